Background: an optimization exercise with open tools, aiming at small area and a short achievable clock period. Do not read the settings as production practice.
RTL that was checked went through simulation tests only; none was proved equivalent to the original.
Order is by start time. A run may have started before the one above it ended, and the first run may already hold edits.
The series may have gaps, and a smaller design here may also do less where the tests do not look.
Function not checked in runs 2, 4, 6, 7, 12 to 14, 16 and 18: the RTL went through the layout flow alone.

`flow/run.sh`:
```
#!/bin/bash
# synth_recipe.tcl (not shown) runs the flow's synth.tcl, then flattens the netlist and writes it again
# the make line also repeats each setting of config.mk as NAME=value (left out here)
make -C /OpenROAD-flow-scripts/flow DESIGN_CONFIG=/design/flow/config.mk WORK_HOME=/design/flow/orfs CLKGATE_MAP_FILE= SYNTH_SCRIPT=/design/flow/synth_recipe.tcl finish
```
`flow/config.mk`:
```
export PLATFORM = sky130hd
export DESIGN_NAME = float_recip
export DESIGN_NICKNAME = float_recip
export VERILOG_FILES = /design/flow/design.v
export SDC_FILE = /design/flow/constraint.sdc
export NUM_CORES = 4
export LEC_CHECK = 0
export CAP_MARGIN = 20
export CORE_MARGIN = 2
export CORE_UTILIZATION = 40
export PLACE_DENSITY = 0.6
export SLEW_MARGIN = 20
```
`flow/constraint.sdc`:
```
create_clock -name core_clock -period 10.0 [get_ports {clk}]
set_input_delay 2.0000 -clock core_clock [delete_from_list [all_inputs] [get_ports {clk}]]
set_output_delay 2.0000 -clock core_clock [all_outputs]
set_load 0.01 [all_outputs]
```
`flow/design.v`:
```
module recip_lut(n, mantissa);
input  wire [6:0] n;
output reg [3:0] mantissa;
always@*
begin
case(n[6:0])
7'b0000000: mantissa = 4'b0000;
7'b0000001: mantissa = 4'b1111;
7'b0000010: mantissa = 4'b1111;
7'b0000011: mantissa = 4'b1111;
7'b0000100: mantissa = 4'b1111;
7'b0000101: mantissa = 4'b1110;
7'b0000110: mantissa = 4'b1110;
7'b0000111: mantissa = 4'b1110;
7'b0001000: mantissa = 4'b1110;
7'b0001001: mantissa = 4'b1101;
7'b0001010: mantissa = 4'b1101;
7'b0001011: mantissa = 4'b1101;
7'b0001100: mantissa = 4'b1101;
7'b0001101: mantissa = 4'b1101;
7'b0001110: mantissa = 4'b1100;
7'b0001111: mantissa = 4'b1100;
7'b0010000: mantissa = 4'b1100;
7'b0010001: mantissa = 4'b1100;
7'b0010010: mantissa = 4'b1100;
7'b0010011: mantissa = 4'b1011;
7'b0010100: mantissa = 4'b1011;
7'b0010101: mantissa = 4'b1011;
7'b0010110: mantissa = 4'b1011;
7'b0010111: mantissa = 4'b1011;
7'b0011000: mantissa = 4'b1010;
7'b0011001: mantissa = 4'b1010;
7'b0011010: mantissa = 4'b1010;
7'b0011011: mantissa = 4'b1010;
7'b0011100: mantissa = 4'b1010;
7'b0011101: mantissa = 4'b1010;
7'b0011110: mantissa = 4'b1001;
7'b0011111: mantissa = 4'b1001;
7'b0100000: mantissa = 4'b1001;
7'b0100001: mantissa = 4'b1001;
7'b0100010: mantissa = 4'b1001;
7'b0100011: mantissa = 4'b1001;
7'b0100100: mantissa = 4'b1000;
7'b0100101: mantissa = 4'b1000;
7'b0100110: mantissa = 4'b1000;
7'b0100111: mantissa = 4'b1000;
7'b0101000: mantissa = 4'b1000;
7'b0101001: mantissa = 4'b1000;
7'b0101010: mantissa = 4'b1000;
7'b0101011: mantissa = 4'b0111;
7'b0101100: mantissa = 4'b0111;
7'b0101101: mantissa = 4'b0111;
7'b0101110: mantissa = 4'b0111;
7'b0101111: mantissa = 4'b0111;
7'b0110000: mantissa = 4'b0111;
7'b0110001: mantissa = 4'b0111;
7'b0110010: mantissa = 4'b0111;
7'b0110011: mantissa = 4'b0110;
7'b0110100: mantissa = 4'b0110;
7'b0110101: mantissa = 4'b0110;
7'b0110110: mantissa = 4'b0110;
7'b0110111: mantissa = 4'b0110;
7'b0111000: mantissa = 4'b0110;
7'b0111001: mantissa = 4'b0110;
7'b0111010: mantissa = 4'b0110;
7'b0111011: mantissa = 4'b0101;
7'b0111100: mantissa = 4'b0101;
7'b0111101: mantissa = 4'b0101;
7'b0111110: mantissa = 4'b0101;
7'b0111111: mantissa = 4'b0101;
7'b1000000: mantissa = 4'b0101;
7'b1000001: mantissa = 4'b0101;
7'b1000010: mantissa = 4'b0101;
7'b1000011: mantissa = 4'b0101;
7'b1000100: mantissa = 4'b0100;
7'b1000101: mantissa = 4'b0100;
7'b1000110: mantissa = 4'b0100;
7'b1000111: mantissa = 4'b0100;
7'b1001000: mantissa = 4'b0100;
7'b1001001: mantissa = 4'b0100;
7'b1001010: mantissa = 4'b0100;
7'b1001011: mantissa = 4'b0100;
7'b1001100: mantissa = 4'b0100;
7'b1001101: mantissa = 4'b0011;
7'b1001110: mantissa = 4'b0011;
7'b1001111: mantissa = 4'b0011;
7'b1010000: mantissa = 4'b0011;
7'b1010001: mantissa = 4'b0011;
7'b1010010: mantissa = 4'b0011;
7'b1010011: mantissa = 4'b0011;
7'b1010100: mantissa = 4'b0011;
7'b1010101: mantissa = 4'b0011;
7'b1010110: mantissa = 4'b0011;
7'b1010111: mantissa = 4'b0011;
7'b1011000: mantissa = 4'b0010;
7'b1011001: mantissa = 4'b0010;
7'b1011010: mantissa = 4'b0010;
7'b1011011: mantissa = 4'b0010;
7'b1011100: mantissa = 4'b0010;
7'b1011101: mantissa = 4'b0010;
7'b1011110: mantissa = 4'b0010;
7'b1011111: mantissa = 4'b0010;
7'b1100000: mantissa = 4'b0010;
7'b1100001: mantissa = 4'b0010;
7'b1100010: mantissa = 4'b0010;
7'b1100011: mantissa = 4'b0010;
7'b1100100: mantissa = 4'b0001;
7'b1100101: mantissa = 4'b0001;
7'b1100110: mantissa = 4'b0001;
7'b1100111: mantissa = 4'b0001;
7'b1101000: mantissa = 4'b0001;
7'b1101001: mantissa = 4'b0001;
7'b1101010: mantissa = 4'b0001;
7'b1101011: mantissa = 4'b0001;
7'b1101100: mantissa = 4'b0001;
7'b1101101: mantissa = 4'b0001;
7'b1101110: mantissa = 4'b0001;
7'b1101111: mantissa = 4'b0001;
7'b1110000: mantissa = 4'b0001;
7'b1110001: mantissa = 4'b0000;
7'b1110010: mantissa = 4'b0000;
7'b1110011: mantissa = 4'b0000;
7'b1110100: mantissa = 4'b0000;
7'b1110101: mantissa = 4'b0000;
7'b1110110: mantissa = 4'b0000;
7'b1110111: mantissa = 4'b0000;
7'b1111000: mantissa = 4'b0000;
7'b1111001: mantissa = 4'b0000;
7'b1111010: mantissa = 4'b0000;
7'b1111011: mantissa = 4'b0000;
7'b1111100: mantissa = 4'b0000;
7'b1111101: mantissa = 4'b0000;
7'b1111110: mantissa = 4'b0000;
7'b1111111: mantissa = 4'b0000;
endcase
end
endmodule
module float_recip(clk,rst,i_cip,i_sj,i_vstart,i_vector_length,i_v0,i_v1,i_v2,i_v3,i_v4,i_v5,i_v6,i_v7,o_result, o_busy);
input  wire clk;         
input  wire rst;
input  wire [15:0] i_cip;     
input  wire i_vstart;
input  wire [6:0] i_vector_length;
input wire [63:0] i_v0;
input wire [63:0] i_v1;
input wire [63:0] i_v2;
input wire [63:0] i_v3;
input wire [63:0] i_v4;
input wire [63:0] i_v5;
input wire [63:0] i_v6;
input wire [63:0] i_v7;
input  wire [63:0] i_sj;
output reg [63:0] o_result;
output wire       o_busy;
reg  [2:0]  cur_j;
reg  [7:0]  reservation_time;
reg  [15:0]  sj [8:0];  
wire [63:0]  selected_src;
reg  [63:0]  tmp_src;
reg  [63:0]  v_src;
wire [3:0]  x_init;
reg  [4:0]  x0, x0_2, x0_3, x0_4;
reg  [9:0]  x1_a;
reg  [10:0] x1_b1;
reg  [10:0] x1_b2;
wire [15:0] x1_c;
reg  [7:0]  x1, x1_2, x1_3, x1_4;
reg  [15:0] x2_a;
reg  [16:0] x2_b1;
reg  [16:0] x2_b2;
wire [24:0] x2_c;
reg  [15:0] x2, x2_2, x2_3, x2_4;
reg  [31:0] x3_a;
reg  [32:0] x3_b1;
reg  [32:0] x3_b2;
wire [48:0] x3_c;
reg  [47:0] x3;
reg  [47:0] x3_2;
reg [14:0] exponent_1;
reg [14:0] exponent_2;
reg [14:0] exponent_3;
reg [14:0] exponent_4;
reg [14:0] exponent_5;
reg [14:0] exponent_6;
reg [14:0] exponent_7;
reg [14:0] exponent_8;
reg [14:0] exponent_9;
reg [14:0] exponent_10;
reg [14:0] exponent_11;
reg [14:0] exponent_12;
reg [12:0] sign;
reg [12:0] is_half;
always@*
   begin
	   case(cur_j)
		   3'o0:v_src = i_v0;
			3'o1:v_src = i_v1;
			3'o2:v_src = i_v2;
			3'o3:v_src = i_v3;
			3'o4:v_src = i_v4;
			3'o5:v_src = i_v5;
			3'o6:v_src = i_v6;
			3'o7:v_src = i_v7;
		endcase
	end
assign selected_src = (reservation_time==7'b0) ? i_sj : v_src;
always@(posedge clk)
   if(rst)
	    reservation_time <= 7'b0;
	else if(i_vstart)
	    reservation_time <= i_vector_length + 7'b0000100;    
	else if(reservation_time!=7'b0)
	    reservation_time <= reservation_time - 7'b1;
always@(posedge clk)
   if(i_vstart)
      cur_j <= i_cip[5:3];
assign o_busy = (reservation_time != 7'b0);
always@(posedge clk)
   o_result <= is_half[12] ? {sign[12],exponent_12,1'b1,47'b0} : {sign[12],exponent_12,x3};
always@(posedge clk)
begin
   sj[0] <= selected_src[47:32];
	sj[1] <= sj[0];
	sj[2] <= sj[1];
	sj[3] <= sj[2];
	sj[4] <= sj[3];
	sj[5] <= sj[4];
	sj[6] <= sj[5];
	sj[7] <= sj[6];
	sj[8] <= sj[7];
end
always@(posedge clk)
begin
   is_half[0] <= (selected_src[47:40]==8'b10000000);
   is_half[12:1] <= is_half[11:0];
end
recip_lut lut(.n(selected_src[46:40]), .mantissa(x_init));
always@(posedge clk)
begin
   x0   <= {1'b1,x_init};
   x0_2 <= x0;                
	x0_3 <= x0_2;
	x0_4 <= x0_3;
end
always@(posedge clk)
   x1_a <= x0 * sj[0][15:11];
always@(posedge clk)
   x1_b1 <= (11'b10000000000 - {1'b0,x1_a});
always@(posedge clk)
   x1_b2 <= x1_b1[10] ? x1_b1 : x1_b1[9] ? x1_b1 << 1 :  x1_b1 << 2;
assign x1_c = x0_4 * x1_b2;
always@(posedge clk)
begin
   x1 <= x1_c[15] ? x1_c[15:8] : x1_c[14] ? x1_c[14:7] : x1_c[13:6];
	x1_2 <= x1;
	x1_3 <= x1_2;
	x1_4 <= x1_3;
end
always@(posedge clk)
   x2_a <= x1 * sj[4][15:8];
always@(posedge clk)
   x2_b1 <= (17'b10000000000000000 - {1'b0,x2_a});
always@(posedge clk)
   x2_b2 <= x2_b1[16] ? x2_b1 : x2_b1[15] ? x2_b1 << 1 : x2_b1 << 2;
assign x2_c = x1_4 * x2_b2;
always@(posedge clk)
begin
   x2 <= x2_c[24] ? x2_c[24:9] : x2_c[23] ? x2_c[23:8] : x2_c[22:7];
	x2_2 <= x2;
	x2_3 <= x2_2;
	x2_4 <= x2_3;
end
always@(posedge clk)
   x3_a <= x2 * sj[8];
always@(posedge clk)
   x3_b1 <= (33'b100000000000000000000000000000000 - {1'b0,x3_a});
always@(posedge clk)
   x3_b2 <= x3_b1[32] ? x3_b1 : x3_b1[31] ? x3_b1 << 1 : x3_b1 << 2;
assign x3_c = x2_4 * x3_b2;
always@(posedge clk)
begin
   x3[47:0] <= x3_c[48] ? x3_c[48:1] : x3_c[47] ? x3_c[47:0] : {x3_c[46:0],1'b0};
end
always@(posedge clk)
   tmp_src <= selected_src[63:0];
always@(posedge clk)
   begin
	   exponent_1 <= (tmp_src[47:40]==8'b10000000) ? (tmp_src[62] ? (~(tmp_src[62:48]-15'b10) + 15'b1) : (~(tmp_src[62:48]+15'b10) + 15'b1)) : (tmp_src[62] ? (~(tmp_src[62:48]-15'b1) + 15'b1) : (~(tmp_src[62:48]+15'b1) + 15'b1)) ;
		exponent_2 <= exponent_1;
		exponent_3 <= exponent_2;
		exponent_4 <= exponent_3;
		exponent_5 <= exponent_4;
		exponent_6 <= exponent_5;
		exponent_7 <= exponent_6;
		exponent_8 <= exponent_7;
		exponent_9 <= exponent_8;
		exponent_10 <= exponent_9;
		exponent_11 <= exponent_10;
		exponent_12 <= exponent_11;
	end
always@(posedge clk)
   begin
      sign[0]    <= selected_src[63];
		sign[12:1] <= sign[11:0];
   end
endmodule
```
==> out/results.ini, run 1 <==
[critical_path]
worstPathArrival_ns=8.92
path_delay_family=adder cells
path_cells=buf_4, nand2_1, fa_1, inv_1, fa_1, inv_1, fa_1, inv_1, fa_1, fa_1, inv_1, fa_1, inv_1, ha_1, and3_1, and4_1, and3_1, a221oi_1, a21oi_1, o41ai_1, xnor2_2, buf_12, mux2_2
crit_fanout=92
worstPathRequired_ns=10.60
crit_path_start_kind=flip-flop
cpMostUsedCell=fa_1
crit_buf_inv=7
cpMaxStageDelayCell=dfxtp_1
worst-path-stages=23
cpPeakStageDelay_ns=1.06
cp-end-kind=flip-flop
critPathKind=flip-flop to flip-flop
r2r.worst_path.cells=23

[synthesis]
async_flop_share_pct=0
yosysTopAreaCell=fa_1
synth_top_area_share_pct=28.0
synth_simple_gate_area_share_pct=14.7
synthFlopType=dfxtp_1
synth_fa_ha_area_share_pct=36.0
synth_common_cells=inv_1 (895), nand2_1 (804), fa_1 (786), dfxtp_1 (777), and2_1 (484)
synthMuxAreaShare_pct=4.24
avgSynthCellArea_um2=9.74
ys_warn_count=3
synth_seq_area_share_pct=27.8
synth-xor-area-share_pct=3.16
synth_compound_area_share_pct=6.39
synth_area_leaders=fa_1 (28%), dfxtp_1 (28%), ha_1 (8.0%), inv_1 (6.0%), and2_1 (5.4%)
synth_edf_count=3
synth_cell_type_count=83
syn-cell-area_mm2=0.0562
ys_ff_latch=780
syn_inst=5765
yosysMostFrequentCell=inv_1
synth_top_family_by_area=adder cells

[route]
drcViolationCount=0
routed_wl_mm=136
viasPerCell=4.89
num_vias=39000
drt-initial-drc-count=1845
wl_per_cell_um=17.0
final_antenna_net_count=0
firstDrtPassIters=5

[global_routing]
track_usage_pct=19.3
grtUsageMet3_pct=2.75
grt_pass1_vias=40700
use_met2_pct=34.1
grt_pass1_wl_mm=219
grt_busiest_layer=met2
grt_use_met1_pct=23.3
grt.overflow.total=0
antenna_found_initial=17
grt_max_degree=93

[worst_hold_path]
hold_depth=0
hold_class=flip-flop to flip-flop

[clock_network]
cts-resized-gates=0
clk_pin_slew_ns=0.08
clock_path_buffers=3
insertion_delay_ns=0.73
cts_hold_repair.buffers=0
cts_buffers=84
cts_sinks=780
htreeDepth=3
cts_tree=yes
cts_setup_buffers=0
ctsRootBufferMaster=clkbuf_16

[floorplan]
start_util_pct=40.3
die_area_mm2=0.143
die_h_um=379
rows=137
io_pins=667
die-width_um=379
core_mm2=0.140

[layout]
fin_nets=7767
syn_to_final_growth_pct=14.8
drive_gt1_share_pct=4.42

[timing]
tightest_slew_ns=1.13
skew_ns=0.0794
fin_setup_tns_ns=0
hold_viol_final=0
setup_viol=0
rsz0062_at_grt=no
fmax_mhz=120
min_period_ns=8.32
period_share_pct=83.2
maxSlewViolCount=0
maxSlewHeadroom_pct=24.8

[placed_design]
detailed_place_hpwl_mm=106
gp_congestion=0.927
port_buffers=365

[job]
maxCapViolCount=0

[outcome]
status=finished clean

flip-flops by register name (all words and copies together), names as in the netlist, 16 cells and up:
| signal | count |
|---|---|
| o_result | 64 |
| x2_4 | 16 |
| x3_a | 32 |
| tmp_src | 16 |
| x2_b1 | 17 |
| x3_b2 | 33 |
| x2_2 | 16 |
| x2 | 16 |
| x3_b1 | 33 |
| x3 | 48 |
| x2_b2 | 17 |
| x2_3 | 16 |
| x2_a | 16 |
| sj | 143 |
path summary, 6_finish.rpt:
| check | startpoint | end | slack (ns) |
|---|---|---|---|
| max | x2_4[4] | x3[25] | 1.68 |
| min | x2_3[15] | x2_4[15] | 0.26 |
| max reg2reg | x2_4[4] | x3[25] | 1.68 |
| min reg2reg | x2_3[15] | x2_4[15] | 0.26 |
logic make-up after synthesis:
logic type	Yosys count
and+or+nand+nor	1716
muxes	203
buffers and inverters	1128
xor gates and xnor gates	202
adders and majority gates	1144
AOI/OAI and AO/OA	592
DFF	780
placed cells by master, fill, tap and decap left out, types with 19 or more instances in the layout:
master           count
nand2_1            804
nand3_1             41
nor2_1             166
nor3_1              44
xor2_1              66
inv_1              895
nand4_1             19
dfxtp_1            767
clkbuf_16           84
ha_1               358
nor2b_1             59
a21o_1              53
o21ai_1             45
and2_1             484
fa_1               786
mux2i_1            133
nand2b_1            20
buf_4               32
o21ai_0            178
a21oi_1            144
xnor2_1            133
clkdlybuf4s50_1    365
mux2_2              40
mux4_2              22
a211oi_1            21
area by class of cell:
cell class	instances	area (um^2)
diodes	10	25.0
clock buffers	110	2300
clock inverters	45	596
fillers	13300	75100
inverters	900	3380
multi-input cells	3857	36300
flip-flops and latches	780	15700
well taps	1876	2350
repair buffers	398	3910
stage by stage:
stage / worst slack (ns) / util [%] / cell area, um^2 / hold WS (ns) / cells
2_1_floorplan: 3.36 / - / 56200 / 0.310 / 5765
3_3_place_gp: 1.64 / 44.1 / 61600 / 0.310 / 7811
3_5_place_dp: 1.62 / 44.1 / 61600 / 0.312 / 7811
4_1_cts: 1.68 / 46.2 / 64400 / 0.245 / 7966
5_1_grt: 1.29 / 46.2 / 64500 / 0.283 / 7975
6_report: 1.68 / 46.2 / 64500 / 0.255 / 7976
metal layers:
layer / vias to the layer above / wire length, um / share of wire (%)
met3: 241 / 6280 / 4.6
li1: 18500 / - / -
met4: 0 / 5440 / 4.0
met2: 942 / 68600 / 51
met1: 19400 / 55400 / 41
met5: - / 0 / 0
Power of run 1 is not shown: default switching activity piles up to over one toggle a cycle in this logic, so the estimate is an artifact.
==> run 2: too many edits to list; what changed since run 1 <==
flow/design.v: 306 -> 2031 lines; modules unchanged: 0
  recip_x2_lut: new, 265 lines
  float_recip: edited, 169 -> 123 lines
  mul_a: new, 559 lines, not shown
  mul_c: new, 1067 lines, shown in part
  rfa: new, 6 lines
  rha: new, 6 lines
  rbp: new, 5 lines
  removed: recip_lut
==> module recip_x2_lut as of run 2 <==
module recip_x2_lut(n, y);
input  wire [7:0] n;
output reg [14:0] y;
always @*
begin
case (n)
8'd0: y = 15'h0000;
8'd1: y = 15'h770f;
8'd2: y = 15'h761f;
8'd3: y = 15'h752f;
8'd4: y = 15'h743f;
8'd5: y = 15'h6b9b;
8'd6: y = 15'h6aba;
8'd7: y = 15'h69d9;
8'd8: y = 15'h616e;
8'd9: y = 15'h5a0c;
8'd10: y = 15'h5946;
8'd11: y = 15'h5880;
8'd12: y = 15'h57ba;
8'd13: y = 15'h56f5;
8'd14: y = 15'h4ef0;
8'd15: y = 15'h4e38;
8'd16: y = 15'h4821;
8'd17: y = 15'h4773;
8'd18: y = 15'h46c5;
8'd19: y = 15'h3fef;
8'd20: y = 15'h3f4c;
8'd21: y = 15'h3eaa;
8'd22: y = 15'h3e07;
8'd23: y = 15'h3d65;
8'd24: y = 15'h3280;
8'd25: y = 15'h31f0;
8'd26: y = 15'h3160;
8'd27: y = 15'h30d0;
8'd28: y = 15'h3040;
8'd29: y = 15'h2fb0;
8'd30: y = 15'h2955;
8'd31: y = 15'h28cf;
8'd32: y = 15'h242e;
8'd33: y = 15'h23af;
8'd34: y = 15'h2330;
8'd35: y = 15'h22b2;
8'd36: y = 15'h1d5e;
8'd37: y = 15'h1ce8;
8'd38: y = 15'h1c71;
8'd39: y = 15'h1bfb;
8'd40: y = 15'h1791;
8'd41: y = 15'h1721;
8'd42: y = 15'h16b2;
8'd43: y = 15'h1191;
8'd44: y = 15'h1129;
8'd45: y = 15'h10c1;
8'd46: y = 15'h1059;
8'd47: y = 15'h0ff2;
8'd48: y = 15'h0c7b;
8'd49: y = 15'h0c19;
8'd50: y = 15'h0bb6;
8'd51: y = 15'h06c8;
8'd52: y = 15'h066d;
8'd53: y = 15'h0611;
8'd54: y = 15'h05b6;
8'd55: y = 15'h055a;
8'd56: y = 15'h0207;
8'd57: y = 15'h01b0;
8'd58: y = 15'h015a;
8'd59: y = 15'h792e;
8'd60: y = 15'h788e;
8'd61: y = 15'h77ee;
8'd62: y = 15'h774f;
8'd63: y = 15'h76af;
8'd64: y = 15'h71b8;
8'd65: y = 15'h711e;
8'd66: y = 15'h7085;
8'd67: y = 15'h6fec;
8'd68: y = 15'h682d;
8'd69: y = 15'h679f;
8'd70: y = 15'h6711;
8'd71: y = 15'h6682;
8'd72: y = 15'h604a;
8'd73: y = 15'h5fc4;
8'd74: y = 15'h5f3e;
8'd75: y = 15'h5eb8;
8'd76: y = 15'h5e32;
8'd77: y = 15'h31cb;
8'd78: y = 15'h30d1;
8'd79: y = 15'h2fd7;
8'd80: y = 15'h2c86;
8'd81: y = 15'h2b98;
8'd82: y = 15'h2aaa;
8'd83: y = 15'h29bb;
8'd84: y = 15'h28cd;
8'd85: y = 15'h27df;
8'd86: y = 15'h26f0;
8'd87: y = 15'h2602;
8'd88: y = 15'h1fba;
8'd89: y = 15'h1ee7;
8'd90: y = 15'h1e15;
8'd91: y = 15'h1d43;
8'd92: y = 15'h1c71;
8'd93: y = 15'h1b9e;
8'd94: y = 15'h1acc;
8'd95: y = 15'h19fa;
8'd96: y = 15'h1784;
8'd97: y = 15'h16bb;
8'd98: y = 15'h15f2;
8'd99: y = 15'h1528;
8'd100: y = 15'h1125;
8'd101: y = 15'h106d;
8'd102: y = 15'h0fb5;
8'd103: y = 15'h0efe;
8'd104: y = 15'h0d00;
8'd105: y = 15'h0c4f;
8'd106: y = 15'h0b9e;
8'd107: y = 15'h0aed;
8'd108: y = 15'h0a3b;
8'd109: y = 15'h098a;
8'd110: y = 15'h08d9;
8'd111: y = 15'h0828;
8'd112: y = 15'h0610;
8'd113: y = 15'h0307;
8'd114: y = 15'h026b;
8'd115: y = 15'h01cf;
8'd116: y = 15'h0133;
8'd117: y = 15'h0096;
8'd118: y = 15'h7ff5;
8'd119: y = 15'h7ebc;
8'd120: y = 15'h7b51;
8'd121: y = 15'h7a24;
8'd122: y = 15'h78f8;
8'd123: y = 15'h77cc;
8'd124: y = 15'h76a0;
8'd125: y = 15'h7574;
8'd126: y = 15'h7448;
8'd127: y = 15'h731c;
8'd128: y = 15'h7000;
8'd129: y = 15'h7e02;
8'd130: y = 15'h7c06;
8'd131: y = 15'h7a0a;
8'd132: y = 15'h780e;
8'd133: y = 15'h7612;
8'd134: y = 15'h7416;
8'd135: y = 15'h721a;
8'd136: y = 15'h70f0;
8'd137: y = 15'h6f2e;
8'd138: y = 15'h6d6c;
8'd139: y = 15'h6baa;
8'd140: y = 15'h69e8;
8'd141: y = 15'h6826;
8'd142: y = 15'h6677;
8'd143: y = 15'h64b9;
8'd144: y = 15'h638d;
8'd145: y = 15'h61fb;
8'd146: y = 15'h6068;
8'd147: y = 15'h5ede;
8'd148: y = 15'h5d4f;
8'd149: y = 15'h5bc0;
8'd150: y = 15'h5a31;
8'd151: y = 15'h58a2;
8'd152: y = 15'h5793;
8'd153: y = 15'h562a;
8'd154: y = 15'h54c1;
8'd155: y = 15'h5358;
8'd156: y = 15'h51ef;
8'd157: y = 15'h5086;
8'd158: y = 15'h4f2e;
8'd159: y = 15'h4dc8;
8'd160: y = 15'h4ccc;
8'd161: y = 15'h4b86;
8'd162: y = 15'h4a41;
8'd163: y = 15'h48fc;
8'd164: y = 15'h47b7;
8'd165: y = 15'h4672;
8'd166: y = 15'h452d;
8'd167: y = 15'h43e8;
8'd168: y = 15'h430c;
8'd169: y = 15'h41e3;
8'd170: y = 15'h40ba;
8'd171: y = 15'h3f98;
8'd172: y = 15'h3e72;
8'd173: y = 15'h3d4c;
8'd174: y = 15'h3c26;
8'd175: y = 15'h3b00;
8'd176: y = 15'h3a2e;
8'd177: y = 15'h3920;
8'd178: y = 15'h3811;
8'd179: y = 15'h370a;
8'd180: y = 15'h35ff;
8'd181: y = 15'h34f3;
8'd182: y = 15'h33e8;
8'd183: y = 15'h32dc;
8'd184: y = 15'h3216;
8'd185: y = 15'h311e;
8'd186: y = 15'h3027;
8'd187: y = 15'h2f36;
8'd188: y = 15'h2e41;
8'd189: y = 15'h2d4c;
8'd190: y = 15'h2c58;
8'd191: y = 15'h2b63;
8'd192: y = 15'h2aaa;
8'd193: y = 15'h29c8;
8'd194: y = 15'h28e6;
8'd195: y = 15'h2804;
8'd196: y = 15'h2722;
8'd197: y = 15'h2641;
8'd198: y = 15'h255f;
8'd199: y = 15'h247d;
8'd200: y = 15'h23d5;
8'd201: y = 15'h2306;
8'd202: y = 15'h2236;
8'd203: y = 15'h2167;
8'd204: y = 15'h2097;
8'd205: y = 15'h1fd0;
8'd206: y = 15'h1f03;
8'd207: y = 15'h1e36;
8'd208: y = 15'h1d89;
8'd209: y = 15'h1cc8;
8'd210: y = 15'h1c08;
8'd211: y = 15'h1b47;
8'd212: y = 15'h1a87;
8'd213: y = 15'h19c6;
8'd214: y = 15'h1905;
8'd215: y = 15'h1845;
8'd216: y = 15'h17b3;
8'd217: y = 15'h1701;
8'd218: y = 15'h164f;
8'd219: y = 15'h159c;
8'd220: y = 15'h14ea;
8'd221: y = 15'h1438;
8'd222: y = 15'h1386;
8'd223: y = 15'h12d4;
8'd224: y = 15'h1249;
8'd225: y = 15'h11a2;
8'd226: y = 15'h10fb;
8'd227: y = 15'h1055;
8'd228: y = 15'h0fb5;
8'd229: y = 15'h0f10;
8'd230: y = 15'h0e6c;
8'd231: y = 15'h0dc8;
8'd232: y = 15'h0d3d;
8'd233: y = 15'h0ca2;
8'd234: y = 15'h0c07;
8'd235: y = 15'h0b6b;
8'd236: y = 15'h0ad0;
8'd237: y = 15'h0a35;
8'd238: y = 15'h0999;
8'd239: y = 15'h08fe;
8'd240: y = 15'h0888;
8'd241: y = 15'h07f7;
8'd242: y = 15'h0767;
8'd243: y = 15'h06d6;
8'd244: y = 15'h0646;
8'd245: y = 15'h05b5;
8'd246: y = 15'h0525;
8'd247: y = 15'h0494;
8'd248: y = 15'h0421;
8'd249: y = 15'h0398;
8'd250: y = 15'h0310;
8'd251: y = 15'h0288;
8'd252: y = 15'h0200;
8'd253: y = 15'h0178;
8'd254: y = 15'h00f0;
8'd255: y = 15'h0068;
endcase
end
endmodule
==> module float_recip as of run 2 <==
module float_recip(clk,rst,i_cip,i_sj,i_vstart,i_vector_length,i_v0,i_v1,i_v2,i_v3,i_v4,i_v5,i_v6,i_v7,o_result, o_busy);
input  wire clk;         
input  wire rst;
input  wire [15:0] i_cip;     
input  wire i_vstart;
input  wire [6:0] i_vector_length;
input wire [63:0] i_v0;
input wire [63:0] i_v1;
input wire [63:0] i_v2;
input wire [63:0] i_v3;
input wire [63:0] i_v4;
input wire [63:0] i_v5;
input wire [63:0] i_v6;
input wire [63:0] i_v7;
input  wire [63:0] i_sj;
output reg [63:0] o_result;
output wire       o_busy;
reg  [7:0] reservation_time;
reg        busy;         
reg  [7:0] vsel;         
always @(posedge clk)
   if (rst)
      reservation_time <= 8'd0;
   else if (i_vstart)
      reservation_time <= {1'b0, i_vector_length} + 8'd4;    
   else if (reservation_time != 8'd0)
      reservation_time <= reservation_time - 8'd1;
wire busy_next = ~rst & (i_vstart | (reservation_time[7:1] != 7'd0));
always @(posedge clk)
begin
   busy <= busy_next;
   if (i_vstart)
      vsel <= busy_next ? (8'd1 << i_cip[5:3]) : 8'd0;
   else
      vsel <= busy_next ? vsel : 8'd0;
end
assign o_busy = busy;
wire [31:0] src = ({32{~busy}}   & i_sj[63:32]) |
                  ({32{vsel[0]}} & i_v0[63:32]) |
                  ({32{vsel[1]}} & i_v1[63:32]) |
                  ({32{vsel[2]}} & i_v2[63:32]) |
                  ({32{vsel[3]}} & i_v3[63:32]) |
                  ({32{vsel[4]}} & i_v4[63:32]) |
                  ({32{vsel[5]}} & i_v5[63:32]) |
                  ({32{vsel[6]}} & i_v6[63:32]) |
                  ({32{vsel[7]}} & i_v7[63:32]);
reg        s0;
reg [14:0] e0;
reg [15:0] d0;
always @(posedge clk)
begin
   s0 <= src[31];
   e0 <= src[30:16];
   d0 <= src[15:0];
end
wire        half0 = (d0[15:8] == 8'h80);
wire [14:0] exp0  = half0 ? (e0[14] ? (~(e0 - 15'd2) + 15'd1) : (~(e0 + 15'd2) + 15'd1))
                          : (e0[14] ? (~(e0 - 15'd1) + 15'd1) : (~(e0 + 15'd1) + 15'd1));
reg [15:0] se1, se2, se3, se4, se5, se6, se7, se8, se9, se10, se11, se12;    
reg [15:0] d1, d2, d3, d4, d5, d6, d7, d8, d9;
always @(posedge clk)
begin
   se1  <= {s0, exp0};
   se2  <= se1;
   se3  <= se2;
   se4  <= se3;
   se5  <= se4;
   se6  <= se5;
   se7  <= se6;
   se8  <= se7;
   se9  <= se8;
   se10 <= se9;
   se11 <= se10;
   se12 <= se11;
   d1 <= d0;
   d2 <= d1;
   d3 <= d2;
   d4 <= d3;
   d5 <= d4;
   d6 <= d5;
   d7 <= d6;
   d8 <= d7;
   d9 <= d8;
end
wire [14:0] x2_tab;
recip_x2_lut lut(.n(d8[15:8]), .y(x2_tab));
reg [14:0] x2_9, x2_10, x2_11;
reg        half9, half10, half11, half12;
always @(posedge clk)
begin
   x2_9   <= x2_tab;
   x2_10  <= x2_9;
   x2_11  <= x2_10;
   half9  <= (d8[15:8] == 8'h80);
   half10 <= half9;
   half11 <= half10;
   half12 <= half11;
end
wire [32:0] b3_a, b3_b;
mul_a ma(.yl(x2_9), .m(d9), .ra(b3_a), .rb(b3_b));
reg  [32:0] b3a_10, b3b_10;
always @(posedge clk)
begin
   b3a_10 <= b3_a;
   b3b_10 <= b3_b;
end
wire [32:0] b3 = b3a_10 + b3b_10;
reg  [32:0] n3_11;
always @(posedge clk)
   n3_11 <= b3[32] ? b3 : b3[31] ? {b3[31:0], 1'b0} : {b3[30:0], 2'b0};
wire [48:0] c3_a, c3_b;
mul_c mc(.yl(x2_11), .m(n3_11), .ra(c3_a), .rb(c3_b));
reg  [48:0] c3a_12, c3b_12;
always @(posedge clk)
begin
   c3a_12 <= c3_a;
   c3b_12 <= c3_b;
end
wire [48:0] c3 = c3a_12 + c3b_12;
wire [47:0] x3 = c3[48] ? c3[48:1] : c3[47] ? c3[47:0] : {c3[46:0], 1'b0};
always @(posedge clk)
   o_result <= half12 ? {se12, 1'b1, 47'b0} : {se12, x3};
endmodule
==> module mul_c as of run 2, first 43 of 1067 lines <==
module mul_c(yl, m, ra, rb);
input  wire [14:0] yl;
input  wire [32:0] m;
output wire [48:0] ra;
output wire [48:0] rb;
wire [15:0] yy = {1'b1, yl};
wire one0 = yy[0] ^ 1'b0;
wire two0 = (yy[1] & ~yy[0] & ~1'b0) | (~yy[1] & yy[0] & 1'b0);
wire sg0 = yy[1];
wire p0_0 = (one0 & m[0]) ^ sg0;
wire p0_1;
rbp b0_1 (.one(one0), .two(two0), .neg(sg0), .a(m[1]), .b(m[0]), .p(p0_1));
wire p0_2;
rbp b0_2 (.one(one0), .two(two0), .neg(sg0), .a(m[2]), .b(m[1]), .p(p0_2));
wire p0_3;
rbp b0_3 (.one(one0), .two(two0), .neg(sg0), .a(m[3]), .b(m[2]), .p(p0_3));
wire p0_4;
rbp b0_4 (.one(one0), .two(two0), .neg(sg0), .a(m[4]), .b(m[3]), .p(p0_4));
wire p0_5;
rbp b0_5 (.one(one0), .two(two0), .neg(sg0), .a(m[5]), .b(m[4]), .p(p0_5));
wire p0_6;
rbp b0_6 (.one(one0), .two(two0), .neg(sg0), .a(m[6]), .b(m[5]), .p(p0_6));
wire p0_7;
rbp b0_7 (.one(one0), .two(two0), .neg(sg0), .a(m[7]), .b(m[6]), .p(p0_7));
wire p0_8;
rbp b0_8 (.one(one0), .two(two0), .neg(sg0), .a(m[8]), .b(m[7]), .p(p0_8));
wire p0_9;
rbp b0_9 (.one(one0), .two(two0), .neg(sg0), .a(m[9]), .b(m[8]), .p(p0_9));
wire p0_10;
rbp b0_10 (.one(one0), .two(two0), .neg(sg0), .a(m[10]), .b(m[9]), .p(p0_10));
wire p0_11;
rbp b0_11 (.one(one0), .two(two0), .neg(sg0), .a(m[11]), .b(m[10]), .p(p0_11));
wire p0_12;
rbp b0_12 (.one(one0), .two(two0), .neg(sg0), .a(m[12]), .b(m[11]), .p(p0_12));
wire p0_13;
rbp b0_13 (.one(one0), .two(two0), .neg(sg0), .a(m[13]), .b(m[12]), .p(p0_13));
wire p0_14;
rbp b0_14 (.one(one0), .two(two0), .neg(sg0), .a(m[14]), .b(m[13]), .p(p0_14));
wire p0_15;
rbp b0_15 (.one(one0), .two(two0), .neg(sg0), .a(m[15]), .b(m[14]), .p(p0_15));
wire p0_16;
rbp b0_16 (.one(one0), .two(two0), .neg(sg0), .a(m[16]), .b(m[15]), .p(p0_16));
wire p0_17;
==> module rfa as of run 2 <==
module rfa(a, b, c, s, co);
input wire a, b, c;
output wire s, co;
assign s = a ^ b ^ c;
assign co = (a & b) | (a & c) | (b & c);
endmodule
==> module rha as of run 2 <==
module rha(a, b, s, co);
input wire a, b;
output wire s, co;
assign s = a ^ b;
assign co = a & b;
endmodule
==> module rbp as of run 2 <==
module rbp(one, two, neg, a, b, p);
input wire one, two, neg, a, b;
output wire p;
assign p = ((one & a) | (two & b)) ^ neg;
endmodule
--- a/flow/config.mk
+++ b/flow/config.mk
@@ -11,2 +11,4 @@
 export PLACE_DENSITY = 0.6
 export SLEW_MARGIN = 20
+export SYNTH_HIERARCHICAL = 1
+export SYNTH_MINIMUM_KEEP_SIZE = 0
==> run 2 against run 1 <==
First-iteration DRC count up 73%. Critical path depth down 13. Synthesized cell count down 25%. Final area down 18%. Utilization up 0.62 points. Clock skew down 0.031 ns. Critical path type unchanged. Cell count down 23%. Critical endpoint is now c3b_12[20]. Sequential cell count down 85. Sequential share of layout area up 2.3 points.
==> out/results.ini, run 2 <==
[outcome]
status=finished clean

[route]
firstDrtPassIters=8
routed_wl_mm=137
drcViolationCount=0
wl_per_cell_um=22.4
final_antenna_net_count=0
num_vias=34800
viasPerCell=5.68
drt-initial-drc-count=3185

[critical_path]
critPathCapture=c3b_12[20]
r2r.worst_path.cells=10
rr_endpoint=c3b_12[20]
crit_fanout=40
crit_path_start_kind=flip-flop
cp-end-kind=flip-flop
critPathLaunch=x2_11[9]
worstPathRequired_ns=10.55
path_cells=buf_4, nand2b_1, o21ai_4, buf_4, a22oi_2, xnor2_1, fa_1, fa_1, fa_1, fa_1
ff2ff_setup_slack_ns=5.32
rr_startpoint=x2_11[9]
cpMostUsedCell=fa_1
critPathKind=flip-flop to flip-flop
worstPathArrival_ns=5.23
cpMaxStageDelayCell=buf_4
cpPeakStageDelay_ns=0.68

[global_routing]
track_usage_pct=23.0
grt_pass1_vias=35000
antenna_found_initial=3
grt.overflow.total=0
grt_max_degree=72
grt_pass1_wl_mm=210

[timing]
hold_viol_final=0
fin_setup_tns_ns=0
maxSlewHeadroom_pct=18.6
period_share_pct=46.8
maxSlewViolCount=0
min_period_ns=4.68
fmax_mhz=214
tightest_slew_ns=1.22
skew_ns=0.0482
rsz0062_at_grt=no
setup_viol=0

[synthesis]
yosysTopAreaCell=dfxtp_1
synthFlopType=dfxtp_1
synth_common_cells=dfxtp_1 (687), xnor2_1 (461), a22oi_2 (376), fa_1 (339), nand2_1 (220)
async_flop_share_pct=0
synth_top_area_share_pct=30.3
ys_warn_count=8
synth_area_leaders=dfxtp_1 (30%), fa_1 (15%), a22oi_2 (10%), xnor2_1 (8.9%), ha_1 (3.9%)
synth_seq_area_share_pct=30.8
synth_cell_type_count=107
syn_inst=4330
ys_ff_latch=695
syn-cell-area_mm2=0.0454
synth_edf_count=8
yosysMostFrequentCell=dfxtp_1
avgSynthCellArea_um2=10.5

[layout]
nFillCells=10500
syn_to_final_growth_pct=16.1
largest_register=o_result
drive_gt1_share_pct=15.7
fin_nets=5645
reg.largest.list=o_result (64), c3a_12 (49), c3b_12 (49)
final_cell_mix=dfxtp_1 (673), xnor2_1 (461), a22oi_2 (376), clkdlybuf4s50_1 (365), fa_1 (339)
final_common_cell=dfxtp_1
largest_reg_flops=64

[clock_network]
cts_setup_buffers=0
insertion_delay_ns=0.67
cts_tree=yes
cts_sinks=695
cts_buffers=75
clk_pin_slew_ns=0.07
cts-resized-gates=0
cts_hold_repair.buffers=0
ctsRootBufferMaster=clkbuf_16
clock_path_buffers=3
htreeDepth=3

[placed_design]
gp_congestion=0.970
detailed_place_hpwl_mm=95.1
port_buffers=365

[floorplan]
io_pins=667
start_util_pct=40.4
die_area_mm2=0.116
die-width_um=341
core_mm2=0.112
rows=123
die_h_um=341

[worst_hold_path]
hold_depth=0
hold_start=x2_10[5]
hold_class=flip-flop to flip-flop

[job]
maxCapViolCount=0

run 2: cell count changes in the layout (fill, tap and decap cells not counted), sizes merged, moves of 101 or more:
cell	change
inv	-798
nand2	-581
fa	-447
xnor2	+329
ha	-215
mux2i	-101
a22oi	+408
and2	-461
run 2: per-module statistics from Yosys (local to each module, per instance):
module,cells inside,cell area (um^2),copies in the design,flip-flops and latches
mul_c,196,1300,1,0
rha,1,12.5,34,0
recip_x2_lut,728,4450,1,0
rfa,1,20.0,337,0
float_recip,2120,23400,1,695
rbp,2,21.3,376,0
mul_a,163,1040,1,0
run 2: cell families (layout without fill, tap and decap cells):
family | count (synthesis) | in the layout | share of synthesized area [%]
AOI/OAI and AO/OA | 1279 | 1279 | 24.3
xor gates and xnor gates | 514 | 514 | 10.0
adders and majority gates | 482 | 482 | 18.9
buffers and inverters | 469 | 713 | 5.84
DFF | 695 | 695 | 30.8
muxes | 42 | 42 | 1.05
other | 4 | 55 | 0.0331
and+or+nand+nor | 845 | 845 | 9.08
run 2: metrics by stage:
stage	area, um^2	std cells	util, %	hold slack, ns	setup WS (ns)
after floorplan	45600	4380	-	0.310	2.77
after global placement	49900	5984	44.4	0.310	5.41
after detailed placement	49900	5984	44.4	0.312	5.37
after CTS	52700	6124	46.8	0.316	5.37
after global routing	52700	6124	46.8	0.325	5.14
final	52700	6125	46.8	0.310	5.32
run 2: layer usage:
layer / global-route usage, % / wire length, um / vias up
met4: 8.67 / 5220 / 4
met2: 37.3 / 63100 / 1492
met5: 0 / 14 / -
met3: 4.26 / 10600 / 323
li1: - / - / 15900
met1: 30.4 / 58300 / 17000
run 2: area by class of cell:
class	count	area [um^2]	area share, %
Antenna cell	1	2.50	0.00475
Clock buffer	97	2130	4.05
Clock inverter	43	618	1.17
Inverter	97	364	0.691
Multi-Input combinational cell	3216	29200	55.4
Sequential cell	695	14000	26.6
Tap cell	1500	1880	3.56
Timing Repair Buffer	476	4490	8.52
run 2: worst min path at each step:
| stage | end | slack (ns) |
|---|---|---|
| 3_5_place_dp | d8[10] | 0.31 |
| 2_1_floorplan | d1[0] | 0.31 |
| 6_report | x2_11[5] | 0.31 |
| 5_1_grt | d7[13] | 0.33 |
| 4_1_cts | d6[0] | 0.32 |
| 3_3_place_gp | se3[9] | 0.31 |
run 2: critical path: cells and delay by family (launching register included):
family / cells / cell delay [ns]
AO/OA/AOI/OAI: 2 / 0.64
buffers and inverters: 2 / 1.22
AND/OR/NAND/NOR: 1 / 0.19
flip-flops: 1 / 0.32
adder cells (fa/ha/maj): 4 / 1.91
XOR/XNOR: 1 / 0.23
Power of run 2 is left out for the same reason.
## Run 3: large edit since run 2, in outline
flow/design.v: 2031 -> 2023 lines; modules unchanged: 4
  float_recip: edited, 123 -> 132 lines
  mul_a: edited, 559 -> 544 lines
  mul_c: edited, 1067 -> 1052 lines, shown in part
  booth_enc: new, 13 lines
==> module float_recip, changes in run 3 <==
@@ -55,6 +55,5 @@
 end
 wire        half0 = (d0[15:8] == 8'h80);
-wire [14:0] exp0  = half0 ? (e0[14] ? (~(e0 - 15'd2) + 15'd1) : (~(e0 + 15'd2) + 15'd1))
-                          : (e0[14] ? (~(e0 - 15'd1) + 15'd1) : (~(e0 + 15'd1) + 15'd1));
+wire [14:0] exp0  = ~e0 + (half0 ? (e0[14] ? 15'd3 : 15'h7fff) : (e0[14] ? 15'd2 : 15'd0));
 reg [15:0] se1, se2, se3, se4, se5, se6, se7, se8, se9, se10, se11, se12;    
 reg [15:0] d1, d2, d3, d4, d5, d6, d7, d8, d9;
@@ -85,11 +84,21 @@
 wire [14:0] x2_tab;
 recip_x2_lut lut(.n(d8[15:8]), .y(x2_tab));
-reg [14:0] x2_9, x2_10, x2_11;
+wire [7:0]  x2_neg, x2_one, x2_two;
+booth_enc enc(.yl(x2_tab), .neg(x2_neg), .one(x2_one), .two(x2_two));
+reg [6:0]  neg9, neg10, neg11;
+reg [7:0]  one9, one10, one11;
+reg [7:0]  two9, two10, two11;
 reg        half9, half10, half11, half12;
 always @(posedge clk)
 begin
-   x2_9   <= x2_tab;
-   x2_10  <= x2_9;
-   x2_11  <= x2_10;
+   neg9   <= x2_neg[6:0];
+   one9   <= x2_one;
+   two9   <= x2_two;
+   neg10  <= neg9;
+   one10  <= one9;
+   two10  <= two9;
+   neg11  <= neg10;
+   one11  <= one10;
+   two11  <= two10;
    half9  <= (d8[15:8] == 8'h80);
    half10 <= half9;
@@ -98,5 +107,5 @@
 end
 wire [32:0] b3_a, b3_b;
-mul_a ma(.yl(x2_9), .m(d9), .ra(b3_a), .rb(b3_b));
+mul_a ma(.neg({1'b1, neg9}), .one(one9), .two(two9), .m(d9), .ra(b3_a), .rb(b3_b));
 reg  [32:0] b3a_10, b3b_10;
 always @(posedge clk)
@@ -110,5 +119,5 @@
    n3_11 <= b3[32] ? b3 : b3[31] ? {b3[31:0], 1'b0} : {b3[30:0], 2'b0};
 wire [48:0] c3_a, c3_b;
-mul_c mc(.yl(x2_11), .m(n3_11), .ra(c3_a), .rb(c3_b));
+mul_c mc(.neg({1'b1, neg11}), .one(one11), .two(two11), .m(n3_11), .ra(c3_a), .rb(c3_b));
 reg  [48:0] c3a_12, c3b_12;
 always @(posedge clk)
==> module mul_a as of run 3 <==
module mul_a(neg, one, two, m, ra, rb);
input  wire [7:0] neg;
input  wire [7:0] one;
input  wire [7:0] two;
input  wire [15:0] m;
output wire [32:0] ra;
output wire [32:0] rb;
wire sg0 = ~neg[0];
wire p0_0 = (one[0] & m[0]) ^ sg0;
wire p0_1;
rbp b0_1 (.one(one[0]), .two(two[0]), .neg(sg0), .a(m[1]), .b(m[0]), .p(p0_1));
wire p0_2;
rbp b0_2 (.one(one[0]), .two(two[0]), .neg(sg0), .a(m[2]), .b(m[1]), .p(p0_2));
wire p0_3;
rbp b0_3 (.one(one[0]), .two(two[0]), .neg(sg0), .a(m[3]), .b(m[2]), .p(p0_3));
wire p0_4;
rbp b0_4 (.one(one[0]), .two(two[0]), .neg(sg0), .a(m[4]), .b(m[3]), .p(p0_4));
wire p0_5;
rbp b0_5 (.one(one[0]), .two(two[0]), .neg(sg0), .a(m[5]), .b(m[4]), .p(p0_5));
wire p0_6;
rbp b0_6 (.one(one[0]), .two(two[0]), .neg(sg0), .a(m[6]), .b(m[5]), .p(p0_6));
wire p0_7;
rbp b0_7 (.one(one[0]), .two(two[0]), .neg(sg0), .a(m[7]), .b(m[6]), .p(p0_7));
wire p0_8;
rbp b0_8 (.one(one[0]), .two(two[0]), .neg(sg0), .a(m[8]), .b(m[7]), .p(p0_8));
wire p0_9;
rbp b0_9 (.one(one[0]), .two(two[0]), .neg(sg0), .a(m[9]), .b(m[8]), .p(p0_9));
wire p0_10;
rbp b0_10 (.one(one[0]), .two(two[0]), .neg(sg0), .a(m[10]), .b(m[9]), .p(p0_10));
wire p0_11;
rbp b0_11 (.one(one[0]), .two(two[0]), .neg(sg0), .a(m[11]), .b(m[10]), .p(p0_11));
wire p0_12;
rbp b0_12 (.one(one[0]), .two(two[0]), .neg(sg0), .a(m[12]), .b(m[11]), .p(p0_12));
wire p0_13;
rbp b0_13 (.one(one[0]), .two(two[0]), .neg(sg0), .a(m[13]), .b(m[12]), .p(p0_13));
wire p0_14;
rbp b0_14 (.one(one[0]), .two(two[0]), .neg(sg0), .a(m[14]), .b(m[13]), .p(p0_14));
wire p0_15;
rbp b0_15 (.one(one[0]), .two(two[0]), .neg(sg0), .a(m[15]), .b(m[14]), .p(p0_15));
wire p0_16 = (two[0] & m[15]) ^ sg0;
wire sg1 = ~neg[1];
wire p1_0 = (one[1] & m[0]) ^ sg1;
wire p1_1;
rbp b1_1 (.one(one[1]), .two(two[1]), .neg(sg1), .a(m[1]), .b(m[0]), .p(p1_1));
wire p1_2;
rbp b1_2 (.one(one[1]), .two(two[1]), .neg(sg1), .a(m[2]), .b(m[1]), .p(p1_2));
wire p1_3;
rbp b1_3 (.one(one[1]), .two(two[1]), .neg(sg1), .a(m[3]), .b(m[2]), .p(p1_3));
wire p1_4;
rbp b1_4 (.one(one[1]), .two(two[1]), .neg(sg1), .a(m[4]), .b(m[3]), .p(p1_4));
wire p1_5;
rbp b1_5 (.one(one[1]), .two(two[1]), .neg(sg1), .a(m[5]), .b(m[4]), .p(p1_5));
wire p1_6;
rbp b1_6 (.one(one[1]), .two(two[1]), .neg(sg1), .a(m[6]), .b(m[5]), .p(p1_6));
wire p1_7;
rbp b1_7 (.one(one[1]), .two(two[1]), .neg(sg1), .a(m[7]), .b(m[6]), .p(p1_7));
wire p1_8;
rbp b1_8 (.one(one[1]), .two(two[1]), .neg(sg1), .a(m[8]), .b(m[7]), .p(p1_8));
wire p1_9;
rbp b1_9 (.one(one[1]), .two(two[1]), .neg(sg1), .a(m[9]), .b(m[8]), .p(p1_9));
wire p1_10;
rbp b1_10 (.one(one[1]), .two(two[1]), .neg(sg1), .a(m[10]), .b(m[9]), .p(p1_10));
wire p1_11;
rbp b1_11 (.one(one[1]), .two(two[1]), .neg(sg1), .a(m[11]), .b(m[10]), .p(p1_11));
wire p1_12;
rbp b1_12 (.one(one[1]), .two(two[1]), .neg(sg1), .a(m[12]), .b(m[11]), .p(p1_12));
wire p1_13;
rbp b1_13 (.one(one[1]), .two(two[1]), .neg(sg1), .a(m[13]), .b(m[12]), .p(p1_13));
wire p1_14;
rbp b1_14 (.one(one[1]), .two(two[1]), .neg(sg1), .a(m[14]), .b(m[13]), .p(p1_14));
wire p1_15;
rbp b1_15 (.one(one[1]), .two(two[1]), .neg(sg1), .a(m[15]), .b(m[14]), .p(p1_15));
wire p1_16 = (two[1] & m[15]) ^ sg1;
wire sg2 = ~neg[2];
wire p2_0 = (one[2] & m[0]) ^ sg2;
wire p2_1;
rbp b2_1 (.one(one[2]), .two(two[2]), .neg(sg2), .a(m[1]), .b(m[0]), .p(p2_1));
wire p2_2;
rbp b2_2 (.one(one[2]), .two(two[2]), .neg(sg2), .a(m[2]), .b(m[1]), .p(p2_2));
wire p2_3;
rbp b2_3 (.one(one[2]), .two(two[2]), .neg(sg2), .a(m[3]), .b(m[2]), .p(p2_3));
wire p2_4;
rbp b2_4 (.one(one[2]), .two(two[2]), .neg(sg2), .a(m[4]), .b(m[3]), .p(p2_4));
wire p2_5;
rbp b2_5 (.one(one[2]), .two(two[2]), .neg(sg2), .a(m[5]), .b(m[4]), .p(p2_5));
wire p2_6;
rbp b2_6 (.one(one[2]), .two(two[2]), .neg(sg2), .a(m[6]), .b(m[5]), .p(p2_6));
wire p2_7;
rbp b2_7 (.one(one[2]), .two(two[2]), .neg(sg2), .a(m[7]), .b(m[6]), .p(p2_7));
wire p2_8;
rbp b2_8 (.one(one[2]), .two(two[2]), .neg(sg2), .a(m[8]), .b(m[7]), .p(p2_8));
wire p2_9;
rbp b2_9 (.one(one[2]), .two(two[2]), .neg(sg2), .a(m[9]), .b(m[8]), .p(p2_9));
wire p2_10;
rbp b2_10 (.one(one[2]), .two(two[2]), .neg(sg2), .a(m[10]), .b(m[9]), .p(p2_10));
wire p2_11;
rbp b2_11 (.one(one[2]), .two(two[2]), .neg(sg2), .a(m[11]), .b(m[10]), .p(p2_11));
wire p2_12;
rbp b2_12 (.one(one[2]), .two(two[2]), .neg(sg2), .a(m[12]), .b(m[11]), .p(p2_12));
wire p2_13;
rbp b2_13 (.one(one[2]), .two(two[2]), .neg(sg2), .a(m[13]), .b(m[12]), .p(p2_13));
wire p2_14;
rbp b2_14 (.one(one[2]), .two(two[2]), .neg(sg2), .a(m[14]), .b(m[13]), .p(p2_14));
wire p2_15;
rbp b2_15 (.one(one[2]), .two(two[2]), .neg(sg2), .a(m[15]), .b(m[14]), .p(p2_15));
wire p2_16 = (two[2] & m[15]) ^ sg2;
wire sg3 = ~neg[3];
wire p3_0 = (one[3] & m[0]) ^ sg3;
wire p3_1;
rbp b3_1 (.one(one[3]), .two(two[3]), .neg(sg3), .a(m[1]), .b(m[0]), .p(p3_1));
wire p3_2;
rbp b3_2 (.one(one[3]), .two(two[3]), .neg(sg3), .a(m[2]), .b(m[1]), .p(p3_2));
wire p3_3;
rbp b3_3 (.one(one[3]), .two(two[3]), .neg(sg3), .a(m[3]), .b(m[2]), .p(p3_3));
wire p3_4;
rbp b3_4 (.one(one[3]), .two(two[3]), .neg(sg3), .a(m[4]), .b(m[3]), .p(p3_4));
wire p3_5;
rbp b3_5 (.one(one[3]), .two(two[3]), .neg(sg3), .a(m[5]), .b(m[4]), .p(p3_5));
wire p3_6;
rbp b3_6 (.one(one[3]), .two(two[3]), .neg(sg3), .a(m[6]), .b(m[5]), .p(p3_6));
wire p3_7;
rbp b3_7 (.one(one[3]), .two(two[3]), .neg(sg3), .a(m[7]), .b(m[6]), .p(p3_7));
wire p3_8;
rbp b3_8 (.one(one[3]), .two(two[3]), .neg(sg3), .a(m[8]), .b(m[7]), .p(p3_8));
wire p3_9;
rbp b3_9 (.one(one[3]), .two(two[3]), .neg(sg3), .a(m[9]), .b(m[8]), .p(p3_9));
wire p3_10;
rbp b3_10 (.one(one[3]), .two(two[3]), .neg(sg3), .a(m[10]), .b(m[9]), .p(p3_10));
wire p3_11;
rbp b3_11 (.one(one[3]), .two(two[3]), .neg(sg3), .a(m[11]), .b(m[10]), .p(p3_11));
wire p3_12;
rbp b3_12 (.one(one[3]), .two(two[3]), .neg(sg3), .a(m[12]), .b(m[11]), .p(p3_12));
wire p3_13;
rbp b3_13 (.one(one[3]), .two(two[3]), .neg(sg3), .a(m[13]), .b(m[12]), .p(p3_13));
wire p3_14;
rbp b3_14 (.one(one[3]), .two(two[3]), .neg(sg3), .a(m[14]), .b(m[13]), .p(p3_14));
wire p3_15;
rbp b3_15 (.one(one[3]), .two(two[3]), .neg(sg3), .a(m[15]), .b(m[14]), .p(p3_15));
wire p3_16 = (two[3] & m[15]) ^ sg3;
wire sg4 = ~neg[4];
wire p4_0 = (one[4] & m[0]) ^ sg4;
wire p4_1;
rbp b4_1 (.one(one[4]), .two(two[4]), .neg(sg4), .a(m[1]), .b(m[0]), .p(p4_1));
wire p4_2;
rbp b4_2 (.one(one[4]), .two(two[4]), .neg(sg4), .a(m[2]), .b(m[1]), .p(p4_2));
wire p4_3;
rbp b4_3 (.one(one[4]), .two(two[4]), .neg(sg4), .a(m[3]), .b(m[2]), .p(p4_3));
wire p4_4;
rbp b4_4 (.one(one[4]), .two(two[4]), .neg(sg4), .a(m[4]), .b(m[3]), .p(p4_4));
wire p4_5;
rbp b4_5 (.one(one[4]), .two(two[4]), .neg(sg4), .a(m[5]), .b(m[4]), .p(p4_5));
wire p4_6;
rbp b4_6 (.one(one[4]), .two(two[4]), .neg(sg4), .a(m[6]), .b(m[5]), .p(p4_6));
wire p4_7;
rbp b4_7 (.one(one[4]), .two(two[4]), .neg(sg4), .a(m[7]), .b(m[6]), .p(p4_7));
wire p4_8;
rbp b4_8 (.one(one[4]), .two(two[4]), .neg(sg4), .a(m[8]), .b(m[7]), .p(p4_8));
wire p4_9;
rbp b4_9 (.one(one[4]), .two(two[4]), .neg(sg4), .a(m[9]), .b(m[8]), .p(p4_9));
wire p4_10;
rbp b4_10 (.one(one[4]), .two(two[4]), .neg(sg4), .a(m[10]), .b(m[9]), .p(p4_10));
wire p4_11;
rbp b4_11 (.one(one[4]), .two(two[4]), .neg(sg4), .a(m[11]), .b(m[10]), .p(p4_11));
wire p4_12;
rbp b4_12 (.one(one[4]), .two(two[4]), .neg(sg4), .a(m[12]), .b(m[11]), .p(p4_12));
wire p4_13;
rbp b4_13 (.one(one[4]), .two(two[4]), .neg(sg4), .a(m[13]), .b(m[12]), .p(p4_13));
wire p4_14;
rbp b4_14 (.one(one[4]), .two(two[4]), .neg(sg4), .a(m[14]), .b(m[13]), .p(p4_14));
wire p4_15;
rbp b4_15 (.one(one[4]), .two(two[4]), .neg(sg4), .a(m[15]), .b(m[14]), .p(p4_15));
wire p4_16 = (two[4] & m[15]) ^ sg4;
wire sg5 = ~neg[5];
wire p5_0 = (one[5] & m[0]) ^ sg5;
wire p5_1;
rbp b5_1 (.one(one[5]), .two(two[5]), .neg(sg5), .a(m[1]), .b(m[0]), .p(p5_1));
wire p5_2;
rbp b5_2 (.one(one[5]), .two(two[5]), .neg(sg5), .a(m[2]), .b(m[1]), .p(p5_2));
wire p5_3;
rbp b5_3 (.one(one[5]), .two(two[5]), .neg(sg5), .a(m[3]), .b(m[2]), .p(p5_3));
wire p5_4;
rbp b5_4 (.one(one[5]), .two(two[5]), .neg(sg5), .a(m[4]), .b(m[3]), .p(p5_4));
wire p5_5;
rbp b5_5 (.one(one[5]), .two(two[5]), .neg(sg5), .a(m[5]), .b(m[4]), .p(p5_5));
wire p5_6;
rbp b5_6 (.one(one[5]), .two(two[5]), .neg(sg5), .a(m[6]), .b(m[5]), .p(p5_6));
wire p5_7;
rbp b5_7 (.one(one[5]), .two(two[5]), .neg(sg5), .a(m[7]), .b(m[6]), .p(p5_7));
wire p5_8;
rbp b5_8 (.one(one[5]), .two(two[5]), .neg(sg5), .a(m[8]), .b(m[7]), .p(p5_8));
wire p5_9;
rbp b5_9 (.one(one[5]), .two(two[5]), .neg(sg5), .a(m[9]), .b(m[8]), .p(p5_9));
wire p5_10;
rbp b5_10 (.one(one[5]), .two(two[5]), .neg(sg5), .a(m[10]), .b(m[9]), .p(p5_10));
wire p5_11;
rbp b5_11 (.one(one[5]), .two(two[5]), .neg(sg5), .a(m[11]), .b(m[10]), .p(p5_11));
wire p5_12;
rbp b5_12 (.one(one[5]), .two(two[5]), .neg(sg5), .a(m[12]), .b(m[11]), .p(p5_12));
wire p5_13;
rbp b5_13 (.one(one[5]), .two(two[5]), .neg(sg5), .a(m[13]), .b(m[12]), .p(p5_13));
wire p5_14;
rbp b5_14 (.one(one[5]), .two(two[5]), .neg(sg5), .a(m[14]), .b(m[13]), .p(p5_14));
wire p5_15;
rbp b5_15 (.one(one[5]), .two(two[5]), .neg(sg5), .a(m[15]), .b(m[14]), .p(p5_15));
wire p5_16 = (two[5] & m[15]) ^ sg5;
wire sg6 = ~neg[6];
wire p6_0 = (one[6] & m[0]) ^ sg6;
wire p6_1;
rbp b6_1 (.one(one[6]), .two(two[6]), .neg(sg6), .a(m[1]), .b(m[0]), .p(p6_1));
wire p6_2;
rbp b6_2 (.one(one[6]), .two(two[6]), .neg(sg6), .a(m[2]), .b(m[1]), .p(p6_2));
wire p6_3;
rbp b6_3 (.one(one[6]), .two(two[6]), .neg(sg6), .a(m[3]), .b(m[2]), .p(p6_3));
wire p6_4;
rbp b6_4 (.one(one[6]), .two(two[6]), .neg(sg6), .a(m[4]), .b(m[3]), .p(p6_4));
wire p6_5;
rbp b6_5 (.one(one[6]), .two(two[6]), .neg(sg6), .a(m[5]), .b(m[4]), .p(p6_5));
wire p6_6;
rbp b6_6 (.one(one[6]), .two(two[6]), .neg(sg6), .a(m[6]), .b(m[5]), .p(p6_6));
wire p6_7;
rbp b6_7 (.one(one[6]), .two(two[6]), .neg(sg6), .a(m[7]), .b(m[6]), .p(p6_7));
wire p6_8;
rbp b6_8 (.one(one[6]), .two(two[6]), .neg(sg6), .a(m[8]), .b(m[7]), .p(p6_8));
wire p6_9;
rbp b6_9 (.one(one[6]), .two(two[6]), .neg(sg6), .a(m[9]), .b(m[8]), .p(p6_9));
wire p6_10;
rbp b6_10 (.one(one[6]), .two(two[6]), .neg(sg6), .a(m[10]), .b(m[9]), .p(p6_10));
wire p6_11;
rbp b6_11 (.one(one[6]), .two(two[6]), .neg(sg6), .a(m[11]), .b(m[10]), .p(p6_11));
wire p6_12;
rbp b6_12 (.one(one[6]), .two(two[6]), .neg(sg6), .a(m[12]), .b(m[11]), .p(p6_12));
wire p6_13;
rbp b6_13 (.one(one[6]), .two(two[6]), .neg(sg6), .a(m[13]), .b(m[12]), .p(p6_13));
wire p6_14;
rbp b6_14 (.one(one[6]), .two(two[6]), .neg(sg6), .a(m[14]), .b(m[13]), .p(p6_14));
wire p6_15;
rbp b6_15 (.one(one[6]), .two(two[6]), .neg(sg6), .a(m[15]), .b(m[14]), .p(p6_15));
wire p6_16 = (two[6] & m[15]) ^ sg6;
wire sg7 = ~neg[7];
wire p7_0 = (one[7] & m[0]) ^ sg7;
wire p7_1;
rbp b7_1 (.one(one[7]), .two(two[7]), .neg(sg7), .a(m[1]), .b(m[0]), .p(p7_1));
wire p7_2;
rbp b7_2 (.one(one[7]), .two(two[7]), .neg(sg7), .a(m[2]), .b(m[1]), .p(p7_2));
wire p7_3;
rbp b7_3 (.one(one[7]), .two(two[7]), .neg(sg7), .a(m[3]), .b(m[2]), .p(p7_3));
wire p7_4;
rbp b7_4 (.one(one[7]), .two(two[7]), .neg(sg7), .a(m[4]), .b(m[3]), .p(p7_4));
wire p7_5;
rbp b7_5 (.one(one[7]), .two(two[7]), .neg(sg7), .a(m[5]), .b(m[4]), .p(p7_5));
wire p7_6;
rbp b7_6 (.one(one[7]), .two(two[7]), .neg(sg7), .a(m[6]), .b(m[5]), .p(p7_6));
wire p7_7;
rbp b7_7 (.one(one[7]), .two(two[7]), .neg(sg7), .a(m[7]), .b(m[6]), .p(p7_7));
wire p7_8;
rbp b7_8 (.one(one[7]), .two(two[7]), .neg(sg7), .a(m[8]), .b(m[7]), .p(p7_8));
wire p7_9;
rbp b7_9 (.one(one[7]), .two(two[7]), .neg(sg7), .a(m[9]), .b(m[8]), .p(p7_9));
wire p7_10;
rbp b7_10 (.one(one[7]), .two(two[7]), .neg(sg7), .a(m[10]), .b(m[9]), .p(p7_10));
wire p7_11;
rbp b7_11 (.one(one[7]), .two(two[7]), .neg(sg7), .a(m[11]), .b(m[10]), .p(p7_11));
wire p7_12;
rbp b7_12 (.one(one[7]), .two(two[7]), .neg(sg7), .a(m[12]), .b(m[11]), .p(p7_12));
wire p7_13;
rbp b7_13 (.one(one[7]), .two(two[7]), .neg(sg7), .a(m[13]), .b(m[12]), .p(p7_13));
wire p7_14;
rbp b7_14 (.one(one[7]), .two(two[7]), .neg(sg7), .a(m[14]), .b(m[13]), .p(p7_14));
wire p7_15;
rbp b7_15 (.one(one[7]), .two(two[7]), .neg(sg7), .a(m[15]), .b(m[14]), .p(p7_15));
wire p7_16 = (two[7] & m[15]) ^ sg7;
wire ts0 = ~(~m[0]);
wire tc0 = ~m[0];
wire ts1 = ~((~sg0) ^ (~m[1]));
wire tc1 = (~sg0) | (~m[1]);
wire ts2 = ~(~m[2]);
wire tc2 = ~m[2];
wire ts3, tc3;
rha uts3 (.a(sg5), .b(p0_10), .s(ts3), .co(tc3));
wire ts4, tc4;
rha uts4 (.a(p0_11), .b(p1_9), .s(ts4), .co(tc4));
wire ts5, tc5;
rfa uts5 (.a(sg6), .b(p0_12), .c(p1_10), .s(ts5), .co(tc5));
wire ts6, tc6;
rha uts6 (.a(p2_8), .b(p3_6), .s(ts6), .co(tc6));
wire ts7, tc7;
rfa uts7 (.a(p0_13), .b(p1_11), .c(p2_9), .s(ts7), .co(tc7));
wire ts8, tc8;
rha uts8 (.a(p3_7), .b(p4_5), .s(ts8), .co(tc8));
wire ts9, tc9;
rfa uts9 (.a(sg7), .b(p0_14), .c(p1_12), .s(ts9), .co(tc9));
wire ts10, tc10;
rfa uts10 (.a(p2_10), .b(p3_8), .c(p4_6), .s(ts10), .co(tc10));
wire ts11, tc11;
rha uts11 (.a(p5_4), .b(p6_2), .s(ts11), .co(tc11));
wire ts12, tc12;
rfa uts12 (.a(p0_15), .b(p1_13), .c(p2_11), .s(ts12), .co(tc12));
wire ts13, tc13;
rfa uts13 (.a(p3_9), .b(p4_7), .c(p5_5), .s(ts13), .co(tc13));
wire ts14, tc14;
rha uts14 (.a(p6_3), .b(p7_1), .s(ts14), .co(tc14));
wire ts15, tc15;
rfa uts15 (.a(ts0), .b(p0_16), .c(p1_14), .s(ts15), .co(tc15));
wire ts16, tc16;
rfa uts16 (.a(p2_12), .b(p3_10), .c(p4_8), .s(ts16), .co(tc16));
wire ts17, tc17;
rfa uts17 (.a(p5_6), .b(p6_4), .c(p7_2), .s(ts17), .co(tc17));
wire ts18, tc18;
rfa uts18 (.a(tc0), .b(ts1), .c(p1_15), .s(ts18), .co(tc18));
wire ts19, tc19;
rfa uts19 (.a(p2_13), .b(p3_11), .c(p4_9), .s(ts19), .co(tc19));
wire ts20, tc20;
rfa uts20 (.a(p5_7), .b(p6_5), .c(p7_3), .s(ts20), .co(tc20));
wire ts21, tc21;
rfa uts21 (.a(ts2), .b(tc1), .c(p1_16), .s(ts21), .co(tc21));
wire ts22, tc22;
rfa uts22 (.a(p2_14), .b(p3_12), .c(p4_10), .s(ts22), .co(tc22));
wire ts23, tc23;
rfa uts23 (.a(p5_8), .b(p6_6), .c(p7_4), .s(ts23), .co(tc23));
wire ts24, tc24;
rfa uts24 (.a(~sg1), .b(tc2), .c(~m[3]), .s(ts24), .co(tc24));
wire ts25, tc25;
rfa uts25 (.a(p2_15), .b(p3_13), .c(p4_11), .s(ts25), .co(tc25));
wire ts26, tc26;
rfa uts26 (.a(p5_9), .b(p6_7), .c(p7_5), .s(ts26), .co(tc26));
wire ts27 = ~((~m[4]) ^ (p2_16));
wire tc27 = (~m[4]) | (p2_16);
wire ts28, tc28;
rfa uts28 (.a(p3_14), .b(p4_12), .c(p5_10), .s(ts28), .co(tc28));
wire ts29, tc29;
rha uts29 (.a(p6_8), .b(p7_6), .s(ts29), .co(tc29));
wire ts30, tc30;
rfa uts30 (.a(~sg2), .b(~m[5]), .c(p3_15), .s(ts30), .co(tc30));
wire ts31, tc31;
rfa uts31 (.a(p4_13), .b(p5_11), .c(p6_9), .s(ts31), .co(tc31));
wire ts32 = ~((~m[6]) ^ (p3_16));
wire tc32 = (~m[6]) | (p3_16);
wire ts33, tc33;
rha uts33 (.a(p4_14), .b(p5_12), .s(ts33), .co(tc33));
wire ts34, tc34;
rfa uts34 (.a(~sg3), .b(~m[7]), .c(p4_15), .s(ts34), .co(tc34));
wire ts35 = ~(~m[8]);
wire tc35 = ~m[8];
wire ts36, tc36;
rha uts36 (.a(sg3), .b(p0_6), .s(ts36), .co(tc36));
wire ts37, tc37;
rha uts37 (.a(p0_7), .b(p1_5), .s(ts37), .co(tc37));
wire ts38, tc38;
rfa uts38 (.a(sg4), .b(p0_8), .c(p1_6), .s(ts38), .co(tc38));
wire ts39, tc39;
rha uts39 (.a(p2_4), .b(p3_2), .s(ts39), .co(tc39));
wire ts40, tc40;
rfa uts40 (.a(p0_9), .b(p1_7), .c(p2_5), .s(ts40), .co(tc40));
wire ts41, tc41;
rha uts41 (.a(p3_3), .b(p4_1), .s(ts41), .co(tc41));
wire ts42, tc42;
rfa uts42 (.a(p1_8), .b(p2_6), .c(p3_4), .s(ts42), .co(tc42));
wire ts43, tc43;
rfa uts43 (.a(p4_2), .b(p5_0), .c(ts3), .s(ts43), .co(tc43));
wire ts44, tc44;
rfa uts44 (.a(p2_7), .b(p3_5), .c(p4_3), .s(ts44), .co(tc44));
wire ts45, tc45;
rfa uts45 (.a(p5_1), .b(tc3), .c(ts4), .s(ts45), .co(tc45));
wire ts46, tc46;
rfa uts46 (.a(p4_4), .b(p5_2), .c(p6_0), .s(ts46), .co(tc46));
wire ts47, tc47;
rfa uts47 (.a(tc4), .b(ts6), .c(ts5), .s(ts47), .co(tc47));
wire ts48, tc48;
rfa uts48 (.a(p5_3), .b(p6_1), .c(tc6), .s(ts48), .co(tc48));
wire ts49, tc49;
rfa uts49 (.a(ts8), .b(tc5), .c(ts7), .s(ts49), .co(tc49));
wire ts50, tc50;
rfa uts50 (.a(p7_0), .b(tc8), .c(ts11), .s(ts50), .co(tc50));
wire ts51, tc51;
rfa uts51 (.a(tc7), .b(ts9), .c(ts10), .s(ts51), .co(tc51));
wire ts52, tc52;
rfa uts52 (.a(tc11), .b(ts14), .c(tc9), .s(ts52), .co(tc52));
wire ts53, tc53;
rfa uts53 (.a(tc10), .b(ts12), .c(ts13), .s(ts53), .co(tc53));
wire ts54, tc54;
rfa uts54 (.a(tc14), .b(tc12), .c(tc13), .s(ts54), .co(tc54));
wire ts55, tc55;
rfa uts55 (.a(ts15), .b(ts16), .c(ts17), .s(ts55), .co(tc55));
wire ts56, tc56;
rfa uts56 (.a(tc15), .b(tc16), .c(tc17), .s(ts56), .co(tc56));
wire ts57, tc57;
rfa uts57 (.a(ts18), .b(ts19), .c(ts20), .s(ts57), .co(tc57));
wire ts58, tc58;
rfa uts58 (.a(tc18), .b(tc19), .c(tc20), .s(ts58), .co(tc58));
wire ts59, tc59;
rfa uts59 (.a(ts21), .b(ts22), .c(ts23), .s(ts59), .co(tc59));
wire ts60, tc60;
rfa uts60 (.a(ts24), .b(tc21), .c(tc22), .s(ts60), .co(tc60));
wire ts61, tc61;
rfa uts61 (.a(tc23), .b(ts25), .c(ts26), .s(ts61), .co(tc61));
wire ts62, tc62;
rfa uts62 (.a(tc24), .b(ts27), .c(ts29), .s(ts62), .co(tc62));
wire ts63, tc63;
rfa uts63 (.a(tc25), .b(tc26), .c(ts28), .s(ts63), .co(tc63));
wire ts64, tc64;
rfa uts64 (.a(p7_7), .b(tc29), .c(tc27), .s(ts64), .co(tc64));
wire ts65, tc65;
rfa uts65 (.a(tc28), .b(ts30), .c(ts31), .s(ts65), .co(tc65));
wire ts66, tc66;
rfa uts66 (.a(p6_10), .b(p7_8), .c(ts32), .s(ts66), .co(tc66));
wire ts67, tc67;
rfa uts67 (.a(ts33), .b(tc30), .c(tc31), .s(ts67), .co(tc67));
wire ts68, tc68;
rfa uts68 (.a(p5_13), .b(p6_11), .c(p7_9), .s(ts68), .co(tc68));
wire ts69, tc69;
rfa uts69 (.a(tc33), .b(tc32), .c(ts34), .s(ts69), .co(tc69));
wire ts70, tc70;
rfa uts70 (.a(ts35), .b(p4_16), .c(p5_14), .s(ts70), .co(tc70));
wire ts71, tc71;
rfa uts71 (.a(p6_12), .b(p7_10), .c(tc34), .s(ts71), .co(tc71));
wire ts72, tc72;
rfa uts72 (.a(~sg4), .b(tc35), .c(~m[9]), .s(ts72), .co(tc72));
wire ts73, tc73;
rfa uts73 (.a(p5_15), .b(p6_13), .c(p7_11), .s(ts73), .co(tc73));
wire ts74 = ~((~m[10]) ^ (p5_16));
wire tc74 = (~m[10]) | (p5_16);
wire ts75, tc75;
rha uts75 (.a(p6_14), .b(p7_12), .s(ts75), .co(tc75));
wire ts76, tc76;
rfa uts76 (.a(~sg5), .b(~m[11]), .c(p6_15), .s(ts76), .co(tc76));
wire ts77 = ~(~m[12]);
wire tc77 = ~m[12];
wire ts78, tc78;
rha uts78 (.a(sg2), .b(p0_4), .s(ts78), .co(tc78));
wire ts79, tc79;
rha uts79 (.a(p0_5), .b(p1_3), .s(ts79), .co(tc79));
wire ts80, tc80;
rfa uts80 (.a(p1_4), .b(p2_2), .c(p3_0), .s(ts80), .co(tc80));
wire ts81, tc81;
rfa uts81 (.a(p2_3), .b(p3_1), .c(tc36), .s(ts81), .co(tc81));
wire ts82, tc82;
rfa uts82 (.a(p4_0), .b(tc37), .c(ts39), .s(ts82), .co(tc82));
wire ts83, tc83;
rfa uts83 (.a(tc39), .b(ts41), .c(tc38), .s(ts83), .co(tc83));
wire ts84, tc84;
rfa uts84 (.a(tc41), .b(tc40), .c(ts42), .s(ts84), .co(tc84));
wire ts85, tc85;
rfa uts85 (.a(tc42), .b(ts44), .c(tc43), .s(ts85), .co(tc85));
wire ts86, tc86;
rfa uts86 (.a(tc44), .b(ts46), .c(tc45), .s(ts86), .co(tc86));
wire ts87, tc87;
rfa uts87 (.a(tc46), .b(ts48), .c(tc47), .s(ts87), .co(tc87));
wire ts88, tc88;
rfa uts88 (.a(tc48), .b(ts50), .c(tc49), .s(ts88), .co(tc88));
wire ts89, tc89;
rfa uts89 (.a(tc50), .b(tc51), .c(ts52), .s(ts89), .co(tc89));
wire ts90, tc90;
rfa uts90 (.a(tc52), .b(tc53), .c(ts54), .s(ts90), .co(tc90));
wire ts91, tc91;
rfa uts91 (.a(tc54), .b(tc55), .c(ts56), .s(ts91), .co(tc91));
wire ts92, tc92;
rfa uts92 (.a(tc56), .b(tc57), .c(ts58), .s(ts92), .co(tc92));
wire ts93, tc93;
rfa uts93 (.a(tc58), .b(tc59), .c(ts60), .s(ts93), .co(tc93));
wire ts94, tc94;
rfa uts94 (.a(ts62), .b(tc60), .c(tc61), .s(ts94), .co(tc94));
wire ts95, tc95;
rfa uts95 (.a(tc62), .b(ts64), .c(tc63), .s(ts95), .co(tc95));
wire ts96, tc96;
rfa uts96 (.a(tc64), .b(ts66), .c(tc65), .s(ts96), .co(tc96));
wire ts97, tc97;
rfa uts97 (.a(ts68), .b(tc66), .c(tc67), .s(ts97), .co(tc97));
wire ts98, tc98;
rfa uts98 (.a(tc68), .b(ts70), .c(tc69), .s(ts98), .co(tc98));
wire ts99, tc99;
rfa uts99 (.a(ts72), .b(tc70), .c(ts73), .s(ts99), .co(tc99));
wire ts100, tc100;
rfa uts100 (.a(tc72), .b(ts74), .c(ts75), .s(ts100), .co(tc100));
wire ts101, tc101;
rfa uts101 (.a(p7_13), .b(tc75), .c(tc74), .s(ts101), .co(tc101));
wire ts102, tc102;
rfa uts102 (.a(ts77), .b(p6_16), .c(p7_14), .s(ts102), .co(tc102));
wire ts103, tc103;
rfa uts103 (.a(~sg6), .b(tc77), .c(~m[13]), .s(ts103), .co(tc103));
wire ts104 = ~(~m[14]);
wire tc104 = ~m[14];
wire ts105, tc105;
rha uts105 (.a(sg1), .b(p0_2), .s(ts105), .co(tc105));
wire ts106, tc106;
rha uts106 (.a(p0_3), .b(p1_1), .s(ts106), .co(tc106));
wire ts107, tc107;
rfa uts107 (.a(p1_2), .b(p2_0), .c(ts78), .s(ts107), .co(tc107));
wire ts108, tc108;
rfa uts108 (.a(p2_1), .b(tc78), .c(ts79), .s(ts108), .co(tc108));
wire ts109, tc109;
rfa uts109 (.a(tc79), .b(ts36), .c(ts80), .s(ts109), .co(tc109));
wire ts110, tc110;
rfa uts110 (.a(ts37), .b(tc80), .c(ts81), .s(ts110), .co(tc110));
wire ts111, tc111;
rfa uts111 (.a(ts38), .b(tc81), .c(ts82), .s(ts111), .co(tc111));
wire ts112, tc112;
rfa uts112 (.a(ts40), .b(tc82), .c(ts83), .s(ts112), .co(tc112));
wire ts113, tc113;
rfa uts113 (.a(ts43), .b(tc83), .c(ts84), .s(ts113), .co(tc113));
wire ts114, tc114;
rfa uts114 (.a(ts45), .b(tc84), .c(ts85), .s(ts114), .co(tc114));
wire ts115, tc115;
rfa uts115 (.a(ts47), .b(tc85), .c(ts86), .s(ts115), .co(tc115));
wire ts116, tc116;
rfa uts116 (.a(ts49), .b(tc86), .c(ts87), .s(ts116), .co(tc116));
wire ts117, tc117;
rfa uts117 (.a(ts51), .b(tc87), .c(ts88), .s(ts117), .co(tc117));
wire ts118, tc118;
rfa uts118 (.a(ts53), .b(tc88), .c(ts89), .s(ts118), .co(tc118));
wire ts119, tc119;
rfa uts119 (.a(ts55), .b(tc89), .c(ts90), .s(ts119), .co(tc119));
wire ts120, tc120;
rfa uts120 (.a(ts57), .b(tc90), .c(ts91), .s(ts120), .co(tc120));
wire ts121, tc121;
rfa uts121 (.a(ts59), .b(tc91), .c(ts92), .s(ts121), .co(tc121));
wire ts122, tc122;
rfa uts122 (.a(ts61), .b(tc92), .c(ts93), .s(ts122), .co(tc122));
wire ts123, tc123;
rfa uts123 (.a(ts63), .b(tc93), .c(ts94), .s(ts123), .co(tc123));
wire ts124, tc124;
rfa uts124 (.a(ts65), .b(tc94), .c(ts95), .s(ts124), .co(tc124));
wire ts125, tc125;
rfa uts125 (.a(ts67), .b(tc95), .c(ts96), .s(ts125), .co(tc125));
wire ts126, tc126;
rfa uts126 (.a(ts69), .b(tc96), .c(ts97), .s(ts126), .co(tc126));
wire ts127, tc127;
rfa uts127 (.a(ts71), .b(tc97), .c(ts98), .s(ts127), .co(tc127));
wire ts128, tc128;
rfa uts128 (.a(tc71), .b(ts99), .c(tc98), .s(ts128), .co(tc128));
wire ts129, tc129;
rfa uts129 (.a(tc73), .b(ts100), .c(tc99), .s(ts129), .co(tc129));
wire ts130, tc130;
rfa uts130 (.a(ts76), .b(tc100), .c(ts101), .s(ts130), .co(tc130));
wire ts131, tc131;
rfa uts131 (.a(tc76), .b(ts102), .c(tc101), .s(ts131), .co(tc131));
wire ts132, tc132;
rfa uts132 (.a(ts103), .b(p7_15), .c(tc102), .s(ts132), .co(tc132));
wire ts133, tc133;
rfa uts133 (.a(ts104), .b(tc103), .c(p7_16), .s(ts133), .co(tc133));
wire ts134, tc134;
rfa uts134 (.a(~sg7), .b(tc104), .c(~m[15]), .s(ts134), .co(tc134));
assign ra = {tc134, tc133, tc132, tc131, tc130, tc129, tc128, tc127, tc126, tc125, tc124, tc123, tc122, tc121, tc120, tc119, tc118, tc117, tc116, tc115, tc114, tc113, tc112, tc111, tc110, tc109, tc108, tc107, tc106, tc105, ts105, p0_1, sg0};
assign rb = {1'b1, ts134, ts133, ts132, ts131, ts130, ts129, ts128, ts127, ts126, ts125, ts124, ts123, ts122, ts121, ts120, ts119, ts118, ts117, ts116, ts115, ts114, ts113, ts112, ts111, ts110, ts109, ts108, ts107, ts106, p1_0, 1'b0, p0_0};
endmodule
==> module mul_c, changes in run 3, first 40 of 845 lines <==
@@ -1,560 +1,545 @@
-module mul_c(yl, m, ra, rb);
-input  wire [14:0] yl;
+module mul_c(neg, one, two, m, ra, rb);
+input  wire [7:0] neg;
+input  wire [7:0] one;
+input  wire [7:0] two;
 input  wire [32:0] m;
 output wire [48:0] ra;
 output wire [48:0] rb;
-wire [15:0] yy = {1'b1, yl};
-wire one0 = yy[0] ^ 1'b0;
-wire two0 = (yy[1] & ~yy[0] & ~1'b0) | (~yy[1] & yy[0] & 1'b0);
-wire sg0 = yy[1];
-wire p0_0 = (one0 & m[0]) ^ sg0;
+wire sg0 = neg[0];
+wire p0_0 = (one[0] & m[0]) ^ sg0;
 wire p0_1;
-rbp b0_1 (.one(one0), .two(two0), .neg(sg0), .a(m[1]), .b(m[0]), .p(p0_1));
+rbp b0_1 (.one(one[0]), .two(two[0]), .neg(sg0), .a(m[1]), .b(m[0]), .p(p0_1));
 wire p0_2;
-rbp b0_2 (.one(one0), .two(two0), .neg(sg0), .a(m[2]), .b(m[1]), .p(p0_2));
+rbp b0_2 (.one(one[0]), .two(two[0]), .neg(sg0), .a(m[2]), .b(m[1]), .p(p0_2));
 wire p0_3;
-rbp b0_3 (.one(one0), .two(two0), .neg(sg0), .a(m[3]), .b(m[2]), .p(p0_3));
+rbp b0_3 (.one(one[0]), .two(two[0]), .neg(sg0), .a(m[3]), .b(m[2]), .p(p0_3));
 wire p0_4;
-rbp b0_4 (.one(one0), .two(two0), .neg(sg0), .a(m[4]), .b(m[3]), .p(p0_4));
+rbp b0_4 (.one(one[0]), .two(two[0]), .neg(sg0), .a(m[4]), .b(m[3]), .p(p0_4));
 wire p0_5;
-rbp b0_5 (.one(one0), .two(two0), .neg(sg0), .a(m[5]), .b(m[4]), .p(p0_5));
+rbp b0_5 (.one(one[0]), .two(two[0]), .neg(sg0), .a(m[5]), .b(m[4]), .p(p0_5));
 wire p0_6;
-rbp b0_6 (.one(one0), .two(two0), .neg(sg0), .a(m[6]), .b(m[5]), .p(p0_6));
+rbp b0_6 (.one(one[0]), .two(two[0]), .neg(sg0), .a(m[6]), .b(m[5]), .p(p0_6));
 wire p0_7;
-rbp b0_7 (.one(one0), .two(two0), .neg(sg0), .a(m[7]), .b(m[6]), .p(p0_7));
+rbp b0_7 (.one(one[0]), .two(two[0]), .neg(sg0), .a(m[7]), .b(m[6]), .p(p0_7));
 wire p0_8;
-rbp b0_8 (.one(one0), .two(two0), .neg(sg0), .a(m[8]), .b(m[7]), .p(p0_8));
==> module booth_enc as of run 3 <==
module booth_enc(yl, neg, one, two);
input  wire [14:0] yl;
output wire [7:0] neg;
output wire [7:0] one;
output wire [7:0] two;
wire [16:0] yy = {1'b1, yl, 1'b0};
genvar i;
generate for (i = 0; i < 8; i = i + 1) begin : dig
   assign neg[i] = yy[2*i+2];
   assign one[i] = yy[2*i+1] ^ yy[2*i];
   assign two[i] = (yy[2*i+2] & ~yy[2*i+1] & ~yy[2*i]) | (~yy[2*i+2] & yy[2*i+1] & yy[2*i]);
end endgenerate
endmodule
--- a/flow/config.mk
+++ b/flow/config.mk
@@ -10,4 +10,5 @@
 export CORE_UTILIZATION = 40
 export PLACE_DENSITY = 0.6
+export SETUP_SLACK_MARGIN = 5
 export SLEW_MARGIN = 20
 export SYNTH_HIERARCHICAL = 1
==> run 3 against run 2 <==
Final area shrank 1.2%. Count of clock-buffer cells in the layout grew 7. Synthesized cell count is 3.4% lower. Clock skew decreased by 0.014 ns. Area after synthesis is 0.39% lower. First-iteration DRC count decreased by 20%. Sequential cell count up 24. Highest routed layer unchanged. Largest cell class unchanged. Critical endpoint is now se1[14].
==> out/results.ini, run 3 <==
[clock_network]
insertion_delay_ns=0.66
htreeDepth=3
clock_path_buffers=3
cts_hold_repair.buffers=0
ctsRootBufferMaster=clkbuf_16
cts_sinks=719
cts_buffers=77
cts-resized-gates=0
clk_pin_slew_ns=0.06
cts_tree=yes
cts_setup_buffers=0

[layout]
reg.largest.list=o_result (64), c3a_12 (49), c3b_12 (49)
drive_gt1_share_pct=16.0
final_cells=5985
stdcell_area_mm2=0.0521
fin_nets=5502
final_common_cell=dfxtp_1
largest_reg_flops=64
largest_register=o_result
syn_to_final_growth_pct=15.1
final_cell_mix=dfxtp_1 (671), xnor2_1 (446), a22oi_2 (376), clkdlybuf4s50_1 (365), fa_1 (340)

[floorplan]
start_util_pct=40.2
die_area_mm2=0.116
die_h_um=340
core_mm2=0.112
die-width_um=340
io_pins=667
rows=123

[synthesis]
syn_inst=4184
ys_warn_count=8
avgSynthCellArea_um2=10.8
syn-cell-area_mm2=0.0452

[critical_path]
worstPathRequired_ns=10.58
critPathKind=flip-flop to flip-flop
crit_path_start_kind=flip-flop
critPathLaunch=d0[9]
rr_startpoint=d0[9]
crit_fanout=12
worstPathArrival_ns=4.87
cp-end-kind=flip-flop

[route]
wl_per_cell_um=22.8
drt-initial-drc-count=2537
firstDrtPassIters=9
num_vias=33700
drcViolationCount=0
viasPerCell=5.63
routed_wl_mm=136
final_antenna_net_count=0

[timing]
setup_slack_ns=5.71
tightest_slew_ns=1.18
fmax_mhz=233
maxSlewViolCount=0
maxSlewHeadroom_pct=19.3
skew_ns=0.0344
period_share_pct=42.9
setup_viol=0
min_period_ns=4.29
hold_viol_final=0
fin_setup_tns_ns=0
rsz0062_at_grt=no

[global_routing]
grt.overflow.total=0
grt_pass1_wl_mm=209
track_usage_pct=23.2
antenna_found_initial=12
grt_max_degree=60
grt_pass1_vias=34400

[job]
maxCapViolCount=0

[placed_design]
port_buffers=365
placed_area_mm2=0.0494
dp.cells=5829
post-place-ws_ns=5.60
detailed_place_hpwl_mm=96.2
gp_congestion=0.956

[outcome]
status=finished clean

[worst_hold_path]
hold_start=se10[1]
hold_class=flip-flop to flip-flop

[run 3: final timing paths]
| check | end | slack, ns | cells after the start |
|---|---|---|---|
| max reg2reg | se1[14] | 5.71 | 14 |
| min | se11[1] | 0.32 | 0 |
| max | se1[14] | 5.71 | 14 |
| min reg2reg | se11[1] | 0.32 | 0 |
[run 3: cell type report]
cell class              count  area [um^2]
clock buffers             104         2100
multi-input cells        3044        28300
well taps                1500         1880
diodes                     12         30.0
repair buffers            457         4360
clock inverters            39          490
flip-flops and latches    719        14500
fillers                 10500        60300
inverters                 110          413
[run 3: critical path, cell delays in order, from the launching register on]
cell,delay (ns)
dfxtp_1,0.32
nor4_1,0.62
nand2_1,0.32
nor2_1,0.73
ha_1,0.41
a21o_1,0.19
a21oi_1,0.23
o21bai_1,0.09
a21oi_1,0.22
o21bai_1,0.10
a21oi_1,0.26
o211ai_1,0.16
a31o_2,0.25
a21oi_1,0.16
xor2_1,0.15
[run 3: metrics by stage]
stage	hold slack (ns)	utilization [%]
2_1_floorplan	0.310	-
3_3_place_gp	0.310	44.0
3_5_place_dp	0.312	44.0
4_1_cts	0.322	46.3
5_1_grt	0.325	46.3
6_report	0.321	46.3
[run 3: per-layer routing]
layer	part of all wire (%)	vias up	track usage (%)
li1	-	15400	-
met1	40	16400	28.3
met2	48	1562	39.4
met3	7.0	342	4.10
met4	4.9	2	11.3
met5	0.0088	-	0
Power of run 3 is left out for the same reason.
==> run 4, diff against run 3 <==
--- a/flow/design.v
+++ b/flow/design.v
@@ -319,12 +319,19 @@
    d0 <= src[15:0];
 end
-wire        half0 = (d0[15:8] == 8'h80);
-wire [14:0] exp0  = ~e0 + (half0 ? (e0[14] ? 15'd3 : 15'h7fff) : (e0[14] ? 15'd2 : 15'd0));
-reg [15:0] se1, se2, se3, se4, se5, se6, se7, se8, se9, se10, se11, se12;    
-reg [15:0] d1, d2, d3, d4, d5, d6, d7, d8, d9;
+reg        s1;
+reg [14:0] e1;
+reg        h1;
 always @(posedge clk)
 begin
-   se1  <= {s0, exp0};
-   se2  <= se1;
+   s1 <= s0;
+   e1 <= e0;
+   h1 <= (d0[15:8] == 8'h80);
+end
+wire [14:0] exp1 = ~e1 + (h1 ? (e1[14] ? 15'd3 : 15'h7fff) : (e1[14] ? 15'd2 : 15'd0));
+reg [15:0] se2, se3, se4, se5, se6, se7, se8, se9, se10, se11, se12;    
+reg [15:0] d1, d2, d3, d4, d5, d6, d7, d8;
+always @(posedge clk)
+begin
+   se2  <= {s1, exp1};
    se3  <= se2;
    se4  <= se3;
@@ -345,51 +352,62 @@
    d7 <= d6;
    d8 <= d7;
-   d9 <= d8;
 end
 wire [14:0] x2_tab;
-recip_x2_lut lut(.n(d8[15:8]), .y(x2_tab));
-wire [7:0]  x2_neg, x2_one, x2_two;
-booth_enc enc(.yl(x2_tab), .neg(x2_neg), .one(x2_one), .two(x2_two));
-reg [6:0]  neg9, neg10, neg11;
-reg [7:0]  one9, one10, one11;
-reg [7:0]  two9, two10, two11;
-reg        half9, half10, half11, half12;
-always @(posedge clk)
-begin
-   neg9   <= x2_neg[6:0];
-   one9   <= x2_one;
-   two9   <= x2_two;
-   neg10  <= neg9;
-   one10  <= one9;
-   two10  <= two9;
-   neg11  <= neg10;
-   one11  <= one10;
-   two11  <= two10;
-   half9  <= (d8[15:8] == 8'h80);
+recip_x2_lut lut(.n(d6[15:8]), .y(x2_tab));
+reg  [14:0] x2_7;
+reg         half7, half8, half9, half10, half11, half12;
+always @(posedge clk)
+begin
+   x2_7   <= x2_tab;
+   half7  <= (d6[15:8] == 8'h80);
+   half8  <= half7;
+   half9  <= half8;
    half10 <= half9;
    half11 <= half10;
    half12 <= half11;
 end
+wire [7:0]  x2_neg, x2_one, x2_two;
+booth_enc enc(.yl(x2_7), .neg(x2_neg), .one(x2_one), .two(x2_two));
+reg [6:0]  neg8, neg9, neg10;
+reg [7:0]  one8, one9, one10;
+reg [7:0]  two8, two9, two10;
+always @(posedge clk)
+begin
+   neg8  <= x2_neg[6:0];
+   one8  <= x2_one;
+   two8  <= x2_two;
+   neg9  <= neg8;
+   one9  <= one8;
+   two9  <= two8;
+   neg10 <= neg9;
+   one10 <= one9;
+   two10 <= two9;
+end
 wire [32:0] b3_a, b3_b;
-mul_a ma(.neg({1'b1, neg9}), .one(one9), .two(two9), .m(d9), .ra(b3_a), .rb(b3_b));
-reg  [32:0] b3a_10, b3b_10;
+mul_a ma(.neg({1'b1, neg8}), .one(one8), .two(two8), .m(d8), .ra(b3_a), .rb(b3_b));
+reg  [32:0] b3a_9, b3b_9;
 always @(posedge clk)
 begin
-   b3a_10 <= b3_a;
-   b3b_10 <= b3_b;
+   b3a_9 <= b3_a;
+   b3b_9 <= b3_b;
 end
-wire [32:0] b3 = b3a_10 + b3b_10;
-reg  [32:0] n3_11;
+reg  [32:0] b3_10;
 always @(posedge clk)
-   n3_11 <= b3[32] ? b3 : b3[31] ? {b3[31:0], 1'b0} : {b3[30:0], 2'b0};
-wire [48:0] c3_a, c3_b;
-mul_c mc(.neg({1'b1, neg11}), .one(one11), .two(two11), .m(n3_11), .ra(c3_a), .rb(c3_b));
-reg  [48:0] c3a_12, c3b_12;
+   b3_10 <= b3a_9 + b3b_9;
+wire [48:0] p_a, p_b;
+mul_c mc(.neg({1'b1, neg10}), .one(one10), .two(two10), .m(b3_10), .ra(p_a), .rb(p_b));
+reg  [48:0] pa_11, pb_11;
+reg  [1:0]  s11, s12;
 always @(posedge clk)
 begin
-   c3a_12 <= c3_a;
-   c3b_12 <= c3_b;
+   pa_11 <= p_a;
+   pb_11 <= p_b;
+   s11   <= b3_10[32] ? 2'd0 : b3_10[31] ? 2'd1 : 2'd2;
+   s12   <= s11;
 end
-wire [48:0] c3 = c3a_12 + c3b_12;
+reg  [48:0] p_12;
+always @(posedge clk)
+   p_12 <= pa_11 + pb_11;
+wire [48:0] c3 = p_12 << s12;
 wire [47:0] x3 = c3[48] ? c3[48:1] : c3[47] ? c3[47:0] : {c3[46:0], 1'b0};
 always @(posedge clk)
--- a/flow/config.mk
+++ b/flow/config.mk
@@ -10,5 +10,4 @@
 export CORE_UTILIZATION = 40
 export PLACE_DENSITY = 0.6
-export SETUP_SLACK_MARGIN = 5
 export SLEW_MARGIN = 20
 export SYNTH_HIERARCHICAL = 1
==> run 4 against run 3 <==
Highest routed layer unchanged. Hold slack worse by 0.035 ns. Still clean on timing, DRC and antenna. Largest cell class unchanged. Cell count shrank 0.25%. Via count up 0.28%.
==> out/results.ini, run 4 <==
[timing]
setup_viol=0
fmax_mhz=243
hold_viol_final=0
min_period_ns=4.12
maxSlewViolCount=0
rsz0062_at_grt=no
tightest_slew_ns=1.16
period_share_pct=41.2
maxSlewHeadroom_pct=22.6
skew_ns=0.0563
fin_setup_tns_ns=0
setup_slack_ns=5.88

[floorplan]
die-width_um=344
rows=124
die_h_um=344
io_pins=667
die_area_mm2=0.118
core_mm2=0.115
start_util_pct=40.4

[clock_network]
cts_sinks=774
ctsRootBufferMaster=clkbuf_16
insertion_delay_ns=0.68
cts_setup_buffers=0
clk_pin_slew_ns=0.06
cts_buffers=81
clock_path_buffers=3
cts_tree=yes
cts-resized-gates=0
htreeDepth=3
cts_hold_repair.buffers=0

[critical_path]
crit_fanout=25
crit_path_start_kind=flip-flop
path_cells=buf_4, inv_1, ha_1, buf_4, nor2_2, a21oi_1, a211oi_1, or3_1, a21oi_1, nor4_1
critPathKind=flip-flop to flip-flop
path_delay_family=simple AND/OR/NAND/NOR gates
cpMaxStageDelayCell=nor4_1
worstPathRequired_ns=10.43
cpPeakStageDelay_ns=0.83
worstPathArrival_ns=4.56
cp-end-kind=flip-flop
crit_buf_inv=3

[global_routing]
grt_pass1_wl_mm=209
track_usage_pct=23.1
grt.overflow.total=0
antenna_found_initial=18
grt_pass1_vias=34500
grt_max_degree=89

[route]
wl_per_cell_um=23.3
viasPerCell=5.66
routed_wl_mm=139
num_vias=33800
drcViolationCount=0
drt-initial-drc-count=2516
firstDrtPassIters=8
final_antenna_net_count=0

[layout]
fin_nets=5473
final_common_cell=dfxtp_1
drive_gt1_share_pct=16.9
final_cell_mix=dfxtp_1 (728), xnor2_1 (458), a22oi_2 (376), clkdlybuf4s50_1 (365), fa_1 (340)
final_cells=5970
syn_to_final_growth_pct=16.0
largest_register=o_result
utilization_pct=46.9
largest_reg_flops=64

[synthesis]
avgSynthCellArea_um2=11.2
syn_inst=4144
ys_warn_count=8
syn-cell-area_mm2=0.0463

[placed_design]
port_buffers=365
post-place-ws_ns=6.05
gp_congestion=0.967
detailed_place_hpwl_mm=98.2
dp.cells=5808

[job]
maxCapViolCount=0

[worst_hold_path]
hold_class=flip-flop to flip-flop

[outcome]
status=finished clean

-- run 4: path summary, 6_finish.rpt --
path / start / end / slack, ns / cells past startpoint
worst max-delay path: d6[8] / x2_7[5] / 5.88 / 10
worst min register to register: d5[15] / d6[15] / 0.29 / 0
worst max register to register: d6[8] / x2_7[5] / 5.88 / 10
worst min-delay path: d5[15] / d6[15] / 0.29 / 0
-- run 4: cell type report --
class	instances	area (um^2)
inverter	101	379
sequential	774	15600
multi-input combinational	2951	28300
clock buffer	112	2350
tap	1512	1890
antenna	12	30.0
timing repair buffer	471	4460
fill	10600	60800
clock inverter	37	631
-- run 4: per-layer routing --
layer  share of wire [%]  vias up  GRT usage (%)
li1                    -    15300              -
met1                  39    16600           27.2
met2                  48     1486           38.8
met3                 7.2      366           4.41
met4                 6.4        2           14.4
met5              0.0094        -              0
-- run 4: stage by stage --
stage	hold WS [ns]	instance area [um^2]
after CTS	0.285	53600
after global routing	0.284	53700
final	0.286	53700
after global placement	0.310	50600
after floorplan	0.310	46400
after detailed placement	0.312	50600
Power of run 4 is left out for the same reason.
==> run 5, diff against run 4 <==
==> flow/design.v: back to that of run 3 <==
==> run 5 against run 4 <==
Still clean. Synthesized cell count grew 0.97%. Highest routed layer unchanged. Sequential cell count shrank 55. Hold slack better by 0.035 ns. Area after synthesis fell by 2.3%. Critical path type unchanged.
==> out/results.ini, run 5 <==
[clock_network]
cts_sinks=719
ctsRootBufferMaster=clkbuf_16
cts_hold_repair.buffers=0
clock_path_buffers=3
cts_buffers=77
clk_pin_slew_ns=0.06
cts_tree=yes
cts_setup_buffers=0
cts-resized-gates=0
insertion_delay_ns=0.66
htreeDepth=3

[global_routing]
grtUsageMet3_pct=4.10
grt_pass1_vias=34400
grt_use_met1_pct=28.3
antenna_found_initial=12
track_usage_pct=23.2
grt_pass1_wl_mm=209
use_met2_pct=39.4
grt.overflow.total=0
grt_busiest_layer=met2
grt_max_degree=60

[timing]
period_share_pct=42.9
tightest_slew_ns=1.18
maxSlewViolCount=0
fmax_mhz=233
min_period_ns=4.29
maxSlewHeadroom_pct=19.3
fin_setup_tns_ns=0
rsz0062_at_grt=no
skew_ns=0.0344
setup_viol=0
hold_viol_final=0

[critical_path]
critPathKind=flip-flop to flip-flop
crit_path_start_kind=flip-flop
worstPathRequired_ns=10.58
worstPathArrival_ns=4.87
cp-end-kind=flip-flop
crit_fanout=12
path_cells=nor4_1, nand2_1, nor2_1, ha_1, a21o_1, a21oi_1, o21bai_1, a21oi_1, o21bai_1, a21oi_1, o211ai_1, a31o_2, a21oi_1, xor2_1
cpPeakStageDelay_ns=0.73
r2r.worst_path.cells=14
cpMaxStageDelayCell=nor2_1
cpMostUsedCell=a21oi_1

[route]
viasPerCell=5.63
drcViolationCount=0
firstDrtPassIters=9
drt-initial-drc-count=2537
final_antenna_net_count=0
wl_per_cell_um=22.8
num_vias=33700
routed_wl_mm=136

[floorplan]
die_area_mm2=0.116
rows=123
core_mm2=0.112
io_pins=667
die_h_um=340
die-width_um=340
start_util_pct=40.2

[placed_design]
port_buffers=365
detailed_place_hpwl_mm=96.2
gp_congestion=0.956

[outcome]
status=finished clean

[synthesis]
avgSynthCellArea_um2=10.8
syn_inst=4184
ys_warn_count=8
syn-cell-area_mm2=0.0452

[job]
maxCapViolCount=0

[worst_hold_path]
hold_class=flip-flop to flip-flop
hold_depth=0

[layout]
reg.largest.list=o_result (64), c3a_12 (49), c3b_12 (49)
syn_to_final_growth_pct=15.1
largest_reg_flops=64
largest_register=o_result
final_common_cell=dfxtp_1
fin_nets=5502
utilization_pct=46.3
drive_gt1_share_pct=16.0
final_cell_mix=dfxtp_1 (671), xnor2_1 (446), a22oi_2 (376), clkdlybuf4s50_1 (365), fa_1 (340)

==> run 5: through the flow <==
step / worst slack (ns) / cell area, um^2 / instances / hold WS (ns)
2_1_floorplan: 6.20 / 45400 / 4221 / 0.310
5_1_grt: 5.42 / 52100 / 5983 / 0.325
3_3_place_gp: 5.59 / 49400 / 5829 / 0.310
4_1_cts: 5.58 / 52000 / 5972 / 0.322
6_report: 5.71 / 52100 / 5985 / 0.321
3_5_place_dp: 5.60 / 49400 / 5829 / 0.312
==> run 5: layer usage <==
metal	wire length (um)	part of all wire [%]
met1	54600	40
met2	65600	48
met3	9490	7.0
met4	6710	4.9
met5	12	0.0088
==> run 5: critical path, delay by kind of cell, from the launching register on <==
| family | cells | cell delay, ns |
|---|---|---|
| adder cells (fa/ha/maj) | 1 | 0.41 |
| XOR/XNOR | 1 | 0.15 |
| AO/OA/AOI/OAI | 9 | 1.66 |
| AND/OR/NAND/NOR | 3 | 1.67 |
| flip-flops | 1 | 0.32 |
==> run 5: layout make-up <==
| cell class | count | area [um^2] |
|---|---|---|
| Multi-Input combinational cell | 3044 | 28300 |
| Sequential cell | 719 | 14500 |
| Inverter | 110 | 413 |
| Fill cell | 10500 | 60300 |
| Tap cell | 1500 | 1880 |
| Clock buffer | 104 | 2100 |
| Clock inverter | 39 | 490 |
| Antenna cell | 12 | 30.0 |
| Timing Repair Buffer | 457 | 4360 |
==> run 5: worst paths after layout <==
kind / from / endpoint / slack [ns]
worst max-delay path: d0[9] / se1[14] / 5.71
worst max register to register: d0[9] / se1[14] / 5.71
worst min register to register: se10[1] / se11[1] / 0.32
worst min-delay path: se10[1] / se11[1] / 0.32
Power of run 5 is left out for the same reason.
==> run 6, diff against run 5 <==
--- a/flow/design.v
+++ b/flow/design.v
@@ -1,266 +1,21 @@
-module recip_x2_lut(n, y);
-input  wire [7:0] n;
-output reg [14:0] y;
-always @*
-begin
-case (n)
-8'd0: y = 15'h0000;
-8'd1: y = 15'h770f;
-8'd2: y = 15'h761f;
-8'd3: y = 15'h752f;
-8'd4: y = 15'h743f;
-8'd5: y = 15'h6b9b;
-8'd6: y = 15'h6aba;
-8'd7: y = 15'h69d9;
-8'd8: y = 15'h616e;
-8'd9: y = 15'h5a0c;
-8'd10: y = 15'h5946;
-8'd11: y = 15'h5880;
-8'd12: y = 15'h57ba;
-8'd13: y = 15'h56f5;
-8'd14: y = 15'h4ef0;
-8'd15: y = 15'h4e38;
-8'd16: y = 15'h4821;
-8'd17: y = 15'h4773;
-8'd18: y = 15'h46c5;
-8'd19: y = 15'h3fef;
-8'd20: y = 15'h3f4c;
-8'd21: y = 15'h3eaa;
-8'd22: y = 15'h3e07;
-8'd23: y = 15'h3d65;
-8'd24: y = 15'h3280;
-8'd25: y = 15'h31f0;
-8'd26: y = 15'h3160;
-8'd27: y = 15'h30d0;
-8'd28: y = 15'h3040;
-8'd29: y = 15'h2fb0;
-8'd30: y = 15'h2955;
-8'd31: y = 15'h28cf;
-8'd32: y = 15'h242e;
-8'd33: y = 15'h23af;
-8'd34: y = 15'h2330;
-8'd35: y = 15'h22b2;
-8'd36: y = 15'h1d5e;
-8'd37: y = 15'h1ce8;
-8'd38: y = 15'h1c71;
-8'd39: y = 15'h1bfb;
-8'd40: y = 15'h1791;
-8'd41: y = 15'h1721;
-8'd42: y = 15'h16b2;
-8'd43: y = 15'h1191;
-8'd44: y = 15'h1129;
-8'd45: y = 15'h10c1;
-8'd46: y = 15'h1059;
-8'd47: y = 15'h0ff2;
-8'd48: y = 15'h0c7b;
-8'd49: y = 15'h0c19;
-8'd50: y = 15'h0bb6;
-8'd51: y = 15'h06c8;
-8'd52: y = 15'h066d;
-8'd53: y = 15'h0611;
-8'd54: y = 15'h05b6;
-8'd55: y = 15'h055a;
-8'd56: y = 15'h0207;
-8'd57: y = 15'h01b0;
-8'd58: y = 15'h015a;
-8'd59: y = 15'h792e;
-8'd60: y = 15'h788e;
-8'd61: y = 15'h77ee;
-8'd62: y = 15'h774f;
-8'd63: y = 15'h76af;
-8'd64: y = 15'h71b8;
-8'd65: y = 15'h711e;
-8'd66: y = 15'h7085;
-8'd67: y = 15'h6fec;
-8'd68: y = 15'h682d;
-8'd69: y = 15'h679f;
-8'd70: y = 15'h6711;
-8'd71: y = 15'h6682;
-8'd72: y = 15'h604a;
-8'd73: y = 15'h5fc4;
-8'd74: y = 15'h5f3e;
-8'd75: y = 15'h5eb8;
-8'd76: y = 15'h5e32;
-8'd77: y = 15'h31cb;
-8'd78: y = 15'h30d1;
-8'd79: y = 15'h2fd7;
-8'd80: y = 15'h2c86;
-8'd81: y = 15'h2b98;
-8'd82: y = 15'h2aaa;
-8'd83: y = 15'h29bb;
-8'd84: y = 15'h28cd;
-8'd85: y = 15'h27df;
-8'd86: y = 15'h26f0;
-8'd87: y = 15'h2602;
-8'd88: y = 15'h1fba;
-8'd89: y = 15'h1ee7;
-8'd90: y = 15'h1e15;
-8'd91: y = 15'h1d43;
-8'd92: y = 15'h1c71;
-8'd93: y = 15'h1b9e;
-8'd94: y = 15'h1acc;
-8'd95: y = 15'h19fa;
-8'd96: y = 15'h1784;
-8'd97: y = 15'h16bb;
-8'd98: y = 15'h15f2;
-8'd99: y = 15'h1528;
-8'd100: y = 15'h1125;
-8'd101: y = 15'h106d;
-8'd102: y = 15'h0fb5;
-8'd103: y = 15'h0efe;
-8'd104: y = 15'h0d00;
-8'd105: y = 15'h0c4f;
-8'd106: y = 15'h0b9e;
-8'd107: y = 15'h0aed;
-8'd108: y = 15'h0a3b;
-8'd109: y = 15'h098a;
-8'd110: y = 15'h08d9;
-8'd111: y = 15'h0828;
-8'd112: y = 15'h0610;
-8'd113: y = 15'h0307;
-8'd114: y = 15'h026b;
-8'd115: y = 15'h01cf;
-8'd116: y = 15'h0133;
-8'd117: y = 15'h0096;
-8'd118: y = 15'h7ff5;
-8'd119: y = 15'h7ebc;
-8'd120: y = 15'h7b51;
-8'd121: y = 15'h7a24;
-8'd122: y = 15'h78f8;
-8'd123: y = 15'h77cc;
-8'd124: y = 15'h76a0;
-8'd125: y = 15'h7574;
-8'd126: y = 15'h7448;
-8'd127: y = 15'h731c;
-8'd128: y = 15'h7000;
-8'd129: y = 15'h7e02;
-8'd130: y = 15'h7c06;
-8'd131: y = 15'h7a0a;
-8'd132: y = 15'h780e;
-8'd133: y = 15'h7612;
-8'd134: y = 15'h7416;
-8'd135: y = 15'h721a;
-8'd136: y = 15'h70f0;
-8'd137: y = 15'h6f2e;
-8'd138: y = 15'h6d6c;
-8'd139: y = 15'h6baa;
-8'd140: y = 15'h69e8;
-8'd141: y = 15'h6826;
-8'd142: y = 15'h6677;
-8'd143: y = 15'h64b9;
-8'd144: y = 15'h638d;
-8'd145: y = 15'h61fb;
-8'd146: y = 15'h6068;
-8'd147: y = 15'h5ede;
-8'd148: y = 15'h5d4f;
-8'd149: y = 15'h5bc0;
-8'd150: y = 15'h5a31;
-8'd151: y = 15'h58a2;
-8'd152: y = 15'h5793;
-8'd153: y = 15'h562a;
-8'd154: y = 15'h54c1;
-8'd155: y = 15'h5358;
-8'd156: y = 15'h51ef;
-8'd157: y = 15'h5086;
-8'd158: y = 15'h4f2e;
-8'd159: y = 15'h4dc8;
-8'd160: y = 15'h4ccc;
-8'd161: y = 15'h4b86;
-8'd162: y = 15'h4a41;
-8'd163: y = 15'h48fc;
-8'd164: y = 15'h47b7;
-8'd165: y = 15'h4672;
-8'd166: y = 15'h452d;
-8'd167: y = 15'h43e8;
-8'd168: y = 15'h430c;
-8'd169: y = 15'h41e3;
-8'd170: y = 15'h40ba;
-8'd171: y = 15'h3f98;
-8'd172: y = 15'h3e72;
-8'd173: y = 15'h3d4c;
-8'd174: y = 15'h3c26;
-8'd175: y = 15'h3b00;
-8'd176: y = 15'h3a2e;
-8'd177: y = 15'h3920;
-8'd178: y = 15'h3811;
-8'd179: y = 15'h370a;
-8'd180: y = 15'h35ff;
-8'd181: y = 15'h34f3;
-8'd182: y = 15'h33e8;
-8'd183: y = 15'h32dc;
-8'd184: y = 15'h3216;
-8'd185: y = 15'h311e;
-8'd186: y = 15'h3027;
-8'd187: y = 15'h2f36;
-8'd188: y = 15'h2e41;
-8'd189: y = 15'h2d4c;
-8'd190: y = 15'h2c58;
-8'd191: y = 15'h2b63;
-8'd192: y = 15'h2aaa;
-8'd193: y = 15'h29c8;
-8'd194: y = 15'h28e6;
-8'd195: y = 15'h2804;
-8'd196: y = 15'h2722;
-8'd197: y = 15'h2641;
-8'd198: y = 15'h255f;
-8'd199: y = 15'h247d;
-8'd200: y = 15'h23d5;
-8'd201: y = 15'h2306;
-8'd202: y = 15'h2236;
-8'd203: y = 15'h2167;
-8'd204: y = 15'h2097;
-8'd205: y = 15'h1fd0;
-8'd206: y = 15'h1f03;
-8'd207: y = 15'h1e36;
-8'd208: y = 15'h1d89;
-8'd209: y = 15'h1cc8;
-8'd210: y = 15'h1c08;
-8'd211: y = 15'h1b47;
-8'd212: y = 15'h1a87;
-8'd213: y = 15'h19c6;
-8'd214: y = 15'h1905;
-8'd215: y = 15'h1845;
-8'd216: y = 15'h17b3;
-8'd217: y = 15'h1701;
-8'd218: y = 15'h164f;
-8'd219: y = 15'h159c;
-8'd220: y = 15'h14ea;
-8'd221: y = 15'h1438;
-8'd222: y = 15'h1386;
-8'd223: y = 15'h12d4;
-8'd224: y = 15'h1249;
-8'd225: y = 15'h11a2;
-8'd226: y = 15'h10fb;
-8'd227: y = 15'h1055;
-8'd228: y = 15'h0fb5;
-8'd229: y = 15'h0f10;
-8'd230: y = 15'h0e6c;
-8'd231: y = 15'h0dc8;
-8'd232: y = 15'h0d3d;
-8'd233: y = 15'h0ca2;
-8'd234: y = 15'h0c07;
-8'd235: y = 15'h0b6b;
-8'd236: y = 15'h0ad0;
-8'd237: y = 15'h0a35;
-8'd238: y = 15'h0999;
-8'd239: y = 15'h08fe;
-8'd240: y = 15'h0888;
-8'd241: y = 15'h07f7;
-8'd242: y = 15'h0767;
-8'd243: y = 15'h06d6;
-8'd244: y = 15'h0646;
-8'd245: y = 15'h05b5;
-8'd246: y = 15'h0525;
-8'd247: y = 15'h0494;
-8'd248: y = 15'h0421;
-8'd249: y = 15'h0398;
-8'd250: y = 15'h0310;
-8'd251: y = 15'h0288;
-8'd252: y = 15'h0200;
-8'd253: y = 15'h0178;
-8'd254: y = 15'h00f0;
-8'd255: y = 15'h0068;
-endcase
-end
+module recip_x2_lut(h, l, y);
+input  wire [15:0] h;
+input  wire [15:0] l;
+output wire [14:0] y;
+assign y[0] = (h[0] & (l[1] | l[2] | l[3] | l[4] | l[5] | l[7] | l[13])) | (h[1] & (l[0] | l[1] | l[2] | l[3] | l[6] | l[7] | l[14] | l[15])) | (h[2] & (l[1] | l[6] | l[7] | l[8] | l[9] | l[11] | l[12] | l[13] | l[14])) | (h[3] & (l[0] | l[1] | l[4] | l[5] | l[8] | l[14] | l[15])) | (h[4] & (l[2] | l[4] | l[5] | l[6] | l[13] | l[14] | l[15])) | (h[5] & (l[3] | l[4] | l[5] | l[9] | l[10] | l[11] | l[12])) | (h[6] & (l[1] | l[4] | l[5] | l[6] | l[9] | l[11] | l[12] | l[14])) | (h[7] & (l[1] | l[2] | l[3] | l[4] | l[6] | l[8])) | (h[8] & (l[14] | l[15])) | (h[9] & (l[0] | l[1] | l[4] | l[6] | l[8] | l[10] | l[12])) | (h[10] & (l[2] | l[4] | l[6] | l[9])) | (h[11] & (l[2] | l[4] | l[5] | l[10] | l[12] | l[15])) | (h[12] & (l[5] | l[6] | l[7] | l[8] | l[11] | l[12] | l[14])) | (h[13] & (l[0] | l[3] | l[4] | l[6] | l[7] | l[8] | l[9] | l[10])) | (h[14] & (l[0] | l[2] | l[3] | l[4] | l[8] | l[10] | l[11] | l[13] | l[14])) | (h[15] & (l[1] | l[2] | l[5] | l[6] | l[8]));
+assign y[1] = (h[0] & (l[1] | l[2] | l[3] | l[4] | l[5] | l[6] | l[8] | l[10] | l[12])) | (h[1] & (l[1] | l[3] | l[5] | l[6] | l[15])) | (h[2] & (l[0] | l[1] | l[3] | l[4] | l[7] | l[10] | l[15])) | (h[3] & (l[0] | l[2] | l[6] | l[7] | l[8] | l[10] | l[11] | l[12] | l[13] | l[14] | l[15])) | (h[4] & (l[1] | l[5] | l[7] | l[8] | l[10] | l[12] | l[13] | l[15])) | (h[5] & (l[0] | l[2] | l[3] | l[5] | l[7] | l[8] | l[9] | l[11] | l[13] | l[15])) | (h[6] & (l[1] | l[2] | l[7] | l[9] | l[10] | l[12] | l[13])) | (h[7] & (l[1] | l[2] | l[3] | l[4] | l[5])) | (h[8] & (l[1] | l[2] | l[3] | l[4] | l[5] | l[6] | l[7] | l[9] | l[11] | l[13] | l[14])) | (h[9] & (l[1] | l[3] | l[4] | l[7] | l[8] | l[9] | l[12] | l[13] | l[14])) | (h[10] & (l[1] | l[4] | l[5] | l[9] | l[10] | l[12] | l[14])) | (h[11] & (l[0] | l[3] | l[4] | l[5] | l[8] | l[9] | l[10] | l[11] | l[15])) | (h[12] & (l[0] | l[2] | l[4] | l[6] | l[9] | l[10] | l[11] | l[12] | l[14] | l[15])) | (h[13] & (l[3] | l[4] | l[5] | l[8] | l[10] | l[12] | l[14])) | (h[14] & (l[1] | l[2] | l[9] | l[10] | l[11] | l[15])) | (h[15] & (l[1] | l[2] | l[3] | l[4]));
+assign y[2] = (h[0] & (l[1] | l[2] | l[3] | l[4] | l[8] | l[9] | l[10] | l[13])) | (h[1] & (l[2] | l[3] | l[4] | l[6] | l[7] | l[14] | l[15])) | (h[2] & (l[0] | l[1] | l[4])) | (h[3] & (l[2] | l[4] | l[6] | l[8] | l[11] | l[12] | l[13] | l[14] | l[15])) | (h[4] & (l[1] | l[2] | l[3] | l[4] | l[5] | l[9] | l[10] | l[15])) | (h[5] & (l[0] | l[4] | l[5] | l[9] | l[10] | l[13] | l[14])) | (h[6] & (l[0] | l[4] | l[5] | l[6] | l[7] | l[9] | l[10] | l[11])) | (h[7] & (l[1] | l[3] | l[5] | l[6] | l[7] | l[9] | l[11] | l[13] | l[15])) | (h[8] & (l[2] | l[4] | l[6] | l[9] | l[10] | l[13] | l[14])) | (h[9] & (l[0] | l[3] | l[4] | l[12] | l[13] | l[14])) | (h[10] & (l[0] | l[1] | l[3] | l[4] | l[6] | l[8] | l[13] | l[14])) | (h[11] & (l[0] | l[4] | l[7] | l[8] | l[9] | l[10] | l[11] | l[13])) | (h[12] & (l[2] | l[3] | l[6] | l[7] | l[8] | l[9] | l[10] | l[11] | l[12] | l[15])) | (h[13] & (l[3] | l[4] | l[5] | l[6] | l[7] | l[10] | l[11] | l[14] | l[15])) | (h[14] & (l[3] | l[4] | l[6] | l[8] | l[10] | l[13] | l[15])) | (h[15] & (l[1] | l[2] | l[3] | l[4] | l[5] | l[6] | l[7]));
+assign y[3] = (h[0] & (l[1] | l[2] | l[3] | l[4] | l[5] | l[6] | l[7] | l[8] | l[9] | l[12] | l[15])) | (h[1] & (l[3] | l[4] | l[5] | l[15])) | (h[2] & (l[0] | l[1] | l[4] | l[5] | l[7] | l[12] | l[14])) | (h[3] & (l[0] | l[1] | l[3] | l[4] | l[7] | l[10] | l[11] | l[12] | l[13] | l[14] | l[15])) | (h[4] & (l[0] | l[1] | l[3] | l[4] | l[5] | l[8] | l[10] | l[11] | l[13])) | (h[5] & (l[1] | l[2] | l[3] | l[4] | l[5] | l[8] | l[13] | l[14] | l[15])) | (h[6] & (l[1] | l[3] | l[5] | l[7] | l[9] | l[10] | l[11] | l[12] | l[13] | l[14] | l[15])) | (h[7] & (l[2] | l[3] | l[7] | l[10] | l[11] | l[14] | l[15])) | (h[8] & (l[3] | l[4] | l[7] | l[9] | l[10] | l[11] | l[12] | l[15])) | (h[9] & (l[0] | l[1] | l[2] | l[3] | l[4] | l[9] | l[11] | l[12] | l[14] | l[15])) | (h[10] & (l[0] | l[3] | l[6] | l[7] | l[8] | l[10] | l[11] | l[13])) | (h[11] & (l[0] | l[3] | l[4] | l[6] | l[7] | l[9] | l[13] | l[14])) | (h[12] & (l[0] | l[1] | l[6] | l[7])) | (h[13] & (l[0] | l[1] | l[2] | l[10] | l[11] | l[12] | l[13])) | (h[14] & (l[0] | l[2] | l[6] | l[7] | l[8] | l[11] | l[14] | l[15])) | (h[15] & (l[0] | l[9] | l[11] | l[13] | l[15]));
+assign y[4] = (h[0] & (l[2] | l[4] | l[5] | l[6] | l[7] | l[12] | l[13] | l[14] | l[15])) | (h[1] & (l[1] | l[9] | l[11] | l[13] | l[14])) | (h[2] & (l[2] | l[3] | l[4] | l[6] | l[7] | l[8] | l[10] | l[11] | l[14] | l[15])) | (h[3] & (l[0] | l[1] | l[2] | l[5] | l[6] | l[7] | l[9] | l[10])) | (h[4] & (l[0] | l[1] | l[5] | l[6] | l[10] | l[11] | l[12] | l[14] | l[15])) | (h[5] & (l[1] | l[3] | l[5] | l[6] | l[8] | l[10] | l[12] | l[13] | l[15])) | (h[6] & (l[1] | l[2] | l[6] | l[7] | l[10] | l[12] | l[14])) | (h[7] & (l[0] | l[4] | l[5] | l[6] | l[7] | l[8] | l[10] | l[13] | l[15])) | (h[8] & (l[5] | l[6] | l[7] | l[8] | l[14] | l[15])) | (h[9] & (l[1] | l[3] | l[6] | l[8] | l[11])) | (h[10] & (l[3] | l[4] | l[5] | l[10] | l[11] | l[12])) | (h[11] & (l[2] | l[4] | l[5] | l[7] | l[8] | l[9] | l[11] | l[14])) | (h[12] & (l[6] | l[7] | l[8] | l[10] | l[12] | l[13] | l[15])) | (h[13] & (l[8] | l[11] | l[13] | l[15])) | (h[14] & (l[2] | l[3] | l[4] | l[5] | l[8] | l[12] | l[13] | l[14] | l[15])) | (h[15] & (l[1] | l[3] | l[5] | l[7] | l[9] | l[10] | l[13] | l[14]));
+assign y[5] = (h[0] & (l[3] | l[4] | l[6] | l[8] | l[12] | l[13] | l[14] | l[15])) | (h[1] & (l[0] | l[1] | l[3] | l[5] | l[7] | l[9] | l[10] | l[13])) | (h[2] & (l[0] | l[1] | l[2] | l[3] | l[5] | l[6] | l[7] | l[9] | l[10] | l[12] | l[15])) | (h[3] & (l[0] | l[2] | l[4] | l[6] | l[9] | l[11] | l[13] | l[15])) | (h[4] & (l[0] | l[3] | l[4] | l[10] | l[11] | l[12])) | (h[5] & (l[2] | l[3] | l[6] | l[8] | l[9] | l[12] | l[15])) | (h[6] & (l[1] | l[2] | l[3] | l[4] | l[5] | l[6] | l[7] | l[11] | l[12] | l[15])) | (h[7] & (l[2] | l[4] | l[6] | l[7] | l[9] | l[10] | l[12] | l[13])) | (h[8] & (l[8] | l[9] | l[10] | l[11] | l[12] | l[13] | l[14] | l[15])) | (h[9] & (l[1] | l[2] | l[6] | l[7] | l[9] | l[12] | l[14])) | (h[10] & (l[3] | l[4] | l[5] | l[6] | l[7] | l[9] | l[10] | l[12] | l[14])) | (h[11] & (l[0] | l[1] | l[4] | l[5] | l[6] | l[10] | l[11] | l[15])) | (h[12] & (l[0] | l[2] | l[4] | l[7] | l[10] | l[11] | l[15])) | (h[13] & (l[8] | l[12] | l[13])) | (h[14] & (l[1] | l[2] | l[4] | l[6] | l[8] | l[9] | l[11] | l[13] | l[15])) | (h[15] & (l[1] | l[2] | l[5] | l[6] | l[8] | l[13] | l[14] | l[15]));
+assign y[6] = (h[0] & (l[7] | l[8] | l[10] | l[13] | l[14])) | (h[1] & (l[1] | l[2] | l[3] | l[4] | l[7] | l[9] | l[10] | l[11] | l[12] | l[14] | l[15])) | (h[2] & (l[4] | l[5] | l[6] | l[7] | l[13] | l[14] | l[15])) | (h[3] & (l[0] | l[3] | l[4] | l[7] | l[10] | l[13] | l[14])) | (h[4] & (l[3] | l[8] | l[9] | l[13] | l[14] | l[15])) | (h[5] & (l[4] | l[5] | l[6] | l[9] | l[11] | l[12] | l[14] | l[15])) | (h[6] & (l[2] | l[5] | l[7] | l[9] | l[11] | l[14])) | (h[7] & (l[2] | l[3] | l[6] | l[8] | l[10] | l[11] | l[13] | l[14])) | (h[8] & (l[8] | l[10] | l[12] | l[14])) | (h[9] & (l[1] | l[2] | l[3] | l[4] | l[5] | l[10] | l[11] | l[12] | l[15])) | (h[10] & (l[0] | l[2] | l[3] | l[5] | l[7] | l[9] | l[12] | l[13])) | (h[11] & (l[4] | l[5] | l[6] | l[7] | l[12] | l[13] | l[14] | l[15])) | (h[12] & (l[1] | l[2] | l[5] | l[6] | l[7] | l[8] | l[11] | l[13])) | (h[13] & (l[1] | l[3] | l[5] | l[7] | l[10] | l[12] | l[15])) | (h[14] & (l[0] | l[2] | l[3] | l[6] | l[7] | l[11] | l[12] | l[15])) | (h[15] & (l[1] | l[2] | l[3] | l[4] | l[13] | l[14] | l[15]));
+assign y[7] = (h[0] & (l[5] | l[6] | l[7] | l[11] | l[12] | l[13] | l[14])) | (h[1] & (l[2] | l[3] | l[5] | l[8] | l[9] | l[11] | l[13] | l[15])) | (h[2] & (l[1] | l[3] | l[5] | l[7] | l[8] | l[10] | l[11] | l[13] | l[15])) | (h[3] & (l[2] | l[3] | l[6] | l[9] | l[12] | l[13] | l[15])) | (h[4] & (l[0] | l[2] | l[3] | l[5] | l[7] | l[9] | l[11] | l[13] | l[14] | l[15])) | (h[5] & (l[0] | l[1] | l[2] | l[3] | l[4] | l[5] | l[6] | l[8] | l[9] | l[13] | l[14] | l[15])) | (h[6] & (l[0] | l[1] | l[2] | l[6] | l[7] | l[10] | l[11] | l[13] | l[14])) | (h[7] & (l[3] | l[5] | l[6] | l[7] | l[10] | l[11] | l[12])) | (h[8] & (l[8] | l[11] | l[12] | l[15])) | (h[9] & (l[0] | l[1] | l[3] | l[5] | l[7] | l[8] | l[10] | l[12] | l[13] | l[15])) | (h[10] & (l[0] | l[1] | l[3] | l[4] | l[7] | l[9] | l[10] | l[11])) | (h[11] & (l[4] | l[5] | l[6] | l[7])) | (h[12] & (l[0] | l[1] | l[2] | l[8] | l[12] | l[13])) | (h[13] & (l[0] | l[1] | l[4] | l[5] | l[8] | l[11] | l[12] | l[14] | l[15])) | (h[14] & (l[1] | l[2] | l[4] | l[7] | l[9] | l[12] | l[14] | l[15])) | (h[15] & (l[0] | l[1] | l[3] | l[5] | l[7] | l[9] | l[11] | l[14]));
+assign y[8] = (h[0] & (l[1] | l[3] | l[5] | l[7] | l[8] | l[10] | l[12])) | (h[1] & (l[1] | l[3] | l[4] | l[7] | l[9] | l[10] | l[13] | l[14])) | (h[2] & (l[1] | l[2] | l[4] | l[7] | l[8] | l[9] | l[11] | l[12] | l[15])) | (h[3] & (l[2] | l[6] | l[7] | l[9] | l[10] | l[11] | l[13] | l[14])) | (h[4] & (l[0] | l[1] | l[3] | l[5] | l[6] | l[9] | l[10] | l[13] | l[15])) | (h[5] & (l[1] | l[3] | l[5] | l[8] | l[11] | l[13] | l[15])) | (h[6] & (l[0] | l[2] | l[3] | l[4] | l[6] | l[8] | l[10] | l[13])) | (h[7] & (l[1] | l[3] | l[4] | l[6] | l[8] | l[11] | l[13] | l[15])) | (h[8] & (l[9] | l[10] | l[11] | l[12])) | (h[9] & (l[0] | l[1] | l[4] | l[5] | l[8] | l[11] | l[12] | l[14] | l[15])) | (h[10] & (l[1] | l[4] | l[6] | l[7] | l[8] | l[9] | l[11] | l[13] | l[15])) | (h[11] & (l[1] | l[3] | l[4] | l[6] | l[9] | l[11] | l[13] | l[15])) | (h[12] & (l[1] | l[4] | l[6] | l[8] | l[9] | l[11] | l[13] | l[14])) | (h[13] & (l[0] | l[3] | l[5] | l[6] | l[8] | l[9] | l[11] | l[14])) | (h[14] & (l[1] | l[4] | l[5] | l[7] | l[8] | l[11] | l[14])) | (h[15] & (l[1] | l[2] | l[5] | l[6] | l[9] | l[10] | l[13]));
+assign y[9] = (h[0] & (l[1] | l[2] | l[5] | l[6] | l[9] | l[12] | l[13] | l[14] | l[15])) | (h[1] & (l[1] | l[2] | l[3] | l[4] | l[5] | l[6] | l[8] | l[13])) | (h[2] & (l[1] | l[2] | l[3] | l[7] | l[8] | l[9] | l[10] | l[15])) | (h[3] & (l[2] | l[3] | l[4] | l[5] | l[8] | l[13] | l[14] | l[15])) | (h[4] & (l[3] | l[5] | l[6] | l[7] | l[9] | l[10] | l[11] | l[12] | l[15])) | (h[5] & (l[1] | l[2] | l[5] | l[6] | l[7] | l[8] | l[9] | l[10] | l[13] | l[14])) | (h[6] & (l[0] | l[1] | l[6] | l[7] | l[10] | l[11] | l[12])) | (h[7] & (l[0] | l[1] | l[2] | l[6] | l[7] | l[8] | l[9] | l[11] | l[12] | l[15])) | (h[8] & (l[1] | l[3] | l[5] | l[7] | l[9] | l[11] | l[14])) | (h[9] & (l[0] | l[3] | l[5] | l[6] | l[8] | l[9] | l[11] | l[14])) | (h[10] & (l[1] | l[2] | l[4] | l[5] | l[7] | l[8] | l[11] | l[12] | l[15])) | (h[11] & (l[0] | l[3] | l[6] | l[7] | l[8] | l[11] | l[12] | l[15])) | (h[12] & (l[0] | l[4] | l[5] | l[8] | l[9] | l[10] | l[13] | l[14] | l[15])) | (h[13] & (l[3] | l[4] | l[8] | l[9] | l[10] | l[14] | l[15])) | (h[14] & (l[0] | l[4] | l[5] | l[6] | l[11] | l[12] | l[13])) | (h[15] & (l[1] | l[2] | l[3] | l[4] | l[9] | l[10] | l[11] | l[12]));
+assign y[10] = (h[0] & (l[1] | l[2] | l[3] | l[4] | l[12] | l[13] | l[14] | l[15])) | (h[1] & (l[1] | l[2] | l[3] | l[4] | l[5] | l[6] | l[7] | l[13])) | (h[2] & (l[0] | l[4] | l[5] | l[6] | l[8] | l[9] | l[10] | l[15])) | (h[3] & (l[0] | l[1] | l[3] | l[4] | l[5] | l[6] | l[7] | l[13] | l[14] | l[15])) | (h[4] & (l[3] | l[5] | l[6] | l[7] | l[9] | l[10] | l[11] | l[12] | l[15])) | (h[5] & (l[0] | l[5] | l[6] | l[7] | l[8] | l[9] | l[10] | l[11] | l[12])) | (h[6] & (l[0] | l[1] | l[2] | l[3] | l[6] | l[7] | l[8] | l[9])) | (h[7] & (l[0] | l[6] | l[7] | l[11] | l[12] | l[13] | l[14])) | (h[8] & (l[1] | l[2] | l[5] | l[6] | l[9] | l[10] | l[14] | l[15])) | (h[9] & (l[3] | l[4] | l[8] | l[9] | l[10] | l[14] | l[15])) | (h[10] & (l[0] | l[4] | l[5] | l[6] | l[11] | l[12] | l[13] | l[14])) | (h[11] & (l[3] | l[4] | l[5] | l[11] | l[12] | l[13] | l[14])) | (h[12] & (l[4] | l[5] | l[6] | l[7] | l[13] | l[14] | l[15])) | (h[13] & (l[0] | l[1] | l[2] | l[8] | l[9] | l[10] | l[11] | l[12] | l[13])) | (h[14] & (l[4] | l[5] | l[6] | l[7] | l[8] | l[9] | l[10])) | (h[15] & (l[1] | l[2] | l[3] | l[4] | l[5] | l[6] | l[7] | l[8]));
+assign y[11] = (h[0] & (l[5] | l[6] | l[7] | l[9] | l[10] | l[11] | l[14] | l[15])) | (h[1] & (l[0] | l[3] | l[4] | l[5] | l[6] | l[7] | l[13] | l[14] | l[15])) | (h[2] & (l[4] | l[5] | l[6] | l[7] | l[15])) | (h[3] & (l[0] | l[1] | l[2] | l[11] | l[12])) | (h[4] & (l[3] | l[4] | l[9] | l[10] | l[11] | l[12] | l[15])) | (h[5] & (l[0] | l[1] | l[2] | l[3] | l[4] | l[8] | l[9] | l[10] | l[11] | l[12] | l[13] | l[14] | l[15])) | (h[6] & (l[6] | l[7] | l[8] | l[9] | l[10] | l[11] | l[12] | l[13] | l[14] | l[15])) | (h[7] & (l[6] | l[7] | l[8] | l[9] | l[10])) | (h[8] & (l[1] | l[2] | l[3] | l[4] | l[9] | l[10] | l[11] | l[12] | l[13])) | (h[9] & (l[3] | l[4] | l[5] | l[6] | l[7] | l[14] | l[15])) | (h[10] & (l[0] | l[1] | l[2] | l[3] | l[11] | l[12] | l[13] | l[14] | l[15])) | (h[11] & (l[0] | l[1] | l[2] | l[11] | l[12] | l[13] | l[14] | l[15])) | (h[12] & (l[0] | l[1] | l[2] | l[3] | l[13] | l[14] | l[15])) | (h[13] & (l[0] | l[1] | l[2] | l[3] | l[4] | l[5] | l[6] | l[7])) | (h[14] & (l[4] | l[5] | l[6] | l[7] | l[8] | l[9] | l[10] | l[11] | l[12] | l[13] | l[14] | l[15])) | (h[15] & (l[0]));
+assign y[12] = (h[0] & (l[1] | l[2] | l[3] | l[4] | l[9] | l[10] | l[11] | l[12] | l[13])) | (h[1] & (l[3] | l[4] | l[5] | l[6] | l[7] | l[8] | l[9] | l[10] | l[11] | l[12])) | (h[2] & (l[4] | l[5] | l[6] | l[7] | l[8] | l[9] | l[10] | l[11] | l[12] | l[13] | l[14])) | (h[3] & (l[11] | l[12] | l[13] | l[14] | l[15])) | (h[4] & (l[0] | l[1] | l[2] | l[9] | l[10] | l[11] | l[12] | l[13] | l[14])) | (h[5] & (l[8] | l[9] | l[10] | l[11] | l[12] | l[13] | l[14] | l[15])) | (h[6] & (l[0] | l[1] | l[2] | l[3] | l[4] | l[5])) | (h[7] & (l[6] | l[7] | l[8] | l[9] | l[10] | l[11] | l[12] | l[13] | l[14] | l[15])) | (h[8] & (l[0] | l[1] | l[2] | l[3] | l[4] | l[5] | l[6] | l[7] | l[8])) | (h[9] & (l[3] | l[4] | l[5] | l[6] | l[7] | l[8] | l[9] | l[10] | l[11] | l[12] | l[13])) | (h[10] & (l[11] | l[12] | l[13] | l[14] | l[15])) | (h[11] & (l[0] | l[1] | l[2] | l[3] | l[4] | l[5] | l[6] | l[7] | l[8] | l[9] | l[10])) | (h[12] & (l[13] | l[14] | l[15])) | h[13] | (h[14] & (l[0] | l[1] | l[2] | l[3]));
+assign y[13] = (h[0] & (l[1] | l[2] | l[3] | l[4] | l[5] | l[6] | l[7] | l[8])) | (h[1] & (l[3] | l[4] | l[5] | l[6] | l[7] | l[8] | l[9] | l[10] | l[11] | l[12] | l[13] | l[14] | l[15])) | (h[2] & (l[0] | l[1] | l[2] | l[3])) | (h[3] & (l[11] | l[12] | l[13] | l[14] | l[15])) | (h[4] & (l[0] | l[1] | l[2] | l[3] | l[4] | l[5] | l[6] | l[7] | l[8] | l[13] | l[14] | l[15])) | (h[5] & (l[0] | l[1] | l[2] | l[3] | l[4] | l[5] | l[6] | l[7])) | (h[7] & (l[6] | l[7] | l[8] | l[9] | l[10] | l[11] | l[12] | l[13] | l[14] | l[15])) | h[8] | (h[9] & (l[0] | l[1] | l[2])) | (h[10] & (l[11] | l[12] | l[13] | l[14] | l[15])) | h[11] | (h[12] & (l[0] | l[1] | l[2] | l[3] | l[4] | l[5] | l[6] | l[7] | l[8] | l[9] | l[10] | l[11] | l[12]));
+assign y[14] = (h[0] & (l[1] | l[2] | l[3] | l[4] | l[5] | l[6] | l[7] | l[8] | l[9] | l[10] | l[11] | l[12] | l[13] | l[14] | l[15])) | (h[1] & (l[0] | l[1] | l[2])) | (h[3] & (l[11] | l[12] | l[13] | l[14] | l[15])) | (h[4] & (l[0] | l[1] | l[2] | l[3] | l[4] | l[5] | l[6] | l[7] | l[8] | l[9] | l[10] | l[11] | l[12])) | (h[7] & (l[6] | l[7] | l[8] | l[9] | l[10] | l[11] | l[12] | l[13] | l[14] | l[15])) | h[8] | h[9] | (h[10] & (l[0] | l[1] | l[2] | l[3] | l[4] | l[5] | l[6] | l[7] | l[8] | l[9] | l[10]));
 endmodule
 module float_recip(clk,rst,i_cip,i_sj,i_vstart,i_vector_length,i_v0,i_v1,i_v2,i_v3,i_v4,i_v5,i_v6,i_v7,o_result, o_busy);
@@ -319,13 +74,36 @@
    d0 <= src[15:0];
 end
-wire        half0 = (d0[15:8] == 8'h80);
-wire [14:0] exp0  = ~e0 + (half0 ? (e0[14] ? 15'd3 : 15'h7fff) : (e0[14] ? 15'd2 : 15'd0));
-reg [15:0] se1, se2, se3, se4, se5, se6, se7, se8, se9, se10, se11, se12;    
-reg [15:0] d1, d2, d3, d4, d5, d6, d7, d8, d9;
+reg        s1;
+reg [14:0] e1;
+reg        h1;
+always @(posedge clk)
+begin
+   s1 <= s0;
+   e1 <= e0;
+   h1 <= (d0[15:8] == 8'h80);
+end
+wire [14:0] ek1 = h1 ? (e1[14] ? 15'd3 : 15'h7fff) : (e1[14] ? 15'd2 : 15'd0);
+wire [8:0]  elo1 = {1'b0, ~e1[7:0]} + {1'b0, ek1[7:0]};
+reg        s2;
+reg [7:0]  elo2;
+reg        ec2;          
+reg [6:0]  ehi2;         
+reg        em2;          
+always @(posedge clk)
+begin
+   s2   <= s1;
+   elo2 <= elo1[7:0];
+   ec2  <= elo1[8];
+   ehi2 <= ~e1[14:8];
+   em2  <= ek1[14];
+end
+wire [6:0] ehi = ehi2 + {7{em2}} + {6'd0, ec2};
+reg [15:0] se3, se4, se5, se6, se7, se8, se9, se10, se11, se12;    
+reg [15:0] d1, d2, d3, d4, d5, d6;
+reg [7:0]  d7lo;
+reg [15:0] d8;
 always @(posedge clk)
 begin
-   se1  <= {s0, exp0};
-   se2  <= se1;
-   se3  <= se2;
+   se3  <= {s2, ehi, elo2};
    se4  <= se3;
    se5  <= se4;
@@ -343,28 +121,39 @@
    d5 <= d4;
    d6 <= d5;
-   d7 <= d6;
-   d8 <= d7;
-   d9 <= d8;
+   d7lo <= d6[7:0];
+end
+reg [15:0] dh7;          
+reg [15:0] dl7;          
+always @(posedge clk)
+begin
+   dh7 <= 16'd1 << d6[15:12];
+   dl7 <= 16'd1 << d6[11:8];
 end
+wire [3:0] dh7_bin = {|dh7[15:8], |{dh7[15:12], dh7[7:4]}, |{dh7[15:14], dh7[11:10], dh7[7:6], dh7[3:2]},
+                      |{dh7[15], dh7[13], dh7[11], dh7[9], dh7[7], dh7[5], dh7[3], dh7[1]}};
+wire [3:0] dl7_bin = {|dl7[15:8], |{dl7[15:12], dl7[7:4]}, |{dl7[15:14], dl7[11:10], dl7[7:6], dl7[3:2]},
+                      |{dl7[15], dl7[13], dl7[11], dl7[9], dl7[7], dl7[5], dl7[3], dl7[1]}};
 wire [14:0] x2_tab;
-recip_x2_lut lut(.n(d8[15:8]), .y(x2_tab));
+recip_x2_lut lut(.h(dh7), .l(dl7), .y(x2_tab));
 wire [7:0]  x2_neg, x2_one, x2_two;
 booth_enc enc(.yl(x2_tab), .neg(x2_neg), .one(x2_one), .two(x2_two));
-reg [6:0]  neg9, neg10, neg11;
-reg [7:0]  one9, one10, one11;
-reg [7:0]  two9, two10, two11;
-reg        half9, half10, half11, half12;
-always @(posedge clk)
-begin
-   neg9   <= x2_neg[6:0];
-   one9   <= x2_one;
-   two9   <= x2_two;
-   neg10  <= neg9;
-   one10  <= one9;
-   two10  <= two9;
-   neg11  <= neg10;
-   one11  <= one10;
-   two11  <= two10;
-   half9  <= (d8[15:8] == 8'h80);
+reg [6:0]  neg8, neg9, neg10;
+reg [7:0]  one8, one9, one10;
+reg [7:0]  two8, two9, two10;
+reg        half8, half9, half10, half11, half12;
+always @(posedge clk)
+begin
+   d8    <= {dh7_bin, dl7_bin, d7lo};
+   neg8  <= x2_neg[6:0];
+   one8  <= x2_one;
+   two8  <= x2_two;
+   neg9  <= neg8;
+   one9  <= one8;
+   two9  <= two8;
+   neg10 <= neg9;
+   one10 <= one9;
+   two10 <= two9;
+   half8  <= dh7[8] & dl7[0];
+   half9  <= half8;
    half10 <= half9;
    half11 <= half10;
@@ -372,24 +161,29 @@
 end
 wire [32:0] b3_a, b3_b;
-mul_a ma(.neg({1'b1, neg9}), .one(one9), .two(two9), .m(d9), .ra(b3_a), .rb(b3_b));
-reg  [32:0] b3a_10, b3b_10;
+mul_a ma(.neg({1'b1, neg8}), .one(one8), .two(two8), .m(d8), .ra(b3_a), .rb(b3_b));
+reg  [32:0] b3a_9, b3b_9;
 always @(posedge clk)
 begin
-   b3a_10 <= b3_a;
-   b3b_10 <= b3_b;
+   b3a_9 <= b3_a;
+   b3b_9 <= b3_b;
 end
-wire [32:0] b3 = b3a_10 + b3b_10;
-reg  [32:0] n3_11;
+reg  [32:0] b3_10;
 always @(posedge clk)
-   n3_11 <= b3[32] ? b3 : b3[31] ? {b3[31:0], 1'b0} : {b3[30:0], 2'b0};
-wire [48:0] c3_a, c3_b;
-mul_c mc(.neg({1'b1, neg11}), .one(one11), .two(two11), .m(n3_11), .ra(c3_a), .rb(c3_b));
-reg  [48:0] c3a_12, c3b_12;
+   b3_10 <= b3a_9 + b3b_9;
+wire [48:0] p_a, p_b;
+mul_c mc(.neg({1'b1, neg10}), .one(one10), .two(two10), .m(b3_10), .ra(p_a), .rb(p_b));
+reg  [48:0] pa_11, pb_11;
+reg  [1:0]  s11, s12;
 always @(posedge clk)
 begin
-   c3a_12 <= c3_a;
-   c3b_12 <= c3_b;
+   pa_11 <= p_a;
+   pb_11 <= p_b;
+   s11   <= b3_10[32] ? 2'd0 : b3_10[31] ? 2'd1 : 2'd2;
+   s12   <= s11;
 end
-wire [48:0] c3 = c3a_12 + c3b_12;
+reg  [48:0] p_12;
+always @(posedge clk)
+   p_12 <= pa_11 + pb_11;
+wire [48:0] c3 = p_12 << s12;
 wire [47:0] x3 = c3[48] ? c3[48:1] : c3[47] ? c3[47:0] : {c3[46:0], 1'b0};
 always @(posedge clk)
==> run 6 against run 5 <==
Global-route usage shrank 0.58 points. Hold slack lost 0.030 ns. Fmax rose by 19%. Critical endpoint is now o_result[48]. Via count down 1.6%. Count of clock-buffer cells in the layout grew 1. Register-to-register slack better by 0.71 ns. Final area up 2.3%. Sequential cell count rose by 65. Utilization rose by 0.42 points. Synthesized cell count is 3.7% lower. Sequential share of layout area grew 1.8 points. Cell count down 2.1%.
==> out/results.ini, run 6 <==
[timing]
hold_viol_final=0
tightest_slew_ns=1.16
fin_setup_tns_ns=0
setup_viol=0
skew_ns=0.0500
maxSlewViolCount=0
maxSlewHeadroom_pct=22.3
rsz0062_at_grt=no
min_period_ns=3.60
period_share_pct=36.0
fmax_mhz=278

[route]
firstDrtPassIters=9
wl_per_cell_um=22.8
viasPerCell=5.65
drcViolationCount=0
final_antenna_net_count=0
routed_wl_mm=134
drt-initial-drc-count=2480
num_vias=33100

[clock_network]
cts_setup_buffers=0
cts_tree=yes
clock_path_buffers=3
clk_pin_slew_ns=0.06
cts_sinks=784
cts-resized-gates=0
cts_hold_repair.buffers=0
ctsRootBufferMaster=clkbuf_16
insertion_delay_ns=0.68
htreeDepth=3
cts_buffers=83

[synthesis]
avgSynthCellArea_um2=11.4
ys_warn_count=7
syn_inst=4029
syn-cell-area_mm2=0.0458

[critical_path]
cp-end-kind=output port
path_cells=clkdlybuf4s50_1
critPathKind=flip-flop to output port
worstPathArrival_ns=1.60
crit_buf_inv=1
cpMaxStageDelayCell=clkdlybuf4s50_1
cpPeakStageDelay_ns=0.55
crit_fanout=1
worstPathRequired_ns=8.00
crit_path_start_kind=flip-flop
path_delay_family=buffers and inverters

[layout]
fin_nets=5359
largest_register=o_result
nFillCells=10500
final_common_cell=dfxtp_1
largest_reg_flops=64
syn_to_final_growth_pct=16.3
final_cell_mix=dfxtp_1 (740), xnor2_1 (460), a22oi_2 (376), clkdlybuf4s50_1 (365), fa_1 (342)
drive_gt1_share_pct=17.4

[floorplan]
die_area_mm2=0.117
rows=124
die_h_um=342
core_mm2=0.114
io_pins=667
start_util_pct=40.2
die-width_um=342

[placed_design]
gp_congestion=0.953
detailed_place_hpwl_mm=92.8
port_buffers=365

[job]
maxCapViolCount=0

[global_routing]
grt_pass1_wl_mm=205
track_usage_pct=22.6
grt_max_degree=89
antenna_found_initial=14
grt.overflow.total=0
grt_pass1_vias=34000

[outcome]
status=finished clean

[worst_hold_path]
hold_class=flip-flop to flip-flop

-- run 6: layout make-up --
type / instances / area, um^2 / share of cell area (%)
inverters: 110 / 413 / 0.775
repair buffers: 466 / 4430 / 8.31
clock buffers: 105 / 2280 / 4.28
multi-input cells: 2833 / 27700 / 52.1
flip-flops and latches: 784 / 15800 / 29.7
diodes: 11 / 27.5 / 0.0517
well taps: 1512 / 1890 / 3.55
clock inverters: 40 / 646 / 1.21
-- run 6: layer usage --
layer  GRT usage, %  part of all wire [%]  up-vias
met1           25.9                    38    16200
li1               -                     -    15000
met5              0                     0        -
met3           4.37                   6.9      418
met4           12.8                   5.5        0
met2           39.4                    49     1494
-- run 6: final timing paths --
kind | from | endpoint | cells past startpoint | slack [ns]
max | o_result[48] | o_result[48] | 1 | 6.40
min | d5[13] | d6[13] | 0 | 0.29
max reg2reg | d8[14] | b3b_9[17] | 6 | 6.42
min reg2reg | d5[13] | d6[13] | 0 | 0.29
-- run 6: stage by stage --
| step | util, % | instance area [um^2] | hold slack (ns) | worst slack (ns) | std cells |
|---|---|---|---|---|---|
| floorplan | - | 45900 | 0.310 | 6.20 | 4066 |
| global placement | 44.1 | 50300 | 0.310 | 6.23 | 5703 |
| detailed placement | 44.1 | 50300 | 0.312 | 6.22 | 5703 |
| CTS | 46.7 | 53200 | 0.277 | 6.31 | 5848 |
| global route | 46.8 | 53200 | 0.299 | 6.27 | 5861 |
| finish | 46.8 | 53200 | 0.291 | 6.40 | 5861 |
Power of run 6 is left out for the same reason.
==> run 7, diff against run 6 <==
==> flow/flow/run.sh (new file) <==
#!/bin/bash
set -euo pipefail
bash standard.sh SETUP_SLACK_MARGIN=6.3 "BUFFER_PORTS_ARGS=-buffer_cell sky130_fd_sc_hd__buf_2" finish > standard_flow.log 2>&1
==> flow/standard.sh (new file) <==
#!/bin/bash
# synth_recipe.tcl (not shown) runs the flow's synth.tcl, then flattens the netlist and writes it again
# the make line also repeats each setting of config.mk as NAME=value (left out here)
make -C /OpenROAD-flow-scripts/flow DESIGN_CONFIG=/design/flow/config.mk WORK_HOME=/design/flow/orfs CLKGATE_MAP_FILE= SYNTH_SCRIPT=/design/flow/synth_recipe.tcl "${@:-finish}"
removed: flow/run.sh
==> run 7 against run 6 <==
Largest cell class unchanged. First-iteration DRC count up 7.7%. Hold slack worse by 0.0084 ns. Highest routed layer is now met5. Cell count up 0.12%. Sequential share of layout area up 1.1 points. Count of clock-buffer cells in the layout up 3. Non-clock buffer count down 8.
==> out/results.ini, run 7 <==
[outcome]
status=finished clean

[clock_network]
htreeDepth=3
cts_sinks=784
clk_pin_slew_ns=0.06
cts_tree=yes
cts_setup_buffers=0
cts_hold_repair.buffers=0
clock_path_buffers=3
ctsRootBufferMaster=clkbuf_16
cts_buffers=85
insertion_delay_ns=0.70

[global_routing]
track_usage_pct=22.4
antenna_found_initial=23
use_met2_pct=37.2
grt_max_degree=89
grt_use_met1_pct=27.4
grtUsageMet3_pct=4.70
grt.overflow.total=0
grt_busiest_layer=met2
grt_pass1_vias=33900
grt_pass1_wl_mm=204

[route]
final_antenna_net_count=0
drt-initial-drc-count=2672
firstDrtPassIters=9
viasPerCell=5.68
num_vias=33300
wl_per_cell_um=22.6
drcViolationCount=0
routed_wl_mm=133

[floorplan]
die_h_um=342
rows=124
io_pins=667
die_area_mm2=0.117
die-width_um=342
start_util_pct=40.2
core_mm2=0.114

[layout]
nFillCells=10800
final_cell_mix=dfxtp_1 (737), xnor2_1 (460), a22oi_2 (376), buf_2 (365), fa_1 (342)
fin_nets=5353
largest_reg_flops=64
syn_to_final_growth_pct=12.4
final_common_cell=dfxtp_1
drive_gt1_share_pct=26.0
largest_register=o_result
stdcell_area_mm2=0.0514

[critical_path]
path_cells=inv_1, xnor2_1, fa_1, fa_1, fa_1, fa_1
crit_buf_inv=1
worstPathArrival_ns=4.18
critPathLaunch=neg8[6]
critPathKind=flip-flop to flip-flop
crit_path_start_kind=flip-flop
cpPeakStageDelay_ns=0.83
cpMostUsedCell=fa_1
path_delay_family=adder cells
worstPathRequired_ns=10.53
cp-end-kind=flip-flop
rr_startpoint=neg8[6]
cpMaxStageDelayCell=inv_1
crit_fanout=18

[job]
maxCapViolCount=0

[timing]
skew_ns=0.0628
hold_viol_final=0
period_share_pct=36.6
maxSlewHeadroom_pct=24.4
tightest_slew_ns=1.13
fin_setup_tns_ns=0
setup_viol=0
fmax_mhz=274
rsz0062_at_grt=yes
maxSlewViolCount=0
min_period_ns=3.66

[placed_design]
port_buffers=365
gp_congestion=0.991
detailed_place_hpwl_mm=91.0
placed_area_mm2=0.0484

[synthesis]
avgSynthCellArea_um2=11.4
ys_warn_count=7
syn-cell-area_mm2=0.0458
syn_inst=4029

[worst_hold_path]
hold_start=d0[6]
hold_class=flip-flop to flip-flop

[run 7: worst register-to-register path, delay by kind of cell (launching register included)]
family | cells | cell delay [ns]
XOR/XNOR | 1 | 0.23
flip-flops | 1 | 0.40
buffers and inverters | 1 | 0.84
adder cells (fa/ha/maj) | 4 | 2.03
[run 7: final timing paths]
check	depth (start not counted)	slack, ns	to
min reg2reg	0	0.28	d1[6]
min	0	0.28	d1[6]
max	6	6.34	b3b_9[17]
max reg2reg	6	6.34	b3b_9[17]
[run 7: timing repair]
action	4_1_cts	5_1_grt
resized for setup	0	5
endpoints found under the setup margin	0	10
hold endpoints to repair	0	0
[run 7: final cells by class]
cell class                      instances  area (um^2)  area share (%)
Multi-Input combinational cell       2833        27700            53.9
Clock buffer                          108         2360            4.59
Antenna cell                           18         45.0          0.0876
Timing Repair Buffer                  458         2530            4.92
Inverter                              110          413           0.803
Sequential cell                       784        15800            30.8
Clock inverter                         45          624            1.21
Tap cell                             1512         1890            3.68
[run 7: per-layer routing]
layer | wire length (um) | share of wire [%]
met5 | 13 | 0.0098
met4 | 6730 | 5.1
met3 | 10100 | 7.6
met2 | 63200 | 48
met1 | 52700 | 40
[run 7: metrics by stage]
step	worst slack, ns	instances	hold slack [ns]	util (%)
after floorplan	6.30	4066	0.310	-
after global placement	6.36	5696	0.310	42.5
after detailed placement	6.35	5696	0.312	42.5
after CTS	6.33	5849	0.275	45.1
after global routing	6.26	5865	0.293	45.2
final	6.34	5868	0.283	45.2
Power of run 7 is left out for the same reason.
==> run 8, diff against run 7 <==
--- a/flow/design.v
+++ b/flow/design.v
@@ -172,5 +172,5 @@
    b3_10 <= b3a_9 + b3b_9;
 wire [48:0] p_a, p_b;
-mul_c mc(.neg({1'b1, neg10}), .one(one10), .two(two10), .m(b3_10), .ra(p_a), .rb(p_b));
+mul_c mc(.neg({1'b1, neg10}), .one(one10), .two(two10), .m(b3_10[31:0]), .ra(p_a), .rb(p_b));
 reg  [48:0] pa_11, pb_11;
 reg  [1:0]  s11, s12;
@@ -186,5 +186,6 @@
    p_12 <= pa_11 + pb_11;
 wire [48:0] c3 = p_12 << s12;
-wire [47:0] x3 = c3[48] ? c3[48:1] : c3[47] ? c3[47:0] : {c3[46:0], 1'b0};
+wire [47:0] x3 = (s12 == 2'd0) ? {1'b1, 47'b0} :
+                 c3[48] ? c3[48:1] : c3[47] ? c3[47:0] : {c3[46:0], 1'b0};
 always @(posedge clk)
    o_result <= half12 ? {se12, 1'b1, 47'b0} : {se12, x3};
@@ -738,5 +739,5 @@
 input  wire [7:0] one;
 input  wire [7:0] two;
-input  wire [32:0] m;
+input  wire [31:0] m;
 output wire [48:0] ra;
 output wire [48:0] rb;
@@ -805,7 +806,5 @@
 wire p0_31;
 rbp b0_31 (.one(one[0]), .two(two[0]), .neg(sg0), .a(m[31]), .b(m[30]), .p(p0_31));
-wire p0_32;
-rbp b0_32 (.one(one[0]), .two(two[0]), .neg(sg0), .a(m[32]), .b(m[31]), .p(p0_32));
-wire p0_33 = (two[0] & m[32]) ^ sg0;
+wire p0_32 = (two[0] & m[31]) ^ sg0;
 wire sg1 = neg[1];
 wire p1_0 = (one[1] & m[0]) ^ sg1;
@@ -872,7 +871,5 @@
 wire p1_31;
 rbp b1_31 (.one(one[1]), .two(two[1]), .neg(sg1), .a(m[31]), .b(m[30]), .p(p1_31));
-wire p1_32;
-rbp b1_32 (.one(one[1]), .two(two[1]), .neg(sg1), .a(m[32]), .b(m[31]), .p(p1_32));
-wire p1_33 = (two[1] & m[32]) ^ sg1;
+wire p1_32 = (two[1] & m[31]) ^ sg1;
 wire sg2 = neg[2];
 wire p2_0 = (one[2] & m[0]) ^ sg2;
@@ -939,7 +936,5 @@
 wire p2_31;
 rbp b2_31 (.one(one[2]), .two(two[2]), .neg(sg2), .a(m[31]), .b(m[30]), .p(p2_31));
-wire p2_32;
-rbp b2_32 (.one(one[2]), .two(two[2]), .neg(sg2), .a(m[32]), .b(m[31]), .p(p2_32));
-wire p2_33 = (two[2] & m[32]) ^ sg2;
+wire p2_32 = (two[2] & m[31]) ^ sg2;
 wire sg3 = neg[3];
 wire p3_0 = (one[3] & m[0]) ^ sg3;
@@ -1006,7 +1001,5 @@
 wire p3_31;
 rbp b3_31 (.one(one[3]), .two(two[3]), .neg(sg3), .a(m[31]), .b(m[30]), .p(p3_31));
-wire p3_32;
-rbp b3_32 (.one(one[3]), .two(two[3]), .neg(sg3), .a(m[32]), .b(m[31]), .p(p3_32));
-wire p3_33 = (two[3] & m[32]) ^ sg3;
+wire p3_32 = (two[3] & m[31]) ^ sg3;
 wire sg4 = neg[4];
 wire p4_0 = (one[4] & m[0]) ^ sg4;
@@ -1073,7 +1066,5 @@
 wire p4_31;
 rbp b4_31 (.one(one[4]), .two(two[4]), .neg(sg4), .a(m[31]), .b(m[30]), .p(p4_31));
-wire p4_32;
-rbp b4_32 (.one(one[4]), .two(two[4]), .neg(sg4), .a(m[32]), .b(m[31]), .p(p4_32));
-wire p4_33 = (two[4] & m[32]) ^ sg4;
+wire p4_32 = (two[4] & m[31]) ^ sg4;
 wire sg5 = neg[5];
 wire p5_0 = (one[5] & m[0]) ^ sg5;
@@ -1140,7 +1131,5 @@
 wire p5_31;
 rbp b5_31 (.one(one[5]), .two(two[5]), .neg(sg5), .a(m[31]), .b(m[30]), .p(p5_31));
-wire p5_32;
-rbp b5_32 (.one(one[5]), .two(two[5]), .neg(sg5), .a(m[32]), .b(m[31]), .p(p5_32));
-wire p5_33 = (two[5] & m[32]) ^ sg5;
+wire p5_32 = (two[5] & m[31]) ^ sg5;
 wire sg6 = neg[6];
 wire p6_0 = (one[6] & m[0]) ^ sg6;
@@ -1207,7 +1196,5 @@
 wire p6_31;
 rbp b6_31 (.one(one[6]), .two(two[6]), .neg(sg6), .a(m[31]), .b(m[30]), .p(p6_31));
-wire p6_32;
-rbp b6_32 (.one(one[6]), .two(two[6]), .neg(sg6), .a(m[32]), .b(m[31]), .p(p6_32));
-wire p6_33 = (two[6] & m[32]) ^ sg6;
+wire p6_32 = (two[6] & m[31]) ^ sg6;
 wire sg7 = neg[7];
 wire p7_0 = (one[7] & m[0]) ^ sg7;
@@ -1274,11 +1261,9 @@
 wire p7_31;
 rbp b7_31 (.one(one[7]), .two(two[7]), .neg(sg7), .a(m[31]), .b(m[30]), .p(p7_31));
-wire p7_32;
-rbp b7_32 (.one(one[7]), .two(two[7]), .neg(sg7), .a(m[32]), .b(m[31]), .p(p7_32));
-wire p7_33 = (two[7] & m[32]) ^ sg7;
+wire p7_32 = (two[7] & m[31]) ^ sg7;
 wire ts0 = ~(~sg0);
 wire tc0 = ~sg0;
-wire ts1 = ~(m[19]);
-wire tc1 = m[19];
+wire ts1 = ~(m[18]);
+wire tc1 = m[18];
 wire ts2, tc2;
 rha uts2 (.a(sg5), .b(p0_10), .s(ts2), .co(tc2));
@@ -1408,5 +1393,5 @@
 rfa uts64 (.a(p5_22), .b(p6_20), .c(p7_18), .s(ts64), .co(tc64));
 wire ts65, tc65;
-rfa uts65 (.a(m[17]), .b(p0_33), .c(p1_31), .s(ts65), .co(tc65));
+rfa uts65 (.a(m[17]), .b(ts0), .c(p1_31), .s(ts65), .co(tc65));
 wire ts66, tc66;
 rfa uts66 (.a(p2_29), .b(p3_27), .c(p4_25), .s(ts66), .co(tc66));
@@ -1414,5 +1399,5 @@
 rfa uts67 (.a(p5_23), .b(p6_21), .c(p7_19), .s(ts67), .co(tc67));
 wire ts68, tc68;
-rfa uts68 (.a(m[18]), .b(ts0), .c(p1_32), .s(ts68), .co(tc68));
+rfa uts68 (.a(tc0), .b(ts1), .c(p1_32), .s(ts68), .co(tc68));
 wire ts69, tc69;
 rfa uts69 (.a(p2_30), .b(p3_28), .c(p4_26), .s(ts69), .co(tc69));
@@ -1420,369 +1405,355 @@
 rfa uts70 (.a(p5_24), .b(p6_22), .c(p7_20), .s(ts70), .co(tc70));
 wire ts71, tc71;
-rfa uts71 (.a(tc0), .b(ts1), .c(p1_33), .s(ts71), .co(tc71));
+rfa uts71 (.a(~sg1), .b(tc1), .c(m[19]), .s(ts71), .co(tc71));
 wire ts72, tc72;
 rfa uts72 (.a(p2_31), .b(p3_29), .c(p4_27), .s(ts72), .co(tc72));
 wire ts73, tc73;
 rfa uts73 (.a(p5_25), .b(p6_23), .c(p7_21), .s(ts73), .co(tc73));
-wire ts74, tc74;
-rfa uts74 (.a(~sg1), .b(tc1), .c(m[20]), .s(ts74), .co(tc74));
+wire ts74 = ~((m[20]) ^ (p2_32));
+wire tc74 = (m[20]) | (p2_32);
 wire ts75, tc75;
-rfa uts75 (.a(p2_32), .b(p3_30), .c(p4_28), .s(ts75), .co(tc75));
+rfa uts75 (.a(p3_30), .b(p4_28), .c(p5_26), .s(ts75), .co(tc75));
 wire ts76, tc76;
-rfa uts76 (.a(p5_26), .b(p6_24), .c(p7_22), .s(ts76), .co(tc76));
-wire ts77 = ~((m[21]) ^ (p2_33));
-wire tc77 = (m[21]) | (p2_33);
+rha uts76 (.a(p6_24), .b(p7_22), .s(ts76), .co(tc76));
+wire ts77, tc77;
+rfa uts77 (.a(~sg2), .b(m[21]), .c(p3_31), .s(ts77), .co(tc77));
 wire ts78, tc78;
-rfa uts78 (.a(p3_31), .b(p4_29), .c(p5_27), .s(ts78), .co(tc78));
-wire ts79, tc79;
-rha uts79 (.a(p6_25), .b(p7_23), .s(ts79), .co(tc79));
+rfa uts78 (.a(p4_29), .b(p5_27), .c(p6_25), .s(ts78), .co(tc78));
+wire ts79 = ~((m[22]) ^ (p3_32));
+wire tc79 = (m[22]) | (p3_32);
 wire ts80, tc80;
-rfa uts80 (.a(~sg2), .b(m[22]), .c(p3_32), .s(ts80), .co(tc80));
+rha uts80 (.a(p4_30), .b(p5_28), .s(ts80), .co(tc80));
 wire ts81, tc81;
-rfa uts81 (.a(p4_30), .b(p5_28), .c(p6_26), .s(ts81), .co(tc81));
-wire ts82 = ~((m[23]) ^ (p3_33));
-wire tc82 = (m[23]) | (p3_33);
+rfa uts81 (.a(~sg3), .b(m[23]), .c(p4_31), .s(ts81), .co(tc81));
+wire ts82 = ~(m[24]);
+wire tc82 = m[24];
 wire ts83, tc83;
-rha uts83 (.a(p4_31), .b(p5_29), .s(ts83), .co(tc83));
+rha uts83 (.a(sg3), .b(p0_6), .s(ts83), .co(tc83));
 wire ts84, tc84;
-rfa uts84 (.a(~sg3), .b(m[24]), .c(p4_32), .s(ts84), .co(tc84));
-wire ts85 = ~(m[25]);
-wire tc85 = m[25];
+rha uts84 (.a(p0_7), .b(p1_5), .s(ts84), .co(tc84));
+wire ts85, tc85;
+rfa uts85 (.a(sg4), .b(p0_8), .c(p1_6), .s(ts85), .co(tc85));
 wire ts86, tc86;
-rha uts86 (.a(sg3), .b(p0_6), .s(ts86), .co(tc86));
+rha uts86 (.a(p2_4), .b(p3_2), .s(ts86), .co(tc86));
 wire ts87, tc87;
-rha uts87 (.a(p0_7), .b(p1_5), .s(ts87), .co(tc87));
+rfa uts87 (.a(p0_9), .b(p1_7), .c(p2_5), .s(ts87), .co(tc87));
 wire ts88, tc88;
-rfa uts88 (.a(sg4), .b(p0_8), .c(p1_6), .s(ts88), .co(tc88));
+rha uts88 (.a(p3_3), .b(p4_1), .s(ts88), .co(tc88));
 wire ts89, tc89;
-rha uts89 (.a(p2_4), .b(p3_2), .s(ts89), .co(tc89));
+rfa uts89 (.a(p1_8), .b(p2_6), .c(p3_4), .s(ts89), .co(tc89));
 wire ts90, tc90;
-rfa uts90 (.a(p0_9), .b(p1_7), .c(p2_5), .s(ts90), .co(tc90));
+rfa uts90 (.a(p4_2), .b(p5_0), .c(ts2), .s(ts90), .co(tc90));
 wire ts91, tc91;
-rha uts91 (.a(p3_3), .b(p4_1), .s(ts91), .co(tc91));
+rfa uts91 (.a(p2_7), .b(p3_5), .c(p4_3), .s(ts91), .co(tc91));
 wire ts92, tc92;
-rfa uts92 (.a(p1_8), .b(p2_6), .c(p3_4), .s(ts92), .co(tc92));
+rfa uts92 (.a(p5_1), .b(tc2), .c(ts3), .s(ts92), .co(tc92));
 wire ts93, tc93;
-rfa uts93 (.a(p4_2), .b(p5_0), .c(ts2), .s(ts93), .co(tc93));
+rfa uts93 (.a(p4_4), .b(p5_2), .c(p6_0), .s(ts93), .co(tc93));
 wire ts94, tc94;
-rfa uts94 (.a(p2_7), .b(p3_5), .c(p4_3), .s(ts94), .co(tc94));
+rfa uts94 (.a(tc3), .b(ts5), .c(ts4), .s(ts94), .co(tc94));
 wire ts95, tc95;
-rfa uts95 (.a(p5_1), .b(tc2), .c(ts3), .s(ts95), .co(tc95));
+rfa uts95 (.a(p5_3), .b(p6_1), .c(tc5), .s(ts95), .co(tc95));
 wire ts96, tc96;
-rfa uts96 (.a(p4_4), .b(p5_2), .c(p6_0), .s(ts96), .co(tc96));
+rfa uts96 (.a(ts7), .b(tc4), .c(ts6), .s(ts96), .co(tc96));
 wire ts97, tc97;
-rfa uts97 (.a(tc3), .b(ts5), .c(ts4), .s(ts97), .co(tc97));
+rfa uts97 (.a(p7_0), .b(tc7), .c(ts10), .s(ts97), .co(tc97));
 wire ts98, tc98;
-rfa uts98 (.a(p5_3), .b(p6_1), .c(tc5), .s(ts98), .co(tc98));
+rfa uts98 (.a(tc6), .b(ts8), .c(ts9), .s(ts98), .co(tc98));
 wire ts99, tc99;
-rfa uts99 (.a(ts7), .b(tc4), .c(ts6), .s(ts99), .co(tc99));
+rfa uts99 (.a(tc10), .b(ts13), .c(tc8), .s(ts99), .co(tc99));
 wire ts100, tc100;
-rfa uts100 (.a(p7_0), .b(tc7), .c(ts10), .s(ts100), .co(tc100));
+rfa uts100 (.a(tc9), .b(ts11), .c(ts12), .s(ts100), .co(tc100));
 wire ts101, tc101;
-rfa uts101 (.a(tc6), .b(ts8), .c(ts9), .s(ts101), .co(tc101));
+rfa uts101 (.a(tc13), .b(tc11), .c(tc12), .s(ts101), .co(tc101));
 wire ts102, tc102;
-rfa uts102 (.a(tc10), .b(ts13), .c(tc8), .s(ts102), .co(tc102));
+rfa uts102 (.a(ts14), .b(ts15), .c(ts16), .s(ts102), .co(tc102));
 wire ts103, tc103;
-rfa uts103 (.a(tc9), .b(ts11), .c(ts12), .s(ts103), .co(tc103));
+rfa uts103 (.a(tc14), .b(tc15), .c(tc16), .s(ts103), .co(tc103));
 wire ts104, tc104;
-rfa uts104 (.a(tc13), .b(tc11), .c(tc12), .s(ts104), .co(tc104));
+rfa uts104 (.a(ts17), .b(ts18), .c(ts19), .s(ts104), .co(tc104));
 wire ts105, tc105;
-rfa uts105 (.a(ts14), .b(ts15), .c(ts16), .s(ts105), .co(tc105));
+rfa uts105 (.a(tc17), .b(tc18), .c(tc19), .s(ts105), .co(tc105));
 wire ts106, tc106;
-rfa uts106 (.a(tc14), .b(tc15), .c(tc16), .s(ts106), .co(tc106));
+rfa uts106 (.a(ts20), .b(ts21), .c(ts22), .s(ts106), .co(tc106));
 wire ts107, tc107;
-rfa uts107 (.a(ts17), .b(ts18), .c(ts19), .s(ts107), .co(tc107));
+rfa uts107 (.a(tc20), .b(tc21), .c(tc22), .s(ts107), .co(tc107));
 wire ts108, tc108;
-rfa uts108 (.a(tc17), .b(tc18), .c(tc19), .s(ts108), .co(tc108));
+rfa uts108 (.a(ts23), .b(ts24), .c(ts25), .s(ts108), .co(tc108));
 wire ts109, tc109;
-rfa uts109 (.a(ts20), .b(ts21), .c(ts22), .s(ts109), .co(tc109));
+rfa uts109 (.a(tc23), .b(tc24), .c(tc25), .s(ts109), .co(tc109));
 wire ts110, tc110;
-rfa uts110 (.a(tc20), .b(tc21), .c(tc22), .s(ts110), .co(tc110));
+rfa uts110 (.a(ts26), .b(ts27), .c(ts28), .s(ts110), .co(tc110));
 wire ts111, tc111;
-rfa uts111 (.a(ts23), .b(ts24), .c(ts25), .s(ts111), .co(tc111));
+rfa uts111 (.a(tc26), .b(tc27), .c(tc28), .s(ts111), .co(tc111));
 wire ts112, tc112;
-rfa uts112 (.a(tc23), .b(tc24), .c(tc25), .s(ts112), .co(tc112));
+rfa uts112 (.a(ts29), .b(ts30), .c(ts31), .s(ts112), .co(tc112));
 wire ts113, tc113;
-rfa uts113 (.a(ts26), .b(ts27), .c(ts28), .s(ts113), .co(tc113));
+rfa uts113 (.a(tc29), .b(tc30), .c(tc31), .s(ts113), .co(tc113));
 wire ts114, tc114;
-rfa uts114 (.a(tc26), .b(tc27), .c(tc28), .s(ts114), .co(tc114));
+rfa uts114 (.a(ts32), .b(ts33), .c(ts34), .s(ts114), .co(tc114));
 wire ts115, tc115;
-rfa uts115 (.a(ts29), .b(ts30), .c(ts31), .s(ts115), .co(tc115));
+rfa uts115 (.a(tc32), .b(tc33), .c(tc34), .s(ts115), .co(tc115));
 wire ts116, tc116;
-rfa uts116 (.a(tc29), .b(tc30), .c(tc31), .s(ts116), .co(tc116));
+rfa uts116 (.a(ts35), .b(ts36), .c(ts37), .s(ts116), .co(tc116));
 wire ts117, tc117;
-rfa uts117 (.a(ts32), .b(ts33), .c(ts34), .s(ts117), .co(tc117));
+rfa uts117 (.a(tc35), .b(tc36), .c(tc37), .s(ts117), .co(tc117));
 wire ts118, tc118;
-rfa uts118 (.a(tc32), .b(tc33), .c(tc34), .s(ts118), .co(tc118));
+rfa uts118 (.a(ts38), .b(ts39), .c(ts40), .s(ts118), .co(tc118));
 wire ts119, tc119;
-rfa uts119 (.a(ts35), .b(ts36), .c(ts37), .s(ts119), .co(tc119));
+rfa uts119 (.a(tc38), .b(tc39), .c(tc40), .s(ts119), .co(tc119));
 wire ts120, tc120;
-rfa uts120 (.a(tc35), .b(tc36), .c(tc37), .s(ts120), .co(tc120));
+rfa uts120 (.a(ts41), .b(ts42), .c(ts43), .s(ts120), .co(tc120));
 wire ts121, tc121;
-rfa uts121 (.a(ts38), .b(ts39), .c(ts40), .s(ts121), .co(tc121));
+rfa uts121 (.a(tc41), .b(tc42), .c(tc43), .s(ts121), .co(tc121));
 wire ts122, tc122;
-rfa uts122 (.a(tc38), .b(tc39), .c(tc40), .s(ts122), .co(tc122));
+rfa uts122 (.a(ts44), .b(ts45), .c(ts46), .s(ts122), .co(tc122));
 wire ts123, tc123;
-rfa uts123 (.a(ts41), .b(ts42), .c(ts43), .s(ts123), .co(tc123));
+rfa uts123 (.a(tc44), .b(tc45), .c(tc46), .s(ts123), .co(tc123));
 wire ts124, tc124;
-rfa uts124 (.a(tc41), .b(tc42), .c(tc43), .s(ts124), .co(tc124));
+rfa uts124 (.a(ts47), .b(ts48), .c(ts49), .s(ts124), .co(tc124));
 wire ts125, tc125;
-rfa uts125 (.a(ts44), .b(ts45), .c(ts46), .s(ts125), .co(tc125));
+rfa uts125 (.a(tc47), .b(tc48), .c(tc49), .s(ts125), .co(tc125));
 wire ts126, tc126;
-rfa uts126 (.a(tc44), .b(tc45), .c(tc46), .s(ts126), .co(tc126));
+rfa uts126 (.a(ts50), .b(ts51), .c(ts52), .s(ts126), .co(tc126));
 wire ts127, tc127;
-rfa uts127 (.a(ts47), .b(ts48), .c(ts49), .s(ts127), .co(tc127));
+rfa uts127 (.a(tc50), .b(tc51), .c(tc52), .s(ts127), .co(tc127));
 wire ts128, tc128;
-rfa uts128 (.a(tc47), .b(tc48), .c(tc49), .s(ts128), .co(tc128));
+rfa uts128 (.a(ts53), .b(ts54), .c(ts55), .s(ts128), .co(tc128));
 wire ts129, tc129;
-rfa uts129 (.a(ts50), .b(ts51), .c(ts52), .s(ts129), .co(tc129));
+rfa uts129 (.a(tc53), .b(tc54), .c(tc55), .s(ts129), .co(tc129));
 wire ts130, tc130;
-rfa uts130 (.a(tc50), .b(tc51), .c(tc52), .s(ts130), .co(tc130));
+rfa uts130 (.a(ts56), .b(ts57), .c(ts58), .s(ts130), .co(tc130));
 wire ts131, tc131;
-rfa uts131 (.a(ts53), .b(ts54), .c(ts55), .s(ts131), .co(tc131));
+rfa uts131 (.a(tc56), .b(tc57), .c(tc58), .s(ts131), .co(tc131));
 wire ts132, tc132;
-rfa uts132 (.a(tc53), .b(tc54), .c(tc55), .s(ts132), .co(tc132));
+rfa uts132 (.a(ts59), .b(ts60), .c(ts61), .s(ts132), .co(tc132));
 wire ts133, tc133;
-rfa uts133 (.a(ts56), .b(ts57), .c(ts58), .s(ts133), .co(tc133));
+rfa uts133 (.a(tc59), .b(tc60), .c(tc61), .s(ts133), .co(tc133));
 wire ts134, tc134;
-rfa uts134 (.a(tc56), .b(tc57), .c(tc58), .s(ts134), .co(tc134));
+rfa uts134 (.a(ts62), .b(ts63), .c(ts64), .s(ts134), .co(tc134));
 wire ts135, tc135;
-rfa uts135 (.a(ts59), .b(ts60), .c(ts61), .s(ts135), .co(tc135));
+rfa uts135 (.a(tc62), .b(tc63), .c(tc64), .s(ts135), .co(tc135));
 wire ts136, tc136;
-rfa uts136 (.a(tc59), .b(tc60), .c(tc61), .s(ts136), .co(tc136));
+rfa uts136 (.a(ts65), .b(ts66), .c(ts67), .s(ts136), .co(tc136));
 wire ts137, tc137;
-rfa uts137 (.a(ts62), .b(ts63), .c(ts64), .s(ts137), .co(tc137));
+rfa uts137 (.a(tc65), .b(tc66), .c(tc67), .s(ts137), .co(tc137));
 wire ts138, tc138;
-rfa uts138 (.a(tc62), .b(tc63), .c(tc64), .s(ts138), .co(tc138));
+rfa uts138 (.a(ts68), .b(ts69), .c(ts70), .s(ts138), .co(tc138));
 wire ts139, tc139;
-rfa uts139 (.a(ts65), .b(ts66), .c(ts67), .s(ts139), .co(tc139));
+rfa uts139 (.a(ts71), .b(tc68), .c(tc69), .s(ts139), .co(tc139));
 wire ts140, tc140;
-rfa uts140 (.a(tc65), .b(tc66), .c(tc67), .s(ts140), .co(tc140));
+rfa uts140 (.a(tc70), .b(ts72), .c(ts73), .s(ts140), .co(tc140));
 wire ts141, tc141;
-rfa uts141 (.a(ts68), .b(ts69), .c(ts70), .s(ts141), .co(tc141));
+rfa uts141 (.a(tc71), .b(ts74), .c(ts76), .s(ts141), .co(tc141));
 wire ts142, tc142;
-rfa uts142 (.a(tc68), .b(tc69), .c(tc70), .s(ts142), .co(tc142));
+rfa uts142 (.a(tc72), .b(tc73), .c(ts75), .s(ts142), .co(tc142));
 wire ts143, tc143;
-rfa uts143 (.a(ts71), .b(ts72), .c(ts73), .s(ts143), .co(tc143));
+rfa uts143 (.a(p7_23), .b(tc76), .c(tc74), .s(ts143), .co(tc143));
 wire ts144, tc144;
-rfa uts144 (.a(ts74), .b(tc71), .c(tc72), .s(ts144), .co(tc144));
+rfa uts144 (.a(tc75), .b(ts77), .c(ts78), .s(ts144), .co(tc144));
 wire ts145, tc145;
-rfa uts145 (.a(tc73), .b(ts75), .c(ts76), .s(ts145), .co(tc145));
+rfa uts145 (.a(p6_26), .b(p7_24), .c(ts79), .s(ts145), .co(tc145));
 wire ts146, tc146;
-rfa uts146 (.a(tc74), .b(ts77), .c(ts79), .s(ts146), .co(tc146));
+rfa uts146 (.a(ts80), .b(tc77), .c(tc78), .s(ts146), .co(tc146));
 wire ts147, tc147;
-rfa uts147 (.a(tc75), .b(tc76), .c(ts78), .s(ts147), .co(tc147));
+rfa uts147 (.a(p5_29), .b(p6_27), .c(p7_25), .s(ts147), .co(tc147));
 wire ts148, tc148;
-rfa uts148 (.a(p7_24), .b(tc79), .c(tc77), .s(ts148), .co(tc148));
+rfa uts148 (.a(tc80), .b(tc79), .c(ts81), .s(ts148), .co(tc148));
 wire ts149, tc149;
-rfa uts149 (.a(tc78), .b(ts80), .c(ts81), .s(ts149), .co(tc149));
+rfa uts149 (.a(ts82), .b(p4_32), .c(p5_30), .s(ts149), .co(tc149));
 wire ts150, tc150;
-rfa uts150 (.a(p6_27), .b(p7_25), .c(ts82), .s(ts150), .co(tc150));
+rfa uts150 (.a(p6_28), .b(p7_26), .c(tc81), .s(ts150), .co(tc150));
 wire ts151, tc151;
-rfa uts151 (.a(ts83), .b(tc80), .c(tc81), .s(ts151), .co(tc151));
+rfa uts151 (.a(~sg4), .b(tc82), .c(m[25]), .s(ts151), .co(tc151));
 wire ts152, tc152;
-rfa uts152 (.a(p5_30), .b(p6_28), .c(p7_26), .s(ts152), .co(tc152));
-wire ts153, tc153;
-rfa uts153 (.a(tc83), .b(tc82), .c(ts84), .s(ts153), .co(tc153));
+rfa uts152 (.a(p5_31), .b(p6_29), .c(p7_27), .s(ts152), .co(tc152));
+wire ts153 = ~((m[26]) ^ (p5_32));
+wire tc153 = (m[26]) | (p5_32);
 wire ts154, tc154;
-rfa uts154 (.a(ts85), .b(p4_33), .c(p5_31), .s(ts154), .co(tc154));
+rha uts154 (.a(p6_30), .b(p7_28), .s(ts154), .co(tc154));
 wire ts155, tc155;
-rfa uts155 (.a(p6_29), .b(p7_27), .c(tc84), .s(ts155), .co(tc155));
-wire ts156, tc156;
-rfa uts156 (.a(~sg4), .b(tc85), .c(m[26]), .s(ts156), .co(tc156));
+rfa uts155 (.a(~sg5), .b(m[27]), .c(p6_31), .s(ts155), .co(tc155));
+wire ts156 = ~(m[28]);
+wire tc156 = m[28];
 wire ts157, tc157;
-rfa uts157 (.a(p5_32), .b(p6_30), .c(p7_28), .s(ts157), .co(tc157));
-wire ts158 = ~((m[27]) ^ (p5_33));
-wire tc158 = (m[27]) | (p5_33);
+rha uts157 (.a(sg2), .b(p0_4), .s(ts157), .co(tc157));
+wire ts158, tc158;
+rha uts158 (.a(p0_5), .b(p1_3), .s(ts158), .co(tc158));
 wire ts159, tc159;
-rha uts159 (.a(p6_31), .b(p7_29), .s(ts159), .co(tc159));
+rfa uts159 (.a(p1_4), .b(p2_2), .c(p3_0), .s(ts159), .co(tc159));
 wire ts160, tc160;
-rfa uts160 (.a(~sg5), .b(m[28]), .c(p6_32), .s(ts160), .co(tc160));
-wire ts161 = ~(m[29]);
-wire tc161 = m[29];
+rfa uts160 (.a(p2_3), .b(p3_1), .c(tc83), .s(ts160), .co(tc160));
+wire ts161, tc161;
+rfa uts161 (.a(p4_0), .b(tc84), .c(ts86), .s(ts161), .co(tc161));
 wire ts162, tc162;
-rha uts162 (.a(sg2), .b(p0_4), .s(ts162), .co(tc162));
+rfa uts162 (.a(tc86), .b(ts88), .c(tc85), .s(ts162), .co(tc162));
 wire ts163, tc163;
-rha uts163 (.a(p0_5), .b(p1_3), .s(ts163), .co(tc163));
+rfa uts163 (.a(tc88), .b(tc87), .c(ts89), .s(ts163), .co(tc163));
 wire ts164, tc164;
-rfa uts164 (.a(p1_4), .b(p2_2), .c(p3_0), .s(ts164), .co(tc164));
+rfa uts164 (.a(tc89), .b(ts91), .c(tc90), .s(ts164), .co(tc164));
 wire ts165, tc165;
-rfa uts165 (.a(p2_3), .b(p3_1), .c(tc86), .s(ts165), .co(tc165));
+rfa uts165 (.a(tc91), .b(ts93), .c(tc92), .s(ts165), .co(tc165));
 wire ts166, tc166;
-rfa uts166 (.a(p4_0), .b(tc87), .c(ts89), .s(ts166), .co(tc166));
+rfa uts166 (.a(tc93), .b(ts95), .c(tc94), .s(ts166), .co(tc166));
 wire ts167, tc167;
-rfa uts167 (.a(tc89), .b(ts91), .c(tc88), .s(ts167), .co(tc167));
+rfa uts167 (.a(tc95), .b(ts97), .c(tc96), .s(ts167), .co(tc167));
 wire ts168, tc168;
-rfa uts168 (.a(tc91), .b(tc90), .c(ts92), .s(ts168), .co(tc168));
+rfa uts168 (.a(tc97), .b(tc98), .c(ts99), .s(ts168), .co(tc168));
 wire ts169, tc169;
-rfa uts169 (.a(tc92), .b(ts94), .c(tc93), .s(ts169), .co(tc169));
+rfa uts169 (.a(tc99), .b(tc100), .c(ts101), .s(ts169), .co(tc169));
 wire ts170, tc170;
-rfa uts170 (.a(tc94), .b(ts96), .c(tc95), .s(ts170), .co(tc170));
+rfa uts170 (.a(tc101), .b(tc102), .c(ts103), .s(ts170), .co(tc170));
 wire ts171, tc171;
-rfa uts171 (.a(tc96), .b(ts98), .c(tc97), .s(ts171), .co(tc171));
+rfa uts171 (.a(tc103), .b(tc104), .c(ts105), .s(ts171), .co(tc171));
 wire ts172, tc172;
-rfa uts172 (.a(tc98), .b(ts100), .c(tc99), .s(ts172), .co(tc172));
+rfa uts172 (.a(tc105), .b(tc106), .c(ts107), .s(ts172), .co(tc172));
 wire ts173, tc173;
-rfa uts173 (.a(tc100), .b(tc101), .c(ts102), .s(ts173), .co(tc173));
+rfa uts173 (.a(tc107), .b(tc108), .c(ts109), .s(ts173), .co(tc173));
 wire ts174, tc174;
-rfa uts174 (.a(tc102), .b(tc103), .c(ts104), .s(ts174), .co(tc174));
+rfa uts174 (.a(tc109), .b(tc110), .c(ts111), .s(ts174), .co(tc174));
 wire ts175, tc175;
-rfa uts175 (.a(tc104), .b(tc105), .c(ts106), .s(ts175), .co(tc175));
+rfa uts175 (.a(tc111), .b(tc112), .c(ts113), .s(ts175), .co(tc175));
 wire ts176, tc176;
-rfa uts176 (.a(tc106), .b(tc107), .c(ts108), .s(ts176), .co(tc176));
+rfa uts176 (.a(tc113), .b(tc114), .c(ts115), .s(ts176), .co(tc176));
 wire ts177, tc177;
-rfa uts177 (.a(tc108), .b(tc109), .c(ts110), .s(ts177), .co(tc177));
+rfa uts177 (.a(tc115), .b(tc116), .c(ts117), .s(ts177), .co(tc177));
 wire ts178, tc178;
-rfa uts178 (.a(tc110), .b(tc111), .c(ts112), .s(ts178), .co(tc178));
+rfa uts178 (.a(tc117), .b(tc118), .c(ts119), .s(ts178), .co(tc178));
 wire ts179, tc179;
-rfa uts179 (.a(tc112), .b(tc113), .c(ts114), .s(ts179), .co(tc179));
+rfa uts179 (.a(tc119), .b(tc120), .c(ts121), .s(ts179), .co(tc179));
 wire ts180, tc180;
-rfa uts180 (.a(tc114), .b(tc115), .c(ts116), .s(ts180), .co(tc180));
+rfa uts180 (.a(tc121), .b(tc122), .c(ts123), .s(ts180), .co(tc180));
 wire ts181, tc181;
-rfa uts181 (.a(tc116), .b(tc117), .c(ts118), .s(ts181), .co(tc181));
+rfa uts181 (.a(tc123), .b(tc124), .c(ts125), .s(ts181), .co(tc181));
 wire ts182, tc182;
-rfa uts182 (.a(tc118), .b(tc119), .c(ts120), .s(ts182), .co(tc182));
+rfa uts182 (.a(tc125), .b(tc126), .c(ts127), .s(ts182), .co(tc182));
 wire ts183, tc183;
-rfa uts183 (.a(tc120), .b(tc121), .c(ts122), .s(ts183), .co(tc183));
+rfa uts183 (.a(tc127), .b(tc128), .c(ts129), .s(ts183), .co(tc183));
 wire ts184, tc184;
-rfa uts184 (.a(tc122), .b(tc123), .c(ts124), .s(ts184), .co(tc184));
+rfa uts184 (.a(tc129), .b(tc130), .c(ts131), .s(ts184), .co(tc184));
 wire ts185, tc185;
-rfa uts185 (.a(tc124), .b(tc125), .c(ts126), .s(ts185), .co(tc185));
+rfa uts185 (.a(tc131), .b(tc132), .c(ts133), .s(ts185), .co(tc185));
 wire ts186, tc186;
-rfa uts186 (.a(tc126), .b(tc127), .c(ts128), .s(ts186), .co(tc186));
+rfa uts186 (.a(tc133), .b(tc134), .c(ts135), .s(ts186), .co(tc186));
 wire ts187, tc187;
-rfa uts187 (.a(tc128), .b(tc129), .c(ts130), .s(ts187), .co(tc187));
+rfa uts187 (.a(tc135), .b(tc136), .c(ts137), .s(ts187), .co(tc187));
 wire ts188, tc188;
-rfa uts188 (.a(tc130), .b(tc131), .c(ts132), .s(ts188), .co(tc188));
+rfa uts188 (.a(tc137), .b(tc138), .c(ts139), .s(ts188), .co(tc188));
 wire ts189, tc189;
-rfa uts189 (.a(tc132), .b(tc133), .c(ts134), .s(ts189), .co(tc189));
+rfa uts189 (.a(ts141), .b(tc139), .c(tc140), .s(ts189), .co(tc189));
 wire ts190, tc190;
-rfa uts190 (.a(tc134), .b(tc135), .c(ts136), .s(ts190), .co(tc190));
+rfa uts190 (.a(tc141), .b(ts143), .c(tc142), .s(ts190), .co(tc190));
 wire ts191, tc191;
-rfa uts191 (.a(tc136), .b(tc137), .c(ts138), .s(ts191), .co(tc191));
+rfa uts191 (.a(tc143), .b(ts145), .c(tc144), .s(ts191), .co(tc191));
 wire ts192, tc192;
-rfa uts192 (.a(tc138), .b(tc139), .c(ts140), .s(ts192), .co(tc192));
+rfa uts192 (.a(ts147), .b(tc145), .c(tc146), .s(ts192), .co(tc192));
 wire ts193, tc193;
-rfa uts193 (.a(tc140), .b(tc141), .c(ts142), .s(ts193), .co(tc193));
+rfa uts193 (.a(tc147), .b(ts149), .c(tc148), .s(ts193), .co(tc193));
 wire ts194, tc194;
-rfa uts194 (.a(tc142), .b(tc143), .c(ts144), .s(ts194), .co(tc194));
+rfa uts194 (.a(ts151), .b(tc149), .c(ts152), .s(ts194), .co(tc194));
 wire ts195, tc195;
-rfa uts195 (.a(ts146), .b(tc144), .c(tc145), .s(ts195), .co(tc195));
+rfa uts195 (.a(tc151), .b(ts153), .c(ts154), .s(ts195), .co(tc195));
 wire ts196, tc196;
-rfa uts196 (.a(tc146), .b(ts148), .c(tc147), .s(ts196), .co(tc196));
+rfa uts196 (.a(p7_29), .b(tc154), .c(tc153), .s(ts196), .co(tc196));
 wire ts197, tc197;
-rfa uts197 (.a(tc148), .b(ts150), .c(tc149), .s(ts197), .co(tc197));
+rfa uts197 (.a(ts156), .b(p6_32), .c(p7_30), .s(ts197), .co(tc197));
 wire ts198, tc198;
-rfa uts198 (.a(ts152), .b(tc150), .c(tc151), .s(ts198), .co(tc198));
-wire ts199, tc199;
-rfa uts199 (.a(tc152), .b(ts154), .c(tc153), .s(ts199), .co(tc199));
+rfa uts198 (.a(~sg6), .b(tc156), .c(m[29]), .s(ts198), .co(tc198));
+wire ts199 = ~(m[30]);
+wire tc199 = m[30];
 wire ts200, tc200;
-rfa uts200 (.a(ts156), .b(tc154), .c(ts157), .s(ts200), .co(tc200));
+rha uts200 (.a(sg1), .b(p0_2), .s(ts200), .co(tc200));
 wire ts201, tc201;
-rfa uts201 (.a(tc156), .b(ts158), .c(ts159), .s(ts201), .co(tc201));
+rha uts201 (.a(p0_3), .b(p1_1), .s(ts201), .co(tc201));
 wire ts202, tc202;
-rfa uts202 (.a(p7_30), .b(tc159), .c(tc158), .s(ts202), .co(tc202));
+rfa uts202 (.a(p1_2), .b(p2_0), .c(ts157), .s(ts202), .co(tc202));
 wire ts203, tc203;
-rfa uts203 (.a(ts161), .b(p6_33), .c(p7_31), .s(ts203), .co(tc203));
+rfa uts203 (.a(p2_1), .b(tc157), .c(ts158), .s(ts203), .co(tc203));
 wire ts204, tc204;
-rfa uts204 (.a(~sg6), .b(tc161), .c(m[30]), .s(ts204), .co(tc204));
-wire ts205 = ~(m[31]);
-wire tc205 = m[31];
+rfa uts204 (.a(tc158), .b(ts83), .c(ts159), .s(ts204), .co(tc204));
+wire ts205, tc205;
+rfa uts205 (.a(ts84), .b(tc159), .c(ts160), .s(ts205), .co(tc205));
 wire ts206, tc206;
-rha uts206 (.a(sg1), .b(p0_2), .s(ts206), .co(tc206));
+rfa uts206 (.a(ts85), .b(tc160), .c(ts161), .s(ts206), .co(tc206));
 wire ts207, tc207;
-rha uts207 (.a(p0_3), .b(p1_1), .s(ts207), .co(tc207));
+rfa uts207 (.a(ts87), .b(tc161), .c(ts162), .s(ts207), .co(tc207));
 wire ts208, tc208;
-rfa uts208 (.a(p1_2), .b(p2_0), .c(ts162), .s(ts208), .co(tc208));
+rfa uts208 (.a(ts90), .b(tc162), .c(ts163), .s(ts208), .co(tc208));
 wire ts209, tc209;
-rfa uts209 (.a(p2_1), .b(tc162), .c(ts163), .s(ts209), .co(tc209));
+rfa uts209 (.a(ts92), .b(tc163), .c(ts164), .s(ts209), .co(tc209));
 wire ts210, tc210;
-rfa uts210 (.a(tc163), .b(ts86), .c(ts164), .s(ts210), .co(tc210));
+rfa uts210 (.a(ts94), .b(tc164), .c(ts165), .s(ts210), .co(tc210));
 wire ts211, tc211;
-rfa uts211 (.a(ts87), .b(tc164), .c(ts165), .s(ts211), .co(tc211));
+rfa uts211 (.a(ts96), .b(tc165), .c(ts166), .s(ts211), .co(tc211));
 wire ts212, tc212;
-rfa uts212 (.a(ts88), .b(tc165), .c(ts166), .s(ts212), .co(tc212));
+rfa uts212 (.a(ts98), .b(tc166), .c(ts167), .s(ts212), .co(tc212));
 wire ts213, tc213;
-rfa uts213 (.a(ts90), .b(tc166), .c(ts167), .s(ts213), .co(tc213));
+rfa uts213 (.a(ts100), .b(tc167), .c(ts168), .s(ts213), .co(tc213));
 wire ts214, tc214;
-rfa uts214 (.a(ts93), .b(tc167), .c(ts168), .s(ts214), .co(tc214));
+rfa uts214 (.a(ts102), .b(tc168), .c(ts169), .s(ts214), .co(tc214));
 wire ts215, tc215;
-rfa uts215 (.a(ts95), .b(tc168), .c(ts169), .s(ts215), .co(tc215));
+rfa uts215 (.a(ts104), .b(tc169), .c(ts170), .s(ts215), .co(tc215));
 wire ts216, tc216;
-rfa uts216 (.a(ts97), .b(tc169), .c(ts170), .s(ts216), .co(tc216));
+rfa uts216 (.a(ts106), .b(tc170), .c(ts171), .s(ts216), .co(tc216));
 wire ts217, tc217;
-rfa uts217 (.a(ts99), .b(tc170), .c(ts171), .s(ts217), .co(tc217));
+rfa uts217 (.a(ts108), .b(tc171), .c(ts172), .s(ts217), .co(tc217));
 wire ts218, tc218;
-rfa uts218 (.a(ts101), .b(tc171), .c(ts172), .s(ts218), .co(tc218));
+rfa uts218 (.a(ts110), .b(tc172), .c(ts173), .s(ts218), .co(tc218));
 wire ts219, tc219;
-rfa uts219 (.a(ts103), .b(tc172), .c(ts173), .s(ts219), .co(tc219));
+rfa uts219 (.a(ts112), .b(tc173), .c(ts174), .s(ts219), .co(tc219));
 wire ts220, tc220;
-rfa uts220 (.a(ts105), .b(tc173), .c(ts174), .s(ts220), .co(tc220));
+rfa uts220 (.a(ts114), .b(tc174), .c(ts175), .s(ts220), .co(tc220));
 wire ts221, tc221;
-rfa uts221 (.a(ts107), .b(tc174), .c(ts175), .s(ts221), .co(tc221));
+rfa uts221 (.a(ts116), .b(tc175), .c(ts176), .s(ts221), .co(tc221));
 wire ts222, tc222;
-rfa uts222 (.a(ts109), .b(tc175), .c(ts176), .s(ts222), .co(tc222));
+rfa uts222 (.a(ts118), .b(tc176), .c(ts177), .s(ts222), .co(tc222));
 wire ts223, tc223;
-rfa uts223 (.a(ts111), .b(tc176), .c(ts177), .s(ts223), .co(tc223));
+rfa uts223 (.a(ts120), .b(tc177), .c(ts178), .s(ts223), .co(tc223));
 wire ts224, tc224;
-rfa uts224 (.a(ts113), .b(tc177), .c(ts178), .s(ts224), .co(tc224));
+rfa uts224 (.a(ts122), .b(tc178), .c(ts179), .s(ts224), .co(tc224));
 wire ts225, tc225;
-rfa uts225 (.a(ts115), .b(tc178), .c(ts179), .s(ts225), .co(tc225));
+rfa uts225 (.a(ts124), .b(tc179), .c(ts180), .s(ts225), .co(tc225));
 wire ts226, tc226;
-rfa uts226 (.a(ts117), .b(tc179), .c(ts180), .s(ts226), .co(tc226));
+rfa uts226 (.a(ts126), .b(tc180), .c(ts181), .s(ts226), .co(tc226));
 wire ts227, tc227;
-rfa uts227 (.a(ts119), .b(tc180), .c(ts181), .s(ts227), .co(tc227));
+rfa uts227 (.a(ts128), .b(tc181), .c(ts182), .s(ts227), .co(tc227));
 wire ts228, tc228;
-rfa uts228 (.a(ts121), .b(tc181), .c(ts182), .s(ts228), .co(tc228));
+rfa uts228 (.a(ts130), .b(tc182), .c(ts183), .s(ts228), .co(tc228));
 wire ts229, tc229;
-rfa uts229 (.a(ts123), .b(tc182), .c(ts183), .s(ts229), .co(tc229));
+rfa uts229 (.a(ts132), .b(tc183), .c(ts184), .s(ts229), .co(tc229));
 wire ts230, tc230;
-rfa uts230 (.a(ts125), .b(tc183), .c(ts184), .s(ts230), .co(tc230));
+rfa uts230 (.a(ts134), .b(tc184), .c(ts185), .s(ts230), .co(tc230));
 wire ts231, tc231;
-rfa uts231 (.a(ts127), .b(tc184), .c(ts185), .s(ts231), .co(tc231));
+rfa uts231 (.a(ts136), .b(tc185), .c(ts186), .s(ts231), .co(tc231));
 wire ts232, tc232;
-rfa uts232 (.a(ts129), .b(tc185), .c(ts186), .s(ts232), .co(tc232));
+rfa uts232 (.a(ts138), .b(tc186), .c(ts187), .s(ts232), .co(tc232));
 wire ts233, tc233;
-rfa uts233 (.a(ts131), .b(tc186), .c(ts187), .s(ts233), .co(tc233));
+rfa uts233 (.a(ts140), .b(tc187), .c(ts188), .s(ts233), .co(tc233));
 wire ts234, tc234;
-rfa uts234 (.a(ts133), .b(tc187), .c(ts188), .s(ts234), .co(tc234));
+rfa uts234 (.a(ts142), .b(tc188), .c(ts189), .s(ts234), .co(tc234));
 wire ts235, tc235;
-rfa uts235 (.a(ts135), .b(tc188), .c(ts189), .s(ts235), .co(tc235));
+rfa uts235 (.a(ts144), .b(tc189), .c(ts190), .s(ts235), .co(tc235));
 wire ts236, tc236;
-rfa uts236 (.a(ts137), .b(tc189), .c(ts190), .s(ts236), .co(tc236));
+rfa uts236 (.a(ts146), .b(tc190), .c(ts191), .s(ts236), .co(tc236));
 wire ts237, tc237;
-rfa uts237 (.a(ts139), .b(tc190), .c(ts191), .s(ts237), .co(tc237));
+rfa uts237 (.a(ts148), .b(tc191), .c(ts192), .s(ts237), .co(tc237));
 wire ts238, tc238;
-rfa uts238 (.a(ts141), .b(tc191), .c(ts192), .s(ts238), .co(tc238));
+rfa uts238 (.a(ts150), .b(tc192), .c(ts193), .s(ts238), .co(tc238));
 wire ts239, tc239;
-rfa uts239 (.a(ts143), .b(tc192), .c(ts193), .s(ts239), .co(tc239));
+rfa uts239 (.a(tc150), .b(ts194), .c(tc193), .s(ts239), .co(tc239));
 wire ts240, tc240;
-rfa uts240 (.a(ts145), .b(tc193), .c(ts194), .s(ts240), .co(tc240));
+rfa uts240 (.a(tc152), .b(ts195), .c(tc194), .s(ts240), .co(tc240));
 wire ts241, tc241;
-rfa uts241 (.a(ts147), .b(tc194), .c(ts195), .s(ts241), .co(tc241));
+rfa uts241 (.a(ts155), .b(tc195), .c(ts196), .s(ts241), .co(tc241));
 wire ts242, tc242;
-rfa uts242 (.a(ts149), .b(tc195), .c(ts196), .s(ts242), .co(tc242));
+rfa uts242 (.a(tc155), .b(ts197), .c(tc196), .s(ts242), .co(tc242));
 wire ts243, tc243;
-rfa uts243 (.a(ts151), .b(tc196), .c(ts197), .s(ts243), .co(tc243));
+rfa uts243 (.a(ts198), .b(p7_31), .c(tc197), .s(ts243), .co(tc243));
 wire ts244, tc244;
-rfa uts244 (.a(ts153), .b(tc197), .c(ts198), .s(ts244), .co(tc244));
+rfa uts244 (.a(ts199), .b(tc198), .c(p7_32), .s(ts244), .co(tc244));
 wire ts245, tc245;
-rfa uts245 (.a(ts155), .b(tc198), .c(ts199), .s(ts245), .co(tc245));
-wire ts246, tc246;
-rfa uts246 (.a(tc155), .b(ts200), .c(tc199), .s(ts246), .co(tc246));
-wire ts247, tc247;
-rfa uts247 (.a(tc157), .b(ts201), .c(tc200), .s(ts247), .co(tc247));
-wire ts248, tc248;
-rfa uts248 (.a(ts160), .b(tc201), .c(ts202), .s(ts248), .co(tc248));
-wire ts249, tc249;
-rfa uts249 (.a(tc160), .b(ts203), .c(tc202), .s(ts249), .co(tc249));
-wire ts250, tc250;
-rfa uts250 (.a(ts204), .b(p7_32), .c(tc203), .s(ts250), .co(tc250));
-wire ts251, tc251;
-rfa uts251 (.a(ts205), .b(tc204), .c(p7_33), .s(ts251), .co(tc251));
-wire ts252, tc252;
-rfa uts252 (.a(~sg7), .b(tc205), .c(m[32]), .s(ts252), .co(tc252));
-assign ra = {tc251, tc250, tc249, tc248, tc247, tc246, tc245, tc244, tc243, tc242, tc241, tc240, tc239, tc238, tc237, tc236, tc235, tc234, tc233, tc232, tc231, tc230, tc229, tc228, tc227, tc226, tc225, tc224, tc223, tc222, tc221, tc220, tc219, tc218, tc217, tc216, tc215, tc214, tc213, tc212, tc211, tc210, tc209, tc208, tc207, tc206, ts206, p0_1, sg0};
-assign rb = {ts252, ts251, ts250, ts249, ts248, ts247, ts246, ts245, ts244, ts243, ts242, ts241, ts240, ts239, ts238, ts237, ts236, ts235, ts234, ts233, ts232, ts231, ts230, ts229, ts228, ts227, ts226, ts225, ts224, ts223, ts222, ts221, ts220, ts219, ts218, ts217, ts216, ts215, ts214, ts213, ts212, ts211, ts210, ts209, ts208, ts207, p1_0, 1'b0, p0_0};
+rfa uts245 (.a(~sg7), .b(tc199), .c(m[31]), .s(ts245), .co(tc245));
+assign ra = {tc245, tc244, tc243, tc242, tc241, tc240, tc239, tc238, tc237, tc236, tc235, tc234, tc233, tc232, tc231, tc230, tc229, tc228, tc227, tc226, tc225, tc224, tc223, tc222, tc221, tc220, tc219, tc218, tc217, tc216, tc215, tc214, tc213, tc212, tc211, tc210, tc209, tc208, tc207, tc206, tc205, tc204, tc203, tc202, tc201, tc200, ts200, p0_1, sg0};
+assign rb = {1'b1, ts245, ts244, ts243, ts242, ts241, ts240, ts239, ts238, ts237, ts236, ts235, ts234, ts233, ts232, ts231, ts230, ts229, ts228, ts227, ts226, ts225, ts224, ts223, ts222, ts221, ts220, ts219, ts218, ts217, ts216, ts215, ts214, ts213, ts212, ts211, ts210, ts209, ts208, ts207, ts206, ts205, ts204, ts203, ts202, ts201, p1_0, 1'b0, p0_0};
 endmodule
 module booth_enc(yl, neg, one, two);
==> flow/run.sh (new file) <==
#!/bin/bash
# synth_recipe.tcl (not shown) runs the flow's synth.tcl, then flattens the netlist and writes it again
# the make line also repeats each setting of config.mk as NAME=value (left out here)
make -C /OpenROAD-flow-scripts/flow DESIGN_CONFIG=/design/flow/config.mk WORK_HOME=/design/flow/orfs CLKGATE_MAP_FILE= SYNTH_SCRIPT=/design/flow/synth_recipe.tcl finish
--- a/flow/config.mk
+++ b/flow/config.mk
@@ -9,4 +9,5 @@
 export CORE_MARGIN = 2
 export CORE_UTILIZATION = 40
+export CTS_BUF_LIST = sky130_fd_sc_hd__clkbuf_4 sky130_fd_sc_hd__clkbuf_8
 export PLACE_DENSITY = 0.6
 export SLEW_MARGIN = 20
removed: flow/flow/run.sh
removed: flow/standard.sh
==> run 8 against run 7 <==
Still clean on timing, DRC and antenna. Critical path depth down 5. Synthesized cell count down 0.97%. Worst setup slack worse by 0.078 ns. Via count down 0.46%. Die area down 1.1%. Sequential cell count unchanged. Hold slack better by 0.024 ns. Fmax down 2.1%. Non-clock buffer count up 6. Utilization up 1.8 points. Final area up 2.7%. Critical endpoint is now o_result[48].
==> out/results.ini, run 8 <==
[outcome]
status=finished clean

[timing]
tightest_slew_ns=1.15
maxSlewHeadroom_pct=23.0
skew_ns=0.0461
period_share_pct=37.3
maxSlewViolCount=0
fmax_mhz=268
hold_viol_final=0
fin_setup_tns_ns=0
min_period_ns=3.73
setup_viol=0
rsz0062_at_grt=no

[clock_network]
cts_tree=yes
cts_setup_buffers=0
insertion_delay_ns=0.84
cts_buffers=132
ctsRootBufferMaster=clkbuf_8
cts_hold_repair.buffers=0
cts_sinks=784
clk_pin_slew_ns=0.07
htreeDepth=4
cts-resized-gates=0
clock_path_buffers=3

[placed_design]
port_buffers=365
gp_congestion=0.948
detailed_place_hpwl_mm=92.1
dp.cells=5653

[critical_path]
rr_startpoint=b3_10[29]
worstPathRequired_ns=8.00
cpMaxStageDelayCell=clkdlybuf4s50_1
crit_buf_inv=1
cp-end-kind=output port
crit_path_start_kind=flip-flop
path_delay_family=buffers and inverters
r2r.worst_path.cells=6
cpPeakStageDelay_ns=0.56
rr_endpoint=pb_11[30]
crit_fanout=1
critPathKind=flip-flop to output port
path_cells=clkdlybuf4s50_1
ff2ff_setup_slack_ns=6.33
worstPathArrival_ns=1.73

[floorplan]
die-width_um=340
start_util_pct=40.3
core_mm2=0.112
die_area_mm2=0.116
io_pins=667
rows=123
die_h_um=340

[layout]
largest_register=o_result
final_cells=5910
syn_to_final_growth_pct=16.8
drive_gt1_share_pct=19.1
final_common_cell=dfxtp_1
multi_input_area_mm2=0.0273
final_cell_mix=dfxtp_1 (746), xnor2_1 (455), a22oi_2 (368), clkdlybuf4s50_1 (365), fa_1 (335)
seq_area_mm2=0.0158
fin_nets=5362
nFillCells=10400
largest_reg_flops=64

[synthesis]
syn-cell-area_mm2=0.0452
ys_warn_count=7
avgSynthCellArea_um2=11.3
syn_inst=3990

[global_routing]
track_usage_pct=22.7
antenna_found_initial=15
grt_pass1_wl_mm=204
grt.overflow.total=0
grt_pass1_vias=34700
grt_max_degree=92

[worst_hold_path]
hold_class=flip-flop to flip-flop
hold_depth=0
hold_start=d7lo[7]
whs_endpoint=d8[7]

[route]
routed_wl_mm=133
drcViolationCount=0
firstDrtPassIters=6
wl_per_cell_um=22.5
drt-initial-drc-count=2538
viasPerCell=5.61
num_vias=33200
final_antenna_net_count=0

[job]
maxCapViolCount=0

==> run 8: metal layers <==
metal	routed length, um	vias up	global-route usage [%]
li1	-	15000	-
met1	50200	16100	25.5
met2	65800	1601	39.7
met3	10100	417	4.98
met4	6780	0	12.7
met5	0	-	0
==> run 8: metrics by stage <==
stage | worst slack (ns) | util (%) | cell area (um^2) | hold WS (ns)
after floorplan | 6.24 | - | 45400 | 0.310
after global placement | 6.20 | 44.3 | 49700 | 0.310
after detailed placement | 6.19 | 44.3 | 49800 | 0.312
after CTS | 6.14 | 47.0 | 52800 | 0.308
after global routing | 6.15 | 47.0 | 52800 | 0.314
final | 6.27 | 47.0 | 52800 | 0.307
==> run 8: cell type report <==
type | instances | share of cell area [%]
Antenna cell | 17 | 0.0805
Clock buffer | 202 | 4.88
Clock inverter | 37 | 0.817
Inverter | 105 | 0.746
Multi-Input combinational cell | 2801 | 51.6
Sequential cell | 784 | 29.9
Tap cell | 1500 | 3.55
Timing Repair Buffer | 464 | 8.34
==> run 8: worst max-delay path by stage <==
stage	slack (ns)	to	from	cells after the start
after floorplan	6.24	pb_11[36]	neg10[2]	8
after global placement	6.20	vsel[1]	i_vstart	2
after detailed placement	6.19	vsel[5]	i_vstart	2
after CTS	6.14	o_result[48]	o_result[48]	1
after global routing	6.15	o_result[48]	o_result[48]	1
final	6.27	o_result[48]	o_result[48]	1
Power of run 8 is left out for the same reason.
==> run 9, diff against run 8 <==
==> flow/flow/run.sh (new file) <==
#!/bin/bash
set -euo pipefail
bash standard.sh SETUP_SLACK_MARGIN=7.0 "BUFFER_PORTS_ARGS=-buffer_cell sky130_fd_sc_hd__buf_2" finish > standard_flow.log 2>&1
==> flow/standard.sh (new file) <==
#!/bin/bash
# synth_recipe.tcl (not shown) runs the flow's synth.tcl, then flattens the netlist and writes it again
# the make line also repeats each setting of config.mk as NAME=value (left out here)
make -C /OpenROAD-flow-scripts/flow DESIGN_CONFIG=/design/flow/config.mk WORK_HOME=/design/flow/orfs CLKGATE_MAP_FILE= SYNTH_SCRIPT=/design/flow/synth_recipe.tcl "${@:-finish}"
--- a/flow/config.mk
+++ b/flow/config.mk
@@ -9,5 +9,4 @@
 export CORE_MARGIN = 2
 export CORE_UTILIZATION = 40
-export CTS_BUF_LIST = sky130_fd_sc_hd__clkbuf_4 sky130_fd_sc_hd__clkbuf_8
 export PLACE_DENSITY = 0.6
 export SLEW_MARGIN = 20
removed: flow/run.sh
==> run 9 against run 8 <==
Non-clock buffer count grew 239. Die area is the same. Worst setup slack gained 0.61 ns. Final area grew 4.7%. Utilization grew 2.2 points. Critical path type unchanged.
==> out/results.ini, run 9 <==
[layout]
largest_reg_flops=64
seq_area_mm2=0.0161
largest_register=o_result
multi_input_area_mm2=0.0281
fin_nets=5553
syn_to_final_growth_pct=22.2
final_cell_mix=dfxtp_1 (660), xnor2_1 (403), a22oi_2 (368), buf_2 (346), fa_1 (269)
nFillCells=10100
final_common_cell=dfxtp_1
drive_gt1_share_pct=34.9

[worst_hold_path]
hold_class=flip-flop to flip-flop

[global_routing]
grt_busiest_layer=met2
antenna_found_initial=17
use_met2_pct=40.3
grt_pass1_vias=35100
grtUsageMet3_pct=4.45
grt_use_met1_pct=26.9
grt.overflow.total=0
track_usage_pct=23.4
grt_max_degree=92
grt_pass1_wl_mm=210

[route]
drcViolationCount=0
num_vias=34600
viasPerCell=5.70
firstDrtPassIters=6
drt-initial-drc-count=2887
wl_per_cell_um=23.1
routed_wl_mm=140
final_antenna_net_count=0

[timing]
setup_viol=0
period_share_pct=31.3
hold_viol_final=0
tightest_slew_ns=1.04
maxSlewViolCount=0
rsz0062_at_grt=yes
fin_setup_tns_ns=0
skew_ns=0.0524
maxSlewHeadroom_pct=30.4
min_period_ns=3.13
fmax_mhz=320

[floorplan]
core_mm2=0.112
die_h_um=340
die_area_mm2=0.116
die-width_um=340
start_util_pct=40.3
rows=123
io_pins=667

[synthesis]
avgSynthCellArea_um2=11.3
ys_warn_count=7
syn-cell-area_mm2=0.0452
syn_inst=3990

[critical_path]
worstPathArrival_ns=1.13
worstPathRequired_ns=8.00
critPathKind=flip-flop to output port
ff2ff_setup_slack_ns=6.93
path_cells=buf_6
cpPeakStageDelay_ns=0.34
cp-end-kind=output port
crit_path_start_kind=flip-flop
crit_buf_inv=1
path_delay_family=flip-flops
cpMaxStageDelayCell=dfxtp_2
crit_fanout=2

[clock_network]
cts_tree=yes
clock_path_buffers=3
clk_pin_slew_ns=0.06
cts_sinks=784
insertion_delay_ns=0.70
ctsRootBufferMaster=clkbuf_16
cts_hold_repair.buffers=0
htreeDepth=3
cts_buffers=84

[placed_design]
port_buffers=365
detailed_place_hpwl_mm=90.2
gp_congestion=0.954

[job]
maxCapViolCount=0

[outcome]
status=finished clean

-- run 9: metrics by stage --
stage	hold WS [ns]	instances	setup WS (ns)	instance area, um^2	util [%]
after floorplan	0.309	4026	6.91	45700	-
after global placement	0.310	5590	6.54	47800	42.5
after detailed placement	0.312	5590	6.53	47800	42.5
after CTS	0.302	5896	6.80	53300	47.5
after global routing	0.312	6056	6.81	55300	49.2
final	0.303	6058	6.87	55300	49.2
-- run 9: final timing paths --
path | cells after the start | endpoint | from
min | 0 | neg10[3] | neg9[3]
max | 1 | o_busy | busy
min reg2reg | 0 | neg10[3] | neg9[3]
max reg2reg | 7 | pb_11[29] | one10[2]
-- run 9: timing repair --
item | CTS | global route
gates resized for setup | 117 | 123
cloned | 1 | 3
setup endpoints to repair | 173 | 140
pin swaps | 23 | 70
setup buffers | 150 | 149
-- run 9: layer usage --
metal	wire length (um)	vias to the layer above
li1	-	15400
met1	52300	16800
met2	67800	1834
met3	10300	579
met4	9580	0
met5	0	-
-- run 9: area by class of cell --
cell class | instances | area share, %
diodes | 10 | 0.0452
flip-flops and latches | 784 | 29.2
repair buffers | 703 | 10.3
well taps | 1500 | 3.39
inverters | 105 | 0.760
clock buffers | 113 | 4.27
multi-input cells | 2801 | 50.8
clock inverters | 42 | 1.21
-- run 9: worst reg2reg max path: cells and delay by family, from the launching register on --
family | cells | cell delay [ns]
xor gates and xnor gates | 1 | 0.23
AOI/OAI and AO/OA | 1 | 0.09
DFF | 1 | 0.48
buffers and inverters | 1 | 0.19
adders and majority gates | 4 | 1.91
Power of run 9 is left out for the same reason.
==> run 10, diff against run 9 <==
==> flow/flow/run.sh (replaced) <==
#!/bin/bash
set -euo pipefail
bash standard.sh SETUP_SLACK_MARGIN=7.0 TNS_END_PERCENT=0 "BUFFER_PORTS_ARGS=-buffer_cell sky130_fd_sc_hd__buf_2" finish > standard_flow.log 2>&1
==> run 10 against run 9 <==
Register-to-register slack lost 0.05 ns. Final area shrank 5.6%. Via count shrank 3.0%. Utilization shrank 2.8 points. Critical endpoint unchanged.
==> out/results.ini, run 10 <==
[layout]
fin_nets=5351
final_common_cell=dfxtp_1
final_cell_mix=dfxtp_1 (674), xnor2_1 (450), a22oi_2 (368), buf_2 (360), fa_1 (331)
drive_gt1_share_pct=28.4
largest_reg_flops=64
largest_register=o_result
syn_to_final_growth_pct=15.4

[clock_network]
cts_tree=yes
ctsRootBufferMaster=clkbuf_16
cts_sinks=784
insertion_delay_ns=0.68
clk_pin_slew_ns=0.06
htreeDepth=3
cts_buffers=82
clock_path_buffers=3

[global_routing]
grt_pass1_wl_mm=207
grt.overflow.total=0
grt_max_degree=92
track_usage_pct=23.0
antenna_found_initial=23
grt_pass1_vias=34700

[synthesis]
syn_inst=3990
syn-cell-area_mm2=0.0452
avgSynthCellArea_um2=11.3
ys_warn_count=7

[floorplan]
core_mm2=0.112
start_util_pct=40.3
die-width_um=340
rows=123
die_area_mm2=0.116
io_pins=667
die_h_um=340

[timing]
rsz0062_at_grt=yes
maxSlewHeadroom_pct=32.8
skew_ns=0.0393
fmax_mhz=318
setup_slack_ns=6.85
period_share_pct=31.5
min_period_ns=3.15
tightest_slew_ns=1.01
fin_setup_tns_ns=0
hold_viol_final=0
whs_ns=0.313
setup_viol=0
maxSlewViolCount=0

[route]
num_vias=33500
drt-initial-drc-count=2940
wl_per_cell_um=23.2
drcViolationCount=0
firstDrtPassIters=7
viasPerCell=5.72
final_antenna_net_count=0
routed_wl_mm=136

[critical_path]
crit_fanout=2
path_cells=buf_2
cpPeakStageDelay_ns=0.35
cpMaxStageDelayCell=dfxtp_2
worstPathRequired_ns=8.00
crit_path_start_kind=flip-flop
cp-end-kind=output port
worstPathArrival_ns=1.15
crit_buf_inv=1
path_delay_family=flip-flops
critPathKind=flip-flop to output port

[job]
maxCapViolCount=0

[placed_design]
gp_congestion=0.956
post-place-ws_ns=6.51
detailed_place_hpwl_mm=90.8
port_buffers=365

[worst_hold_path]
hold_class=flip-flop to flip-flop

[outcome]
status=finished clean

## run 10: worst register-to-register path, cell delays in order, from the launching register on
cell and delay (ns):
dfxtp_4 0.62, buf_12 0.29, xnor2_1 0.17, fa_1 0.46
fa_1 0.45, fa_1 0.55, fa_1 0.44
## run 10: cell type report
cell class              count  area (um^2)
fillers                 10400        60100
multi-input cells        2801        27400
flip-flops and latches    784        16100
repair buffers            503         3460
clock buffers             113         2340
well taps                1500         1880
clock inverters            36          561
inverters                 105          420
diodes                     15         37.5
## run 10: per-stage QoR
stage                     instances  utilization [%]  area [um^2]
final                          5857             46.5        52200
after global routing           5856             46.5        52200
after CTS                      5778             45.6        51300
after detailed placement       5590             42.4        47600
after global placement         5590             42.4        47600
after floorplan                4026                -        45600
## run 10: what timing repair did
action | in CTS | in global routing
setup buffers | 39 | 64
setup endpoints to repair | 179 | 190
hold buffers | 0 | 0
resized for setup | 53 | 44
pin swaps | 1 | 5
## run 10: final timing paths
path                  from        end  slack, ns  cells past startpoint
setup reg to reg  neg10[2]  pb_11[16]       6.88                      6
setup / recovery      busy     o_busy       6.85                      1
hold / removal     one9[0]   one10[0]       0.31                      0
hold reg to reg    one9[0]   one10[0]       0.31                      0
## run 10: per-layer routing
| layer | wire length, um | vias to the layer above | GRT usage [%] |
|---|---|---|---|
| met5 | 0 | - | 0 |
| met4 | 8340 | 0 | 13.6 |
| met3 | 10000 | 491 | 4.32 |
| met2 | 66500 | 1689 | 39.6 |
| met1 | 51300 | 16400 | 26.6 |
| li1 | - | 14900 | - |
Power of run 10 is left out for the same reason.
==> run 11, diff against run 10 <==
==> flow/flow/run.sh (replaced) <==
#!/bin/bash
set -euo pipefail
bash standard.sh SETUP_SLACK_MARGIN=6.85 "BUFFER_PORTS_ARGS=-buffer_cell sky130_fd_sc_hd__buf_2" finish > standard_flow.log 2>&1
==> run 11 against run 10 <==
Final area grew 0.25%. Non-clock buffer count up 10. Still clean on timing, DRC and antenna. Register-to-register slack barely moved. Global-route usage decreased by 0.13 points. Wire length shrank 0.25%. Critical path type unchanged. Critical path depth did not move. Via count decreased by 0.52%.
==> out/results.ini, run 11 <==
[outcome]
status=finished clean

[global_routing]
grt_pass1_vias=34100
grt_max_degree=92
antenna_found_initial=23
grt_pass1_wl_mm=205
grt.overflow.total=0
track_usage_pct=22.9

[synthesis]
avgSynthCellArea_um2=11.3
ys_warn_count=7
syn-cell-area_mm2=0.0452
syn_inst=3990

[placed_design]
gp_congestion=1.00
port_buffers=365
detailed_place_hpwl_mm=90.2

[critical_path]
r2r.worst_path.cells=6
ff2ff_setup_slack_ns=6.89
critPathKind=flip-flop to output port
crit_path_start_kind=flip-flop
crit_fanout=1
worst-path-stages=1
cp-end-kind=output port
cpPeakStageDelay_ns=0.35
cpMaxStageDelayCell=dfxtp_2
path_cells=buf_6
worstPathRequired_ns=8.00
path_delay_family=flip-flops
crit_buf_inv=1
worstPathArrival_ns=1.12

[timing]
maxSlewHeadroom_pct=32.7
period_share_pct=31.2
skew_ns=0.0416
rsz0062_at_grt=yes
setup_viol=0
maxSlewViolCount=0
fmax_mhz=320
tightest_slew_ns=1.01
hold_viol_final=0
min_period_ns=3.12
fin_setup_tns_ns=0

[floorplan]
core_mm2=0.112
die_h_um=340
die_area_mm2=0.116
rows=123
start_util_pct=40.3
io_pins=667
die-width_um=340

[layout]
syn_to_final_growth_pct=15.7
fin_nets=5362
largest_reg_flops=64
largest_register=o_result
final_common_cell=dfxtp_1
utilization_pct=46.6
nFillCells=10400
drive_gt1_share_pct=28.7
final_cell_mix=dfxtp_1 (670), xnor2_1 (454), a22oi_2 (368), buf_2 (345), fa_1 (331)

[route]
wl_met3_mm=9.59
wl_met2_mm=66.5
num_vias=33300
wl_per_cell_um=23.2
drt-initial-drc-count=2611
viasPerCell=5.68
final_antenna_net_count=0
firstDrtPassIters=9
routed_wl_mm=136
drt-met1-wl_mm=51.3
highest_layer=met5
drcViolationCount=0

[job]
maxCapViolCount=0

[clock_network]
insertion_delay_ns=0.68
cts_sinks=784
cts_buffers=83
clock_path_buffers=3
cts_hold_repair.buffers=0
clk_pin_slew_ns=0.06
cts_tree=yes
htreeDepth=3
ctsRootBufferMaster=clkbuf_16

[worst_hold_path]
hold_depth=0
hold_class=flip-flop to flip-flop

-- run 11: cell types whose count changed in the layout (fill, tap and decap cells not counted), sizes merged --
cell / before / now
bufinv: 8 / 6
buf: 503 / 513
clkinv: 20 / 22
clkbuf: 113 / 107
diode: 15 / 14
clkinvlp: 10 / 15
-- run 11: repair_timing --
action,in CTS,in global routing
setup endpoints to repair,121,105
pin swaps,2,10
setup buffers,50,48
cloned,0,0
gates resized for setup,89,55
-- run 11: layer usage --
| metal | vias up | global-route usage, % |
|---|---|---|
| li1 | 15000 | - |
| met1 | 16300 | 26.3 |
| met2 | 1617 | 39.6 |
| met3 | 485 | 4.12 |
| met4 | 2 | 13.9 |
| met5 | - | 0 |
-- run 11: layout make-up --
class	instances	area (um^2)	share of cell area (%)
repair buffers	513	3650	6.98
multi-input cells	2801	27400	52.4
diodes	14	35.0	0.0669
clock buffers	107	2310	4.41
clock inverters	41	538	1.03
well taps	1500	1880	3.59
flip-flops and latches	784	16100	30.7
inverters	105	417	0.796
-- run 11: path summary, 6_finish.rpt --
path,startpoint,endpoint
worst min register to register,d7lo[4],d8[4]
worst max register to register,neg10[3],pb_11[21]
worst max-delay path,o_result[48],o_result[48]
worst min-delay path,d7lo[4],d8[4]
-- run 11: metrics by stage --
step | area, um^2 | hold slack (ns) | instances | setup slack, ns
global placement | 47700 | 0.309 | 5605 | 6.29
floorplan | 45500 | 0.309 | 4026 | 6.85
CTS | 51500 | 0.309 | 5803 | 6.80
global route | 52300 | 0.317 | 5863 | 6.82
detailed placement | 47700 | 0.312 | 5605 | 6.42
finish | 52300 | 0.309 | 5865 | 6.88
Power of run 11 is left out for the same reason.
==> run 12, diff against run 11 <==
--- a/flow/design.v
+++ b/flow/design.v
@@ -138,5 +138,5 @@
 wire [7:0]  x2_neg, x2_one, x2_two;
 booth_enc enc(.yl(x2_tab), .neg(x2_neg), .one(x2_one), .two(x2_two));
-reg [6:0]  neg8, neg9, neg10;
+reg [6:0]  sg8, neg9, neg10;
 reg [7:0]  one8, one9, one10;
 reg [7:0]  two8, two9, two10;
@@ -145,8 +145,8 @@
 begin
    d8    <= {dh7_bin, dl7_bin, d7lo};
-   neg8  <= x2_neg[6:0];
+   sg8   <= ~x2_neg[6:0];
    one8  <= x2_one;
    two8  <= x2_two;
-   neg9  <= neg8;
+   neg9  <= ~sg8;
    one9  <= one8;
    two9  <= two8;
@@ -161,5 +161,5 @@
 end
 wire [32:0] b3_a, b3_b;
-mul_a ma(.neg({1'b1, neg8}), .one(one8), .two(two8), .m(d8), .ra(b3_a), .rb(b3_b));
+mul_a ma(.sg({1'b0, sg8}), .one(one8), .two(two8), .m(d8), .ra(b3_a), .rb(b3_b));
 reg  [32:0] b3a_9, b3b_9;
 always @(posedge clk)
@@ -191,6 +191,6 @@
    o_result <= half12 ? {se12, 1'b1, 47'b0} : {se12, x3};
 endmodule
-module mul_a(neg, one, two, m, ra, rb);
-input  wire [7:0] neg;
+module mul_a(sg, one, two, m, ra, rb);
+input  wire [7:0] sg;
 input  wire [7:0] one;
 input  wire [7:0] two;
@@ -198,5 +198,5 @@
 output wire [32:0] ra;
 output wire [32:0] rb;
-wire sg0 = ~neg[0];
+wire sg0 = sg[0];
 wire p0_0 = (one[0] & m[0]) ^ sg0;
 wire p0_1;
@@ -231,5 +231,5 @@
 rbp b0_15 (.one(one[0]), .two(two[0]), .neg(sg0), .a(m[15]), .b(m[14]), .p(p0_15));
 wire p0_16 = (two[0] & m[15]) ^ sg0;
-wire sg1 = ~neg[1];
+wire sg1 = sg[1];
 wire p1_0 = (one[1] & m[0]) ^ sg1;
 wire p1_1;
@@ -264,5 +264,5 @@
 rbp b1_15 (.one(one[1]), .two(two[1]), .neg(sg1), .a(m[15]), .b(m[14]), .p(p1_15));
 wire p1_16 = (two[1] & m[15]) ^ sg1;
-wire sg2 = ~neg[2];
+wire sg2 = sg[2];
 wire p2_0 = (one[2] & m[0]) ^ sg2;
 wire p2_1;
@@ -297,5 +297,5 @@
 rbp b2_15 (.one(one[2]), .two(two[2]), .neg(sg2), .a(m[15]), .b(m[14]), .p(p2_15));
 wire p2_16 = (two[2] & m[15]) ^ sg2;
-wire sg3 = ~neg[3];
+wire sg3 = sg[3];
 wire p3_0 = (one[3] & m[0]) ^ sg3;
 wire p3_1;
@@ -330,5 +330,5 @@
 rbp b3_15 (.one(one[3]), .two(two[3]), .neg(sg3), .a(m[15]), .b(m[14]), .p(p3_15));
 wire p3_16 = (two[3] & m[15]) ^ sg3;
-wire sg4 = ~neg[4];
+wire sg4 = sg[4];
 wire p4_0 = (one[4] & m[0]) ^ sg4;
 wire p4_1;
@@ -363,5 +363,5 @@
 rbp b4_15 (.one(one[4]), .two(two[4]), .neg(sg4), .a(m[15]), .b(m[14]), .p(p4_15));
 wire p4_16 = (two[4] & m[15]) ^ sg4;
-wire sg5 = ~neg[5];
+wire sg5 = sg[5];
 wire p5_0 = (one[5] & m[0]) ^ sg5;
 wire p5_1;
@@ -396,5 +396,5 @@
 rbp b5_15 (.one(one[5]), .two(two[5]), .neg(sg5), .a(m[15]), .b(m[14]), .p(p5_15));
 wire p5_16 = (two[5] & m[15]) ^ sg5;
-wire sg6 = ~neg[6];
+wire sg6 = sg[6];
 wire p6_0 = (one[6] & m[0]) ^ sg6;
 wire p6_1;
@@ -429,5 +429,5 @@
 rbp b6_15 (.one(one[6]), .two(two[6]), .neg(sg6), .a(m[15]), .b(m[14]), .p(p6_15));
 wire p6_16 = (two[6] & m[15]) ^ sg6;
-wire sg7 = ~neg[7];
+wire sg7 = sg[7];
 wire p7_0 = (one[7] & m[0]) ^ sg7;
 wire p7_1;
--- a/flow/config.mk
+++ b/flow/config.mk
@@ -9,4 +9,6 @@
 export CORE_MARGIN = 2
 export CORE_UTILIZATION = 40
+export CTS_CLUSTER_DIAMETER = 150
+export CTS_CLUSTER_SIZE = 30
 export PLACE_DENSITY = 0.6
 export SLEW_MARGIN = 20
==> run 12 against run 11 <==
Area after synthesis is 0.17% higher. Via count is 2.2% lower. Wire length is 3.2% lower. Clock skew is 0.011 ns higher. Non-clock buffer count is 39 lower. Cell count is 1.8% lower. Critical path type unchanged.
==> out/results.ini, run 12 <==
[critical_path]
ff2ff_setup_slack_ns=6.92
cpPeakStageDelay_ns=0.33
cpMaxStageDelayCell=dfxtp_2
worstPathArrival_ns=1.10
worstPathRequired_ns=8.00
crit_fanout=1
critPathKind=flip-flop to output port
cp-end-kind=output port
path_delay_family=flip-flops
crit_path_start_kind=flip-flop
crit_buf_inv=1
path_cells=buf_2

[placed_design]
detailed_place_hpwl_mm=88.5
port_buffers=365
post-place-ws_ns=6.50
placed_area_mm2=0.0478
gp_congestion=0.941

[clock_network]
insertion_delay_ns=0.65
clk_pin_slew_ns=0.10
clock_path_buffers=3
cts_sinks=784
ctsRootBufferMaster=clkbuf_16
cts_buffers=34
htreeDepth=2
cts_tree=yes
cts_hold_repair.buffers=0

[route]
drt-initial-drc-count=2640
drt-met1-wl_mm=52.6
final_antenna_net_count=0
num_vias=32600
wl_met2_mm=63.2
viasPerCell=5.66
firstDrtPassIters=8
highest_layer=met4
wl_met3_mm=9.21
drcViolationCount=0
routed_wl_mm=132
wl_per_cell_um=22.8

[timing]
min_period_ns=3.10
skew_ns=0.0527
fmax_mhz=323
rsz0062_at_grt=yes
period_share_pct=31.0
hold_viol_final=0
setup_viol=0
maxSlewHeadroom_pct=28.9
setup_slack_ns=6.90
fin_setup_tns_ns=0
tightest_slew_ns=1.07
maxSlewViolCount=0

[synthesis]
syn_inst=4010
ys_warn_count=7
avgSynthCellArea_um2=11.3
syn-cell-area_mm2=0.0453

[outcome]
status=finished clean

[layout]
fin_nets=5312
final_cell_mix=dfxtp_1 (676), xnor2_1 (458), a22oi_2 (368), buf_2 (357), fa_1 (334)
stdcell_area_mm2=0.0501
largest_reg_flops=64
syn_to_final_growth_pct=10.6
final_common_cell=dfxtp_1
largest_register=o_result
drive_gt1_share_pct=25.9

[global_routing]
grt.overflow.total=0
grt_max_degree=92
grt_pass1_vias=33100
grt_pass1_wl_mm=202
antenna_found_initial=20
track_usage_pct=22.3

[worst_hold_path]
hold_class=flip-flop to flip-flop

[floorplan]
core_mm2=0.112
start_util_pct=40.3
die-width_um=341
io_pins=667
die_area_mm2=0.116
die_h_um=341
rows=123

[job]
maxCapViolCount=0

## run 12: final cells by class
class,count,area (um^2)
repair buffers,474,3200
flip-flops and latches,784,16100
clock buffers,40,873
inverters,119,447
clock inverters,9,141
fillers,10600,62400
multi-input cells,2825,27500
well taps,1500,1880
diodes,9,22.5
## run 12: stage by stage
step,hold WS (ns),utilization [%],instances
2_1_floorplan,0.309,-,4062
3_3_place_gp,0.309,42.5,5643
3_5_place_dp,0.312,42.5,5643
4_1_cts,0.314,44.1,5725
5_1_grt,0.308,44.6,5759
6_report,0.308,44.6,5760
## run 12: routing by layer
layer | vias up | GRT usage [%]
met5 | - | 0
met4 | 0 | 10.1
met3 | 355 | 3.49
met2 | 1445 | 38.2
met1 | 16000 | 27.5
li1 | 14800 | -
## run 12: final timing paths
| path | from | end | cells after the start |
|---|---|---|---|
| worst min-delay path | se10[5] | se11[5] | 0 |
| worst max-delay path | o_result[53] | o_result[53] | 1 |
| worst min register to register | se10[5] | se11[5] | 0 |
| worst max register to register | b3b_9[0] | b3_10[32] | 11 |
## run 12: timing repair
action | 4_1_cts | 5_1_grt
buffers inserted | 33 | 26
hold endpoints to repair | 0 | 0
pin swaps | 2 | 11
resized for setup | 74 | 52
setup endpoints to repair | 100 | 76
## run 12: worst reg2reg max path, cell delays in order (launching register included)
cell      delay, ns
dfxtp_2        0.35
ha_4           0.17
fa_2           0.37
a211oi_2       0.26
o21ai_2        0.10
a311o_1        0.41
and2_4         0.17
a221o_2        0.45
a211o_4        0.38
a21oi_4        0.16
o21ai_2        0.08
xnor2_1        0.12
Power of run 12 is left out for the same reason.
==> run 13, diff against run 12 <==
--- a/flow/design.v
+++ b/flow/design.v
@@ -1785,4 +1785,16 @@
 input wire one, two, neg, a, b;
 output wire p;
-assign p = ((one & a) | (two & b)) ^ neg;
+wire t;
+rbp_sel sel (.one(one), .two(two), .a(a), .b(b), .t(t));
+rbp_inv inv (.t(t), .neg(neg), .p(p));
+endmodule
+module rbp_sel(one, two, a, b, t);
+input wire one, two, a, b;
+output wire t;
+assign t = (one & a) | (two & b);
+endmodule
+module rbp_inv(t, neg, p);
+input wire t, neg;
+output wire p;
+assign p = t ^ neg;
 endmodule
==> run 13 against run 12 <==
Critical endpoint is now b3_10[32]. Non-clock buffer count shrank 6. Register-to-register slack lost 0.10 ns. Final area shrank 3.1%. Still clean on timing, DRC and antenna. Highest routed layer is now met5. Critical path depth grew 10.
==> out/results.ini, run 13 <==
[outcome]
status=finished clean

[clock_network]
cts_buffers=30
htreeDepth=1
cts_tree=yes
insertion_delay_ns=0.69
clock_path_buffers=3
cts_sinks=784
ctsRootBufferMaster=clkbuf_16
clk_pin_slew_ns=0.12

[timing]
period_share_pct=31.8
rsz0062_at_grt=yes
min_period_ns=3.18
maxSlewHeadroom_pct=33.5
maxSlewViolCount=0
fin_setup_tns_ns=0
setup_viol=0
fmax_mhz=314
skew_ns=0.0575
tightest_slew_ns=0.996
hold_viol_final=0

[floorplan]
rows=121
die-width_um=335
io_pins=667
die_area_mm2=0.113
start_util_pct=40.4
core_mm2=0.109
die_h_um=335

[layout]
largest_register=o_result
final_cell_mix=dfxtp_1 (673), a22o_1 (401), xor2_1 (400), buf_2 (350), fa_1 (334)
drive_gt1_share_pct=17.1
multi_input_area_mm2=0.0261
final_common_cell=dfxtp_1
syn_to_final_growth_pct=10.5
final_cells=5660
utilization_pct=44.6
largest_reg_flops=64
seq_area_mm2=0.0161
fin_nets=5302
nFillCells=10200

[route]
routed_wl_mm=130
drt-met1-wl_mm=50.5
num_vias=32500
wl_met2_mm=62.1
viasPerCell=5.74
drcViolationCount=0
firstDrtPassIters=8
highest_layer=met5
drt-initial-drc-count=3148
wl_met3_mm=10.2
final_antenna_net_count=0
wl_per_cell_um=22.9

[synthesis]
avgSynthCellArea_um2=11.0
syn-cell-area_mm2=0.0439
ys_warn_count=7
syn_inst=4010

[global_routing]
grt_max_degree=92
track_usage_pct=22.4
grt_pass1_wl_mm=197
grt_pass1_vias=32800
antenna_found_initial=25
grt.overflow.total=0

[placed_design]
dp.cells=5556
gp_congestion=0.981
detailed_place_hpwl_mm=85.8
port_buffers=365

[critical_path]
worstPathRequired_ns=10.54
cp-end-kind=flip-flop
crit_path_start_kind=flip-flop
worstPathArrival_ns=3.72
crit_fanout=5
critPathKind=flip-flop to flip-flop

[worst_hold_path]
hold_class=flip-flop to flip-flop

[job]
maxCapViolCount=0

==> run 13: what timing repair did <==
action                     4_1_cts  5_1_grt
hold endpoints to repair         0        0
setup endpoints to repair      120      107
gates resized for setup        104       96
hold buffers                     0        0
pin swaps                        4       14
setup buffers                   23       31
==> run 13: critical path, stage by stage (launching register included) <==
cell      delay [ns]
dfxtp_2         0.35
ha_4            0.16
fa_2            0.38
a211oi_2        0.30
o21ai_2         0.10
a311o_1         0.40
and2_4          0.17
a221o_2         0.45
a211o_4         0.37
a21oi_4         0.15
o21ai_2         0.08
xnor2_1         0.12
==> run 13: path summary, 6_finish.rpt <==
path | slack [ns] | cells after the start | to | start
max reg2reg | 6.82 | 11 | b3_10[32] | b3b_9[0]
max | 6.82 | 11 | b3_10[32] | b3b_9[0]
min reg2reg | 0.31 | 0 | d6[10] | d5[10]
min | 0.31 | 0 | d6[10] | d5[10]
==> run 13: stage by stage <==
step / hold WS, ns / setup slack (ns) / cell area [um^2]
2_1_floorplan: 0.309 / 6.81 / 44200
3_3_place_gp: 0.309 / 6.25 / 46200
3_5_place_dp: 0.312 / 6.37 / 46200
4_1_cts: 0.306 / 6.76 / 47700
5_1_grt: 0.313 / 6.74 / 48500
6_report: 0.309 / 6.82 / 48500
==> run 13: routing by layer <==
| layer | track usage (%) | vias to the layer above |
|---|---|---|
| met5 | 0 | - |
| met4 | 10.1 | 6 |
| met3 | 3.79 | 414 |
| met2 | 38.7 | 1584 |
| met1 | 27.3 | 15700 |
| li1 | - | 14800 |
==> run 13: layout make-up <==
cell class                      instances  share of cell area [%]
Timing Repair Buffer                  468                    6.68
Antenna cell                           12                  0.0619
Clock inverter                          4                   0.175
Tap cell                             1414                    3.64
Inverter                              119                   0.920
Sequential cell                       784                    33.1
Clock buffer                           34                    1.58
Multi-Input combinational cell       2825                    53.8
Power of run 13 is left out for the same reason.
==> run 14, diff against run 13 <==
--- a/flow/config.mk
+++ b/flow/config.mk
@@ -9,6 +9,6 @@
 export CORE_MARGIN = 2
 export CORE_UTILIZATION = 40
-export CTS_CLUSTER_DIAMETER = 150
-export CTS_CLUSTER_SIZE = 30
+export CTS_CLUSTER_DIAMETER = 120
+export CTS_CLUSTER_SIZE = 24
 export PLACE_DENSITY = 0.6
 export SLEW_MARGIN = 20
==> run 14 against run 13 <==
Hold slack improved by 0.016 ns. Sequential cell count unchanged. Sequential share of layout area decreased by 0.48 points. First-iteration DRC count decreased by 0.92%. Area after synthesis unchanged. Synthesized cell count unchanged. Still clean on timing, DRC and antenna. Critical endpoint is now pb_11[36]. Critical path type unchanged.
==> out/results.ini, run 14 <==
[clock_network]
ctsRootBufferMaster=clkbuf_16
cts_sinks=784
cts_tree=yes
cts_buffers=40
clk_pin_slew_ns=0.09
htreeDepth=2
insertion_delay_ns=0.66
clock_path_buffers=3
cts_hold_repair.buffers=0

[floorplan]
core_mm2=0.109
rows=121
die-width_um=335
start_util_pct=40.4
io_pins=667
die_area_mm2=0.113
die_h_um=335

[critical_path]
ff2ff_setup_slack_ns=6.83
worstPathArrival_ns=3.65
critPathKind=flip-flop to flip-flop
worstPathRequired_ns=10.49
rr_startpoint=one10[4]
crit_path_start_kind=flip-flop
crit_fanout=7
cp-end-kind=flip-flop
r2r.worst_path.cells=8
rr_endpoint=pb_11[36]

[global_routing]
track_usage_pct=22.7
grtUsageMet3_pct=3.90
use_met2_pct=38.9
grt_pass1_vias=33000
grt.overflow.total=0
grt_busiest_layer=met2
grt_max_degree=92
antenna_found_initial=26
grt_use_met1_pct=27.6
grt_pass1_wl_mm=199

[layout]
largest_register=o_result
largest_reg_flops=64
final_common_cell=dfxtp_1
stdcell_area_mm2=0.0492
final_cells=5692
fin_nets=5327
nFillCells=10100
syn_to_final_growth_pct=12.1
final_cell_mix=dfxtp_1 (679), a22o_1 (400), xor2_1 (380), buf_2 (359), fa_1 (301)
drive_gt1_share_pct=18.8

[route]
drcViolationCount=0
firstDrtPassIters=6
num_vias=32700
routed_wl_mm=131
drt-initial-drc-count=3119
viasPerCell=5.75
wl_per_cell_um=23.0
final_antenna_net_count=0

[timing]
min_period_ns=3.17
hold_viol_final=0
skew_ns=0.0683
setup_slack_ns=6.83
period_share_pct=31.7
fin_setup_tns_ns=0
fmax_mhz=316
maxSlewHeadroom_pct=32.9
setup_viol=0
rsz0062_at_grt=yes
tightest_slew_ns=1.00
maxSlewViolCount=0

[placed_design]
placed_area_mm2=0.0462
port_buffers=365
detailed_place_hpwl_mm=85.8
dp.cells=5556
gp_congestion=0.981
post-place-ws_ns=6.37

[synthesis]
syn_inst=4010
ys_warn_count=7
syn-cell-area_mm2=0.0439
avgSynthCellArea_um2=11.0

[worst_hold_path]
whs_endpoint=se9[1]
hold_start=se8[1]
hold_depth=0
hold_class=flip-flop to flip-flop

[job]
maxCapViolCount=0

[outcome]
status=finished clean

[run 14: worst max-delay path by stage]
| stage | start | endpoint | slack [ns] |
|---|---|---|---|
| 2_1_floorplan | neg10[2] | pb_11[36] | 6.81 |
| 3_3_place_gp | dl7[15] | two8[1] | 6.25 |
| 3_5_place_dp | dl7[15] | two8[1] | 6.37 |
| 4_1_cts | o_result[63] | o_result[63] | 6.81 |
| 5_1_grt | b3b_9[0] | b3_10[32] | 6.79 |
| 6_report | one10[4] | pb_11[36] | 6.83 |
[run 14: per-layer routing]
| layer | routed length, um | vias to the layer above |
|---|---|---|
| met2 | 62500 | 1638 |
| met5 | 28 | - |
| met3 | 10300 | 425 |
| li1 | - | 14800 |
| met1 | 50900 | 15800 |
| met4 | 7150 | 6 |
[run 14: metrics by stage]
step / hold slack, ns / util [%]
final: 0.324 / 45.2
after global routing: 0.328 / 45.2
after CTS: 0.327 / 44.4
after detailed placement: 0.312 / 42.5
after global placement: 0.309 / 42.5
after floorplan: 0.309 / -
[run 14: timing repair]
item	4_1_cts	5_1_grt
hold endpoints to repair	0	0
resized for setup	123	128
pin swaps	2	43
cloned	0	0
setup endpoints to repair	106	71
setup buffers	42	27
[run 14: layout make-up]
cell class	count	area [um^2]	share of cell area, %
clock buffers	45	1020	2.07
multi-input cells	2825	26400	53.6
inverters	119	447	0.907
clock inverters	9	148	0.300
repair buffers	483	3360	6.83
well taps	1414	1770	3.59
flip-flops and latches	784	16100	32.7
diodes	13	32.5	0.0661
[run 14: critical path, cell delays in order (launching register included)]
cell and delay, ns:
dfxtp_4 0.42, buf_8 0.16, buf_4 0.14, a22o_1 0.24
xor2_1 0.19, fa_2 0.49, fa_1 0.42, fa_1 0.51
fa_1 0.44
Power of run 14 is left out for the same reason.
==> run 15, diff against run 14 <==
--- a/flow/design.v
+++ b/flow/design.v
@@ -429,37 +429,36 @@
 rbp b6_15 (.one(one[6]), .two(two[6]), .neg(sg6), .a(m[15]), .b(m[14]), .p(p6_15));
 wire p6_16 = (two[6] & m[15]) ^ sg6;
-wire sg7 = sg[7];
-wire p7_0 = (one[7] & m[0]) ^ sg7;
+wire p7_0 = (one[7] & m[0]);
 wire p7_1;
-rbp b7_1 (.one(one[7]), .two(two[7]), .neg(sg7), .a(m[1]), .b(m[0]), .p(p7_1));
+rbp_sel b7_1 (.one(one[7]), .two(two[7]), .a(m[1]), .b(m[0]), .t(p7_1));
 wire p7_2;
-rbp b7_2 (.one(one[7]), .two(two[7]), .neg(sg7), .a(m[2]), .b(m[1]), .p(p7_2));
+rbp_sel b7_2 (.one(one[7]), .two(two[7]), .a(m[2]), .b(m[1]), .t(p7_2));
 wire p7_3;
-rbp b7_3 (.one(one[7]), .two(two[7]), .neg(sg7), .a(m[3]), .b(m[2]), .p(p7_3));
+rbp_sel b7_3 (.one(one[7]), .two(two[7]), .a(m[3]), .b(m[2]), .t(p7_3));
 wire p7_4;
-rbp b7_4 (.one(one[7]), .two(two[7]), .neg(sg7), .a(m[4]), .b(m[3]), .p(p7_4));
+rbp_sel b7_4 (.one(one[7]), .two(two[7]), .a(m[4]), .b(m[3]), .t(p7_4));
 wire p7_5;
-rbp b7_5 (.one(one[7]), .two(two[7]), .neg(sg7), .a(m[5]), .b(m[4]), .p(p7_5));
+rbp_sel b7_5 (.one(one[7]), .two(two[7]), .a(m[5]), .b(m[4]), .t(p7_5));
 wire p7_6;
-rbp b7_6 (.one(one[7]), .two(two[7]), .neg(sg7), .a(m[6]), .b(m[5]), .p(p7_6));
+rbp_sel b7_6 (.one(one[7]), .two(two[7]), .a(m[6]), .b(m[5]), .t(p7_6));
 wire p7_7;
-rbp b7_7 (.one(one[7]), .two(two[7]), .neg(sg7), .a(m[7]), .b(m[6]), .p(p7_7));
+rbp_sel b7_7 (.one(one[7]), .two(two[7]), .a(m[7]), .b(m[6]), .t(p7_7));
 wire p7_8;
-rbp b7_8 (.one(one[7]), .two(two[7]), .neg(sg7), .a(m[8]), .b(m[7]), .p(p7_8));
+rbp_sel b7_8 (.one(one[7]), .two(two[7]), .a(m[8]), .b(m[7]), .t(p7_8));
 wire p7_9;
-rbp b7_9 (.one(one[7]), .two(two[7]), .neg(sg7), .a(m[9]), .b(m[8]), .p(p7_9));
+rbp_sel b7_9 (.one(one[7]), .two(two[7]), .a(m[9]), .b(m[8]), .t(p7_9));
 wire p7_10;
-rbp b7_10 (.one(one[7]), .two(two[7]), .neg(sg7), .a(m[10]), .b(m[9]), .p(p7_10));
+rbp_sel b7_10 (.one(one[7]), .two(two[7]), .a(m[10]), .b(m[9]), .t(p7_10));
 wire p7_11;
-rbp b7_11 (.one(one[7]), .two(two[7]), .neg(sg7), .a(m[11]), .b(m[10]), .p(p7_11));
+rbp_sel b7_11 (.one(one[7]), .two(two[7]), .a(m[11]), .b(m[10]), .t(p7_11));
 wire p7_12;
-rbp b7_12 (.one(one[7]), .two(two[7]), .neg(sg7), .a(m[12]), .b(m[11]), .p(p7_12));
+rbp_sel b7_12 (.one(one[7]), .two(two[7]), .a(m[12]), .b(m[11]), .t(p7_12));
 wire p7_13;
-rbp b7_13 (.one(one[7]), .two(two[7]), .neg(sg7), .a(m[13]), .b(m[12]), .p(p7_13));
+rbp_sel b7_13 (.one(one[7]), .two(two[7]), .a(m[13]), .b(m[12]), .t(p7_13));
 wire p7_14;
-rbp b7_14 (.one(one[7]), .two(two[7]), .neg(sg7), .a(m[14]), .b(m[13]), .p(p7_14));
+rbp_sel b7_14 (.one(one[7]), .two(two[7]), .a(m[14]), .b(m[13]), .t(p7_14));
 wire p7_15;
-rbp b7_15 (.one(one[7]), .two(two[7]), .neg(sg7), .a(m[15]), .b(m[14]), .p(p7_15));
-wire p7_16 = (two[7] & m[15]) ^ sg7;
+rbp_sel b7_15 (.one(one[7]), .two(two[7]), .a(m[15]), .b(m[14]), .t(p7_15));
+wire p7_16 = (two[7] & m[15]);
 wire ts0 = ~(~m[0]);
 wire tc0 = ~m[0];
@@ -481,257 +480,253 @@
 rha uts8 (.a(p3_7), .b(p4_5), .s(ts8), .co(tc8));
 wire ts9, tc9;
-rfa uts9 (.a(sg7), .b(p0_14), .c(p1_12), .s(ts9), .co(tc9));
+rfa uts9 (.a(p0_14), .b(p1_12), .c(p2_10), .s(ts9), .co(tc9));
 wire ts10, tc10;
-rfa uts10 (.a(p2_10), .b(p3_8), .c(p4_6), .s(ts10), .co(tc10));
+rfa uts10 (.a(p3_8), .b(p4_6), .c(p5_4), .s(ts10), .co(tc10));
 wire ts11, tc11;
-rha uts11 (.a(p5_4), .b(p6_2), .s(ts11), .co(tc11));
+rfa uts11 (.a(p0_15), .b(p1_13), .c(p2_11), .s(ts11), .co(tc11));
 wire ts12, tc12;
-rfa uts12 (.a(p0_15), .b(p1_13), .c(p2_11), .s(ts12), .co(tc12));
+rfa uts12 (.a(p3_9), .b(p4_7), .c(p5_5), .s(ts12), .co(tc12));
 wire ts13, tc13;
-rfa uts13 (.a(p3_9), .b(p4_7), .c(p5_5), .s(ts13), .co(tc13));
+rfa uts13 (.a(ts0), .b(p0_16), .c(p1_14), .s(ts13), .co(tc13));
 wire ts14, tc14;
-rha uts14 (.a(p6_3), .b(p7_1), .s(ts14), .co(tc14));
+rfa uts14 (.a(p2_12), .b(p3_10), .c(p4_8), .s(ts14), .co(tc14));
 wire ts15, tc15;
-rfa uts15 (.a(ts0), .b(p0_16), .c(p1_14), .s(ts15), .co(tc15));
+rha uts15 (.a(p5_6), .b(p6_4), .s(ts15), .co(tc15));
 wire ts16, tc16;
-rfa uts16 (.a(p2_12), .b(p3_10), .c(p4_8), .s(ts16), .co(tc16));
+rfa uts16 (.a(tc0), .b(ts1), .c(p1_15), .s(ts16), .co(tc16));
 wire ts17, tc17;
-rfa uts17 (.a(p5_6), .b(p6_4), .c(p7_2), .s(ts17), .co(tc17));
+rfa uts17 (.a(p2_13), .b(p3_11), .c(p4_9), .s(ts17), .co(tc17));
 wire ts18, tc18;
-rfa uts18 (.a(tc0), .b(ts1), .c(p1_15), .s(ts18), .co(tc18));
+rfa uts18 (.a(p5_7), .b(p6_5), .c(p7_3), .s(ts18), .co(tc18));
 wire ts19, tc19;
-rfa uts19 (.a(p2_13), .b(p3_11), .c(p4_9), .s(ts19), .co(tc19));
+rfa uts19 (.a(ts2), .b(tc1), .c(p1_16), .s(ts19), .co(tc19));
 wire ts20, tc20;
-rfa uts20 (.a(p5_7), .b(p6_5), .c(p7_3), .s(ts20), .co(tc20));
+rfa uts20 (.a(p2_14), .b(p3_12), .c(p4_10), .s(ts20), .co(tc20));
 wire ts21, tc21;
-rfa uts21 (.a(ts2), .b(tc1), .c(p1_16), .s(ts21), .co(tc21));
+rfa uts21 (.a(p5_8), .b(p6_6), .c(p7_4), .s(ts21), .co(tc21));
 wire ts22, tc22;
-rfa uts22 (.a(p2_14), .b(p3_12), .c(p4_10), .s(ts22), .co(tc22));
+rfa uts22 (.a(~sg1), .b(tc2), .c(~m[3]), .s(ts22), .co(tc22));
 wire ts23, tc23;
-rfa uts23 (.a(p5_8), .b(p6_6), .c(p7_4), .s(ts23), .co(tc23));
+rfa uts23 (.a(p2_15), .b(p3_13), .c(p4_11), .s(ts23), .co(tc23));
 wire ts24, tc24;
-rfa uts24 (.a(~sg1), .b(tc2), .c(~m[3]), .s(ts24), .co(tc24));
-wire ts25, tc25;
-rfa uts25 (.a(p2_15), .b(p3_13), .c(p4_11), .s(ts25), .co(tc25));
+rfa uts24 (.a(p5_9), .b(p6_7), .c(p7_5), .s(ts24), .co(tc24));
+wire ts25 = ~((~m[4]) ^ (p2_16));
+wire tc25 = (~m[4]) | (p2_16);
 wire ts26, tc26;
-rfa uts26 (.a(p5_9), .b(p6_7), .c(p7_5), .s(ts26), .co(tc26));
-wire ts27 = ~((~m[4]) ^ (p2_16));
-wire tc27 = (~m[4]) | (p2_16);
+rfa uts26 (.a(p3_14), .b(p4_12), .c(p5_10), .s(ts26), .co(tc26));
+wire ts27, tc27;
+rha uts27 (.a(p6_8), .b(p7_6), .s(ts27), .co(tc27));
 wire ts28, tc28;
-rfa uts28 (.a(p3_14), .b(p4_12), .c(p5_10), .s(ts28), .co(tc28));
+rfa uts28 (.a(~sg2), .b(~m[5]), .c(p3_15), .s(ts28), .co(tc28));
 wire ts29, tc29;
-rha uts29 (.a(p6_8), .b(p7_6), .s(ts29), .co(tc29));
-wire ts30, tc30;
-rfa uts30 (.a(~sg2), .b(~m[5]), .c(p3_15), .s(ts30), .co(tc30));
+rfa uts29 (.a(p4_13), .b(p5_11), .c(p6_9), .s(ts29), .co(tc29));
+wire ts30 = ~((~m[6]) ^ (p3_16));
+wire tc30 = (~m[6]) | (p3_16);
 wire ts31, tc31;
-rfa uts31 (.a(p4_13), .b(p5_11), .c(p6_9), .s(ts31), .co(tc31));
-wire ts32 = ~((~m[6]) ^ (p3_16));
-wire tc32 = (~m[6]) | (p3_16);
-wire ts33, tc33;
-rha uts33 (.a(p4_14), .b(p5_12), .s(ts33), .co(tc33));
+rha uts31 (.a(p4_14), .b(p5_12), .s(ts31), .co(tc31));
+wire ts32, tc32;
+rfa uts32 (.a(~sg3), .b(~m[7]), .c(p4_15), .s(ts32), .co(tc32));
+wire ts33 = ~(~m[8]);
+wire tc33 = ~m[8];
 wire ts34, tc34;
-rfa uts34 (.a(~sg3), .b(~m[7]), .c(p4_15), .s(ts34), .co(tc34));
-wire ts35 = ~(~m[8]);
-wire tc35 = ~m[8];
+rha uts34 (.a(sg3), .b(p0_6), .s(ts34), .co(tc34));
+wire ts35, tc35;
+rha uts35 (.a(p0_7), .b(p1_5), .s(ts35), .co(tc35));
 wire ts36, tc36;
-rha uts36 (.a(sg3), .b(p0_6), .s(ts36), .co(tc36));
+rfa uts36 (.a(sg4), .b(p0_8), .c(p1_6), .s(ts36), .co(tc36));
 wire ts37, tc37;
-rha uts37 (.a(p0_7), .b(p1_5), .s(ts37), .co(tc37));
+rha uts37 (.a(p2_4), .b(p3_2), .s(ts37), .co(tc37));
 wire ts38, tc38;
-rfa uts38 (.a(sg4), .b(p0_8), .c(p1_6), .s(ts38), .co(tc38));
+rfa uts38 (.a(p0_9), .b(p1_7), .c(p2_5), .s(ts38), .co(tc38));
 wire ts39, tc39;
-rha uts39 (.a(p2_4), .b(p3_2), .s(ts39), .co(tc39));
+rha uts39 (.a(p3_3), .b(p4_1), .s(ts39), .co(tc39));
 wire ts40, tc40;
-rfa uts40 (.a(p0_9), .b(p1_7), .c(p2_5), .s(ts40), .co(tc40));
+rfa uts40 (.a(p1_8), .b(p2_6), .c(p3_4), .s(ts40), .co(tc40));
 wire ts41, tc41;
-rha uts41 (.a(p3_3), .b(p4_1), .s(ts41), .co(tc41));
+rfa uts41 (.a(p4_2), .b(p5_0), .c(ts3), .s(ts41), .co(tc41));
 wire ts42, tc42;
-rfa uts42 (.a(p1_8), .b(p2_6), .c(p3_4), .s(ts42), .co(tc42));
+rfa uts42 (.a(p2_7), .b(p3_5), .c(p4_3), .s(ts42), .co(tc42));
 wire ts43, tc43;
-rfa uts43 (.a(p4_2), .b(p5_0), .c(ts3), .s(ts43), .co(tc43));
+rfa uts43 (.a(p5_1), .b(tc3), .c(ts4), .s(ts43), .co(tc43));
 wire ts44, tc44;
-rfa uts44 (.a(p2_7), .b(p3_5), .c(p4_3), .s(ts44), .co(tc44));
+rfa uts44 (.a(p4_4), .b(p5_2), .c(p6_0), .s(ts44), .co(tc44));
 wire ts45, tc45;
-rfa uts45 (.a(p5_1), .b(tc3), .c(ts4), .s(ts45), .co(tc45));
+rfa uts45 (.a(tc4), .b(ts6), .c(ts5), .s(ts45), .co(tc45));
 wire ts46, tc46;
-rfa uts46 (.a(p4_4), .b(p5_2), .c(p6_0), .s(ts46), .co(tc46));
+rfa uts46 (.a(p5_3), .b(p6_1), .c(tc6), .s(ts46), .co(tc46));
 wire ts47, tc47;
-rfa uts47 (.a(tc4), .b(ts6), .c(ts5), .s(ts47), .co(tc47));
+rfa uts47 (.a(ts8), .b(tc5), .c(ts7), .s(ts47), .co(tc47));
 wire ts48, tc48;
-rfa uts48 (.a(p5_3), .b(p6_1), .c(tc6), .s(ts48), .co(tc48));
+rfa uts48 (.a(p6_2), .b(p7_0), .c(tc8), .s(ts48), .co(tc48));
 wire ts49, tc49;
-rfa uts49 (.a(ts8), .b(tc5), .c(ts7), .s(ts49), .co(tc49));
+rfa uts49 (.a(tc7), .b(ts9), .c(ts10), .s(ts49), .co(tc49));
 wire ts50, tc50;
-rfa uts50 (.a(p7_0), .b(tc8), .c(ts11), .s(ts50), .co(tc50));
+rfa uts50 (.a(p6_3), .b(p7_1), .c(tc9), .s(ts50), .co(tc50));
 wire ts51, tc51;
-rfa uts51 (.a(tc7), .b(ts9), .c(ts10), .s(ts51), .co(tc51));
+rfa uts51 (.a(tc10), .b(ts11), .c(ts12), .s(ts51), .co(tc51));
 wire ts52, tc52;
-rfa uts52 (.a(tc11), .b(ts14), .c(tc9), .s(ts52), .co(tc52));
+rfa uts52 (.a(p7_2), .b(ts15), .c(tc11), .s(ts52), .co(tc52));
 wire ts53, tc53;
-rfa uts53 (.a(tc10), .b(ts12), .c(ts13), .s(ts53), .co(tc53));
+rfa uts53 (.a(tc12), .b(ts13), .c(ts14), .s(ts53), .co(tc53));
 wire ts54, tc54;
-rfa uts54 (.a(tc14), .b(tc12), .c(tc13), .s(ts54), .co(tc54));
+rfa uts54 (.a(tc15), .b(tc13), .c(tc14), .s(ts54), .co(tc54));
 wire ts55, tc55;
-rfa uts55 (.a(ts15), .b(ts16), .c(ts17), .s(ts55), .co(tc55));
+rfa uts55 (.a(ts16), .b(ts17), .c(ts18), .s(ts55), .co(tc55));
 wire ts56, tc56;
-rfa uts56 (.a(tc15), .b(tc16), .c(tc17), .s(ts56), .co(tc56));
+rfa uts56 (.a(tc16), .b(tc17), .c(tc18), .s(ts56), .co(tc56));
 wire ts57, tc57;
-rfa uts57 (.a(ts18), .b(ts19), .c(ts20), .s(ts57), .co(tc57));
+rfa uts57 (.a(ts19), .b(ts20), .c(ts21), .s(ts57), .co(tc57));
 wire ts58, tc58;
-rfa uts58 (.a(tc18), .b(tc19), .c(tc20), .s(ts58), .co(tc58));
+rfa uts58 (.a(ts22), .b(tc19), .c(tc20), .s(ts58), .co(tc58));
 wire ts59, tc59;
-rfa uts59 (.a(ts21), .b(ts22), .c(ts23), .s(ts59), .co(tc59));
+rfa uts59 (.a(tc21), .b(ts23), .c(ts24), .s(ts59), .co(tc59));
 wire ts60, tc60;
-rfa uts60 (.a(ts24), .b(tc21), .c(tc22), .s(ts60), .co(tc60));
+rfa uts60 (.a(tc22), .b(ts25), .c(ts27), .s(ts60), .co(tc60));
 wire ts61, tc61;
-rfa uts61 (.a(tc23), .b(ts25), .c(ts26), .s(ts61), .co(tc61));
+rfa uts61 (.a(tc23), .b(tc24), .c(ts26), .s(ts61), .co(tc61));
 wire ts62, tc62;
-rfa uts62 (.a(tc24), .b(ts27), .c(ts29), .s(ts62), .co(tc62));
+rfa uts62 (.a(p7_7), .b(tc27), .c(tc25), .s(ts62), .co(tc62));
 wire ts63, tc63;
-rfa uts63 (.a(tc25), .b(tc26), .c(ts28), .s(ts63), .co(tc63));
+rfa uts63 (.a(tc26), .b(ts28), .c(ts29), .s(ts63), .co(tc63));
 wire ts64, tc64;
-rfa uts64 (.a(p7_7), .b(tc29), .c(tc27), .s(ts64), .co(tc64));
+rfa uts64 (.a(p6_10), .b(p7_8), .c(ts30), .s(ts64), .co(tc64));
 wire ts65, tc65;
-rfa uts65 (.a(tc28), .b(ts30), .c(ts31), .s(ts65), .co(tc65));
+rfa uts65 (.a(ts31), .b(tc28), .c(tc29), .s(ts65), .co(tc65));
 wire ts66, tc66;
-rfa uts66 (.a(p6_10), .b(p7_8), .c(ts32), .s(ts66), .co(tc66));
+rfa uts66 (.a(p5_13), .b(p6_11), .c(p7_9), .s(ts66), .co(tc66));
 wire ts67, tc67;
-rfa uts67 (.a(ts33), .b(tc30), .c(tc31), .s(ts67), .co(tc67));
+rfa uts67 (.a(tc31), .b(tc30), .c(ts32), .s(ts67), .co(tc67));
 wire ts68, tc68;
-rfa uts68 (.a(p5_13), .b(p6_11), .c(p7_9), .s(ts68), .co(tc68));
+rfa uts68 (.a(ts33), .b(p4_16), .c(p5_14), .s(ts68), .co(tc68));
 wire ts69, tc69;
-rfa uts69 (.a(tc33), .b(tc32), .c(ts34), .s(ts69), .co(tc69));
+rfa uts69 (.a(p6_12), .b(p7_10), .c(tc32), .s(ts69), .co(tc69));
 wire ts70, tc70;
-rfa uts70 (.a(ts35), .b(p4_16), .c(p5_14), .s(ts70), .co(tc70));
+rfa uts70 (.a(~sg4), .b(tc33), .c(~m[9]), .s(ts70), .co(tc70));
 wire ts71, tc71;
-rfa uts71 (.a(p6_12), .b(p7_10), .c(tc34), .s(ts71), .co(tc71));
-wire ts72, tc72;
-rfa uts72 (.a(~sg4), .b(tc35), .c(~m[9]), .s(ts72), .co(tc72));
+rfa uts71 (.a(p5_15), .b(p6_13), .c(p7_11), .s(ts71), .co(tc71));
+wire ts72 = ~((~m[10]) ^ (p5_16));
+wire tc72 = (~m[10]) | (p5_16);
 wire ts73, tc73;
-rfa uts73 (.a(p5_15), .b(p6_13), .c(p7_11), .s(ts73), .co(tc73));
-wire ts74 = ~((~m[10]) ^ (p5_16));
-wire tc74 = (~m[10]) | (p5_16);
-wire ts75, tc75;
-rha uts75 (.a(p6_14), .b(p7_12), .s(ts75), .co(tc75));
+rha uts73 (.a(p6_14), .b(p7_12), .s(ts73), .co(tc73));
+wire ts74, tc74;
+rfa uts74 (.a(~sg5), .b(~m[11]), .c(p6_15), .s(ts74), .co(tc74));
+wire ts75 = ~(~m[12]);
+wire tc75 = ~m[12];
 wire ts76, tc76;
-rfa uts76 (.a(~sg5), .b(~m[11]), .c(p6_15), .s(ts76), .co(tc76));
-wire ts77 = ~(~m[12]);
-wire tc77 = ~m[12];
+rha uts76 (.a(sg2), .b(p0_4), .s(ts76), .co(tc76));
+wire ts77, tc77;
+rha uts77 (.a(p0_5), .b(p1_3), .s(ts77), .co(tc77));
 wire ts78, tc78;
-rha uts78 (.a(sg2), .b(p0_4), .s(ts78), .co(tc78));
+rfa uts78 (.a(p1_4), .b(p2_2), .c(p3_0), .s(ts78), .co(tc78));
 wire ts79, tc79;
-rha uts79 (.a(p0_5), .b(p1_3), .s(ts79), .co(tc79));
+rfa uts79 (.a(p2_3), .b(p3_1), .c(tc34), .s(ts79), .co(tc79));
 wire ts80, tc80;
-rfa uts80 (.a(p1_4), .b(p2_2), .c(p3_0), .s(ts80), .co(tc80));
+rfa uts80 (.a(p4_0), .b(tc35), .c(ts37), .s(ts80), .co(tc80));
 wire ts81, tc81;
-rfa uts81 (.a(p2_3), .b(p3_1), .c(tc36), .s(ts81), .co(tc81));
+rfa uts81 (.a(tc37), .b(ts39), .c(tc36), .s(ts81), .co(tc81));
 wire ts82, tc82;
-rfa uts82 (.a(p4_0), .b(tc37), .c(ts39), .s(ts82), .co(tc82));
+rfa uts82 (.a(tc39), .b(tc38), .c(ts40), .s(ts82), .co(tc82));
 wire ts83, tc83;
-rfa uts83 (.a(tc39), .b(ts41), .c(tc38), .s(ts83), .co(tc83));
+rfa uts83 (.a(tc40), .b(ts42), .c(tc41), .s(ts83), .co(tc83));
 wire ts84, tc84;
-rfa uts84 (.a(tc41), .b(tc40), .c(ts42), .s(ts84), .co(tc84));
+rfa uts84 (.a(tc42), .b(ts44), .c(tc43), .s(ts84), .co(tc84));
 wire ts85, tc85;
-rfa uts85 (.a(tc42), .b(ts44), .c(tc43), .s(ts85), .co(tc85));
+rfa uts85 (.a(tc44), .b(ts46), .c(tc45), .s(ts85), .co(tc85));
 wire ts86, tc86;
-rfa uts86 (.a(tc44), .b(ts46), .c(tc45), .s(ts86), .co(tc86));
+rfa uts86 (.a(tc46), .b(ts48), .c(tc47), .s(ts86), .co(tc86));
 wire ts87, tc87;
-rfa uts87 (.a(tc46), .b(ts48), .c(tc47), .s(ts87), .co(tc87));
+rfa uts87 (.a(tc48), .b(tc49), .c(ts50), .s(ts87), .co(tc87));
 wire ts88, tc88;
-rfa uts88 (.a(tc48), .b(ts50), .c(tc49), .s(ts88), .co(tc88));
+rfa uts88 (.a(tc50), .b(tc51), .c(ts52), .s(ts88), .co(tc88));
 wire ts89, tc89;
-rfa uts89 (.a(tc50), .b(tc51), .c(ts52), .s(ts89), .co(tc89));
+rfa uts89 (.a(tc52), .b(tc53), .c(ts54), .s(ts89), .co(tc89));
 wire ts90, tc90;
-rfa uts90 (.a(tc52), .b(tc53), .c(ts54), .s(ts90), .co(tc90));
+rfa uts90 (.a(tc54), .b(tc55), .c(ts56), .s(ts90), .co(tc90));
 wire ts91, tc91;
-rfa uts91 (.a(tc54), .b(tc55), .c(ts56), .s(ts91), .co(tc91));
+rfa uts91 (.a(tc56), .b(tc57), .c(ts58), .s(ts91), .co(tc91));
 wire ts92, tc92;
-rfa uts92 (.a(tc56), .b(tc57), .c(ts58), .s(ts92), .co(tc92));
+rfa uts92 (.a(ts60), .b(tc58), .c(tc59), .s(ts92), .co(tc92));
 wire ts93, tc93;
-rfa uts93 (.a(tc58), .b(tc59), .c(ts60), .s(ts93), .co(tc93));
+rfa uts93 (.a(tc60), .b(ts62), .c(tc61), .s(ts93), .co(tc93));
 wire ts94, tc94;
-rfa uts94 (.a(ts62), .b(tc60), .c(tc61), .s(ts94), .co(tc94));
+rfa uts94 (.a(tc62), .b(ts64), .c(tc63), .s(ts94), .co(tc94));
 wire ts95, tc95;
-rfa uts95 (.a(tc62), .b(ts64), .c(tc63), .s(ts95), .co(tc95));
+rfa uts95 (.a(ts66), .b(tc64), .c(tc65), .s(ts95), .co(tc95));
 wire ts96, tc96;
-rfa uts96 (.a(tc64), .b(ts66), .c(tc65), .s(ts96), .co(tc96));
+rfa uts96 (.a(tc66), .b(ts68), .c(tc67), .s(ts96), .co(tc96));
 wire ts97, tc97;
-rfa uts97 (.a(ts68), .b(tc66), .c(tc67), .s(ts97), .co(tc97));
+rfa uts97 (.a(ts70), .b(tc68), .c(ts71), .s(ts97), .co(tc97));
 wire ts98, tc98;
-rfa uts98 (.a(tc68), .b(ts70), .c(tc69), .s(ts98), .co(tc98));
+rfa uts98 (.a(tc70), .b(ts72), .c(ts73), .s(ts98), .co(tc98));
 wire ts99, tc99;
-rfa uts99 (.a(ts72), .b(tc70), .c(ts73), .s(ts99), .co(tc99));
+rfa uts99 (.a(p7_13), .b(tc73), .c(tc72), .s(ts99), .co(tc99));
 wire ts100, tc100;
-rfa uts100 (.a(tc72), .b(ts74), .c(ts75), .s(ts100), .co(tc100));
+rfa uts100 (.a(ts75), .b(p6_16), .c(p7_14), .s(ts100), .co(tc100));
 wire ts101, tc101;
-rfa uts101 (.a(p7_13), .b(tc75), .c(tc74), .s(ts101), .co(tc101));
-wire ts102, tc102;
-rfa uts102 (.a(ts77), .b(p6_16), .c(p7_14), .s(ts102), .co(tc102));
+rfa uts101 (.a(~sg6), .b(tc75), .c(~m[13]), .s(ts101), .co(tc101));
+wire ts102 = ~(~m[14]);
+wire tc102 = ~m[14];
 wire ts103, tc103;
-rfa uts103 (.a(~sg6), .b(tc77), .c(~m[13]), .s(ts103), .co(tc103));
-wire ts104 = ~(~m[14]);
-wire tc104 = ~m[14];
+rha uts103 (.a(sg1), .b(p0_2), .s(ts103), .co(tc103));
+wire ts104, tc104;
+rha uts104 (.a(p0_3), .b(p1_1), .s(ts104), .co(tc104));
 wire ts105, tc105;
-rha uts105 (.a(sg1), .b(p0_2), .s(ts105), .co(tc105));
+rfa uts105 (.a(p1_2), .b(p2_0), .c(ts76), .s(ts105), .co(tc105));
 wire ts106, tc106;
-rha uts106 (.a(p0_3), .b(p1_1), .s(ts106), .co(tc106));
+rfa uts106 (.a(p2_1), .b(tc76), .c(ts77), .s(ts106), .co(tc106));
 wire ts107, tc107;
-rfa uts107 (.a(p1_2), .b(p2_0), .c(ts78), .s(ts107), .co(tc107));
+rfa uts107 (.a(tc77), .b(ts34), .c(ts78), .s(ts107), .co(tc107));
 wire ts108, tc108;
-rfa uts108 (.a(p2_1), .b(tc78), .c(ts79), .s(ts108), .co(tc108));
+rfa uts108 (.a(ts35), .b(tc78), .c(ts79), .s(ts108), .co(tc108));
 wire ts109, tc109;
-rfa uts109 (.a(tc79), .b(ts36), .c(ts80), .s(ts109), .co(tc109));
+rfa uts109 (.a(ts36), .b(tc79), .c(ts80), .s(ts109), .co(tc109));
 wire ts110, tc110;
-rfa uts110 (.a(ts37), .b(tc80), .c(ts81), .s(ts110), .co(tc110));
+rfa uts110 (.a(ts38), .b(tc80), .c(ts81), .s(ts110), .co(tc110));
 wire ts111, tc111;
-rfa uts111 (.a(ts38), .b(tc81), .c(ts82), .s(ts111), .co(tc111));
+rfa uts111 (.a(ts41), .b(tc81), .c(ts82), .s(ts111), .co(tc111));
 wire ts112, tc112;
-rfa uts112 (.a(ts40), .b(tc82), .c(ts83), .s(ts112), .co(tc112));
+rfa uts112 (.a(ts43), .b(tc82), .c(ts83), .s(ts112), .co(tc112));
 wire ts113, tc113;
-rfa uts113 (.a(ts43), .b(tc83), .c(ts84), .s(ts113), .co(tc113));
+rfa uts113 (.a(ts45), .b(tc83), .c(ts84), .s(ts113), .co(tc113));
 wire ts114, tc114;
-rfa uts114 (.a(ts45), .b(tc84), .c(ts85), .s(ts114), .co(tc114));
+rfa uts114 (.a(ts47), .b(tc84), .c(ts85), .s(ts114), .co(tc114));
 wire ts115, tc115;
-rfa uts115 (.a(ts47), .b(tc85), .c(ts86), .s(ts115), .co(tc115));
+rfa uts115 (.a(ts49), .b(tc85), .c(ts86), .s(ts115), .co(tc115));
 wire ts116, tc116;
-rfa uts116 (.a(ts49), .b(tc86), .c(ts87), .s(ts116), .co(tc116));
+rfa uts116 (.a(ts51), .b(tc86), .c(ts87), .s(ts116), .co(tc116));
 wire ts117, tc117;
-rfa uts117 (.a(ts51), .b(tc87), .c(ts88), .s(ts117), .co(tc117));
+rfa uts117 (.a(ts53), .b(tc87), .c(ts88), .s(ts117), .co(tc117));
 wire ts118, tc118;
-rfa uts118 (.a(ts53), .b(tc88), .c(ts89), .s(ts118), .co(tc118));
+rfa uts118 (.a(ts55), .b(tc88), .c(ts89), .s(ts118), .co(tc118));
 wire ts119, tc119;
-rfa uts119 (.a(ts55), .b(tc89), .c(ts90), .s(ts119), .co(tc119));
+rfa uts119 (.a(ts57), .b(tc89), .c(ts90), .s(ts119), .co(tc119));
 wire ts120, tc120;
-rfa uts120 (.a(ts57), .b(tc90), .c(ts91), .s(ts120), .co(tc120));
+rfa uts120 (.a(ts59), .b(tc90), .c(ts91), .s(ts120), .co(tc120));
 wire ts121, tc121;
-rfa uts121 (.a(ts59), .b(tc91), .c(ts92), .s(ts121), .co(tc121));
+rfa uts121 (.a(ts61), .b(tc91), .c(ts92), .s(ts121), .co(tc121));
 wire ts122, tc122;
-rfa uts122 (.a(ts61), .b(tc92), .c(ts93), .s(ts122), .co(tc122));
+rfa uts122 (.a(ts63), .b(tc92), .c(ts93), .s(ts122), .co(tc122));
 wire ts123, tc123;
-rfa uts123 (.a(ts63), .b(tc93), .c(ts94), .s(ts123), .co(tc123));
+rfa uts123 (.a(ts65), .b(tc93), .c(ts94), .s(ts123), .co(tc123));
 wire ts124, tc124;
-rfa uts124 (.a(ts65), .b(tc94), .c(ts95), .s(ts124), .co(tc124));
+rfa uts124 (.a(ts67), .b(tc94), .c(ts95), .s(ts124), .co(tc124));
 wire ts125, tc125;
-rfa uts125 (.a(ts67), .b(tc95), .c(ts96), .s(ts125), .co(tc125));
+rfa uts125 (.a(ts69), .b(tc95), .c(ts96), .s(ts125), .co(tc125));
 wire ts126, tc126;
-rfa uts126 (.a(ts69), .b(tc96), .c(ts97), .s(ts126), .co(tc126));
+rfa uts126 (.a(tc69), .b(ts97), .c(tc96), .s(ts126), .co(tc126));
 wire ts127, tc127;
-rfa uts127 (.a(ts71), .b(tc97), .c(ts98), .s(ts127), .co(tc127));
+rfa uts127 (.a(tc71), .b(ts98), .c(tc97), .s(ts127), .co(tc127));
 wire ts128, tc128;
-rfa uts128 (.a(tc71), .b(ts99), .c(tc98), .s(ts128), .co(tc128));
+rfa uts128 (.a(ts74), .b(tc98), .c(ts99), .s(ts128), .co(tc128));
 wire ts129, tc129;
-rfa uts129 (.a(tc73), .b(ts100), .c(tc99), .s(ts129), .co(tc129));
+rfa uts129 (.a(tc74), .b(ts100), .c(tc99), .s(ts129), .co(tc129));
 wire ts130, tc130;
-rfa uts130 (.a(ts76), .b(tc100), .c(ts101), .s(ts130), .co(tc130));
+rfa uts130 (.a(ts101), .b(p7_15), .c(tc100), .s(ts130), .co(tc130));
 wire ts131, tc131;
-rfa uts131 (.a(tc76), .b(ts102), .c(tc101), .s(ts131), .co(tc131));
-wire ts132, tc132;
-rfa uts132 (.a(ts103), .b(p7_15), .c(tc102), .s(ts132), .co(tc132));
-wire ts133, tc133;
-rfa uts133 (.a(ts104), .b(tc103), .c(p7_16), .s(ts133), .co(tc133));
-wire ts134, tc134;
-rfa uts134 (.a(~sg7), .b(tc104), .c(~m[15]), .s(ts134), .co(tc134));
-assign ra = {tc134, tc133, tc132, tc131, tc130, tc129, tc128, tc127, tc126, tc125, tc124, tc123, tc122, tc121, tc120, tc119, tc118, tc117, tc116, tc115, tc114, tc113, tc112, tc111, tc110, tc109, tc108, tc107, tc106, tc105, ts105, p0_1, sg0};
-assign rb = {1'b1, ts134, ts133, ts132, ts131, ts130, ts129, ts128, ts127, ts126, ts125, ts124, ts123, ts122, ts121, ts120, ts119, ts118, ts117, ts116, ts115, ts114, ts113, ts112, ts111, ts110, ts109, ts108, ts107, ts106, p1_0, 1'b0, p0_0};
+rfa uts131 (.a(ts102), .b(tc101), .c(p7_16), .s(ts131), .co(tc131));
+wire ts132 = ~((tc102) ^ (~m[15]));
+wire tc132 = (tc102) | (~m[15]);
+assign ra = {tc132, tc131, tc130, tc129, tc128, tc127, tc126, tc125, tc124, tc123, tc122, tc121, tc120, tc119, tc118, tc117, tc116, tc115, tc114, tc113, tc112, tc111, tc110, tc109, tc108, tc107, tc106, tc105, tc104, tc103, ts103, p0_1, sg0};
+assign rb = {1'b1, ts132, ts131, ts130, ts129, ts128, ts127, ts126, ts125, ts124, ts123, ts122, ts121, ts120, ts119, ts118, ts117, ts116, ts115, ts114, ts113, ts112, ts111, ts110, ts109, ts108, ts107, ts106, ts105, ts104, p1_0, 1'b0, p0_0};
 endmodule
 module mul_c(neg, one, two, m, ra, rb);
@@ -1197,69 +1192,68 @@
 rbp b6_31 (.one(one[6]), .two(two[6]), .neg(sg6), .a(m[31]), .b(m[30]), .p(p6_31));
 wire p6_32 = (two[6] & m[31]) ^ sg6;
-wire sg7 = neg[7];
-wire p7_0 = (one[7] & m[0]) ^ sg7;
+wire p7_0 = ~(one[7] & m[0]);
 wire p7_1;
-rbp b7_1 (.one(one[7]), .two(two[7]), .neg(sg7), .a(m[1]), .b(m[0]), .p(p7_1));
+rbp_seln b7_1 (.one(one[7]), .two(two[7]), .a(m[1]), .b(m[0]), .tn(p7_1));
 wire p7_2;
-rbp b7_2 (.one(one[7]), .two(two[7]), .neg(sg7), .a(m[2]), .b(m[1]), .p(p7_2));
+rbp_seln b7_2 (.one(one[7]), .two(two[7]), .a(m[2]), .b(m[1]), .tn(p7_2));
 wire p7_3;
-rbp b7_3 (.one(one[7]), .two(two[7]), .neg(sg7), .a(m[3]), .b(m[2]), .p(p7_3));
+rbp_seln b7_3 (.one(one[7]), .two(two[7]), .a(m[3]), .b(m[2]), .tn(p7_3));
 wire p7_4;
-rbp b7_4 (.one(one[7]), .two(two[7]), .neg(sg7), .a(m[4]), .b(m[3]), .p(p7_4));
+rbp_seln b7_4 (.one(one[7]), .two(two[7]), .a(m[4]), .b(m[3]), .tn(p7_4));
 wire p7_5;
-rbp b7_5 (.one(one[7]), .two(two[7]), .neg(sg7), .a(m[5]), .b(m[4]), .p(p7_5));
+rbp_seln b7_5 (.one(one[7]), .two(two[7]), .a(m[5]), .b(m[4]), .tn(p7_5));
 wire p7_6;
-rbp b7_6 (.one(one[7]), .two(two[7]), .neg(sg7), .a(m[6]), .b(m[5]), .p(p7_6));
+rbp_seln b7_6 (.one(one[7]), .two(two[7]), .a(m[6]), .b(m[5]), .tn(p7_6));
 wire p7_7;
-rbp b7_7 (.one(one[7]), .two(two[7]), .neg(sg7), .a(m[7]), .b(m[6]), .p(p7_7));
+rbp_seln b7_7 (.one(one[7]), .two(two[7]), .a(m[7]), .b(m[6]), .tn(p7_7));
 wire p7_8;
-rbp b7_8 (.one(one[7]), .two(two[7]), .neg(sg7), .a(m[8]), .b(m[7]), .p(p7_8));
+rbp_seln b7_8 (.one(one[7]), .two(two[7]), .a(m[8]), .b(m[7]), .tn(p7_8));
 wire p7_9;
-rbp b7_9 (.one(one[7]), .two(two[7]), .neg(sg7), .a(m[9]), .b(m[8]), .p(p7_9));
+rbp_seln b7_9 (.one(one[7]), .two(two[7]), .a(m[9]), .b(m[8]), .tn(p7_9));
 wire p7_10;
-rbp b7_10 (.one(one[7]), .two(two[7]), .neg(sg7), .a(m[10]), .b(m[9]), .p(p7_10));
+rbp_seln b7_10 (.one(one[7]), .two(two[7]), .a(m[10]), .b(m[9]), .tn(p7_10));
 wire p7_11;
-rbp b7_11 (.one(one[7]), .two(two[7]), .neg(sg7), .a(m[11]), .b(m[10]), .p(p7_11));
+rbp_seln b7_11 (.one(one[7]), .two(two[7]), .a(m[11]), .b(m[10]), .tn(p7_11));
 wire p7_12;
-rbp b7_12 (.one(one[7]), .two(two[7]), .neg(sg7), .a(m[12]), .b(m[11]), .p(p7_12));
+rbp_seln b7_12 (.one(one[7]), .two(two[7]), .a(m[12]), .b(m[11]), .tn(p7_12));
 wire p7_13;
-rbp b7_13 (.one(one[7]), .two(two[7]), .neg(sg7), .a(m[13]), .b(m[12]), .p(p7_13));
+rbp_seln b7_13 (.one(one[7]), .two(two[7]), .a(m[13]), .b(m[12]), .tn(p7_13));
 wire p7_14;
-rbp b7_14 (.one(one[7]), .two(two[7]), .neg(sg7), .a(m[14]), .b(m[13]), .p(p7_14));
+rbp_seln b7_14 (.one(one[7]), .two(two[7]), .a(m[14]), .b(m[13]), .tn(p7_14));
 wire p7_15;
-rbp b7_15 (.one(one[7]), .two(two[7]), .neg(sg7), .a(m[15]), .b(m[14]), .p(p7_15));
+rbp_seln b7_15 (.one(one[7]), .two(two[7]), .a(m[15]), .b(m[14]), .tn(p7_15));
 wire p7_16;
-rbp b7_16 (.one(one[7]), .two(two[7]), .neg(sg7), .a(m[16]), .b(m[15]), .p(p7_16));
+rbp_seln b7_16 (.one(one[7]), .two(two[7]), .a(m[16]), .b(m[15]), .tn(p7_16));
 wire p7_17;
-rbp b7_17 (.one(one[7]), .two(two[7]), .neg(sg7), .a(m[17]), .b(m[16]), .p(p7_17));
+rbp_seln b7_17 (.one(one[7]), .two(two[7]), .a(m[17]), .b(m[16]), .tn(p7_17));
 wire p7_18;
-rbp b7_18 (.one(one[7]), .two(two[7]), .neg(sg7), .a(m[18]), .b(m[17]), .p(p7_18));
+rbp_seln b7_18 (.one(one[7]), .two(two[7]), .a(m[18]), .b(m[17]), .tn(p7_18));
 wire p7_19;
-rbp b7_19 (.one(one[7]), .two(two[7]), .neg(sg7), .a(m[19]), .b(m[18]), .p(p7_19));
+rbp_seln b7_19 (.one(one[7]), .two(two[7]), .a(m[19]), .b(m[18]), .tn(p7_19));
 wire p7_20;
-rbp b7_20 (.one(one[7]), .two(two[7]), .neg(sg7), .a(m[20]), .b(m[19]), .p(p7_20));
+rbp_seln b7_20 (.one(one[7]), .two(two[7]), .a(m[20]), .b(m[19]), .tn(p7_20));
 wire p7_21;
-rbp b7_21 (.one(one[7]), .two(two[7]), .neg(sg7), .a(m[21]), .b(m[20]), .p(p7_21));
+rbp_seln b7_21 (.one(one[7]), .two(two[7]), .a(m[21]), .b(m[20]), .tn(p7_21));
 wire p7_22;
-rbp b7_22 (.one(one[7]), .two(two[7]), .neg(sg7), .a(m[22]), .b(m[21]), .p(p7_22));
+rbp_seln b7_22 (.one(one[7]), .two(two[7]), .a(m[22]), .b(m[21]), .tn(p7_22));
 wire p7_23;
-rbp b7_23 (.one(one[7]), .two(two[7]), .neg(sg7), .a(m[23]), .b(m[22]), .p(p7_23));
+rbp_seln b7_23 (.one(one[7]), .two(two[7]), .a(m[23]), .b(m[22]), .tn(p7_23));
 wire p7_24;
-rbp b7_24 (.one(one[7]), .two(two[7]), .neg(sg7), .a(m[24]), .b(m[23]), .p(p7_24));
+rbp_seln b7_24 (.one(one[7]), .two(two[7]), .a(m[24]), .b(m[23]), .tn(p7_24));
 wire p7_25;
-rbp b7_25 (.one(one[7]), .two(two[7]), .neg(sg7), .a(m[25]), .b(m[24]), .p(p7_25));
+rbp_seln b7_25 (.one(one[7]), .two(two[7]), .a(m[25]), .b(m[24]), .tn(p7_25));
 wire p7_26;
-rbp b7_26 (.one(one[7]), .two(two[7]), .neg(sg7), .a(m[26]), .b(m[25]), .p(p7_26));
+rbp_seln b7_26 (.one(one[7]), .two(two[7]), .a(m[26]), .b(m[25]), .tn(p7_26));
 wire p7_27;
-rbp b7_27 (.one(one[7]), .two(two[7]), .neg(sg7), .a(m[27]), .b(m[26]), .p(p7_27));
+rbp_seln b7_27 (.one(one[7]), .two(two[7]), .a(m[27]), .b(m[26]), .tn(p7_27));
 wire p7_28;
-rbp b7_28 (.one(one[7]), .two(two[7]), .neg(sg7), .a(m[28]), .b(m[27]), .p(p7_28));
+rbp_seln b7_28 (.one(one[7]), .two(two[7]), .a(m[28]), .b(m[27]), .tn(p7_28));
 wire p7_29;
-rbp b7_29 (.one(one[7]), .two(two[7]), .neg(sg7), .a(m[29]), .b(m[28]), .p(p7_29));
+rbp_seln b7_29 (.one(one[7]), .two(two[7]), .a(m[29]), .b(m[28]), .tn(p7_29));
 wire p7_30;
-rbp b7_30 (.one(one[7]), .two(two[7]), .neg(sg7), .a(m[30]), .b(m[29]), .p(p7_30));
+rbp_seln b7_30 (.one(one[7]), .two(two[7]), .a(m[30]), .b(m[29]), .tn(p7_30));
 wire p7_31;
-rbp b7_31 (.one(one[7]), .two(two[7]), .neg(sg7), .a(m[31]), .b(m[30]), .p(p7_31));
-wire p7_32 = (two[7] & m[31]) ^ sg7;
+rbp_seln b7_31 (.one(one[7]), .two(two[7]), .a(m[31]), .b(m[30]), .tn(p7_31));
+wire p7_32 = ~(two[7] & m[31]);
 wire ts0 = ~(~sg0);
 wire tc0 = ~sg0;
@@ -1278,6 +1272,6 @@
 wire ts7, tc7;
 rha uts7 (.a(p3_7), .b(p4_5), .s(ts7), .co(tc7));
-wire ts8, tc8;
-rfa uts8 (.a(sg7), .b(p0_14), .c(p1_12), .s(ts8), .co(tc8));
+wire ts8 = ~((p0_14) ^ (p1_12));
+wire tc8 = (p0_14) | (p1_12);
 wire ts9, tc9;
 rfa uts9 (.a(p2_10), .b(p3_8), .c(p4_6), .s(ts9), .co(tc9));
@@ -1457,9 +1451,9 @@
 rfa uts96 (.a(ts7), .b(tc4), .c(ts6), .s(ts96), .co(tc96));
 wire ts97, tc97;
-rfa uts97 (.a(p7_0), .b(tc7), .c(ts10), .s(ts97), .co(tc97));
+rfa uts97 (.a(p7_0), .b(tc7), .c(ts8), .s(ts97), .co(tc97));
 wire ts98, tc98;
-rfa uts98 (.a(tc6), .b(ts8), .c(ts9), .s(ts98), .co(tc98));
+rfa uts98 (.a(ts10), .b(tc6), .c(ts9), .s(ts98), .co(tc98));
 wire ts99, tc99;
-rfa uts99 (.a(tc10), .b(ts13), .c(tc8), .s(ts99), .co(tc99));
+rfa uts99 (.a(tc10), .b(tc8), .c(ts13), .s(ts99), .co(tc99));
 wire ts100, tc100;
 rfa uts100 (.a(tc9), .b(ts11), .c(ts12), .s(ts100), .co(tc100));
@@ -1599,5 +1593,5 @@
 rfa uts167 (.a(tc95), .b(ts97), .c(tc96), .s(ts167), .co(tc167));
 wire ts168, tc168;
-rfa uts168 (.a(tc97), .b(tc98), .c(ts99), .s(ts168), .co(tc168));
+rfa uts168 (.a(tc97), .b(ts99), .c(tc98), .s(ts168), .co(tc168));
 wire ts169, tc169;
 rfa uts169 (.a(tc99), .b(tc100), .c(ts101), .s(ts169), .co(tc169));
@@ -1753,5 +1747,5 @@
 rfa uts244 (.a(ts199), .b(tc198), .c(p7_32), .s(ts244), .co(tc244));
 wire ts245, tc245;
-rfa uts245 (.a(~sg7), .b(tc199), .c(m[31]), .s(ts245), .co(tc245));
+rha uts245 (.a(tc199), .b(m[31]), .s(ts245), .co(tc245));
 assign ra = {tc245, tc244, tc243, tc242, tc241, tc240, tc239, tc238, tc237, tc236, tc235, tc234, tc233, tc232, tc231, tc230, tc229, tc228, tc227, tc226, tc225, tc224, tc223, tc222, tc221, tc220, tc219, tc218, tc217, tc216, tc215, tc214, tc213, tc212, tc211, tc210, tc209, tc208, tc207, tc206, tc205, tc204, tc203, tc202, tc201, tc200, ts200, p0_1, sg0};
 assign rb = {1'b1, ts245, ts244, ts243, ts242, ts241, ts240, ts239, ts238, ts237, ts236, ts235, ts234, ts233, ts232, ts231, ts230, ts229, ts228, ts227, ts226, ts225, ts224, ts223, ts222, ts221, ts220, ts219, ts218, ts217, ts216, ts215, ts214, ts213, ts212, ts211, ts210, ts209, ts208, ts207, ts206, ts205, ts204, ts203, ts202, ts201, p1_0, 1'b0, p0_0};
@@ -1794,4 +1788,9 @@
 assign t = (one & a) | (two & b);
 endmodule
+module rbp_seln(one, two, a, b, tn);
+input wire one, two, a, b;
+output wire tn;
+assign tn = ~((one & a) | (two & b));
+endmodule
 module rbp_inv(t, neg, p);
 input wire t, neg;
--- a/flow/config.mk
+++ b/flow/config.mk
@@ -9,6 +9,6 @@
 export CORE_MARGIN = 2
 export CORE_UTILIZATION = 40
-export CTS_CLUSTER_DIAMETER = 120
-export CTS_CLUSTER_SIZE = 24
+export CTS_CLUSTER_DIAMETER = 150
+export CTS_CLUSTER_SIZE = 30
 export PLACE_DENSITY = 0.6
 export SLEW_MARGIN = 20
==> run 15 against run 14 <==
Still clean. Synthesized cell count fell by 1.3%. First-iteration DRC count fell by 5.3%. Sequential cell count did not move. Non-clock buffer count rose by 11. Global-route usage fell by 0.74 points. Die area fell by 0.89%. Clock skew fell by 0.023 ns. Count of clock-buffer cells in the layout fell by 9. Area after synthesis fell by 0.90%. Via count fell by 1.0%. Critical path depth fell by 7. Worst setup slack got worse by 0.012 ns. Critical endpoint is now o_busy. Highest routed layer unchanged.
==> out/results.ini, run 15 <==
[outcome]
status=finished clean

[critical_path]
cp-end-kind=output port
worstPathArrival_ns=1.18
crit_path_start_kind=flip-flop
path_delay_family=flip-flops
worstPathRequired_ns=8.00
rr_startpoint=one10[0]
crit_fanout=2
cpPeakStageDelay_ns=0.38
path_cells=buf_6
critPathKind=flip-flop to output port
crit_buf_inv=1
critPathLaunch=busy
cpMaxStageDelayCell=dfxtp_2

[route]
drt-initial-drc-count=2953
drcViolationCount=0
num_vias=32400
final_antenna_net_count=0
viasPerCell=5.80
routed_wl_mm=129
firstDrtPassIters=7
wl_per_cell_um=23.0

[layout]
fin_nets=5223
final_common_cell=dfxtp_1
stdcell_area_mm2=0.0483
syn_to_final_growth_pct=11.0
drive_gt1_share_pct=19.6
final_cell_mix=dfxtp_1 (666), a22o_1 (368), buf_2 (348), xor2_1 (342), fa_1 (315)
largest_reg_flops=64
utilization_pct=44.6
largest_register=o_result

[global_routing]
grt_max_degree=92
grt.overflow.total=0
antenna_found_initial=25
grt_pass1_vias=32000
grt_pass1_wl_mm=193
track_usage_pct=22.0

[worst_hold_path]
hold_start=two9[1]
hold_class=flip-flop to flip-flop

[clock_network]
clk_pin_slew_ns=0.12
ctsRootBufferMaster=clkbuf_16
clock_path_buffers=3
cts_tree=yes
cts_hold_repair.buffers=0
cts_sinks=784
htreeDepth=1
insertion_delay_ns=0.69
cts_buffers=31

[timing]
hold_viol_final=0
rsz0062_at_grt=yes
fin_setup_tns_ns=0
period_share_pct=31.8
min_period_ns=3.18
maxSlewViolCount=0
fmax_mhz=314
tightest_slew_ns=1.01
skew_ns=0.0456
maxSlewHeadroom_pct=32.2
setup_viol=0

[floorplan]
die_area_mm2=0.111
io_pins=667
start_util_pct=40.2
core_mm2=0.108
rows=121
die_h_um=334
die-width_um=334

[synthesis]
syn_inst=3957
avgSynthCellArea_um2=11.0
ys_warn_count=7
syn-cell-area_mm2=0.0435

[placed_design]
gp_congestion=1.02
placed_area_mm2=0.0457
port_buffers=365
detailed_place_hpwl_mm=84.6

[job]
maxCapViolCount=0

==> run 15: worst paths after layout <==
path,endpoint,slack (ns),cells after the start
setup / recovery,o_busy,6.82,1
hold / removal,two10[1],0.31,0
setup reg to reg,pb_11[28],6.86,8
hold reg to reg,two10[1],0.31,0
==> run 15: what timing repair did <==
action,in CTS,in global routing
pin swaps,2,36
resized for setup,120,105
buffers inserted,27,52
gates cloned,0,0
endpoints found under the setup margin,123,124
==> run 15: through the flow <==
stage               cells  worst slack [ns]  hold WS (ns)
floorplan            3957              6.86         0.309
global placement     5452              6.23         0.310
detailed placement   5453              6.47         0.312
CTS                  5520              6.78         0.322
global route         5583              6.77         0.316
finish               5585              6.82         0.308
==> run 15: cell type report <==
class / count / area (um^2)
tap: 1414 / 1770
inverter: 121 / 454
multi-input combinational: 2719 / 25700
clock inverter: 4 / 96.3
fill: 10200 / 60100
timing repair buffer: 494 / 3450
sequential: 784 / 16100
antenna: 13 / 32.5
clock buffer: 36 / 795
==> run 15: metal layers <==
layer  vias up  wire (um)  GRT usage [%]
met5         -         27              0
met4         4       7190           10.6
met3       419      10300           3.08
met2      1784      60900           37.6
met1     15600      50100           27.3
li1      14600          -              -
Power of run 15 is left out for the same reason.
==> run 16, diff against run 15 <==
--- a/flow/design.v
+++ b/flow/design.v
@@ -168,7 +168,9 @@
    b3b_9 <= b3_b;
 end
+wire [32:0] b3_sum;
+cpa33 add_b3(.a(b3a_9), .b(b3b_9), .s(b3_sum));
 reg  [32:0] b3_10;
 always @(posedge clk)
-   b3_10 <= b3a_9 + b3b_9;
+   b3_10 <= b3_sum;
 wire [48:0] p_a, p_b;
 mul_c mc(.neg({1'b1, neg10}), .one(one10), .two(two10), .m(b3_10[31:0]), .ra(p_a), .rb(p_b));
@@ -182,7 +184,9 @@
    s12   <= s11;
 end
+wire [48:0] p_sum;
+cpa49 add_p(.a(pa_11), .b(pb_11), .s(p_sum));
 reg  [48:0] p_12;
 always @(posedge clk)
-   p_12 <= pa_11 + pb_11;
+   p_12 <= p_sum;
 wire [48:0] c3 = p_12 << s12;
 wire [47:0] x3 = (s12 == 2'd0) ? {1'b1, 47'b0} :
@@ -1751,4 +1755,384 @@
 assign rb = {1'b1, ts245, ts244, ts243, ts242, ts241, ts240, ts239, ts238, ts237, ts236, ts235, ts234, ts233, ts232, ts231, ts230, ts229, ts228, ts227, ts226, ts225, ts224, ts223, ts222, ts221, ts220, ts219, ts218, ts217, ts216, ts215, ts214, ts213, ts212, ts211, ts210, ts209, ts208, ts207, ts206, ts205, ts204, ts203, ts202, ts201, p1_0, 1'b0, p0_0};
 endmodule
+module cpa33(a, b, s);
+input  wire [32:0] a;
+input  wire [32:0] b;
+output wire [32:0] s;
+wire [32:0] p0 = a ^ b;
+wire [32:0] g0 = a & b;
+wire gk0 = g0[1] | (p0[1] & g0[0]);
+wire gk1 = g0[3] | (p0[3] & g0[2]);
+wire pk1 = p0[3] & p0[2];
+wire gk2 = g0[5] | (p0[5] & g0[4]);
+wire pk2 = p0[5] & p0[4];
+wire gk3 = g0[7] | (p0[7] & g0[6]);
+wire pk3 = p0[7] & p0[6];
+wire gk4 = g0[9] | (p0[9] & g0[8]);
+wire pk4 = p0[9] & p0[8];
+wire gk5 = g0[11] | (p0[11] & g0[10]);
+wire pk5 = p0[11] & p0[10];
+wire gk6 = g0[13] | (p0[13] & g0[12]);
+wire pk6 = p0[13] & p0[12];
+wire gk7 = g0[15] | (p0[15] & g0[14]);
+wire pk7 = p0[15] & p0[14];
+wire gk8 = g0[17] | (p0[17] & g0[16]);
+wire pk8 = p0[17] & p0[16];
+wire gk9 = g0[19] | (p0[19] & g0[18]);
+wire pk9 = p0[19] & p0[18];
+wire gk10 = g0[21] | (p0[21] & g0[20]);
+wire pk10 = p0[21] & p0[20];
+wire gk11 = g0[23] | (p0[23] & g0[22]);
+wire pk11 = p0[23] & p0[22];
+wire gk12 = g0[25] | (p0[25] & g0[24]);
+wire pk12 = p0[25] & p0[24];
+wire gk13 = g0[27] | (p0[27] & g0[26]);
+wire pk13 = p0[27] & p0[26];
+wire gk14 = g0[29] | (p0[29] & g0[28]);
+wire pk14 = p0[29] & p0[28];
+wire gk15 = g0[31] | (p0[31] & g0[30]);
+wire pk15 = p0[31] & p0[30];
+wire gk16 = gk1 | (pk1 & gk0);
+wire gk17 = gk3 | (pk3 & gk2);
+wire pk17 = pk3 & pk2;
+wire gk18 = gk5 | (pk5 & gk4);
+wire pk18 = pk5 & pk4;
+wire gk19 = gk7 | (pk7 & gk6);
+wire pk19 = pk7 & pk6;
+wire gk20 = gk9 | (pk9 & gk8);
+wire pk20 = pk9 & pk8;
+wire gk21 = gk11 | (pk11 & gk10);
+wire pk21 = pk11 & pk10;
+wire gk22 = gk13 | (pk13 & gk12);
+wire pk22 = pk13 & pk12;
+wire gk23 = gk15 | (pk15 & gk14);
+wire pk23 = pk15 & pk14;
+wire gk24 = gk17 | (pk17 & gk16);
+wire gk25 = gk19 | (pk19 & gk18);
+wire pk25 = pk19 & pk18;
+wire gk26 = gk21 | (pk21 & gk20);
+wire pk26 = pk21 & pk20;
+wire gk27 = gk23 | (pk23 & gk22);
+wire pk27 = pk23 & pk22;
+wire gk28 = gk25 | (pk25 & gk24);
+wire gk29 = gk27 | (pk27 & gk26);
+wire pk29 = pk27 & pk26;
+wire gk30 = gk29 | (pk29 & gk28);
+wire gk31 = gk26 | (pk26 & gk28);
+wire pk31 = pk26 & pk25;
+wire gk32 = gk18 | (pk18 & gk24);
+wire pk32 = pk18 & pk17;
+wire gk33 = gk20 | (pk20 & gk28);
+wire pk33 = pk20 & pk25;
+wire gk34 = gk22 | (pk22 & gk31);
+wire pk34 = pk22 & pk31;
+wire gk35 = gk2 | (pk2 & gk16);
+wire pk35 = pk2 & pk1;
+wire gk36 = gk4 | (pk4 & gk24);
+wire pk36 = pk4 & pk17;
+wire gk37 = gk6 | (pk6 & gk32);
+wire pk37 = pk6 & pk32;
+wire gk38 = gk8 | (pk8 & gk28);
+wire pk38 = pk8 & pk25;
+wire gk39 = gk10 | (pk10 & gk33);
+wire pk39 = pk10 & pk33;
+wire gk40 = gk12 | (pk12 & gk31);
+wire pk40 = pk12 & pk31;
+wire gk41 = gk14 | (pk14 & gk34);
+wire pk41 = pk14 & pk34;
+wire gk42 = g0[2] | (p0[2] & gk0);
+wire pk42 = p0[2] & p0[1];
+wire gk43 = g0[4] | (p0[4] & gk16);
+wire pk43 = p0[4] & pk1;
+wire gk44 = g0[6] | (p0[6] & gk35);
+wire pk44 = p0[6] & pk35;
+wire gk45 = g0[8] | (p0[8] & gk24);
+wire pk45 = p0[8] & pk17;
+wire gk46 = g0[10] | (p0[10] & gk36);
+wire pk46 = p0[10] & pk36;
+wire gk47 = g0[12] | (p0[12] & gk32);
+wire pk47 = p0[12] & pk32;
+wire gk48 = g0[14] | (p0[14] & gk37);
+wire pk48 = p0[14] & pk37;
+wire gk49 = g0[16] | (p0[16] & gk28);
+wire pk49 = p0[16] & pk25;
+wire gk50 = g0[18] | (p0[18] & gk38);
+wire pk50 = p0[18] & pk38;
+wire gk51 = g0[20] | (p0[20] & gk33);
+wire pk51 = p0[20] & pk33;
+wire gk52 = g0[22] | (p0[22] & gk39);
+wire pk52 = p0[22] & pk39;
+wire gk53 = g0[24] | (p0[24] & gk31);
+wire pk53 = p0[24] & pk31;
+wire gk54 = g0[26] | (p0[26] & gk40);
+wire pk54 = p0[26] & pk40;
+wire gk55 = g0[28] | (p0[28] & gk34);
+wire pk55 = p0[28] & pk34;
+wire gk56 = g0[30] | (p0[30] & gk41);
+wire pk56 = p0[30] & pk41;
+wire gk57 = g0[32] | (p0[32] & gk30);
+wire pk57 = p0[32] & pk29;
+assign s[0] = p0[0];
+assign s[1] = p0[1] ^ g0[0];
+assign s[2] = p0[2] ^ gk0;
+assign s[3] = p0[3] ^ gk42;
+assign s[4] = p0[4] ^ gk16;
+assign s[5] = p0[5] ^ gk43;
+assign s[6] = p0[6] ^ gk35;
+assign s[7] = p0[7] ^ gk44;
+assign s[8] = p0[8] ^ gk24;
+assign s[9] = p0[9] ^ gk45;
+assign s[10] = p0[10] ^ gk36;
+assign s[11] = p0[11] ^ gk46;
+assign s[12] = p0[12] ^ gk32;
+assign s[13] = p0[13] ^ gk47;
+assign s[14] = p0[14] ^ gk37;
+assign s[15] = p0[15] ^ gk48;
+assign s[16] = p0[16] ^ gk28;
+assign s[17] = p0[17] ^ gk49;
+assign s[18] = p0[18] ^ gk38;
+assign s[19] = p0[19] ^ gk50;
+assign s[20] = p0[20] ^ gk33;
+assign s[21] = p0[21] ^ gk51;
+assign s[22] = p0[22] ^ gk39;
+assign s[23] = p0[23] ^ gk52;
+assign s[24] = p0[24] ^ gk31;
+assign s[25] = p0[25] ^ gk53;
+assign s[26] = p0[26] ^ gk40;
+assign s[27] = p0[27] ^ gk54;
+assign s[28] = p0[28] ^ gk34;
+assign s[29] = p0[29] ^ gk55;
+assign s[30] = p0[30] ^ gk41;
+assign s[31] = p0[31] ^ gk56;
+assign s[32] = p0[32] ^ gk30;
+endmodule
+module cpa49(a, b, s);
+input  wire [48:0] a;
+input  wire [48:0] b;
+output wire [48:0] s;
+wire [48:0] p0 = a ^ b;
+wire [48:0] g0 = a & b;
+wire gk0 = g0[1] | (p0[1] & g0[0]);
+wire gk1 = g0[3] | (p0[3] & g0[2]);
+wire pk1 = p0[3] & p0[2];
+wire gk2 = g0[5] | (p0[5] & g0[4]);
+wire pk2 = p0[5] & p0[4];
+wire gk3 = g0[7] | (p0[7] & g0[6]);
+wire pk3 = p0[7] & p0[6];
+wire gk4 = g0[9] | (p0[9] & g0[8]);
+wire pk4 = p0[9] & p0[8];
+wire gk5 = g0[11] | (p0[11] & g0[10]);
+wire pk5 = p0[11] & p0[10];
+wire gk6 = g0[13] | (p0[13] & g0[12]);
+wire pk6 = p0[13] & p0[12];
+wire gk7 = g0[15] | (p0[15] & g0[14]);
+wire pk7 = p0[15] & p0[14];
+wire gk8 = g0[17] | (p0[17] & g0[16]);
+wire pk8 = p0[17] & p0[16];
+wire gk9 = g0[19] | (p0[19] & g0[18]);
+wire pk9 = p0[19] & p0[18];
+wire gk10 = g0[21] | (p0[21] & g0[20]);
+wire pk10 = p0[21] & p0[20];
+wire gk11 = g0[23] | (p0[23] & g0[22]);
+wire pk11 = p0[23] & p0[22];
+wire gk12 = g0[25] | (p0[25] & g0[24]);
+wire pk12 = p0[25] & p0[24];
+wire gk13 = g0[27] | (p0[27] & g0[26]);
+wire pk13 = p0[27] & p0[26];
+wire gk14 = g0[29] | (p0[29] & g0[28]);
+wire pk14 = p0[29] & p0[28];
+wire gk15 = g0[31] | (p0[31] & g0[30]);
+wire pk15 = p0[31] & p0[30];
+wire gk16 = g0[33] | (p0[33] & g0[32]);
+wire pk16 = p0[33] & p0[32];
+wire gk17 = g0[35] | (p0[35] & g0[34]);
+wire pk17 = p0[35] & p0[34];
+wire gk18 = g0[37] | (p0[37] & g0[36]);
+wire pk18 = p0[37] & p0[36];
+wire gk19 = g0[39] | (p0[39] & g0[38]);
+wire pk19 = p0[39] & p0[38];
+wire gk20 = g0[41] | (p0[41] & g0[40]);
+wire pk20 = p0[41] & p0[40];
+wire gk21 = g0[43] | (p0[43] & g0[42]);
+wire pk21 = p0[43] & p0[42];
+wire gk22 = g0[45] | (p0[45] & g0[44]);
+wire pk22 = p0[45] & p0[44];
+wire gk23 = g0[47] | (p0[47] & g0[46]);
+wire pk23 = p0[47] & p0[46];
+wire gk24 = gk1 | (pk1 & gk0);
+wire gk25 = gk3 | (pk3 & gk2);
+wire pk25 = pk3 & pk2;
+wire gk26 = gk5 | (pk5 & gk4);
+wire pk26 = pk5 & pk4;
+wire gk27 = gk7 | (pk7 & gk6);
+wire pk27 = pk7 & pk6;
+wire gk28 = gk9 | (pk9 & gk8);
+wire pk28 = pk9 & pk8;
+wire gk29 = gk11 | (pk11 & gk10);
+wire pk29 = pk11 & pk10;
+wire gk30 = gk13 | (pk13 & gk12);
+wire pk30 = pk13 & pk12;
+wire gk31 = gk15 | (pk15 & gk14);
+wire pk31 = pk15 & pk14;
+wire gk32 = gk17 | (pk17 & gk16);
+wire pk32 = pk17 & pk16;
+wire gk33 = gk19 | (pk19 & gk18);
+wire pk33 = pk19 & pk18;
+wire gk34 = gk21 | (pk21 & gk20);
+wire pk34 = pk21 & pk20;
+wire gk35 = gk23 | (pk23 & gk22);
+wire pk35 = pk23 & pk22;
+wire gk36 = gk25 | (pk25 & gk24);
+wire gk37 = gk27 | (pk27 & gk26);
+wire pk37 = pk27 & pk26;
+wire gk38 = gk29 | (pk29 & gk28);
+wire pk38 = pk29 & pk28;
+wire gk39 = gk31 | (pk31 & gk30);
+wire pk39 = pk31 & pk30;
+wire gk40 = gk33 | (pk33 & gk32);
+wire pk40 = pk33 & pk32;
+wire gk41 = gk35 | (pk35 & gk34);
+wire pk41 = pk35 & pk34;
+wire gk42 = gk37 | (pk37 & gk36);
+wire gk43 = gk39 | (pk39 & gk38);
+wire pk43 = pk39 & pk38;
+wire gk44 = gk41 | (pk41 & gk40);
+wire pk44 = pk41 & pk40;
+wire gk45 = gk43 | (pk43 & gk42);
+wire gk46 = gk44 | (pk44 & gk45);
+wire pk46 = pk44 & pk43;
+wire gk47 = gk38 | (pk38 & gk42);
+wire pk47 = pk38 & pk37;
+wire gk48 = gk40 | (pk40 & gk45);
+wire pk48 = pk40 & pk43;
+wire gk49 = gk26 | (pk26 & gk36);
+wire pk49 = pk26 & pk25;
+wire gk50 = gk28 | (pk28 & gk42);
+wire pk50 = pk28 & pk37;
+wire gk51 = gk30 | (pk30 & gk47);
+wire pk51 = pk30 & pk47;
+wire gk52 = gk32 | (pk32 & gk45);
+wire pk52 = pk32 & pk43;
+wire gk53 = gk34 | (pk34 & gk48);
+wire pk53 = pk34 & pk48;
+wire gk54 = gk2 | (pk2 & gk24);
+wire pk54 = pk2 & pk1;
+wire gk55 = gk4 | (pk4 & gk36);
+wire pk55 = pk4 & pk25;
+wire gk56 = gk6 | (pk6 & gk49);
+wire pk56 = pk6 & pk49;
+wire gk57 = gk8 | (pk8 & gk42);
+wire pk57 = pk8 & pk37;
+wire gk58 = gk10 | (pk10 & gk50);
+wire pk58 = pk10 & pk50;
+wire gk59 = gk12 | (pk12 & gk47);
+wire pk59 = pk12 & pk47;
+wire gk60 = gk14 | (pk14 & gk51);
+wire pk60 = pk14 & pk51;
+wire gk61 = gk16 | (pk16 & gk45);
+wire pk61 = pk16 & pk43;
+wire gk62 = gk18 | (pk18 & gk52);
+wire pk62 = pk18 & pk52;
+wire gk63 = gk20 | (pk20 & gk48);
+wire pk63 = pk20 & pk48;
+wire gk64 = gk22 | (pk22 & gk53);
+wire pk64 = pk22 & pk53;
+wire gk65 = g0[2] | (p0[2] & gk0);
+wire pk65 = p0[2] & p0[1];
+wire gk66 = g0[4] | (p0[4] & gk24);
+wire pk66 = p0[4] & pk1;
+wire gk67 = g0[6] | (p0[6] & gk54);
+wire pk67 = p0[6] & pk54;
+wire gk68 = g0[8] | (p0[8] & gk36);
+wire pk68 = p0[8] & pk25;
+wire gk69 = g0[10] | (p0[10] & gk55);
+wire pk69 = p0[10] & pk55;
+wire gk70 = g0[12] | (p0[12] & gk49);
+wire pk70 = p0[12] & pk49;
+wire gk71 = g0[14] | (p0[14] & gk56);
+wire pk71 = p0[14] & pk56;
+wire gk72 = g0[16] | (p0[16] & gk42);
+wire pk72 = p0[16] & pk37;
+wire gk73 = g0[18] | (p0[18] & gk57);
+wire pk73 = p0[18] & pk57;
+wire gk74 = g0[20] | (p0[20] & gk50);
+wire pk74 = p0[20] & pk50;
+wire gk75 = g0[22] | (p0[22] & gk58);
+wire pk75 = p0[22] & pk58;
+wire gk76 = g0[24] | (p0[24] & gk47);
+wire pk76 = p0[24] & pk47;
+wire gk77 = g0[26] | (p0[26] & gk59);
+wire pk77 = p0[26] & pk59;
+wire gk78 = g0[28] | (p0[28] & gk51);
+wire pk78 = p0[28] & pk51;
+wire gk79 = g0[30] | (p0[30] & gk60);
+wire pk79 = p0[30] & pk60;
+wire gk80 = g0[32] | (p0[32] & gk45);
+wire pk80 = p0[32] & pk43;
+wire gk81 = g0[34] | (p0[34] & gk61);
+wire pk81 = p0[34] & pk61;
+wire gk82 = g0[36] | (p0[36] & gk52);
+wire pk82 = p0[36] & pk52;
+wire gk83 = g0[38] | (p0[38] & gk62);
+wire pk83 = p0[38] & pk62;
+wire gk84 = g0[40] | (p0[40] & gk48);
+wire pk84 = p0[40] & pk48;
+wire gk85 = g0[42] | (p0[42] & gk63);
+wire pk85 = p0[42] & pk63;
+wire gk86 = g0[44] | (p0[44] & gk53);
+wire pk86 = p0[44] & pk53;
+wire gk87 = g0[46] | (p0[46] & gk64);
+wire pk87 = p0[46] & pk64;
+wire gk88 = g0[48] | (p0[48] & gk46);
+wire pk88 = p0[48] & pk46;
+assign s[0] = p0[0];
+assign s[1] = p0[1] ^ g0[0];
+assign s[2] = p0[2] ^ gk0;
+assign s[3] = p0[3] ^ gk65;
+assign s[4] = p0[4] ^ gk24;
+assign s[5] = p0[5] ^ gk66;
+assign s[6] = p0[6] ^ gk54;
+assign s[7] = p0[7] ^ gk67;
+assign s[8] = p0[8] ^ gk36;
+assign s[9] = p0[9] ^ gk68;
+assign s[10] = p0[10] ^ gk55;
+assign s[11] = p0[11] ^ gk69;
+assign s[12] = p0[12] ^ gk49;
+assign s[13] = p0[13] ^ gk70;
+assign s[14] = p0[14] ^ gk56;
+assign s[15] = p0[15] ^ gk71;
+assign s[16] = p0[16] ^ gk42;
+assign s[17] = p0[17] ^ gk72;
+assign s[18] = p0[18] ^ gk57;
+assign s[19] = p0[19] ^ gk73;
+assign s[20] = p0[20] ^ gk50;
+assign s[21] = p0[21] ^ gk74;
+assign s[22] = p0[22] ^ gk58;
+assign s[23] = p0[23] ^ gk75;
+assign s[24] = p0[24] ^ gk47;
+assign s[25] = p0[25] ^ gk76;
+assign s[26] = p0[26] ^ gk59;
+assign s[27] = p0[27] ^ gk77;
+assign s[28] = p0[28] ^ gk51;
+assign s[29] = p0[29] ^ gk78;
+assign s[30] = p0[30] ^ gk60;
+assign s[31] = p0[31] ^ gk79;
+assign s[32] = p0[32] ^ gk45;
+assign s[33] = p0[33] ^ gk80;
+assign s[34] = p0[34] ^ gk61;
+assign s[35] = p0[35] ^ gk81;
+assign s[36] = p0[36] ^ gk52;
+assign s[37] = p0[37] ^ gk82;
+assign s[38] = p0[38] ^ gk62;
+assign s[39] = p0[39] ^ gk83;
+assign s[40] = p0[40] ^ gk48;
+assign s[41] = p0[41] ^ gk84;
+assign s[42] = p0[42] ^ gk63;
+assign s[43] = p0[43] ^ gk85;
+assign s[44] = p0[44] ^ gk53;
+assign s[45] = p0[45] ^ gk86;
+assign s[46] = p0[46] ^ gk64;
+assign s[47] = p0[47] ^ gk87;
+assign s[48] = p0[48] ^ gk46;
+endmodule
 module booth_enc(yl, neg, one, two);
 input  wire [14:0] yl;
--- a/flow/config.mk
+++ b/flow/config.mk
@@ -9,6 +9,6 @@
 export CORE_MARGIN = 2
 export CORE_UTILIZATION = 40
-export CTS_CLUSTER_DIAMETER = 150
-export CTS_CLUSTER_SIZE = 30
+export CTS_CLUSTER_DIAMETER = 120
+export CTS_CLUSTER_SIZE = 24
 export PLACE_DENSITY = 0.6
 export SLEW_MARGIN = 20
==> run 16 against run 15 <==
Critical path type unchanged. Via count is 5.4% lower. Sequential share of layout area is 0.47 points higher. Critical endpoint unchanged. Non-clock buffer count down 23. Global-route usage grew 0.13 points.
==> out/results.ini, run 16 <==
[layout]
fin_nets=5036
syn_to_final_growth_pct=11.2
largest_register=o_result
drive_gt1_share_pct=19.6
final_cells=5364
final_cell_mix=dfxtp_1 (672), a22o_1 (372), fa_1 (367), xor2_1 (358), buf_2 (350)
final_common_cell=dfxtp_1
largest_reg_flops=64

[synthesis]
ys_warn_count=7
syn_inst=3731
avgSynthCellArea_um2=11.5
syn-cell-area_mm2=0.0428

[clock_network]
cts_buffers=42
cts_tree=yes
htreeDepth=2
insertion_delay_ns=0.68
clk_pin_slew_ns=0.09
cts_sinks=784
ctsRootBufferMaster=clkbuf_16
clock_path_buffers=3

[floorplan]
core_mm2=0.107
die_h_um=331
die_area_mm2=0.110
die-width_um=331
start_util_pct=40.2
io_pins=667
rows=120

[route]
final_antenna_net_count=0
wl_per_cell_um=23.2
firstDrtPassIters=8
drcViolationCount=0
routed_wl_mm=125
num_vias=30700
drt-initial-drc-count=2377
viasPerCell=5.72

[timing]
min_period_ns=3.11
period_share_pct=31.1
maxSlewViolCount=0
tightest_slew_ns=1.05
fin_setup_tns_ns=0
hold_viol_final=0
skew_ns=0.0574
setup_viol=0
maxSlewHeadroom_pct=30.1
fmax_mhz=322
rsz0062_at_grt=yes

[placed_design]
detailed_place_hpwl_mm=82.9
gp_congestion=0.947
port_buffers=365
dp.cells=5237

[global_routing]
grt_pass1_wl_mm=188
grt.overflow.total=0
grt_max_degree=85
track_usage_pct=22.1
antenna_found_initial=25
grt_pass1_vias=30900

[critical_path]
path_delay_family=flip-flops
cpMaxStageDelayCell=dfxtp_2
cpPeakStageDelay_ns=0.34
worstPathArrival_ns=1.11
crit_fanout=2
critPathKind=flip-flop to output port
crit_buf_inv=1
path_cells=buf_6
crit_path_start_kind=flip-flop
cp-end-kind=output port
worstPathRequired_ns=8.00

[outcome]
status=finished clean

[job]
maxCapViolCount=0

[worst_hold_path]
hold_class=flip-flop to flip-flop

[run 16: what timing repair did]
action,4_1_cts,5_1_grt
gates resized for setup,101,72
setup buffers,11,42
hold buffers,0,0
pin swaps,2,5
setup endpoints to repair,100,83
hold endpoints to repair,0,0
[run 16: worst paths after layout]
path / endpoint / slack, ns / start / depth (start not counted)
worst max register to register: pb_11[30] / 6.90 / one10[7] / 6
worst min-delay path: d4[4] / 0.32 / d3[4] / 0
worst min register to register: d4[4] / 0.32 / d3[4] / 0
worst max-delay path: o_busy / 6.89 / busy / 1
[run 16: metal layers]
layer	wire length, um	part of all wire, %	GRT usage (%)
met3	9760	7.8	4.03
met5	26	0.021	0
met4	6790	5.4	11.3
met1	47500	38	26.7
met2	60600	49	37.7
[run 16: per-stage QoR]
stage / hold WS (ns) / worst slack (ns) / util, % / area [um^2]
finish: 0.316 / 6.89 / 44.7 / 47600
global route: 0.315 / 6.82 / 44.6 / 47600
CTS: 0.319 / 6.83 / 43.7 / 46600
detailed placement: 0.312 / 6.48 / 42.1 / 44900
global placement: 0.310 / 6.53 / 42.1 / 44900
floorplan: 0.309 / 6.86 / - / 42800
[run 16: cell type report]
cell class,count,area [um^2]
fill,9962,59000
multi-input combinational,2481,24600
sequential,784,16100
timing repair buffer,471,3280
tap,1403,1760
clock buffer,46,1070
inverter,151,567
clock inverter,11,198
antenna,17,42.5
Power of run 16 is left out for the same reason.
==> run 17, diff against run 16 <==
==> flow/design.v: back to that of run 15 <==
--- a/flow/config.mk
+++ b/flow/config.mk
@@ -8,8 +8,8 @@
 export CAP_MARGIN = 20
 export CORE_MARGIN = 2
-export CORE_UTILIZATION = 40
+export CORE_UTILIZATION = 55
 export CTS_CLUSTER_DIAMETER = 120
 export CTS_CLUSTER_SIZE = 24
-export PLACE_DENSITY = 0.6
+export PLACE_DENSITY = 0.7
 export SLEW_MARGIN = 20
 export SYNTH_HIERARCHICAL = 1
==> run 17 against run 16 <==
Still clean. Area after synthesis up 1.7%. Final area decreased by 0.29%. Synthesized cell count is 6.1% higher. Register-to-register slack worse by 0.03 ns. Critical path depth rose by 5. Via count is 7.1% higher. Utilization rose by 16 points. Critical path type is now flip-flop to flip-flop.
==> out/results.ini, run 17 <==
[layout]
final_cell_mix=dfxtp_1 (682), a22o_1 (370), buf_2 (365), xor2_1 (355), fa_1 (330)
num_antenna_cells=0
stdcell_area_mm2=0.0475
syn_to_final_growth_pct=9.02
fin_nets=5196
largest_reg_flops=64
final_common_cell=dfxtp_1
largest_register=o_result
drive_gt1_share_pct=18.1
utilization_pct=60.4

[synthesis]
syn-cell-area_mm2=0.0435
avgSynthCellArea_um2=11.0
ys_warn_count=7
syn_inst=3957

[clock_network]
htreeDepth=2
cts_buffers=41
clk_pin_slew_ns=0.10
clock_path_buffers=3
cts_tree=yes
ctsRootBufferMaster=clkbuf_16
cts_hold_repair.buffers=0
insertion_delay_ns=0.63
cts_sinks=784

[placed_design]
port_buffers=365
placed_area_mm2=0.0451
detailed_place_hpwl_mm=80.3
gp_congestion=0.999
post-place-ws_ns=6.49

[job]
maxCapViolCount=0

[critical_path]
crit_path_start_kind=flip-flop
worstPathArrival_ns=3.66
worstPathRequired_ns=10.52
critPathKind=flip-flop to flip-flop
crit_fanout=17
cp-end-kind=flip-flop

[timing]
min_period_ns=3.13
skew_ns=0.0261
setup_slack_ns=6.87
fin_setup_tns_ns=0
period_share_pct=31.3
tightest_slew_ns=1.09
setup_viol=0
rsz0062_at_grt=yes
maxSlewViolCount=0
maxSlewHeadroom_pct=26.9
hold_viol_final=0
fmax_mhz=319

[route]
firstDrtPassIters=6
wl_per_cell_um=23.6
viasPerCell=6.33
num_vias=32800
drt-initial-drc-count=3472
final_antenna_net_count=0
routed_wl_mm=122
drcViolationCount=0

[floorplan]
core_mm2=0.0786
start_util_pct=55.4
die-width_um=285
die_h_um=285
rows=103
io_pins=667
die_area_mm2=0.0814

[global_routing]
grt_pass1_wl_mm=186
grt_max_degree=92
antenna_found_initial=1
grt.overflow.total=0
grt_pass1_vias=33100
track_usage_pct=28.9

[outcome]
status=finished clean

[worst_hold_path]
hold_class=flip-flop to flip-flop

==> run 17: cell types whose count changed in the layout (fill, tap and decap cells not counted), sizes merged, moves of 23 or more <==
cell	delta
o21ai	+23
a21oi	+65
a21o	+24
nand2	+24
inv	-30
fa	-38
xnor2	+39
==> run 17: final timing paths <==
check	depth (start not counted)	slack (ns)	from	to
worst max-delay path	6	6.87	two8[1]	b3b_9[18]
worst min-delay path	0	0.31	d7lo[3]	d8[3]
worst max register to register	6	6.87	two8[1]	b3b_9[18]
worst min register to register	0	0.31	d7lo[3]	d8[3]
==> run 17: timing repair <==
| action | 4_1_cts | 5_1_grt |
|---|---|---|
| buffers inserted | 6 | 45 |
| resized for setup | 93 | 48 |
| endpoints found under the setup margin | 102 | 79 |
| pin swaps | 2 | 8 |
| endpoints found under the hold margin | 0 | 0 |
==> run 17: layer usage <==
metal / vias up / GRT usage, % / wire length, um / part of all wire, %
li1: 14600 / - / - / -
met1: 15800 / 34.0 / 45400 / 37
met2: 1951 / 49.8 / 58400 / 48
met3: 496 / 5.73 / 10900 / 8.9
met4: 0 / 15.2 / 7630 / 6.2
met5: - / 0 / 0 / 0
==> run 17: through the flow <==
stage,cells,hold slack [ns]
after floorplan,3957,0.309
after global placement,5080,0.309
after detailed placement,5080,0.312
after CTS,5141,0.314
after global routing,5186,0.326
final,5186,0.312
==> run 17: worst max-delay path, stage by stage (launching register included) <==
cell	delay, ns
dfxtp_2	0.64
a22o_1	0.24
xor2_1	0.20
fa_1	0.48
fa_1	0.47
fa_1	0.58
fa_1	0.42
==> run 17: cell type report <==
cell class	instances	area, um^2
Fill cell	6472	31100
Multi-Input combinational cell	2719	25500
Sequential cell	784	16000
Timing Repair Buffer	457	2930
Tap cell	1050	1310
Clock buffer	45	1040
Inverter	121	454
Clock inverter	10	181
Power of run 17 is left out for the same reason.
==> run 18, diff against run 17 <==
==> flow/design.v: back to that of run 16 <==
==> run 18 against run 17 <==
Still clean. Synthesized cell count decreased by 5.7%. Register-to-register slack worse by 0.02 ns. Cell count fell by 3.8%. First-iteration DRC count shrank 19%. Critical endpoint is now two8[1].
==> out/results.ini, run 18 <==
[outcome]
status=finished clean

[critical_path]
critPathKind=flip-flop to flip-flop
worstPathRequired_ns=10.58
crit_path_start_kind=flip-flop
worstPathArrival_ns=3.73
crit_fanout=26
ff2ff_setup_slack_ns=6.85
critPathLaunch=dl7[0]
r2r.worst_path.cells=9
cpMaxStageDelayCell=or3_1
rr_endpoint=two8[1]
path_cells=buf_4, or3_1, o41ai_2, nand4_1, a2111oi_0, nand4_1, buf_4, nand3b_1, o21ai_1
rr_startpoint=dl7[0]
cpPeakStageDelay_ns=0.70
cp-end-kind=flip-flop

[timing]
rsz0062_at_grt=yes
skew_ns=0.0516
setup_slack_ns=6.85
tightest_slew_ns=1.09
fmax_mhz=318
maxSlewViolCount=0
min_period_ns=3.15
setup_viol=0
fin_setup_tns_ns=0
period_share_pct=31.5
maxSlewHeadroom_pct=27.2
hold_viol_final=0

[layout]
largest_reg_flops=64
utilization_pct=60.6
nFillCells=6257
final_common_cell=dfxtp_1
largest_register=o_result
syn_to_final_growth_pct=9.34
drive_gt1_share_pct=19.3
stdcell_area_mm2=0.0468
final_cell_mix=dfxtp_1 (676), a22o_1 (372), fa_1 (367), xor2_1 (362), buf_2 (359)
fin_nets=5035

[synthesis]
syn_inst=3731
syn-cell-area_mm2=0.0428
avgSynthCellArea_um2=11.5
ys_warn_count=7

[placed_design]
post-place-ws_ns=6.50
port_buffers=365
detailed_place_hpwl_mm=79.3
placed_area_mm2=0.0444
gp_congestion=0.996

[floorplan]
core_mm2=0.0772
die-width_um=283
io_pins=667
die_h_um=283
start_util_pct=55.4
rows=102
die_area_mm2=0.0801

[global_routing]
grt_max_degree=85
grt.overflow.total=0
antenna_found_initial=10
grt_pass1_wl_mm=180
grt_pass1_vias=31400
track_usage_pct=28.5

[route]
routed_wl_mm=120
viasPerCell=6.20
drcViolationCount=0
firstDrtPassIters=6
drt-initial-drc-count=2803
num_vias=30900
wl_per_cell_um=24.0
final_antenna_net_count=0

[worst_hold_path]
hold_class=flip-flop to flip-flop
hold_start=two9[6]
whs_endpoint=two10[6]
hold_depth=0

[clock_network]
clock_path_buffers=3
cts_buffers=40
cts_sinks=784
htreeDepth=2
clk_pin_slew_ns=0.09
ctsRootBufferMaster=clkbuf_16
cts_hold_repair.buffers=0
insertion_delay_ns=0.66
cts_tree=yes

[job]
maxCapViolCount=0

==> run 18: worst max path at each step <==
stage	end	slack, ns	cells past startpoint
after floorplan	b3b_9[20]	6.86	6
after global placement	pb_11[16]	6.54	6
after detailed placement	b3b_9[20]	6.50	7
after CTS	o_result[58]	6.84	1
after global routing	p_12[42]	6.80	13
final	two8[1]	6.85	9
==> run 18: cell type report <==
| type | count | area (um^2) | area share (%) |
|---|---|---|---|
| Antenna cell | 6 | 15.0 | 0.0321 |
| Clock buffer | 46 | 1020 | 2.19 |
| Clock inverter | 8 | 151 | 0.323 |
| Inverter | 151 | 567 | 1.21 |
| Multi-Input combinational cell | 2481 | 24600 | 52.5 |
| Sequential cell | 784 | 16100 | 34.3 |
| Tap cell | 1040 | 1300 | 2.78 |
| Timing Repair Buffer | 472 | 3110 | 6.64 |
==> run 18: timing repair <==
item	CTS	global route
pin swaps	2	3
gates resized for setup	93	60
buffers inserted	5	54
setup endpoints to repair	98	66
==> run 18: worst max-delay path, delay by kind of cell, from the launching register on <==
kind            cells  cell delay [ns]
compound gates      3             1.05
simple gates        4             1.27
flops               1             0.30
buf+inv             2             0.44
==> run 18: through the flow <==
stage | hold WS, ns | std cells
final | 0.312 | 4988
after global placement | 0.310 | 4869
after floorplan | 0.309 | 3731
after global routing | 0.300 | 4988
after detailed placement | 0.312 | 4869
after CTS | 0.303 | 4928
==> run 18: per-layer routing <==
metal  GRT usage, %  vias up  share of wire [%]
met1           33.3    15000                 37
met3           5.09      465                8.5
met4           15.8        2                6.1
met2           49.7     1757                 49
met5              0        -              0.011
li1               -    13700                  -
Power of run 18 is left out for the same reason.
==> run 19, diff against run 18 <==
--- a/flow/design.v
+++ b/flow/design.v
@@ -38,5 +38,5 @@
 reg  [7:0] reservation_time;
 reg        busy;         
-reg  [7:0] vsel;         
+reg  [2:0] cur_j;        
 always @(posedge clk)
    if (rst)
@@ -46,13 +46,10 @@
    else if (reservation_time != 8'd0)
       reservation_time <= reservation_time - 8'd1;
-wire busy_next = ~rst & (i_vstart | (reservation_time[7:1] != 7'd0));
 always @(posedge clk)
-begin
-   busy <= busy_next;
+   busy <= ~rst & (i_vstart | (reservation_time[7:1] != 7'd0));
+always @(posedge clk)
    if (i_vstart)
-      vsel <= busy_next ? (8'd1 << i_cip[5:3]) : 8'd0;
-   else
-      vsel <= busy_next ? vsel : 8'd0;
-end
+      cur_j <= i_cip[5:3];
+wire [7:0] vsel = busy ? (8'd1 << cur_j) : 8'd0;
 assign o_busy = busy;
 wire [31:0] src = ({32{~busy}}   & i_sj[63:32]) |
--- a/flow/config.mk
+++ b/flow/config.mk
@@ -8,8 +8,8 @@
 export CAP_MARGIN = 20
 export CORE_MARGIN = 2
-export CORE_UTILIZATION = 55
+export CORE_UTILIZATION = 40
 export CTS_CLUSTER_DIAMETER = 120
 export CTS_CLUSTER_SIZE = 24
-export PLACE_DENSITY = 0.7
+export PLACE_DENSITY = 0.6
 export SLEW_MARGIN = 20
 export SYNTH_HIERARCHICAL = 1
==> run 19 against run 18 <==
Still clean on timing, DRC and antenna. Final area is 1.5% higher. Sequential cell count shrank 5. Hold slack lost 0.016 ns. Global-route usage is 5.8 points lower. Fmax shrank 3.8%. Critical path depth shrank 7. Non-clock buffer count is 2 lower. Clock skew is 0.0040 ns lower. First-iteration DRC count decreased by 4.6%. Register-to-register slack better by 0.06 ns. Sequential share of layout area fell by 0.82 points. Wire length is 8.3% higher. Highest routed layer unchanged.
==> out/results.ini, run 19 <==
[outcome]
status=finished clean

[route]
num_vias=31000
drt-initial-drc-count=2674
routed_wl_mm=130
viasPerCell=5.74
final_antenna_net_count=0
firstDrtPassIters=6
wl_per_cell_um=24.0
drcViolationCount=0

[clock_network]
cts_buffers=40
clk_pin_slew_ns=0.10
clock_path_buffers=3
htreeDepth=2
cts_hold_repair.buffers=0
cts_sinks=779
insertion_delay_ns=0.66
cts_tree=yes
ctsRootBufferMaster=clkbuf_16

[placed_design]
detailed_place_hpwl_mm=87.0
port_buffers=365
gp_congestion=0.965

[timing]
hold_viol_final=0
tightest_slew_ns=1.15
skew_ns=0.0476
setup_viol=0
fin_setup_tns_ns=0
rsz0062_at_grt=yes
period_share_pct=32.7
maxSlewViolCount=0
min_period_ns=3.27
maxSlewHeadroom_pct=23.1
fmax_mhz=305

[layout]
drive_gt1_share_pct=19.4
largest_register=o_result
final_cell_mix=dfxtp_1 (683), a22o_1 (370), fa_1 (368), xor2_1 (365), buf_2 (363)
final_common_cell=dfxtp_1
nFillCells=9984
multi_input_area_mm2=0.0248
syn_to_final_growth_pct=10.8
utilization_pct=44.5
fin_nets=5073
seq_area_mm2=0.0159
largest_reg_flops=64

[job]
maxCapViolCount=0

[floorplan]
rows=120
die_h_um=331
die_area_mm2=0.110
core_mm2=0.107
start_util_pct=40.2
die-width_um=331
io_pins=667

[critical_path]
ff2ff_setup_slack_ns=6.91
worstPathRequired_ns=8.00
critPathKind=flip-flop to output port
crit_fanout=2
worstPathArrival_ns=1.27
cp-end-kind=output port
crit_path_start_kind=flip-flop

[synthesis]
syn-cell-area_mm2=0.0429
ys_warn_count=7
syn_inst=3768
avgSynthCellArea_um2=11.4

[global_routing]
grt.overflow.total=0
grt_pass1_vias=31600
grt_pass1_wl_mm=195
antenna_found_initial=39
grt_max_degree=85
track_usage_pct=22.8

[worst_hold_path]
hold_class=flip-flop to flip-flop

-- run 19: final cells by class --
cell class,count,area share (%)
Multi-Input combinational cell,2520,52.3
Sequential cell,779,33.5
Clock inverter,10,0.421
Inverter,154,1.22
Tap cell,1403,3.69
Antenna cell,15,0.0790
Timing Repair Buffer,470,6.67
Clock buffer,44,2.14
-- run 19: final timing paths --
kind	from	endpoint	cells past startpoint
worst min register to register	d2[6]	d3[6]	0
worst max register to register	neg10[3]	pb_11[35]	6
worst min-delay path	d2[6]	d3[6]	0
worst max-delay path	busy	o_busy	2
-- run 19: per-stage QoR --
| step | cells | setup slack, ns | hold slack, ns | cell area, um^2 |
|---|---|---|---|---|
| 2_1_floorplan | 3768 | 6.86 | 0.309 | 42900 |
| 3_3_place_gp | 5263 | 6.51 | 0.310 | 44900 |
| 3_5_place_dp | 5263 | 6.48 | 0.312 | 44900 |
| 4_1_cts | 5329 | 6.68 | 0.295 | 46500 |
| 5_1_grt | 5393 | 6.69 | 0.327 | 47500 |
| 6_report | 5395 | 6.73 | 0.296 | 47500 |
-- run 19: timing repair --
| action | in CTS | in global routing |
|---|---|---|
| buffers inserted | 11 | 51 |
| setup endpoints to repair | 89 | 77 |
| pin swaps | 2 | 4 |
| gates cloned | 1 | 0 |
| gates resized for setup | 89 | 62 |
-- run 19: critical path: stages, from the launching register on --
cell and delay [ns]:
dfxtp_4 0.36, buf_12 0.14, buf_6 0.12
-- run 19: routing by layer --
layer,wire [um],GRT usage (%),part of all wire (%),vias up
met2,63800,40.2,49,1706
met5,22,0,0.017,-
met3,9810,3.61,7.6,442
met4,8140,13.2,6.3,4
li1,-,-,-,13800
met1,47700,26.1,37,15000
Power of run 19 is left out for the same reason.
==> run 20, diff against run 19 <==
--- a/flow/config.mk
+++ b/flow/config.mk
@@ -8,8 +8,8 @@
 export CAP_MARGIN = 20
 export CORE_MARGIN = 2
-export CORE_UTILIZATION = 40
+export CORE_UTILIZATION = 55
 export CTS_CLUSTER_DIAMETER = 120
 export CTS_CLUSTER_SIZE = 24
-export PLACE_DENSITY = 0.6
+export PLACE_DENSITY = 0.7
 export SLEW_MARGIN = 20
 export SYNTH_HIERARCHICAL = 1
==> run 20 against run 19 <==
Count of clock-buffer cells in the layout is 1 higher. Clock skew up 0.026 ns. Critical path depth increased by 5. Sequential cell count is the same. Critical endpoint is now pb_11[36]. Worst setup slack improved by 0.15 ns. Die area is 27% lower.
==> out/results.ini, run 20 <==
[layout]
fin_nets=5053
syn_to_final_growth_pct=8.59
final_common_cell=dfxtp_1
seq_area_mm2=0.0158
multi_input_area_mm2=0.0248
largest_register=o_result
final_cell_mix=dfxtp_1 (687), a22o_1 (370), fa_1 (369), xor2_1 (364), buf_2 (364)
largest_reg_flops=64
nFillCells=6411
drive_gt1_share_pct=18.7

[timing]
maxSlewHeadroom_pct=30.5
hold_viol_final=0
maxSlewViolCount=0
fmax_mhz=320
fin_setup_tns_ns=0
min_period_ns=3.12
rsz0062_at_grt=yes
skew_ns=0.0733
period_share_pct=31.2
tightest_slew_ns=1.04
setup_viol=0

[floorplan]
io_pins=667
rows=102
die_area_mm2=0.0802
start_util_pct=55.5
die-width_um=283
core_mm2=0.0773
die_h_um=283

[clock_network]
cts_hold_repair.buffers=0
cts_sinks=779
cts_buffers=38
clock_path_buffers=3
cts_tree=yes
insertion_delay_ns=0.64
ctsRootBufferMaster=clkbuf_16
htreeDepth=2
clk_pin_slew_ns=0.10

[synthesis]
syn_inst=3768
avgSynthCellArea_um2=11.4
syn-cell-area_mm2=0.0429
ys_warn_count=7

[global_routing]
antenna_found_initial=35
grt_pass1_vias=31100
track_usage_pct=29.6
grt_pass1_wl_mm=185
grt.overflow.total=0
grt_max_degree=85

[critical_path]
critPathKind=flip-flop to flip-flop
crit_path_start_kind=flip-flop
path_delay_family=adder cells
cpMostUsedCell=fa_1
cp-end-kind=flip-flop
cpPeakStageDelay_ns=0.55
worstPathRequired_ns=10.51
path_cells=buf_16, a22o_1, xor2_1, fa_1, fa_1, fa_1, fa_1
crit_buf_inv=1
worstPathArrival_ns=3.64
crit_fanout=17
cpMaxStageDelayCell=dfxtp_4

[placed_design]
port_buffers=365
detailed_place_hpwl_mm=85.9
gp_congestion=0.972

[route]
final_antenna_net_count=0
firstDrtPassIters=7
routed_wl_mm=124
wl_per_cell_um=24.8
viasPerCell=6.19
num_vias=31000
drcViolationCount=0
drt-initial-drc-count=3037

[worst_hold_path]
hold_class=flip-flop to flip-flop

[outcome]
status=finished clean

[job]
maxCapViolCount=0

==> run 20: per-layer routing <==
metal / share of wire [%] / GRT usage, % / wire [um]
met1: 36 / 33.6 / 44400
met2: 49 / 51.4 / 61200
met4: 7.2 / 18.8 / 9000
met5: 0 / 0 / 0
met3: 7.8 / 5.21 / 9760
==> run 20: area by class of cell <==
type                       instances  share of cell area, %
antenna                           15                 0.0806
timing repair buffer             452                   6.29
tap                             1040                   2.79
clock inverter                     4                  0.196
clock buffer                      45                   2.10
inverter                         154                   1.24
sequential                       779                   34.0
multi-input combinational       2520                   53.3
==> run 20: what timing repair did <==
item | CTS | global route
pin swaps | 2 | 2
resized for setup | 72 | 39
buffers inserted | 4 | 38
endpoints found under the setup margin | 82 | 75
==> run 20: final timing paths <==
check	start	to	slack (ns)	depth (start not counted)
worst max-delay path	one10[4]	pb_11[36]	6.88	7
worst min-delay path	se3[4]	se4[4]	0.30	0
worst max register to register	one10[4]	pb_11[36]	6.88	7
worst min register to register	se3[4]	se4[4]	0.30	0
==> run 20: stage by stage <==
| stage | hold WS (ns) | setup WS [ns] | std cells | util (%) | cell area [um^2] |
|---|---|---|---|---|---|
| 2_1_floorplan | 0.309 | 6.86 | 3768 | - | 42900 |
| 3_3_place_gp | 0.309 | 6.52 | 4903 | 57.5 | 44500 |
| 4_1_cts | 0.308 | 6.84 | 4956 | 59.1 | 45700 |
| 5_1_grt | 0.308 | 6.77 | 5007 | 60.2 | 46600 |
| 6_report | 0.303 | 6.88 | 5009 | 60.2 | 46600 |
| 3_5_place_dp | 0.312 | 6.54 | 4903 | 57.5 | 44500 |
Power of run 20 is left out for the same reason.
==> run 21, diff against run 20 <==
--- a/flow/config.mk
+++ b/flow/config.mk
@@ -8,8 +8,8 @@
 export CAP_MARGIN = 20
 export CORE_MARGIN = 2
-export CORE_UTILIZATION = 55
+export CORE_UTILIZATION = 65
 export CTS_CLUSTER_DIAMETER = 120
 export CTS_CLUSTER_SIZE = 24
-export PLACE_DENSITY = 0.7
+export PLACE_DENSITY = 0.78
 export SLEW_MARGIN = 20
 export SYNTH_HIERARCHICAL = 1
==> run 21 against run 20 <==
Cell count decreased by 3.7%. Count of clock-buffer cells in the layout decreased by 2. Hold slack improved by 0.0065 ns. Fmax decreased by 1.5%. Critical path type is now flip-flop to output port. First-iteration DRC count increased by 26%. Sequential share of layout area increased by 0.17 points. Wire length increased by 0.73%. Worst setup slack got worse by 0.047 ns. Final area decreased by 0.26%.
==> out/results.ini, run 21 <==
[outcome]
status=finished clean

[global_routing]
antenna_found_initial=5
grt_pass1_vias=32300
grt_max_degree=85
grt.overflow.total=0
grt_pass1_wl_mm=185
track_usage_pct=35.3

[layout]
nFillCells=4629
syn_to_final_growth_pct=8.32
drive_gt1_share_pct=19.0
fin_nets=5057
final_cell_mix=dfxtp_1 (684), a22o_1 (370), fa_1 (366), xor2_1 (364), buf_2 (364)
final_common_cell=dfxtp_1
largest_reg_flops=64
largest_register=o_result

[clock_network]
insertion_delay_ns=0.61
cts_sinks=779
cts_tree=yes
clk_pin_slew_ns=0.09
clock_path_buffers=3
cts_hold_repair.buffers=0
ctsRootBufferMaster=clkbuf_16
cts_buffers=39
htreeDepth=2

[route]
drt-met1-wl_mm=43.7
drt-initial-drc-count=3822
viasPerCell=6.57
highest_layer=met5
wl_met2_mm=59.8
routed_wl_mm=125
firstDrtPassIters=9
wl_per_cell_um=26.0
wl_met3_mm=12.3
drcViolationCount=0
num_vias=31700
final_antenna_net_count=0

[timing]
min_period_ns=3.17
fmax_mhz=315
maxSlewViolCount=0
setup_viol=0
rsz0062_at_grt=yes
tightest_slew_ns=1.06
hold_viol_final=0
fin_setup_tns_ns=0
skew_ns=0.0350
period_share_pct=31.7
maxSlewHeadroom_pct=28.8

[floorplan]
die_h_um=261
die_area_mm2=0.0681
core_mm2=0.0655
die-width_um=261
io_pins=667
rows=94
start_util_pct=65.5

[critical_path]
crit_fanout=2
crit_path_start_kind=flip-flop
critPathLaunch=busy
worstPathArrival_ns=1.17
rr_startpoint=neg10[1]
worstPathRequired_ns=8.00
critPathKind=flip-flop to output port
cp-end-kind=output port

[job]
maxCapViolCount=0

[placed_design]
port_buffers=365
detailed_place_hpwl_mm=82.1
gp_congestion=1.00

[synthesis]
syn_inst=3768
ys_warn_count=7
avgSynthCellArea_um2=11.4
syn-cell-area_mm2=0.0429

[worst_hold_path]
hold_class=flip-flop to flip-flop
hold_start=d3[11]

## run 21: layout make-up
type / count / area (um^2) / share of cell area (%)
Antenna cell: 5 / 12.5 / 0.0269
Clock buffer: 43 / 991 / 2.13
Clock inverter: 6 / 67.6 / 0.145
Inverter: 154 / 578 / 1.24
Multi-Input combinational cell: 2520 / 24900 / 53.5
Sequential cell: 779 / 15900 / 34.2
Tap cell: 864 / 1080 / 2.33
Timing Repair Buffer: 455 / 2980 / 6.42
## run 21: critical path: stages, from the launching register on
cell     delay (ns)
dfxtp_4        0.36
buf_12         0.12
buf_6          0.11
## run 21: final timing paths
check	end	slack (ns)	cells after the start
min reg2reg	d4[11]	0.31	0
max reg2reg	pb_11[14]	6.84	8
min	d4[11]	0.31	0
max	o_busy	6.83	2
## run 21: repair_timing
action / in CTS / in global routing
setup endpoints to repair: 87 / 71
cloned: 1 / 0
pin swaps: 1 / 6
setup buffers: 8 / 42
resized for setup: 90 / 47
## run 21: per-stage QoR
stage / setup slack (ns) / std cells / area [um^2] / hold WS, ns / util [%]
after floorplan: 6.86 / 3768 / 42900 / 0.309 / -
after global placement: 6.54 / 4721 / 44200 / 0.309 / 67.5
after detailed placement: 6.49 / 4721 / 44200 / 0.312 / 67.5
after CTS: 6.75 / 4779 / 45600 / 0.312 / 69.6
after global routing: 6.76 / 4823 / 46500 / 0.312 / 70.9
final: 6.83 / 4826 / 46500 / 0.309 / 70.9
## run 21: metal layers
| layer | vias up | track usage, % |
|---|---|---|
| met4 | 2 | 22.0 |
| met2 | 2099 | 59.7 |
| met1 | 15300 | 40.7 |
| li1 | 13800 | - |
| met3 | 579 | 7.81 |
| met5 | - | 0 |
Power of run 21 is left out for the same reason.
==> run 22, diff against run 21 <==
==> flow/flow/run.sh (replaced) <==
#!/bin/bash
set -euo pipefail
bash standard.sh SETUP_SLACK_MARGIN=7.0 TNS_END_PERCENT=0 "BUFFER_PORTS_ARGS=-buffer_cell sky130_fd_sc_hd__buf_2" finish > standard_flow.log 2>&1
--- a/flow/config.mk
+++ b/flow/config.mk
@@ -8,8 +8,8 @@
 export CAP_MARGIN = 20
 export CORE_MARGIN = 2
-export CORE_UTILIZATION = 65
+export CORE_UTILIZATION = 55
 export CTS_CLUSTER_DIAMETER = 120
 export CTS_CLUSTER_SIZE = 24
-export PLACE_DENSITY = 0.78
+export PLACE_DENSITY = 0.7
 export SLEW_MARGIN = 20
 export SYNTH_HIERARCHICAL = 1
==> run 22 against run 21 <==
Wire length rose by 1.5%. Critical path type unchanged. Via count fell by 1.6%. Utilization fell by 10 points. Count of clock-buffer cells in the layout rose by 3. Sequential share of layout area fell by 0.31 points. Global-route usage fell by 4.8 points. Area after synthesis did not move.
==> out/results.ini, run 22 <==
[floorplan]
rows=102
die_h_um=283
die-width_um=283
core_mm2=0.0773
die_area_mm2=0.0802
io_pins=667
start_util_pct=55.5

[critical_path]
crit_buf_inv=1
path_cells=buf_6
crit_fanout=2
cpPeakStageDelay_ns=0.36
critPathKind=flip-flop to output port
cpMaxStageDelayCell=dfxtp_2
cp-end-kind=output port
path_delay_family=flip-flops
crit_path_start_kind=flip-flop
worstPathArrival_ns=1.09
worstPathRequired_ns=8.00

[route]
viasPerCell=6.22
firstDrtPassIters=7
num_vias=31200
final_antenna_net_count=0
drcViolationCount=0
drt-initial-drc-count=3037
routed_wl_mm=127
wl_per_cell_um=25.3

[timing]
maxSlewHeadroom_pct=26.5
min_period_ns=3.09
maxSlewViolCount=0
hold_viol_final=0
tightest_slew_ns=1.10
fmax_mhz=323
fin_setup_tns_ns=0
setup_viol=0
period_share_pct=30.9
skew_ns=0.0490
rsz0062_at_grt=yes

[clock_network]
ctsRootBufferMaster=clkbuf_16
cts_sinks=779
clk_pin_slew_ns=0.09
htreeDepth=2
insertion_delay_ns=0.64
cts_tree=yes
clock_path_buffers=3
cts_buffers=40

[layout]
syn_to_final_growth_pct=9.41
nFillCells=6294
largest_reg_flops=64
stdcell_area_mm2=0.0469
final_cell_mix=dfxtp_1 (673), a22o_1 (370), fa_1 (367), buf_2 (361), xor2_1 (360)
final_common_cell=dfxtp_1
largest_register=o_result
drive_gt1_share_pct=19.6
fin_nets=5065
utilization_pct=60.7

[global_routing]
grt_use_met1_pct=34.4
grtUsageMet3_pct=5.61
grt_busiest_layer=met2
grt.overflow.total=0
track_usage_pct=30.5
grt_pass1_vias=31600
antenna_found_initial=34
grt_pass1_wl_mm=189
use_met2_pct=53.7
grt_max_degree=85

[synthesis]
avgSynthCellArea_um2=11.4
syn_inst=3768
ys_warn_count=7
syn-cell-area_mm2=0.0429

[placed_design]
placed_area_mm2=0.0445
port_buffers=365
gp_congestion=1.01
detailed_place_hpwl_mm=87.0

[worst_hold_path]
hold_class=flip-flop to flip-flop

[job]
maxCapViolCount=0

[outcome]
status=finished clean

## run 22: final timing paths
check,from,endpoint,slack [ns],cells past startpoint
worst max-delay path,busy,o_busy,6.91,1
worst min-delay path,one9[4],one10[4],0.30,0
worst max register to register,one10[2],pb_11[31],6.91,7
worst min register to register,one9[4],one10[4],0.30,0
## run 22: metal layers
layer | part of all wire, % | vias to the layer above
li1 | - | 13800
met1 | 35 | 15100
met2 | 49 | 1759
met3 | 8.2 | 574
met4 | 7.5 | 2
met5 | 0.010 | -
## run 22: through the flow
stage                     worst slack [ns]  hold WS [ns]  std cells
after global routing                  6.84         0.314       5018
after floorplan                       6.95         0.309       3768
after global placement                6.55         0.309       4897
after CTS                             6.87         0.292       4959
final                                 6.91         0.296       5020
after detailed placement              6.58         0.312       4897
## run 22: repair_timing
item | in CTS | in global routing
setup buffers | 9 | 49
pin swaps | 1 | 4
setup endpoints to repair | 175 | 185
gates resized for setup | 71 | 51
hold buffers | 0 | 0
## run 22: layout make-up
type                       count  area [um^2]  area share, %
multi-input combinational   2520        24900           53.1
sequential                   779        15900           33.9
timing repair buffer         462         3020           6.43
tap                         1040         1300           2.77
clock buffer                  46         1030           2.20
inverter                     154          578           1.23
clock inverter                 7          159          0.339
antenna                       12         30.0         0.0640
Power of run 22 is left out for the same reason.
==> run 23, diff against run 22 <==
==> flow/flow/run.sh (replaced) <==
#!/bin/bash
set -euo pipefail
bash standard.sh SETUP_SLACK_MARGIN=6.95 "BUFFER_PORTS_ARGS=-buffer_cell sky130_fd_sc_hd__buf_2" finish > standard_flow.log 2>&1
==> run 23 against run 22 <==
Cell count up 1.0%. Wire length up 1.7%. Count of clock-buffer cells in the layout unchanged. Non-clock buffer count up 48. Critical path type unchanged. First-iteration DRC count up 0.53%. Largest cell class unchanged. Final area up 2.0%. Register-to-register slack about the same.
==> out/results.ini, run 23 <==
[layout]
largest_reg_flops=64
nFillCells=6165
final_cell_mix=dfxtp_1 (660), a22o_1 (369), buf_2 (348), xor2_1 (342), fa_1 (333)
drive_gt1_share_pct=22.3
fin_nets=5113
syn_to_final_growth_pct=11.6
stdcell_area_mm2=0.0479
multi_input_area_mm2=0.0252
final_common_cell=dfxtp_1
seq_area_mm2=0.0160
largest_register=o_result

[timing]
period_share_pct=30.9
fmax_mhz=324
fin_setup_tns_ns=0
maxSlewHeadroom_pct=29.8
tightest_slew_ns=1.05
setup_slack_ns=6.91
hold_viol_final=0
skew_ns=0.0490
setup_viol=0
min_period_ns=3.09
whs_ns=0.291
rsz0062_at_grt=yes
maxSlewViolCount=0

[route]
wl_per_cell_um=25.5
final_antenna_net_count=0
drcViolationCount=0
drt-initial-drc-count=3053
viasPerCell=6.22
firstDrtPassIters=8
num_vias=31500
routed_wl_mm=129

[critical_path]
worstPathArrival_ns=1.09
crit_buf_inv=1
crit_fanout=1
worstPathRequired_ns=8.00
critPathKind=flip-flop to output port
path_cells=buf_6
cp-end-kind=output port
cpPeakStageDelay_ns=0.36
cpMaxStageDelayCell=dfxtp_2
crit_path_start_kind=flip-flop
path_delay_family=flip-flops

[outcome]
status=finished clean

[clock_network]
cts_tree=yes
cts_hold_repair.buffers=0
cts_buffers=40
htreeDepth=2
clock_path_buffers=3
ctsRootBufferMaster=clkbuf_16
clk_pin_slew_ns=0.09
insertion_delay_ns=0.64
cts_sinks=779

[floorplan]
start_util_pct=55.5
core_mm2=0.0773
io_pins=667
rows=102
die_area_mm2=0.0802
die-width_um=283
die_h_um=283

[worst_hold_path]
hold_class=flip-flop to flip-flop

[synthesis]
avgSynthCellArea_um2=11.4
ys_warn_count=7
syn_inst=3768
syn-cell-area_mm2=0.0429

[placed_design]
port_buffers=365
placed_area_mm2=0.0445
detailed_place_hpwl_mm=87.0
gp_congestion=1.01
post-place-ws_ns=6.58

[global_routing]
antenna_found_initial=34
track_usage_pct=31.2
grt_pass1_wl_mm=193
grt.overflow.total=0
grt_max_degree=85
grt_pass1_vias=32000

[job]
maxCapViolCount=0

-- run 23: layout make-up --
type	count	share of cell area, %
diodes	14	0.0732
repair buffers	510	7.61
clock buffers	46	2.16
multi-input cells	2520	52.5
inverters	154	1.21
well taps	1040	2.72
clock inverters	7	0.332
flip-flops and latches	779	33.4
-- run 23: through the flow --
step / utilization [%] / instances
2_1_floorplan: - / 3768
3_5_place_dp: 57.5 / 4897
3_3_place_gp: 57.5 / 4897
4_1_cts: 60.2 / 4991
5_1_grt: 61.9 / 5066
6_report: 61.9 / 5070
-- run 23: layer usage --
metal / vias up / track usage, % / routed length [um]
li1: 13900 / - / -
met1: 15200 / 34.8 / 44800
met2: 1875 / 54.4 / 63200
met3: 580 / 6.27 / 11300
met4: 2 / 20.0 / 10000
met5: - / 0 / 13
-- run 23: worst paths after layout --
path         slack [ns]  cells past startpoint           end         start
min reg2reg        0.29                      0      one10[4]       one9[4]
max                6.91                      1  o_result[48]  o_result[48]
min                0.29                      0      one10[4]       one9[4]
max reg2reg        6.92                      7     pb_11[31]      one10[0]
-- run 23: timing repair --
action,in CTS,in global routing
pin swaps,2,29
resized for setup,99,134
buffers inserted,41,65
setup endpoints to repair,162,159
Power of run 23 is left out for the same reason.

## static timing again, ports no longer ideal
No port has a modelled driver above. Below, the same layouts with a new extraction and two added sets of constraints.
Step 1 sets driving cells, clkbuf_16 on the clock port and buf_2 on the other inputs (assumed; they add their load-dependent delay and slew).
Step 2, shift: input delay + t, output delay - t, t = (earliest + latest rising clock arrival at the registers) / 2. This alone moves slack from input paths to output paths.
Slacks: ideal / step 1 / step 2; pairs: ideal / step 1.
run | t (ns) | setup WS [ns] | clock arrival spread, ns | worst slew at a driven data input, ns
run 1 | 0.751 | 1.681 / 1.681 / 1.681 | 0.079 / 0.080 | 0.19
run 2 | 0.707 | 5.318 / 5.318 / 5.318 | 0.060 / 0.061 | 0.10
run 3 | 0.706 | 5.713 / 5.713 / 5.713 | 0.036 / 0.035 | 0.15
run 4 | 0.728 | 5.877 / 5.877 / 5.877 | 0.058 / 0.057 | 0.20
run 5 | 0.706 | 5.713 / 5.713 / 5.713 | 0.036 / 0.035 | 0.15
run 6 | 0.731 | 6.400 / 6.328 / 6.134 | 0.057 / 0.058 | 0.15
run 7 | 0.738 | 6.344 / 6.344 / 6.344 | 0.066 / 0.066 | 0.18
run 8 | 0.879 | 6.266 / 6.198 / 6.160 | 0.049 / 0.049 | 0.19
run 9 | 0.732 | 6.873 / 6.808 / 6.842 | 0.072 / 0.072 | 0.16
run 10 | 0.730 | 6.853 / 6.786 / 6.838 | 0.050 / 0.050 | 0.16
run 11 | 0.736 | 6.878 / 6.805 / 6.660 | 0.056 / 0.055 | 0.15
run 12 | 0.692 | 6.902 / 6.834 / 6.775 | 0.054 / 0.053 | 0.15
run 13 | 0.739 | 6.815 / 6.762 / 6.815 | 0.064 / 0.064 | 0.15
run 14 | 0.707 | 6.832 / 6.807 / 6.832 | 0.073 / 0.073 | 0.14
run 15 | 0.739 | 6.820 / 6.748 / 6.858 | 0.046 / 0.046 | 0.16
run 16 | 0.714 | 6.892 / 6.827 / 6.828 | 0.061 / 0.061 | 0.18
run 17 | 0.690 | 6.869 / 6.835 / 6.869 | 0.027 / 0.027 | 0.12
run 18 | 0.707 | 6.852 / 6.813 / 6.852 | 0.055 / 0.055 | 0.23
run 19 | 0.704 | 6.727 / 6.657 / 6.570 | 0.051 / 0.051 | 0.24
run 20 | 0.675 | 6.876 / 6.825 / 6.684 | 0.076 / 0.076 | 0.25
run 21 | 0.661 | 6.829 / 6.757 / 6.732 | 0.039 / 0.039 | 0.16
run 22 | 0.681 | 6.908 / 6.835 / 6.608 | 0.057 / 0.056 | 0.25
run 23 | 0.674 | 6.913 / 6.848 / 6.547 | 0.060 / 0.061 | 0.25
After both steps setup and hold are still met in every run listed. The setup slack of run 23, which loses most, moves by -0.065 ns with the drivers and by -0.366 ns with both steps.
